Background: an optimization exercise with open tools, aiming at small area, a short achievable clock period and few clock cycles per item. Do not read the settings as production practice. RTL that was checked went through simulation tests only; none was proved equivalent to the original. The runs stand in the order in which they began. Some may have run side by side, so a run need not build on the results above it, and the first need not be the original design. Not every run is shown, and edits may drop behaviour that the tests do not exercise. Only the layout flow was run in runs 6 to 8, 12, 13, 19 and 20; the RTL was not checked for function there.

### run.sh
#!/bin/bash
# synth_recipe.tcl (not shown) runs the flow's synth.tcl, then flattens the netlist and writes it again
# the make line also repeats each setting of config.mk as NAME=value (left out here)
make -C /OpenROAD-flow-scripts/flow DESIGN_CONFIG=/design/flow/config.mk WORK_HOME=/design/flow/orfs CLKGATE_MAP_FILE= SYNTH_SCRIPT=/design/flow/synth_recipe.tcl finish
### config.mk
export PLATFORM = sky130hd
export DESIGN_NAME = M1
export DESIGN_NICKNAME = M1
export VERILOG_FILES = /design/flow/design.v
export SDC_FILE = /design/flow/constraint.sdc
export NUM_CORES = 4
export LEC_CHECK = 0
export CAP_MARGIN = 20
export CORE_MARGIN = 2
export CORE_UTILIZATION = 40
export SLEW_MARGIN = 20
### constraint.sdc
create_clock -name core_clock -period 24.0 [get_ports {Clock}]
set_input_delay 4.8000 -clock core_clock [delete_from_list [all_inputs] [get_ports {Clock}]]
set_output_delay 4.8000 -clock core_clock [all_outputs]
set_load 0.01 [all_outputs]
### design.v
`timescale 1ns/100ps
`default_nettype none
module M1 (
  input logic Clock,
  input logic Resetn,
  input logic Start,
  output logic Stop,
  output logic[17:0]   SRAM_address,
  output logic[15:0]   SRAM_write_data,
  output logic         SRAM_we_n,
  input logic[15:0]    SRAM_read_data
);
localparam logic [17:0] Y_START = 18'd0;
localparam logic [17:0] U_START = 18'd38400;
localparam logic [17:0] V_START = 18'd57600;
localparam logic [17:0] RGB_START = 18'd146944;
localparam logic [15:0] IMG_WIDTH = 16'd320;
localparam logic [15:0] IMG_HEIGHT = 16'd240;
localparam logic [31:0] NUM_ITERATIONS = 32'd19200; 
logic [7:0] Yp0, Yp1, Yp2, Yp3;  
logic [7:0] YP0, YP1, YP2, YP3;
logic [7:0] Un4, Un2, U0, Up2, Up4, Up6, Up8, Up10;
logic [7:0] UP8, UP10;
logic [7:0] Vn4, Vn2, V0, Vp2, Vp4, Vp6, Vp8, Vp10;  
logic [7:0] VP8, VP10;
logic signed [31:0] mult00, mult01, mult10, mult11, mult20, mult21, mult30, mult31;
logic signed [63:0] MULT0, MULT1, MULT2, MULT3;
logic [7:0] R0, G0, B0, R1, G1, B1, R2, G2, B2, R3, G3, B3;  
logic [7:0] r0, g0, b0, r1, g1, b1, r2, g2, b2, r3, g3, b3;  
logic signed [31:0] r_unclipped, g_unclipped, b_unclipped;  
logic signed [31:0] U_0, U_1, U_2, U_3,
                    V_0, V_1, V_2, V_3;
logic signed [31:0] U_3B0, U_3B1, U_3B2;
logic signed [63:0] A11, A21, A31_0, A31_1, A31_2, A31_3;
logic[17:0] ITERATION;
enum logic [7:0] {
  IDLE,
  I0, I1, I2, I3, I4, I5, I6,
  C0, C1, C2, C3, C4, C5, C6, C7, C8, C9, C10, C11,
  O0
} STATE;
always_comb begin
  MULT0 = $signed(mult00 * mult01);
  MULT1 = $signed(mult10 * mult11);
  MULT2 = $signed(mult20 * mult21);
  MULT3 = $signed(mult30 * mult31);
end
always_comb begin
  YP0 = 0; YP1 = 0; YP2 = 0; YP3 = 0;
  UP8 = 0; UP10 = 0;
  VP8 = 0; VP10 = 0;
  r_unclipped = 0; g_unclipped = 0; b_unclipped = 0;
  mult00 = 0; mult01 = 0;
  mult10 = 0; mult11 = 0;
  mult20 = 0; mult21 = 0;
  mult30 = 0; mult31 = 0;
  r0 = 0; r1 = 0; r2 = 0; r3 = 0;
  g0 =0; g1 = 0; g2 = 0; g3 = 0;
  b0 = 0; b1 = 0; b2 = 0; b3 = 0;
  case(STATE)
	C3: begin
		YP0 = SRAM_read_data[15:8];
		YP1 = SRAM_read_data[7:0];
		mult00 = 32'd76284;
		mult01 = YP0 - 8'd16;
		mult10 = 32'd76284;
		mult11 = YP1 - 8'd16;
	end
	C4: begin
		YP2 = SRAM_read_data[15:8];
		YP3 = SRAM_read_data[7:0];
		mult20 = 32'd76284;
		mult21 = YP2 - 8'd16;
		mult30 = 32'd76284;
		mult31 = YP3 - 8'd16;
	end
	C5: begin
		if((ITERATION % (IMG_WIDTH >> 2)) > ((IMG_WIDTH >> 2) - 3)) begin
			UP8 = Up6;
			UP10 = Up6;
		end
		else begin
			UP8 = SRAM_read_data[15:8];
			UP10 = SRAM_read_data[7:0];
		end
		mult00 = 32'd21;
		mult01 = Up6 + Un4;
		mult10 = 32'd52;
		mult11 = Up4 + Un2;
		mult20 = 32'd159;
		mult21 = Up2 + U0;  
		mult30 = 32'd21;
		mult31 = UP8 + Un2;
	end
	C6: begin
		if((ITERATION % (IMG_WIDTH >> 2)) > ((IMG_WIDTH >> 2) - 3)) begin
			VP8 = Vp6;
			VP10 = Vp6;
		end
		else begin
			VP8 = SRAM_read_data[15:8];
			VP10 = SRAM_read_data[7:0];
		end
		mult00 = 32'd21;
		mult01 = Vp6 + Vn4;
		mult10 = 32'd52;
		mult11 = Vp4 + Vn2;
		mult20 = 32'd159;
		mult21 = Vp2 + V0;  
		mult30 = 32'd52;
		mult31 = Up6 + U0;
	end
	C7: begin
		mult00 = 32'd104595;
		mult01 = V_0 - 32'd128;
		mult10 = -32'd25624;
		mult11 = U_0 - 32'd128;
		mult20 = -32'd53281;
		mult21 = V_0 - 32'd128;
		mult30 = 32'd132251;
		mult31 = U_0 - 32'd128;
		r_unclipped = (A31_0 + MULT0) >>> 16;
		g_unclipped = (A31_0 + MULT1 + MULT2) >>> 16;
		b_unclipped = (A31_0 + MULT3) >>> 16;
		if(r_unclipped >= 0) begin
			if(r_unclipped < 256) r0 = r_unclipped[7:0];
			else r0 = 8'd255;
		end
		else r0 = 0;
		if(g_unclipped > 0) begin
			if(g_unclipped < 256) g0 = g_unclipped[7:0];
			else g0 = 8'd255;
		end
		else g0 = 0;
		if(b_unclipped > 0) begin
			if(b_unclipped < 256) b0 = b_unclipped[7:0];
			else b0 = 8'd255;
		end
		else b0 = 0;
	end
	C8: begin
		mult00 = 32'd104595;
		mult01 = V_1 - 32'd128;
		mult10 = -32'd25624;
		mult11 = U_1 - 32'd128;
		mult20 = -32'd53281;
		mult21 = V_1 - 32'd128;
		mult30 = 32'd132251;
		mult31 = U_1 - 32'd128;
		r_unclipped = (A31_1 + MULT0) >>> 16;
		g_unclipped = (A31_1 + MULT1 + MULT2) >>> 16;
		b_unclipped = (A31_1 + MULT3) >>> 16;
		if(r_unclipped >= 0) begin
			if(r_unclipped < 256) r1 = r_unclipped[7:0];
			else r1 = 8'd255;
		end
		else r1 = 0;
		if(g_unclipped > 0) begin
			if(g_unclipped < 256) g1 = g_unclipped[7:0];
			else g1 = 8'd255;
		end
		else g1 = 0;
		if(b_unclipped > 0) begin
			if(b_unclipped < 256) b1 = b_unclipped[7:0];
			else b1 = 8'd255;
		end
		else b1 = 0;
	end
	C9: begin
		mult00 = 32'd21;
		mult01 = Vp8 + Vn2;
		mult10 = 32'd52;
		mult11 = Vp6 + V0;
		mult20 = 32'd159;
		mult21 = Vp4 + Vp2;  
		mult30 = 32'd159;
		mult31 = Up4 + Up2;  
	end
	C10: begin
		mult00 = 32'd104595;
		mult01 = V_2 - 32'd128;
		mult10 = -32'd25624;
		mult11 = U_2 - 32'd128;
		mult20 = -32'd53281;
		mult21 = V_2 - 32'd128;
		mult30 = 32'd132251;
		mult31 = U_2 - 32'd128;
		r_unclipped = (A31_2 + MULT0) >>> 16;
		g_unclipped = (A31_2 + MULT1 + MULT2) >>> 16;
		b_unclipped = (A31_2 + MULT3) >>> 16;
		if(r_unclipped >= 0) begin
			if(r_unclipped < 256) r2 = r_unclipped[7:0];
			else r2 = 8'd255;
		end
		else r2 = 0;
		if(g_unclipped > 0) begin
			if(g_unclipped < 256) g2 = g_unclipped[7:0];
			else g2 = 8'd255;
		end
		else g2 = 0;
		if(b_unclipped > 0) begin
			if(b_unclipped < 256) b2 = b_unclipped[7:0];
			else b2 = 8'd255;
		end
		else b2 = 0;
	end
	C11: begin
		mult00 = 32'd104595;
		mult01 = V_3 - 32'd128;
		mult10 = -32'd25624;
		mult11 = U_3 - 32'd128;
		mult20 = -32'd53281;
		mult21 = V_3 - 32'd128;
		mult30 = 32'd132251;
		mult31 = U_3 - 32'd128;
		r_unclipped = (A31_3 + MULT0) >>> 16;
		g_unclipped = (A31_3 + MULT1 + MULT2) >>> 16;
		b_unclipped = (A31_3 + MULT3) >>> 16;
		if(r_unclipped >= 0) begin
			if(r_unclipped < 256) r3 = r_unclipped[7:0];
			else r3 = 8'd255;
		end
		else r3 = 0;
		if(g_unclipped > 0) begin
			if(g_unclipped < 256) g3 = g_unclipped[7:0];
			else g3 = 8'd255;
		end
		else g3 = 0;
		if(b_unclipped > 0) begin
			if(b_unclipped < 256) b3 = b_unclipped[7:0];
			else b3 = 8'd255;
		end
		else b3 = 0;
	end
  endcase
end
logic [17:0] IDLE_PERIOD_WRITE_ADDRESS;
logic [15:0] IDLE_PERIOD_WRITE_DATA;
logic IDLE_SHOULD_WRITE_BE_PERFORMED;
always_ff @(posedge Clock or negedge Resetn) begin
  if(~Resetn) begin
	STATE <= IDLE;
	Stop <= 0;
	R0 <= 0; R1 <= 0; R2 <= 0; R3 <= 0;
	G0 <= 0; G1 <= 0; G2 <= 0; G3 <= 0;
	B0 <= 0; B1 <= 0; B2 <= 0; B3 <= 0;
	U_0 <= 0; U_1 <= 0; U_2 <= 0; U_3 <= 0;
	V_0 <= 0; V_1 <= 0; V_2 <= 0; V_3 <= 0;
	Yp0 <= 0; Yp1 <= 0; Yp2 <= 0; Yp3 <=0;
	Un4 <=0; Un2 <=0; U0 <= 0; Up2 <= 0; Up4 <=0; Up6 <= 0; Up8 <= 0; Up10 <= 0;
	Vn4 <= 0; Vn2 <= 0; V0 <= 0; Vp2 <=0; Vp4 <= 0; Vp6 <= 0; Vp8 <= 0; Vp10 <=0;
	IDLE_PERIOD_WRITE_ADDRESS <= 0;
	IDLE_PERIOD_WRITE_DATA <= 0;
	IDLE_SHOULD_WRITE_BE_PERFORMED <= 0;
	SRAM_address <= 0;
	SRAM_write_data <= 0;
	SRAM_we_n <= 1;
	ITERATION <= 0;
	A31_0 <= 0; A31_1 <= 0; A31_2 <= 0; A31_3 <= 0;
	U_3B0 <= 0; U_3B1 <= 0; U_3B2 <= 0;
  end
  else begin
	case(STATE)
		IDLE: begin
			SRAM_address <= 0;
			SRAM_write_data <= 0;
			SRAM_we_n <= 1;
			ITERATION <= 0;
			if(Start && ~Stop) STATE <= I0;
			else STATE <= IDLE;
		end
		I0: begin
			SRAM_we_n <= 1;
			SRAM_address <= U_START + ITERATION;
			STATE <= I1;
		end
		I1: begin
			SRAM_we_n <= 1;
			SRAM_address <= U_START + ITERATION + 1;
			STATE <= I2;
		end
		I2: begin
			SRAM_we_n <= 1;
			SRAM_address <= V_START + ITERATION;
			STATE <= I3;
		end
		I3: begin
			Up2 <= SRAM_read_data[7:0];
			U0 <= SRAM_read_data[15:8];
			Un2 <= SRAM_read_data[15:8];
			Un4 <= SRAM_read_data[15:8];
			SRAM_we_n <= 1;
			SRAM_address <= V_START + ITERATION + 1;
			STATE <= I4;
		end
		I4: begin
			Up4 <= SRAM_read_data[15:8];
			Up6 <= SRAM_read_data[7:0];
			Up8 <= 0;
			Up10 <= 0;
			STATE <= I5;
		end
		I5: begin
			Vp2 <= SRAM_read_data[7:0];
			V0 <= SRAM_read_data[15:8];
			Vn2 <= SRAM_read_data[15:8];
			Vn4 <= SRAM_read_data[15:8];
			STATE <= I6;
		end
		I6: begin
			Vp4 <= SRAM_read_data[15:8];
			Vp6 <= SRAM_read_data[7:0];
			Vp8 <= 0;
			Vp10 <= 0;
			STATE <= C0;
		end
		C0: begin
			SRAM_address <= Y_START + (ITERATION << 1);
			SRAM_we_n <= 1;
			STATE <= C1;
		end
		C1: begin
			SRAM_address <= Y_START + 1 + (ITERATION << 1);
			SRAM_we_n <= 1;
			STATE <= C2;
		end
		C2: begin
			SRAM_address <= U_START + ITERATION + 2;  
			SRAM_we_n <= 1;
			STATE <= C3;
		end
		C3: begin
			SRAM_address <= V_START + ITERATION + 2;  
			SRAM_we_n <= 1;
			Yp0 <= YP0;
			Yp1 <= YP1;
			A31_0 <= MULT0;
			A31_1 <= MULT1;
			STATE <= C4;
		end
		C4: begin
			if(IDLE_SHOULD_WRITE_BE_PERFORMED) begin
				SRAM_we_n <= 0;
				SRAM_address <= IDLE_PERIOD_WRITE_ADDRESS;
				SRAM_write_data <= IDLE_PERIOD_WRITE_DATA;
				IDLE_SHOULD_WRITE_BE_PERFORMED <= 0;
			end
			A31_2 <= MULT2;
			A31_3 <= MULT3;
			Yp2 <= YP2;
			Yp3 <= YP3;
			STATE <= C5;
		end
		C5: begin
			Up10 <= UP10;
			Up8 <= UP8;
			U_0 <= U0;
			U_1 <= (MULT0 + MULT2 + 32'd128 - MULT1) >> 8;
			U_2 <= Up2;
			U_3B0 <= MULT3;
			SRAM_we_n <= 1;
			STATE <= C6;
		end
		C6: begin
			Vp10 <= VP10;
			Vp8 <= VP8;
			V_0 <= V0;
			V_1 <= (MULT0 - MULT1 + MULT2 + 32'd128) >> 8;
			V_2 <= Vp2;
			U_3B1 <= MULT3;
			STATE <= C7;
		end
		C7: begin
			R0 <= r0;
			G0 <= g0;
			B0 <= b0;
			SRAM_we_n <= 0;
			SRAM_address <= RGB_START + 0 + (ITERATION << 2) + (ITERATION << 1);
			SRAM_write_data <= {r0, g0};
			STATE <= C8;
		end
		C8: begin
			R1 <= r1;
			G1 <= g1;
			B1 <= b1;
			SRAM_we_n <= 0;
			SRAM_address <= RGB_START + 1 + (ITERATION << 2) + (ITERATION << 1);
			SRAM_write_data <= {B0, r1};
			STATE <= C9;
		end
		C9: begin
			U_3B2 <= MULT3;  
			U_3 <= (U_3B0 - U_3B1 + MULT3 + 32'd128) >> 8;
			V_3 <= (MULT0 - MULT1 + MULT2 + 32'd128) >> 8;
			SRAM_we_n <= 0;
			SRAM_address <= RGB_START + 2 + (ITERATION << 2) + (ITERATION << 1);
			SRAM_write_data <= {G1, B1};
			STATE <= C10;
		end
		C10: begin
			R2 <= r2;
			G2 <= g2;
			B2 <= b2;
			SRAM_we_n <= 0;
			SRAM_address <= RGB_START + 3 + (ITERATION << 2) + (ITERATION << 1);
			SRAM_write_data <= {r2, g2};
			STATE <= C11;
		end
		C11: begin
			R3 <= r3;
			G3 <= g3;
			B3 <= b3;
			SRAM_we_n <= 0;
			SRAM_address <= RGB_START + 4 + (ITERATION << 2) + (ITERATION << 1);
			SRAM_write_data <= {B2, r3};
			IDLE_PERIOD_WRITE_ADDRESS <= RGB_START + 5 + (ITERATION << 2) + (ITERATION << 1);
			IDLE_PERIOD_WRITE_DATA <= {g3, b3};
			IDLE_SHOULD_WRITE_BE_PERFORMED <= 1;
			Up10 <= 0; Up8 <= 0; 
			Up6 <= Up10; Up4 <= Up8; Up2 <= Up6; U0 <= Up4; Un2 <= Up2; Un4 <= U0;
			Vp10 <= 0; Vp8 <= 0; 
			Vp6 <= Vp10; Vp4 <= Vp8; Vp2 <= Vp6; V0 <= Vp4; Vn2 <= Vp2; Vn4 <= V0;
			ITERATION <= ITERATION + 1;
			if(ITERATION == NUM_ITERATIONS - 1) STATE <= O0;
			else if(ITERATION % (IMG_WIDTH >> 2) == ((IMG_WIDTH >> 2) - 1)) STATE <= I0;  
			else STATE <= C0;
		end
		O0: begin
			if(IDLE_SHOULD_WRITE_BE_PERFORMED) begin
				SRAM_we_n <= 0;
				SRAM_address <= IDLE_PERIOD_WRITE_ADDRESS;
				SRAM_write_data <= IDLE_PERIOD_WRITE_DATA;
				IDLE_SHOULD_WRITE_BE_PERFORMED <= 0;
			end
			STATE <= IDLE;
			Stop <= 1;
		end
	endcase
  end
end
endmodule
==> results by group, run 1 <==
Outcome
  • Status: complete, no violations

Yosys
  • Synth unique cells: 106
  • Top cells by area, synth: fa_1 (25%), ha_1 (16%), dfrtp_1 (15%)
  • Yosys top cell by area: fa_1
  • Post-synth EDFFs: 0
  • Synth Flop Type: dfrtp_1
  • Syn Nets: 14.3k
  • Sequential fraction of the synthesis area: 0.148
  • Cells after synthesis: 11.7k
  • Commonest cells post-synth: inv_1 (2015), nand2_1 (1332), ha_1 (1315), fa_1 (1281), nor2_1 (702)
  • FFs w/ async S/R, synth: 1.00
  • Most used standard cell by instance count after synthesis: inv_1
  • Share of the synthesized area in the top cell type: 0.252
  • FF+latch count, synth: 604
  • Area of the mapped netlist: 102000 sq um
  • Mapped Avg Cell Area: 8.74 sq um
  • Yosys Warn Count: 1

Worst setup path
  • Worst Path Max Fanout: 12
  • Worst path arrival time: 23.35 ns
  • CP max-delay cell: a2111oi_0
  • Kind of critical path: reg2reg
  • Slowest cell delay on critical path: 0.63 ns
  • Worst EP required: 24.61 ns
  • Crit. End Element: flop
  • Crit path max-delay family: compound AO/OA/AOI/OAI gates
  • Worst path buffer plus inverter count: 9
  • Worst Setup Start Kind: flop
  • Crit path top cell by count: a21boi_0

CTS
  • CTS clk-pin slew, worst paths: 0.06 ns
  • Worst-Skew Late Latency: 0.76 ns
  • Clk root buf: clkbuf_16
  • CTS max path bufs: 3
  • Num Clock Sinks: 604
  • H-tree depth: 3
  • TritonCTS Buffers: 83
  • TritonCTS clock tree: yes

STA
  • Rel. slew slack: 0.190
  • Final hold vios: 0
  • # setup viols final: 0
  • Achievable Freq: 44.0 MHz
  • Min Tclk post-route: 22.74 ns
  • Hold WS: 0.474 ns
  • Clk_skew: 0.0376 ns
  • Unrepaired setup endpoints after global routing: false
  • Slew @ Worst Pin: 1.21 ns
  • Final Cycle Share: 0.947
  • Slew Limit Fails: 0

Cells and area
  • P&R area growth vs syn: 8.77%
  • Nets: 14.4k
  • Share of cells above drive strength 1: 0.0536

Route
  • Routed WL: 365000 microns
  • DR vias/cell: 5.57
  • Drt pass-1 iters: 6
  • Vias: 84.6k
  • ANT nets after route: 0
  • Initial DRC Count: 7906
  • DRC Markers: 0
  • Average wire per standard cell: 24.0 microns

GRT
  • GRT overflow: 0
  • First-pass GRT wire length: 552000 microns
  • Initial antenna violation count: 10
  • Vias in the first global route: 85.5k
  • Largest net degree at the start of global routing: 199
  • Gr usage total: 0.283

Die
  • Die ar.: 259000 sq um
  • Rows: 185
  • Die H: 509 microns
  • Die X: 509 microns
  • Initial core utilization: 0.402
  • Placeable Area: 254000 sq um
  • # IOs: 55

Placement
  • Placer Congestion: 0.986
  • Detailed Place HPWL: 301000 microns
  • IO buf count: 54

Job
  • Max-cap violations: 0

Hold path
  • HP Class: reg2reg
## sequential cells by signal (all words and copies together) (netlist names), 16 cells and up
name / cells
SRAM_address: 18
U_1: 32
V_1: 32
U_3: 32
V_3: 32
A31_2: 32
A31_1: 30
A31_3: 32
U_3B1: 32
A31_0: 32
SRAM_write_data: 16
IDLE_PERIOD_WRITE_DATA: 16
ITERATION: 18
IDLE_PERIOD_WRITE_ADDRESS: 18
U_3B0: 32
## stage by stage
| stage | instances | area, sq um | setup slack (ns) | utilization | setup TNS (ns) |
|---|---|---|---|---|---|
| detailed placement | 15000 | 108000 | -0.107 | 0.425 | -1.00 |
| finish | 15200 | 111000 | 1.26 | 0.437 | 0 |
| global placement | 15000 | 108000 | -0.0752 | 0.425 | -0.676 |
| floorplan | 11700 | 102000 | 3.89 | - | 0 |
| CTS | 15200 | 111000 | 0.0420 | 0.436 | 0 |
| global route | 15200 | 111000 | 0.00331 | 0.437 | 0 |
## layout by cell type (no fill, tap or decap), types with 30 or more instances in the layout
cell type / instances
nand2_1: 1324
nand3_1: 147
or2_2: 54
a21oi_1: 540
o22ai_1: 33
fa_1: 1281
o221ai_1: 32
xnor2_1: 508
a21o_1: 162
inv_1: 2015
and3_1: 75
buf_4: 264
clkbuf_16: 83
nor4_1: 53
nand2b_1: 60
a31oi_1: 62
o31ai_1: 42
nor2_1: 686
ha_1: 1315
xor2_1: 216
a221oi_1: 38
xnor2_2: 30
a21boi_0: 45
mux2i_1: 72
a221o_1: 54
clkdlybuf4s50_1: 53
a22oi_1: 50
a211oi_1: 41
or3_1: 60
and2_1: 92
o21a_1: 158
o211ai_1: 49
o21ai_0: 598
nor2b_1: 55
dfrtp_1: 602
nand4_1: 37
nor3_1: 180
o21bai_1: 134
## cell families after synthesis
logic type                 share of synthesized area
and+or+nand+nor                                0.129
muxes                                        0.00972
xor gates and xnor gates                      0.0652
DFF                                            0.148
adders and majority gates                      0.414
AOI/OAI and AO/OA                              0.147
buffers and inverters                         0.0866
## final cells by class
type / count / area, sq um
diodes: 5 / 12.5
well taps: 3366 / 4210
clock inverters: 41 / 458
multi-input cells: 8715 / 78500
inverters: 2019 / 7580
repair buffers: 323 / 2590
clock buffers: 113 / 2340
flip-flops and latches: 604 / 15100
fillers: 24900 / 143000
## worst register-to-register path, delay by kind of cell, from the launching register on
kind	cells	cell delay [ns]
and+or+nand+nor	18	6.06
buffers and inverters	9	1.15
AOI/OAI and AO/OA	42	10.24
muxes	1	0.27
DFF	1	0.60
adders and majority gates	11	4.19
xor gates and xnor gates	1	0.11
## per-layer routing
metal  vias up  track usage  share of wire
met5         -            0       0.000036
met4         2        0.117          0.048
met3       617       0.0439          0.076
met2      3367        0.437           0.44
met1     42100        0.395           0.43
li1      38600            -              -
## worst paths after layout
| kind | start | to | slack (ns) | depth (start not counted) |
|---|---|---|---|---|
| setup reg to reg | ITERATION[15]$_DFFE_PN0P_ | U_3[25]$_DFFE_PN0P_ | 1.26 | 82 |
| min in group asynchronous | Resetn | A31_2[20]$_DFFE_PN0P_ | 4.08 | 1 |
| hold / removal | V_3[4]$_DFFE_PN0P_ | V_3[4]$_DFFE_PN0P_ | 0.47 | 2 |
| setup / recovery | ITERATION[15]$_DFFE_PN0P_ | U_3[25]$_DFFE_PN0P_ | 1.26 | 82 |
| hold reg to reg | V_3[4]$_DFFE_PN0P_ | V_3[4]$_DFFE_PN0P_ | 0.47 | 2 |
| max in group asynchronous | Resetn | U_0[5]$_DFFE_PN0P_ | 17.58 | 3 |
## repair_timing
action	4_1_cts	5_1_grt
gates resized for setup	3	26
endpoints found under the setup margin	15	46
cloned	0	0
hold buffers	0	0
buffers inserted	0	8
pin swaps	0	5
hold endpoints to repair	0	0
Testbench counts, summed over its fixed seeds: cycles 928,332, images 4.
Power of run 1 is not shown: default switching activity piles up to over one toggle a cycle in this logic, so the estimate is an artifact.
==> run 2, diff against run 1 <==
==> design.v (replaced) <==
`timescale 1ns/100ps
`default_nettype none
module M1 (
  input logic Clock,
  input logic Resetn,
  input logic Start,
  output logic Stop,
  output logic[17:0]   SRAM_address,
  output logic[15:0]   SRAM_write_data,
  output logic         SRAM_we_n,
  input logic[15:0]    SRAM_read_data
);
localparam logic [17:0] U_START   = 18'd38400;
localparam logic [17:0] V_START   = 18'd57600;
localparam logic [17:0] RGB_START = 18'd146944;
logic        act;
logic [3:0]  ph;
logic [15:0] ya;       
logic [14:0] ca;       
logic [17:0] wa;       
logic [6:0]  col;      
logic        wen;
logic [7:0]  wu [0:7];    
logic [7:0]  wv [0:7];
logic [15:0] y0w, y1w;    
logic [8:0] iu, iv;           
logic        i_v;     
logic        i_3;     
always_comb begin
  i_v = (ph == 4'd0) || (ph == 4'd2);
  i_3 = (ph == 4'd1) || (ph == 4'd2);
end
logic [7:0] p [0:6];
logic [7:0] q [0:6];
always_comb begin
  for (int k = 0; k < 7; k++) p[k] = i_v ? wv[k] : wu[k];
  q[0] = (col == 7'd0) ? p[2] : p[0];
  q[1] = (col == 7'd0) ? p[2] : p[1];
  q[2] = p[2];
  q[3] = p[3];
  q[4] = (col == 7'd79) ? p[3] : p[4];
  q[5] = (col == 7'd79) ? p[3] : p[5];
  q[6] = (col == 7'd79) ? p[3] : (col == 7'd78) ? p[5] : p[6];
end
logic [8:0] ia, ib, ic;
logic [16:0] isum;
always_comb begin
  ia = i_3 ? ({1'b0, q[1]} + {1'b0, q[6]}) : ({1'b0, q[0]} + {1'b0, q[5]});
  ib = i_3 ? ({1'b0, q[2]} + {1'b0, q[5]}) : ({1'b0, q[1]} + {1'b0, q[4]});
  ic = i_3 ? ({1'b0, q[3]} + {1'b0, q[4]}) : ({1'b0, q[2]} + {1'b0, q[3]});
  isum = ({8'd0, ia} << 0) + ({8'd0, ia} << 2) + ({8'd0, ia} << 4) + ({8'd0, ~ib} << 2) + ({8'd0, ~ib} << 4) + ({8'd0, ~ib} << 5) + ({8'd0, ~ic} << 0) + ({8'd0, ic} << 5) + ({8'd0, ic} << 7) + 17'd5813;
end
logic [7:0] ey;
logic [8:0] eu, ev;
always_comb begin
  case (ph)
    4'd0:    begin ey = y0w[15:8]; eu = {wu[2][7], ~wu[2][7], wu[2][6:0]}; ev = {wv[2][7], ~wv[2][7], wv[2][6:0]}; end
    4'd3:    begin ey = y1w[15:8]; eu = {wu[1][7], ~wu[1][7], wu[1][6:0]}; ev = {wv[3][7], ~wv[3][7], wv[3][6:0]}; end
    4'd1:    begin ey = y0w[7:0];  eu = iu; ev = iv; end
    default: begin ey = y1w[7:0];  eu = iu; ev = iv; end
  endcase
end
logic [26:0] sR, sG, sB;
always_comb begin
  sR = ({19'd0, ~ey} << 2) + ({19'd0, ey} << 9) + ({19'd0, ey} << 11) + ({19'd0, ey} << 13) + ({19'd0, ey} << 16) + ({18'd0, ev} << 0) + ({18'd0, ev} << 1) + ({18'd0, ev} << 4) + ({18'd0, ev} << 7) + ({18'd0, ev} << 11) + ({18'd0, ev} << 12) + ({18'd0, ev} << 15) + ({18'd0, ev} << 16) + 27'd106219844;
  sG = ({19'd0, ~ey} << 2) + ({19'd0, ey} << 9) + ({19'd0, ey} << 11) + ({19'd0, ey} << 13) + ({19'd0, ey} << 16) + ({18'd0, ~eu} << 3) + ({18'd0, ~eu} << 4) + ({18'd0, ~eu} << 10) + ({18'd0, ~eu} << 13) + ({18'd0, ~eu} << 14) + ({18'd0, ~ev} << 0) + ({18'd0, ~ev} << 5) + ({18'd0, ~ev} << 12) + ({18'd0, ~ev} << 14) + ({18'd0, ~ev} << 15) + 27'd112875389;
  sB = ({19'd0, ~ey} << 2) + ({19'd0, ey} << 9) + ({19'd0, ey} << 11) + ({19'd0, ey} << 13) + ({19'd0, ey} << 16) + ({18'd0, ~eu} << 0) + ({18'd0, ~eu} << 2) + ({18'd0, eu} << 5) + ({18'd0, eu} << 7) + ({18'd0, eu} << 10) + ({18'd0, eu} << 17) + 27'd99137353;
end
logic signed [10:0] qr, qg, qb;     
logic [7:0] cr, cg, cb, hb;
function automatic logic [7:0] clip(input logic signed [10:0] x);
  if (x[10]) clip = 8'd0;
  else if (x[9:8] != 2'b00) clip = 8'd255;
  else clip = x[7:0];
endfunction
always_comb begin
  cr = clip(qr);
  cg = clip(qg);
  cb = clip(qb);
end
logic [3:0] ph_n;
always_comb ph_n = (ph == 4'd9) ? 4'd0 : ph + 4'd1;
always_ff @(posedge Clock or negedge Resetn) begin
  if (~Resetn) begin
    act <= 1'b0;
    Stop <= 1'b0;
    SRAM_we_n <= 1'b1;
  end else begin
    SRAM_we_n <= 1'b1;
    if (!act) begin
      if (Start && !Stop) act <= 1'b1;
    end else if (wen && ph_n >= 4'd2 && ph_n <= 4'd7) begin
      SRAM_we_n <= 1'b0;
      if (wa == 18'h3FFFF) begin
        Stop <= 1'b1;
        act <= 1'b0;
      end
    end
  end
end
always_ff @(posedge Clock) begin
  if (!act) begin
    ph <= 4'd0;
    ya <= 16'hFFFD;
    ca <= 15'd0;
    wa <= RGB_START;
    col <= 7'd77;
    wen <= 1'b0;
    SRAM_address <= U_START;
  end else begin
    ph <= ph_n;
    case (ph_n)
      4'd0: SRAM_address <= U_START + {3'd0, ca};
      4'd1: SRAM_address <= V_START + {3'd0, ca};
      4'd8, 4'd9: begin SRAM_address <= {2'd0, ya}; ya <= ya + 16'd1; end
      default: if (wen) begin SRAM_address <= wa; wa <= wa + 18'd1; end
    endcase
    if (ph == 4'd1) ca <= ca + 15'd1;
    if (ph == 4'd0 && ca == 15'd3) wen <= 1'b1;
    if (ph == 4'd8) col <= (col == 7'd79) ? 7'd0 : col + 7'd1;
  end
end
always_ff @(posedge Clock) begin
  if (ph == 4'd0) y1w <= SRAM_read_data;
  if (ph == 4'd1) y0w <= SRAM_read_data;
  if (ph == 4'd2) begin
    for (int k = 0; k < 6; k++) wu[k] <= wu[k+2];
    wu[6] <= SRAM_read_data[15:8];
    wu[7] <= SRAM_read_data[7:0];
  end
  if (ph == 4'd3) begin
    for (int k = 0; k < 6; k++) wv[k] <= wv[k+2];
    wv[6] <= SRAM_read_data[15:8];
    wv[7] <= SRAM_read_data[7:0];
  end
  if (ph == 4'd9 || ph == 4'd1) iu <= isum[16:8];
  if (ph == 4'd0 || ph == 4'd2) iv <= isum[16:8];
  if (ph == 4'd0 || ph == 4'd1 || ph == 4'd3 || ph == 4'd4) begin
    qr <= sR[26:16];
    qg <= sG[26:16];
    qb <= sB[26:16];
  end
  case (ph)
    4'd1, 4'd4: begin SRAM_write_data <= {cr, cg}; hb <= cb; end
    4'd2, 4'd5: SRAM_write_data <= {hb, cr};
    4'd3, 4'd6: SRAM_write_data <= {cg, cb};
    default: ;
  endcase
end
endmodule
==> results by group, run 2 <==
Route
  • Drt pass-1 iters: 6 (unchanged)
  • DRC Markers: 0 (unchanged)
  • Initial DRC Count: 1265 (-84%)
  • Vias: 17.4k (-79%)
  • Routed WL: 63400 microns (-83%)
  • ANT nets after route: 0 (unchanged)
  • DR vias/cell: 5.29 (-5.1%)
  • Average wire per standard cell: 19.3 microns (-20%)

STA
  • Min Tclk post-route: 10.59 ns (-12.15 ns)
  • Clk_skew: 0.0505 ns (+0.0129 ns)
  • Final Cycle Share: 0.441 (-0.506)
  • Achievable Freq: 94.4 MHz (+110%)
  • Unrepaired setup endpoints after global routing: false
  • Fin Setup TNS: 0 ns (unchanged)
  • # setup viols final: 0 (unchanged)
  • Final hold vios: 0 (unchanged)
  • Slew @ Worst Pin: 1.15 ns (-0.0618 ns)
  • Rel. slew slack: 0.234 (+0.0432)
  • Slew Limit Fails: 0 (unchanged)

Yosys
  • Synth unique cells: 92 (-13%)
  • Post-synth EDFFs: 235 (+235)
  • Yosys top cell by area: edfxtp_1
  • Commonest cells post-synth: ha_1 (312), inv_1 (309), edfxtp_1 (235), nand2_1 (231), fa_1 (203)
  • Area of the mapped netlist: 25300 sq um (-75%)
  • Synth Flop Type: edfxtp_1
  • FF+latch count, synth: 317 (-48%)
  • Top cells by area, synth: edfxtp_1 (28%), fa_1 (16%), ha_1 (15%)
  • Yosys Warn Count: 5 (+4)
  • Cells after synthesis: 2367 (-80%)
  • Most used standard cell by instance count after synthesis: ha_1
  • Mapped Avg Cell Area: 10.7 sq um (+22%)
  • Share of the synthesized area in the top cell type: 0.279 (+0.0275)
  • FFs w/ async S/R, synth: 0.00946 (-0.991)
  • Syn Nets: 2901 (-80%)
  • Sequential fraction of the synthesis area: 0.345 (+0.197)

GRT
  • Largest net degree at the start of global routing: 89 (-55%)
  • First-pass GRT wire length: 99500 microns (-82%)
  • Initial antenna violation count: 3 (-7)
  • Gr usage total: 0.194 (-0.0889)
  • GRT overflow: 0 (unchanged)
  • Vias in the first global route: 17.7k (-79%)

Worst setup path
  • Worst setup path end: iu[8]$_DFFE_PP_
  • Worst Setup Start Kind: flop
  • Worst Path Max Fanout: 55 (+43)
  • Setup slack, reg-to-reg: 13.41 ns (+12.15 ns)
  • Worst EP required: 24.31 ns (-0.30 ns)
  • Crit. End Element: flop
  • Worst path arrival time: 10.90 ns (-12.45 ns)
  • R2R Path End: iu[8]$_DFFE_PP_
  • R2r startpoint: ph[0]$_SDFF_PN0_
  • CP max-delay cell: nor2_4
  • Slowest cell delay on critical path: 0.89 ns (+0.26 ns)
  • R2R cell count: 37 (-55%)
  • Crit path launch: ph[0]$_SDFF_PN0_
  • Kind of critical path: reg2reg

Die
  • Initial core utilization: 0.403 (+0.00122)
  • # IOs: 55 (unchanged)
  • Die H: 255 microns (-50%)
  • Rows: 92 (-50%)
  • Die X: 255 microns (-50%)
  • Placeable Area: 62700 sq um (-75%)
  • Die ar.: 65200 sq um (-75%)

Outcome
  • Status: complete, no violations

CTS
  • TritonCTS Buffers: 37 (-55%)
  • Post-CTS resize count: 0 (-3)
  • CTS clk-pin slew, worst paths: 0.07 ns (about the same)
  • Clk root buf: clkbuf_16
  • Post-CTS Setup Inserts: 0 (unchanged)
  • Worst-Skew Late Latency: 0.58 ns (-0.18 ns)
  • CTS max path bufs: 3 (unchanged)
  • TritonCTS clock tree: yes
  • CTS Hold Buffers Added: 0 (unchanged)
  • Num Clock Sinks: 317 (-48%)
  • H-tree depth: 2 (-1)

Cells and area
  • Nets: 2945 (-79%)
  • Finished Layout Cells: 3286 (-78%)
  • Leading cell type in the layout, fill and taps excluded: ha_1
  • Ant. Diodes: 0 (-5)
  • P&R area growth vs syn: 10.6%
  • Biggest regs: wu (64), wv (64)
  • Share of cells above drive strength 1: 0.0561 (+0.00257)
  • Commonest non-fill, non-tap cells in the layout: ha_1 (312), inv_1 (309), edfxtp_1 (235)

Hold path
  • HP Class: reg2reg

Placement
  • Detailed Place HPWL: 49600 microns (-84%)
  • IO buf count: 54 (unchanged)
  • Placed insts: 3218 (-79%)
  • Placer Congestion: 0.878 (-11%)

Job
  • Max-cap violations: 0 (unchanged)
[run 2: changes by cell type in the layout (fill, tap and decap cells not counted), moves of 245 or more]
cell     change
inv_1     -1706
nand2_1   -1093
ha_1      -1003
nor2_1     -562
a21oi_1    -465
dfrtp_1    -601
o21ai_0    -519
buf_4      -245
fa_1      -1078
xnor2_1    -434
[run 2: final cells by class]
type                       count  area [sq um]
fill                        5839         34800
multi-input combinational   1669         15100
clock inverter                26           236
sequential                   317          8720
timing repair buffer          73           683
tap                          846          1060
inverter                     313          1180
clock buffer                  42           965
[run 2: kinds of logic after synthesis]
group,count (synthesis),synth area share
compound gates,384,0.106
xor+xnor,113,0.0395
fa+ha+maj,515,0.315
buf+inv,381,0.0582
flops,317,0.345
mux,55,0.0232
simple gates,602,0.113
[run 2: routing by layer]
layer  wire length [microns]  share of wire  track usage  vias up
li1                        -              -            -     8298
met5                      13        0.00020            0        -
met3                    3260          0.051       0.0249       90
met1                   29700           0.47        0.277     8512
met4                    1620          0.025       0.0547        2
met2                   28800           0.45        0.310      475
[run 2: metrics by stage]
| step | cell area [sq um] | setup slack (ns) | hold slack, ns | utilization |
|---|---|---|---|---|
| CTS | 27900 | 13.42 | 0.421 | 0.445 |
| global route | 27900 | 12.62 | 0.425 | 0.445 |
| finish | 27900 | 13.41 | 0.419 | 0.445 |
| detailed placement | 26700 | 13.43 | 0.405 | 0.426 |
| global placement | 26700 | 13.73 | 0.401 | 0.426 |
| floorplan | 25300 | 13.92 | 0.400 | - |
[run 2: critical path, delay by kind of cell, from the launching register on]
| kind | cells | cell delay [ns] |
|---|---|---|
| and+or+nand+nor | 7 | 2.00 |
| muxes | 1 | 0.31 |
| AOI/OAI and AO/OA | 12 | 2.74 |
| adders and majority gates | 8 | 3.43 |
| buffers and inverters | 8 | 1.31 |
| xor gates and xnor gates | 1 | 0.10 |
| DFF | 1 | 0.38 |
[run 2: worst min-delay path by stage]
stage | startpoint | end | slack, ns | cells after the start
floorplan | wu[7][0]$_DFFE_PP_ | wu[5][0]$_DFFE_PP_ | 0.40 | 0
global placement | wv[7][0]$_DFFE_PN_ | wv[5][0]$_DFFE_PN_ | 0.40 | 0
detailed placement | wu[7][0]$_DFFE_PP_ | wu[5][0]$_DFFE_PP_ | 0.40 | 0
CTS | wv[7][1]$_DFFE_PN_ | wv[5][1]$_DFFE_PN_ | 0.42 | 0
global route | wv[7][0]$_DFFE_PN_ | wv[5][0]$_DFFE_PN_ | 0.42 | 0
finish | wv[7][2]$_DFFE_PN_ | wv[5][2]$_DFFE_PN_ | 0.42 | 0
Testbench counts for the RTL of run 2, summed over its fixed seeds: cycles 768,116, images 4.
Power of run 2 is left out for the same reason.
==> run 3, diff against run 2 <==
==> design.v (replaced) <==
`timescale 1ns/100ps
`default_nettype none
module M1 (
  input logic Clock,
  input logic Resetn,
  input logic Start,
  output logic Stop,
  output logic[17:0]   SRAM_address,
  output logic[15:0]   SRAM_write_data,
  output logic         SRAM_we_n,
  input logic[15:0]    SRAM_read_data
);
localparam logic [17:0] U_START   = 18'd38400;
localparam logic [17:0] V_START   = 18'd57600;
localparam logic [17:0] RGB_START = 18'd146944;
logic        act;
logic [9:0]  ph;       
logic [15:0] ya;       
logic [14:0] ca;       
logic [17:0] wa;       
logic [6:0]  col;      
logic        wen;
logic [7:0]  pu [0:7];
logic [7:0]  pv [0:7];
logic [15:0] y0w, y1w;        
logic [8:0]  iu, iv;          
logic i_v, i_3, m0, m78, m79;
always_comb begin
  i_v = ph[9] | ph[1];        
  i_3 = ph[0] | ph[1];        
  m0  = (col == 7'd0);
  m78 = (col == 7'd78);
  m79 = (col == 7'd79);
end
logic [7:0] t [0:5];
logic [7:0] s0, s1, s2, s3, s4, s5;
always_comb begin
  for (int k = 0; k < 6; k++) t[k] = i_v ? pv[k] : pu[k];
  s0 = (m0 & ~i_3) ? t[2] : (m0 & i_3) ? t[1] : t[0];
  s1 = (m0 & ~i_3) ? t[2] : t[1];
  s2 = t[2];
  s3 = (m79 & i_3) ? t[2] : t[3];
  s4 = (m79 & ~i_3) ? t[3] : (m79 & i_3) ? t[2] : t[4];
  s5 = (m79 & ~i_3) ? t[3] : (m79 & i_3) ? t[2] : (m78 & i_3) ? t[4] : t[5];
end
logic [8:0] ia, ib, ic;       
always_ff @(posedge Clock) begin
  ia <= {1'b0, s0} + {1'b0, s5};
  ib <= {1'b0, s1} + {1'b0, s4};
  ic <= {1'b0, s2} + {1'b0, s3};
end
wire [16:0] isum;
wire ti_w1 = ia[7] ^ ia[5]; wire ti_w2 = ia[7] & ia[5];
wire ti_w3 = ia[8] ^ ia[6]; wire ti_w4 = ia[8] & ia[6];
wire ti_w5 = ia[4] ^ ia[2]; wire ti_w6 = ia[4] & ia[2];
wire ti_w7 = ia[5] ^ ia[3] ^ ia[1]; wire ti_w8 = (ia[5] & ia[3]) | (ia[1] & (ia[5] ^ ia[3]));
wire ti_w9 = ~ib[3] ^ ~ib[1] ^ ~ib[0]; wire ti_w10 = (~ib[3] & ~ib[1]) | (~ib[0] & (~ib[3] ^ ~ib[1]));
wire ti_w11 = ia[6] ^ ia[4] ^ ia[2]; wire ti_w12 = (ia[6] & ia[4]) | (ia[2] & (ia[6] ^ ia[4]));
wire ti_w13 = ~ib[4] ^ ~ib[2] ^ ~ib[1]; wire ti_w14 = (~ib[4] & ~ib[2]) | (~ib[1] & (~ib[4] ^ ~ib[2]));
wire ti_w15 = ia[3] ^ ~ib[5] ^ ~ib[3]; wire ti_w16 = (ia[3] & ~ib[5]) | (~ib[3] & (ia[3] ^ ~ib[5]));
wire ti_w17 = ~ib[2] ^ ~ic[7] ^ ic[2]; wire ti_w18 = (~ib[2] & ~ic[7]) | (ic[2] & (~ib[2] ^ ~ic[7]));
wire ti_w19 = ic[0] ^ ti_w1; wire ti_w20 = ic[0] & ti_w1;
wire ti_w21 = ia[4] ^ ~ib[6] ^ ~ib[4]; wire ti_w22 = (ia[4] & ~ib[6]) | (~ib[4] & (ia[4] ^ ~ib[6]));
wire ti_w23 = ~ib[3] ^ ~ic[8] ^ ic[3]; wire ti_w24 = (~ib[3] & ~ic[8]) | (ic[3] & (~ib[3] ^ ~ic[8]));
wire ti_w25 = ic[1] ^ ti_w2 ^ ti_w3; wire ti_w26 = (ic[1] & ti_w2) | (ti_w3 & (ic[1] ^ ti_w2));
wire ti_w27 = ia[7] ^ ia[5] ^ ~ib[7]; wire ti_w28 = (ia[7] & ia[5]) | (~ib[7] & (ia[7] ^ ia[5]));
wire ti_w29 = ~ib[5] ^ ~ib[4] ^ ic[4]; wire ti_w30 = (~ib[5] & ~ib[4]) | (ic[4] & (~ib[5] ^ ~ib[4]));
wire ti_w31 = ~(ic[2] ^ ti_w4); wire ti_w32 = (ic[2]) | (ti_w4);
wire ti_w33 = ia[8] ^ ia[6] ^ ~ib[8]; wire ti_w34 = (ia[8] & ia[6]) | (~ib[8] & (ia[8] ^ ia[6]));
wire ti_w35 = ~ib[6] ^ ~ib[5] ^ ic[5]; wire ti_w36 = (~ib[6] & ~ib[5]) | (ic[5] & (~ib[6] ^ ~ib[5]));
wire ti_w37 = ~(ic[3]); wire ti_w38 = ic[3];
wire ti_w39 = ia[7] ^ ~ib[7] ^ ~ib[6]; wire ti_w40 = (ia[7] & ~ib[7]) | (~ib[6] & (ia[7] ^ ~ib[7]));
wire ti_w41 = ia[8] ^ ~ib[8]; wire ti_w42 = ia[8] & ~ib[8];
wire ti_w43 = ia[2] ^ ia[0]; wire ti_w44 = ia[2] & ia[0];
wire ti_w45 = ia[3] ^ ia[1]; wire ti_w46 = ia[3] & ia[1];
wire ti_w47 = ia[0] ^ ~ib[2] ^ ~ib[0]; wire ti_w48 = (ia[0] & ~ib[2]) | (~ib[0] & (ia[0] ^ ~ib[2]));
wire ti_w49 = ~ic[4] ^ ti_w5; wire ti_w50 = ~ic[4] & ti_w5;
wire ti_w51 = ~ic[5] ^ ic[0] ^ ti_w6; wire ti_w52 = (~ic[5] & ic[0]) | (ti_w6 & (~ic[5] ^ ic[0]));
wire ti_w53 = ~(ti_w7 ^ ti_w9); wire ti_w54 = (ti_w7) | (ti_w9);
wire ti_w55 = ~ic[6] ^ ic[1] ^ ti_w8; wire ti_w56 = (~ic[6] & ic[1]) | (ti_w8 & (~ic[6] ^ ic[1]));
wire ti_w57 = ti_w10 ^ ti_w11 ^ ti_w13; wire ti_w58 = (ti_w10 & ti_w11) | (ti_w13 & (ti_w10 ^ ti_w11));
wire ti_w59 = ti_w12 ^ ti_w14 ^ ti_w15; wire ti_w60 = (ti_w12 & ti_w14) | (ti_w15 & (ti_w12 ^ ti_w14));
wire ti_w61 = ~(ti_w17 ^ ti_w19); wire ti_w62 = (ti_w17) | (ti_w19);
wire ti_w63 = ti_w16 ^ ti_w18 ^ ti_w20; wire ti_w64 = (ti_w16 & ti_w18) | (ti_w20 & (ti_w16 ^ ti_w18));
wire ti_w65 = ti_w21 ^ ti_w23 ^ ti_w25; wire ti_w66 = (ti_w21 & ti_w23) | (ti_w25 & (ti_w21 ^ ti_w23));
wire ti_w67 = ti_w22 ^ ti_w24 ^ ti_w26; wire ti_w68 = (ti_w22 & ti_w24) | (ti_w26 & (ti_w22 ^ ti_w24));
wire ti_w69 = ti_w27 ^ ti_w29 ^ ti_w31; wire ti_w70 = (ti_w27 & ti_w29) | (ti_w31 & (ti_w27 ^ ti_w29));
wire ti_w71 = ti_w28 ^ ti_w30 ^ ti_w32; wire ti_w72 = (ti_w28 & ti_w30) | (ti_w32 & (ti_w28 ^ ti_w30));
wire ti_w73 = ti_w33 ^ ti_w35 ^ ti_w37; wire ti_w74 = (ti_w33 & ti_w35) | (ti_w37 & (ti_w33 ^ ti_w35));
wire ti_w75 = ic[6] ^ ic[4] ^ ti_w34; wire ti_w76 = (ic[6] & ic[4]) | (ti_w34 & (ic[6] ^ ic[4]));
wire ti_w77 = ti_w36 ^ ti_w38 ^ ti_w39; wire ti_w78 = (ti_w36 & ti_w38) | (ti_w39 & (ti_w36 ^ ti_w38));
wire ti_w79 = ~ib[7] ^ ic[7] ^ ic[5]; wire ti_w80 = (~ib[7] & ic[7]) | (ic[5] & (~ib[7] ^ ic[7]));
wire ti_w81 = ~(ti_w40 ^ ti_w41); wire ti_w82 = (ti_w40) | (ti_w41);
wire ti_w83 = ~ib[8] ^ ic[8] ^ ic[6]; wire ti_w84 = (~ib[8] & ic[8]) | (ic[6] & (~ib[8] ^ ic[8]));
wire ti_w85 = ~ib[0] ^ ~ic[2]; wire ti_w86 = ~ib[0] & ~ic[2];
wire ti_w87 = ~ib[1] ^ ~ic[3] ^ ti_w44; wire ti_w88 = (~ib[1] & ~ic[3]) | (ti_w44 & (~ib[1] ^ ~ic[3]));
wire ti_w89 = ti_w46 ^ ti_w47 ^ ti_w49; wire ti_w90 = (ti_w46 & ti_w47) | (ti_w49 & (ti_w46 ^ ti_w47));
wire ti_w91 = ti_w48 ^ ti_w50 ^ ti_w51; wire ti_w92 = (ti_w48 & ti_w50) | (ti_w51 & (ti_w48 ^ ti_w50));
wire ti_w93 = ti_w52 ^ ti_w54 ^ ti_w55; wire ti_w94 = (ti_w52 & ti_w54) | (ti_w55 & (ti_w52 ^ ti_w54));
wire ti_w95 = ti_w56 ^ ti_w58 ^ ti_w59; wire ti_w96 = (ti_w56 & ti_w58) | (ti_w59 & (ti_w56 ^ ti_w58));
wire ti_w97 = ti_w60 ^ ti_w62 ^ ti_w63; wire ti_w98 = (ti_w60 & ti_w62) | (ti_w63 & (ti_w60 ^ ti_w62));
wire ti_w99 = ti_w64 ^ ti_w66 ^ ti_w67; wire ti_w100 = (ti_w64 & ti_w66) | (ti_w67 & (ti_w64 ^ ti_w66));
wire ti_w101 = ti_w68 ^ ti_w70 ^ ti_w71; wire ti_w102 = (ti_w68 & ti_w70) | (ti_w71 & (ti_w68 ^ ti_w70));
wire ti_w103 = ti_w72 ^ ti_w74 ^ ti_w75; wire ti_w104 = (ti_w72 & ti_w74) | (ti_w75 & (ti_w72 ^ ti_w74));
wire ti_w105 = ti_w76 ^ ti_w78 ^ ti_w79; wire ti_w106 = (ti_w76 & ti_w78) | (ti_w79 & (ti_w76 ^ ti_w78));
wire ti_w107 = ti_w42 ^ ti_w80 ^ ti_w82; wire ti_w108 = (ti_w42 & ti_w80) | (ti_w82 & (ti_w42 ^ ti_w80));
wire ti_w109 = ia[0] ^ ~ic[0]; wire ti_w110 = ia[0] & ~ic[0];
wire ti_w111 = ia[1] ^ ~ic[1]; wire ti_w112 = ia[1] & ~ic[1];
wire ti_w113 = ~(ti_w43 ^ ti_w85); wire ti_w114 = (ti_w43) | (ti_w85);
wire ti_w115 = ti_w45 ^ ti_w86 ^ ti_w87; wire ti_w116 = (ti_w45 & ti_w86) | (ti_w87 & (ti_w45 ^ ti_w86));
wire ti_w117 = ~(ti_w88 ^ ti_w89); wire ti_w118 = (ti_w88) | (ti_w89);
wire ti_w119 = ti_w53 ^ ti_w90 ^ ti_w91; wire ti_w120 = (ti_w53 & ti_w90) | (ti_w91 & (ti_w53 ^ ti_w90));
wire ti_w121 = ti_w57 ^ ti_w92 ^ ti_w93; wire ti_w122 = (ti_w57 & ti_w92) | (ti_w93 & (ti_w57 ^ ti_w92));
wire ti_w123 = ti_w61 ^ ti_w94 ^ ti_w95; wire ti_w124 = (ti_w61 & ti_w94) | (ti_w95 & (ti_w61 ^ ti_w94));
wire ti_w125 = ti_w65 ^ ti_w96 ^ ti_w97; wire ti_w126 = (ti_w65 & ti_w96) | (ti_w97 & (ti_w65 ^ ti_w96));
wire ti_w127 = ti_w69 ^ ti_w98 ^ ti_w99; wire ti_w128 = (ti_w69 & ti_w98) | (ti_w99 & (ti_w69 ^ ti_w98));
wire ti_w129 = ti_w73 ^ ti_w100 ^ ti_w101; wire ti_w130 = (ti_w73 & ti_w100) | (ti_w101 & (ti_w73 ^ ti_w100));
wire ti_w131 = ti_w77 ^ ti_w102 ^ ti_w103; wire ti_w132 = (ti_w77 & ti_w102) | (ti_w103 & (ti_w77 ^ ti_w102));
wire ti_w133 = ti_w81 ^ ti_w104 ^ ti_w105; wire ti_w134 = (ti_w81 & ti_w104) | (ti_w105 & (ti_w81 ^ ti_w104));
wire ti_w135 = ti_w83 ^ ti_w106 ^ ti_w107; wire ti_w136 = (ti_w83 & ti_w106) | (ti_w107 & (ti_w83 ^ ti_w106));
wire ti_w137 = ic[7] ^ ti_w84 ^ ti_w108; wire ti_w138 = (ic[7] & ti_w84) | (ti_w108 & (ic[7] ^ ti_w84));
wire [16:0] ti_ra = {1'b0, ic[8], ti_w136, ti_w134, ti_w132, ti_w130, ti_w128, ti_w126, ti_w124, ti_w122, ti_w120, ti_w118, ti_w116, ti_w114, ti_w112, ti_w110, 1'b1};
wire [16:0] ti_rb = {1'b0, ti_w138, ti_w137, ti_w135, ti_w133, ti_w131, ti_w129, ti_w127, ti_w125, ti_w123, ti_w121, ti_w119, ti_w117, ti_w115, ti_w113, ti_w111, ti_w109};
assign isum = ti_ra + ti_rb;
logic [7:0] ey;
logic [8:0] eu, ev;
always_comb begin
  ey = ({8{ph[0]}} & y0w[15:8]) | ({8{ph[1]}} & y0w[7:0])
     | ({8{ph[3]}} & y1w[15:8]) | ({8{ph[4]}} & y1w[7:0]);
  if (ph[1] | ph[4]) begin
    eu = iu;
    ev = iv;
  end else begin
    eu = {pu[1][7], ~pu[1][7], pu[1][6:0]};
    ev = {pv[2][7], ~pv[2][7], pv[2][6:0]};
  end
end
wire [26:0] sR, sG, sB;
wire tr_w1 = ey[5] ^ ey[3]; wire tr_w2 = ey[5] & ey[3];
wire tr_w3 = ey[6] ^ ey[4] ^ ey[2]; wire tr_w4 = (ey[6] & ey[4]) | (ey[2] & (ey[6] ^ ey[4]));
wire tr_w5 = ev[8] ^ ev[4]; wire tr_w6 = ev[8] & ev[4];
wire tr_w7 = ey[7] ^ ey[5] ^ ey[3]; wire tr_w8 = (ey[7] & ey[5]) | (ey[3] & (ey[7] ^ ey[5]));
wire tr_w9 = ey[0] ^ ev[5] ^ ev[4]; wire tr_w10 = (ey[0] & ev[5]) | (ev[4] & (ey[0] ^ ev[5]));
wire tr_w11 = ey[6] ^ ey[4] ^ ey[1]; wire tr_w12 = (ey[6] & ey[4]) | (ey[1] & (ey[6] ^ ey[4]));
wire tr_w13 = ev[6] ^ ev[5]; wire tr_w14 = ev[6] & ev[5];
wire tr_w15 = ey[7] ^ ey[5] ^ ey[2]; wire tr_w16 = (ey[7] & ey[5]) | (ey[2] & (ey[7] ^ ey[5]));
wire tr_w17 = ev[7] ^ ev[6] ^ ev[3]; wire tr_w18 = (ev[7] & ev[6]) | (ev[3] & (ev[7] ^ ev[6]));
wire tr_w19 = ey[6] ^ ey[3] ^ ev[8]; wire tr_w20 = (ey[6] & ey[3]) | (ev[8] & (ey[6] ^ ey[3]));
wire tr_w21 = ey[7] ^ ey[4]; wire tr_w22 = ey[7] & ey[4];
wire tr_w23 = ~ey[4] ^ ev[6]; wire tr_w24 = ~ey[4] & ev[6];
wire tr_w25 = ~ey[5] ^ ev[7] ^ ev[6]; wire tr_w26 = (~ey[5] & ev[7]) | (ev[6] & (~ey[5] ^ ev[7]));
wire tr_w27 = ~ey[6] ^ ev[8] ^ ev[7]; wire tr_w28 = (~ey[6] & ev[8]) | (ev[7] & (~ey[6] ^ ev[8]));
wire tr_w29 = ev[4] ^ ev[1]; wire tr_w30 = ev[4] & ev[1];
wire tr_w31 = ~ey[7] ^ ey[0] ^ ev[8]; wire tr_w32 = (~ey[7] & ey[0]) | (ev[8] & (~ey[7] ^ ey[0]));
wire tr_w33 = ev[5] ^ ev[2]; wire tr_w34 = ev[5] & ev[2];
wire tr_w35 = ey[1] ^ ev[6]; wire tr_w36 = ey[1] & ev[6];
wire tr_w37 = ey[2] ^ ey[0] ^ ev[7]; wire tr_w38 = (ey[2] & ey[0]) | (ev[7] & (ey[2] ^ ey[0]));
wire tr_w39 = ev[4] ^ ev[0]; wire tr_w40 = ev[4] & ev[0];
wire tr_w41 = ey[3] ^ ey[1] ^ ev[8]; wire tr_w42 = (ey[3] & ey[1]) | (ev[8] & (ey[3] ^ ey[1]));
wire tr_w43 = ev[5] ^ ev[1] ^ ev[0]; wire tr_w44 = (ev[5] & ev[1]) | (ev[0] & (ev[5] ^ ev[1]));
wire tr_w45 = ey[4] ^ ey[2] ^ ey[0]; wire tr_w46 = (ey[4] & ey[2]) | (ey[0] & (ey[4] ^ ey[2]));
wire tr_w47 = ev[6] ^ ev[2] ^ ev[1]; wire tr_w48 = (ev[6] & ev[2]) | (ev[1] & (ev[6] ^ ev[2]));
wire tr_w49 = ey[1] ^ ev[7] ^ ev[3]; wire tr_w50 = (ey[1] & ev[7]) | (ev[3] & (ey[1] ^ ev[7]));
wire tr_w51 = ~(ev[2] ^ tr_w1); wire tr_w52 = (ev[2]) | (tr_w1);
wire tr_w53 = ev[3] ^ ev[0] ^ tr_w2; wire tr_w54 = (ev[3] & ev[0]) | (tr_w2 & (ev[3] ^ ev[0]));
wire tr_w55 = ~(tr_w3 ^ tr_w5); wire tr_w56 = (tr_w3) | (tr_w5);
wire tr_w57 = ev[1] ^ ev[0] ^ tr_w4; wire tr_w58 = (ev[1] & ev[0]) | (tr_w4 & (ev[1] ^ ev[0]));
wire tr_w59 = tr_w6 ^ tr_w7 ^ tr_w9; wire tr_w60 = (tr_w6 & tr_w7) | (tr_w9 & (tr_w6 ^ tr_w7));
wire tr_w61 = ev[2] ^ ev[1] ^ tr_w8; wire tr_w62 = (ev[2] & ev[1]) | (tr_w8 & (ev[2] ^ ev[1]));
wire tr_w63 = tr_w10 ^ tr_w11 ^ tr_w13; wire tr_w64 = (tr_w10 & tr_w11) | (tr_w13 & (tr_w10 ^ tr_w11));
wire tr_w65 = ev[2] ^ tr_w12 ^ tr_w14; wire tr_w66 = (ev[2] & tr_w12) | (tr_w14 & (ev[2] ^ tr_w12));
wire tr_w67 = ~(tr_w15 ^ tr_w17); wire tr_w68 = (tr_w15) | (tr_w17);
wire tr_w69 = ev[7] ^ ev[4] ^ ev[3]; wire tr_w70 = (ev[7] & ev[4]) | (ev[3] & (ev[7] ^ ev[4]));
wire tr_w71 = tr_w16 ^ tr_w18 ^ tr_w19; wire tr_w72 = (tr_w16 & tr_w18) | (tr_w19 & (tr_w16 ^ tr_w18));
wire tr_w73 = ev[8] ^ ev[5] ^ ev[4]; wire tr_w74 = (ev[8] & ev[5]) | (ev[4] & (ev[8] ^ ev[5]));
wire tr_w75 = ~(tr_w20 ^ tr_w21); wire tr_w76 = (tr_w20) | (tr_w21);
wire tr_w77 = ey[5] ^ ev[6] ^ ev[5]; wire tr_w78 = (ey[5] & ev[6]) | (ev[5] & (ey[5] ^ ev[6]));
wire tr_w79 = ey[6] ^ ev[7]; wire tr_w80 = ey[6] & ev[7];
wire tr_w81 = ~ey[0] ^ ev[2]; wire tr_w82 = ~ey[0] & ev[2];
wire tr_w83 = ~ey[1] ^ ev[3]; wire tr_w84 = ~ey[1] & ev[3];
wire tr_w85 = ~ey[2] ^ ev[4] ^ ev[3]; wire tr_w86 = (~ey[2] & ev[4]) | (ev[3] & (~ey[2] ^ ev[4]));
wire tr_w87 = ~ey[3] ^ ev[5] ^ ev[4]; wire tr_w88 = (~ey[3] & ev[5]) | (ev[4] & (~ey[3] ^ ev[5]));
wire tr_w89 = ev[5] ^ ev[2] ^ tr_w23; wire tr_w90 = (ev[5] & ev[2]) | (tr_w23 & (ev[5] ^ ev[2]));
wire tr_w91 = ev[3] ^ ev[0] ^ tr_w24; wire tr_w92 = (ev[3] & ev[0]) | (tr_w24 & (ev[3] ^ ev[0]));
wire tr_w93 = tr_w26 ^ tr_w27 ^ tr_w29; wire tr_w94 = (tr_w26 & tr_w27) | (tr_w29 & (tr_w26 ^ tr_w27));
wire tr_w95 = tr_w28 ^ tr_w30 ^ tr_w31; wire tr_w96 = (tr_w28 & tr_w30) | (tr_w31 & (tr_w28 ^ tr_w30));
wire tr_w97 = ev[3] ^ tr_w32 ^ tr_w34; wire tr_w98 = (ev[3] & tr_w32) | (tr_w34 & (ev[3] ^ tr_w32));
wire tr_w99 = tr_w36 ^ tr_w37 ^ tr_w39; wire tr_w100 = (tr_w36 & tr_w37) | (tr_w39 & (tr_w36 ^ tr_w37));
wire tr_w101 = tr_w38 ^ tr_w40 ^ tr_w41; wire tr_w102 = (tr_w38 & tr_w40) | (tr_w41 & (tr_w38 ^ tr_w40));
wire tr_w103 = tr_w42 ^ tr_w44 ^ tr_w45; wire tr_w104 = (tr_w42 & tr_w44) | (tr_w45 & (tr_w42 ^ tr_w44));
wire tr_w105 = tr_w46 ^ tr_w48 ^ tr_w49; wire tr_w106 = (tr_w46 & tr_w48) | (tr_w49 & (tr_w46 ^ tr_w48));
wire tr_w107 = tr_w50 ^ tr_w52 ^ tr_w53; wire tr_w108 = (tr_w50 & tr_w52) | (tr_w53 & (tr_w50 ^ tr_w52));
wire tr_w109 = tr_w54 ^ tr_w56 ^ tr_w57; wire tr_w110 = (tr_w54 & tr_w56) | (tr_w57 & (tr_w54 ^ tr_w56));
wire tr_w111 = tr_w58 ^ tr_w60 ^ tr_w61; wire tr_w112 = (tr_w58 & tr_w60) | (tr_w61 & (tr_w58 ^ tr_w60));
wire tr_w113 = tr_w62 ^ tr_w64 ^ tr_w65; wire tr_w114 = (tr_w62 & tr_w64) | (tr_w65 & (tr_w62 ^ tr_w64));
wire tr_w115 = tr_w66 ^ tr_w68 ^ tr_w69; wire tr_w116 = (tr_w66 & tr_w68) | (tr_w69 & (tr_w66 ^ tr_w68));
wire tr_w117 = tr_w70 ^ tr_w72 ^ tr_w73; wire tr_w118 = (tr_w70 & tr_w72) | (tr_w73 & (tr_w70 ^ tr_w72));
wire tr_w119 = tr_w22 ^ tr_w74 ^ tr_w76; wire tr_w120 = (tr_w22 & tr_w74) | (tr_w76 & (tr_w22 ^ tr_w74));
wire tr_w121 = ev[6] ^ tr_w78 ^ tr_w79; wire tr_w122 = (ev[6] & tr_w78) | (tr_w79 & (ev[6] ^ tr_w78));
wire tr_w123 = ey[7] ^ ev[8] ^ ev[7]; wire tr_w124 = (ey[7] & ev[8]) | (ev[7] & (ey[7] ^ ev[8]));
wire tr_w125 = ev[1] ^ tr_w81; wire tr_w126 = ev[1] & tr_w81;
wire tr_w127 = ev[2] ^ tr_w82 ^ tr_w83; wire tr_w128 = (ev[2] & tr_w82) | (tr_w83 & (ev[2] ^ tr_w82));
wire tr_w129 = ev[0] ^ tr_w84 ^ tr_w85; wire tr_w130 = (ev[0] & tr_w84) | (tr_w85 & (ev[0] ^ tr_w84));
wire tr_w131 = ev[1] ^ tr_w86 ^ tr_w87; wire tr_w132 = (ev[1] & tr_w86) | (tr_w87 & (ev[1] ^ tr_w86));
wire tr_w133 = ~(tr_w88 ^ tr_w89); wire tr_w134 = (tr_w88) | (tr_w89);
wire tr_w135 = tr_w25 ^ tr_w90 ^ tr_w91; wire tr_w136 = (tr_w25 & tr_w90) | (tr_w91 & (tr_w25 ^ tr_w90));
wire tr_w137 = ~(tr_w92 ^ tr_w93); wire tr_w138 = (tr_w92) | (tr_w93);
wire tr_w139 = tr_w33 ^ tr_w94 ^ tr_w95; wire tr_w140 = (tr_w33 & tr_w94) | (tr_w95 & (tr_w33 ^ tr_w94));
wire tr_w141 = tr_w35 ^ tr_w96 ^ tr_w97; wire tr_w142 = (tr_w35 & tr_w96) | (tr_w97 & (tr_w35 ^ tr_w96));
wire tr_w143 = ~(tr_w98 ^ tr_w99); wire tr_w144 = (tr_w98) | (tr_w99);
wire tr_w145 = tr_w43 ^ tr_w100 ^ tr_w101; wire tr_w146 = (tr_w43 & tr_w100) | (tr_w101 & (tr_w43 ^ tr_w100));
wire tr_w147 = tr_w47 ^ tr_w102 ^ tr_w103; wire tr_w148 = (tr_w47 & tr_w102) | (tr_w103 & (tr_w47 ^ tr_w102));
wire tr_w149 = tr_w51 ^ tr_w104 ^ tr_w105; wire tr_w150 = (tr_w51 & tr_w104) | (tr_w105 & (tr_w51 ^ tr_w104));
wire tr_w151 = tr_w55 ^ tr_w106 ^ tr_w107; wire tr_w152 = (tr_w55 & tr_w106) | (tr_w107 & (tr_w55 ^ tr_w106));
wire tr_w153 = tr_w59 ^ tr_w108 ^ tr_w109; wire tr_w154 = (tr_w59 & tr_w108) | (tr_w109 & (tr_w59 ^ tr_w108));
wire tr_w155 = tr_w63 ^ tr_w110 ^ tr_w111; wire tr_w156 = (tr_w63 & tr_w110) | (tr_w111 & (tr_w63 ^ tr_w110));
wire tr_w157 = tr_w67 ^ tr_w112 ^ tr_w113; wire tr_w158 = (tr_w67 & tr_w112) | (tr_w113 & (tr_w67 ^ tr_w112));
wire tr_w159 = tr_w71 ^ tr_w114 ^ tr_w115; wire tr_w160 = (tr_w71 & tr_w114) | (tr_w115 & (tr_w71 ^ tr_w114));
wire tr_w161 = tr_w75 ^ tr_w116 ^ tr_w117; wire tr_w162 = (tr_w75 & tr_w116) | (tr_w117 & (tr_w75 ^ tr_w116));
wire tr_w163 = tr_w77 ^ tr_w118 ^ tr_w119; wire tr_w164 = (tr_w77 & tr_w118) | (tr_w119 & (tr_w77 ^ tr_w118));
wire tr_w165 = ~(tr_w120 ^ tr_w121); wire tr_w166 = (tr_w120) | (tr_w121);
wire tr_w167 = tr_w80 ^ tr_w122 ^ tr_w123; wire tr_w168 = (tr_w80 & tr_w122) | (tr_w123 & (tr_w80 ^ tr_w122));
wire tr_w169 = ev[8] ^ tr_w124; wire tr_w170 = ev[8] & tr_w124;
wire [26:0] tr_ra = {1'b1, 1'b1, tr_w168, tr_w166, tr_w164, tr_w162, tr_w160, tr_w158, tr_w156, tr_w154, tr_w152, tr_w150, tr_w148, tr_w146, tr_w144, tr_w142, tr_w140, tr_w138, tr_w136, tr_w134, tr_w132, tr_w130, tr_w128, tr_w126, 1'b1, ev[1], ev[0]};
wire [26:0] tr_rb = {1'b0, tr_w170, tr_w169, tr_w167, tr_w165, tr_w163, tr_w161, tr_w159, tr_w157, tr_w155, tr_w153, tr_w151, tr_w149, tr_w147, tr_w145, tr_w143, tr_w141, tr_w139, tr_w137, tr_w135, tr_w133, tr_w131, tr_w129, tr_w127, tr_w125, ev[0], 1'b0};
assign sR = tr_ra + tr_rb;
wire tg_w1 = ey[7] ^ ey[5]; wire tg_w2 = ey[7] & ey[5];
wire tg_w3 = ey[6] ^ ey[4] ^ ey[1]; wire tg_w4 = (ey[6] & ey[4]) | (ey[1] & (ey[6] ^ ey[4]));
wire tg_w5 = ey[7] ^ ey[5]; wire tg_w6 = ey[7] & ey[5];
wire tg_w7 = ey[3] ^ ey[1]; wire tg_w8 = ey[3] & ey[1];
wire tg_w9 = ey[4] ^ ey[2] ^ ey[0]; wire tg_w10 = (ey[4] & ey[2]) | (ey[0] & (ey[4] ^ ey[2]));
wire tg_w11 = ey[5] ^ ey[3] ^ ey[1]; wire tg_w12 = (ey[5] & ey[3]) | (ey[1] & (ey[5] ^ ey[3]));
wire tg_w13 = ~eu[4] ^ ~eu[1] ^ ~eu[0]; wire tg_w14 = (~eu[4] & ~eu[1]) | (~eu[0] & (~eu[4] ^ ~eu[1]));
wire tg_w15 = ey[6] ^ ey[4] ^ ey[2]; wire tg_w16 = (ey[6] & ey[4]) | (ey[2] & (ey[6] ^ ey[4]));
wire tg_w17 = ~eu[5] ^ ~eu[2] ^ ~eu[1]; wire tg_w18 = (~eu[5] & ~eu[2]) | (~eu[1] & (~eu[5] ^ ~eu[2]));
wire tg_w19 = ~ev[3] ^ ~ev[1]; wire tg_w20 = ~ev[3] & ~ev[1];
wire tg_w21 = ey[3] ^ ey[0] ^ ~eu[6]; wire tg_w22 = (ey[3] & ey[0]) | (~eu[6] & (ey[3] ^ ey[0]));
wire tg_w23 = ~eu[3] ^ ~eu[2] ^ ~ev[4]; wire tg_w24 = (~eu[3] & ~eu[2]) | (~ev[4] & (~eu[3] ^ ~eu[2]));
wire tg_w25 = ~ev[2] ^ ~ev[1] ^ tg_w1; wire tg_w26 = (~ev[2] & ~ev[1]) | (tg_w1 & (~ev[2] ^ ~ev[1]));
wire tg_w27 = ~eu[7] ^ ~eu[4] ^ ~eu[3]; wire tg_w28 = (~eu[7] & ~eu[4]) | (~eu[3] & (~eu[7] ^ ~eu[4]));
wire tg_w29 = ~ev[5] ^ ~ev[3] ^ ~ev[2]; wire tg_w30 = (~ev[5] & ~ev[3]) | (~ev[2] & (~ev[5] ^ ~ev[3]));
wire tg_w31 = ~(tg_w2 ^ tg_w3); wire tg_w32 = (tg_w2) | (tg_w3);
wire tg_w33 = ey[2] ^ ~eu[8] ^ ~eu[5]; wire tg_w34 = (ey[2] & ~eu[8]) | (~eu[5] & (ey[2] ^ ~eu[8]));
wire tg_w35 = ~eu[4] ^ ~ev[6] ^ ~ev[4]; wire tg_w36 = (~eu[4] & ~ev[6]) | (~ev[4] & (~eu[4] ^ ~ev[6]));
wire tg_w37 = ~ev[3] ^ tg_w4 ^ tg_w5; wire tg_w38 = (~ev[3] & tg_w4) | (tg_w5 & (~ev[3] ^ tg_w4));
wire tg_w39 = ey[6] ^ ey[3] ^ ~eu[6]; wire tg_w40 = (ey[6] & ey[3]) | (~eu[6] & (ey[6] ^ ey[3]));
wire tg_w41 = ~eu[5] ^ ~ev[7] ^ ~ev[5]; wire tg_w42 = (~eu[5] & ~ev[7]) | (~ev[5] & (~eu[5] ^ ~ev[7]));
wire tg_w43 = ~(~ev[4] ^ tg_w6); wire tg_w44 = (~ev[4]) | (tg_w6);
wire tg_w45 = ey[7] ^ ey[4] ^ ~eu[7]; wire tg_w46 = (ey[7] & ey[4]) | (~eu[7] & (ey[7] ^ ey[4]));
wire tg_w47 = ~eu[6] ^ ~ev[8] ^ ~ev[6]; wire tg_w48 = (~eu[6] & ~ev[8]) | (~ev[6] & (~eu[6] ^ ~ev[8]));
wire tg_w49 = ~(~ev[5]); wire tg_w50 = ~ev[5];
wire tg_w51 = ey[5] ^ ~eu[8] ^ ~eu[7]; wire tg_w52 = (ey[5] & ~eu[8]) | (~eu[7] & (ey[5] ^ ~eu[8]));
wire tg_w53 = ~ev[7] ^ ~ev[6]; wire tg_w54 = ~ev[7] & ~ev[6];
wire tg_w55 = ~ey[2] ^ ~eu[1]; wire tg_w56 = ~ey[2] & ~eu[1];
wire tg_w57 = ~ey[3] ^ ~eu[2] ^ ~eu[1]; wire tg_w58 = (~ey[3] & ~eu[2]) | (~eu[1] & (~ey[3] ^ ~eu[2]));
wire tg_w59 = ~ev[5] ^ ~ev[0]; wire tg_w60 = ~ev[5] & ~ev[0];
wire tg_w61 = ~ey[4] ^ ~eu[3] ^ ~eu[2]; wire tg_w62 = (~ey[4] & ~eu[3]) | (~eu[2] & (~ey[4] ^ ~eu[3]));
wire tg_w63 = ~(~ev[6] ^ ~ev[1]); wire tg_w64 = (~ev[6]) | (~ev[1]);
wire tg_w65 = ~ey[5] ^ ~eu[4] ^ ~eu[3]; wire tg_w66 = (~ey[5] & ~eu[4]) | (~eu[3] & (~ey[5] ^ ~eu[4]));
wire tg_w67 = ~ev[7] ^ ~ev[2]; wire tg_w68 = ~ev[7] & ~ev[2];
wire tg_w69 = ~ey[6] ^ ~eu[5] ^ ~eu[4]; wire tg_w70 = (~ey[6] & ~eu[5]) | (~eu[4] & (~ey[6] ^ ~eu[5]));
wire tg_w71 = ~(~ev[8] ^ ~ev[3]); wire tg_w72 = (~ev[8]) | (~ev[3]);
wire tg_w73 = ~ey[7] ^ ey[0] ^ ~eu[6]; wire tg_w74 = (~ey[7] & ey[0]) | (~eu[6] & (~ey[7] ^ ey[0]));
wire tg_w75 = ~(~eu[5] ^ ~ev[4]); wire tg_w76 = (~eu[5]) | (~ev[4]);
wire tg_w77 = ey[1] ^ ~eu[7] ^ ~eu[6]; wire tg_w78 = (ey[1] & ~eu[7]) | (~eu[6] & (ey[1] ^ ~eu[7]));
wire tg_w79 = ~(~eu[0] ^ ~ev[5]); wire tg_w80 = (~eu[0]) | (~ev[5]);
wire tg_w81 = ey[2] ^ ey[0] ^ ~eu[8]; wire tg_w82 = (ey[2] & ey[0]) | (~eu[8] & (ey[2] ^ ey[0]));
wire tg_w83 = ~eu[7] ^ ~eu[1] ^ ~ev[6]; wire tg_w84 = (~eu[7] & ~eu[1]) | (~ev[6] & (~eu[7] ^ ~eu[1]));
wire tg_w85 = ~eu[8] ^ ~eu[2] ^ ~ev[7]; wire tg_w86 = (~eu[8] & ~eu[2]) | (~ev[7] & (~eu[8] ^ ~eu[2]));
wire tg_w87 = ~(~ev[0] ^ tg_w7); wire tg_w88 = (~ev[0]) | (tg_w7);
wire tg_w89 = ~eu[3] ^ ~eu[0] ^ ~ev[8]; wire tg_w90 = (~eu[3] & ~eu[0]) | (~ev[8] & (~eu[3] ^ ~eu[0]));
wire tg_w91 = ~ev[1] ^ tg_w8 ^ tg_w9; wire tg_w92 = (~ev[1] & tg_w8) | (tg_w9 & (~ev[1] ^ tg_w8));
wire tg_w93 = ~ev[2] ^ ~ev[0] ^ tg_w10; wire tg_w94 = (~ev[2] & ~ev[0]) | (tg_w10 & (~ev[2] ^ ~ev[0]));
wire tg_w95 = ~(tg_w11 ^ tg_w13); wire tg_w96 = (tg_w11) | (tg_w13);
wire tg_w97 = ~ev[0] ^ tg_w12 ^ tg_w14; wire tg_w98 = (~ev[0] & tg_w12) | (tg_w14 & (~ev[0] ^ tg_w12));
wire tg_w99 = tg_w15 ^ tg_w17 ^ tg_w19; wire tg_w100 = (tg_w15 & tg_w17) | (tg_w19 & (tg_w15 ^ tg_w17));
wire tg_w101 = tg_w16 ^ tg_w18 ^ tg_w20; wire tg_w102 = (tg_w16 & tg_w18) | (tg_w20 & (tg_w16 ^ tg_w18));
wire tg_w103 = tg_w21 ^ tg_w23 ^ tg_w25; wire tg_w104 = (tg_w21 & tg_w23) | (tg_w25 & (tg_w21 ^ tg_w23));
wire tg_w105 = tg_w22 ^ tg_w24 ^ tg_w26; wire tg_w106 = (tg_w22 & tg_w24) | (tg_w26 & (tg_w22 ^ tg_w24));
wire tg_w107 = tg_w27 ^ tg_w29 ^ tg_w31; wire tg_w108 = (tg_w27 & tg_w29) | (tg_w31 & (tg_w27 ^ tg_w29));
wire tg_w109 = tg_w28 ^ tg_w30 ^ tg_w32; wire tg_w110 = (tg_w28 & tg_w30) | (tg_w32 & (tg_w28 ^ tg_w30));
wire tg_w111 = tg_w33 ^ tg_w35 ^ tg_w37; wire tg_w112 = (tg_w33 & tg_w35) | (tg_w37 & (tg_w33 ^ tg_w35));
wire tg_w113 = tg_w34 ^ tg_w36 ^ tg_w38; wire tg_w114 = (tg_w34 & tg_w36) | (tg_w38 & (tg_w34 ^ tg_w36));
wire tg_w115 = tg_w39 ^ tg_w41 ^ tg_w43; wire tg_w116 = (tg_w39 & tg_w41) | (tg_w43 & (tg_w39 ^ tg_w41));
wire tg_w117 = tg_w40 ^ tg_w42 ^ tg_w44; wire tg_w118 = (tg_w40 & tg_w42) | (tg_w44 & (tg_w40 ^ tg_w42));
wire tg_w119 = tg_w45 ^ tg_w47 ^ tg_w49; wire tg_w120 = (tg_w45 & tg_w47) | (tg_w49 & (tg_w45 ^ tg_w47));
wire tg_w121 = tg_w46 ^ tg_w48 ^ tg_w50; wire tg_w122 = (tg_w46 & tg_w48) | (tg_w50 & (tg_w46 ^ tg_w48));
wire tg_w123 = ~(tg_w51 ^ tg_w53); wire tg_w124 = (tg_w51) | (tg_w53);
wire tg_w125 = ey[6] ^ ~eu[8] ^ ~ev[8]; wire tg_w126 = (ey[6] & ~eu[8]) | (~ev[8] & (ey[6] ^ ~eu[8]));
wire tg_w127 = ~ev[7] ^ tg_w52 ^ tg_w54; wire tg_w128 = (~ev[7] & tg_w52) | (tg_w54 & (~ev[7] ^ tg_w52));
wire tg_w129 = ey[7] ^ ~ev[8]; wire tg_w130 = ey[7] & ~ev[8];
wire tg_w131 = ~ey[1] ^ ~eu[0]; wire tg_w132 = ~ey[1] & ~eu[0];
wire tg_w133 = ~eu[0] ^ ~ev[4] ^ tg_w55; wire tg_w134 = (~eu[0] & ~ev[4]) | (tg_w55 & (~eu[0] ^ ~ev[4]));
wire tg_w135 = tg_w56 ^ tg_w57 ^ tg_w59; wire tg_w136 = (tg_w56 & tg_w57) | (tg_w59 & (tg_w56 ^ tg_w57));
wire tg_w137 = tg_w58 ^ tg_w60 ^ tg_w61; wire tg_w138 = (tg_w58 & tg_w60) | (tg_w61 & (tg_w58 ^ tg_w60));
wire tg_w139 = tg_w62 ^ tg_w64 ^ tg_w65; wire tg_w140 = (tg_w62 & tg_w64) | (tg_w65 & (tg_w62 ^ tg_w64));
wire tg_w141 = tg_w66 ^ tg_w68 ^ tg_w69; wire tg_w142 = (tg_w66 & tg_w68) | (tg_w69 & (tg_w66 ^ tg_w68));
wire tg_w143 = tg_w70 ^ tg_w72 ^ tg_w73; wire tg_w144 = (tg_w70 & tg_w72) | (tg_w73 & (tg_w70 ^ tg_w72));
wire tg_w145 = tg_w74 ^ tg_w76 ^ tg_w77; wire tg_w146 = (tg_w74 & tg_w76) | (tg_w77 & (tg_w74 ^ tg_w76));
wire tg_w147 = tg_w78 ^ tg_w80 ^ tg_w81; wire tg_w148 = (tg_w78 & tg_w80) | (tg_w81 & (tg_w78 ^ tg_w80));
wire tg_w149 = tg_w82 ^ tg_w84 ^ tg_w85; wire tg_w150 = (tg_w82 & tg_w84) | (tg_w85 & (tg_w82 ^ tg_w84));
wire tg_w151 = tg_w86 ^ tg_w88 ^ tg_w89; wire tg_w152 = (tg_w86 & tg_w88) | (tg_w89 & (tg_w86 ^ tg_w88));
wire tg_w153 = tg_w90 ^ tg_w92 ^ tg_w93; wire tg_w154 = (tg_w90 & tg_w92) | (tg_w93 & (tg_w90 ^ tg_w92));
wire tg_w155 = tg_w94 ^ tg_w96 ^ tg_w97; wire tg_w156 = (tg_w94 & tg_w96) | (tg_w97 & (tg_w94 ^ tg_w96));
wire tg_w157 = tg_w98 ^ tg_w100 ^ tg_w101; wire tg_w158 = (tg_w98 & tg_w100) | (tg_w101 & (tg_w98 ^ tg_w100));
wire tg_w159 = tg_w102 ^ tg_w104 ^ tg_w105; wire tg_w160 = (tg_w102 & tg_w104) | (tg_w105 & (tg_w102 ^ tg_w104));
wire tg_w161 = tg_w106 ^ tg_w108 ^ tg_w109; wire tg_w162 = (tg_w106 & tg_w108) | (tg_w109 & (tg_w106 ^ tg_w108));
wire tg_w163 = tg_w110 ^ tg_w112 ^ tg_w113; wire tg_w164 = (tg_w110 & tg_w112) | (tg_w113 & (tg_w110 ^ tg_w112));
wire tg_w165 = tg_w114 ^ tg_w116 ^ tg_w117; wire tg_w166 = (tg_w114 & tg_w116) | (tg_w117 & (tg_w114 ^ tg_w116));
wire tg_w167 = tg_w118 ^ tg_w120 ^ tg_w121; wire tg_w168 = (tg_w118 & tg_w120) | (tg_w121 & (tg_w118 ^ tg_w120));
wire tg_w169 = tg_w122 ^ tg_w124 ^ tg_w125; wire tg_w170 = (tg_w122 & tg_w124) | (tg_w125 & (tg_w122 ^ tg_w124));
wire tg_w171 = tg_w126 ^ tg_w128 ^ tg_w129; wire tg_w172 = (tg_w126 & tg_w128) | (tg_w129 & (tg_w126 ^ tg_w128));
wire tg_w173 = ~ey[0] ^ ~ev[2]; wire tg_w174 = ~ey[0] & ~ev[2];
wire tg_w175 = ~(~ev[3] ^ tg_w131); wire tg_w176 = (~ev[3]) | (tg_w131);
wire tg_w177 = ~(tg_w132 ^ tg_w133); wire tg_w178 = (tg_w132) | (tg_w133);
wire tg_w179 = ~(tg_w134 ^ tg_w135); wire tg_w180 = (tg_w134) | (tg_w135);
wire tg_w181 = tg_w63 ^ tg_w136 ^ tg_w137; wire tg_w182 = (tg_w63 & tg_w136) | (tg_w137 & (tg_w63 ^ tg_w136));
wire tg_w183 = tg_w67 ^ tg_w138 ^ tg_w139; wire tg_w184 = (tg_w67 & tg_w138) | (tg_w139 & (tg_w67 ^ tg_w138));
wire tg_w185 = tg_w71 ^ tg_w140 ^ tg_w141; wire tg_w186 = (tg_w71 & tg_w140) | (tg_w141 & (tg_w71 ^ tg_w140));
wire tg_w187 = tg_w75 ^ tg_w142 ^ tg_w143; wire tg_w188 = (tg_w75 & tg_w142) | (tg_w143 & (tg_w75 ^ tg_w142));
wire tg_w189 = tg_w79 ^ tg_w144 ^ tg_w145; wire tg_w190 = (tg_w79 & tg_w144) | (tg_w145 & (tg_w79 ^ tg_w144));
wire tg_w191 = tg_w83 ^ tg_w146 ^ tg_w147; wire tg_w192 = (tg_w83 & tg_w146) | (tg_w147 & (tg_w83 ^ tg_w146));
wire tg_w193 = tg_w87 ^ tg_w148 ^ tg_w149; wire tg_w194 = (tg_w87 & tg_w148) | (tg_w149 & (tg_w87 ^ tg_w148));
wire tg_w195 = tg_w91 ^ tg_w150 ^ tg_w151; wire tg_w196 = (tg_w91 & tg_w150) | (tg_w151 & (tg_w91 ^ tg_w150));
wire tg_w197 = tg_w95 ^ tg_w152 ^ tg_w153; wire tg_w198 = (tg_w95 & tg_w152) | (tg_w153 & (tg_w95 ^ tg_w152));
wire tg_w199 = tg_w99 ^ tg_w154 ^ tg_w155; wire tg_w200 = (tg_w99 & tg_w154) | (tg_w155 & (tg_w99 ^ tg_w154));
wire tg_w201 = tg_w103 ^ tg_w156 ^ tg_w157; wire tg_w202 = (tg_w103 & tg_w156) | (tg_w157 & (tg_w103 ^ tg_w156));
wire tg_w203 = tg_w107 ^ tg_w158 ^ tg_w159; wire tg_w204 = (tg_w107 & tg_w158) | (tg_w159 & (tg_w107 ^ tg_w158));
wire tg_w205 = tg_w111 ^ tg_w160 ^ tg_w161; wire tg_w206 = (tg_w111 & tg_w160) | (tg_w161 & (tg_w111 ^ tg_w160));
wire tg_w207 = tg_w115 ^ tg_w162 ^ tg_w163; wire tg_w208 = (tg_w115 & tg_w162) | (tg_w163 & (tg_w115 ^ tg_w162));
wire tg_w209 = tg_w119 ^ tg_w164 ^ tg_w165; wire tg_w210 = (tg_w119 & tg_w164) | (tg_w165 & (tg_w119 ^ tg_w164));
wire tg_w211 = tg_w123 ^ tg_w166 ^ tg_w167; wire tg_w212 = (tg_w123 & tg_w166) | (tg_w167 & (tg_w123 ^ tg_w166));
wire tg_w213 = tg_w127 ^ tg_w168 ^ tg_w169; wire tg_w214 = (tg_w127 & tg_w168) | (tg_w169 & (tg_w127 ^ tg_w168));
wire tg_w215 = ~(tg_w170 ^ tg_w171); wire tg_w216 = (tg_w170) | (tg_w171);
wire tg_w217 = tg_w130 ^ tg_w172; wire tg_w218 = tg_w130 & tg_w172;
wire [26:0] tg_ra = {1'b1, 1'b1, tg_w216, tg_w214, tg_w212, tg_w210, tg_w208, tg_w206, tg_w204, tg_w202, tg_w200, tg_w198, tg_w196, tg_w194, tg_w192, tg_w190, tg_w188, tg_w186, tg_w184, tg_w182, tg_w180, tg_w178, tg_w176, tg_w174, 1'b1, ~ev[1], ~ev[0]};
wire [26:0] tg_rb = {1'b0, tg_w218, tg_w217, tg_w215, tg_w213, tg_w211, tg_w209, tg_w207, tg_w205, tg_w203, tg_w201, tg_w199, tg_w197, tg_w195, tg_w193, tg_w191, tg_w189, tg_w187, tg_w185, tg_w183, tg_w181, tg_w179, tg_w177, tg_w175, tg_w173, 1'b0, 1'b1};
assign sG = tg_ra + tg_rb;
wire tb_w1 = ey[4] ^ ey[2]; wire tb_w2 = ey[4] & ey[2];
wire tb_w3 = ~ey[4] ^ ~eu[6]; wire tb_w4 = ~ey[4] & ~eu[6];
wire tb_w5 = ~ey[5] ^ ~eu[7] ^ ~eu[5]; wire tb_w6 = (~ey[5] & ~eu[7]) | (~eu[5] & (~ey[5] ^ ~eu[7]));
wire tb_w7 = ~ey[6] ^ ~eu[8] ^ ~eu[6]; wire tb_w8 = (~ey[6] & ~eu[8]) | (~eu[6] & (~ey[6] ^ ~eu[8]));
wire tb_w9 = eu[3] ^ eu[1]; wire tb_w10 = eu[3] & eu[1];
wire tb_w11 = ~ey[7] ^ ey[0] ^ ~eu[7]; wire tb_w12 = (~ey[7] & ey[0]) | (~eu[7] & (~ey[7] ^ ey[0]));
wire tb_w13 = ~(eu[4] ^ eu[2]); wire tb_w14 = (eu[4]) | (eu[2]);
wire tb_w15 = ey[1] ^ ~eu[8] ^ eu[5]; wire tb_w16 = (ey[1] & ~eu[8]) | (eu[5] & (ey[1] ^ ~eu[8]));
wire tb_w17 = ~(eu[3] ^ eu[0]); wire tb_w18 = (eu[3]) | (eu[0]);
wire tb_w19 = ey[2] ^ ey[0] ^ eu[6]; wire tb_w20 = (ey[2] & ey[0]) | (eu[6] & (ey[2] ^ ey[0]));
wire tb_w21 = eu[4] ^ eu[1]; wire tb_w22 = eu[4] & eu[1];
wire tb_w23 = ey[3] ^ ey[1] ^ eu[7]; wire tb_w24 = (ey[3] & ey[1]) | (eu[7] & (ey[3] ^ ey[1]));
wire tb_w25 = ~(eu[5] ^ eu[2]); wire tb_w26 = (eu[5]) | (eu[2]);
wire tb_w27 = ey[0] ^ eu[8] ^ eu[6]; wire tb_w28 = (ey[0] & eu[8]) | (eu[6] & (ey[0] ^ eu[8]));
wire tb_w29 = ~(eu[3] ^ tb_w1); wire tb_w30 = (eu[3]) | (tb_w1);
wire tb_w31 = ey[5] ^ ey[3] ^ ey[1]; wire tb_w32 = (ey[5] & ey[3]) | (ey[1] & (ey[5] ^ ey[3]));
wire tb_w33 = eu[7] ^ eu[4] ^ tb_w2; wire tb_w34 = (eu[7] & eu[4]) | (tb_w2 & (eu[7] ^ eu[4]));
wire tb_w35 = ey[6] ^ ey[4] ^ ey[2]; wire tb_w36 = (ey[6] & ey[4]) | (ey[2] & (ey[6] ^ ey[4]));
wire tb_w37 = ~(eu[8] ^ eu[5]); wire tb_w38 = (eu[8]) | (eu[5]);
wire tb_w39 = ey[7] ^ ey[5] ^ ey[3]; wire tb_w40 = (ey[7] & ey[5]) | (ey[3] & (ey[7] ^ ey[5]));
wire tb_w41 = ey[0] ^ eu[6]; wire tb_w42 = ey[0] & eu[6];
wire tb_w43 = ey[6] ^ ey[4] ^ ey[1]; wire tb_w44 = (ey[6] & ey[4]) | (ey[1] & (ey[6] ^ ey[4]));
wire tb_w45 = eu[7] ^ eu[0]; wire tb_w46 = eu[7] & eu[0];
wire tb_w47 = ey[7] ^ ey[5] ^ ey[2]; wire tb_w48 = (ey[7] & ey[5]) | (ey[2] & (ey[7] ^ ey[5]));
wire tb_w49 = eu[8] ^ eu[1]; wire tb_w50 = eu[8] & eu[1];
wire tb_w51 = ey[6] ^ ey[3] ^ eu[2]; wire tb_w52 = (ey[6] & ey[3]) | (eu[2] & (ey[6] ^ ey[3]));
wire tb_w53 = ~ey[1] ^ ~eu[3]; wire tb_w54 = ~ey[1] & ~eu[3];
wire tb_w55 = ~ey[2] ^ ~eu[4]; wire tb_w56 = ~ey[2] & ~eu[4];
wire tb_w57 = ~ey[3] ^ ~eu[5] ^ ~eu[3]; wire tb_w58 = (~ey[3] & ~eu[5]) | (~eu[3] & (~ey[3] ^ ~eu[5]));
wire tb_w59 = ~eu[4] ^ eu[1] ^ tb_w3; wire tb_w60 = (~eu[4] & eu[1]) | (tb_w3 & (~eu[4] ^ eu[1]));
wire tb_w61 = eu[2] ^ eu[0] ^ tb_w4; wire tb_w62 = (eu[2] & eu[0]) | (tb_w4 & (eu[2] ^ eu[0]));
wire tb_w63 = tb_w6 ^ tb_w7 ^ tb_w9; wire tb_w64 = (tb_w6 & tb_w7) | (tb_w9 & (tb_w6 ^ tb_w7));
wire tb_w65 = tb_w8 ^ tb_w10 ^ tb_w11; wire tb_w66 = (tb_w8 & tb_w10) | (tb_w11 & (tb_w8 ^ tb_w10));
wire tb_w67 = tb_w12 ^ tb_w14 ^ tb_w15; wire tb_w68 = (tb_w12 & tb_w14) | (tb_w15 & (tb_w12 ^ tb_w14));
wire tb_w69 = tb_w16 ^ tb_w18 ^ tb_w19; wire tb_w70 = (tb_w16 & tb_w18) | (tb_w19 & (tb_w16 ^ tb_w18));
wire tb_w71 = tb_w20 ^ tb_w22 ^ tb_w23; wire tb_w72 = (tb_w20 & tb_w22) | (tb_w23 & (tb_w20 ^ tb_w22));
wire tb_w73 = tb_w24 ^ tb_w26 ^ tb_w27; wire tb_w74 = (tb_w24 & tb_w26) | (tb_w27 & (tb_w24 ^ tb_w26));
wire tb_w75 = tb_w28 ^ tb_w30 ^ tb_w31; wire tb_w76 = (tb_w28 & tb_w30) | (tb_w31 & (tb_w28 ^ tb_w30));
wire tb_w77 = tb_w32 ^ tb_w34 ^ tb_w35; wire tb_w78 = (tb_w32 & tb_w34) | (tb_w35 & (tb_w32 ^ tb_w34));
wire tb_w79 = tb_w36 ^ tb_w38 ^ tb_w39; wire tb_w80 = (tb_w36 & tb_w38) | (tb_w39 & (tb_w36 ^ tb_w38));
wire tb_w81 = tb_w40 ^ tb_w42 ^ tb_w43; wire tb_w82 = (tb_w40 & tb_w42) | (tb_w43 & (tb_w40 ^ tb_w42));
wire tb_w83 = tb_w44 ^ tb_w46 ^ tb_w47; wire tb_w84 = (tb_w44 & tb_w46) | (tb_w47 & (tb_w44 ^ tb_w46));
wire tb_w85 = tb_w48 ^ tb_w50 ^ tb_w51; wire tb_w86 = (tb_w48 & tb_w50) | (tb_w51 & (tb_w48 ^ tb_w50));
wire tb_w87 = ey[7] ^ ey[4] ^ eu[3]; wire tb_w88 = (ey[7] & ey[4]) | (eu[3] & (ey[7] ^ ey[4]));
wire tb_w89 = ey[5] ^ eu[4]; wire tb_w90 = ey[5] & eu[4];
wire tb_w91 = ey[6] ^ eu[5]; wire tb_w92 = ey[6] & eu[5];
wire tb_w93 = ey[7] ^ eu[6]; wire tb_w94 = ey[7] & eu[6];
wire tb_w95 = ~ey[0] ^ ~eu[2]; wire tb_w96 = ~ey[0] & ~eu[2];
wire tb_w97 = ~(~eu[1] ^ tb_w53); wire tb_w98 = (~eu[1]) | (tb_w53);
wire tb_w99 = ~eu[2] ^ tb_w54 ^ tb_w55; wire tb_w100 = (~eu[2] & tb_w54) | (tb_w55 & (~eu[2] ^ tb_w54));
wire tb_w101 = eu[0] ^ tb_w56 ^ tb_w57; wire tb_w102 = (eu[0] & tb_w56) | (tb_w57 & (eu[0] ^ tb_w56));
wire tb_w103 = ~(tb_w58 ^ tb_w59); wire tb_w104 = (tb_w58) | (tb_w59);
wire tb_w105 = tb_w5 ^ tb_w60 ^ tb_w61; wire tb_w106 = (tb_w5 & tb_w60) | (tb_w61 & (tb_w5 ^ tb_w60));
wire tb_w107 = ~(tb_w62 ^ tb_w63); wire tb_w108 = (tb_w62) | (tb_w63);
wire tb_w109 = tb_w13 ^ tb_w64 ^ tb_w65; wire tb_w110 = (tb_w13 & tb_w64) | (tb_w65 & (tb_w13 ^ tb_w64));
wire tb_w111 = tb_w17 ^ tb_w66 ^ tb_w67; wire tb_w112 = (tb_w17 & tb_w66) | (tb_w67 & (tb_w17 ^ tb_w66));
wire tb_w113 = tb_w21 ^ tb_w68 ^ tb_w69; wire tb_w114 = (tb_w21 & tb_w68) | (tb_w69 & (tb_w21 ^ tb_w68));
wire tb_w115 = tb_w25 ^ tb_w70 ^ tb_w71; wire tb_w116 = (tb_w25 & tb_w70) | (tb_w71 & (tb_w25 ^ tb_w70));
wire tb_w117 = tb_w29 ^ tb_w72 ^ tb_w73; wire tb_w118 = (tb_w29 & tb_w72) | (tb_w73 & (tb_w29 ^ tb_w72));
wire tb_w119 = tb_w33 ^ tb_w74 ^ tb_w75; wire tb_w120 = (tb_w33 & tb_w74) | (tb_w75 & (tb_w33 ^ tb_w74));
wire tb_w121 = tb_w37 ^ tb_w76 ^ tb_w77; wire tb_w122 = (tb_w37 & tb_w76) | (tb_w77 & (tb_w37 ^ tb_w76));
wire tb_w123 = tb_w41 ^ tb_w78 ^ tb_w79; wire tb_w124 = (tb_w41 & tb_w78) | (tb_w79 & (tb_w41 ^ tb_w78));
wire tb_w125 = tb_w45 ^ tb_w80 ^ tb_w81; wire tb_w126 = (tb_w45 & tb_w80) | (tb_w81 & (tb_w45 ^ tb_w80));
wire tb_w127 = tb_w49 ^ tb_w82 ^ tb_w83; wire tb_w128 = (tb_w49 & tb_w82) | (tb_w83 & (tb_w49 ^ tb_w82));
wire tb_w129 = ~(tb_w84 ^ tb_w85); wire tb_w130 = (tb_w84) | (tb_w85);
wire tb_w131 = tb_w52 ^ tb_w86 ^ tb_w87; wire tb_w132 = (tb_w52 & tb_w86) | (tb_w87 & (tb_w52 ^ tb_w86));
wire tb_w133 = ~(tb_w88 ^ tb_w89); wire tb_w134 = (tb_w88) | (tb_w89);
wire tb_w135 = ~(tb_w90 ^ tb_w91); wire tb_w136 = (tb_w90) | (tb_w91);
wire tb_w137 = ~(tb_w92 ^ tb_w93); wire tb_w138 = (tb_w92) | (tb_w93);
wire tb_w139 = ~(eu[7] ^ tb_w94); wire tb_w140 = (eu[7]) | (tb_w94);
wire [26:0] tb_ra = {1'b1, eu[8], tb_w138, tb_w136, tb_w134, tb_w132, tb_w130, tb_w128, tb_w126, tb_w124, tb_w122, tb_w120, tb_w118, tb_w116, tb_w114, tb_w112, tb_w110, tb_w108, tb_w106, tb_w104, tb_w102, tb_w100, tb_w98, tb_w96, ~eu[0], ~eu[1], ~eu[0]};
wire [26:0] tb_rb = {1'b0, tb_w140, tb_w139, tb_w137, tb_w135, tb_w133, tb_w131, tb_w129, tb_w127, tb_w125, tb_w123, tb_w121, tb_w119, tb_w117, tb_w115, tb_w113, tb_w111, tb_w109, tb_w107, tb_w105, tb_w103, tb_w101, tb_w99, tb_w97, tb_w95, 1'b0, 1'b1};
assign sB = tb_ra + tb_rb;
logic [10:0] qr, qg, qb;     
logic [7:0] cr, cg, cb, hb;
function automatic logic [7:0] clip(input logic [10:0] x);
  if (x[10]) clip = 8'd0;
  else if (x[9:8] != 2'b00) clip = 8'd255;
  else clip = x[7:0];
endfunction
always_comb begin
  cr = clip(qr);
  cg = clip(qg);
  cb = clip(qb);
end
logic wr_next;     
always_comb wr_next = wen & (ph[1] | ph[2] | ph[3] | ph[4] | ph[5] | ph[6]);
always_ff @(posedge Clock or negedge Resetn) begin
  if (~Resetn) begin
    act <= 1'b0;
    Stop <= 1'b0;
    SRAM_we_n <= 1'b1;
  end else begin
    SRAM_we_n <= 1'b1;
    if (!act) begin
      if (Start && !Stop) act <= 1'b1;
    end else if (wr_next) begin
      SRAM_we_n <= 1'b0;
      if (wa == 18'h3FFFF) begin
        Stop <= 1'b1;
        act <= 1'b0;
      end
    end
  end
end
always_ff @(posedge Clock) begin
  if (!act) begin
    ph <= 10'd1;
    ya <= 16'hFFFD;
    ca <= 15'd0;
    wa <= RGB_START;
    col <= 7'd77;
    wen <= 1'b0;
    SRAM_address <= U_START;
  end else begin
    ph <= {ph[8:0], ph[9]};
    if (ph[9]) SRAM_address <= U_START + {3'd0, ca};
    if (ph[0]) SRAM_address <= V_START + {3'd0, ca};
    if (ph[7] | ph[8]) begin SRAM_address <= {2'd0, ya}; ya <= ya + 16'd1; end
    if (wr_next) begin SRAM_address <= wa; wa <= wa + 18'd1; end
    if (ph[1]) ca <= ca + 15'd1;
    if (ph[0] && ca == 15'd3) wen <= 1'b1;
    if (ph[7]) col <= (col == 7'd79) ? 7'd0 : col + 7'd1;
  end
end
always_ff @(posedge Clock) begin
  if (ph[0]) y1w <= SRAM_read_data;
  if (ph[1]) y0w <= SRAM_read_data;
  if (ph[8] | ph[2]) begin
    for (int k = 0; k < 6; k++) pu[k] <= pu[k+1];
    pu[6] <= ph[2] ? SRAM_read_data[15:8] : pu[7];
    pu[7] <= SRAM_read_data[7:0];
  end
  if (ph[0] | ph[3]) begin
    for (int k = 0; k < 6; k++) pv[k] <= pv[k+1];
    pv[6] <= ph[3] ? SRAM_read_data[15:8] : pv[7];
    pv[7] <= SRAM_read_data[7:0];
  end
  if (ph[9] | ph[1]) iu <= isum[16:8];
  if (ph[0] | ph[2]) iv <= isum[16:8];
  if (ph[0] | ph[1] | ph[3] | ph[4]) begin
    qr <= sR[26:16];
    qg <= sG[26:16];
    qb <= sB[26:16];
  end
  if (ph[1] | ph[4]) begin SRAM_write_data <= {cr, cg}; hb <= cb; end
  if (ph[2] | ph[5]) SRAM_write_data <= {hb, cr};
  if (ph[3] | ph[6]) SRAM_write_data <= {cg, cb};
end
endmodule
==> results by group, run 3 <==
Outcome
  • Status: complete, no violations

Route
  • ANT nets after route: 0 (unchanged)
  • Routed WL: 62500 microns (-1.4%)
  • Drt pass-1 iters: 5 (-1)
  • DR vias/cell: 5.18 (-2.0%)
  • Initial DRC Count: 1332 (+5.3%)
  • DRC Markers: 0 (unchanged)
  • Average wire per standard cell: 19.1 microns (-0.82%)
  • Vias: 16.9k (-2.6%)

Cells and area
  • Share of cells above drive strength 1: 0.0548 (-0.00139)
  • Number of fill cells: 5795 (-0.75%)
  • Leading cell type in the layout, fill and taps excluded: inv_1
  • Nets: 2868 (-2.6%)
  • Area of the multi-input gates: 14000 sq um (-7.6%)
  • Finished Layout Cells: 3267 (-0.58%)
  • P&R area growth vs syn: 10.7%
  • Commonest non-fill, non-tap cells in the layout: inv_1 (421), fa_1 (237), edfxtp_1 (235)
  • Biggest regs: pu (64), pv (64)
  • Reg area: 9380 sq um (+7.6%)

Die
  • Placeable Area: 61900 sq um (-1.3%)
  • Die ar.: 64900 sq um (-0.41%)
  • Initial core utilization: 0.406 (+0.00348)
  • # IOs: 55 (unchanged)
  • Rows: 91 (-1.1%)
  • Die H: 255 microns (-0.21%)
  • Die X: 255 microns (-0.21%)

Placement
  • Detailed Place HPWL: 48100 microns (-3.0%)
  • Placed insts: 3194 (-0.75%)
  • Placer Congestion: 0.940 (+7.0%)
  • IO buf count: 54 (unchanged)

CTS
  • CTS max path bufs: 3 (unchanged)
  • Clk root buf: clkbuf_16
  • Post-CTS Setup Inserts: 0 (unchanged)
  • Num Clock Sinks: 350 (+10%)
  • H-tree depth: 2 (unchanged)
  • Post-CTS resize count: 0 (unchanged)
  • CTS Hold Buffers Added: 0 (unchanged)
  • CTS clk-pin slew, worst paths: 0.06 ns (about the same)
  • TritonCTS clock tree: yes
  • Worst-Skew Late Latency: 0.59 ns (about the same)
  • TritonCTS Buffers: 39 (+5.4%)

Yosys
  • FF+latch count, synth: 350 (+10%)
  • Share of the synthesized area in the top cell type: 0.280 (+0.00117)
  • Top cells by area, synth: edfxtp_1 (28%), fa_1 (19%), ha_1 (11%)
  • Yosys Warn Count: 4 (-1)
  • Sequential fraction of the synthesis area: 0.373 (+0.0277)
  • Syn Nets: 2818 (-2.9%)
  • Yosys top cell by area: edfxtp_1
  • Synth unique cells: 68 (-26%)
  • Commonest cells post-synth: inv_1 (421), fa_1 (237), edfxtp_1 (235), ha_1 (213), nand2_1 (179)
  • Mapped Avg Cell Area: 10.7 sq um (+0.35%)
  • FFs w/ async S/R, synth: 0.00857 (-0.000892)
  • Cells after synthesis: 2349 (-0.76%)
  • Most used standard cell by instance count after synthesis: inv_1
  • Post-synth EDFFs: 235 (unchanged)
  • Synth Flop Type: edfxtp_1
  • Area of the mapped netlist: 25200 sq um (-0.42%)

STA
  • Achievable Freq: 130 MHz (+38%)
  • Unrepaired setup endpoints after global routing: false
  • Min Tclk post-route: 7.67 ns (-2.92 ns)
  • Fin Setup TNS: 0 ns (unchanged)
  • Clk_skew: 0.0196 ns (-0.0309 ns)
  • # setup viols final: 0 (unchanged)
  • Final Cycle Share: 0.320 (-0.122)
  • Final hold vios: 0 (unchanged)
  • Slew Limit Fails: 0 (unchanged)
  • Slew @ Worst Pin: 1.05 ns (-0.0972 ns)
  • Rel. slew slack: 0.300 (+0.0665)

Worst setup path
  • Crit path launch: ph[4]$_SDFF_PN0_
  • Kind of critical path: reg2reg
  • Crit. End Element: flop
  • Worst Path Max Fanout: 21 (-62%)
  • Worst Setup Start Kind: flop
  • Worst path arrival time: 7.99 ns (-2.91 ns)
  • R2r startpoint: ph[4]$_SDFF_PN0_
  • Worst EP required: 24.32 ns (about the same)

Hold path
  • Hold_sp: pv[6][1]$_DFFE_PP_
  • HP Class: reg2reg

GRT
  • Initial antenna violation count: 0 (-3)
  • Vias in the first global route: 17.2k (-2.8%)
  • First-pass GRT wire length: 98200 microns (-1.3%)
  • Met1 Usage GRT: 0.272 (-0.00501)
  • GR peak layer: met2
  • GR Layer Usage met3: 0.0269 (+0.00204)
  • Gr usage total: 0.197 (+0.00249)
  • GRT overflow: 0 (unchanged)
  • Met2 Use GR: 0.326 (+0.0160)
  • Largest net degree at the start of global routing: 89 (unchanged)

Job
  • Max-cap violations: 0 (unchanged)
run 3: changes by cell type after synthesis, moves of 27 or more:
| cell | change |
|---|---|
| inv_1 | +112 |
| ha_1 | -99 |
| nand2_1 | -52 |
| a221o_1 | -39 |
| fa_1 | +34 |
| dfxtp_1 | +33 |
| a21oi_1 | +31 |
| mux2i_1 | +27 |
| o211ai_1 | +27 |
run 3: worst max-delay path, cell delays in order (launching register included):
cell	delay (ns)
dfxtp_1	0.49
nor2_2	0.81
clkinv_1	1.04
mux2i_1	0.97
inv_1	0.51
fa_1	0.55
fa_1	0.50
inv_1	0.05
fa_1	0.49
fa_1	0.41
ha_1	0.39
a21oi_1	0.35
nand3b_1	0.12
nor3_1	0.27
o31ai_1	0.14
a21oi_1	0.20
xnor2_1	0.08
run 3: final timing paths:
path | end | slack [ns] | cells after the start
setup reg to reg | qg[8]$_DFFE_PP_ | 16.33 | 16
min in group asynchronous | Stop$_DFFE_PN0P_ | 4.40 | 1
max in group asynchronous | SRAM_we_n$_DFF_PN1_ | 19.37 | 1
hold reg to reg | pv[5][1]$_DFFE_PP_ | 0.42 | 0
setup / recovery | qg[8]$_DFFE_PP_ | 16.33 | 16
hold / removal | pv[5][1]$_DFFE_PP_ | 0.42 | 0
run 3: cell families (layout without fill, tap and decap cells):
family | Yosys count | in the layout | share of synthesized area
compound gates | 361 | 361 | 0.0911
xor+xnor | 92 | 92 | 0.0320
fa+ha+maj | 450 | 450 | 0.294
buf+inv | 487 | 567 | 0.0734
flops | 350 | 350 | 0.373
mux | 78 | 78 | 0.0358
other cells | 0 | 1 | 0
simple gates | 531 | 531 | 0.101
run 3: through the flow:
step	worst slack [ns]	area, sq um	hold WS [ns]	util
4_1_cts	16.33	27800	0.419	0.450
3_5_place_dp	16.37	26600	0.405	0.430
6_report	16.33	27900	0.416	0.450
3_3_place_gp	16.63	26600	0.402	0.430
2_1_floorplan	17.77	25200	0.400	-
5_1_grt	15.75	27900	0.431	0.450
run 3: area by class of cell:
cell class / count / share of cell area
Multi-Input combinational cell: 1512 / 0.501
Sequential cell: 350 / 0.337
Inverter: 423 / 0.0570
Tap cell: 837 / 0.0376
Clock buffer: 52 / 0.0375
Timing Repair Buffer: 73 / 0.0247
Clock inverter: 19 / 0.00557
Antenna cell: 1 / 0.0000898
run 3: metal layers:
metal	wire (microns)	up-vias
met5	0	-
met4	1470	0
met3	3010	84
met2	29600	417
met1	28500	8479
li1	-	7948
Testbench counts for the RTL of run 3, summed over its fixed seeds: cycles 768,116, images 4.
Power of run 3 is left out for the same reason.
==> run 4, diff against run 3 <==
--- a/design.v
+++ b/design.v
@@ -27,6 +27,6 @@
 logic i_v, i_3, m0, m78, m79;
 always_comb begin
-  i_v = ph[9] | ph[1];        
-  i_3 = ph[0] | ph[1];        
+  i_v = ph[8] | ph[0];        
+  i_3 = ph[9] | ph[0];        
   m0  = (col == 7'd0);
   m78 = (col == 7'd78);
@@ -125,13 +125,13 @@
 logic [7:0] ey;
 logic [8:0] eu, ev;
-always_comb begin
-  ey = ({8{ph[0]}} & y0w[15:8]) | ({8{ph[1]}} & y0w[7:0])
-     | ({8{ph[3]}} & y1w[15:8]) | ({8{ph[4]}} & y1w[7:0]);
-  if (ph[1] | ph[4]) begin
-    eu = iu;
-    ev = iv;
+always_ff @(posedge Clock) begin
+  ey <= ({8{ph[9]}} & y0w[15:8]) | ({8{ph[0]}} & y0w[7:0])
+      | ({8{ph[2]}} & y1w[15:8]) | ({8{ph[3]}} & y1w[7:0]);
+  if (ph[0] | ph[3]) begin
+    eu <= iu;
+    ev <= iv;
   end else begin
-    eu = {pu[1][7], ~pu[1][7], pu[1][6:0]};
-    ev = {pv[2][7], ~pv[2][7], pv[2][6:0]};
+    eu <= {pu[1][7], ~pu[1][7], pu[1][6:0]};
+    ev <= {pv[2][7], ~pv[2][7], pv[2][6:0]};
   end
 end
@@ -444,6 +444,6 @@
 always_ff @(posedge Clock) begin
   if (!act) begin
-    ph <= 10'd1;
-    ya <= 16'hFFFD;
+    ph <= 10'b10_0000_0000;
+    ya <= 16'hFFFC;
     ca <= 15'd0;
     wa <= RGB_START;
@@ -453,28 +453,28 @@
   end else begin
     ph <= {ph[8:0], ph[9]};
-    if (ph[9]) SRAM_address <= U_START + {3'd0, ca};
+    if (ph[8]) SRAM_address <= U_START + {3'd0, ca};
     if (ph[0]) SRAM_address <= V_START + {3'd0, ca};
-    if (ph[7] | ph[8]) begin SRAM_address <= {2'd0, ya}; ya <= ya + 16'd1; end
+    if (ph[7] | ph[9]) begin SRAM_address <= {2'd0, ya}; ya <= ya + 16'd1; end
     if (wr_next) begin SRAM_address <= wa; wa <= wa + 18'd1; end
     if (ph[1]) ca <= ca + 15'd1;
     if (ph[0] && ca == 15'd3) wen <= 1'b1;
-    if (ph[7]) col <= (col == 7'd79) ? 7'd0 : col + 7'd1;
+    if (ph[6]) col <= (col == 7'd79) ? 7'd0 : col + 7'd1;
   end
 end
 always_ff @(posedge Clock) begin
   if (ph[0]) y1w <= SRAM_read_data;
-  if (ph[1]) y0w <= SRAM_read_data;
-  if (ph[8] | ph[2]) begin
+  if (ph[2]) y0w <= SRAM_read_data;
+  if (ph[8] | ph[1]) begin
     for (int k = 0; k < 6; k++) pu[k] <= pu[k+1];
-    pu[6] <= ph[2] ? SRAM_read_data[15:8] : pu[7];
+    pu[6] <= ph[1] ? SRAM_read_data[15:8] : pu[7];
     pu[7] <= SRAM_read_data[7:0];
   end
-  if (ph[0] | ph[3]) begin
+  if (ph[9] | ph[3]) begin
     for (int k = 0; k < 6; k++) pv[k] <= pv[k+1];
     pv[6] <= ph[3] ? SRAM_read_data[15:8] : pv[7];
     pv[7] <= SRAM_read_data[7:0];
   end
-  if (ph[9] | ph[1]) iu <= isum[16:8];
-  if (ph[0] | ph[2]) iv <= isum[16:8];
+  if (ph[8] | ph[0]) iu <= isum[16:8];
+  if (ph[9] | ph[1]) iv <= isum[16:8];
   if (ph[0] | ph[1] | ph[3] | ph[4]) begin
     qr <= sR[26:16];
==> results by group, run 4 <==
Outcome
  • Status: complete, no violations

Yosys
  • Most used standard cell by instance count after synthesis: inv_1
  • Yosys Warn Count: 4 (unchanged)
  • Compound-Gate Fraction of Synth Area: 0.0878 (-0.00332)
  • Post-Synth Adder-Cell Area: 0.290 (-0.00473)
  • Share of the synthesized area in the top cell type: 0.276 (-0.00450)
  • Area of the mapped netlist: 25600 sq um (+1.6%)
  • Cells after synthesis: 2343 (-0.26%)
  • Post-synth EDFFs: 235 (unchanged)
  • Syn Nets: 2812 (-0.21%)
  • Commonest cells post-synth: inv_1 (425), fa_1 (237), edfxtp_1 (235), ha_1 (213), nand2_1 (176)
  • FFs w/ async S/R, synth: 0.00798 (-0.000593)
  • Yosys top cell by area: edfxtp_1
  • Simple-Gate Fraction of Synth Area: 0.0927 (-0.00783)
  • Top cells by area, synth: edfxtp_1 (28%), fa_1 (19%), dfxtp_1 (11%)
  • Multiplexer area fraction after synthesis: 0.0399 (+0.00412)
  • Mapped Avg Cell Area: 10.9 sq um (+1.9%)
  • FF+latch count, synth: 376 (+7.4%)
  • Sequential fraction of the synthesis area: 0.387 (+0.0144)
  • Synth Area in XOR/XNOR: 0.0301 (-0.00188)
  • Largest family of logic cells by synthesized area: adder cells
  • Synth Flop Type: edfxtp_1
  • Synth unique cells: 74 (+8.8%)

STA
  • # setup viols final: 0 (unchanged)
  • Final hold vios: 0 (unchanged)
  • Rel. slew slack: 0.366 (+0.0664)
  • Slew Limit Fails: 0 (unchanged)
  • Unrepaired setup endpoints after global routing: false
  • Fin Setup TNS: 0 ns (unchanged)
  • Achievable Freq: 156 MHz (+20%)
  • Final Cycle Share: 0.267 (-0.0525)
  • Slew @ Worst Pin: 0.945 ns (-0.104 ns)
  • Clk_skew: 0.0246 ns (+0.00498 ns)
  • Min Tclk post-route: 6.41 ns (-1.26 ns)

CTS
  • Num Clock Sinks: 376 (+7.4%)
  • CTS max path bufs: 3 (unchanged)
  • Post-CTS Setup Inserts: 0 (unchanged)
  • H-tree depth: 2 (unchanged)
  • TritonCTS clock tree: yes
  • Worst-Skew Late Latency: 0.58 ns (about the same)
  • CTS clk-pin slew, worst paths: 0.06 ns (about the same)
  • Clk root buf: clkbuf_16
  • Post-CTS resize count: 0 (unchanged)
  • CTS Hold Buffers Added: 0 (unchanged)
  • TritonCTS Buffers: 43 (+10%)

Hold path
  • HP Class: reg2reg
  • Worst hold path cell count: 0 (unchanged)

Worst setup path
  • Slowest cell delay on critical path: 0.52 ns (-0.52 ns)
  • Worst path buffer plus inverter count: 1 (-2)
  • R2R Path End: qg[8]$_DFFE_PP_
  • Worst EP required: 19.20 ns (-5.12 ns)
  • R2R cell count: 13 (-3)
  • Worst setup path end: SRAM_we_n
  • Worst path cell trace: clkdlybuf4s50_1
  • Worst Setup Start Kind: flop
  • Crit path max-delay family: buffers and inverters
  • CP max-delay cell: clkdlybuf4s50_1
  • Worst path depth: 1 (-15)
  • Worst path arrival time: 1.61 ns (-6.38 ns)
  • Kind of critical path: reg2out
  • R2r startpoint: ey[3]$_DFF_P_
  • Worst Path Max Fanout: 1 (-95%)
  • Crit path launch: SRAM_we_n$_DFF_PN1_
  • Crit. End Element: primary output
  • Setup slack, reg-to-reg: 18.62 ns (+2.29 ns)

GRT
  • Vias in the first global route: 17.6k (+2.2%)
  • First-pass GRT wire length: 93800 microns (-4.5%)
  • Gr usage total: 0.179 (-0.0177)
  • Initial antenna violation count: 0 (unchanged)
  • Largest net degree at the start of global routing: 89 (unchanged)
  • GRT overflow: 0 (unchanged)

Cells and area
  • Leading cell type in the layout, fill and taps excluded: inv_1
  • Commonest non-fill, non-tap cells in the layout: inv_1 (425), fa_1 (237), edfxtp_1 (235)
  • Number of fill cells: 5758 (-0.64%)
  • Biggest regs: pu (64), pv (64)
  • Nets: 2865 (-0.10%)
  • Share of cells above drive strength 1: 0.0613 (+0.00654)
  • Post-route cell area: 28400 sq um (+2.1%)
  • P&R area growth vs syn: 11.2%

Die
  • Die X: 257 microns (+0.80%)
  • Die H: 257 microns (+0.80%)
  • # IOs: 55 (unchanged)
  • Die ar.: 66000 sq um (+1.6%)
  • Rows: 92 (+1.1%)
  • Placeable Area: 63200 sq um (+2.0%)
  • Initial core utilization: 0.405 (-0.00158)

Route
  • Average wire per standard cell: 17.6 microns (-8.0%)
  • Initial DRC Count: 890 (-33%)
  • Drt pass-1 iters: 5 (unchanged)
  • Routed WL: 57700 microns (-7.7%)
  • DRC Markers: 0 (unchanged)
  • DR vias/cell: 5.08 (-2.0%)
  • ANT nets after route: 0 (unchanged)
  • Vias: 16.6k (-1.6%)

Placement
  • Detailed Place HPWL: 44200 microns (-8.1%)
  • Cell area after placement: 27000 sq um (+1.5%)
  • IO buf count: 54 (unchanged)
  • Placer Congestion: 0.919 (-2.3%)

Job
  • Max-cap violations: 0 (unchanged)
[run 4: changes by cell type after synthesis, moves of 7 or more]
cell / change
nor2_1: -7
xor2_1: -9
o21ai_0: -10
dfxtp_1: +26
a21oi_1: -16
o211ai_1: -7
mux2_2: +16
[run 4: cell type report]
| type | instances | area (sq um) | area share |
|---|---|---|---|
| inverters | 426 | 1600 | 0.0563 |
| diodes | 1 | 2.50 | 0.0000880 |
| clock inverters | 24 | 223 | 0.00783 |
| clock buffers | 56 | 1170 | 0.0413 |
| repair buffers | 71 | 668 | 0.0235 |
| well taps | 846 | 1060 | 0.0372 |
| flip-flops and latches | 376 | 9900 | 0.348 |
| multi-input cells | 1478 | 13800 | 0.486 |
[run 4: cell families (layout without fill, tap and decap cells)]
kind of cell / Yosys count / count (layout)
adder cells (fa/ha/maj): 450 / 450
other: 0 / 1
AND/OR/NAND/NOR: 507 / 507
AO/OA/AOI/OAI: 345 / 345
multiplexers: 88 / 88
XOR/XNOR: 88 / 88
buffers and inverters: 489 / 577
flip-flops: 376 / 376
[run 4: layer usage]
metal,share of wire,up-vias,GRT usage
li1,-,7947,-
met5,0,-,0
met1,0.46,8333,0.238
met4,0.026,0,0.0515
met2,0.49,277,0.306
met3,0.031,92,0.0221
[run 4: worst min-delay path by stage]
stage                       start                 end
5_1_grt        pu[6][7]$_DFFE_PP_  pu[5][7]$_DFFE_PP_
4_1_cts        pu[6][5]$_DFFE_PP_  pu[5][5]$_DFFE_PP_
6_report       pu[6][5]$_DFFE_PP_  pu[5][5]$_DFFE_PP_
3_5_place_dp   pv[6][7]$_DFFE_PP_  pv[5][7]$_DFFE_PP_
2_1_floorplan  pu[6][0]$_DFFE_PP_  pu[5][0]$_DFFE_PP_
3_3_place_gp   pv[6][0]$_DFFE_PP_  pv[5][0]$_DFFE_PP_
[run 4: metrics by stage]
step | hold slack (ns) | worst slack (ns) | cells | utilization
after global routing | 0.420 | 17.54 | 3277 | 0.450
after detailed placement | 0.405 | 18.18 | 3197 | 0.428
after CTS | 0.409 | 17.55 | 3277 | 0.450
after global placement | 0.405 | 18.18 | 3197 | 0.428
final | 0.406 | 17.59 | 3278 | 0.450
after floorplan | 0.400 | 18.68 | 2343 | -
Testbench counts for the RTL of run 4, summed over its fixed seeds: cycles 768,120, images 4.
Power of run 4 is left out for the same reason.
==> run 5, diff against run 4 <==
--- a/design.v
+++ b/design.v
@@ -16,5 +16,5 @@
 logic        act;
 logic [9:0]  ph;       
-logic [15:0] ya;       
+logic [14:0] yz;       
 logic [14:0] ca;       
 logic [17:0] wa;       
@@ -23,10 +23,11 @@
 logic [7:0]  pu [0:7];
 logic [7:0]  pv [0:7];
-logic [15:0] y0w, y1w;        
+logic [15:0] y0w;             
+logic [7:0]  y3;              
 logic [8:0]  iu, iv;          
 logic i_v, i_3, m0, m78, m79;
 always_comb begin
-  i_v = ph[8] | ph[0];        
-  i_3 = ph[9] | ph[0];        
+  i_v = ph[8] | ph[1];        
+  i_3 = ph[0] | ph[1];        
   m0  = (col == 7'd0);
   m78 = (col == 7'd78);
@@ -126,7 +127,7 @@
 logic [8:0] eu, ev;
 always_ff @(posedge Clock) begin
-  ey <= ({8{ph[9]}} & y0w[15:8]) | ({8{ph[0]}} & y0w[7:0])
-      | ({8{ph[2]}} & y1w[15:8]) | ({8{ph[3]}} & y1w[7:0]);
-  if (ph[0] | ph[3]) begin
+  ey <= ({8{ph[9]}} & y0w[15:8]) | ({8{ph[0] | ph[1]}} & y0w[7:0])
+      | ({8{ph[2]}} & SRAM_read_data[15:8]) | ({8{ph[3] | ph[4]}} & y3);
+  if (ph[0] | ph[1] | ph[3] | ph[4]) begin
     eu <= iu;
     ev <= iv;
@@ -444,6 +445,6 @@
 always_ff @(posedge Clock) begin
   if (!act) begin
-    ph <= 10'b10_0000_0000;
-    ya <= 16'hFFFC;
+    ph <= 10'b01_0000_0000;
+    yz <= 15'h7FFD;
     ca <= 15'd0;
     wa <= RGB_START;
@@ -453,7 +454,8 @@
   end else begin
     ph <= {ph[8:0], ph[9]};
-    if (ph[8]) SRAM_address <= U_START + {3'd0, ca};
+    if (ph[7]) SRAM_address <= U_START + {3'd0, ca};
+    if (ph[8]) SRAM_address <= {2'd0, yz + 15'd1, 1'b0};
+    if (ph[9]) begin SRAM_address <= {2'd0, yz, 1'b1}; yz <= yz + 15'd1; end
     if (ph[0]) SRAM_address <= V_START + {3'd0, ca};
-    if (ph[7] | ph[9]) begin SRAM_address <= {2'd0, ya}; ya <= ya + 16'd1; end
     if (wr_next) begin SRAM_address <= wa; wa <= wa + 18'd1; end
     if (ph[1]) ca <= ca + 15'd1;
@@ -463,9 +465,9 @@
 end
 always_ff @(posedge Clock) begin
-  if (ph[0]) y1w <= SRAM_read_data;
-  if (ph[2]) y0w <= SRAM_read_data;
-  if (ph[8] | ph[1]) begin
+  if (ph[1]) y0w <= SRAM_read_data;
+  if (ph[2]) y3 <= SRAM_read_data[7:0];
+  if (ph[8] | ph[0]) begin
     for (int k = 0; k < 6; k++) pu[k] <= pu[k+1];
-    pu[6] <= ph[1] ? SRAM_read_data[15:8] : pu[7];
+    pu[6] <= ph[0] ? SRAM_read_data[15:8] : pu[7];
     pu[7] <= SRAM_read_data[7:0];
   end
@@ -475,14 +477,13 @@
     pv[7] <= SRAM_read_data[7:0];
   end
-  if (ph[8] | ph[0]) iu <= isum[16:8];
-  if (ph[9] | ph[1]) iv <= isum[16:8];
-  if (ph[0] | ph[1] | ph[3] | ph[4]) begin
-    qr <= sR[26:16];
-    qg <= sG[26:16];
-    qb <= sB[26:16];
-  end
-  if (ph[1] | ph[4]) begin SRAM_write_data <= {cr, cg}; hb <= cb; end
-  if (ph[2] | ph[5]) SRAM_write_data <= {hb, cr};
-  if (ph[3] | ph[6]) SRAM_write_data <= {cg, cb};
+  if (ph[8] | ph[1]) iu <= isum[16:8];
+  if (ph[9] | ph[2]) iv <= isum[16:8];
+  qr <= sR[26:16];
+  qg <= sG[26:16];
+  qb <= sB[26:16];
+  hb <= cb;
+  if (ph[1] | ph[4]) SRAM_write_data <= {cr, cg};
+  else if (ph[2] | ph[5]) SRAM_write_data <= {hb, cr};
+  else SRAM_write_data <= {cg, cb};
 end
 endmodule
==> results by group, run 5 <==
Outcome
  • Status: complete, no violations

Hold path
  • HP Class: reg2reg
  • WHS Endpoint: pu[5][7]$_DFFE_PP_
  • Hold_sp: pu[6][7]$_DFFE_PP_
  • Worst hold path cell count: 0 (unchanged)

Cells and area
  • Biggest regs: pu (64), pv (64)
  • Commonest non-fill, non-tap cells in the layout: inv_1 (436), fa_1 (237), ha_1 (213)
  • Nets: 2945 (+2.8%)
  • Share of cells above drive strength 1: 0.0582 (-0.00308)
  • Ant. Diodes: 0 (-1)
  • Leading cell type in the layout, fill and taps excluded: inv_1
  • P&R area growth vs syn: 11.1%

Route
  • Drt pass-1 iters: 7 (+2)
  • ANT nets after route: 0 (unchanged)
  • Vias: 17.1k (+2.6%)
  • Initial DRC Count: 1070 (+20%)
  • DR vias/cell: 5.09 (+0.23%)
  • DRC Markers: 0 (unchanged)
  • Average wire per standard cell: 17.6 microns (-0.19%)
  • Routed WL: 58900 microns (+2.1%)

Worst setup path
  • Setup slack, reg-to-reg: 18.58 ns (-0.04 ns)
  • Crit path max-delay family: buffers and inverters
  • Worst path arrival time: 1.61 ns (about the same)
  • CP max-delay cell: clkdlybuf4s50_1
  • Worst Path Max Fanout: 1 (unchanged)
  • Worst path cell trace: clkdlybuf4s50_1
  • Slowest cell delay on critical path: 0.53 ns (about the same)
  • R2R Path End: qg[8]$_DFF_P_
  • Worst EP required: 19.20 ns (about the same)
  • Worst path buffer plus inverter count: 1 (unchanged)
  • Worst Setup Start Kind: flop
  • R2r startpoint: ey[4]$_DFF_P_
  • Crit. End Element: primary output
  • Kind of critical path: reg2out
  • R2R cell count: 14 (+1)

Placement
  • IO buf count: 54 (unchanged)
  • Placer Congestion: 0.892 (-2.8%)
  • Detailed Place HPWL: 44600 microns (+0.86%)

STA
  • # setup viols final: 0 (unchanged)
  • Fin Setup TNS: 0 ns (unchanged)
  • Final hold vios: 0 (unchanged)
  • Unrepaired setup endpoints after global routing: false
  • Clk_skew: 0.0211 ns (-0.00350 ns)
  • Rel. slew slack: 0.390 (+0.0232)
  • Slew @ Worst Pin: 0.916 ns (-0.0296 ns)
  • Achievable Freq: 156 MHz (about the same)
  • Min Tclk post-route: 6.41 ns (-0.000400 ns)
  • Final Cycle Share: 0.267 (about the same)
  • Slew Limit Fails: 0 (unchanged)

Yosys
  • Synth unique cells: 78 (+5.4%)
  • Cells after synthesis: 2438 (+4.1%)
  • Share of the synthesized area in the top cell type: 0.202 (-0.0743)
  • FFs w/ async S/R, synth: 0.00817 (+0.000196)
  • Synth Flop Type: dfxtp_1
  • Top cells by area, synth: edfxtp_1 (20%), fa_1 (19%), dfxtp_1 (15%)
  • Post-synth EDFFs: 170 (-28%)
  • Area of the mapped netlist: 25300 sq um (-1.0%)
  • Yosys top cell by area: edfxtp_1
  • Most used standard cell by instance count after synthesis: inv_1
  • Syn Nets: 2907 (+3.4%)
  • Yosys Warn Count: 4 (unchanged)
  • Sequential fraction of the synthesis area: 0.358 (-0.0289)
  • Mapped Avg Cell Area: 10.4 sq um (-4.9%)
  • FF+latch count, synth: 367 (-2.4%)
  • Commonest cells post-synth: inv_1 (436), fa_1 (237), ha_1 (213), dfxtp_1 (194), nand2_1 (171)

GRT
  • Largest net degree at the start of global routing: 68 (-24%)
  • Gr usage total: 0.183 (+0.00451)
  • GRT overflow: 0 (unchanged)
  • First-pass GRT wire length: 95600 microns (+1.9%)
  • Vias in the first global route: 17.9k (+1.8%)
  • Initial antenna violation count: 0 (unchanged)

CTS
  • TritonCTS clock tree: yes
  • TritonCTS Buffers: 40 (-7.0%)
  • CTS clk-pin slew, worst paths: 0.06 ns (about the same)
  • Post-CTS Setup Inserts: 0 (unchanged)
  • CTS max path bufs: 3 (unchanged)
  • Post-CTS resize count: 0 (unchanged)
  • H-tree depth: 2 (unchanged)
  • Worst-Skew Late Latency: 0.57 ns (about the same)
  • CTS Hold Buffers Added: 0 (unchanged)
  • Clk root buf: clkbuf_16
  • Num Clock Sinks: 367 (-2.4%)

Die
  • Initial core utilization: 0.403 (-0.00190)
  • Die H: 256 microns (-0.50%)
  • Die ar.: 65300 sq um (-1.0%)
  • Placeable Area: 62900 sq um (-0.55%)
  • Rows: 92 (unchanged)
  • Die X: 256 microns (-0.50%)
  • # IOs: 55 (unchanged)

Job
  • Max-cap violations: 0 (unchanged)
run 5: cell type report:
| type | instances | area, sq um |
|---|---|---|
| fillers | 5955 | 34700 |
| multi-input cells | 1558 | 14300 |
| flip-flops and latches | 367 | 9070 |
| inverters | 437 | 1640 |
| clock buffers | 51 | 1100 |
| well taps | 846 | 1060 |
| repair buffers | 72 | 676 |
| clock inverters | 23 | 258 |
run 5: routing by layer:
| layer | up-vias | GRT usage | routed length (microns) |
|---|---|---|---|
| li1 | 8193 | - | - |
| met1 | 8394 | 0.245 | 26400 |
| met2 | 399 | 0.312 | 28200 |
| met3 | 88 | 0.0251 | 2860 |
| met4 | 0 | 0.0513 | 1440 |
| met5 | - | 0 | 0 |
run 5: worst max-delay path by stage:
stage | cells after the start | slack [ns] | endpoint | startpoint
floorplan | 0 | 18.68 | SRAM_we_n | SRAM_we_n$_DFF_PN1_
global route | 1 | 17.55 | SRAM_we_n | SRAM_we_n$_DFF_PN1_
detailed placement | 3 | 18.11 | ey[0]$_DFF_P_ | SRAM_read_data[8]
global placement | 3 | 18.15 | ey[0]$_DFF_P_ | SRAM_read_data[8]
finish | 1 | 17.59 | SRAM_we_n | SRAM_we_n$_DFF_PN1_
CTS | 1 | 17.56 | SRAM_we_n | SRAM_we_n$_DFF_PN1_
run 5: logic make-up after synthesis:
family                     after synthesis  share of synthesized area
DFF                                    367                      0.358
buffers and inverters                  513                     0.0769
xor gates and xnor gates                98                     0.0339
and+or+nand+nor                        521                     0.0971
AOI/OAI and AO/OA                      405                      0.102
adders and majority gates              450                      0.293
muxes                                   84                     0.0388
run 5: per-stage QoR:
step | hold WS, ns | setup slack (ns) | cells | utilization | instance area [sq um]
2_1_floorplan | 0.400 | 18.68 | 2438 | - | 25300
3_3_place_gp | 0.407 | 18.15 | 3280 | 0.426 | 26800
3_5_place_dp | 0.405 | 18.11 | 3280 | 0.426 | 26800
4_1_cts | 0.416 | 17.56 | 3354 | 0.447 | 28100
5_1_grt | 0.419 | 17.55 | 3354 | 0.447 | 28100
6_report | 0.413 | 17.59 | 3354 | 0.447 | 28100
Testbench counts for the RTL of run 5, summed over its fixed seeds: cycles 768,124, images 4.
Power of run 5 is left out for the same reason.
==> run 6, diff against run 5 <==
--- a/design.v
+++ b/design.v
@@ -16,6 +16,5 @@
 logic        act;
 logic [9:0]  ph;       
-logic [14:0] yz;       
-logic [14:0] ca;       
+logic [15:0] yz;       
 logic [17:0] wa;       
 logic [6:0]  col;      
@@ -38,10 +37,10 @@
 always_comb begin
   for (int k = 0; k < 6; k++) t[k] = i_v ? pv[k] : pu[k];
-  s0 = (m0 & ~i_3) ? t[2] : (m0 & i_3) ? t[1] : t[0];
   s1 = (m0 & ~i_3) ? t[2] : t[1];
+  s0 = m0 ? s1 : t[0];
   s2 = t[2];
   s3 = (m79 & i_3) ? t[2] : t[3];
-  s4 = (m79 & ~i_3) ? t[3] : (m79 & i_3) ? t[2] : t[4];
-  s5 = (m79 & ~i_3) ? t[3] : (m79 & i_3) ? t[2] : (m78 & i_3) ? t[4] : t[5];
+  s4 = m79 ? s3 : t[4];
+  s5 = m79 ? s3 : (m78 & i_3) ? t[4] : t[5];
 end
 logic [8:0] ia, ib, ic;       
@@ -425,15 +424,17 @@
 logic wr_next;     
 always_comb wr_next = wen & (ph[1] | ph[2] | ph[3] | ph[4] | ph[5] | ph[6]);
+logic we;          
+assign SRAM_we_n = ~we;
 always_ff @(posedge Clock or negedge Resetn) begin
   if (~Resetn) begin
     act <= 1'b0;
     Stop <= 1'b0;
-    SRAM_we_n <= 1'b1;
+    we <= 1'b0;
   end else begin
-    SRAM_we_n <= 1'b1;
+    we <= 1'b0;
     if (!act) begin
       if (Start && !Stop) act <= 1'b1;
     end else if (wr_next) begin
-      SRAM_we_n <= 1'b0;
+      we <= 1'b1;
       if (wa == 18'h3FFFF) begin
         Stop <= 1'b1;
@@ -446,6 +447,5 @@
   if (!act) begin
     ph <= 10'b01_0000_0000;
-    yz <= 15'h7FFD;
-    ca <= 15'd0;
+    yz <= 16'hFFFD;
     wa <= RGB_START;
     col <= 7'd77;
@@ -454,11 +454,10 @@
   end else begin
     ph <= {ph[8:0], ph[9]};
-    if (ph[7]) SRAM_address <= U_START + {3'd0, ca};
-    if (ph[8]) SRAM_address <= {2'd0, yz + 15'd1, 1'b0};
-    if (ph[9]) begin SRAM_address <= {2'd0, yz, 1'b1}; yz <= yz + 15'd1; end
-    if (ph[0]) SRAM_address <= V_START + {3'd0, ca};
+    if (ph[7]) SRAM_address <= U_START + 18'd3 + {{2{yz[15]}}, yz};
+    if (ph[8]) SRAM_address <= {2'd0, yz[14:0] + 15'd1, 1'b0};
+    if (ph[9]) begin SRAM_address <= {2'd0, yz[14:0], 1'b1}; yz <= yz + 16'd1; end
+    if (ph[0]) SRAM_address <= V_START + 18'd2 + {{2{yz[15]}}, yz};
     if (wr_next) begin SRAM_address <= wa; wa <= wa + 18'd1; end
-    if (ph[1]) ca <= ca + 15'd1;
-    if (ph[0] && ca == 15'd3) wen <= 1'b1;
+    if (ph[0] && yz == 16'd1) wen <= 1'b1;
     if (ph[6]) col <= (col == 7'd79) ? 7'd0 : col + 7'd1;
   end
==> flow/run.sh (new file) <==
#!/bin/bash
# Standard synthesis and layout, with faster port buffers (buf_4) and
# clock-tree clustering settings from flow/cts.env. Logs go to this folder.
set -uo pipefail
here=$(pwd)
bash standard.sh synth > "$here/synth.log" 2>&1 || exit 1
bash standard.sh finish "BUFFER_PORTS_ARGS=-buffer_cell sky130_fd_sc_hd__buf_4" \
  $(cat flow/cts.env) > "$here/layout.log" 2>&1 || exit 1
==> flow/cts.env (new file) <==

==> standard.sh (new file) <==
#!/bin/bash
# synth_recipe.tcl (not shown) runs the flow's synth.tcl, then flattens the netlist and writes it again
# the make line also repeats each setting of config.mk as NAME=value (left out here)
make -C /OpenROAD-flow-scripts/flow DESIGN_CONFIG=/design/flow/config.mk WORK_HOME=/design/flow/orfs CLKGATE_MAP_FILE= SYNTH_SCRIPT=/design/flow/synth_recipe.tcl "${@:-finish}"
removed: run.sh
==> results by group, run 6 <==
Worst setup path
  • Slowest cell delay on critical path: 0.41 ns (-0.12 ns)
  • Kind of critical path: reg2out
  • Worst path cell trace: buf_4
  • Setup slack, reg-to-reg: 18.64 ns (+0.06 ns)
  • Crit. End Element: primary output
  • Worst EP required: 19.20 ns (about the same)
  • Crit path max-delay family: flip-flops
  • R2R cell count: 17 (+3)
  • Worst Path Max Fanout: 3 (+2)
  • CP max-delay cell: dfrtp_1
  • R2r startpoint: ey[0]$_DFF_P_
  • R2R Path End: qg[9]$_DFF_P_
  • Worst Setup Start Kind: flop
  • Crit path launch: Stop$_DFFE_PN0P_
  • Worst path buffer plus inverter count: 1 (unchanged)
  • Worst path arrival time: 1.13 ns (-0.48 ns)

Hold path
  • Worst hold path cell count: 0 (unchanged)
  • HP Class: reg2reg
  • Hold_sp: pv[6][6]$_DFFE_PP_
  • WHS Endpoint: pv[5][6]$_DFFE_PP_

Yosys
  • Post-synth EDFFs: 170 (unchanged)
  • Top cells by area, synth: edfxtp_1 (21%), fa_1 (19%), dfxtp_1 (15%)
  • FF+latch count, synth: 353 (-3.8%)
  • Share of the synthesized area in the top cell type: 0.209 (+0.00696)
  • Synth unique cells: 67 (-14%)
  • Mapped Avg Cell Area: 10.3 sq um (-1.1%)
  • Syn Nets: 2852 (-1.9%)
  • Sequential fraction of the synthesis area: 0.359 (+0.000855)
  • Cells after synthesis: 2384 (-2.2%)
  • Synth Flop Type: dfxtp_1
  • Yosys top cell by area: edfxtp_1
  • Area of the mapped netlist: 24500 sq um (-3.3%)
  • Most used standard cell by instance count after synthesis: inv_1
  • Yosys Warn Count: 4 (unchanged)
  • FFs w/ async S/R, synth: 0.00850 (+0.000324)
  • Commonest cells post-synth: inv_1 (418), fa_1 (237), ha_1 (212), nand2_1 (201), dfxtp_1 (180)

STA
  • Rel. slew slack: 0.340 (-0.0500)
  • Achievable Freq: 169 MHz (+8.1%)
  • Unrepaired setup endpoints after global routing: false
  • Worst setup margin: 18.07 ns (+0.482 ns)
  • # setup viols final: 0 (unchanged)
  • Final Cycle Share: 0.247 (-0.0201)
  • Fin Setup TNS: 0 ns (unchanged)
  • Final hold vios: 0 (unchanged)
  • Min Tclk post-route: 5.93 ns (-0.482 ns)
  • Slew @ Worst Pin: 0.989 ns (+0.0736 ns)
  • Slew Limit Fails: 0 (unchanged)
  • Clk_skew: 0.0190 ns (-0.00208 ns)

GRT
  • GRT overflow: 0 (unchanged)
  • Largest net degree at the start of global routing: 78 (+15%)
  • Initial antenna violation count: 0 (unchanged)
  • Gr usage total: 0.192 (+0.00827)
  • First-pass GRT wire length: 94900 microns (-0.71%)
  • Vias in the first global route: 17.5k (-2.5%)

Route
  • Vias: 16.7k (-2.2%)
  • Routed WL: 58800 microns (-0.30%)
  • Average wire per standard cell: 18.2 microns (+3.5%)
  • ANT nets after route: 0 (unchanged)
  • DRC Markers: 0 (unchanged)
  • Initial DRC Count: 1189 (+11%)
  • DR vias/cell: 5.17 (+1.6%)
  • Drt pass-1 iters: 5 (-2)

Cells and area
  • Ant. Diodes: 0 (unchanged)
  • Finished Core Util: 0.448 (+0.000636)
  • Area of the multi-input gates: 13800 sq um (-3.4%)
  • Reg area: 8780 sq um (-3.1%)
  • Number of fill cells: 5603 (-5.9%)
  • Commonest non-fill, non-tap cells in the layout: inv_1 (417), fa_1 (237), ha_1 (212)
  • Leading cell type in the layout, fill and taps excluded: inv_1
  • Share of cells above drive strength 1: 0.0833 (+0.0251)
  • Nets: 2885 (-2.0%)
  • P&R area growth vs syn: 10.7%
  • Post-route cell area: 27100 sq um (-3.6%)
  • Biggest regs: pu (64), pv (64)

CTS
  • H-tree depth: 2 (unchanged)
  • Clk root buf: clkbuf_16
  • TritonCTS Buffers: 39 (-2.5%)
  • Worst-Skew Late Latency: 0.58 ns (about the same)
  • Post-CTS resize count: 0 (unchanged)
  • TritonCTS clock tree: yes
  • CTS clk-pin slew, worst paths: 0.06 ns (about the same)
  • Post-CTS Setup Inserts: 0 (unchanged)
  • Num Clock Sinks: 353 (-3.8%)
  • CTS Hold Buffers Added: 0 (unchanged)
  • CTS max path bufs: 3 (unchanged)

Placement
  • Placer Congestion: 0.905 (+1.4%)
  • Detailed Place HPWL: 44300 microns (-0.56%)
  • Cell area after placement: 25700 sq um (-3.9%)
  • DP Worst Slack: 18.52 ns (+0.411 ns)
  • IO buf count: 54 (unchanged)

Die
  • Initial core utilization: 0.405 (+0.00188)
  • Die ar.: 63200 sq um (-3.3%)
  • # IOs: 55 (unchanged)
  • Die X: 251 microns (-1.7%)
  • Rows: 90 (-2.2%)
  • Die H: 251 microns (-1.7%)
  • Placeable Area: 60500 sq um (-3.8%)

Outcome
  • Status: complete, no violations

Job
  • Max-cap violations: 0 (unchanged)
==> run 6: cell count changes in the layout (fill, tap and decap cells not counted), moves of 12 or more <==
cell / previous run / this run
buf_4: 18 / 76
clkdlybuf4s50_1: 54 / 0
mux2i_1: 44 / 12
nand2_1: 171 / 200
nor2_1: 128 / 155
a31oi_1: 18 / 41
inv_1: 436 / 417
dfxtp_1: 194 / 180
a21oi_1: 133 / 121
and2_1: 38 / 26
==> run 6: metrics by stage <==
step / cells / hold WS (ns)
floorplan: 2384 / 0.400
global placement: 3158 / 0.403
detailed placement: 3158 / 0.405
CTS: 3230 / 0.417
global route: 3230 / 0.424
finish: 3230 / 0.418
==> run 6: how the worst max path moves through the flow <==
stage | to | slack [ns] | cells past startpoint
floorplan | pu[6][0]$_DFFE_PP_ | 18.70 | 1
global placement | ey[0]$_DFF_P_ | 18.51 | 3
detailed placement | ey[0]$_DFF_P_ | 18.52 | 3
CTS | Stop | 18.06 | 1
global route | Stop | 18.03 | 1
finish | Stop | 18.07 | 1
==> run 6: cells by family (layout without fill, tap and decap cells) <==
| group | Yosys count | in the layout | synth area share |
|---|---|---|---|
| fa+ha+maj | 449 | 449 | 0.302 |
| xor+xnor | 84 | 84 | 0.0301 |
| compound gates | 386 | 386 | 0.101 |
| buf+inv | 502 | 566 | 0.0771 |
| mux | 52 | 52 | 0.0270 |
| simple gates | 558 | 558 | 0.103 |
| flops | 353 | 353 | 0.359 |
==> run 6: cell type report <==
class / instances / area share
Sequential cell: 353 / 0.324
Timing Repair Buffer: 76 / 0.0211
Clock inverter: 23 / 0.0107
Inverter: 418 / 0.0579
Multi-Input combinational cell: 1529 / 0.510
Clock buffer: 49 / 0.0397
Tap cell: 782 / 0.0361
==> run 6: metal layers <==
metal	vias up	track usage	wire (microns)
met4	0	0.0656	1870
li1	7963	-	-
met5	-	0	0
met3	100	0.0310	3040
met1	8219	0.254	26200
met2	421	0.319	27700
Power of run 6 is left out for the same reason.
==> run 7, diff against run 6 <==
==> flow/cts.env (replaced) <==
CTS_CLUSTER_SIZE=25 CTS_CLUSTER_DIAMETER=100
==> results by group, run 7 <==
Cells and area
  • Post-route cell area: 26300 sq um (-2.9%)
  • Ant. Diodes: 0 (unchanged)
  • Share of cells above drive strength 1: 0.0693 (-0.0140)
  • Finished Layout Cells: 3192 (-1.2%)
  • Nets: 2865 (-0.69%)
  • Leading cell type in the layout, fill and taps excluded: inv_1
  • Commonest non-fill, non-tap cells in the layout: inv_1 (417), fa_1 (237), ha_1 (212)
  • Area of the multi-input gates: 13800 sq um (unchanged)
  • Biggest regs: pu (64), pv (64)
  • Number of fill cells: 5657 (+0.96%)
  • Reg area: 8780 sq um (unchanged)
  • P&R area growth vs syn: 7.52%

STA
  • Clk_skew: 0.0259 ns (+0.00683 ns)
  • Fin Setup TNS: 0 ns (unchanged)
  • Unrepaired setup endpoints after global routing: false
  • Final hold vios: 0 (unchanged)
  • Achievable Freq: 169 MHz (about the same)
  • Min Tclk post-route: 5.92 ns (-0.00290 ns)
  • Final Cycle Share: 0.247 (about the same)
  • Worst setup margin: 18.08 ns (+0.00290 ns)
  • # setup viols final: 0 (unchanged)
  • Slew Limit Fails: 0 (unchanged)
  • Slew @ Worst Pin: 0.974 ns (-0.0149 ns)
  • Rel. slew slack: 0.350 (+0.00997)

Die
  • Die X: 251 microns (unchanged)
  • Die H: 251 microns (unchanged)
  • Die ar.: 63200 sq um (unchanged)
  • Rows: 90 (unchanged)
  • # IOs: 55 (unchanged)
  • Placeable Area: 60500 sq um (unchanged)
  • Initial core utilization: 0.405 (unchanged)

Worst setup path
  • Worst Setup Start Kind: flop
  • Worst EP required: 19.20 ns (about the same)
  • Worst path cell trace: buf_4
  • Worst path buffer plus inverter count: 1 (unchanged)
  • Crit path launch: Stop$_DFFE_PN0P_
  • Setup slack, reg-to-reg: 18.66 ns (+0.02 ns)
  • Worst path arrival time: 1.12 ns (about the same)
  • R2R Path End: qg[9]$_DFF_P_
  • Crit. End Element: primary output
  • R2r startpoint: ey[0]$_DFF_P_
  • Worst setup path end: Stop
  • Kind of critical path: reg2out
  • CP max-delay cell: dfrtp_1
  • Worst Path Max Fanout: 3 (unchanged)
  • Worst path depth: 1 (unchanged)
  • Slowest cell delay on critical path: 0.42 ns (about the same)
  • R2R cell count: 17 (unchanged)
  • Crit path max-delay family: flip-flops

Route
  • Wl on met1: 25800 microns (-1.2%)
  • Initial DRC Count: 1128 (-5.1%)
  • ANT nets after route: 0 (unchanged)
  • Drt pass-1 iters: 7 (+2)
  • Met3 WL: 3020 microns (-0.53%)
  • Vias: 16.5k (-0.95%)
  • Routed WL: 58400 microns (-0.56%)
  • Met2 wire length: 27800 microns (+0.58%)
  • Highest Signal Layer: met4
  • DR vias/cell: 5.18 (+0.23%)
  • Average wire per standard cell: 18.3 microns (+0.62%)
  • DRC Markers: 0 (unchanged)

Yosys
  • Synth unique cells: 67 (unchanged)
  • Cells after synthesis: 2384 (unchanged)
  • Most used standard cell by instance count after synthesis: inv_1
  • Commonest cells post-synth: inv_1 (418), fa_1 (237), ha_1 (212), nand2_1 (201), dfxtp_1 (180)
  • Mapped Avg Cell Area: 10.3 sq um (unchanged)
  • Sequential fraction of the synthesis area: 0.359 (unchanged)
  • Top cells by area, synth: edfxtp_1 (21%), fa_1 (19%), dfxtp_1 (15%)
  • Syn Nets: 2852 (unchanged)
  • Yosys Warn Count: 4 (unchanged)
  • Yosys top cell by area: edfxtp_1
  • Post-synth EDFFs: 170 (unchanged)
  • FF+latch count, synth: 353 (unchanged)
  • FFs w/ async S/R, synth: 0.00850 (unchanged)
  • Area of the mapped netlist: 24500 sq um (unchanged)
  • Share of the synthesized area in the top cell type: 0.209 (unchanged)
  • Synth Flop Type: dfxtp_1

GRT
  • Initial antenna violation count: 0 (unchanged)
  • Gr usage total: 0.189 (-0.00233)
  • Vias in the first global route: 17.3k (-0.97%)
  • First-pass GRT wire length: 94200 microns (-0.74%)
  • Largest net degree at the start of global routing: 78 (unchanged)
  • GRT overflow: 0 (unchanged)

CTS
  • Post-CTS Setup Inserts: 0 (unchanged)
  • CTS clk-pin slew, worst paths: 0.09 ns (+0.03 ns)
  • Clk root buf: clkbuf_16
  • Num Clock Sinks: 353 (unchanged)
  • CTS max path bufs: 3 (unchanged)
  • Worst-Skew Late Latency: 0.56 ns (-0.02 ns)
  • H-tree depth: 1 (-1)
  • CTS Hold Buffers Added: 0 (unchanged)
  • TritonCTS clock tree: yes
  • TritonCTS Buffers: 19 (-51%)
  • Post-CTS resize count: 0 (unchanged)

Placement
  • Placed insts: 3158 (unchanged)
  • Detailed Place HPWL: 44300 microns (unchanged)
  • IO buf count: 54 (unchanged)
  • DP Worst Slack: 18.52 ns (unchanged)
  • Placer Congestion: 0.905 (unchanged)
  • Cell area after placement: 25700 sq um (unchanged)

Hold path
  • Worst hold path cell count: 0 (unchanged)
  • HP Class: reg2reg

Job
  • Max-cap violations: 0 (unchanged)

Outcome
  • Status: complete, no violations
## run 7: final cells by class
cell class,count,share of cell area
Tap cell,782,0.0372
Clock buffer,30,0.0200
Timing Repair Buffer,76,0.0217
Multi-Input combinational cell,1529,0.525
Inverter,418,0.0596
Sequential cell,353,0.334
Clock inverter,4,0.00233
## run 7: cells by family after synthesis
group / after synthesis / synth area share
AOI/OAI and AO/OA: 386 / 0.101
buffers and inverters: 502 / 0.0771
and+or+nand+nor: 558 / 0.103
muxes: 52 / 0.0270
xor gates and xnor gates: 84 / 0.0301
adders and majority gates: 449 / 0.302
DFF: 353 / 0.359
## run 7: worst min path at each step
stage | start | endpoint
finish | pu[6][4]$_DFFE_PP_ | pu[5][4]$_DFFE_PP_
detailed placement | pu[6][4]$_DFFE_PP_ | pu[5][4]$_DFFE_PP_
floorplan | pu[6][0]$_DFFE_PP_ | pu[5][0]$_DFFE_PP_
global placement | pu[6][2]$_DFFE_PP_ | pu[5][2]$_DFFE_PP_
global route | pu[6][3]$_DFFE_PP_ | pu[5][3]$_DFFE_PP_
CTS | pv[6][4]$_DFFE_PP_ | pv[5][4]$_DFFE_PP_
## run 7: metrics by stage
stage / util / hold WS [ns]
2_1_floorplan: - / 0.400
3_3_place_gp: 0.425 / 0.403
3_5_place_dp: 0.425 / 0.405
4_1_cts: 0.435 / 0.428
5_1_grt: 0.435 / 0.433
6_report: 0.435 / 0.423
## run 7: per-layer routing
layer / up-vias / track usage
met2: 404 / 0.320
li1: 7903 / -
met3: 84 / 0.0239
met4: 0 / 0.0563
met1: 8154 / 0.255
met5: - / 0
Power of run 7 is left out for the same reason.
==> run 8, diff against run 7 <==
==> flow/cts.env (replaced) <==
CTS_CLUSTER_SIZE=30 CTS_CLUSTER_DIAMETER=80
==> results by group, run 8 <==
Cells and area
  • Reg area: 8780 sq um (unchanged)
  • Share of cells above drive strength 1: 0.0745 (+0.00521)
  • Number of fill cells: 5648 (-0.16%)
  • Area of the multi-input gates: 13800 sq um (unchanged)
  • Commonest non-fill, non-tap cells in the layout: inv_1 (417), fa_1 (237), ha_1 (212)
  • Nets: 2868 (+0.10%)
  • Leading cell type in the layout, fill and taps excluded: inv_1
  • P&R area growth vs syn: 8.48%
  • Ant. Diodes: 0 (unchanged)
  • Biggest regs: pu (64), pv (64)

Worst setup path
  • CP max-delay cell: dfrtp_1
  • Crit path max-delay family: flip-flops
  • Worst Path Max Fanout: 3 (unchanged)
  • Slowest cell delay on critical path: 0.41 ns (about the same)
  • R2r startpoint: ey[0]$_DFF_P_
  • Kind of critical path: reg2out
  • Worst path cell trace: buf_4
  • Crit. End Element: primary output
  • Worst Setup Start Kind: flop
  • Worst EP required: 19.20 ns (about the same)
  • Worst path arrival time: 1.14 ns (+0.02 ns)
  • Crit path launch: Stop$_DFFE_PN0P_
  • Worst path buffer plus inverter count: 1 (unchanged)

CTS
  • CTS Hold Buffers Added: 0 (unchanged)
  • Post-CTS Setup Inserts: 0 (unchanged)
  • Clk root buf: clkbuf_16
  • CTS clk-pin slew, worst paths: 0.09 ns (about the same)
  • Worst-Skew Late Latency: 0.58 ns (+0.02 ns)
  • TritonCTS Buffers: 22 (+3)
  • Post-CTS resize count: 0 (unchanged)
  • Num Clock Sinks: 353 (unchanged)
  • H-tree depth: 1 (unchanged)
  • TritonCTS clock tree: yes
  • CTS max path bufs: 3 (unchanged)

Yosys
  • Synth Flop Type: dfxtp_1
  • Syn Nets: 2852 (unchanged)
  • Yosys top cell by area: edfxtp_1
  • Synth unique cells: 67 (unchanged)
  • Most used standard cell by instance count after synthesis: inv_1
  • Sequential fraction of the synthesis area: 0.359 (unchanged)
  • FFs w/ async S/R, synth: 0.00850 (unchanged)
  • Mapped Avg Cell Area: 10.3 sq um (unchanged)
  • Commonest cells post-synth: inv_1 (418), fa_1 (237), ha_1 (212), nand2_1 (201), dfxtp_1 (180)
  • Top cells by area, synth: edfxtp_1 (21%), fa_1 (19%), dfxtp_1 (15%)
  • Area of the mapped netlist: 24500 sq um (unchanged)
  • Cells after synthesis: 2384 (unchanged)
  • Post-synth EDFFs: 170 (unchanged)
  • Yosys Warn Count: 4 (unchanged)
  • Share of the synthesized area in the top cell type: 0.209 (unchanged)
  • FF+latch count, synth: 353 (unchanged)

GRT
  • Vias in the first global route: 17.4k (+0.60%)
  • GRT overflow: 0 (unchanged)
  • Largest net degree at the start of global routing: 78 (unchanged)
  • First-pass GRT wire length: 94400 microns (+0.19%)
  • Gr usage total: 0.190 (+0.000302)
  • Initial antenna violation count: 0 (unchanged)

STA
  • # setup viols final: 0 (unchanged)
  • Min Tclk post-route: 5.94 ns (+0.0184 ns)
  • Final Cycle Share: 0.248 (+0.000767)
  • Slew @ Worst Pin: 1.00 ns (+0.0278 ns)
  • Rel. slew slack: 0.331 (-0.0186)
  • Slew Limit Fails: 0 (unchanged)
  • Achievable Freq: 168 MHz (-0.31%)
  • Final hold vios: 0 (unchanged)
  • Clk_skew: 0.0375 ns (+0.0117 ns)
  • Unrepaired setup endpoints after global routing: false
  • Fin Setup TNS: 0 ns (unchanged)

Die
  • Placeable Area: 60500 sq um (unchanged)
  • Initial core utilization: 0.405 (unchanged)
  • # IOs: 55 (unchanged)
  • Die H: 251 microns (unchanged)
  • Die X: 251 microns (unchanged)
  • Die ar.: 63200 sq um (unchanged)
  • Rows: 90 (unchanged)

Route
  • Drt pass-1 iters: 5 (-2)
  • ANT nets after route: 0 (unchanged)
  • Initial DRC Count: 1125 (-0.27%)
  • DRC Markers: 0 (unchanged)
  • Average wire per standard cell: 18.2 microns (-0.29%)
  • DR vias/cell: 5.21 (+0.61%)
  • Routed WL: 58400 microns (-0.10%)
  • Vias: 16.7k (+0.80%)

Placement
  • Detailed Place HPWL: 44300 microns (unchanged)
  • Placer Congestion: 0.905 (unchanged)
  • IO buf count: 54 (unchanged)

Hold path
  • Hold_sp: pv[6][7]$_DFFE_PP_
  • HP Class: reg2reg

Outcome
  • Status: complete, no violations

Job
  • Max-cap violations: 0 (unchanged)
==> run 8: changes by cell type in the layout (fill, tap and decap cells not counted) <==
cell	previous run	this run
bufinv_16	0	1
clkbuf_1	10	3
clkbuf_16	19	22
clkbuf_8	1	0
clkinv_16	0	3
clkinv_2	0	1
clkinv_4	0	1
clkinvlp_4	0	1
inv_12	1	5
inv_16	1	0
inv_6	1	0
inv_8	0	2
==> run 8: kinds of logic after synthesis <==
logic type / Yosys count / share of synthesized area
simple gates: 558 / 0.103
mux: 52 / 0.0270
buf+inv: 502 / 0.0771
xor+xnor: 84 / 0.0301
flops: 353 / 0.359
compound gates: 386 / 0.101
fa+ha+maj: 449 / 0.302
==> run 8: final cells by class <==
class / instances / share of cell area
clock buffers: 25 / 0.0212
clock inverters: 15 / 0.00985
inverters: 418 / 0.0591
multi-input cells: 1529 / 0.521
flip-flops and latches: 353 / 0.331
well taps: 782 / 0.0369
repair buffers: 76 / 0.0215
==> run 8: per-layer routing <==
| layer | global-route usage | wire, microns | vias to the layer above |
|---|---|---|---|
| li1 | - | - | 7920 |
| met5 | 0 | 0 | - |
| met4 | 0.0653 | 2000 | 0 |
| met1 | 0.255 | 26100 | 8231 |
| met3 | 0.0236 | 2800 | 96 |
| met2 | 0.317 | 27400 | 430 |
==> run 8: final timing paths <==
check / endpoint / slack (ns) / depth (start not counted)
min: pv[5][7]$_DFFE_PP_ / 0.41 / 0
max: Stop / 18.06 / 1
max reg2reg: qg[9]$_DFF_P_ / 18.64 / 17
min reg2reg: pv[5][7]$_DFFE_PP_ / 0.41 / 0
max in group asynchronous: act$_DFF_PN0_ / 19.90 / 1
min in group asynchronous: act$_DFF_PN0_ / 4.00 / 1
==> run 8: metrics by stage <==
step | worst slack [ns] | cells | utilization | cell area, sq um | hold WS [ns]
final | 18.06 | 3198 | 0.439 | 26500 | 0.413
after CTS | 18.03 | 3198 | 0.439 | 26500 | 0.407
after detailed placement | 18.52 | 3158 | 0.425 | 25700 | 0.405
after global routing | 18.01 | 3198 | 0.439 | 26500 | 0.418
after global placement | 18.51 | 3158 | 0.425 | 25700 | 0.403
after floorplan | 18.70 | 2384 | - | 24500 | 0.400
Power of run 8 is left out for the same reason.
==> run 9, diff against run 8 <==
--- a/design.v
+++ b/design.v
@@ -16,5 +16,5 @@
 logic        act;
 logic [9:0]  ph;       
-logic [15:0] yz;       
+logic [16:0] ya;       
 logic [17:0] wa;       
 logic [6:0]  col;      
@@ -22,11 +22,10 @@
 logic [7:0]  pu [0:7];
 logic [7:0]  pv [0:7];
-logic [15:0] y0w;             
-logic [7:0]  y3;              
+logic [15:0] yw;              
 logic [8:0]  iu, iv;          
 logic i_v, i_3, m0, m78, m79;
 always_comb begin
-  i_v = ph[8] | ph[1];        
-  i_3 = ph[0] | ph[1];        
+  i_v = ph[0] | ph[4];        
+  i_3 = ph[3] | ph[4];        
   m0  = (col == 7'd0);
   m78 = (col == 7'd78);
@@ -124,105 +123,132 @@
 assign isum = ti_ra + ti_rb;
 logic [7:0] ey;
-logic [8:0] eu, ev;
+logic [8:0] eu, ev, ex;       
+logic       mb;               
+logic [8:0] u_even, v_even;
+always_comb begin
+  u_even = {pu[1][7], ~pu[1][7], pu[1][6:0]};
+  v_even = {pv[2][7], ~pv[2][7], pv[2][6:0]};
+end
 always_ff @(posedge Clock) begin
-  ey <= ({8{ph[9]}} & y0w[15:8]) | ({8{ph[0] | ph[1]}} & y0w[7:0])
-      | ({8{ph[2]}} & SRAM_read_data[15:8]) | ({8{ph[3] | ph[4]}} & y3);
-  if (ph[0] | ph[1] | ph[3] | ph[4]) begin
+  ey <= ({8{ph[0] | ph[4]}} & SRAM_read_data[15:8])
+      | ({8{ph[1] | ph[5]}} & yw[15:8])
+      | ({8{ph[2] | ph[3] | ph[6] | ph[7]}} & yw[7:0]);
+  if (ph[0] | ph[1] | ph[4] | ph[5]) begin
+    eu <= u_even;
+    ev <= v_even;
+  end else begin
     eu <= iu;
     ev <= iv;
-  end else begin
-    eu <= {pu[1][7], ~pu[1][7], pu[1][6:0]};
-    ev <= {pv[2][7], ~pv[2][7], pv[2][6:0]};
   end
+  if (ph[0] | ph[4]) ex <= v_even;
+  else if (ph[1] | ph[5]) ex <= u_even;
+  else if (ph[2] | ph[6]) ex <= iv;
+  else ex <= iu;
+  mb <= ph[1] | ph[3] | ph[5] | ph[7];
 end
-wire [26:0] sR, sG, sB;
-wire tr_w1 = ey[5] ^ ey[3]; wire tr_w2 = ey[5] & ey[3];
-wire tr_w3 = ey[6] ^ ey[4] ^ ey[2]; wire tr_w4 = (ey[6] & ey[4]) | (ey[2] & (ey[6] ^ ey[4]));
-wire tr_w5 = ev[8] ^ ev[4]; wire tr_w6 = ev[8] & ev[4];
-wire tr_w7 = ey[7] ^ ey[5] ^ ey[3]; wire tr_w8 = (ey[7] & ey[5]) | (ey[3] & (ey[7] ^ ey[5]));
-wire tr_w9 = ey[0] ^ ev[5] ^ ev[4]; wire tr_w10 = (ey[0] & ev[5]) | (ev[4] & (ey[0] ^ ev[5]));
-wire tr_w11 = ey[6] ^ ey[4] ^ ey[1]; wire tr_w12 = (ey[6] & ey[4]) | (ey[1] & (ey[6] ^ ey[4]));
-wire tr_w13 = ev[6] ^ ev[5]; wire tr_w14 = ev[6] & ev[5];
-wire tr_w15 = ey[7] ^ ey[5] ^ ey[2]; wire tr_w16 = (ey[7] & ey[5]) | (ey[2] & (ey[7] ^ ey[5]));
-wire tr_w17 = ev[7] ^ ev[6] ^ ev[3]; wire tr_w18 = (ev[7] & ev[6]) | (ev[3] & (ev[7] ^ ev[6]));
-wire tr_w19 = ey[6] ^ ey[3] ^ ev[8]; wire tr_w20 = (ey[6] & ey[3]) | (ev[8] & (ey[6] ^ ey[3]));
-wire tr_w21 = ey[7] ^ ey[4]; wire tr_w22 = ey[7] & ey[4];
-wire tr_w23 = ~ey[4] ^ ev[6]; wire tr_w24 = ~ey[4] & ev[6];
-wire tr_w25 = ~ey[5] ^ ev[7] ^ ev[6]; wire tr_w26 = (~ey[5] & ev[7]) | (ev[6] & (~ey[5] ^ ev[7]));
-wire tr_w27 = ~ey[6] ^ ev[8] ^ ev[7]; wire tr_w28 = (~ey[6] & ev[8]) | (ev[7] & (~ey[6] ^ ev[8]));
-wire tr_w29 = ev[4] ^ ev[1]; wire tr_w30 = ev[4] & ev[1];
-wire tr_w31 = ~ey[7] ^ ey[0] ^ ev[8]; wire tr_w32 = (~ey[7] & ey[0]) | (ev[8] & (~ey[7] ^ ey[0]));
-wire tr_w33 = ev[5] ^ ev[2]; wire tr_w34 = ev[5] & ev[2];
-wire tr_w35 = ey[1] ^ ev[6]; wire tr_w36 = ey[1] & ev[6];
-wire tr_w37 = ey[2] ^ ey[0] ^ ev[7]; wire tr_w38 = (ey[2] & ey[0]) | (ev[7] & (ey[2] ^ ey[0]));
-wire tr_w39 = ev[4] ^ ev[0]; wire tr_w40 = ev[4] & ev[0];
-wire tr_w41 = ey[3] ^ ey[1] ^ ev[8]; wire tr_w42 = (ey[3] & ey[1]) | (ev[8] & (ey[3] ^ ey[1]));
-wire tr_w43 = ev[5] ^ ev[1] ^ ev[0]; wire tr_w44 = (ev[5] & ev[1]) | (ev[0] & (ev[5] ^ ev[1]));
-wire tr_w45 = ey[4] ^ ey[2] ^ ey[0]; wire tr_w46 = (ey[4] & ey[2]) | (ey[0] & (ey[4] ^ ey[2]));
-wire tr_w47 = ev[6] ^ ev[2] ^ ev[1]; wire tr_w48 = (ev[6] & ev[2]) | (ev[1] & (ev[6] ^ ev[2]));
-wire tr_w49 = ey[1] ^ ev[7] ^ ev[3]; wire tr_w50 = (ey[1] & ev[7]) | (ev[3] & (ey[1] ^ ev[7]));
-wire tr_w51 = ~(ev[2] ^ tr_w1); wire tr_w52 = (ev[2]) | (tr_w1);
-wire tr_w53 = ev[3] ^ ev[0] ^ tr_w2; wire tr_w54 = (ev[3] & ev[0]) | (tr_w2 & (ev[3] ^ ev[0]));
-wire tr_w55 = ~(tr_w3 ^ tr_w5); wire tr_w56 = (tr_w3) | (tr_w5);
-wire tr_w57 = ev[1] ^ ev[0] ^ tr_w4; wire tr_w58 = (ev[1] & ev[0]) | (tr_w4 & (ev[1] ^ ev[0]));
-wire tr_w59 = tr_w6 ^ tr_w7 ^ tr_w9; wire tr_w60 = (tr_w6 & tr_w7) | (tr_w9 & (tr_w6 ^ tr_w7));
-wire tr_w61 = ev[2] ^ ev[1] ^ tr_w8; wire tr_w62 = (ev[2] & ev[1]) | (tr_w8 & (ev[2] ^ ev[1]));
-wire tr_w63 = tr_w10 ^ tr_w11 ^ tr_w13; wire tr_w64 = (tr_w10 & tr_w11) | (tr_w13 & (tr_w10 ^ tr_w11));
-wire tr_w65 = ev[2] ^ tr_w12 ^ tr_w14; wire tr_w66 = (ev[2] & tr_w12) | (tr_w14 & (ev[2] ^ tr_w12));
-wire tr_w67 = ~(tr_w15 ^ tr_w17); wire tr_w68 = (tr_w15) | (tr_w17);
-wire tr_w69 = ev[7] ^ ev[4] ^ ev[3]; wire tr_w70 = (ev[7] & ev[4]) | (ev[3] & (ev[7] ^ ev[4]));
-wire tr_w71 = tr_w16 ^ tr_w18 ^ tr_w19; wire tr_w72 = (tr_w16 & tr_w18) | (tr_w19 & (tr_w16 ^ tr_w18));
-wire tr_w73 = ev[8] ^ ev[5] ^ ev[4]; wire tr_w74 = (ev[8] & ev[5]) | (ev[4] & (ev[8] ^ ev[5]));
-wire tr_w75 = ~(tr_w20 ^ tr_w21); wire tr_w76 = (tr_w20) | (tr_w21);
-wire tr_w77 = ey[5] ^ ev[6] ^ ev[5]; wire tr_w78 = (ey[5] & ev[6]) | (ev[5] & (ey[5] ^ ev[6]));
-wire tr_w79 = ey[6] ^ ev[7]; wire tr_w80 = ey[6] & ev[7];
-wire tr_w81 = ~ey[0] ^ ev[2]; wire tr_w82 = ~ey[0] & ev[2];
-wire tr_w83 = ~ey[1] ^ ev[3]; wire tr_w84 = ~ey[1] & ev[3];
-wire tr_w85 = ~ey[2] ^ ev[4] ^ ev[3]; wire tr_w86 = (~ey[2] & ev[4]) | (ev[3] & (~ey[2] ^ ev[4]));
-wire tr_w87 = ~ey[3] ^ ev[5] ^ ev[4]; wire tr_w88 = (~ey[3] & ev[5]) | (ev[4] & (~ey[3] ^ ev[5]));
-wire tr_w89 = ev[5] ^ ev[2] ^ tr_w23; wire tr_w90 = (ev[5] & ev[2]) | (tr_w23 & (ev[5] ^ ev[2]));
-wire tr_w91 = ev[3] ^ ev[0] ^ tr_w24; wire tr_w92 = (ev[3] & ev[0]) | (tr_w24 & (ev[3] ^ ev[0]));
-wire tr_w93 = tr_w26 ^ tr_w27 ^ tr_w29; wire tr_w94 = (tr_w26 & tr_w27) | (tr_w29 & (tr_w26 ^ tr_w27));
-wire tr_w95 = tr_w28 ^ tr_w30 ^ tr_w31; wire tr_w96 = (tr_w28 & tr_w30) | (tr_w31 & (tr_w28 ^ tr_w30));
-wire tr_w97 = ev[3] ^ tr_w32 ^ tr_w34; wire tr_w98 = (ev[3] & tr_w32) | (tr_w34 & (ev[3] ^ tr_w32));
-wire tr_w99 = tr_w36 ^ tr_w37 ^ tr_w39; wire tr_w100 = (tr_w36 & tr_w37) | (tr_w39 & (tr_w36 ^ tr_w37));
-wire tr_w101 = tr_w38 ^ tr_w40 ^ tr_w41; wire tr_w102 = (tr_w38 & tr_w40) | (tr_w41 & (tr_w38 ^ tr_w40));
-wire tr_w103 = tr_w42 ^ tr_w44 ^ tr_w45; wire tr_w104 = (tr_w42 & tr_w44) | (tr_w45 & (tr_w42 ^ tr_w44));
-wire tr_w105 = tr_w46 ^ tr_w48 ^ tr_w49; wire tr_w106 = (tr_w46 & tr_w48) | (tr_w49 & (tr_w46 ^ tr_w48));
-wire tr_w107 = tr_w50 ^ tr_w52 ^ tr_w53; wire tr_w108 = (tr_w50 & tr_w52) | (tr_w53 & (tr_w50 ^ tr_w52));
-wire tr_w109 = tr_w54 ^ tr_w56 ^ tr_w57; wire tr_w110 = (tr_w54 & tr_w56) | (tr_w57 & (tr_w54 ^ tr_w56));
-wire tr_w111 = tr_w58 ^ tr_w60 ^ tr_w61; wire tr_w112 = (tr_w58 & tr_w60) | (tr_w61 & (tr_w58 ^ tr_w60));
-wire tr_w113 = tr_w62 ^ tr_w64 ^ tr_w65; wire tr_w114 = (tr_w62 & tr_w64) | (tr_w65 & (tr_w62 ^ tr_w64));
-wire tr_w115 = tr_w66 ^ tr_w68 ^ tr_w69; wire tr_w116 = (tr_w66 & tr_w68) | (tr_w69 & (tr_w66 ^ tr_w68));
-wire tr_w117 = tr_w70 ^ tr_w72 ^ tr_w73; wire tr_w118 = (tr_w70 & tr_w72) | (tr_w73 & (tr_w70 ^ tr_w72));
-wire tr_w119 = tr_w22 ^ tr_w74 ^ tr_w76; wire tr_w120 = (tr_w22 & tr_w74) | (tr_w76 & (tr_w22 ^ tr_w74));
-wire tr_w121 = ev[6] ^ tr_w78 ^ tr_w79; wire tr_w122 = (ev[6] & tr_w78) | (tr_w79 & (ev[6] ^ tr_w78));
-wire tr_w123 = ey[7] ^ ev[8] ^ ev[7]; wire tr_w124 = (ey[7] & ev[8]) | (ev[7] & (ey[7] ^ ev[8]));
-wire tr_w125 = ev[1] ^ tr_w81; wire tr_w126 = ev[1] & tr_w81;
-wire tr_w127 = ev[2] ^ tr_w82 ^ tr_w83; wire tr_w128 = (ev[2] & tr_w82) | (tr_w83 & (ev[2] ^ tr_w82));
-wire tr_w129 = ev[0] ^ tr_w84 ^ tr_w85; wire tr_w130 = (ev[0] & tr_w84) | (tr_w85 & (ev[0] ^ tr_w84));
-wire tr_w131 = ev[1] ^ tr_w86 ^ tr_w87; wire tr_w132 = (ev[1] & tr_w86) | (tr_w87 & (ev[1] ^ tr_w86));
-wire tr_w133 = ~(tr_w88 ^ tr_w89); wire tr_w134 = (tr_w88) | (tr_w89);
-wire tr_w135 = tr_w25 ^ tr_w90 ^ tr_w91; wire tr_w136 = (tr_w25 & tr_w90) | (tr_w91 & (tr_w25 ^ tr_w90));
-wire tr_w137 = ~(tr_w92 ^ tr_w93); wire tr_w138 = (tr_w92) | (tr_w93);
-wire tr_w139 = tr_w33 ^ tr_w94 ^ tr_w95; wire tr_w140 = (tr_w33 & tr_w94) | (tr_w95 & (tr_w33 ^ tr_w94));
-wire tr_w141 = tr_w35 ^ tr_w96 ^ tr_w97; wire tr_w142 = (tr_w35 & tr_w96) | (tr_w97 & (tr_w35 ^ tr_w96));
-wire tr_w143 = ~(tr_w98 ^ tr_w99); wire tr_w144 = (tr_w98) | (tr_w99);
-wire tr_w145 = tr_w43 ^ tr_w100 ^ tr_w101; wire tr_w146 = (tr_w43 & tr_w100) | (tr_w101 & (tr_w43 ^ tr_w100));
-wire tr_w147 = tr_w47 ^ tr_w102 ^ tr_w103; wire tr_w148 = (tr_w47 & tr_w102) | (tr_w103 & (tr_w47 ^ tr_w102));
-wire tr_w149 = tr_w51 ^ tr_w104 ^ tr_w105; wire tr_w150 = (tr_w51 & tr_w104) | (tr_w105 & (tr_w51 ^ tr_w104));
-wire tr_w151 = tr_w55 ^ tr_w106 ^ tr_w107; wire tr_w152 = (tr_w55 & tr_w106) | (tr_w107 & (tr_w55 ^ tr_w106));
-wire tr_w153 = tr_w59 ^ tr_w108 ^ tr_w109; wire tr_w154 = (tr_w59 & tr_w108) | (tr_w109 & (tr_w59 ^ tr_w108));
-wire tr_w155 = tr_w63 ^ tr_w110 ^ tr_w111; wire tr_w156 = (tr_w63 & tr_w110) | (tr_w111 & (tr_w63 ^ tr_w110));
-wire tr_w157 = tr_w67 ^ tr_w112 ^ tr_w113; wire tr_w158 = (tr_w67 & tr_w112) | (tr_w113 & (tr_w67 ^ tr_w112));
-wire tr_w159 = tr_w71 ^ tr_w114 ^ tr_w115; wire tr_w160 = (tr_w71 & tr_w114) | (tr_w115 & (tr_w71 ^ tr_w114));
-wire tr_w161 = tr_w75 ^ tr_w116 ^ tr_w117; wire tr_w162 = (tr_w75 & tr_w116) | (tr_w117 & (tr_w75 ^ tr_w116));
-wire tr_w163 = tr_w77 ^ tr_w118 ^ tr_w119; wire tr_w164 = (tr_w77 & tr_w118) | (tr_w119 & (tr_w77 ^ tr_w118));
-wire tr_w165 = ~(tr_w120 ^ tr_w121); wire tr_w166 = (tr_w120) | (tr_w121);
-wire tr_w167 = tr_w80 ^ tr_w122 ^ tr_w123; wire tr_w168 = (tr_w80 & tr_w122) | (tr_w123 & (tr_w80 ^ tr_w122));
-wire tr_w169 = ev[8] ^ tr_w124; wire tr_w170 = ev[8] & tr_w124;
-wire [26:0] tr_ra = {1'b1, 1'b1, tr_w168, tr_w166, tr_w164, tr_w162, tr_w160, tr_w158, tr_w156, tr_w154, tr_w152, tr_w150, tr_w148, tr_w146, tr_w144, tr_w142, tr_w140, tr_w138, tr_w136, tr_w134, tr_w132, tr_w130, tr_w128, tr_w126, 1'b1, ev[1], ev[0]};
-wire [26:0] tr_rb = {1'b0, tr_w170, tr_w169, tr_w167, tr_w165, tr_w163, tr_w161, tr_w159, tr_w157, tr_w155, tr_w153, tr_w151, tr_w149, tr_w147, tr_w145, tr_w143, tr_w141, tr_w139, tr_w137, tr_w135, tr_w133, tr_w131, tr_w129, tr_w127, tr_w125, ev[0], 1'b0};
-assign sR = tr_ra + tr_rb;
+wire [26:0] sX, sG;
+wire tx_w1 = ~ey[6] ^ ex[8]; wire tx_w2 = ~ey[6] & ex[8];
+wire tx_w3 = ~ey[7] ^ ey[0]; wire tx_w4 = ~ey[7] & ey[0];
+wire tx_w5 = ey[2] ^ ey[0]; wire tx_w6 = ey[2] & ey[0];
+wire tx_w7 = ey[3] ^ ey[1]; wire tx_w8 = ey[3] & ey[1];
+wire tx_w9 = ey[4] ^ ey[2]; wire tx_w10 = ey[4] & ey[2];
+wire tx_w11 = ey[5] ^ ey[3] ^ ey[1]; wire tx_w12 = (ey[5] & ey[3]) | (ey[1] & (ey[5] ^ ey[3]));
+wire tx_w13 = ey[6] ^ ey[4] ^ ey[2]; wire tx_w14 = (ey[6] & ey[4]) | (ey[2] & (ey[6] ^ ey[4]));
+wire tx_w15 = ex[8] ^ (mb ? ex[5] : ex[4]); wire tx_w16 = ex[8] & (mb ? ex[5] : ex[4]);
+wire tx_w17 = ey[7] ^ ey[5] ^ ey[3]; wire tx_w18 = (ey[7] & ey[5]) | (ey[3] & (ey[7] ^ ey[5]));
+wire tx_w19 = ey[0] ^ (mb ? ex[6] : ex[5]) ^ (~mb & ex[0]); wire tx_w20 = (ey[0] & (mb ? ex[6] : ex[5])) | ((~mb & ex[0]) & (ey[0] ^ (mb ? ex[6] : ex[5])));
+wire tx_w21 = ey[6] ^ ey[4] ^ ey[1]; wire tx_w22 = (ey[6] & ey[4]) | (ey[1] & (ey[6] ^ ey[4]));
+wire tx_w23 = (mb ? ex[7] : ex[6]) ^ (mb ? ex[0] : ex[1]); wire tx_w24 = (mb ? ex[7] : ex[6]) & (mb ? ex[0] : ex[1]);
+wire tx_w25 = ey[7] ^ ey[5] ^ ey[2]; wire tx_w26 = (ey[7] & ey[5]) | (ey[2] & (ey[7] ^ ey[5]));
+wire tx_w27 = ~mb ^ (mb ? ex[8] : ex[7]) ^ (mb ? ex[1] : ex[2]); wire tx_w28 = (~mb & (mb ? ex[8] : ex[7])) | ((mb ? ex[1] : ex[2]) & (~mb ^ (mb ? ex[8] : ex[7])));
+wire tx_w29 = ey[6] ^ ey[3] ^ mb; wire tx_w30 = (ey[6] & ey[3]) | (mb & (ey[6] ^ ey[3]));
+wire tx_w31 = (~mb & ex[8]) ^ (mb ? ex[2] : ex[3]); wire tx_w32 = (~mb & ex[8]) & (mb ? ex[2] : ex[3]);
+wire tx_w33 = ey[7] ^ ey[4] ^ ~mb; wire tx_w34 = (ey[7] & ey[4]) | (~mb & (ey[7] ^ ey[4]));
+wire tx_w35 = ~ey[2] ^ ex[4]; wire tx_w36 = ~ey[2] & ex[4];
+wire tx_w37 = ~ey[3] ^ ex[5] ^ ex[4]; wire tx_w38 = (~ey[3] & ex[5]) | (ex[4] & (~ey[3] ^ ex[5]));
+wire tx_w39 = ~ey[4] ^ ex[6] ^ ex[5]; wire tx_w40 = (~ey[4] & ex[6]) | (ex[5] & (~ey[4] ^ ex[6]));
+wire tx_w41 = ex[2] ^ (mb & ex[3]); wire tx_w42 = ex[2] & (mb & ex[3]);
+wire tx_w43 = ~ey[5] ^ ex[7] ^ ex[6]; wire tx_w44 = (~ey[5] & ex[7]) | (ex[6] & (~ey[5] ^ ex[7]));
+wire tx_w45 = ex[3] ^ ex[0] ^ (mb & ex[4]); wire tx_w46 = (ex[3] & ex[0]) | ((mb & ex[4]) & (ex[3] ^ ex[0]));
+wire tx_w47 = ex[7] ^ ex[4] ^ ex[1]; wire tx_w48 = (ex[7] & ex[4]) | (ex[1] & (ex[7] ^ ex[4]));
+wire tx_w49 = ~((mb & ex[5]) ^ tx_w1); wire tx_w50 = ((mb & ex[5])) | (tx_w1);
+wire tx_w51 = ex[8] ^ ex[5] ^ ex[2]; wire tx_w52 = (ex[8] & ex[5]) | (ex[2] & (ex[8] ^ ex[5]));
+wire tx_w53 = (mb & ex[6]) ^ tx_w2 ^ tx_w3; wire tx_w54 = ((mb & ex[6]) & tx_w2) | (tx_w3 & ((mb & ex[6]) ^ tx_w2));
+wire tx_w55 = ey[1] ^ ex[6] ^ ex[3]; wire tx_w56 = (ey[1] & ex[6]) | (ex[3] & (ey[1] ^ ex[6]));
+wire tx_w57 = (mb & ex[0]) ^ (mb & ex[7]) ^ tx_w4; wire tx_w58 = ((mb & ex[0]) & (mb & ex[7])) | (tx_w4 & ((mb & ex[0]) ^ (mb & ex[7])));
+wire tx_w59 = ex[7] ^ ex[4] ^ ~mb; wire tx_w60 = (ex[7] & ex[4]) | (~mb & (ex[7] ^ ex[4]));
+wire tx_w61 = (mb ? ex[1] : ex[0]) ^ (mb & ex[8]) ^ tx_w5; wire tx_w62 = ((mb ? ex[1] : ex[0]) & (mb & ex[8])) | (tx_w5 & ((mb ? ex[1] : ex[0]) ^ (mb & ex[8])));
+wire tx_w63 = ex[8] ^ ex[5] ^ (mb ? ex[2] : ex[1]); wire tx_w64 = (ex[8] & ex[5]) | ((mb ? ex[2] : ex[1]) & (ex[8] ^ ex[5]));
+wire tx_w65 = (~mb & ex[0]) ^ tx_w6 ^ tx_w7; wire tx_w66 = ((~mb & ex[0]) & tx_w6) | (tx_w7 & ((~mb & ex[0]) ^ tx_w6));
+wire tx_w67 = ey[0] ^ ex[6] ^ (mb ? ex[3] : ex[2]); wire tx_w68 = (ey[0] & ex[6]) | ((mb ? ex[3] : ex[2]) & (ey[0] ^ ex[6]));
+wire tx_w69 = (~mb & ex[1]) ^ tx_w8 ^ tx_w9; wire tx_w70 = ((~mb & ex[1]) & tx_w8) | (tx_w9 & ((~mb & ex[1]) ^ tx_w8));
+wire tx_w71 = ex[7] ^ (mb ? ex[4] : ex[3]) ^ (~mb & ex[2]); wire tx_w72 = (ex[7] & (mb ? ex[4] : ex[3])) | ((~mb & ex[2]) & (ex[7] ^ (mb ? ex[4] : ex[3])));
+wire tx_w73 = ~(tx_w10 ^ tx_w11); wire tx_w74 = (tx_w10) | (tx_w11);
+wire tx_w75 = (~mb & ex[3]) ^ (~mb & ex[0]) ^ tx_w12; wire tx_w76 = ((~mb & ex[3]) & (~mb & ex[0])) | (tx_w12 & ((~mb & ex[3]) ^ (~mb & ex[0])));
+wire tx_w77 = ~(tx_w13 ^ tx_w15); wire tx_w78 = (tx_w13) | (tx_w15);
+wire tx_w79 = (~mb & ex[4]) ^ (~mb & ex[1]) ^ tx_w14; wire tx_w80 = ((~mb & ex[4]) & (~mb & ex[1])) | (tx_w14 & ((~mb & ex[4]) ^ (~mb & ex[1])));
+wire tx_w81 = tx_w16 ^ tx_w17 ^ tx_w19; wire tx_w82 = (tx_w16 & tx_w17) | (tx_w19 & (tx_w16 ^ tx_w17));
+wire tx_w83 = (~mb & ex[5]) ^ (~mb & ex[2]) ^ tx_w18; wire tx_w84 = ((~mb & ex[5]) & (~mb & ex[2])) | (tx_w18 & ((~mb & ex[5]) ^ (~mb & ex[2])));
+wire tx_w85 = tx_w20 ^ tx_w21 ^ tx_w23; wire tx_w86 = (tx_w20 & tx_w21) | (tx_w23 & (tx_w20 ^ tx_w21));
+wire tx_w87 = (~mb & ex[6]) ^ (~mb & ex[3]) ^ tx_w22; wire tx_w88 = ((~mb & ex[6]) & (~mb & ex[3])) | (tx_w22 & ((~mb & ex[6]) ^ (~mb & ex[3])));
+wire tx_w89 = tx_w24 ^ tx_w25 ^ tx_w27; wire tx_w90 = (tx_w24 & tx_w25) | (tx_w27 & (tx_w24 ^ tx_w25));
+wire tx_w91 = (~mb & ex[7]) ^ (~mb & ex[4]) ^ tx_w26; wire tx_w92 = ((~mb & ex[7]) & (~mb & ex[4])) | (tx_w26 & ((~mb & ex[7]) ^ (~mb & ex[4])));
+wire tx_w93 = tx_w28 ^ tx_w29 ^ tx_w31; wire tx_w94 = (tx_w28 & tx_w29) | (tx_w31 & (tx_w28 ^ tx_w29));
+wire tx_w95 = (mb ? ex[3] : ex[4]) ^ (~mb & ex[8]) ^ (~mb & ex[5]); wire tx_w96 = ((mb ? ex[3] : ex[4]) & (~mb & ex[8])) | ((~mb & ex[5]) & ((mb ? ex[3] : ex[4]) ^ (~mb & ex[8])));
+wire tx_w97 = tx_w30 ^ tx_w32 ^ tx_w33; wire tx_w98 = (tx_w30 & tx_w32) | (tx_w33 & (tx_w30 ^ tx_w32));
+wire tx_w99 = ey[5] ^ mb ^ (mb ? ex[4] : ex[5]); wire tx_w100 = (ey[5] & mb) | ((mb ? ex[4] : ex[5]) & (ey[5] ^ mb));
+wire tx_w101 = (~mb & ex[6]) ^ tx_w34; wire tx_w102 = (~mb & ex[6]) & tx_w34;
+wire tx_w103 = ey[6] ^ (mb ? ex[5] : ex[6]) ^ (~mb & ex[7]); wire tx_w104 = (ey[6] & (mb ? ex[5] : ex[6])) | ((~mb & ex[7]) & (ey[6] ^ (mb ? ex[5] : ex[6])));
+wire tx_w105 = ey[7] ^ mb; wire tx_w106 = ey[7] & mb;
+wire tx_w107 = ~ey[0] ^ ex[2]; wire tx_w108 = ~ey[0] & ex[2];
+wire tx_w109 = ~ey[1] ^ ex[3] ^ ex[2]; wire tx_w110 = (~ey[1] & ex[3]) | (ex[2] & (~ey[1] ^ ex[3]));
+wire tx_w111 = ex[3] ^ ex[0] ^ (mb & ex[1]); wire tx_w112 = (ex[3] & ex[0]) | ((mb & ex[1]) & (ex[3] ^ ex[0]));
+wire tx_w113 = ex[1] ^ (mb & ex[2]) ^ tx_w36; wire tx_w114 = (ex[1] & (mb & ex[2])) | (tx_w36 & (ex[1] ^ (mb & ex[2])));
+wire tx_w115 = tx_w38 ^ tx_w39 ^ tx_w41; wire tx_w116 = (tx_w38 & tx_w39) | (tx_w41 & (tx_w38 ^ tx_w39));
+wire tx_w117 = tx_w40 ^ tx_w42 ^ tx_w43; wire tx_w118 = (tx_w40 & tx_w42) | (tx_w43 & (tx_w40 ^ tx_w42));
+wire tx_w119 = tx_w44 ^ tx_w46 ^ tx_w47; wire tx_w120 = (tx_w44 & tx_w46) | (tx_w47 & (tx_w44 ^ tx_w46));
+wire tx_w121 = tx_w48 ^ tx_w50 ^ tx_w51; wire tx_w122 = (tx_w48 & tx_w50) | (tx_w51 & (tx_w48 ^ tx_w50));
+wire tx_w123 = tx_w52 ^ tx_w54 ^ tx_w55; wire tx_w124 = (tx_w52 & tx_w54) | (tx_w55 & (tx_w52 ^ tx_w54));
+wire tx_w125 = tx_w56 ^ tx_w58 ^ tx_w59; wire tx_w126 = (tx_w56 & tx_w58) | (tx_w59 & (tx_w56 ^ tx_w58));
+wire tx_w127 = tx_w60 ^ tx_w62 ^ tx_w63; wire tx_w128 = (tx_w60 & tx_w62) | (tx_w63 & (tx_w60 ^ tx_w62));
+wire tx_w129 = tx_w64 ^ tx_w66 ^ tx_w67; wire tx_w130 = (tx_w64 & tx_w66) | (tx_w67 & (tx_w64 ^ tx_w66));
+wire tx_w131 = tx_w68 ^ tx_w70 ^ tx_w71; wire tx_w132 = (tx_w68 & tx_w70) | (tx_w71 & (tx_w68 ^ tx_w70));
+wire tx_w133 = tx_w72 ^ tx_w74 ^ tx_w75; wire tx_w134 = (tx_w72 & tx_w74) | (tx_w75 & (tx_w72 ^ tx_w74));
+wire tx_w135 = tx_w76 ^ tx_w78 ^ tx_w79; wire tx_w136 = (tx_w76 & tx_w78) | (tx_w79 & (tx_w76 ^ tx_w78));
+wire tx_w137 = tx_w80 ^ tx_w82 ^ tx_w83; wire tx_w138 = (tx_w80 & tx_w82) | (tx_w83 & (tx_w80 ^ tx_w82));
+wire tx_w139 = tx_w84 ^ tx_w86 ^ tx_w87; wire tx_w140 = (tx_w84 & tx_w86) | (tx_w87 & (tx_w84 ^ tx_w86));
+wire tx_w141 = tx_w88 ^ tx_w90 ^ tx_w91; wire tx_w142 = (tx_w88 & tx_w90) | (tx_w91 & (tx_w88 ^ tx_w90));
+wire tx_w143 = tx_w92 ^ tx_w94 ^ tx_w95; wire tx_w144 = (tx_w92 & tx_w94) | (tx_w95 & (tx_w92 ^ tx_w94));
+wire tx_w145 = tx_w96 ^ tx_w98 ^ tx_w99; wire tx_w146 = (tx_w96 & tx_w98) | (tx_w99 & (tx_w96 ^ tx_w98));
+wire tx_w147 = tx_w100 ^ tx_w102 ^ tx_w103; wire tx_w148 = (tx_w100 & tx_w102) | (tx_w103 & (tx_w100 ^ tx_w102));
+wire tx_w149 = (mb ? ex[6] : ex[7]) ^ (~mb & ex[8]) ^ tx_w104; wire tx_w150 = ((mb ? ex[6] : ex[7]) & (~mb & ex[8])) | (tx_w104 & ((mb ? ex[6] : ex[7]) ^ (~mb & ex[8])));
+wire tx_w151 = mb ^ (mb ? ex[7] : ex[8]); wire tx_w152 = mb & (mb ? ex[7] : ex[8]);
+wire tx_w153 = ex[1] ^ tx_w107; wire tx_w154 = ex[1] & tx_w107;
+wire tx_w155 = (mb & ex[0]) ^ tx_w108 ^ tx_w109; wire tx_w156 = ((mb & ex[0]) & tx_w108) | (tx_w109 & ((mb & ex[0]) ^ tx_w108));
+wire tx_w157 = tx_w35 ^ tx_w110 ^ tx_w111; wire tx_w158 = (tx_w35 & tx_w110) | (tx_w111 & (tx_w35 ^ tx_w110));
+wire tx_w159 = tx_w37 ^ tx_w112 ^ tx_w113; wire tx_w160 = (tx_w37 & tx_w112) | (tx_w113 & (tx_w37 ^ tx_w112));
+wire tx_w161 = ~(tx_w114 ^ tx_w115); wire tx_w162 = (tx_w114) | (tx_w115);
+wire tx_w163 = tx_w45 ^ tx_w116 ^ tx_w117; wire tx_w164 = (tx_w45 & tx_w116) | (tx_w117 & (tx_w45 ^ tx_w116));
+wire tx_w165 = tx_w49 ^ tx_w118 ^ tx_w119; wire tx_w166 = (tx_w49 & tx_w118) | (tx_w119 & (tx_w49 ^ tx_w118));
+wire tx_w167 = tx_w53 ^ tx_w120 ^ tx_w121; wire tx_w168 = (tx_w53 & tx_w120) | (tx_w121 & (tx_w53 ^ tx_w120));
+wire tx_w169 = tx_w57 ^ tx_w122 ^ tx_w123; wire tx_w170 = (tx_w57 & tx_w122) | (tx_w123 & (tx_w57 ^ tx_w122));
+wire tx_w171 = tx_w61 ^ tx_w124 ^ tx_w125; wire tx_w172 = (tx_w61 & tx_w124) | (tx_w125 & (tx_w61 ^ tx_w124));
+wire tx_w173 = tx_w65 ^ tx_w126 ^ tx_w127; wire tx_w174 = (tx_w65 & tx_w126) | (tx_w127 & (tx_w65 ^ tx_w126));
+wire tx_w175 = tx_w69 ^ tx_w128 ^ tx_w129; wire tx_w176 = (tx_w69 & tx_w128) | (tx_w129 & (tx_w69 ^ tx_w128));
+wire tx_w177 = tx_w73 ^ tx_w130 ^ tx_w131; wire tx_w178 = (tx_w73 & tx_w130) | (tx_w131 & (tx_w73 ^ tx_w130));
+wire tx_w179 = tx_w77 ^ tx_w132 ^ tx_w133; wire tx_w180 = (tx_w77 & tx_w132) | (tx_w133 & (tx_w77 ^ tx_w132));
+wire tx_w181 = tx_w81 ^ tx_w134 ^ tx_w135; wire tx_w182 = (tx_w81 & tx_w134) | (tx_w135 & (tx_w81 ^ tx_w134));
+wire tx_w183 = tx_w85 ^ tx_w136 ^ tx_w137; wire tx_w184 = (tx_w85 & tx_w136) | (tx_w137 & (tx_w85 ^ tx_w136));
+wire tx_w185 = tx_w89 ^ tx_w138 ^ tx_w139; wire tx_w186 = (tx_w89 & tx_w138) | (tx_w139 & (tx_w89 ^ tx_w138));
+wire tx_w187 = tx_w93 ^ tx_w140 ^ tx_w141; wire tx_w188 = (tx_w93 & tx_w140) | (tx_w141 & (tx_w93 ^ tx_w140));
+wire tx_w189 = tx_w97 ^ tx_w142 ^ tx_w143; wire tx_w190 = (tx_w97 & tx_w142) | (tx_w143 & (tx_w97 ^ tx_w142));
+wire tx_w191 = tx_w101 ^ tx_w144 ^ tx_w145; wire tx_w192 = (tx_w101 & tx_w144) | (tx_w145 & (tx_w101 ^ tx_w144));
+wire tx_w193 = ~(tx_w146 ^ tx_w147); wire tx_w194 = (tx_w146) | (tx_w147);
+wire tx_w195 = tx_w105 ^ tx_w148 ^ tx_w149; wire tx_w196 = (tx_w105 & tx_w148) | (tx_w149 & (tx_w105 ^ tx_w148));
+wire tx_w197 = tx_w106 ^ tx_w150 ^ tx_w151; wire tx_w198 = (tx_w106 & tx_w150) | (tx_w151 & (tx_w106 ^ tx_w150));
+wire tx_w199 = ~mb ^ (mb & ex[8]) ^ tx_w152; wire tx_w200 = (~mb & (mb & ex[8])) | (tx_w152 & (~mb ^ (mb & ex[8])));
+wire [26:0] tx_ra = {1'b1, tx_w198, tx_w196, tx_w194, tx_w192, tx_w190, tx_w188, tx_w186, tx_w184, tx_w182, tx_w180, tx_w178, tx_w176, tx_w174, tx_w172, tx_w170, tx_w168, tx_w166, tx_w164, tx_w162, tx_w160, tx_w158, tx_w156, tx_w154, 1'b1, ex[1], ex[0]};
+wire [26:0] tx_rb = {tx_w200, tx_w199, tx_w197, tx_w195, tx_w193, tx_w191, tx_w189, tx_w187, tx_w185, tx_w183, tx_w181, tx_w179, tx_w177, tx_w175, tx_w173, tx_w171, tx_w169, tx_w167, tx_w165, tx_w163, tx_w161, tx_w159, tx_w157, tx_w155, tx_w153, ex[0], 1'b0};
+assign sX = tx_ra + tx_rb;
 wire tg_w1 = ey[7] ^ ey[5]; wire tg_w2 = ey[7] & ey[5];
 wire tg_w3 = ey[6] ^ ey[4] ^ ey[1]; wire tg_w4 = (ey[6] & ey[4]) | (ey[1] & (ey[6] ^ ey[4]));
@@ -337,79 +363,6 @@
 wire [26:0] tg_rb = {1'b0, tg_w218, tg_w217, tg_w215, tg_w213, tg_w211, tg_w209, tg_w207, tg_w205, tg_w203, tg_w201, tg_w199, tg_w197, tg_w195, tg_w193, tg_w191, tg_w189, tg_w187, tg_w185, tg_w183, tg_w181, tg_w179, tg_w177, tg_w175, tg_w173, 1'b0, 1'b1};
 assign sG = tg_ra + tg_rb;
-wire tb_w1 = ey[4] ^ ey[2]; wire tb_w2 = ey[4] & ey[2];
-wire tb_w3 = ~ey[4] ^ ~eu[6]; wire tb_w4 = ~ey[4] & ~eu[6];
-wire tb_w5 = ~ey[5] ^ ~eu[7] ^ ~eu[5]; wire tb_w6 = (~ey[5] & ~eu[7]) | (~eu[5] & (~ey[5] ^ ~eu[7]));
-wire tb_w7 = ~ey[6] ^ ~eu[8] ^ ~eu[6]; wire tb_w8 = (~ey[6] & ~eu[8]) | (~eu[6] & (~ey[6] ^ ~eu[8]));
-wire tb_w9 = eu[3] ^ eu[1]; wire tb_w10 = eu[3] & eu[1];
-wire tb_w11 = ~ey[7] ^ ey[0] ^ ~eu[7]; wire tb_w12 = (~ey[7] & ey[0]) | (~eu[7] & (~ey[7] ^ ey[0]));
-wire tb_w13 = ~(eu[4] ^ eu[2]); wire tb_w14 = (eu[4]) | (eu[2]);
-wire tb_w15 = ey[1] ^ ~eu[8] ^ eu[5]; wire tb_w16 = (ey[1] & ~eu[8]) | (eu[5] & (ey[1] ^ ~eu[8]));
-wire tb_w17 = ~(eu[3] ^ eu[0]); wire tb_w18 = (eu[3]) | (eu[0]);
-wire tb_w19 = ey[2] ^ ey[0] ^ eu[6]; wire tb_w20 = (ey[2] & ey[0]) | (eu[6] & (ey[2] ^ ey[0]));
-wire tb_w21 = eu[4] ^ eu[1]; wire tb_w22 = eu[4] & eu[1];
-wire tb_w23 = ey[3] ^ ey[1] ^ eu[7]; wire tb_w24 = (ey[3] & ey[1]) | (eu[7] & (ey[3] ^ ey[1]));
-wire tb_w25 = ~(eu[5] ^ eu[2]); wire tb_w26 = (eu[5]) | (eu[2]);
-wire tb_w27 = ey[0] ^ eu[8] ^ eu[6]; wire tb_w28 = (ey[0] & eu[8]) | (eu[6] & (ey[0] ^ eu[8]));
-wire tb_w29 = ~(eu[3] ^ tb_w1); wire tb_w30 = (eu[3]) | (tb_w1);
-wire tb_w31 = ey[5] ^ ey[3] ^ ey[1]; wire tb_w32 = (ey[5] & ey[3]) | (ey[1] & (ey[5] ^ ey[3]));
-wire tb_w33 = eu[7] ^ eu[4] ^ tb_w2; wire tb_w34 = (eu[7] & eu[4]) | (tb_w2 & (eu[7] ^ eu[4]));
-wire tb_w35 = ey[6] ^ ey[4] ^ ey[2]; wire tb_w36 = (ey[6] & ey[4]) | (ey[2] & (ey[6] ^ ey[4]));
-wire tb_w37 = ~(eu[8] ^ eu[5]); wire tb_w38 = (eu[8]) | (eu[5]);
-wire tb_w39 = ey[7] ^ ey[5] ^ ey[3]; wire tb_w40 = (ey[7] & ey[5]) | (ey[3] & (ey[7] ^ ey[5]));
-wire tb_w41 = ey[0] ^ eu[6]; wire tb_w42 = ey[0] & eu[6];
-wire tb_w43 = ey[6] ^ ey[4] ^ ey[1]; wire tb_w44 = (ey[6] & ey[4]) | (ey[1] & (ey[6] ^ ey[4]));
-wire tb_w45 = eu[7] ^ eu[0]; wire tb_w46 = eu[7] & eu[0];
-wire tb_w47 = ey[7] ^ ey[5] ^ ey[2]; wire tb_w48 = (ey[7] & ey[5]) | (ey[2] & (ey[7] ^ ey[5]));
-wire tb_w49 = eu[8] ^ eu[1]; wire tb_w50 = eu[8] & eu[1];
-wire tb_w51 = ey[6] ^ ey[3] ^ eu[2]; wire tb_w52 = (ey[6] & ey[3]) | (eu[2] & (ey[6] ^ ey[3]));
-wire tb_w53 = ~ey[1] ^ ~eu[3]; wire tb_w54 = ~ey[1] & ~eu[3];
-wire tb_w55 = ~ey[2] ^ ~eu[4]; wire tb_w56 = ~ey[2] & ~eu[4];
-wire tb_w57 = ~ey[3] ^ ~eu[5] ^ ~eu[3]; wire tb_w58 = (~ey[3] & ~eu[5]) | (~eu[3] & (~ey[3] ^ ~eu[5]));
-wire tb_w59 = ~eu[4] ^ eu[1] ^ tb_w3; wire tb_w60 = (~eu[4] & eu[1]) | (tb_w3 & (~eu[4] ^ eu[1]));
-wire tb_w61 = eu[2] ^ eu[0] ^ tb_w4; wire tb_w62 = (eu[2] & eu[0]) | (tb_w4 & (eu[2] ^ eu[0]));
-wire tb_w63 = tb_w6 ^ tb_w7 ^ tb_w9; wire tb_w64 = (tb_w6 & tb_w7) | (tb_w9 & (tb_w6 ^ tb_w7));
-wire tb_w65 = tb_w8 ^ tb_w10 ^ tb_w11; wire tb_w66 = (tb_w8 & tb_w10) | (tb_w11 & (tb_w8 ^ tb_w10));
-wire tb_w67 = tb_w12 ^ tb_w14 ^ tb_w15; wire tb_w68 = (tb_w12 & tb_w14) | (tb_w15 & (tb_w12 ^ tb_w14));
-wire tb_w69 = tb_w16 ^ tb_w18 ^ tb_w19; wire tb_w70 = (tb_w16 & tb_w18) | (tb_w19 & (tb_w16 ^ tb_w18));
-wire tb_w71 = tb_w20 ^ tb_w22 ^ tb_w23; wire tb_w72 = (tb_w20 & tb_w22) | (tb_w23 & (tb_w20 ^ tb_w22));
-wire tb_w73 = tb_w24 ^ tb_w26 ^ tb_w27; wire tb_w74 = (tb_w24 & tb_w26) | (tb_w27 & (tb_w24 ^ tb_w26));
-wire tb_w75 = tb_w28 ^ tb_w30 ^ tb_w31; wire tb_w76 = (tb_w28 & tb_w30) | (tb_w31 & (tb_w28 ^ tb_w30));
-wire tb_w77 = tb_w32 ^ tb_w34 ^ tb_w35; wire tb_w78 = (tb_w32 & tb_w34) | (tb_w35 & (tb_w32 ^ tb_w34));
-wire tb_w79 = tb_w36 ^ tb_w38 ^ tb_w39; wire tb_w80 = (tb_w36 & tb_w38) | (tb_w39 & (tb_w36 ^ tb_w38));
-wire tb_w81 = tb_w40 ^ tb_w42 ^ tb_w43; wire tb_w82 = (tb_w40 & tb_w42) | (tb_w43 & (tb_w40 ^ tb_w42));
-wire tb_w83 = tb_w44 ^ tb_w46 ^ tb_w47; wire tb_w84 = (tb_w44 & tb_w46) | (tb_w47 & (tb_w44 ^ tb_w46));
-wire tb_w85 = tb_w48 ^ tb_w50 ^ tb_w51; wire tb_w86 = (tb_w48 & tb_w50) | (tb_w51 & (tb_w48 ^ tb_w50));
-wire tb_w87 = ey[7] ^ ey[4] ^ eu[3]; wire tb_w88 = (ey[7] & ey[4]) | (eu[3] & (ey[7] ^ ey[4]));
-wire tb_w89 = ey[5] ^ eu[4]; wire tb_w90 = ey[5] & eu[4];
-wire tb_w91 = ey[6] ^ eu[5]; wire tb_w92 = ey[6] & eu[5];
-wire tb_w93 = ey[7] ^ eu[6]; wire tb_w94 = ey[7] & eu[6];
-wire tb_w95 = ~ey[0] ^ ~eu[2]; wire tb_w96 = ~ey[0] & ~eu[2];
-wire tb_w97 = ~(~eu[1] ^ tb_w53); wire tb_w98 = (~eu[1]) | (tb_w53);
-wire tb_w99 = ~eu[2] ^ tb_w54 ^ tb_w55; wire tb_w100 = (~eu[2] & tb_w54) | (tb_w55 & (~eu[2] ^ tb_w54));
-wire tb_w101 = eu[0] ^ tb_w56 ^ tb_w57; wire tb_w102 = (eu[0] & tb_w56) | (tb_w57 & (eu[0] ^ tb_w56));
-wire tb_w103 = ~(tb_w58 ^ tb_w59); wire tb_w104 = (tb_w58) | (tb_w59);
-wire tb_w105 = tb_w5 ^ tb_w60 ^ tb_w61; wire tb_w106 = (tb_w5 & tb_w60) | (tb_w61 & (tb_w5 ^ tb_w60));
-wire tb_w107 = ~(tb_w62 ^ tb_w63); wire tb_w108 = (tb_w62) | (tb_w63);
-wire tb_w109 = tb_w13 ^ tb_w64 ^ tb_w65; wire tb_w110 = (tb_w13 & tb_w64) | (tb_w65 & (tb_w13 ^ tb_w64));
-wire tb_w111 = tb_w17 ^ tb_w66 ^ tb_w67; wire tb_w112 = (tb_w17 & tb_w66) | (tb_w67 & (tb_w17 ^ tb_w66));
-wire tb_w113 = tb_w21 ^ tb_w68 ^ tb_w69; wire tb_w114 = (tb_w21 & tb_w68) | (tb_w69 & (tb_w21 ^ tb_w68));
-wire tb_w115 = tb_w25 ^ tb_w70 ^ tb_w71; wire tb_w116 = (tb_w25 & tb_w70) | (tb_w71 & (tb_w25 ^ tb_w70));
-wire tb_w117 = tb_w29 ^ tb_w72 ^ tb_w73; wire tb_w118 = (tb_w29 & tb_w72) | (tb_w73 & (tb_w29 ^ tb_w72));
-wire tb_w119 = tb_w33 ^ tb_w74 ^ tb_w75; wire tb_w120 = (tb_w33 & tb_w74) | (tb_w75 & (tb_w33 ^ tb_w74));
-wire tb_w121 = tb_w37 ^ tb_w76 ^ tb_w77; wire tb_w122 = (tb_w37 & tb_w76) | (tb_w77 & (tb_w37 ^ tb_w76));
-wire tb_w123 = tb_w41 ^ tb_w78 ^ tb_w79; wire tb_w124 = (tb_w41 & tb_w78) | (tb_w79 & (tb_w41 ^ tb_w78));
-wire tb_w125 = tb_w45 ^ tb_w80 ^ tb_w81; wire tb_w126 = (tb_w45 & tb_w80) | (tb_w81 & (tb_w45 ^ tb_w80));
-wire tb_w127 = tb_w49 ^ tb_w82 ^ tb_w83; wire tb_w128 = (tb_w49 & tb_w82) | (tb_w83 & (tb_w49 ^ tb_w82));
-wire tb_w129 = ~(tb_w84 ^ tb_w85); wire tb_w130 = (tb_w84) | (tb_w85);
-wire tb_w131 = tb_w52 ^ tb_w86 ^ tb_w87; wire tb_w132 = (tb_w52 & tb_w86) | (tb_w87 & (tb_w52 ^ tb_w86));
-wire tb_w133 = ~(tb_w88 ^ tb_w89); wire tb_w134 = (tb_w88) | (tb_w89);
-wire tb_w135 = ~(tb_w90 ^ tb_w91); wire tb_w136 = (tb_w90) | (tb_w91);
-wire tb_w137 = ~(tb_w92 ^ tb_w93); wire tb_w138 = (tb_w92) | (tb_w93);
-wire tb_w139 = ~(eu[7] ^ tb_w94); wire tb_w140 = (eu[7]) | (tb_w94);
-wire [26:0] tb_ra = {1'b1, eu[8], tb_w138, tb_w136, tb_w134, tb_w132, tb_w130, tb_w128, tb_w126, tb_w124, tb_w122, tb_w120, tb_w118, tb_w116, tb_w114, tb_w112, tb_w110, tb_w108, tb_w106, tb_w104, tb_w102, tb_w100, tb_w98, tb_w96, ~eu[0], ~eu[1], ~eu[0]};
-wire [26:0] tb_rb = {1'b0, tb_w140, tb_w139, tb_w137, tb_w135, tb_w133, tb_w131, tb_w129, tb_w127, tb_w125, tb_w123, tb_w121, tb_w119, tb_w117, tb_w115, tb_w113, tb_w111, tb_w109, tb_w107, tb_w105, tb_w103, tb_w101, tb_w99, tb_w97, tb_w95, 1'b0, 1'b1};
-assign sB = tb_ra + tb_rb;
-logic [10:0] qr, qg, qb;     
-logic [7:0] cr, cg, cb, hb;
+logic [10:0] qx, qg;          
+logic [7:0] cx, cg, hb;
 function automatic logic [7:0] clip(input logic [10:0] x);
   if (x[10]) clip = 8'd0;
@@ -418,10 +371,9 @@
 endfunction
 always_comb begin
-  cr = clip(qr);
+  cx = clip(qx);
   cg = clip(qg);
-  cb = clip(qb);
 end
 logic wr_next;     
-always_comb wr_next = wen & (ph[1] | ph[2] | ph[3] | ph[4] | ph[5] | ph[6]);
+always_comb wr_next = wen & (ph[2] | ph[4] | ph[5] | ph[6] | ph[8] | ph[9]);
 logic we;          
 assign SRAM_we_n = ~we;
@@ -446,6 +398,6 @@
 always_ff @(posedge Clock) begin
   if (!act) begin
-    ph <= 10'b01_0000_0000;
-    yz <= 16'hFFFD;
+    ph <= 10'b00_0000_0010;
+    ya <= -17'sd5;
     wa <= RGB_START;
     col <= 7'd77;
@@ -454,35 +406,32 @@
   end else begin
     ph <= {ph[8:0], ph[9]};
-    if (ph[7]) SRAM_address <= U_START + 18'd3 + {{2{yz[15]}}, yz};
-    if (ph[8]) SRAM_address <= {2'd0, yz[14:0] + 15'd1, 1'b0};
-    if (ph[9]) begin SRAM_address <= {2'd0, yz[14:0], 1'b1}; yz <= yz + 16'd1; end
-    if (ph[0]) SRAM_address <= V_START + 18'd2 + {{2{yz[15]}}, yz};
+    if (ph[0]) SRAM_address <= U_START + 18'd3 + {{2{ya[16]}}, ya[16:1]};
+    if (ph[3]) SRAM_address <= V_START + 18'd2 + {{2{ya[16]}}, ya[16:1]};
+    if (ph[1] | ph[7]) begin SRAM_address <= {2'd0, ya[15:0]}; ya <= ya + 17'd1; end
     if (wr_next) begin SRAM_address <= wa; wa <= wa + 18'd1; end
-    if (ph[0] && yz == 16'd1) wen <= 1'b1;
-    if (ph[6]) col <= (col == 7'd79) ? 7'd0 : col + 7'd1;
+    if (ph[1] && ya == 17'd1) wen <= 1'b1;
+    if (ph[8]) col <= (col == 7'd79) ? 7'd0 : col + 7'd1;
   end
 end
 always_ff @(posedge Clock) begin
-  if (ph[1]) y0w <= SRAM_read_data;
-  if (ph[2]) y3 <= SRAM_read_data[7:0];
-  if (ph[8] | ph[0]) begin
+  if (ph[0] | ph[4]) yw <= SRAM_read_data;
+  if (ph[9] | ph[3]) begin
     for (int k = 0; k < 6; k++) pu[k] <= pu[k+1];
-    pu[6] <= ph[0] ? SRAM_read_data[15:8] : pu[7];
+    pu[6] <= ph[3] ? SRAM_read_data[15:8] : pu[7];
     pu[7] <= SRAM_read_data[7:0];
   end
-  if (ph[9] | ph[3]) begin
+  if (ph[1] | ph[6]) begin
     for (int k = 0; k < 6; k++) pv[k] <= pv[k+1];
-    pv[6] <= ph[3] ? SRAM_read_data[15:8] : pv[7];
+    pv[6] <= ph[6] ? SRAM_read_data[15:8] : pv[7];
     pv[7] <= SRAM_read_data[7:0];
   end
-  if (ph[8] | ph[1]) iu <= isum[16:8];
-  if (ph[9] | ph[2]) iv <= isum[16:8];
-  qr <= sR[26:16];
+  if (ph[0] | ph[4]) iu <= isum[16:8];
+  if (ph[1] | ph[5]) iv <= isum[16:8];
+  qx <= sX[26:16];
   qg <= sG[26:16];
-  qb <= sB[26:16];
-  hb <= cb;
-  if (ph[1] | ph[4]) SRAM_write_data <= {cr, cg};
-  else if (ph[2] | ph[5]) SRAM_write_data <= {hb, cr};
-  else SRAM_write_data <= {cg, cb};
+  hb <= cx;
+  if (ph[4] | ph[8]) SRAM_write_data <= {hb, cx};
+  else if (ph[5] | ph[9]) SRAM_write_data <= {cg, cx};
+  else SRAM_write_data <= {cx, cg};
 end
 endmodule
==> flow/cts.env (replaced) <==
CTS_CLUSTER_SIZE=25 CTS_CLUSTER_DIAMETER=100
==> results by group, run 9 <==
Die
  • Die X: 240 microns (-4.7%)
  • Placeable Area: 55000 sq um (-9.1%)
  • Die H: 240 microns (-4.7%)
  • # IOs: 55 (unchanged)
  • Initial core utilization: 0.404 (-0.000844)
  • Die ar.: 57400 sq um (-9.1%)
  • Rows: 86 (-4.4%)

CTS
  • Post-CTS Setup Inserts: 0 (unchanged)
  • H-tree depth: 1 (unchanged)
  • CTS clk-pin slew, worst paths: 0.11 ns (+0.02 ns)
  • TritonCTS clock tree: yes
  • CTS Hold Buffers Added: 0 (unchanged)
  • Num Clock Sinks: 345 (-2.3%)
  • Clk root buf: clkbuf_16
  • CTS max path bufs: 3 (unchanged)
  • Worst-Skew Late Latency: 0.56 ns (-0.02 ns)
  • Post-CTS resize count: 0 (unchanged)
  • TritonCTS Buffers: 18 (-18%)

Worst setup path
  • Slowest cell delay on critical path: 0.40 ns (about the same)
  • Worst EP required: 19.20 ns (about the same)
  • Worst path cell trace: buf_4
  • Crit path max-delay family: flip-flops
  • Worst Path Max Fanout: 3 (unchanged)
  • Worst Setup Start Kind: flop
  • Kind of critical path: reg2out
  • Worst path buffer plus inverter count: 1 (unchanged)
  • CP max-delay cell: dfrtp_1
  • Crit. End Element: primary output
  • Worst path arrival time: 1.10 ns (-0.04 ns)

GRT
  • Met1 Usage GRT: 0.245 (-0.0102)
  • GR Layer Usage met3: 0.0202 (-0.00344)
  • First-pass GRT wire length: 82000 microns (-13%)
  • Met2 Use GR: 0.309 (-0.00790)
  • Gr usage total: 0.182 (-0.00800)
  • GRT overflow: 0 (unchanged)
  • Largest net degree at the start of global routing: 77 (-1.3%)
  • Vias in the first global route: 15.2k (-13%)
  • Initial antenna violation count: 0 (unchanged)
  • GR peak layer: met2

Yosys
  • Commonest cells post-synth: inv_1 (358), fa_1 (213), nand2_1 (198), dfxtp_1 (180), edfxtp_1 (162)
  • Most used standard cell by instance count after synthesis: inv_1
  • FFs w/ async S/R, synth: 0.00870 (+0.000197)
  • Yosys top cell by area: edfxtp_1
  • Yosys Warn Count: 4 (unchanged)
  • Cells after synthesis: 2084 (-13%)
  • Area of the mapped netlist: 22200 sq um (-9.3%)
  • Sequential fraction of the synthesis area: 0.385 (+0.0258)
  • Synth Flop Type: dfxtp_1
  • Mapped Avg Cell Area: 10.7 sq um (+3.8%)
  • Share of the synthesized area in the top cell type: 0.219 (+0.0105)
  • Post-synth EDFFs: 162 (-4.7%)
  • Top cells by area, synth: edfxtp_1 (22%), fa_1 (19%), dfxtp_1 (16%)
  • FF+latch count, synth: 345 (-2.3%)
  • Synth unique cells: 84 (+25%)
  • Syn Nets: 2472 (-13%)

Cells and area
  • Number of fill cells: 5238 (-7.3%)
  • P&R area growth vs syn: 7.79%
  • Ant. Diodes: 0 (unchanged)
  • Area of the multi-input gates: 12000 sq um (-13%)
  • Commonest non-fill, non-tap cells in the layout: inv_1 (358), fa_1 (213), nand2_1 (198)
  • Leading cell type in the layout, fill and taps excluded: inv_1
  • Biggest regs: pu (64), pv (64)
  • Nets: 2491 (-13%)
  • Reg area: 8540 sq um (-2.7%)
  • Finished Layout Cells: 2862 (-11%)
  • Share of cells above drive strength 1: 0.0799 (+0.00544)

STA
  • # setup viols final: 0 (unchanged)
  • Final Cycle Share: 0.246 (-0.00185)
  • Min Tclk post-route: 5.90 ns (-0.0445 ns)
  • Clk_skew: 0.0318 ns (-0.00574 ns)
  • Slew Limit Fails: 0 (unchanged)
  • Slew @ Worst Pin: 0.989 ns (-0.0132 ns)
  • Rel. slew slack: 0.340 (+0.00882)
  • Fin Setup TNS: 0 ns (unchanged)
  • Achievable Freq: 170 MHz (+0.76%)
  • Unrepaired setup endpoints after global routing: false
  • Final hold vios: 0 (unchanged)

Placement
  • Placed insts: 2831 (-10%)
  • Placer Congestion: 0.870 (-3.8%)
  • Detailed Place HPWL: 38900 microns (-12%)
  • IO buf count: 54 (unchanged)

Hold path
  • HP Class: reg2reg

Outcome
  • Status: complete, no violations

Route
  • DRC Markers: 0 (unchanged)
  • Initial DRC Count: 872 (-22%)
  • ANT nets after route: 0 (unchanged)
  • DR vias/cell: 5.03 (-3.6%)
  • Vias: 14.4k (-14%)
  • Drt pass-1 iters: 5 (unchanged)
  • Routed WL: 50300 microns (-14%)
  • Average wire per standard cell: 17.6 microns (-3.7%)

Job
  • Max-cap violations: 0 (unchanged)
run 9: cell types whose count changed after synthesis, sizes merged, moves of 20 or more:
cell	change
inv	-59
ha	-56
nor2	-56
a21oi	-38
fa	-24
clkbuf	-21
o21ai	+20
run 9: cells by family after synthesis:
logic type	after synthesis	synth area share
and+or+nand+nor	487	0.104
DFF	345	0.385
xor gates and xnor gates	77	0.0304
adders and majority gates	369	0.280
AOI/OAI and AO/OA	310	0.0903
buffers and inverters	429	0.0735
muxes	67	0.0370
run 9: final timing paths:
check / cells after the start / startpoint / slack, ns / to
worst min register to register: 0 / pv[6][2]$_DFFE_PP_ / 0.42 / pv[5][2]$_DFFE_PP_
worst max-delay path: 1 / Stop$_DFFE_PN0P_ / 18.10 / Stop
max in group asynchronous: 1 / Resetn / 19.87 / act$_DFF_PN0_
min in group asynchronous: 1 / Resetn / 4.02 / Stop$_DFFE_PN0P_
worst max register to register: 16 / mb$_DFF_P_ / 18.83 / qx[10]$_DFF_P_
worst min-delay path: 0 / pv[6][2]$_DFFE_PP_ / 0.42 / pv[5][2]$_DFFE_PP_
run 9: cell type report:
cell class,count,area share
clock inverter,3,0.00277
multi-input combinational,1310,0.503
inverter,360,0.0565
sequential,345,0.357
timing repair buffer,68,0.0213
clock buffer,28,0.0204
tap,748,0.0391
run 9: worst register-to-register path: stages (launching register included):
cell and delay (ns):
dfxtp_1 0.92, nand2_1 0.30, and2_1 0.25, fa_1 0.47, fa_1 0.36, inv_1 0.08, fa_1 0.41, inv_1 0.08
fa_1 0.40, inv_1 0.07, ha_1 0.27, a21oi_1 0.17, o21ai_0 0.20, o311ai_4 0.39, o211ai_1 0.21, a2111oi_0 0.40
nor3_1 0.09
run 9: per-layer routing:
| metal | wire [microns] | part of all wire |
|---|---|---|
| met1 | 22700 | 0.45 |
| met3 | 2180 | 0.043 |
| met4 | 1320 | 0.026 |
| met2 | 24200 | 0.48 |
| met5 | 0 | 0 |
run 9: stage by stage:
stage                     worst slack, ns   util  cell area [sq um]  hold WS (ns)
after floorplan                     18.70      -              22200         0.400
after global placement              18.57  0.425              23400         0.404
after detailed placement            18.54  0.425              23400         0.405
after CTS                           18.07  0.435              23900         0.421
after global routing                18.06  0.435              23900         0.426
final                               18.10  0.435              23900         0.420
Testbench counts for the RTL of run 9, summed over its fixed seeds: cycles 768,124, images 4.
Power of run 9 is left out for the same reason.
==> run 10, diff against run 9 <==
==> flow/run.sh (replaced) <==
#!/bin/bash
# Standard synthesis and layout, with faster port buffers (buf_4) and the
# extra ORFS settings listed in flow/make.env (one NAME=value per line).
# Logs go to this folder.
set -uo pipefail
here=$(pwd)
args=()
while IFS= read -r line; do [ -n "$line" ] && args+=("$line"); done < flow/make.env
bash standard.sh synth > "$here/synth.log" 2>&1 || exit 1
bash standard.sh finish "BUFFER_PORTS_ARGS=-buffer_cell sky130_fd_sc_hd__buf_4" \
  "${args[@]}" > "$here/layout.log" 2>&1 || exit 1
==> flow/make.env (new file) <==
CTS_ARGS=-sink_clustering_enable -repair_clock_nets -sink_clustering_size 25 -sink_clustering_max_diameter 100 -sink_clustering_levels 1
removed: flow/cts.env
==> results by group, run 10 <==
STA
  • Final Cycle Share: 0.246 (unchanged)
  • Min Tclk post-route: 5.90 ns (unchanged)
  • Clk_skew: 0.0318 ns (unchanged)
  • Slew @ Worst Pin: 0.989 ns (unchanged)
  • Slew Limit Fails: 0 (unchanged)
  • Rel. slew slack: 0.340 (unchanged)
  • # setup viols final: 0 (unchanged)
  • Final hold vios: 0 (unchanged)
  • Achievable Freq: 170 MHz (unchanged)
  • Unrepaired setup endpoints after global routing: false
  • Fin Setup TNS: 0 ns (unchanged)

Yosys
  • Share of the synthesized area in the top cell type: 0.219 (unchanged)
  • Most used standard cell by instance count after synthesis: inv_1
  • FFs w/ async S/R, synth: 0.00870 (unchanged)
  • FF+latch count, synth: 345 (unchanged)
  • Synth Flop Type: dfxtp_1
  • Sequential fraction of the synthesis area: 0.385 (unchanged)
  • Cells after synthesis: 2084 (unchanged)
  • Post-synth EDFFs: 162 (unchanged)
  • Yosys top cell by area: edfxtp_1
  • Mapped Avg Cell Area: 10.7 sq um (unchanged)
  • Top cells by area, synth: edfxtp_1 (22%), fa_1 (19%), dfxtp_1 (16%)
  • Commonest cells post-synth: inv_1 (358), fa_1 (213), nand2_1 (198), dfxtp_1 (180), edfxtp_1 (162)
  • Area of the mapped netlist: 22200 sq um (unchanged)
  • Synth unique cells: 84 (unchanged)
  • Syn Nets: 2472 (unchanged)
  • Yosys Warn Count: 4 (unchanged)

Cells and area
  • Biggest regs: pu (64), pv (64)
  • Number of fill cells: 5238 (unchanged)
  • Ant. Diodes: 0 (unchanged)
  • Area of the multi-input gates: 12000 sq um (unchanged)
  • Commonest non-fill, non-tap cells in the layout: inv_1 (358), fa_1 (213), nand2_1 (198)
  • P&R area growth vs syn: 7.79% (unchanged)
  • Leading cell type in the layout, fill and taps excluded: inv_1
  • Reg area: 8540 sq um (unchanged)
  • Share of cells above drive strength 1: 0.0799 (unchanged)
  • Nets: 2491 (unchanged)

Worst setup path
  • CP max-delay cell: dfrtp_1
  • Slowest cell delay on critical path: 0.40 ns (about the same)
  • Worst Setup Start Kind: flop
  • Worst path buffer plus inverter count: 1 (unchanged)
  • Crit path max-delay family: flip-flops
  • Crit. End Element: primary output
  • Worst path arrival time: 1.10 ns (about the same)
  • Worst EP required: 19.20 ns (about the same)
  • Kind of critical path: reg2out
  • Worst Path Max Fanout: 3 (unchanged)
  • Worst path cell trace: buf_4

GRT
  • Gr usage total: 0.182 (unchanged)
  • Vias in the first global route: 15.2k (unchanged)
  • GRT overflow: 0 (unchanged)
  • First-pass GRT wire length: 82000 microns (unchanged)
  • Initial antenna violation count: 0 (unchanged)
  • Largest net degree at the start of global routing: 77 (unchanged)

Hold path
  • HP Class: reg2reg

CTS
  • Num Clock Sinks: 345 (unchanged)
  • Worst-Skew Late Latency: 0.56 ns (about the same)
  • H-tree depth: 1 (unchanged)
  • CTS max path bufs: 3 (unchanged)
  • CTS Hold Buffers Added: 0 (unchanged)
  • Clk root buf: clkbuf_16
  • TritonCTS clock tree: yes
  • TritonCTS Buffers: 18 (unchanged)
  • Post-CTS Setup Inserts: 0 (unchanged)
  • CTS clk-pin slew, worst paths: 0.11 ns (about the same)
  • Post-CTS resize count: 0 (unchanged)

Die
  • Placeable Area: 55000 sq um (unchanged)
  • Die X: 240 microns (unchanged)
  • Rows: 86 (unchanged)
  • Die ar.: 57400 sq um (unchanged)
  • # IOs: 55 (unchanged)
  • Initial core utilization: 0.404 (unchanged)
  • Die H: 240 microns (unchanged)

Route
  • Routed WL: 50300 microns (unchanged)
  • DRC Markers: 0 (unchanged)
  • Vias: 14.4k (unchanged)
  • Initial DRC Count: 872 (unchanged)
  • Average wire per standard cell: 17.6 microns (unchanged)
  • ANT nets after route: 0 (unchanged)
  • Drt pass-1 iters: 5 (unchanged)
  • DR vias/cell: 5.03 (unchanged)

Job
  • Max-cap violations: 0 (unchanged)

Outcome
  • Status: complete, no violations

Placement
  • Placer Congestion: 0.870 (unchanged)
  • Detailed Place HPWL: 38900 microns (unchanged)
  • IO buf count: 54 (unchanged)
==> run 10: cell counts after synthesis <==
No cell type changed its count.
==> run 10: metal layers <==
layer	GRT usage	vias up	routed length (microns)
li1	-	6904	-
met1	0.245	7151	22700
met2	0.309	287	24200
met3	0.0202	52	2180
met4	0.0525	0	1320
met5	0	-	0
==> run 10: final cells by class <==
type | instances | area share
Inverter | 360 | 0.0565
Multi-Input combinational cell | 1310 | 0.503
Timing Repair Buffer | 68 | 0.0213
Clock inverter | 3 | 0.00277
Tap cell | 748 | 0.0391
Sequential cell | 345 | 0.357
Clock buffer | 28 | 0.0204
==> run 10: final timing paths <==
check / endpoint / cells after the start / slack (ns) / from
min in group asynchronous: Stop$_DFFE_PN0P_ / 1 / 4.02 / Resetn
hold / removal: pv[5][2]$_DFFE_PP_ / 0 / 0.42 / pv[6][2]$_DFFE_PP_
max in group asynchronous: act$_DFF_PN0_ / 1 / 19.87 / Resetn
setup / recovery: Stop / 1 / 18.10 / Stop$_DFFE_PN0P_
setup reg to reg: qx[10]$_DFF_P_ / 16 / 18.83 / mb$_DFF_P_
hold reg to reg: pv[5][2]$_DFFE_PP_ / 0 / 0.42 / pv[6][2]$_DFFE_PP_
==> run 10: cells by family (layout without fill, tap and decap cells) <==
| kind of cell | count (synthesis) | count (layout) | share of synthesized area |
|---|---|---|---|
| buffers and inverters | 429 | 459 | 0.0735 |
| XOR/XNOR | 77 | 77 | 0.0304 |
| AND/OR/NAND/NOR | 487 | 487 | 0.104 |
| adder cells (fa/ha/maj) | 369 | 369 | 0.280 |
| flip-flops | 345 | 345 | 0.385 |
| multiplexers | 67 | 67 | 0.0370 |
| AO/OA/AOI/OAI | 310 | 310 | 0.0903 |
==> run 10: stage by stage <==
stage	cell area (sq um)	cells	utilization	hold WS [ns]	setup slack [ns]
after floorplan	22200	2084	-	0.400	18.70
after global placement	23400	2831	0.425	0.404	18.57
after detailed placement	23400	2831	0.425	0.405	18.54
after CTS	23900	2862	0.435	0.421	18.07
after global routing	23900	2862	0.435	0.426	18.06
final	23900	2862	0.435	0.420	18.10
Power of run 10 is left out for the same reason.
==> run 11, diff against run 10 <==
==> flow/make.env (replaced) <==
CTS_ARGS=-sink_clustering_enable -repair_clock_nets -sink_clustering_size 25 -sink_clustering_max_diameter 100 -balance_levels -num_static_layers 1
==> results by group, run 11 <==
Outcome
  • Status: complete, no violations

Die
  • Die ar.: 57400 sq um (unchanged)
  • Rows: 86 (unchanged)
  • Initial core utilization: 0.404 (unchanged)
  • Placeable Area: 55000 sq um (unchanged)
  • Die H: 240 microns (unchanged)
  • # IOs: 55 (unchanged)
  • Die X: 240 microns (unchanged)

STA
  • Final hold vios: 0 (unchanged)
  • # setup viols final: 0 (unchanged)
  • Clk_skew: 0.0274 ns (-0.00438 ns)
  • Final Cycle Share: 0.246 (about the same)
  • Slew Limit Fails: 0 (unchanged)
  • Unrepaired setup endpoints after global routing: false
  • Slew @ Worst Pin: 1.01 ns (+0.0228 ns)
  • Rel. slew slack: 0.325 (-0.0152)
  • Fin Setup TNS: 0 ns (unchanged)
  • Min Tclk post-route: 5.90 ns (+0.00360 ns)
  • Achievable Freq: 169 MHz (about the same)
  • Worst setup margin: 18.10 ns (-0.00360 ns)
  • Hold WS: 0.416 ns (-0.00395 ns)

Cells and area
  • Post-route cell area: 23900 sq um (unchanged)
  • Share of cells above drive strength 1: 0.0799 (unchanged)
  • Area of the multi-input gates: 12000 sq um (unchanged)
  • Ant. Diodes: 0 (unchanged)
  • Nets: 2491 (unchanged)
  • P&R area growth vs syn: 7.79% (unchanged)
  • Leading cell type in the layout, fill and taps excluded: inv_1
  • Commonest non-fill, non-tap cells in the layout: inv_1 (358), fa_1 (213), nand2_1 (198)
  • Biggest regs: pu (64), pv (64)
  • Reg area: 8540 sq um (unchanged)
  • Number of fill cells: 5238 (unchanged)

Worst setup path
  • Kind of critical path: reg2out
  • Crit path launch: Stop$_DFFE_PN0P_
  • Worst EP required: 19.20 ns (about the same)
  • Worst path cell trace: buf_4
  • R2R cell count: 16 (unchanged)
  • R2r startpoint: mb$_DFF_P_
  • Worst path arrival time: 1.10 ns (about the same)
  • Setup slack, reg-to-reg: 18.82 ns (about the same)
  • Worst Path Max Fanout: 3 (unchanged)
  • Worst Setup Start Kind: flop
  • R2R Path End: qx[10]$_DFF_P_
  • Worst setup path end: Stop
  • Worst path depth: 1 (unchanged)
  • Crit. End Element: primary output
  • CP max-delay cell: dfrtp_1
  • Crit path max-delay family: flip-flops
  • Slowest cell delay on critical path: 0.40 ns (about the same)
  • Worst path buffer plus inverter count: 1 (unchanged)

Route
  • Drt pass-1 iters: 5 (unchanged)
  • DRC Markers: 0 (unchanged)
  • Average wire per standard cell: 17.6 microns (about the same)
  • DR vias/cell: 5.01 (-0.32%)
  • Vias: 14.3k (-0.32%)
  • ANT nets after route: 0 (unchanged)
  • Routed WL: 50300 microns (about the same)
  • Initial DRC Count: 848 (-2.8%)

CTS
  • Num Clock Sinks: 345 (unchanged)
  • H-tree depth: 1 (unchanged)
  • CTS Hold Buffers Added: 0 (unchanged)
  • TritonCTS clock tree: yes
  • Clk root buf: clkbuf_16
  • Worst-Skew Late Latency: 0.56 ns (about the same)
  • CTS clk-pin slew, worst paths: 0.10 ns (about the same)
  • Post-CTS resize count: 0 (unchanged)
  • CTS max path bufs: 3 (unchanged)
  • Post-CTS Setup Inserts: 0 (unchanged)
  • TritonCTS Buffers: 18 (unchanged)

GRT
  • GRT overflow: 0 (unchanged)
  • Gr usage total: 0.182 (about the same)
  • Met1 Usage GRT: 0.245 (about the same)
  • Initial antenna violation count: 0 (unchanged)
  • First-pass GRT wire length: 82000 microns (about the same)
  • Largest net degree at the start of global routing: 77 (unchanged)
  • GR peak layer: met2
  • GR Layer Usage met3: 0.0197 (-0.000461)
  • Met2 Use GR: 0.309 (-0.000351)
  • Vias in the first global route: 15.2k (-0.059%)

Yosys
  • Most used standard cell by instance count after synthesis: inv_1
  • Synth Area in XOR/XNOR: 0.0304 (unchanged)
  • Cells after synthesis: 2084 (unchanged)
  • Simple-Gate Fraction of Synth Area: 0.104 (unchanged)
  • FF+latch count, synth: 345 (unchanged)
  • Post-Synth Adder-Cell Area: 0.280 (unchanged)
  • Largest family of logic cells by synthesized area: adder cells
  • Synth unique cells: 84 (unchanged)
  • Syn Nets: 2472 (unchanged)
  • Post-synth EDFFs: 162 (unchanged)
  • Yosys Warn Count: 4 (unchanged)
  • Commonest cells post-synth: inv_1 (358), fa_1 (213), nand2_1 (198), dfxtp_1 (180), edfxtp_1 (162)
  • Mapped Avg Cell Area: 10.7 sq um (unchanged)
  • Area of the mapped netlist: 22200 sq um (unchanged)
  • Multiplexer area fraction after synthesis: 0.0370 (unchanged)
  • Yosys top cell by area: edfxtp_1
  • FFs w/ async S/R, synth: 0.00870 (unchanged)
  • Share of the synthesized area in the top cell type: 0.219 (unchanged)
  • Synth Flop Type: dfxtp_1
  • Compound-Gate Fraction of Synth Area: 0.0903 (unchanged)
  • Top cells by area, synth: edfxtp_1 (22%), fa_1 (19%), dfxtp_1 (16%)
  • Sequential fraction of the synthesis area: 0.385 (unchanged)

Hold path
  • HP Class: reg2reg
  • Hold_sp: pv[6][2]$_DFFE_PP_

Placement
  • Detailed Place HPWL: 38900 microns (unchanged)
  • Cell area after placement: 23400 sq um (unchanged)
  • DP Worst Slack: 18.54 ns (unchanged)
  • IO buf count: 54 (unchanged)
  • Placer Congestion: 0.870 (unchanged)

Job
  • Max-cap violations: 0 (unchanged)
run 11: cell counts in the layout (fill, tap and decap cells not counted):
No cell type changed its count.
run 11: worst min path at each step:
stage | cells after the start | slack, ns | end
floorplan | 0 | 0.40 | pu[5][0]$_DFFE_PP_
global placement | 0 | 0.40 | pv[5][7]$_DFFE_PP_
detailed placement | 0 | 0.40 | pu[5][4]$_DFFE_PP_
CTS | 0 | 0.42 | pv[5][2]$_DFFE_PP_
global route | 0 | 0.43 | pv[5][2]$_DFFE_PP_
finish | 0 | 0.42 | pv[5][2]$_DFFE_PP_
run 11: area by class of cell:
cell class / instances / area share
timing repair buffer: 68 / 0.0213
inverter: 360 / 0.0565
clock buffer: 28 / 0.0204
clock inverter: 3 / 0.00277
sequential: 345 / 0.357
multi-input combinational: 1310 / 0.503
tap: 748 / 0.0391
run 11: cells by family (layout without fill, tap and decap cells):
group           Yosys count  in the layout
flops                   345            345
fa+ha+maj               369            369
xor+xnor                 77             77
buf+inv                 429            459
simple gates            487            487
compound gates          310            310
mux                      67             67
run 11: metal layers:
layer | part of all wire | vias to the layer above
met5 | 0 | -
met4 | 0.028 | 0
met3 | 0.042 | 58
met2 | 0.48 | 286
met1 | 0.45 | 7106
li1 | - | 6898
run 11: metrics by stage:
step,cells,utilization
final,2862,0.435
after global routing,2862,0.435
after CTS,2862,0.435
after detailed placement,2831,0.425
after global placement,2831,0.425
after floorplan,2084,-
Power of run 11 is left out for the same reason.
==> run 12, diff against run 11 <==
--- a/design.v
+++ b/design.v
@@ -23,9 +23,8 @@
 logic [7:0]  pv [0:7];
 logic [15:0] yw;              
-logic [8:0]  iu, iv;          
 logic i_v, i_3, m0, m78, m79;
 always_comb begin
-  i_v = ph[0] | ph[4];        
-  i_3 = ph[3] | ph[4];        
+  i_v = ph[1] | ph[5];        
+  i_3 = ph[4] | ph[5];        
   m0  = (col == 7'd0);
   m78 = (col == 7'd78);
@@ -50,4 +49,5 @@
 end
 wire [16:0] isum;
+wire [8:0]  ichr = isum[16:8];
 wire ti_w1 = ia[7] ^ ia[5]; wire ti_w2 = ia[7] & ia[5];
 wire ti_w3 = ia[8] ^ ia[6]; wire ti_w4 = ia[8] & ia[6];
@@ -127,22 +127,18 @@
 logic [8:0] u_even, v_even;
 always_comb begin
-  u_even = {pu[1][7], ~pu[1][7], pu[1][6:0]};
+  u_even = {pu[2][7], ~pu[2][7], pu[2][6:0]};
   v_even = {pv[2][7], ~pv[2][7], pv[2][6:0]};
 end
 always_ff @(posedge Clock) begin
-  ey <= ({8{ph[0] | ph[4]}} & SRAM_read_data[15:8])
-      | ({8{ph[1] | ph[5]}} & yw[15:8])
+  ey <= ({8{ph[0]}} & SRAM_read_data[15:8])
+      | ({8{ph[1] | ph[4] | ph[5]}} & yw[15:8])
       | ({8{ph[2] | ph[3] | ph[6] | ph[7]}} & yw[7:0]);
-  if (ph[0] | ph[1] | ph[4] | ph[5]) begin
-    eu <= u_even;
-    ev <= v_even;
-  end else begin
-    eu <= iu;
-    ev <= iv;
-  end
+  if (ph[0] | ph[4]) eu <= u_even;
+  else if (ph[1] | ph[5]) eu <= ichr;
+  if (ph[0] | ph[4]) ev <= v_even;
+  else if (ph[2] | ph[6]) ev <= ichr;
   if (ph[0] | ph[4]) ex <= v_even;
-  else if (ph[1] | ph[5]) ex <= u_even;
-  else if (ph[2] | ph[6]) ex <= iv;
-  else ex <= iu;
+  else if (ph[2] | ph[6]) ex <= ichr;
+  else ex <= eu;
   mb <= ph[1] | ph[3] | ph[5] | ph[7];
 end
@@ -398,6 +394,6 @@
 always_ff @(posedge Clock) begin
   if (!act) begin
-    ph <= 10'b00_0000_0010;
-    ya <= -17'sd5;
+    ph <= 10'b00_0000_0100;
+    ya <= -17'sd4;
     wa <= RGB_START;
     col <= 7'd77;
@@ -406,26 +402,24 @@
   end else begin
     ph <= {ph[8:0], ph[9]};
-    if (ph[0]) SRAM_address <= U_START + 18'd3 + {{2{ya[16]}}, ya[16:1]};
+    if (ph[1]) SRAM_address <= U_START + 18'd2 + {{2{ya[16]}}, ya[16:1]};
     if (ph[3]) SRAM_address <= V_START + 18'd2 + {{2{ya[16]}}, ya[16:1]};
-    if (ph[1] | ph[7]) begin SRAM_address <= {2'd0, ya[15:0]}; ya <= ya + 17'd1; end
+    if (ph[0] | ph[7]) begin SRAM_address <= {2'd0, ya[15:0]}; ya <= ya + 17'd1; end
     if (wr_next) begin SRAM_address <= wa; wa <= wa + 18'd1; end
-    if (ph[1] && ya == 17'd1) wen <= 1'b1;
-    if (ph[8]) col <= (col == 7'd79) ? 7'd0 : col + 7'd1;
+    if (ph[1] && ya == 17'd2) wen <= 1'b1;
+    if (ph[6]) col <= (col == 7'd79) ? 7'd0 : col + 7'd1;
   end
 end
 always_ff @(posedge Clock) begin
-  if (ph[0] | ph[4]) yw <= SRAM_read_data;
-  if (ph[9] | ph[3]) begin
+  if (ph[0] | ph[3]) yw <= SRAM_read_data;
+  if (ph[2] | ph[4]) begin
     for (int k = 0; k < 6; k++) pu[k] <= pu[k+1];
-    pu[6] <= ph[3] ? SRAM_read_data[15:8] : pu[7];
+    pu[6] <= ph[4] ? SRAM_read_data[15:8] : pu[7];
     pu[7] <= SRAM_read_data[7:0];
   end
-  if (ph[1] | ph[6]) begin
+  if (ph[2] | ph[6]) begin
     for (int k = 0; k < 6; k++) pv[k] <= pv[k+1];
     pv[6] <= ph[6] ? SRAM_read_data[15:8] : pv[7];
     pv[7] <= SRAM_read_data[7:0];
   end
-  if (ph[0] | ph[4]) iu <= isum[16:8];
-  if (ph[1] | ph[5]) iv <= isum[16:8];
   qx <= sX[26:16];
   qg <= sG[26:16];
==> flow/make.env (replaced) <==
CTS_CLUSTER_SIZE=25
CTS_CLUSTER_DIAMETER=100
==> results by group, run 12 <==
Cells and area
  • Commonest non-fill, non-tap cells in the layout: inv_1 (376), fa_1 (213), dfxtp_1 (162), edfxtp_1 (162), ha_1 (159)
  • Post-route cell area: 23700 sq um (-1.2%)
  • Nets: 2495 (+0.16%)
  • Number of fill cells: 5086 (-2.9%)
  • Share of cells above drive strength 1: 0.0794 (-0.000511)
  • P&R area growth vs syn: 7.79% (about the same)
  • Biggest regs: pu (64), pv (64)
  • Leading cell type in the layout, fill and taps excluded: inv_1
  • Ant. Diodes: 0 (unchanged)

STA
  • Slew Limit Fails: 0 (unchanged)
  • Rel. slew slack: 0.272 (-0.0523)
  • Final Cycle Share: 0.246 (about the same)
  • Min Tclk post-route: 5.90 ns (-0.000600 ns)
  • # setup viols final: 0 (unchanged)
  • Fin Setup TNS: 0 ns (unchanged)
  • Achievable Freq: 169 MHz (about the same)
  • Unrepaired setup endpoints after global routing: false
  • Clk_skew: 0.0278 ns (+0.000356 ns)
  • Hold WS: 0.428 ns (+0.0117 ns)
  • Final hold vios: 0 (unchanged)
  • Slew @ Worst Pin: 1.08 ns (+0.0662 ns)

Yosys
  • Synth unique cells: 70 (-17%)
  • Synth Flop Type: edfxtp_1
  • Yosys Warn Count: 4 (unchanged)
  • Most used standard cell by instance count after synthesis: inv_1
  • Post-synth EDFFs: 162 (unchanged)
  • Yosys top cell by area: edfxtp_1
  • FFs w/ async S/R, synth: 0.00917 (+0.000479)
  • Top cells by area, synth: edfxtp_1 (22%), fa_1 (19%), dfxtp_1 (15%)
  • Area of the mapped netlist: 21900 sq um (-1.2%)
  • Sequential fraction of the synthesis area: 0.373 (-0.0119)
  • Mapped Avg Cell Area: 10.6 sq um (-0.73%)
  • Commonest cells post-synth: inv_1 (377), fa_1 (213), dfxtp_1 (162), edfxtp_1 (162), ha_1 (159)
  • Share of the synthesized area in the top cell type: 0.222 (+0.00257)
  • Syn Nets: 2466 (-0.24%)
  • FF+latch count, synth: 327 (-5.2%)
  • Cells after synthesis: 2075 (-0.43%)

Die
  • # IOs: 55 (unchanged)
  • Placeable Area: 54000 sq um (-1.7%)
  • Initial core utilization: 0.406 (+0.00239)
  • Die X: 238 microns (-0.57%)
  • Die ar.: 56800 sq um (-1.1%)
  • Rows: 85 (-1.2%)
  • Die H: 238 microns (-0.57%)

GRT
  • GRT overflow: 0 (unchanged)
  • Largest net degree at the start of global routing: 66 (-14%)
  • Gr usage total: 0.188 (+0.00623)
  • First-pass GRT wire length: 83800 microns (+2.2%)
  • Vias in the first global route: 14.9k (-1.6%)
  • Initial antenna violation count: 1 (+1)

Worst setup path
  • Kind of critical path: reg2out
  • Worst path cell trace: buf_4
  • Worst Setup Start Kind: flop
  • Worst Path Max Fanout: 3 (unchanged)
  • CP max-delay cell: dfrtp_1
  • Crit. End Element: primary output
  • Worst path buffer plus inverter count: 1 (unchanged)
  • Worst path arrival time: 1.10 ns (about the same)
  • Slowest cell delay on critical path: 0.41 ns (about the same)
  • Worst EP required: 19.20 ns (about the same)
  • Crit path max-delay family: flip-flops

Route
  • ANT nets after route: 0 (unchanged)
  • Routed WL: 52300 microns (+4.1%)
  • DR vias/cell: 5.18 (+3.4%)
  • Average wire per standard cell: 18.6 microns (+6.0%)
  • Vias: 14.6k (+1.6%)
  • Initial DRC Count: 985 (+16%)
  • DRC Markers: 0 (unchanged)
  • Drt pass-1 iters: 7 (+2)

Hold path
  • HP Class: reg2reg

CTS
  • Worst-Skew Late Latency: 0.54 ns (-0.02 ns)
  • Clk root buf: clkbuf_16
  • TritonCTS Buffers: 17 (-1)
  • CTS max path bufs: 3 (unchanged)
  • Post-CTS resize count: 0 (unchanged)
  • Num Clock Sinks: 327 (-5.2%)
  • H-tree depth: 1 (unchanged)
  • TritonCTS clock tree: yes
  • CTS Hold Buffers Added: 0 (unchanged)
  • Post-CTS Setup Inserts: 0 (unchanged)
  • CTS clk-pin slew, worst paths: 0.10 ns (about the same)

Placement
  • IO buf count: 54 (unchanged)
  • Detailed Place HPWL: 41400 microns (+6.3%)
  • Cell area after placement: 23100 sq um (-1.2%)
  • Placer Congestion: 0.869 (-0.13%)

Outcome
  • Status: complete, no violations

Job
  • Max-cap violations: 0 (unchanged)
## run 12: worst paths after layout
kind | start | slack (ns) | cells past startpoint | endpoint
setup / recovery | Stop$_DFFE_PN0P_ | 18.10 | 1 | Stop
hold / removal | pu[6][7]$_DFFE_PP_ | 0.43 | 0 | pu[5][7]$_DFFE_PP_
setup reg to reg | ey[0]$_DFF_P_ | 18.75 | 14 | qg[9]$_DFF_P_
hold reg to reg | pu[6][7]$_DFFE_PP_ | 0.43 | 0 | pu[5][7]$_DFFE_PP_
max in group asynchronous | Resetn | 19.83 | 1 | act$_DFF_PN0_
min in group asynchronous | Resetn | 4.04 | 1 | Stop$_DFFE_PN0P_
## run 12: kinds of logic after synthesis
family                     Yosys count  share of synthesized area
AOI/OAI and AO/OA                  358                      0.102
xor gates and xnor gates            70                     0.0279
adders and majority gates          372                      0.285
buffers and inverters              437                     0.0758
DFF                                327                      0.373
muxes                               70                     0.0389
and+or+nand+nor                    441                     0.0979
## run 12: layout make-up
type                    count  area, sq um  area share
flip-flops and latches    327         8180       0.346
inverters                 377         1420      0.0598
repair buffers             70          526      0.0222
multi-input cells        1311        12100       0.512
well taps                 696          871      0.0368
clock inverters             5         87.6     0.00370
clock buffers              25          465      0.0197
## run 12: metal layers
layer / track usage / share of wire / vias up
met1: 0.260 / 0.45 / 7207
met5: 0 / 0 / -
li1: - / - / 6961
met4: 0.0466 / 0.024 / 0
met2: 0.314 / 0.48 / 346
met3: 0.0228 / 0.051 / 61
## run 12: stage by stage
stage / instances / utilization / setup WS [ns]
finish: 2811 / 0.438 / 18.10
global route: 2811 / 0.438 / 18.06
CTS: 2811 / 0.438 / 18.08
detailed placement: 2781 / 0.428 / 18.50
global placement: 2781 / 0.428 / 18.54
floorplan: 2075 / - / 18.70
## run 12: worst register-to-register path, stage by stage, from the launching register on
cell	delay (ns)
dfxtp_1	0.74
inv_1	0.49
fa_1	0.57
fa_1	0.54
inv_1	0.05
fa_1	0.39
fa_1	0.41
ha_1	0.39
a21o_1	0.22
a21o_1	0.17
a21o_1	0.16
a21o_1	0.20
a2111oi_0	0.43
o21ai_0	0.16
and4b_1	0.22
Power of run 12 is left out for the same reason.
==> run 13, diff against run 12 <==
--- a/design.v
+++ b/design.v
@@ -20,10 +20,8 @@
 logic [6:0]  col;      
 logic        wen;
-logic [7:0]  pu [0:7];
-logic [7:0]  pv [0:7];
+logic [7:0]  cw [0:15];
 logic [15:0] yw;              
-logic i_v, i_3, m0, m78, m79;
+logic i_3, m0, m78, m79;
 always_comb begin
-  i_v = ph[1] | ph[5];        
   i_3 = ph[4] | ph[5];        
   m0  = (col == 7'd0);
@@ -34,5 +32,5 @@
 logic [7:0] s0, s1, s2, s3, s4, s5;
 always_comb begin
-  for (int k = 0; k < 6; k++) t[k] = i_v ? pv[k] : pu[k];
+  for (int k = 0; k < 6; k++) t[k] = cw[2*k];
   s1 = (m0 & ~i_3) ? t[2] : t[1];
   s0 = m0 ? s1 : t[0];
@@ -127,6 +125,6 @@
 logic [8:0] u_even, v_even;
 always_comb begin
-  u_even = {pu[2][7], ~pu[2][7], pu[2][6:0]};
-  v_even = {pv[2][7], ~pv[2][7], pv[2][6:0]};
+  u_even = {cw[4][7], ~cw[4][7], cw[4][6:0]};
+  v_even = {cw[5][7], ~cw[5][7], cw[5][6:0]};
 end
 always_ff @(posedge Clock) begin
@@ -412,13 +410,8 @@
 always_ff @(posedge Clock) begin
   if (ph[0] | ph[3]) yw <= SRAM_read_data;
-  if (ph[2] | ph[4]) begin
-    for (int k = 0; k < 6; k++) pu[k] <= pu[k+1];
-    pu[6] <= ph[4] ? SRAM_read_data[15:8] : pu[7];
-    pu[7] <= SRAM_read_data[7:0];
-  end
-  if (ph[2] | ph[6]) begin
-    for (int k = 0; k < 6; k++) pv[k] <= pv[k+1];
-    pv[6] <= ph[6] ? SRAM_read_data[15:8] : pv[7];
-    pv[7] <= SRAM_read_data[7:0];
+  if (ph[0] | ph[1] | ph[4] | ph[6]) begin
+    for (int k = 0; k < 15; k++) cw[k] <= cw[k+1];
+    cw[13] <= (ph[4] | ph[6]) ? SRAM_read_data[15:8] : cw[14];
+    cw[15] <= SRAM_read_data[7:0];
   end
   qx <= sX[26:16];
==> results by group, run 13 <==
GRT
  • GRT overflow: 0 (unchanged)
  • Gr usage total: 0.168 (-0.0198)
  • Largest net degree at the start of global routing: 75 (+14%)
  • Initial antenna violation count: 0 (-1)
  • First-pass GRT wire length: 73000 microns (-13%)
  • Vias in the first global route: 13.8k (-7.7%)

Worst setup path
  • Worst path arrival time: 1.10 ns (about the same)
  • Slowest cell delay on critical path: 0.42 ns (about the same)
  • R2R cell count: 14 (unchanged)
  • CP max-delay cell: dfrtp_1
  • Worst Setup Start Kind: flop
  • R2r startpoint: mb$_DFF_P_
  • Worst path cell trace: buf_4
  • Crit path max-delay family: flip-flops
  • Worst Path Max Fanout: 3 (unchanged)
  • Worst EP required: 19.20 ns (about the same)
  • Crit path launch: Stop$_DFFE_PN0P_
  • Worst path buffer plus inverter count: 1 (unchanged)
  • Crit. End Element: primary output
  • R2R Path End: qx[10]$_DFF_P_
  • Setup slack, reg-to-reg: 18.75 ns (about the same)
  • Kind of critical path: reg2out

Placement
  • Placer Congestion: 0.889 (+2.2%)
  • DP Worst Slack: 18.51 ns (+0.0123 ns)
  • IO buf count: 54 (unchanged)
  • Detailed Place HPWL: 35600 microns (-14%)

Cells and area
  • Commonest non-fill, non-tap cells in the layout: inv_1 (362), fa_1 (213), dfxtp_1 (162), edfxtp_1 (162), ha_1 (159)
  • Number of fill cells: 4906 (-3.5%)
  • Nets: 2355 (-5.6%)
  • Largest Register: cw
  • Leading cell type in the layout, fill and taps excluded: inv_1
  • Biggest regs: cw (128), SRAM_address (18), wa (18)
  • Largest register FFs: 128
  • P&R area growth vs syn: 7.50%
  • Share of cells above drive strength 1: 0.0805 (+0.00107)
  • Finished Core Util: 0.435 (-0.00328)

Yosys
  • Mapped Avg Cell Area: 11.0 sq um (+3.8%)
  • Top cells by area, synth: edfxtp_1 (23%), fa_1 (20%), dfxtp_1 (15%)
  • Share of the synthesized area in the top cell type: 0.229 (+0.00778)
  • Most used standard cell by instance count after synthesis: inv_1
  • Synth Flop Type: edfxtp_1
  • FF+latch count, synth: 327 (unchanged)
  • FFs w/ async S/R, synth: 0.00917 (unchanged)
  • Yosys Warn Count: 3 (-1)
  • Cells after synthesis: 1931 (-6.9%)
  • Commonest cells post-synth: inv_1 (362), fa_1 (213), dfxtp_1 (162), edfxtp_1 (162), ha_1 (159)
  • Synth unique cells: 79 (+13%)
  • Post-synth EDFFs: 162 (unchanged)
  • Sequential fraction of the synthesis area: 0.386 (+0.0131)
  • Yosys top cell by area: edfxtp_1
  • Area of the mapped netlist: 21200 sq um (-3.4%)
  • Syn Nets: 2322 (-5.8%)

Route
  • Vias: 13.2k (-9.6%)
  • DRC Markers: 0 (unchanged)
  • ANT nets after route: 0 (unchanged)
  • Routed WL: 44600 microns (-15%)
  • DR vias/cell: 4.94 (-4.6%)
  • Initial DRC Count: 799 (-19%)
  • Average wire per standard cell: 16.7 microns (-10%)
  • Drt pass-1 iters: 5 (-2)

CTS
  • H-tree depth: 1 (unchanged)
  • TritonCTS clock tree: yes
  • CTS Hold Buffers Added: 0 (unchanged)
  • TritonCTS Buffers: 17 (unchanged)
  • Post-CTS resize count: 0 (unchanged)
  • Worst-Skew Late Latency: 0.54 ns (about the same)
  • CTS max path bufs: 3 (unchanged)
  • Clk root buf: clkbuf_16
  • Num Clock Sinks: 327 (unchanged)
  • CTS clk-pin slew, worst paths: 0.10 ns (about the same)
  • Post-CTS Setup Inserts: 0 (unchanged)

STA
  • Final Cycle Share: 0.246 (about the same)
  • Slew @ Worst Pin: 0.963 ns (-0.115 ns)
  • Min Tclk post-route: 5.90 ns (+0.00170 ns)
  • Rel. slew slack: 0.353 (+0.0808)
  • Worst setup margin: 18.10 ns (-0.00170 ns)
  • Final hold vios: 0 (unchanged)
  • Hold WS: 0.417 ns (-0.0105 ns)
  • Unrepaired setup endpoints after global routing: false
  • # setup viols final: 0 (unchanged)
  • Slew Limit Fails: 0 (unchanged)
  • Achievable Freq: 169 MHz (about the same)
  • Fin Setup TNS: 0 ns (unchanged)
  • Clk_skew: 0.0186 ns (-0.00915 ns)

Hold path
  • WHS Endpoint: cw[10][7]$_DFFE_PP_
  • HP Class: reg2reg
  • Worst hold path cell count: 0 (unchanged)
  • Hold_sp: cw[11][7]$_DFFE_PP_

Outcome
  • Status: complete, no violations

Job
  • Max-cap violations: 0 (unchanged)

Die
  • Die ar.: 54900 sq um (-3.3%)
  • Die H: 234 microns (-1.7%)
  • Placeable Area: 52400 sq um (-2.9%)
  • # IOs: 55 (unchanged)
  • Rows: 84 (-1.2%)
  • Die X: 234 microns (-1.7%)
  • Initial core utilization: 0.404 (-0.00195)
run 13: cell types whose count changed after synthesis, moves of 8 or more:
cell,delta
clkbuf_1,-16
mux2_2,-10
and3_1,+9
mux2_4,+8
nand2_1,-17
nor3_1,-8
a21boi_0,-11
o21ai_0,-43
nand3_1,-9
inv_1,-15
or3_1,-8
mux4_2,-8
a21oi_1,-21
run 13: final cells by class:
class | instances | area, sq um | area share
diodes | 1 | 2.50 | 0.000110
clock buffers | 26 | 459 | 0.0201
clock inverters | 4 | 37.5 | 0.00165
inverters | 362 | 1360 | 0.0596
multi-input cells | 1195 | 11400 | 0.501
flip-flops and latches | 327 | 8180 | 0.359
well taps | 688 | 861 | 0.0378
repair buffers | 61 | 458 | 0.0201
run 13: metal layers:
layer / part of all wire / GRT usage / wire, microns / vias to the layer above
li1: - / - / - / 6406
met4: 0.019 / 0.0370 / 866 / 0
met2: 0.48 / 0.288 / 21600 / 207
met5: 0 / 0 / 0 / -
met3: 0.031 / 0.0141 / 1370 / 54
met1: 0.47 / 0.232 / 20700 / 6504
run 13: through the flow:
step	cell area, sq um	std cells
after floorplan	21200	1931
after global placement	22300	2633
after detailed placement	22300	2633
after CTS	22800	2663
after global routing	22800	2663
final	22800	2664
run 13: cells by family (layout without fill, tap and decap cells):
family | after synthesis | after routing | synth area share
flops | 327 | 327 | 0.386
mux | 57 | 57 | 0.0307
compound gates | 279 | 279 | 0.0859
buf+inv | 409 | 453 | 0.0753
fa+ha+maj | 372 | 372 | 0.295
simple gates | 406 | 406 | 0.0937
other cells | 0 | 1 | 0
xor+xnor | 81 | 81 | 0.0335
run 13: worst reg2reg max path, cell delays in order (launching register included):
cell,delay [ns]
dfxtp_1,0.93
nand2_1,0.32
and2_1,0.26
fa_1,0.42
fa_1,0.43
fa_1,0.51
inv_1,0.05
fa_1,0.36
ha_1,0.36
a21oi_1,0.16
o21ai_0,0.10
nor4_1,0.59
nor3_1,0.16
a2111oi_2,0.35
xor2_1,0.18
run 13: worst max-delay path by stage:
stage	end	slack, ns	depth (start not counted)
floorplan	cw[13][0]$_DFFE_PP_	18.71	1
global placement	ey[1]$_DFF_P_	18.55	3
detailed placement	ey[4]$_DFF_P_	18.51	3
CTS	Stop	18.07	1
global route	Stop	18.06	1
finish	Stop	18.10	1
Power of run 13 is left out for the same reason.
==> run 14, diff against run 13 <==
--- a/design.v
+++ b/design.v
@@ -358,5 +358,5 @@
 assign sG = tg_ra + tg_rb;
 logic [10:0] qx, qg;          
-logic [7:0] cx, cg, hb;
+logic [7:0] cx, cg;
 function automatic logic [7:0] clip(input logic [10:0] x);
   if (x[10]) clip = 8'd0;
@@ -417,8 +417,6 @@
   qx <= sX[26:16];
   qg <= sG[26:16];
-  hb <= cx;
-  if (ph[4] | ph[8]) SRAM_write_data <= {hb, cx};
-  else if (ph[5] | ph[9]) SRAM_write_data <= {cg, cx};
-  else SRAM_write_data <= {cx, cg};
+  if (!(ph[4] | ph[8])) SRAM_write_data[15:8] <= (ph[5] | ph[9]) ? cg : cx;
+  SRAM_write_data[7:0] <= (ph[2] | ph[6]) ? cg : cx;
 end
 endmodule
==> results by group, run 14 <==
Worst setup path
  • Crit. End Element: primary output
  • Worst path depth: 1 (unchanged)
  • Worst setup path end: Stop
  • Crit path max-delay family: flip-flops
  • R2R cell count: 17 (+3)
  • Worst Setup Start Kind: flop
  • R2R Path End: qx[10]$_DFF_P_
  • Crit path launch: Stop$_DFFE_PN0P_
  • Worst path buffer plus inverter count: 1 (unchanged)
  • Worst path cell trace: buf_4
  • Worst Path Max Fanout: 3 (unchanged)
  • Slowest cell delay on critical path: 0.40 ns (-0.02 ns)
  • CP max-delay cell: dfrtp_1
  • R2r startpoint: mb$_DFF_P_
  • Setup slack, reg-to-reg: 18.87 ns (+0.12 ns)
  • Kind of critical path: reg2out
  • Worst EP required: 19.20 ns (about the same)
  • Worst path arrival time: 1.08 ns (-0.02 ns)

Yosys
  • Commonest cells post-synth: inv_1 (368), fa_1 (213), edfxtp_1 (170), ha_1 (159), dfxtp_1 (146)
  • Yosys Warn Count: 3 (unchanged)
  • FFs w/ async S/R, synth: 0.00940 (+0.000230)
  • Syn Nets: 2341 (+0.82%)
  • Post-synth EDFFs: 170 (+4.9%)
  • Synth Flop Type: edfxtp_1
  • Cells after synthesis: 1950 (+0.98%)
  • Area of the mapped netlist: 21200 sq um (-0.17%)
  • Most used standard cell by instance count after synthesis: inv_1
  • Mapped Avg Cell Area: 10.9 sq um (-1.1%)
  • Sequential fraction of the synthesis area: 0.383 (-0.00312)
  • FF+latch count, synth: 319 (-2.4%)
  • Top cells by area, synth: edfxtp_1 (24%), fa_1 (20%), dfxtp_1 (14%)
  • Yosys top cell by area: edfxtp_1
  • Synth unique cells: 79 (unchanged)
  • Share of the synthesized area in the top cell type: 0.241 (+0.0117)

STA
  • Achievable Freq: 170 MHz (+0.33%)
  • Fin Setup TNS: 0 ns (unchanged)
  • Slew Limit Fails: 0 (unchanged)
  • Worst setup margin: 18.12 ns (+0.0191 ns)
  • # setup viols final: 0 (unchanged)
  • Min Tclk post-route: 5.88 ns (-0.0191 ns)
  • Rel. slew slack: 0.263 (-0.0898)
  • Final Cycle Share: 0.245 (-0.000796)
  • Slew @ Worst Pin: 1.10 ns (+0.138 ns)
  • Final hold vios: 0 (unchanged)
  • Unrepaired setup endpoints after global routing: false
  • Clk_skew: 0.0319 ns (+0.0132 ns)

Die
  • Die X: 234 microns (about the same)
  • Rows: 84 (unchanged)
  • # IOs: 55 (unchanged)
  • Die H: 234 microns (about the same)
  • Initial core utilization: 0.404 (-0.000692)
  • Placeable Area: 52400 sq um (unchanged)
  • Die ar.: 54800 sq um (-0.17%)

Route
  • DR vias/cell: 5.03 (+1.8%)
  • Drt pass-1 iters: 5 (unchanged)
  • Vias: 13.5k (+2.3%)
  • Initial DRC Count: 886 (+11%)
  • ANT nets after route: 0 (unchanged)
  • DRC Markers: 0 (unchanged)
  • Routed WL: 47300 microns (+5.9%)
  • Average wire per standard cell: 17.7 microns (+5.4%)

CTS
  • H-tree depth: 1 (unchanged)
  • CTS max path bufs: 3 (unchanged)
  • TritonCTS clock tree: yes
  • TritonCTS Buffers: 18 (+1)
  • Clk root buf: clkbuf_16
  • CTS Hold Buffers Added: 0 (unchanged)
  • CTS clk-pin slew, worst paths: 0.10 ns (about the same)
  • Post-CTS Setup Inserts: 0 (unchanged)
  • Worst-Skew Late Latency: 0.54 ns (about the same)
  • Num Clock Sinks: 319 (-2.4%)
  • Post-CTS resize count: 0 (unchanged)

GRT
  • Vias in the first global route: 14.1k (+2.6%)
  • Initial antenna violation count: 0 (unchanged)
  • Gr usage total: 0.178 (+0.00978)
  • Largest net degree at the start of global routing: 77 (+2.7%)
  • First-pass GRT wire length: 76200 microns (+4.4%)
  • GRT overflow: 0 (unchanged)

Hold path
  • HP Class: reg2reg
  • Worst hold path cell count: 0 (unchanged)

Placement
  • Detailed Place HPWL: 37900 microns (+6.3%)
  • IO buf count: 54 (unchanged)
  • Placed insts: 2645 (+0.46%)
  • DP Worst Slack: 18.51 ns (-0.00320 ns)
  • Placer Congestion: 0.917 (+3.1%)

Job
  • Max-cap violations: 0 (unchanged)

Cells and area
  • Biggest regs: cw (128), SRAM_address (18), wa (18)
  • Number of fill cells: 4937 (+0.63%)
  • Largest Register: cw
  • Nets: 2368 (+0.55%)
  • Leading cell type in the layout, fill and taps excluded: inv_1
  • Ant. Diodes: 0 (-1)
  • Finished Layout Cells: 2677 (+0.49%)
  • Largest register FFs: 128 (unchanged)
  • P&R area growth vs syn: 7.85%
  • Commonest non-fill, non-tap cells in the layout: inv_1 (368), fa_1 (213), edfxtp_1 (170)
  • Reg area: 8100 sq um (-0.99%)
  • Area of the multi-input gates: 11400 sq um (+0.18%)
  • Share of cells above drive strength 1: 0.0714 (-0.00911)

Outcome
  • Status: complete, no violations
run 14: cell types whose count changed after synthesis, moves of 13 or more:
cell | previous run | this run
and2_1 | 30 | 17
o21ai_0 | 52 | 68
mux2_2 | 33 | 17
a21o_1 | 20 | 36
dfxtp_1 | 162 | 146
run 14: worst min-delay path by stage:
stage                  startpoint                 end
3_3_place_gp   cw[1][4]$_DFFE_PP_  cw[0][4]$_DFFE_PP_
6_report       cw[7][7]$_DFFE_PP_  cw[6][7]$_DFFE_PP_
4_1_cts        cw[7][7]$_DFFE_PP_  cw[6][7]$_DFFE_PP_
2_1_floorplan  cw[1][0]$_DFFE_PP_  cw[0][0]$_DFFE_PP_
3_5_place_dp   cw[1][5]$_DFFE_PP_  cw[0][5]$_DFFE_PP_
5_1_grt        cw[7][7]$_DFFE_PP_  cw[6][7]$_DFFE_PP_
run 14: metal layers:
metal | vias to the layer above | track usage | routed length (microns)
li1 | 6487 | - | -
met1 | 6623 | 0.242 | 21500
met2 | 284 | 0.297 | 22200
met3 | 74 | 0.0275 | 2360
met4 | 0 | 0.0469 | 1160
met5 | - | 0 | 0
run 14: stage by stage:
step           hold WS [ns]  cell area, sq um  utilization
3_5_place_dp          0.405             22200        0.424
3_3_place_gp          0.400             22200        0.424
4_1_cts               0.401             22800        0.435
2_1_floorplan         0.400             21200            -
5_1_grt               0.418             22800        0.435
6_report              0.406             22800        0.435
run 14: cell type report:
cell class	instances	share of cell area
Multi-Input combinational cell	1209	0.502
Sequential cell	319	0.355
Inverter	368	0.0605
Tap cell	688	0.0377
Clock buffer	26	0.0220
Timing Repair Buffer	61	0.0201
Clock inverter	6	0.00312
run 14: cell families after synthesis:
logic type	Yosys count	share of synthesized area
AO/OA/AOI/OAI	328	0.103
XOR/XNOR	79	0.0327
adder cells (fa/ha/maj)	372	0.295
buffers and inverters	422	0.0766
flip-flops	319	0.383
multiplexers	39	0.0213
AND/OR/NAND/NOR	391	0.0884
Testbench counts for the RTL of run 14, summed over its fixed seeds: cycles 768,120, images 4.
Power of run 14 is not shown: the default activity estimate is doubtful for this run.
==> run 15, diff against run 14 <==
--- a/design.v
+++ b/design.v
@@ -41,8 +41,17 @@
 end
 logic [8:0] ia, ib, ic;       
+function automatic logic [8:0] add8(input logic [7:0] x, input logic [7:0] y);
+  logic c;
+  c = 1'b0;
+  for (int i = 0; i < 8; i++) begin
+    add8[i] = x[i] ^ y[i] ^ c;
+    c = (x[i] & y[i]) | (x[i] & c) | (y[i] & c);
+  end
+  add8[8] = c;
+endfunction
 always_ff @(posedge Clock) begin
-  ia <= {1'b0, s0} + {1'b0, s5};
-  ib <= {1'b0, s1} + {1'b0, s4};
-  ic <= {1'b0, s2} + {1'b0, s3};
+  ia <= add8(s0, s5);
+  ib <= add8(s1, s4);
+  ic <= add8(s2, s3);
 end
 wire [16:0] isum;
==> results by group, run 15 <==
CTS
  • Post-CTS Setup Inserts: 0 (unchanged)
  • Num Clock Sinks: 319 (unchanged)
  • Clk root buf: clkbuf_16
  • H-tree depth: 1 (unchanged)
  • TritonCTS clock tree: yes
  • Worst-Skew Late Latency: 0.53 ns (about the same)
  • CTS max path bufs: 3 (unchanged)
  • CTS clk-pin slew, worst paths: 0.10 ns (about the same)
  • Post-CTS resize count: 0 (unchanged)
  • CTS Hold Buffers Added: 0 (unchanged)
  • TritonCTS Buffers: 17 (-1)

Yosys
  • Yosys top cell by area: edfxtp_1
  • Post-synth EDFFs: 170 (unchanged)
  • Synth Flop Type: edfxtp_1
  • Most used standard cell by instance count after synthesis: inv_1
  • FFs w/ async S/R, synth: 0.00940 (unchanged)
  • Share of the synthesized area in the top cell type: 0.248 (+0.00717)
  • Area of the mapped netlist: 20600 sq um (-2.9%)
  • FF+latch count, synth: 319 (unchanged)
  • Commonest cells post-synth: inv_1 (358), fa_1 (231), edfxtp_1 (170), dfxtp_1 (146), nand2_1 (140)
  • Syn Nets: 2217 (-5.3%)
  • Mapped Avg Cell Area: 11.2 sq um (+3.5%)
  • Cells after synthesis: 1829 (-6.2%)
  • Yosys Warn Count: 3 (unchanged)
  • Sequential fraction of the synthesis area: 0.394 (+0.0114)
  • Synth unique cells: 81 (+2.5%)
  • Top cells by area, synth: edfxtp_1 (25%), fa_1 (22%), dfxtp_1 (14%)

GRT
  • Gr usage total: 0.166 (-0.0116)
  • Largest net degree at the start of global routing: 93 (+21%)
  • Vias in the first global route: 13.3k (-5.5%)
  • Initial antenna violation count: 0 (unchanged)
  • GRT overflow: 0 (unchanged)
  • First-pass GRT wire length: 70500 microns (-7.5%)

STA
  • Hold WS: 0.419 ns (+0.0131 ns)
  • Final Cycle Share: 0.245 (about the same)
  • Rel. slew slack: 0.387 (+0.124)
  • Fin Setup TNS: 0 ns (unchanged)
  • Achievable Freq: 170 MHz (about the same)
  • Unrepaired setup endpoints after global routing: false
  • Worst setup margin: 18.12 ns (-0.000500 ns)
  • Min Tclk post-route: 5.88 ns (+0.000500 ns)
  • Clk_skew: 0.0220 ns (-0.00990 ns)
  • Slew Limit Fails: 0 (unchanged)
  • # setup viols final: 0 (unchanged)
  • Slew @ Worst Pin: 0.916 ns (-0.185 ns)
  • Final hold vios: 0 (unchanged)

Placement
  • Placer Congestion: 0.870 (-5.1%)
  • IO buf count: 54 (unchanged)
  • Detailed Place HPWL: 34100 microns (-9.9%)
  • DP Worst Slack: 18.53 ns (+0.0196 ns)
  • Placed insts: 2524 (-4.6%)

Worst setup path
  • Worst Path Max Fanout: 3 (unchanged)
  • R2r startpoint: col[0]$_SDFFE_PN1P_
  • CP max-delay cell: dfrtp_1
  • Worst Setup Start Kind: flop
  • Slowest cell delay on critical path: 0.41 ns (about the same)
  • Setup slack, reg-to-reg: 18.59 ns (-0.28 ns)
  • Worst setup path end: Stop
  • Crit path launch: Stop$_DFFE_PN0P_
  • Worst path arrival time: 1.08 ns (about the same)
  • Worst path depth: 1 (unchanged)
  • Worst path cell trace: buf_4
  • Crit path max-delay family: flip-flops
  • R2R cell count: 19 (+2)
  • Worst path buffer plus inverter count: 1 (unchanged)
  • R2R Path End: ia[7]$_DFF_P_
  • Worst EP required: 19.20 ns (about the same)
  • Kind of critical path: reg2out
  • Crit. End Element: primary output

Cells and area
  • Ant. Diodes: 0 (unchanged)
  • Biggest regs: cw (128), SRAM_address (18), wa (18)
  • Share of cells above drive strength 1: 0.0768 (+0.00545)
  • Nets: 2251 (-4.9%)
  • Number of fill cells: 4891 (-0.93%)
  • Leading cell type in the layout, fill and taps excluded: inv_1
  • P&R area growth vs syn: 8.02%
  • Largest Register: cw
  • Largest register FFs: 128 (unchanged)
  • Finished Layout Cells: 2554 (-4.6%)
  • Commonest non-fill, non-tap cells in the layout: inv_1 (358), fa_1 (231), edfxtp_1 (170)

Outcome
  • Status: complete, no violations

Die
  • Die ar.: 53200 sq um (-2.8%)
  • Die X: 231 microns (-1.4%)
  • Initial core utilization: 0.402 (-0.00128)
  • Rows: 83 (-1.2%)
  • # IOs: 55 (unchanged)
  • Die H: 231 microns (-1.4%)
  • Placeable Area: 51100 sq um (-2.6%)

Job
  • Max-cap violations: 0 (unchanged)

Route
  • DRC Markers: 0 (unchanged)
  • ANT nets after route: 0 (unchanged)
  • DR vias/cell: 4.94 (-1.8%)
  • Drt pass-1 iters: 5 (unchanged)
  • Vias: 12.6k (-6.3%)
  • Routed WL: 42800 microns (-9.4%)
  • Average wire per standard cell: 16.8 microns (-5.1%)
  • Initial DRC Count: 740 (-16%)

Hold path
  • HP Class: reg2reg
  • Worst hold path cell count: 0 (unchanged)
run 15: changes by cell type after synthesis, sizes merged, moves of 7 or more:
cell    previous run  this run
xnor2             42        30
nand2            128       142
a21oi             98        73
inv              368       358
nand3             38        26
fa               213       231
ha               159       138
a21o              36        11
nor2             102        82
xor2              37        24
nand2b            13         6
and2              17        28
o21bai            21        13
run 15: worst min-delay path by stage:
stage                              startpoint                  end
after floorplan            cw[1][0]$_DFFE_PP_   cw[0][0]$_DFFE_PP_
after global placement    cw[15][7]$_DFFE_PP_  cw[14][7]$_DFFE_PP_
after detailed placement   cw[1][6]$_DFFE_PP_   cw[0][6]$_DFFE_PP_
after CTS                 cw[11][7]$_DFFE_PP_  cw[10][7]$_DFFE_PP_
after global routing       cw[1][5]$_DFFE_PP_   cw[0][5]$_DFFE_PP_
final                     cw[11][7]$_DFFE_PP_  cw[10][7]$_DFFE_PP_
run 15: stage by stage:
stage               cell area [sq um]  utilization
finish                          22200        0.435
global route                    22200        0.435
CTS                             22200        0.434
detailed placement              21700        0.424
global placement                21700        0.424
floorplan                       20600            -
run 15: routing by layer:
metal,vias up,track usage,share of wire
li1,6070,-,-
met1,6331,0.229,0.46
met2,175,0.288,0.49
met3,37,0.0174,0.034
met4,0,0.0282,0.014
met5,-,0,0
run 15: final cells by class:
cell class	count	area, sq um	area share
Tap cell	680	851	0.0383
Multi-Input combinational cell	1106	10900	0.492
Inverter	359	1350	0.0607
Clock inverter	4	42.5	0.00192
Sequential cell	319	8110	0.365
Clock buffer	26	480	0.0216
Timing Repair Buffer	60	454	0.0205
run 15: kinds of logic after synthesis:
family / after synthesis / share of synthesized area
AOI/OAI and AO/OA: 273 / 0.0913
adders and majority gates: 369 / 0.309
and+or+nand+nor: 377 / 0.0890
buffers and inverters: 404 / 0.0749
DFF: 319 / 0.394
muxes: 33 / 0.0185
xor gates and xnor gates: 54 / 0.0230
Testbench counts for the RTL of run 15, summed over its fixed seeds: cycles 768,120, images 4.
Power of run 15 is left out: the tool's default activity adds up to more than one toggle a clock period on the data nets, which glitch-free logic cannot reach.
==> run 16, diff against run 15 <==
==> flow/make.env (replaced) <==
CTS_CLUSTER_SIZE=32
CTS_CLUSTER_DIAMETER=120
==> results by group, run 16 <==
Placement
  • Detailed Place HPWL: 34100 microns (unchanged)
  • IO buf count: 54 (unchanged)
  • Cell area after placement: 21700 sq um (unchanged)
  • Placer Congestion: 0.870 (unchanged)

Yosys
  • Area of the mapped netlist: 20600 sq um (unchanged)
  • Most used standard cell by instance count after synthesis: inv_1
  • Cells after synthesis: 1829 (unchanged)
  • FFs w/ async S/R, synth: 0.00940 (unchanged)
  • Compound-Gate Fraction of Synth Area: 0.0913 (unchanged)
  • Synth Area in XOR/XNOR: 0.0230 (unchanged)
  • Post-synth EDFFs: 170 (unchanged)
  • Simple-Gate Fraction of Synth Area: 0.0890 (unchanged)
  • Commonest cells post-synth: inv_1 (358), fa_1 (231), edfxtp_1 (170), dfxtp_1 (146), nand2_1 (140)
  • Largest family of logic cells by synthesized area: adder cells
  • Top cells by area, synth: edfxtp_1 (25%), fa_1 (22%), dfxtp_1 (14%)
  • FF+latch count, synth: 319 (unchanged)
  • Post-Synth Adder-Cell Area: 0.309 (unchanged)
  • Yosys Warn Count: 3 (unchanged)
  • Synth Flop Type: edfxtp_1
  • Share of the synthesized area in the top cell type: 0.248 (unchanged)
  • Mapped Avg Cell Area: 11.2 sq um (unchanged)
  • Multiplexer area fraction after synthesis: 0.0185 (unchanged)
  • Syn Nets: 2217 (unchanged)
  • Yosys top cell by area: edfxtp_1
  • Sequential fraction of the synthesis area: 0.394 (unchanged)
  • Synth unique cells: 81 (unchanged)

Worst setup path
  • CP max-delay cell: dfrtp_1
  • Slowest cell delay on critical path: 0.41 ns (about the same)
  • Kind of critical path: reg2out
  • Crit. End Element: primary output
  • Worst path cell trace: buf_4
  • Worst Setup Start Kind: flop
  • Worst path buffer plus inverter count: 1 (unchanged)
  • Worst path arrival time: 1.09 ns (about the same)
  • Crit path max-delay family: flip-flops
  • Worst Path Max Fanout: 3 (unchanged)
  • Worst EP required: 19.20 ns (about the same)

Die
  • Die ar.: 53200 sq um (unchanged)
  • Initial core utilization: 0.402 (unchanged)
  • Placeable Area: 51100 sq um (unchanged)
  • # IOs: 55 (unchanged)
  • Rows: 83 (unchanged)
  • Die H: 231 microns (unchanged)
  • Die X: 231 microns (unchanged)

Outcome
  • Status: complete, no violations

STA
  • Fin Setup TNS: 0 ns (unchanged)
  • Achievable Freq: 170 MHz (about the same)
  • Slew Limit Fails: 0 (unchanged)
  • Min Tclk post-route: 5.89 ns (+0.00280 ns)
  • Slew @ Worst Pin: 0.914 ns (-0.00203 ns)
  • Final hold vios: 0 (unchanged)
  • Hold WS: 0.411 ns (-0.00827 ns)
  • # setup viols final: 0 (unchanged)
  • Final Cycle Share: 0.245 (about the same)
  • Unrepaired setup endpoints after global routing: false
  • Rel. slew slack: 0.388 (+0.00136)
  • Clk_skew: 0.0312 ns (+0.00924 ns)

Cells and area
  • Largest register FFs: 128 (unchanged)
  • Post-route cell area: 22100 sq um (-0.44%)
  • Biggest regs: cw (128), SRAM_address (18), wa (18)
  • P&R area growth vs syn: 7.55%
  • Ant. Diodes: 0 (unchanged)
  • Largest Register: cw
  • Share of cells above drive strength 1: 0.0749 (-0.00189)
  • Nets: 2248 (-0.13%)
  • Leading cell type in the layout, fill and taps excluded: inv_1
  • Number of fill cells: 4903 (+0.25%)
  • Commonest non-fill, non-tap cells in the layout: inv_1 (358), fa_1 (231), edfxtp_1 (170)

GRT
  • Gr usage total: 0.167 (+0.000503)
  • GRT overflow: 0 (unchanged)
  • Largest net degree at the start of global routing: 93 (unchanged)
  • Vias in the first global route: 13.4k (+0.10%)
  • Initial antenna violation count: 0 (unchanged)
  • First-pass GRT wire length: 70600 microns (+0.14%)

CTS
  • Post-CTS Setup Inserts: 0 (unchanged)
  • Num Clock Sinks: 319 (unchanged)
  • TritonCTS Buffers: 14 (-3)
  • Clk root buf: clkbuf_16
  • H-tree depth: 1 (unchanged)
  • TritonCTS clock tree: yes
  • CTS Hold Buffers Added: 0 (unchanged)
  • Worst-Skew Late Latency: 0.53 ns (about the same)
  • CTS max path bufs: 3 (unchanged)
  • Post-CTS resize count: 0 (unchanged)
  • CTS clk-pin slew, worst paths: 0.12 ns (+0.02 ns)

Job
  • Max-cap violations: 0 (unchanged)

Hold path
  • HP Class: reg2reg

Route
  • DR vias/cell: 4.96 (+0.52%)
  • ANT nets after route: 0 (unchanged)
  • Drt pass-1 iters: 5 (unchanged)
  • Routed WL: 42900 microns (+0.26%)
  • DRC Markers: 0 (unchanged)
  • Initial DRC Count: 765 (+3.4%)
  • Vias: 12.6k (+0.29%)
  • Average wire per standard cell: 16.8 microns (+0.49%)
[run 16: metrics by stage]
step	cells	util	setup slack, ns
after floorplan	1829	-	18.71
after global placement	2524	0.424	18.57
after detailed placement	2524	0.424	18.53
after CTS	2548	0.433	18.09
after global routing	2548	0.433	18.07
final	2548	0.433	18.11
[run 16: kinds of logic (layout without fill, tap and decap cells)]
logic type,count (synthesis),count (layout)
xor+xnor,54,54
compound gates,273,273
buf+inv,404,443
fa+ha+maj,369,369
flops,319,319
mux,33,33
simple gates,377,377
[run 16: cell type report]
| type | count | area (sq um) | area share |
|---|---|---|---|
| clock buffers | 20 | 373 | 0.0169 |
| repair buffers | 60 | 454 | 0.0205 |
| well taps | 680 | 851 | 0.0385 |
| multi-input cells | 1106 | 10900 | 0.494 |
| inverters | 359 | 1350 | 0.0610 |
| clock inverters | 4 | 52.6 | 0.00238 |
| flip-flops and latches | 319 | 8110 | 0.367 |
[run 16: worst paths after layout]
path	from	to	slack [ns]	cells after the start
max	Stop$_DFFE_PN0P_	Stop	18.11	1
min	cw[11][7]$_DFFE_PP_	cw[10][7]$_DFFE_PP_	0.41	0
max reg2reg	mb$_DFF_P_	qx[10]$_DFF_P_	18.59	16
min reg2reg	cw[11][7]$_DFFE_PP_	cw[10][7]$_DFFE_PP_	0.41	0
max in group asynchronous	Resetn	act$_DFF_PN0_	19.81	1
min in group asynchronous	Resetn	act$_DFF_PN0_	4.06	1
[run 16: per-layer routing]
layer,vias to the layer above,wire [microns],track usage
met5,-,0,0
met4,0,654,0.0302
met3,42,1420,0.0175
met2,175,21000,0.291
met1,6377,19800,0.227
li1,6055,-,-
Power of run 16 is left out for the same reason.
==> run 17, diff against run 16 <==
==> flow/make.env (replaced) <==
CTS_ARGS=-sink_clustering_enable -repair_clock_nets -sink_clustering_size 25 -sink_clustering_max_diameter 100 -branching_point_buffers_distance 2000 -distance_between_buffers 2000
==> results by group, run 17 <==
Route
  • DR vias/cell: 4.94 (-0.52%)
  • Met3 WL: 1470 microns (+3.0%)
  • Average wire per standard cell: 16.8 microns (-0.49%)
  • Met2 wire length: 21000 microns (-0.39%)
  • Initial DRC Count: 740 (-3.3%)
  • Highest Signal Layer: met4
  • Wl on met1: 19800 microns (about the same)
  • DRC Markers: 0 (unchanged)
  • ANT nets after route: 0 (unchanged)
  • Drt pass-1 iters: 5 (unchanged)
  • Vias: 12.6k (-0.28%)
  • Routed WL: 42800 microns (-0.26%)

Yosys
  • Yosys top cell by area: edfxtp_1
  • Synth unique cells: 81 (unchanged)
  • Post-synth EDFFs: 170 (unchanged)
  • Top cells by area, synth: edfxtp_1 (25%), fa_1 (22%), dfxtp_1 (14%)
  • Share of the synthesized area in the top cell type: 0.248 (unchanged)
  • Cells after synthesis: 1829 (unchanged)
  • Mapped Avg Cell Area: 11.2 sq um (unchanged)
  • FFs w/ async S/R, synth: 0.00940 (unchanged)
  • Syn Nets: 2217 (unchanged)
  • Sequential fraction of the synthesis area: 0.394 (unchanged)
  • FF+latch count, synth: 319 (unchanged)
  • Area of the mapped netlist: 20600 sq um (unchanged)
  • Yosys Warn Count: 3 (unchanged)
  • Commonest cells post-synth: inv_1 (358), fa_1 (231), edfxtp_1 (170), dfxtp_1 (146), nand2_1 (140)
  • Synth Flop Type: edfxtp_1
  • Most used standard cell by instance count after synthesis: inv_1

CTS
  • CTS max path bufs: 3 (unchanged)
  • TritonCTS clock tree: yes
  • CTS clk-pin slew, worst paths: 0.10 ns (-0.02 ns)
  • TritonCTS Buffers: 17 (+3)
  • Worst-Skew Late Latency: 0.53 ns (about the same)
  • Post-CTS resize count: 0 (unchanged)
  • Clk root buf: clkbuf_16
  • CTS Hold Buffers Added: 0 (unchanged)
  • Num Clock Sinks: 319 (unchanged)
  • H-tree depth: 1 (unchanged)
  • Post-CTS Setup Inserts: 0 (unchanged)

Worst setup path
  • Worst EP required: 19.20 ns (about the same)
  • R2R cell count: 19 (+3)
  • Worst path arrival time: 1.08 ns (about the same)
  • Slowest cell delay on critical path: 0.41 ns (about the same)
  • Crit path max-delay family: flip-flops
  • Worst Setup Start Kind: flop
  • Worst path buffer plus inverter count: 1 (unchanged)
  • Crit. End Element: primary output
  • Kind of critical path: reg2out
  • Worst path cell trace: buf_4
  • Worst Path Max Fanout: 3 (unchanged)
  • Worst path depth: 1 (unchanged)
  • Setup slack, reg-to-reg: 18.59 ns (about the same)
  • CP max-delay cell: dfrtp_1

Cells and area
  • Largest register FFs: 128 (unchanged)
  • P&R area growth vs syn: 8.02%
  • Largest Register: cw
  • Ant. Diodes: 0 (unchanged)
  • Commonest non-fill, non-tap cells in the layout: inv_1 (358), fa_1 (231), edfxtp_1 (170)
  • Nets: 2251 (+0.13%)
  • Leading cell type in the layout, fill and taps excluded: inv_1
  • Share of cells above drive strength 1: 0.0768 (+0.00189)
  • Biggest regs: cw (128), SRAM_address (18), wa (18)

Die
  • Placeable Area: 51100 sq um (unchanged)
  • Die X: 231 microns (unchanged)
  • Rows: 83 (unchanged)
  • Die ar.: 53200 sq um (unchanged)
  • Die H: 231 microns (unchanged)
  • # IOs: 55 (unchanged)
  • Initial core utilization: 0.402 (unchanged)

STA
  • Unrepaired setup endpoints after global routing: false
  • Achievable Freq: 170 MHz (about the same)
  • Rel. slew slack: 0.387 (-0.00136)
  • Min Tclk post-route: 5.88 ns (-0.00280 ns)
  • Clk_skew: 0.0220 ns (-0.00924 ns)
  • Fin Setup TNS: 0 ns (unchanged)
  • Slew @ Worst Pin: 0.916 ns (+0.00203 ns)
  • Final Cycle Share: 0.245 (about the same)
  • Slew Limit Fails: 0 (unchanged)
  • Final hold vios: 0 (unchanged)
  • Hold WS: 0.419 ns (+0.00827 ns)
  • # setup viols final: 0 (unchanged)

Placement
  • Detailed Place HPWL: 34100 microns (unchanged)
  • Placer Congestion: 0.870 (unchanged)
  • IO buf count: 54 (unchanged)

GRT
  • GRT overflow: 0 (unchanged)
  • First-pass GRT wire length: 70500 microns (-0.14%)
  • Gr usage total: 0.166 (-0.000503)
  • Initial antenna violation count: 0 (unchanged)
  • Largest net degree at the start of global routing: 93 (unchanged)
  • Vias in the first global route: 13.3k (-0.10%)

Outcome
  • Status: complete, no violations

Job
  • Max-cap violations: 0 (unchanged)

Hold path
  • Worst hold path cell count: 0 (unchanged)
  • HP Class: reg2reg
[run 17: cell types whose count changed in the layout (fill, tap and decap cells not counted)]
cell,delta
inv_16,-1
clkinv_4,+1
inv_8,-1
clkinv_8,-1
clkinv_2,-1
clkbuf_1,+2
inv_12,+1
inv_6,+2
clkbuf_16,+4
[run 17: layout make-up]
cell class / instances / area, sq um
Clock buffer: 26 / 480
Multi-Input combinational cell: 1106 / 10900
Tap cell: 680 / 851
Timing Repair Buffer: 60 / 454
Clock inverter: 4 / 42.5
Fill cell: 4891 / 28900
Sequential cell: 319 / 8110
Inverter: 359 / 1350
[run 17: logic make-up (layout without fill, tap and decap cells)]
kind of cell | Yosys count | count (layout) | synth area share
AOI/OAI and AO/OA | 273 | 273 | 0.0913
xor gates and xnor gates | 54 | 54 | 0.0230
adders and majority gates | 369 | 369 | 0.309
buffers and inverters | 404 | 449 | 0.0749
DFF | 319 | 319 | 0.394
muxes | 33 | 33 | 0.0185
and+or+nand+nor | 377 | 377 | 0.0890
[run 17: layer usage]
metal / vias to the layer above / track usage
met3: 37 / 0.0174
met1: 6331 / 0.229
li1: 6070 / -
met4: 0 / 0.0282
met2: 175 / 0.288
met5: - / 0
[run 17: metrics by stage]
stage                     cell area [sq um]  worst slack [ns]   util  std cells
final                                 22200             18.12  0.435       2554
after global routing                  22200             18.07  0.435       2554
after CTS                             22200             18.10  0.434       2554
after detailed placement              21700             18.53  0.424       2524
after global placement                21700             18.57  0.424       2524
after floorplan                       20600             18.71      -       1829
[run 17: worst paths after layout]
check | startpoint | endpoint
max | Stop$_DFFE_PN0P_ | Stop
max in group asynchronous | Resetn | act$_DFF_PN0_
max reg2reg | col[0]$_SDFFE_PN1P_ | ia[7]$_DFF_P_
min | cw[11][7]$_DFFE_PP_ | cw[10][7]$_DFFE_PP_
min reg2reg | cw[11][7]$_DFFE_PP_ | cw[10][7]$_DFFE_PP_
min in group asynchronous | Resetn | act$_DFF_PN0_
Power of run 17 is left out for the same reason.
==> run 18, diff against run 17 <==
--- a/design.v
+++ b/design.v
@@ -366,6 +366,5 @@
 wire [26:0] tg_rb = {1'b0, tg_w218, tg_w217, tg_w215, tg_w213, tg_w211, tg_w209, tg_w207, tg_w205, tg_w203, tg_w201, tg_w199, tg_w197, tg_w195, tg_w193, tg_w191, tg_w189, tg_w187, tg_w185, tg_w183, tg_w181, tg_w179, tg_w177, tg_w175, tg_w173, 1'b0, 1'b1};
 assign sG = tg_ra + tg_rb;
-logic [10:0] qx, qg;          
-logic [7:0] cx, cg;
+logic [7:0] cx, cg;           
 function automatic logic [7:0] clip(input logic [10:0] x);
   if (x[10]) clip = 8'd0;
@@ -373,8 +372,4 @@
   else clip = x[7:0];
 endfunction
-always_comb begin
-  cx = clip(qx);
-  cg = clip(qg);
-end
 logic wr_next;     
 always_comb wr_next = wen & (ph[2] | ph[4] | ph[5] | ph[6] | ph[8] | ph[9]);
@@ -424,6 +419,6 @@
     cw[15] <= SRAM_read_data[7:0];
   end
-  qx <= sX[26:16];
-  qg <= sG[26:16];
+  cx <= clip(sX[26:16]);
+  cg <= clip(sG[26:16]);
   if (!(ph[4] | ph[8])) SRAM_write_data[15:8] <= (ph[5] | ph[9]) ? cg : cx;
   SRAM_write_data[7:0] <= (ph[2] | ph[6]) ? cg : cx;
==> flow/make.env (replaced) <==
CTS_CLUSTER_SIZE=25
CTS_CLUSTER_DIAMETER=100
==> results by group, run 18 <==
Outcome
  • Status: complete, no violations

Worst setup path
  • Worst Path Max Fanout: 3 (unchanged)
  • Worst path arrival time: 1.08 ns (about the same)
  • Crit. End Element: primary output
  • CP max-delay cell: dfrtp_1
  • Worst path buffer plus inverter count: 1 (unchanged)
  • Slowest cell delay on critical path: 0.41 ns (about the same)
  • Worst Setup Start Kind: flop
  • Worst path cell trace: buf_4
  • Worst EP required: 19.20 ns (about the same)
  • Crit path max-delay family: flip-flops
  • Kind of critical path: reg2out

CTS
  • TritonCTS clock tree: yes
  • CTS clk-pin slew, worst paths: 0.10 ns (about the same)
  • H-tree depth: 1 (unchanged)
  • Post-CTS resize count: 0 (unchanged)
  • Post-CTS Setup Inserts: 0 (unchanged)
  • Clk root buf: clkbuf_16
  • CTS Hold Buffers Added: 0 (unchanged)
  • Num Clock Sinks: 313 (-1.9%)
  • Worst-Skew Late Latency: 0.53 ns (about the same)
  • CTS max path bufs: 3 (unchanged)
  • TritonCTS Buffers: 16 (-1)

STA
  • Worst setup margin: 18.12 ns (+0.00310 ns)
  • Final hold vios: 0 (unchanged)
  • Final Cycle Share: 0.245 (about the same)
  • Min Tclk post-route: 5.88 ns (-0.00310 ns)
  • # setup viols final: 0 (unchanged)
  • Fin Setup TNS: 0 ns (unchanged)
  • Unrepaired setup endpoints after global routing: false
  • Slew @ Worst Pin: 1.06 ns (+0.146 ns)
  • Rel. slew slack: 0.289 (-0.0979)
  • Achievable Freq: 170 MHz (about the same)
  • Clk_skew: 0.0229 ns (+0.000909 ns)
  • Slew Limit Fails: 0 (unchanged)

Yosys
  • Mapped Avg Cell Area: 11.5 sq um (+1.9%)
  • Syn Nets: 2151 (-3.0%)
  • Compound-Gate Fraction of Synth Area: 0.0860 (-0.00529)
  • Post-Synth Adder-Cell Area: 0.315 (+0.00557)
  • Commonest cells post-synth: inv_1 (352), fa_1 (231), edfxtp_1 (170), dfxtp_1 (140), ha_1 (138)
  • FFs w/ async S/R, synth: 0.00958 (+0.000180)
  • Cells after synthesis: 1763 (-3.6%)
  • Synth unique cells: 70 (-14%)
  • Synth Flop Type: edfxtp_1
  • Simple-Gate Fraction of Synth Area: 0.0777 (-0.0113)
  • Most used standard cell by instance count after synthesis: inv_1
  • Share of the synthesized area in the top cell type: 0.253 (+0.00448)
  • FF+latch count, synth: 313 (-1.9%)
  • Yosys top cell by area: edfxtp_1
  • Sequential fraction of the synthesis area: 0.395 (+0.00116)
  • Yosys Warn Count: 3 (unchanged)
  • Largest family of logic cells by synthesized area: adder cells
  • Synth Area in XOR/XNOR: 0.0247 (+0.00172)
  • Top cells by area, synth: edfxtp_1 (25%), fa_1 (23%), dfxtp_1 (14%)
  • Multiplexer area fraction after synthesis: 0.0278 (+0.00932)
  • Area of the mapped netlist: 20200 sq um (-1.8%)
  • Post-synth EDFFs: 170 (unchanged)

Cells and area
  • Nets: 2189 (-2.8%)
  • Largest Register: cw
  • Commonest non-fill, non-tap cells in the layout: inv_1 (352), fa_1 (231), edfxtp_1 (170)
  • Finished Core Util: 0.437 (+0.00223)
  • P&R area growth vs syn: 8.09% (about the same)
  • Biggest regs: cw (128), SRAM_address (18), wa (18)
  • Ant. Diodes: 0 (unchanged)
  • Finished Layout Cells: 2483 (-2.8%)
  • Leading cell type in the layout, fill and taps excluded: inv_1
  • Share of cells above drive strength 1: 0.0795 (+0.00267)
  • Largest register FFs: 128 (unchanged)

Die
  • Rows: 82 (-1.2%)
  • Die H: 229 microns (-0.88%)
  • Die ar.: 52300 sq um (-1.7%)
  • Die X: 229 microns (-0.88%)
  • # IOs: 55 (unchanged)
  • Initial core utilization: 0.404 (+0.00180)
  • Placeable Area: 50000 sq um (-2.2%)

Route
  • Initial DRC Count: 827 (+12%)
  • DRC Markers: 0 (unchanged)
  • Routed WL: 41800 microns (-2.4%)
  • Average wire per standard cell: 16.8 microns (+0.36%)
  • Drt pass-1 iters: 6 (+1)
  • ANT nets after route: 0 (unchanged)
  • Vias: 12.3k (-2.2%)
  • DR vias/cell: 4.97 (+0.64%)

GRT
  • First-pass GRT wire length: 69800 microns (-1.1%)
  • Largest net degree at the start of global routing: 76 (-18%)
  • Gr usage total: 0.165 (-0.00117)
  • Initial antenna violation count: 0 (unchanged)
  • GRT overflow: 0 (unchanged)
  • Vias in the first global route: 13.3k (-0.45%)

Placement
  • Placer Congestion: 0.921 (+5.9%)
  • Detailed Place HPWL: 33000 microns (-3.4%)
  • Placed insts: 2455 (-2.7%)
  • DP Worst Slack: 18.46 ns (-0.0689 ns)
  • IO buf count: 54 (unchanged)

Hold path
  • HP Class: reg2reg

Job
  • Max-cap violations: 0 (unchanged)
[run 18: cell count changes in the layout (fill, tap and decap cells not counted), sizes merged, moves of 7 or more]
| cell | previous run | this run |
|---|---|---|
| xnor2 | 30 | 40 |
| o21bai | 13 | 5 |
| mux2 | 22 | 38 |
| o21a | 9 | 18 |
| o21ai | 74 | 54 |
| a21oi | 73 | 66 |
| xor2 | 24 | 17 |
| inv | 361 | 353 |
| nand2 | 142 | 125 |
| nor2 | 82 | 52 |
[run 18: layer usage]
layer / GRT usage / wire length [microns] / up-vias
li1: - / - / 5875
met1: 0.225 / 19000 / 6182
met2: 0.286 / 20400 / 237
met3: 0.0171 / 1600 / 47
met4: 0.0353 / 757 / 0
met5: 0 / 0 / -
[run 18: cells by family (layout without fill, tap and decap cells)]
kind of cell	count (synthesis)	after routing
adder cells (fa/ha/maj)	369	369
buffers and inverters	396	444
multiplexers	51	51
AND/OR/NAND/NOR	325	325
AO/OA/AOI/OAI	252	252
XOR/XNOR	57	57
flip-flops	313	313
[run 18: cell type report]
cell class	count	area, sq um
multi-input cells	1054	10700
repair buffers	62	465
inverters	354	1330
fillers	4668	28100
clock inverters	2	32.5
well taps	672	841
clock buffers	26	438
flip-flops and latches	313	7980
[run 18: through the flow]
stage	hold slack, ns	instance area, sq um
after floorplan	0.400	20200
after global placement	0.400	21400
after detailed placement	0.405	21400
after CTS	0.411	21800
after global routing	0.420	21800
final	0.412	21800
[run 18: worst paths after layout]
kind,slack [ns],cells past startpoint,end,from
worst max register to register,18.43,18,cg[1]$_SDFF_PN0_,ey[0]$_DFF_P_
min in group asynchronous,4.05,1,we$_DFF_PN0_,Resetn
worst min-delay path,0.41,0,cw[10][4]$_DFFE_PP_,cw[11][4]$_DFFE_PP_
worst max-delay path,18.12,1,Stop,Stop$_DFFE_PN0P_
max in group asynchronous,19.85,1,act$_DFF_PN0_,Resetn
worst min register to register,0.41,0,cw[10][4]$_DFFE_PP_,cw[11][4]$_DFFE_PP_
Testbench counts for the RTL of run 18, summed over its fixed seeds: cycles 768,120, images 4.
Power of run 18 is left out for the same reason.
==> run 19, diff against run 18 <==
--- a/design.v
+++ b/design.v
@@ -376,16 +376,20 @@
 logic we;          
 assign SRAM_we_n = ~we;
+logic fin;         
 always_ff @(posedge Clock or negedge Resetn) begin
   if (~Resetn) begin
     act <= 1'b0;
+    fin <= 1'b0;
     Stop <= 1'b0;
     we <= 1'b0;
   end else begin
     we <= 1'b0;
+    Stop <= fin;
     if (!act) begin
-      if (Start && !Stop) act <= 1'b1;
+      if (Start && !fin) act <= 1'b1;
     end else if (wr_next) begin
       we <= 1'b1;
       if (wa == 18'h3FFFF) begin
+        fin <= 1'b1;
         Stop <= 1'b1;
         act <= 1'b0;
==> results by group, run 19 <==
Worst setup path
  • Worst Path Max Fanout: 3 (unchanged)
  • Kind of critical path: reg2out
  • Slowest cell delay on critical path: 0.40 ns (about the same)
  • Worst path buffer plus inverter count: 1 (unchanged)
  • R2R Path End: cx[3]$_SDFF_PP0_
  • Worst EP required: 19.20 ns (about the same)
  • Worst path arrival time: 1.08 ns (about the same)
  • Worst path cell trace: buf_4
  • Crit. End Element: primary output
  • CP max-delay cell: dfrtp_1
  • R2R cell count: 17 (-1)
  • Setup slack, reg-to-reg: 18.35 ns (-0.08 ns)
  • Crit path max-delay family: flip-flops
  • R2r startpoint: mb$_DFF_P_
  • Worst Setup Start Kind: flop

Yosys
  • Top cells by area, synth: edfxtp_1 (25%), fa_1 (23%), dfxtp_1 (14%)
  • Syn Nets: 2212 (+2.8%)
  • Mapped Avg Cell Area: 11.2 sq um (-1.9%)
  • Most used standard cell by instance count after synthesis: inv_1
  • Area of the mapped netlist: 20500 sq um (+1.5%)
  • FFs w/ async S/R, synth: 0.00958 (unchanged)
  • Sequential fraction of the synthesis area: 0.390 (-0.00575)
  • Commonest cells post-synth: inv_1 (356), fa_1 (231), edfxtp_1 (170), nand2_1 (149), dfxtp_1 (140)
  • Share of the synthesized area in the top cell type: 0.249 (-0.00368)
  • FF+latch count, synth: 313 (unchanged)
  • Post-synth EDFFs: 170 (unchanged)
  • Cells after synthesis: 1824 (+3.5%)
  • Yosys Warn Count: 3 (unchanged)
  • Synth Flop Type: edfxtp_1
  • Yosys top cell by area: edfxtp_1
  • Synth unique cells: 70 (unchanged)

Route
  • Routed WL: 44000 microns (+5.3%)
  • DRC Markers: 0 (unchanged)
  • Average wire per standard cell: 17.3 microns (+2.9%)
  • Drt pass-1 iters: 5 (-1)
  • Vias: 12.7k (+3.1%)
  • ANT nets after route: 0 (unchanged)
  • Initial DRC Count: 825 (-0.24%)
  • DR vias/cell: 5.01 (+0.70%)

Outcome
  • Status: complete, no violations

Die
  • Placeable Area: 50400 sq um (+0.82%)
  • Initial core utilization: 0.407 (+0.00262)
  • Die ar.: 53000 sq um (+1.5%)
  • # IOs: 55 (unchanged)
  • Rows: 82 (unchanged)
  • Die X: 230 microns (+0.72%)
  • Die H: 230 microns (+0.72%)

Placement
  • Placer Congestion: 0.918 (-0.40%)
  • Detailed Place HPWL: 34900 microns (+5.8%)
  • IO buf count: 54 (unchanged)

GRT
  • Gr usage total: 0.173 (+0.00765)
  • GRT overflow: 0 (unchanged)
  • Initial antenna violation count: 0 (unchanged)
  • Vias in the first global route: 13.7k (+3.4%)
  • First-pass GRT wire length: 73100 microns (+4.8%)
  • Largest net degree at the start of global routing: 76 (unchanged)

Cells and area
  • Nets: 2246 (+2.6%)
  • Share of cells above drive strength 1: 0.0770 (-0.00247)
  • P&R area growth vs syn: 7.99% (about the same)
  • Leading cell type in the layout, fill and taps excluded: inv_1
  • Largest Register: cw
  • Biggest regs: cw (128), SRAM_address (18), wa (18)
  • Ant. Diodes: 0 (unchanged)
  • Commonest non-fill, non-tap cells in the layout: inv_1 (356), fa_1 (231), edfxtp_1 (170)
  • Largest register FFs: 128 (unchanged)

STA
  • Rel. slew slack: 0.300 (+0.0112)
  • Final Cycle Share: 0.245 (about the same)
  • # setup viols final: 0 (unchanged)
  • Slew @ Worst Pin: 1.05 ns (-0.0168 ns)
  • Hold WS: 0.406 ns (-0.00546 ns)
  • Min Tclk post-route: 5.88 ns (+0.000200 ns)
  • Final hold vios: 0 (unchanged)
  • Fin Setup TNS: 0 ns (unchanged)
  • Achievable Freq: 170 MHz (about the same)
  • Unrepaired setup endpoints after global routing: false
  • Clk_skew: 0.0152 ns (-0.00769 ns)
  • Slew Limit Fails: 0 (unchanged)

Hold path
  • HP Class: reg2reg
  • Hold_sp: cw[11][4]$_DFFE_PP_
  • Worst hold path cell count: 0 (unchanged)
  • WHS Endpoint: cw[10][4]$_DFFE_PP_

Job
  • Max-cap violations: 0 (unchanged)

CTS
  • CTS clk-pin slew, worst paths: 0.10 ns (about the same)
  • TritonCTS clock tree: yes
  • Post-CTS Setup Inserts: 0 (unchanged)
  • H-tree depth: 1 (unchanged)
  • CTS Hold Buffers Added: 0 (unchanged)
  • TritonCTS Buffers: 17 (+1)
  • Worst-Skew Late Latency: 0.52 ns (about the same)
  • CTS max path bufs: 3 (unchanged)
  • Clk root buf: clkbuf_16
  • Num Clock Sinks: 313 (unchanged)
  • Post-CTS resize count: 0 (unchanged)
## run 19: cell count changes after synthesis, sizes merged, moves of 8 or more
cell | previous run | this run
a21oi | 66 | 76
and4 | 1 | 12
nand2 | 125 | 149
nor2 | 52 | 61
nor2b | 18 | 8
nor3 | 8 | 19
o21ai | 54 | 46
xnor2 | 40 | 31
xor2 | 17 | 27
## run 19: cells by family after synthesis
kind of cell | count (synthesis) | share of synthesized area
AND/OR/NAND/NOR | 372 | 0.0879
multiplexers | 50 | 0.0268
XOR/XNOR | 58 | 0.0248
buffers and inverters | 404 | 0.0748
adder cells (fa/ha/maj) | 369 | 0.310
AO/OA/AOI/OAI | 258 | 0.0860
flip-flops | 313 | 0.390
## run 19: cell type report
type,count,area (sq um)
Clock buffer,26,459
Clock inverter,4,48.8
Fill cell,4669,28300
Inverter,357,1340
Multi-Input combinational cell,1107,11000
Sequential cell,313,7980
Tap cell,672,841
Timing Repair Buffer,62,465
## run 19: how the worst max path moves through the flow
stage                            startpoint                  end  slack (ns)  cells past startpoint
after detailed placement  SRAM_read_data[8]        ey[0]$_DFF_P_       18.26                      3
after floorplan           SRAM_read_data[8]  cw[13][0]$_DFFE_PP_       18.71                      1
final                      Stop$_DFFE_PN0P_                 Stop       18.12                      1
after CTS                  Stop$_DFFE_PN0P_                 Stop       18.09                      1
after global placement    SRAM_read_data[8]        ey[0]$_DFF_P_       18.26                      3
after global routing             mb$_DFF_P_     cx[2]$_SDFF_PP0_       17.83                     17
## run 19: metal layers
metal	routed length, microns	vias to the layer above	GRT usage
met5	0	-	0
met4	952	0	0.0419
met3	1860	53	0.0191
met1	20200	6316	0.238
met2	21000	261	0.292
li1	-	6088	-
## run 19: worst register-to-register path: stages (launching register included)
cell and delay, ns:
dfxtp_1 0.80, clkinv_1 0.53, nand2_1 0.31, o21ai_0 0.16, fa_1 0.47, fa_1 0.49, inv_1 0.05, fa_1 0.47
inv_1 0.04, ha_1 0.32, a21oi_1 0.17, nand2_1 0.07, a221oi_1 0.34, o211a_1 0.32, nand2_1 0.15, a31oi_1 0.22
xor2_1 0.54, a21oi_1 0.09
## run 19: through the flow
stage	cell area, sq um	utilization	worst slack (ns)	instances
after CTS	22100	0.439	18.09	2541
final	22100	0.439	18.12	2541
after detailed placement	21600	0.429	18.26	2511
after floorplan	20500	-	18.71	1824
after global routing	22100	0.439	17.83	2541
after global placement	21600	0.429	18.26	2511
Power of run 19 is left out for the same reason.
==> run 20, diff against run 19 <==
--- a/design.v
+++ b/design.v
@@ -392,5 +392,4 @@
       if (wa == 18'h3FFFF) begin
         fin <= 1'b1;
-        Stop <= 1'b1;
         act <= 1'b0;
       end
==> results by group, run 20 <==
Outcome
  • Status: complete, no violations

CTS
  • TritonCTS clock tree: yes
  • CTS Hold Buffers Added: 0 (unchanged)
  • Post-CTS resize count: 0 (unchanged)
  • H-tree depth: 1 (unchanged)
  • CTS max path bufs: 3 (unchanged)
  • Worst-Skew Late Latency: 0.53 ns (about the same)
  • Post-CTS Setup Inserts: 0 (unchanged)
  • Num Clock Sinks: 314 (+0.32%)
  • Clk root buf: clkbuf_16
  • TritonCTS Buffers: 16 (-1)
  • CTS clk-pin slew, worst paths: 0.10 ns (about the same)

Cells and area
  • Biggest regs: cw (128), SRAM_address (18), wa (18)
  • Ant. Diodes: 0 (unchanged)
  • Area of the multi-input gates: 10800 sq um (-1.9%)
  • Reg area: 8010 sq um (+0.30%)
  • Commonest non-fill, non-tap cells in the layout: inv_1 (363), fa_1 (231), edfxtp_1 (170)
  • Number of fill cells: 4740 (+1.5%)
  • P&R area growth vs syn: 7.95% (about the same)
  • Share of cells above drive strength 1: 0.0723 (-0.00478)
  • Nets: 2246 (unchanged)
  • Finished Core Util: 0.438 (-0.00165)
  • Largest register FFs: 128 (unchanged)
  • Leading cell type in the layout, fill and taps excluded: inv_1
  • Largest Register: cw

Yosys
  • Share of the synthesized area in the top cell type: 0.251 (+0.00187)
  • Sequential fraction of the synthesis area: 0.394 (+0.00416)
  • Synth Flop Type: edfxtp_1
  • Cells after synthesis: 1821 (-0.16%)
  • Mapped Avg Cell Area: 11.2 sq um (-0.58%)
  • FF+latch count, synth: 314 (+0.32%)
  • Yosys top cell by area: edfxtp_1
  • FFs w/ async S/R, synth: 0.0127 (+0.00315)
  • Most used standard cell by instance count after synthesis: inv_1
  • Top cells by area, synth: edfxtp_1 (25%), fa_1 (23%), dfxtp_1 (14%)
  • Yosys Warn Count: 3 (unchanged)
  • Synth unique cells: 69 (-1.4%)
  • Commonest cells post-synth: inv_1 (363), fa_1 (231), edfxtp_1 (170), nand2_1 (149), dfxtp_1 (140)
  • Post-synth EDFFs: 170 (unchanged)
  • Syn Nets: 2209 (-0.14%)
  • Area of the mapped netlist: 20300 sq um (-0.75%)

Die
  • # IOs: 55 (unchanged)
  • Rows: 82 (unchanged)
  • Placeable Area: 50200 sq um (-0.41%)
  • Die ar.: 52700 sq um (-0.73%)
  • Die X: 229 microns (-0.37%)
  • Die H: 229 microns (-0.37%)
  • Initial core utilization: 0.405 (-0.00138)

Worst setup path
  • Worst path arrival time: 1.08 ns (about the same)
  • Crit path max-delay family: flip-flops
  • CP max-delay cell: edfxtp_1
  • Worst Setup Start Kind: flop
  • Worst path buffer plus inverter count: 1 (unchanged)
  • Worst EP required: 19.20 ns (about the same)
  • Kind of critical path: reg2out
  • Worst Path Max Fanout: 1 (-2)
  • Crit. End Element: primary output
  • Slowest cell delay on critical path: 0.39 ns (about the same)
  • Worst path cell trace: buf_4

Route
  • Routed WL: 44800 microns (+1.7%)
  • ANT nets after route: 0 (unchanged)
  • Average wire per standard cell: 17.6 microns (+1.8%)
  • Initial DRC Count: 849 (+2.9%)
  • DR vias/cell: 5.05 (+0.99%)
  • Drt pass-1 iters: 5 (unchanged)
  • DRC Markers: 0 (unchanged)
  • Vias: 12.8k (+0.95%)

Hold path
  • HP Class: reg2reg

Placement
  • Detailed Place HPWL: 35700 microns (+2.3%)
  • IO buf count: 54 (unchanged)
  • Placer Congestion: 0.911 (-0.71%)

STA
  • Fin Setup TNS: 0 ns (unchanged)
  • Rel. slew slack: 0.326 (+0.0255)
  • # setup viols final: 0 (unchanged)
  • Final hold vios: 0 (unchanged)
  • Slew @ Worst Pin: 1.01 ns (-0.0381 ns)
  • Achievable Freq: 170 MHz (about the same)
  • Clk_skew: 0.0231 ns (+0.00788 ns)
  • Slew Limit Fails: 0 (unchanged)
  • Min Tclk post-route: 5.88 ns (-0.00500 ns)
  • Unrepaired setup endpoints after global routing: false
  • Final Cycle Share: 0.245 (about the same)

GRT
  • Largest net degree at the start of global routing: 73 (-3.9%)
  • GRT overflow: 0 (unchanged)
  • Vias in the first global route: 13.7k (-0.34%)
  • First-pass GRT wire length: 73300 microns (+0.16%)
  • Gr usage total: 0.175 (+0.00220)
  • Initial antenna violation count: 1 (+1)

Job
  • Max-cap violations: 0 (unchanged)
==> run 20: cell count changes in the layout (fill, tap and decap cells not counted), sizes merged, moves of 11 or more <==
cell | previous run | this run
a211oi | 5 | 21
and2 | 28 | 17
nor2 | 61 | 81
o21ai | 46 | 57
==> run 20: final timing paths <==
path	cells after the start	from	endpoint	slack (ns)
setup / recovery	1	SRAM_write_data[11]$_DFFE_PN_	SRAM_write_data[11]	18.12
hold / removal	0	cw[11][5]$_DFFE_PP_	cw[10][5]$_DFFE_PP_	0.42
setup reg to reg	16	mb$_DFF_P_	cx[5]$_SDFF_PP0_	18.20
hold reg to reg	0	cw[11][5]$_DFFE_PP_	cw[10][5]$_DFFE_PP_	0.42
max in group asynchronous	1	Resetn	we$_DFF_PN0_	19.85
min in group asynchronous	1	Resetn	fin$_DFFE_PN0P_	4.05
==> run 20: cells by family (layout without fill, tap and decap cells) <==
| family | Yosys count | count (layout) | share of synthesized area |
|---|---|---|---|
| buf+inv | 408 | 455 | 0.0765 |
| xor+xnor | 49 | 49 | 0.0211 |
| simple gates | 370 | 370 | 0.0841 |
| flops | 314 | 314 | 0.394 |
| fa+ha+maj | 369 | 369 | 0.312 |
| mux | 48 | 48 | 0.0258 |
| compound gates | 263 | 263 | 0.0864 |
==> run 20: per-stage QoR <==
step / setup slack (ns) / instance area [sq um] / hold WS [ns] / instances
final: 18.12 / 22000 / 0.417 / 2540
after global routing: 17.90 / 22000 / 0.433 / 2540
after CTS: 18.09 / 21900 / 0.417 / 2539
after detailed placement: 18.33 / 21500 / 0.396 / 2511
after global placement: 18.41 / 21500 / 0.396 / 2511
after floorplan: 18.71 / 20300 / 0.369 / 1821
==> run 20: per-layer routing <==
| metal | part of all wire | GRT usage | routed length [microns] |
|---|---|---|---|
| met5 | 0 | 0 | 0 |
| met2 | 0.49 | 0.300 | 21900 |
| met3 | 0.044 | 0.0242 | 1990 |
| met4 | 0.022 | 0.0436 | 978 |
| met1 | 0.44 | 0.233 | 19900 |
==> run 20: area by class of cell <==
class / instances / share of cell area
Clock buffer: 26 / 0.0209
Clock inverter: 2 / 0.00114
Inverter: 364 / 0.0622
Multi-Input combinational cell: 1099 / 0.491
Sequential cell: 314 / 0.365
Tap cell: 672 / 0.0383
Timing Repair Buffer: 63 / 0.0215
Power of run 20 is not shown: the default activity estimate is doubtful for this run.
==> run 21, diff against run 20 <==
--- a/design.v
+++ b/design.v
@@ -376,20 +376,17 @@
 logic we;          
 assign SRAM_we_n = ~we;
-logic fin;         
 always_ff @(posedge Clock or negedge Resetn) begin
   if (~Resetn) begin
     act <= 1'b0;
-    fin <= 1'b0;
     Stop <= 1'b0;
     we <= 1'b0;
   end else begin
     we <= 1'b0;
-    Stop <= fin;
     if (!act) begin
-      if (Start && !fin) act <= 1'b1;
+      if (Start && !Stop) act <= 1'b1;
     end else if (wr_next) begin
       we <= 1'b1;
       if (wa == 18'h3FFFF) begin
-        fin <= 1'b1;
+        Stop <= 1'b1;
         act <= 1'b0;
       end
--- a/config.mk
+++ b/config.mk
@@ -8,4 +8,4 @@
 export CAP_MARGIN = 20
 export CORE_MARGIN = 2
-export CORE_UTILIZATION = 40
+export CORE_UTILIZATION = 70
 export SLEW_MARGIN = 20
==> results by group, run 21 <==
Outcome
  • Status: complete, no violations

Die
  • Die ar.: 30200 sq um (-43%)
  • Die H: 174 microns (-24%)
  • Rows: 62 (-24%)
  • Die X: 174 microns (-24%)
  • # IOs: 55 (unchanged)
  • Initial core utilization: 0.707 (+0.302)
  • Placeable Area: 28500 sq um (-43%)

Worst setup path
  • Worst path arrival time: 1.06 ns (-0.02 ns)
  • CP max-delay cell: edfxtp_1
  • Worst Setup Start Kind: flop
  • Worst Path Max Fanout: 1 (unchanged)
  • Kind of critical path: reg2out
  • R2R Path End: cx[4]$_SDFF_PP0_
  • Worst path buffer plus inverter count: 1 (unchanged)
  • Worst path cell trace: buf_4
  • R2R cell count: 17 (+1)
  • Worst EP required: 19.20 ns (about the same)
  • Setup slack, reg-to-reg: 18.49 ns (+0.29 ns)
  • Slowest cell delay on critical path: 0.40 ns (about the same)
  • Crit. End Element: primary output
  • Crit path max-delay family: flip-flops
  • R2r startpoint: mb$_DFF_P_

STA
  • Clk_skew: 0.0239 ns (+0.000852 ns)
  • Final Cycle Share: 0.244 (-0.000617)
  • Final hold vios: 0 (unchanged)
  • Slew Limit Fails: 0 (unchanged)
  • Worst setup margin: 18.14 ns (+0.0148 ns)
  • Fin Setup TNS: 0 ns (unchanged)
  • Min Tclk post-route: 5.86 ns (-0.0148 ns)
  • Unrepaired setup endpoints after global routing: false
  • Achievable Freq: 171 MHz (+0.25%)
  • Hold WS: 0.418 ns (+0.00117 ns)
  • Rel. slew slack: 0.373 (+0.0473)
  • # setup viols final: 0 (unchanged)
  • Slew @ Worst Pin: 0.937 ns (-0.0707 ns)

Yosys
  • Sequential fraction of the synthesis area: 0.395 (+0.00159)
  • Top cells by area, synth: edfxtp_1 (25%), fa_1 (23%), dfxtp_1 (14%)
  • Synth unique cells: 70 (+1.4%)
  • Post-synth EDFFs: 170 (unchanged)
  • Most used standard cell by instance count after synthesis: inv_1
  • Cells after synthesis: 1763 (-3.2%)
  • FF+latch count, synth: 313 (-0.32%)
  • Compound-Gate Fraction of Synth Area: 0.0860 (-0.000371)
  • Area of the mapped netlist: 20200 sq um (-0.71%)
  • Synth Flop Type: edfxtp_1
  • Synth Area in XOR/XNOR: 0.0247 (+0.00362)
  • Commonest cells post-synth: inv_1 (352), fa_1 (231), edfxtp_1 (170), dfxtp_1 (140), ha_1 (138)
  • Yosys Warn Count: 3 (unchanged)
  • Largest family of logic cells by synthesized area: adder cells
  • Yosys top cell by area: edfxtp_1
  • FFs w/ async S/R, synth: 0.00958 (-0.00315)
  • Simple-Gate Fraction of Synth Area: 0.0777 (-0.00634)
  • Syn Nets: 2151 (-2.6%)
  • Share of the synthesized area in the top cell type: 0.253 (+0.00180)
  • Multiplexer area fraction after synthesis: 0.0278 (+0.00198)
  • Mapped Avg Cell Area: 11.5 sq um (+2.6%)
  • Post-Synth Adder-Cell Area: 0.315 (+0.00225)

Cells and area
  • Post-route cell area: 21400 sq um (-2.3%)
  • P&R area growth vs syn: 6.24%
  • Ant. Diodes: 0 (unchanged)
  • Commonest non-fill, non-tap cells in the layout: inv_1 (352), fa_1 (231), edfxtp_1 (170)
  • Share of cells above drive strength 1: 0.0790 (+0.00674)
  • Largest Register: cw
  • Leading cell type in the layout, fill and taps excluded: inv_1
  • Area of the multi-input gates: 10700 sq um (-0.48%)
  • Number of fill cells: 2018 (-57%)
  • Biggest regs: cw (128), SRAM_address (18), wa (18)
  • Reg area: 7990 sq um (-0.27%)
  • Nets: 2188 (-2.6%)
  • Largest register FFs: 128 (unchanged)

Hold path
  • WHS Endpoint: cw[12][2]$_DFFE_PP_
  • HP Class: reg2reg
  • Hold_sp: cw[13][2]$_DFFE_PP_
  • Worst hold path cell count: 0 (unchanged)

Placement
  • Placer Congestion: 0.953 (+4.6%)
  • Detailed Place HPWL: 31800 microns (-11%)
  • IO buf count: 54 (unchanged)
  • Cell area after placement: 21000 sq um (-2.2%)
  • DP Worst Slack: 18.15 ns (-0.183 ns)

Route
  • ANT nets after route: 0 (unchanged)
  • Routed WL: 40300 microns (-9.9%)
  • Initial DRC Count: 1047 (+23%)
  • DR vias/cell: 5.72 (+13%)
  • Average wire per standard cell: 18.4 microns (+4.3%)
  • Vias: 12.6k (-2.2%)
  • DRC Markers: 0 (unchanged)
  • Drt pass-1 iters: 7 (+2)

CTS
  • Clk root buf: clkbuf_16
  • Num Clock Sinks: 313 (-0.32%)
  • Post-CTS resize count: 0 (unchanged)
  • TritonCTS Buffers: 16 (unchanged)
  • Post-CTS Setup Inserts: 0 (unchanged)
  • H-tree depth: 1 (unchanged)
  • TritonCTS clock tree: yes
  • CTS clk-pin slew, worst paths: 0.10 ns (about the same)
  • Worst-Skew Late Latency: 0.52 ns (about the same)
  • CTS Hold Buffers Added: 0 (unchanged)
  • CTS max path bufs: 3 (unchanged)

GRT
  • First-pass GRT wire length: 66800 microns (-8.8%)
  • Largest net degree at the start of global routing: 76 (+4.1%)
  • GRT overflow: 0 (unchanged)
  • Initial antenna violation count: 0 (-1)
  • Vias in the first global route: 13.1k (-4.5%)
  • Gr usage total: 0.279 (+0.104)

Job
  • Max-cap violations: 0 (unchanged)
## run 21: cell count changes in the layout (fill, tap and decap cells not counted), sizes merged, moves of 10 or more
cell and change:
and2 +11, inv -11, nand2 -25, nor2 -29, nor2b +16, nor3 -13
xnor2 +18, xor2 -10
## run 21: per-layer routing
| metal | routed length [microns] | vias to the layer above | track usage |
|---|---|---|---|
| met4 | 830 | 0 | 0.0567 |
| met5 | 0 | - | 0 |
| li1 | - | 5867 | - |
| met2 | 18900 | 379 | 0.456 |
| met3 | 2400 | 54 | 0.0436 |
| met1 | 18200 | 6253 | 0.405 |
## run 21: how the worst max path moves through the flow
stage	to	startpoint	depth (start not counted)
2_1_floorplan	cw[13][0]$_DFFE_PP_	SRAM_read_data[8]	1
3_3_place_gp	ey[2]$_DFF_P_	SRAM_read_data[10]	3
3_5_place_dp	ey[2]$_DFF_P_	SRAM_read_data[10]	3
4_1_cts	SRAM_write_data[9]	SRAM_write_data[9]$_DFFE_PN_	1
5_1_grt	SRAM_write_data[9]	SRAM_write_data[9]$_DFFE_PN_	1
6_report	SRAM_write_data[9]	SRAM_write_data[9]$_DFFE_PN_	1
## run 21: stage by stage
stage                util  std cells
finish              0.751       2194
global route        0.751       2194
CTS                 0.751       2194
detailed placement  0.735       2166
global placement    0.735       2166
floorplan               -       1763
## run 21: area by class of cell
cell class	count	area share
tap	384	0.0224
sequential	313	0.372
multi-input combinational	1054	0.500
clock inverter	3	0.00157
clock buffer	25	0.0202
inverter	354	0.0619
timing repair buffer	61	0.0213
## run 21: cells by family (layout without fill, tap and decap cells)
family,Yosys count,after routing
multiplexers,51,51
flip-flops,313,313
buffers and inverters,396,443
adder cells (fa/ha/maj),369,369
XOR/XNOR,57,57
AND/OR/NAND/NOR,325,325
AO/OA/AOI/OAI,252,252
Testbench counts for the RTL of run 21, summed over its fixed seeds: cycles 768,120, images 4.
Power of run 21 is left out: the tool's default activity adds up to more than one toggle a clock period on the data nets, which glitch-free logic cannot reach.
==> run 22, diff against run 21 <==
--- a/config.mk
+++ b/config.mk
@@ -8,4 +8,4 @@
 export CAP_MARGIN = 20
 export CORE_MARGIN = 2
-export CORE_UTILIZATION = 70
+export CORE_UTILIZATION = 60
 export SLEW_MARGIN = 20
==> results by group, run 22 <==
Route
  • DR vias/cell: 5.41 (-5.5%)
  • DRC Markers: 0 (unchanged)
  • Vias: 12.2k (-2.7%)
  • ANT nets after route: 0 (unchanged)
  • Drt pass-1 iters: 5 (-2)
  • Average wire per standard cell: 18.3 microns (-0.65%)
  • Routed WL: 41300 microns (+2.3%)
  • Initial DRC Count: 833 (-20%)

Cells and area
  • Largest Register: cw
  • Ant. Diodes: 0 (unchanged)
  • Number of fill cells: 2735 (+36%)
  • Share of cells above drive strength 1: 0.0790 (about the same)
  • Reg area: 7990 sq um (unchanged)
  • Largest register FFs: 128 (unchanged)
  • Biggest regs: cw (128), SRAM_address (18), wa (18)
  • Commonest non-fill, non-tap cells in the layout: inv_1 (352), fa_1 (231), edfxtp_1 (170)
  • Post-route cell area: 21500 sq um (+0.42%)
  • Nets: 2189 (+0.046%)
  • P&R area growth vs syn: 6.69%
  • Area of the multi-input gates: 10700 sq um (unchanged)
  • Leading cell type in the layout, fill and taps excluded: inv_1

Worst setup path
  • Worst Path Max Fanout: 1 (unchanged)
  • R2R cell count: 17 (unchanged)
  • Crit path max-delay family: flip-flops
  • R2r startpoint: mb$_DFF_P_
  • Setup slack, reg-to-reg: 18.41 ns (-0.08 ns)
  • Worst Setup Start Kind: flop
  • Worst EP required: 19.20 ns (about the same)
  • Kind of critical path: reg2out
  • Worst path cell trace: buf_4
  • CP max-delay cell: edfxtp_1
  • R2R Path End: cx[2]$_SDFF_PP0_
  • Worst path depth: 1 (unchanged)
  • Slowest cell delay on critical path: 0.40 ns (about the same)
  • Worst path buffer plus inverter count: 1 (unchanged)
  • Crit. End Element: primary output
  • Worst path arrival time: 1.06 ns (about the same)

Yosys
  • Sequential fraction of the synthesis area: 0.395 (unchanged)
  • Commonest cells post-synth: inv_1 (352), fa_1 (231), edfxtp_1 (170), dfxtp_1 (140), ha_1 (138)
  • Area of the mapped netlist: 20200 sq um (unchanged)
  • Top cells by area, synth: edfxtp_1 (25%), fa_1 (23%), dfxtp_1 (14%)
  • Synth unique cells: 70 (unchanged)
  • Synth Flop Type: edfxtp_1
  • Yosys Warn Count: 3 (unchanged)
  • FFs w/ async S/R, synth: 0.00958 (unchanged)
  • FF+latch count, synth: 313 (unchanged)
  • Post-synth EDFFs: 170 (unchanged)
  • Cells after synthesis: 1763 (unchanged)
  • Yosys top cell by area: edfxtp_1
  • Mapped Avg Cell Area: 11.5 sq um (unchanged)
  • Syn Nets: 2151 (unchanged)
  • Share of the synthesized area in the top cell type: 0.253 (unchanged)
  • Most used standard cell by instance count after synthesis: inv_1

Hold path
  • WHS Endpoint: cw[10][7]$_DFFE_PP_
  • Hold_sp: cw[11][7]$_DFFE_PP_
  • HP Class: reg2reg
  • Worst hold path cell count: 0 (unchanged)

Placement
  • Placer Congestion: 0.940 (-1.4%)
  • DP Worst Slack: 17.95 ns (-0.202 ns)
  • Detailed Place HPWL: 32300 microns (+1.6%)
  • IO buf count: 54 (unchanged)
  • Cell area after placement: 21100 sq um (+0.42%)

CTS
  • H-tree depth: 1 (unchanged)
  • Post-CTS Setup Inserts: 0 (unchanged)
  • Clk root buf: clkbuf_16
  • TritonCTS clock tree: yes
  • Post-CTS resize count: 0 (unchanged)
  • Num Clock Sinks: 313 (unchanged)
  • Worst-Skew Late Latency: 0.52 ns (about the same)
  • CTS clk-pin slew, worst paths: 0.11 ns (about the same)
  • CTS Hold Buffers Added: 0 (unchanged)
  • TritonCTS Buffers: 16 (unchanged)
  • CTS max path bufs: 3 (unchanged)

STA
  • Hold WS: 0.404 ns (-0.0138 ns)
  • # setup viols final: 0 (unchanged)
  • Worst setup margin: 18.14 ns (+0.00510 ns)
  • Unrepaired setup endpoints after global routing: false
  • Rel. slew slack: 0.352 (-0.0207)
  • Slew Limit Fails: 0 (unchanged)
  • Fin Setup TNS: 0 ns (unchanged)
  • Achievable Freq: 171 MHz (about the same)
  • Slew @ Worst Pin: 0.968 ns (+0.0310 ns)
  • Min Tclk post-route: 5.86 ns (-0.00510 ns)
  • Final Cycle Share: 0.244 (about the same)
  • Final hold vios: 0 (unchanged)
  • Clk_skew: 0.0353 ns (+0.0114 ns)

Die
  • Rows: 67 (+8.1%)
  • # IOs: 55 (unchanged)
  • Initial core utilization: 0.605 (-0.102)
  • Die X: 187 microns (+7.8%)
  • Die ar.: 35100 sq um (+16%)
  • Placeable Area: 33400 sq um (+17%)
  • Die H: 187 microns (+7.8%)

GRT
  • First-pass GRT wire length: 69000 microns (+3.2%)
  • Gr usage total: 0.248 (-0.0309)
  • Initial antenna violation count: 0 (unchanged)
  • Largest net degree at the start of global routing: 76 (unchanged)
  • GRT overflow: 0 (unchanged)
  • Vias in the first global route: 13.0k (-0.83%)

Outcome
  • Status: complete, no violations

Job
  • Max-cap violations: 0 (unchanged)
## run 22: cell counts after synthesis
No cell type changed its count.
## run 22: final cells by class
class / count / share of cell area
clock buffers: 26 / 0.0203
multi-input cells: 1054 / 0.498
flip-flops and latches: 313 / 0.371
well taps: 448 / 0.0260
clock inverters: 2 / 0.00151
repair buffers: 62 / 0.0216
inverters: 354 / 0.0617
## run 22: worst max-delay path by stage
stage | from | end | slack (ns)
5_1_grt | mb$_DFF_P_ | cx[2]$_SDFF_PP0_ | 18.05
4_1_cts | SRAM_write_data[13]$_DFFE_PN_ | SRAM_write_data[13] | 18.13
3_5_place_dp | SRAM_read_data[10] | ey[2]$_DFF_P_ | 17.95
3_3_place_gp | SRAM_read_data[10] | ey[2]$_DFF_P_ | 17.97
2_1_floorplan | SRAM_read_data[8] | cw[13][0]$_DFFE_PP_ | 18.71
6_report | SRAM_write_data[13]$_DFFE_PN_ | SRAM_write_data[13] | 18.14
## run 22: cell families after synthesis
family,count (synthesis),synth area share
flops,313,0.395
mux,51,0.0278
simple gates,325,0.0777
compound gates,252,0.0860
buf+inv,396,0.0737
fa+ha+maj,369,0.315
xor+xnor,57,0.0247
## run 22: metal layers
metal,wire length [microns],GRT usage,vias to the layer above
met5,0,0,-
met4,673,0.0433,0
met3,1590,0.0259,41
met2,18900,0.395,230
met1,20100,0.379,6075
li1,-,-,5874
## run 22: stage by stage
| step | utilization | std cells |
|---|---|---|
| detailed placement | 0.631 | 2231 |
| finish | 0.646 | 2259 |
| CTS | 0.646 | 2259 |
| floorplan | - | 1763 |
| global placement | 0.631 | 2231 |
| global route | 0.646 | 2259 |
Power of run 22 is left out for the same reason.

## static timing again, ports no longer ideal
How much do the figures lean on ideal ports? The routed layouts below were timed once more, with nothing changed but the port constraints. Step 1: set_driving_cell puts a clkbuf_16 on Clock and a buf_2 on each other input, an assumption about the parent block. Step 2 adds t to the input delays and takes it off the output delays; t is the mean of the earliest and latest rising clock arrival at the registers after step 1. Input paths then give back, and output paths get back, about the clock's delay inside the block. Three values: ideal, step 1, step 2; two values: the first two.
run | shift t [ns] | slack for setup (ns) | slew at the worst register clock pin (ns)
run 1 | 0.827 | 1.262 / 1.262 / 1.262 | 0.07 / 0.07
run 2 | 0.617 | 13.409 / 13.409 / 13.409 | 0.07 / 0.07
run 3 | 0.633 | 16.331 / 16.331 / 16.331 | 0.07 / 0.07
run 4 | 0.629 | 17.591 / 17.533 / 18.163 | 0.07 / 0.07
run 5 | 0.623 | 17.591 / 17.529 / 18.094 | 0.06 / 0.06
run 6 | 0.627 | 18.074 / 18.016 / 18.498 | 0.06 / 0.06
run 7 | 0.607 | 18.076 / 18.019 / 18.494 | 0.11 / 0.11
run 8 | 0.621 | 18.058 / 18.001 / 18.510 | 0.11 / 0.11
run 9 | 0.599 | 18.103 / 18.049 / 18.531 | 0.11 / 0.11
run 10 | 0.599 | 18.103 / 18.049 / 18.531 | 0.11 / 0.11
run 11 | 0.604 | 18.099 / 18.045 / 18.527 | 0.11 / 0.11
run 12 | 0.585 | 18.100 / 18.043 / 18.499 | 0.11 / 0.11
run 13 | 0.583 | 18.098 / 18.041 / 18.503 | 0.10 / 0.10
run 14 | 0.581 | 18.117 / 18.064 / 18.492 | 0.10 / 0.10
run 15 | 0.574 | 18.117 / 18.067 / 18.513 | 0.10 / 0.10
run 16 | 0.569 | 18.114 / 18.062 / 18.544 | 0.12 / 0.12
run 17 | 0.574 | 18.117 / 18.067 / 18.513 | 0.10 / 0.10
run 18 | 0.574 | 18.120 / 18.069 / 18.430 | 0.10 / 0.10
run 19 | 0.567 | 18.119 / 18.071 / 18.233 | 0.10 / 0.10
run 20 | 0.571 | 18.124 / 18.072 / 18.197 | 0.10 / 0.10
run 21 | 0.558 | 18.139 / 18.090 / 18.100 | 0.10 / 0.10
run 22 | 0.552 | 18.144 / 18.094 / 18.005 | 0.11 / 0.11
After both steps setup and hold are still met in every run listed. For run 22, which loses most, drivers alone change the setup slack by -0.050 ns; drivers and shift together by -0.139 ns.
